This is an optimization exercise on Yosys and OpenROAD, whose aim is small area and a short achievable clock period, not a production implementation. RTL that was checked went through simulation tests only; none was proved equivalent to the original. Order is by start time. A run may have started before the one above it ended, and the first run may already hold edits. Some runs may be left out. An edit can pass the tests and still lose a function that they never use. Only the layout flow was run in runs 3 to 16, 18, 19, 21, 23, 25, 27 and 29; the RTL was not checked for function there. Power is estimated from default activity; no workload was simulated.

[flow/run.sh]
#!/bin/bash
# synth_recipe.tcl (not shown) runs the flow's synth.tcl, then flattens the netlist and writes it again
# the make line also repeats each setting of config.mk as NAME=value (left out here)
make -C /OpenROAD-flow-scripts/flow DESIGN_CONFIG=/design/flow/config.mk WORK_HOME=/design/flow/orfs CLKGATE_MAP_FILE= SYNTH_SCRIPT=/design/flow/synth_recipe.tcl finish
[flow/config.mk]
export PLATFORM = sky130hd
export DESIGN_NAME = systolic_array
export DESIGN_NICKNAME = systolic_array
export VERILOG_FILES = /design/flow/design.v
export SDC_FILE = /design/flow/constraint.sdc
export NUM_CORES = 4
export LEC_CHECK = 0
export CAP_MARGIN = 20
export CORE_MARGIN = 2
export CORE_UTILIZATION = 40
export SLEW_MARGIN = 20
[flow/constraint.sdc]
create_clock -name core_clock -period 9.0 [get_ports {clk}]
set_input_delay 1.8000 -clock core_clock [delete_from_list [all_inputs] [get_ports {clk}]]
set_output_delay 1.8000 -clock core_clock [all_outputs]
set_load 0.01 [all_outputs]
[flow/design.v]
module mac (
  input logic clk, rst,
  input logic clear, en,
  input logic signed [7:0] row_input, col_input,
  output logic signed [31:0] accumulate
);
  logic signed [31:0] next_accumulate;
  logic signed [15:0] prod;
  always_comb begin
    prod = row_input * col_input;
    if (clear) next_accumulate = '0;
    else if (en) next_accumulate = accumulate + {{16{prod[15]}}, prod};
    else next_accumulate = accumulate;
  end
  always_ff @(posedge clk or posedge rst) begin
    if (rst) accumulate <= '0;
    else accumulate <= next_accumulate;
  end
endmodule
module systolic_array #(
  parameter int ROW_DIM = 4
) (
  input logic clk, rst,
  input logic en, clear,
  input logic signed [7:0] row0_in, row1_in, row2_in, row3_in,
  input logic signed [7:0] col0_in, col1_in, col2_in, col3_in,
  output logic signed [31:0] mac00, mac01, mac02, mac03,  
  output logic signed [31:0] mac10, mac11, mac12, mac13,
  output logic signed [31:0] mac20, mac21, mac22, mac23,
  output logic signed [31:0] mac30, mac31, mac32, mac33
);
  logic signed [7:0] col1_input1, col1_input2, col1_input3, col1_input4;
  logic signed [7:0] col2_input1, col2_input2, col2_input3, col2_input4;
  logic signed [7:0] col3_input1, col3_input2, col3_input3, col3_input4;
  logic signed [7:0] col4_input1, col4_input2, col4_input3, col4_input4;
  logic signed [7:0] next_col1_input2, next_col1_input3, next_col1_input4;
  logic signed [7:0] next_col2_input2, next_col2_input3, next_col2_input4;
  logic signed [7:0] next_col3_input2, next_col3_input3, next_col3_input4;
  logic signed [7:0] next_col4_input2, next_col4_input3, next_col4_input4;
  assign col1_input1 = (rst || clear) ? '0 : col0_in;
  assign col2_input1 = (rst || clear) ? '0 : col1_in;
  assign col3_input1 = (rst || clear) ? '0 : col2_in;
  assign col4_input1 = (rst || clear) ? '0 : col3_in;
  always_comb begin
    next_col1_input2 = col1_input2;
    next_col2_input2 = col2_input2;
    next_col3_input2 = col3_input2;
    next_col4_input2 = col4_input2;
    next_col1_input3 = col1_input3;
    next_col2_input3 = col2_input3;
    next_col3_input3 = col3_input3;
    next_col4_input3 = col4_input3;
    next_col1_input4 = col1_input4;
    next_col2_input4 = col2_input4;
    next_col3_input4 = col3_input4;
    next_col4_input4 = col4_input4;
    if (clear) begin
      next_col1_input2 = '0;
      next_col2_input2 = '0;
      next_col3_input2 = '0;
      next_col4_input2 = '0;
      next_col1_input3 = '0;
      next_col2_input3 = '0;
      next_col3_input3 = '0;
      next_col4_input3 = '0;
      next_col1_input4 = '0;
      next_col2_input4 = '0;
      next_col3_input4 = '0;
      next_col4_input4 = '0;
    end else if (en) begin
      next_col1_input2 = col1_input1;
      next_col2_input2 = col2_input1;
      next_col3_input2 = col3_input1;
      next_col4_input2 = col4_input1;
      next_col1_input3 = col1_input2;
      next_col2_input3 = col2_input2;
      next_col3_input3 = col3_input2;
      next_col4_input3 = col4_input2;
      next_col1_input4 = col1_input3;
      next_col2_input4 = col2_input3;
      next_col3_input4 = col3_input3;
      next_col4_input4 = col4_input3;
    end
  end
  always_ff @(posedge clk or posedge rst) begin
    if (rst) begin
      col1_input2 <= '0;
      col1_input3 <= '0;
      col1_input4 <= '0;
      col2_input2 <= '0;
      col2_input3 <= '0;
      col2_input4 <= '0;
      col3_input2 <= '0;
      col3_input3 <= '0;
      col3_input4 <= '0;
      col4_input2 <= '0;
      col4_input3 <= '0;
      col4_input4 <= '0;
    end else begin
      col1_input2 <= next_col1_input2;
      col1_input3 <= next_col1_input3;
      col1_input4 <= next_col1_input4;
      col2_input2 <= next_col2_input2;
      col2_input3 <= next_col2_input3;
      col2_input4 <= next_col2_input4;
      col3_input2 <= next_col3_input2;
      col3_input3 <= next_col3_input3;
      col3_input4 <= next_col3_input4;
      col4_input2 <= next_col4_input2;
      col4_input3 <= next_col4_input3;
      col4_input4 <= next_col4_input4;
    end
  end
  mac unit11(
    .clk(clk),
    .rst(rst),
    .clear(clear),
    .en(en),
    .row_input(row0_in),
    .col_input(col1_input1),
    .accumulate(mac00)  
  );
  mac unit12(
    .clk(clk),
    .rst(rst),
    .clear(clear),
    .en(en),
    .row_input(row1_in),
    .col_input(col1_input2),
    .accumulate(mac01)  
  );
  mac unit13(
    .clk(clk),
    .rst(rst),
    .clear(clear),
    .en(en),
    .row_input(row2_in),
    .col_input(col1_input3),
    .accumulate(mac02)  
  );
  mac unit14(
    .clk(clk),
    .rst(rst),
    .clear(clear),
    .en(en),
    .row_input(row3_in),
    .col_input(col1_input4),
    .accumulate(mac03)  
  );
  mac unit21(
    .clk(clk),
    .rst(rst),
    .clear(clear),
    .en(en),
    .row_input(row0_in),
    .col_input(col2_input1),
    .accumulate(mac10)  
  );
  mac unit22(
    .clk(clk),
    .rst(rst),
    .clear(clear),
    .en(en),
    .row_input(row1_in),
    .col_input(col2_input2),
    .accumulate(mac11)  
  );
  mac unit23(
    .clk(clk),
    .rst(rst),
    .clear(clear),
    .en(en),
    .row_input(row2_in),
    .col_input(col2_input3),
    .accumulate(mac12)  
  );
  mac unit24(
    .clk(clk),
    .rst(rst),
    .clear(clear),
    .en(en),
    .row_input(row3_in),
    .col_input(col2_input4),
    .accumulate(mac13)  
  );
  mac unit31(
    .clk(clk),
    .rst(rst),
    .clear(clear),
    .en(en),
    .row_input(row0_in),
    .col_input(col3_input1),
    .accumulate(mac20)  
  );
  mac unit32(
    .clk(clk),
    .rst(rst),
    .clear(clear),
    .en(en),
    .row_input(row1_in),
    .col_input(col3_input2),
    .accumulate(mac21)  
  );
  mac unit33(
    .clk(clk),
    .rst(rst),
    .clear(clear),
    .en(en),
    .row_input(row2_in),
    .col_input(col3_input3),
    .accumulate(mac22)  
  );
  mac unit34(
    .clk(clk),
    .rst(rst),
    .clear(clear),
    .en(en),
    .row_input(row3_in),
    .col_input(col3_input4),
    .accumulate(mac23)  
  );
  mac unit41(
    .clk(clk),
    .rst(rst),
    .clear(clear),
    .en(en),
    .row_input(row0_in),
    .col_input(col4_input1),
    .accumulate(mac30)  
  );
  mac unit42(
    .clk(clk),
    .rst(rst),
    .clear(clear),
    .en(en),
    .row_input(row1_in),
    .col_input(col4_input2),
    .accumulate(mac31)  
  );
  mac unit43(
    .clk(clk),
    .rst(rst),
    .clear(clear),
    .en(en),
    .row_input(row2_in),
    .col_input(col4_input3),
    .accumulate(mac32)  
  );
  mac unit44(
    .clk(clk),
    .rst(rst),
    .clear(clear),
    .en(en),
    .row_input(row3_in),
    .col_input(col4_input4),
    .accumulate(mac33)  
  );
endmodule
==> run summary, run 1 <==
Root Driver clkbuf_16; # nets final 12926; Pre-antenna DRT Iters 6; unrepaired setup endpoints after global routing yes; aggregate negative setup slack 0 ns; CP Launch Type input pin; layout cell share with drive strength beyond 1 10.5%; largest net degree at the start of global routing 141; wire length after detailed routing 258 mm; Layout area overhead 21.6%; Final Setup Violations 0; CTS tree built; Die Ht 468 µm; Worst EP required 9.63 ns; Pins Over Slew Limit 0; Setup Crit Path Kind input pin to flop; Initial Utilization 40.2%; clk sinks 608; clock buffer depth 3; vias per cell 5.20; hold depth 2; CP endpoint kind flop; Slowest cell on crit path clkdlybuf4s50_1; Post-Syn Instances 9756; grt total ovfl 0; Max Cap Violations 0; syn avg cell area 8.82 µm²; std cell rows 170; CP peak stage delay 0.57 ns; IO Pins 580; P per Cell Area 140 nW/µm²; via count 72368; fin area 105000 µm²; worst vdd ir 175 µV; crit path from rst; number of hold violations in the final report 0; total track usage 23.8%; vias in the first global route 75322; worst r2r src col4_input3[2]; worst-margin pin slew 1.06 ns; critical path's top delay family adder cells; flops & latches, synth 608; Post-synth ARST share 100%; DR iter-0 viols 3687; reg-to-reg slack, setup 1.63 ns; Synth cell types 102; R2R Path End unit43.accumulate[31]; die area 219000 µm²; post-route ant nets 0; Worst Hold Class flop to flop; DIE WIDTH 468 µm; htree depth 3; sequential-to-total area share from yosys stat 17.7%; I/O Buffers 579; synthesized area 86100 µm²; crit path buf inv count 9; wire length per cell 18.5 µm; Synth Warn # 2; Critical Path AT 9.25 ns; Hold Path Sink unit24.accumulate[28]; drt drc 0; Leakage 0.0547 µW; Hold Crit Start unit24.accumulate[28]; dominant synthesized flop cell dfrtp_1; Max-slew headroom 29.1%; most frequent cells in the layout 1460 x inv_1, 968 x ha_1, 896 x fa_1; Skew-Pair Late Insertion Delay 0.76 ns; R2R cell count 26; most common cell after layout, fill and taps aside inv_1; gpl congestion 0.913; Clock Pin Slew Worst Setup and Hold Paths 0.06 ns; Setup Skew 0.0540 ns; Post-synth EDFFs 0; placed inst area 101000 µm²; initial antenna violation count 12; Inserted Clock Buffers 89; fmax 116 MHz; CP Max Fanout 14; DP HPWL 203 mm; Tcrit/Tclk final 95.8%; core area 214000 µm²; first-pass GRT wire length 415 mm; run status timing/DRC/antenna clean; fin crit period 8.62 ns
## cell type report
type                    count  area (µm²)
clock buffers             115        2480
clock inverters            49         683
well taps                2838        3550
repair buffers           1476       13000
inverters                1464        5510
diodes                      4        10.0
flip-flops and latches    608       15200
fillers                 20202      110000
multi-input cells        7355       64200
## power breakdown
part	switching [µW]	internal [µW]
clock network	1580	2300
logic	3750	3540
registers	434	3080
## timing repair
action / in CTS / in global routing
hold buffers: 0 / 0
resized for setup: 0 / 9
setup buffers: 0 / 2
endpoints found under the setup margin: 0 / 18
## routing by layer
| layer | vias to the layer above | track usage [%] | share of wire, % |
|---|---|---|---|
| met2 | 1457 | 40.2 | 48 |
| met3 | 326 | 4.25 | 5.6 |
| li1 | 34744 | - | - |
| met5 | - | 0 | 0.026 |
| met1 | 35829 | 30.6 | 43 |
| met4 | 12 | 7.83 | 3.4 |
## Yosys cell counts, types with 98 or more instances
library cell,n,area (µm²)
o21ai_0,320,1600
nand2b_1,106,663
o21bai_1,107,803
fa_1,896,17900
mux2i_1,309,3090
a21oi_1,546,2730
and3_1,211,1320
nor2_1,798,3000
dfrtp_1,608,15200
nor2b_1,98,613
nand3_1,153,766
xor2_1,161,1410
nor3_1,105,526
ha_1,968,12100
and2_1,536,3350
inv_1,1463,5490
nand2_1,549,2060
a21o_1,254,1910
xnor2_1,498,4360
clkbuf_1,272,1020
## flip-flops by register name, indices dropped and copies added, names as in the netlist, 32 cells and up
register,count
unit11.accumulate,32
unit12.accumulate,32
unit13.accumulate,32
unit14.accumulate,32
unit21.accumulate,32
unit22.accumulate,32
unit23.accumulate,32
unit24.accumulate,32
unit31.accumulate,32
unit32.accumulate,32
unit33.accumulate,32
unit34.accumulate,32
unit41.accumulate,32
unit42.accumulate,32
unit43.accumulate,32
unit44.accumulate,32
## how the worst max path moves through the flow
stage                                  to  slack (ns)  cells after the start
global placement    unit21.accumulate[31]       -0.42                     30
detailed placement  unit31.accumulate[31]       -0.52                     34
finish              unit11.accumulate[31]        0.38                     32
CTS                 unit31.accumulate[31]        0.26                     34
floorplan                  col1_input2[0]       -1.10                      1
global route        unit21.accumulate[31]       -0.03                     34
## per-stage QoR
step           total power [µW]  hold WS [ns]  util [%]  worst slack (ns)  instances
2_1_floorplan              7750         0.535         -             -1.10       9756
3_3_place_gp              10700         0.501      47.4            -0.420      13739
3_5_place_dp              10800         0.505      47.4            -0.518      13739
4_1_cts                   14800         0.520      48.8             0.262      13903
5_1_grt                   15800         0.544      48.9           -0.0346      13906
6_report                  14700         0.518      48.9             0.376      13909
## worst register-to-register path, stage by stage, from the launching register on
cell	delay, ns
dfrtp_1	0.72
nand2_1	0.18
fa_1	0.54
fa_1	0.55
inv_1	0.05
fa_1	0.50
fa_1	0.45
ha_1	0.32
inv_1	0.05
o21bai_1	0.15
a21oi_1	0.10
o21ai_0	0.27
a211oi_1	0.15
nor4_1	0.38
buf_4	0.19
nor2_1	0.06
buf_4	0.17
ha_1	0.34
o2111ai_1	0.16
a2111oi_0	0.40
a21oi_1	0.19
o311ai_1	0.40
o221ai_1	0.23
o21ai_1	0.21
mux2i_1	0.25
xnor2_1	0.15
nor2_1	0.05
## kinds of logic after synthesis
kind of cell	after synthesis	synth area share, %
multiplexers	314	3.66
AO/OA/AOI/OAI	1785	13.5
AND/OR/NAND/NOR	2732	15.7
adder cells (fa/ha/maj)	1864	34.9
buffers and inverters	1793	7.84
XOR/XNOR	660	6.73
flip-flops	608	17.7
==> run 2, diff against run 1 <==
==> flow/design.v (replaced) <==
module mac (
  input  logic clk, rst,
  input  logic clear,
  input  logic [7:0] a,    
  input  logic [7:0] b,    
  output logic [31:0] accumulate
);
  wire [15:0] al = accumulate[15:0] & {16{~clear}};
  wire pp1 = a[0] & b[0];
  wire pp2 = a[0] & b[1];
  wire pp3 = a[0] & b[2];
  wire pp4 = a[0] & b[3];
  wire pp5 = a[0] & b[4];
  wire pp6 = a[0] & b[5];
  wire pp7 = a[0] & b[6];
  wire pp8 = ~(a[0] & b[7]);
  wire pp9 = a[1] & b[0];
  wire pp10 = a[1] & b[1];
  wire pp11 = a[1] & b[2];
  wire pp12 = a[1] & b[3];
  wire pp13 = a[1] & b[4];
  wire pp14 = a[1] & b[5];
  wire pp15 = a[1] & b[6];
  wire pp16 = ~(a[1] & b[7]);
  wire pp17 = a[2] & b[0];
  wire pp18 = a[2] & b[1];
  wire pp19 = a[2] & b[2];
  wire pp20 = a[2] & b[3];
  wire pp21 = a[2] & b[4];
  wire pp22 = a[2] & b[5];
  wire pp23 = a[2] & b[6];
  wire pp24 = ~(a[2] & b[7]);
  wire pp25 = a[3] & b[0];
  wire pp26 = a[3] & b[1];
  wire pp27 = a[3] & b[2];
  wire pp28 = a[3] & b[3];
  wire pp29 = a[3] & b[4];
  wire pp30 = a[3] & b[5];
  wire pp31 = a[3] & b[6];
  wire pp32 = ~(a[3] & b[7]);
  wire pp33 = a[4] & b[0];
  wire pp34 = a[4] & b[1];
  wire pp35 = a[4] & b[2];
  wire pp36 = a[4] & b[3];
  wire pp37 = a[4] & b[4];
  wire pp38 = a[4] & b[5];
  wire pp39 = a[4] & b[6];
  wire pp40 = ~(a[4] & b[7]);
  wire pp41 = a[5] & b[0];
  wire pp42 = a[5] & b[1];
  wire pp43 = a[5] & b[2];
  wire pp44 = a[5] & b[3];
  wire pp45 = a[5] & b[4];
  wire pp46 = a[5] & b[5];
  wire pp47 = a[5] & b[6];
  wire pp48 = ~(a[5] & b[7]);
  wire pp49 = a[6] & b[0];
  wire pp50 = a[6] & b[1];
  wire pp51 = a[6] & b[2];
  wire pp52 = a[6] & b[3];
  wire pp53 = a[6] & b[4];
  wire pp54 = a[6] & b[5];
  wire pp55 = a[6] & b[6];
  wire pp56 = ~(a[6] & b[7]);
  wire pp57 = ~(a[7] & b[0]);
  wire pp58 = ~(a[7] & b[1]);
  wire pp59 = ~(a[7] & b[2]);
  wire pp60 = ~(a[7] & b[3]);
  wire pp61 = ~(a[7] & b[4]);
  wire pp62 = ~(a[7] & b[5]);
  wire pp63 = ~(a[7] & b[6]);
  wire pp64 = a[7] & b[7];
  wire s65 = al[1] ^ pp2 ^ pp9;
  wire c66 = (al[1] & pp2) | (al[1] & pp9) | (pp2 & pp9);
  wire s67 = al[2] ^ pp3 ^ pp10;
  wire c68 = (al[2] & pp3) | (al[2] & pp10) | (pp3 & pp10);
  wire s69 = pp17 ^ c66 ^ s67;
  wire c70 = (pp17 & c66) | (pp17 & s67) | (c66 & s67);
  wire s71 = al[3] ^ pp4 ^ pp11;
  wire c72 = (al[3] & pp4) | (al[3] & pp11) | (pp4 & pp11);
  wire s73 = pp18 ^ pp25 ^ c68;
  wire c74 = (pp18 & pp25) | (pp18 & c68) | (pp25 & c68);
  wire s75 = s71 ^ c70 ^ s73;
  wire c76 = (s71 & c70) | (s71 & s73) | (c70 & s73);
  wire s77 = al[4] ^ pp5 ^ pp12;
  wire c78 = (al[4] & pp5) | (al[4] & pp12) | (pp5 & pp12);
  wire s79 = pp19 ^ pp26 ^ pp33;
  wire c80 = (pp19 & pp26) | (pp19 & pp33) | (pp26 & pp33);
  wire s81 = c72 ^ s77 ^ s79;
  wire c82 = (c72 & s77) | (c72 & s79) | (s77 & s79);
  wire s83 = c74 ^ s81 ^ c76;
  wire c84 = (c74 & s81) | (c74 & c76) | (s81 & c76);
  wire s85 = al[5] ^ pp6 ^ pp13;
  wire c86 = (al[5] & pp6) | (al[5] & pp13) | (pp6 & pp13);
  wire s87 = pp20 ^ pp27 ^ pp34;
  wire c88 = (pp20 & pp27) | (pp20 & pp34) | (pp27 & pp34);
  wire s89 = pp41 ^ c78 ^ c80;
  wire c90 = (pp41 & c78) | (pp41 & c80) | (c78 & c80);
  wire s91 = s85 ^ s87 ^ c82;
  wire c92 = (s85 & s87) | (s85 & c82) | (s87 & c82);
  wire s93 = s89 ^ s91 ^ c84;
  wire c94 = (s89 & s91) | (s89 & c84) | (s91 & c84);
  wire s95 = al[6] ^ pp7 ^ pp14;
  wire c96 = (al[6] & pp7) | (al[6] & pp14) | (pp7 & pp14);
  wire s97 = pp21 ^ pp28 ^ pp35;
  wire c98 = (pp21 & pp28) | (pp21 & pp35) | (pp28 & pp35);
  wire s99 = pp42 ^ pp49 ^ c86;
  wire c100 = (pp42 & pp49) | (pp42 & c86) | (pp49 & c86);
  wire s101 = c88 ^ s95 ^ s97;
  wire c102 = (c88 & s95) | (c88 & s97) | (s95 & s97);
  wire s103 = c90 ^ s99 ^ s101;
  wire c104 = (c90 & s99) | (c90 & s101) | (s99 & s101);
  wire s105 = c92 ^ s103 ^ c94;
  wire c106 = (c92 & s103) | (c92 & c94) | (s103 & c94);
  wire s107 = al[7] ^ pp8 ^ pp15;
  wire c108 = (al[7] & pp8) | (al[7] & pp15) | (pp8 & pp15);
  wire s109 = pp22 ^ pp29 ^ pp36;
  wire c110 = (pp22 & pp29) | (pp22 & pp36) | (pp29 & pp36);
  wire s111 = pp43 ^ pp50 ^ pp57;
  wire c112 = (pp43 & pp50) | (pp43 & pp57) | (pp50 & pp57);
  wire s113 = c96 ^ c98 ^ s107;
  wire c114 = (c96 & c98) | (c96 & s107) | (c98 & s107);
  wire s115 = s109 ^ s111 ^ c100;
  wire c116 = (s109 & s111) | (s109 & c100) | (s111 & c100);
  wire s117 = c102 ^ s113 ^ s115;
  wire c118 = (c102 & s113) | (c102 & s115) | (s113 & s115);
  wire s119 = c104 ^ s117 ^ c106;
  wire c120 = (c104 & s117) | (c104 & c106) | (s117 & c106);
  wire s121 = 1'b1 ^ al[8] ^ pp16;
  wire c122 = (1'b1 & al[8]) | (1'b1 & pp16) | (al[8] & pp16);
  wire s123 = pp23 ^ pp30 ^ pp37;
  wire c124 = (pp23 & pp30) | (pp23 & pp37) | (pp30 & pp37);
  wire s125 = pp44 ^ pp51 ^ pp58;
  wire c126 = (pp44 & pp51) | (pp44 & pp58) | (pp51 & pp58);
  wire s127 = c108 ^ c110 ^ c112;
  wire c128 = (c108 & c110) | (c108 & c112) | (c110 & c112);
  wire s129 = s121 ^ s123 ^ s125;
  wire c130 = (s121 & s123) | (s121 & s125) | (s123 & s125);
  wire s131 = c114 ^ s127 ^ s129;
  wire c132 = (c114 & s127) | (c114 & s129) | (s127 & s129);
  wire s133 = c116 ^ s131 ^ c118;
  wire c134 = (c116 & s131) | (c116 & c118) | (s131 & c118);
  wire s135 = al[9] ^ pp24 ^ pp31;
  wire c136 = (al[9] & pp24) | (al[9] & pp31) | (pp24 & pp31);
  wire s137 = pp38 ^ pp45 ^ pp52;
  wire c138 = (pp38 & pp45) | (pp38 & pp52) | (pp45 & pp52);
  wire s139 = pp59 ^ c122 ^ c124;
  wire c140 = (pp59 & c122) | (pp59 & c124) | (c122 & c124);
  wire s141 = c126 ^ s135 ^ s137;
  wire c142 = (c126 & s135) | (c126 & s137) | (s135 & s137);
  wire s143 = c128 ^ c130 ^ s139;
  wire c144 = (c128 & c130) | (c128 & s139) | (c130 & s139);
  wire s145 = s141 ^ c132 ^ s143;
  wire c146 = (s141 & c132) | (s141 & s143) | (c132 & s143);
  wire s147 = al[10] ^ pp32 ^ pp39;
  wire c148 = (al[10] & pp32) | (al[10] & pp39) | (pp32 & pp39);
  wire s149 = pp46 ^ pp53 ^ pp60;
  wire c150 = (pp46 & pp53) | (pp46 & pp60) | (pp53 & pp60);
  wire s151 = c136 ^ c138 ^ s147;
  wire c152 = (c136 & c138) | (c136 & s147) | (c138 & s147);
  wire s153 = s149 ^ c140 ^ c142;
  wire c154 = (s149 & c140) | (s149 & c142) | (c140 & c142);
  wire s155 = s151 ^ c144 ^ s153;
  wire c156 = (s151 & c144) | (s151 & s153) | (c144 & s153);
  wire s157 = al[11] ^ pp40 ^ pp47;
  wire c158 = (al[11] & pp40) | (al[11] & pp47) | (pp40 & pp47);
  wire s159 = pp54 ^ pp61 ^ c148;
  wire c160 = (pp54 & pp61) | (pp54 & c148) | (pp61 & c148);
  wire s161 = c150 ^ s157 ^ c152;
  wire c162 = (c150 & s157) | (c150 & c152) | (s157 & c152);
  wire s163 = s159 ^ c154 ^ s161;
  wire c164 = (s159 & c154) | (s159 & s161) | (c154 & s161);
  wire s165 = al[12] ^ pp48 ^ pp55;
  wire c166 = (al[12] & pp48) | (al[12] & pp55) | (pp48 & pp55);
  wire s167 = pp62 ^ c158 ^ s165;
  wire c168 = (pp62 & c158) | (pp62 & s165) | (c158 & s165);
  wire s169 = c160 ^ s167 ^ c162;
  wire c170 = (c160 & s167) | (c160 & c162) | (s167 & c162);
  wire s171 = al[13] ^ pp56 ^ pp63;
  wire c172 = (al[13] & pp56) | (al[13] & pp63) | (pp56 & pp63);
  wire s173 = c166 ^ s171 ^ c168;
  wire c174 = (c166 & s171) | (c166 & c168) | (s171 & c168);
  wire s175 = al[14] ^ pp64 ^ c172;
  wire c176 = (al[14] & pp64) | (al[14] & c172) | (pp64 & c172);
  wire s177 = 1'b1 ^ al[15] ^ c176;
  wire c178 = (1'b1 & al[15]) | (1'b1 & c176) | (al[15] & c176);
  wire [15:0] ra = {s177, c174, c170, c164, c156, c146, c134, c120, s119, s105, s93, s83, s75, s69, s65, pp1};
  wire [15:0] rb = {1'b0, s175, s173, s169, s163, s155, s145, s133, 1'b0, 1'b0, 1'b0, 1'b0, 1'b0, 1'b0, 1'b0, al[0]};
  wire [16:0] lo = {1'b0, ra} + {1'b0, rb};
  wire [1:0] cnt = 2'(c178) + 2'(lo[16]);
  wire up = cnt[1];
  wire dn = ~cnt[1] & ~cnt[0];
  wire [15:0] hi = accumulate[31:16];
  wire [15:0] ones, zeros;
  assign ones[0] = 1'b1;
  assign zeros[0] = 1'b1;
  genvar i;
  for (i = 1; i < 16; i++) begin : g_chain
    assign ones[i] = ones[i-1] & hi[i-1];
    assign zeros[i] = zeros[i-1] & ~hi[i-1];
  end
  wire [15:0] nhi = (hi ^ (({16{up}} & ones) | ({16{dn}} & zeros))) & {16{~clear}};
  always_ff @(posedge clk or posedge rst) begin
    if (rst) accumulate <= '0;
    else accumulate <= {nhi, lo[15:0]};
  end
endmodule
module systolic_array #(
  parameter int ROW_DIM = 4
) (
  input logic clk, rst,
  input logic en, clear,
  input logic signed [7:0] row0_in, row1_in, row2_in, row3_in,
  input logic signed [7:0] col0_in, col1_in, col2_in, col3_in,
  output logic signed [31:0] mac00, mac01, mac02, mac03,  
  output logic signed [31:0] mac10, mac11, mac12, mac13,
  output logic signed [31:0] mac20, mac21, mac22, mac23,
  output logic signed [31:0] mac30, mac31, mac32, mac33
);
  logic [7:0] x1 [4], x2 [4], x3 [4];
  logic [3:1] valid;
  logic [7:0] col_in [4];
  assign col_in[0] = col0_in;
  assign col_in[1] = col1_in;
  assign col_in[2] = col2_in;
  assign col_in[3] = col3_in;
  always_ff @(posedge clk or posedge rst) begin
    if (rst) valid <= '0;
    else if (clear) valid <= '0;
    else if (en) valid <= {valid[2:1], 1'b1};
  end
  always_ff @(posedge clk) begin
    if (en) begin
      for (int c = 0; c < 4; c++) begin
        x1[c] <= col_in[c];
        x2[c] <= x1[c];
        x3[c] <= x2[c];
      end
    end
  end
  logic step;
  assign step = en & ~clear;
  logic signed [7:0] r0, r1, r2, r3;
  assign r0 = row0_in & {8{step}};
  assign r1 = row1_in & {8{step & valid[1]}};
  assign r2 = row2_in & {8{step & valid[2]}};
  assign r3 = row3_in & {8{step & valid[3]}};
  mac u00 (.clk, .rst, .clear, .a(r0), .b(col0_in), .accumulate(mac00));
  mac u01 (.clk, .rst, .clear, .a(r1), .b(x1[0]),   .accumulate(mac01));
  mac u02 (.clk, .rst, .clear, .a(r2), .b(x2[0]),   .accumulate(mac02));
  mac u03 (.clk, .rst, .clear, .a(r3), .b(x3[0]),   .accumulate(mac03));
  mac u10 (.clk, .rst, .clear, .a(r0), .b(col1_in), .accumulate(mac10));
  mac u11 (.clk, .rst, .clear, .a(r1), .b(x1[1]),   .accumulate(mac11));
  mac u12 (.clk, .rst, .clear, .a(r2), .b(x2[1]),   .accumulate(mac12));
  mac u13 (.clk, .rst, .clear, .a(r3), .b(x3[1]),   .accumulate(mac13));
  mac u20 (.clk, .rst, .clear, .a(r0), .b(col2_in), .accumulate(mac20));
  mac u21 (.clk, .rst, .clear, .a(r1), .b(x1[2]),   .accumulate(mac21));
  mac u22 (.clk, .rst, .clear, .a(r2), .b(x2[2]),   .accumulate(mac22));
  mac u23 (.clk, .rst, .clear, .a(r3), .b(x3[2]),   .accumulate(mac23));
  mac u30 (.clk, .rst, .clear, .a(r0), .b(col3_in), .accumulate(mac30));
  mac u31 (.clk, .rst, .clear, .a(r1), .b(x1[3]),   .accumulate(mac31));
  mac u32 (.clk, .rst, .clear, .a(r2), .b(x2[3]),   .accumulate(mac32));
  mac u33 (.clk, .rst, .clear, .a(r3), .b(x3[3]),   .accumulate(mac33));
endmodule
==> run summary, run 2 <==
run status timing/DRC/antenna clean; flops & latches, synth 611 (+0.49%); Pins Over Slew Limit 0 (unchanged); gpl congestion 0.910 (-0.39%); total power 21200 µW (+45%); Leakage 0.0351 µW (-36%); unrepaired setup endpoints after global routing no; Initial Utilization 40.2% (-0.043 points); Post-synth ARST share 84.3% (-16 points); most frequent cell after synthesis inv_1; R2R cell count 27 (+3.8%); Synth cell types 83 (-19%); Inserted Clock Buffers 84 (-5.6%); P per Cell Area 280 nW/µm² (+100%); via count 48424 (-33%); I/O Buffers 579 (unchanged); Synth top area share 28.2% (+7.3 points); crit path buf inv count 8 (-1); Post-synth EDFFs 96 (+96); largest net degree at the start of global routing 139 (-1.4%); Setup Crit Path Kind input pin to flop; CP most frequent cell fa_1; vias per cell 5.09 (-2.2%); grt total ovfl 0 (unchanged); core area 156000 µm² (-27%); worst r2r src valid[2]; reg-to-reg slack, setup 1.60 ns (-0.03 ns); worst-margin pin slew 0.964 ns (-0.0994 ns); most frequent cells in the layout 1198 x inv_1, 880 x fa_1, 577 x clkdlybuf4s50_1; DR iter-0 viols 2637 (-28%); DP HPWL 148 mm (-27%); drt drc 0 (unchanged); total track usage 24.0% (+0.22 points); Placed Cells incl. Taps 9352 (-32%); Hold Path Sink u32.accumulate[31]; post-cts sizing count 0 (unchanged); sequential-to-total area share from yosys stat 25.2% (+7.5 points); clock buffer depth 3 (unchanged); post-route ant nets 0 (unchanged); Skew-Pair Late Insertion Delay 0.71 ns (-0.05 ns); layout cell share with drive strength beyond 1 7.73% (-2.7 points); CP Max Fanout 9 (-5); Max-slew headroom 35.7% (+6.6 points); dominant synthesized flop cell dfrtp_1; Synth Warn # 10 (+8); synthesized area 62600 µm² (-27%); Root Driver clkbuf_16; hold depth 2 (unchanged); # nets final 8551 (-34%); pre-CTS setup slack -0.555 ns (-0.0377 ns); cts hold-fix bufs 0 (unchanged); Worst Hold Class flop to flop; CP Launch Type input pin; Synth area leaders fa_1 28%, dfrtp_1 21%, inv_1 7.2%; Finished Core Util 48.6% (-0.26 points); Slowest cell on crit path or4b_1; std cell rows 145 (-15%); CP peak stage delay 0.56 ns (about the same); critical path's top delay family adder cells; aggregate negative setup slack 0 ns (unchanged); CTS tree built; IO Pins 580 (unchanged); Post-Syn Instances 6585 (-33%); Setup Skew 0.0349 ns (-0.0190 ns); fin crit period 8.53 ns (-0.0947 ns); Critical Path AT 9.15 ns (-0.10 ns); Die Ht 400 µm (-15%); most frequent cells after synthesis 1199 x inv_1, 880 x fa_1, 565 x nand2_1; R2R Path End u32.accumulate[29]; most common cell after layout, fill and taps aside inv_1; post-synth top area cell fa_1; CP endpoint kind flop; number of hold violations in the final report 0 (unchanged); Max Cap Violations 0 (unchanged); wire length per cell 19.8 µm (+7.0%); Hold Crit Start u32.accumulate[31]; first-pass GRT wire length 296 mm (-29%); fin cells 9513 (-32%); crit path from en; final worst slack 0.471 ns (+0.0947 ns); syn avg cell area 9.50 µm² (+7.7%); initial antenna violation count 3 (-9); Clock Pin Slew Worst Setup and Hold Paths 0.06 ns (about the same); worst vdd ir 183 µV (+4.5%); clk sinks 611 (+0.49%); Pre-antenna DRT Iters 5 (-1); Tcrit/Tclk final 94.8% (-1.1 points); DIE WIDTH 400 µm (-15%); Layout area overhead 21.1%; htree depth 3 (unchanged); Final Setup Violations 0 (unchanged); fmax 117 MHz (+1.1%); die area 160000 µm² (-27%); wire length after detailed routing 189 mm (-27%); Worst EP required 9.62 ns (about the same); vias in the first global route 50856 (-32%)
run 2: worst min-delay path, stage by stage (launching register included):
cell and delay, ns:
dfrtp_1 0.37, o21a_1 0.14, nor3_2 0.04
run 2: worst max-delay path by stage:
stage | depth (start not counted) | to
2_1_floorplan | 1 | u00.accumulate[0]
3_3_place_gp | 29 | u23.accumulate[31]
3_5_place_dp | 29 | u23.accumulate[28]
4_1_cts | 29 | u23.accumulate[30]
5_1_grt | 31 | u13.accumulate[28]
6_report | 30 | u23.accumulate[30]
run 2: power breakdown:
part / total (µW) / switching (µW) / internal [µW] / leakage [µW]
clock network: 3410 / 1480 / 1940 / 0.00135
logic: 12800 / 6620 / 6140 / 0.0261
registers: 5060 / 1270 / 3790 / 0.00765
run 2: layout make-up:
| type | count | area [µm²] |
|---|---|---|
| fill | 14691 | 80100 |
| multi-input combinational | 4564 | 41500 |
| sequential | 611 | 15800 |
| timing repair buffer | 923 | 8620 |
| inverter | 1199 | 4500 |
| tap | 2058 | 2570 |
| clock buffer | 104 | 2240 |
| clock inverter | 52 | 526 |
| antenna | 2 | 5.00 |
run 2: timing repair:
action                                 4_1_cts  5_1_grt
setup endpoints to repair                    0       34
endpoints found under the hold margin        0        0
buffers inserted                             0        3
run 2: kinds of logic after synthesis:
group | after synthesis | share of synthesized area (%)
adders and majority gates | 1100 | 32.6
DFF | 611 | 25.2
xor gates and xnor gates | 337 | 4.72
buffers and inverters | 1410 | 8.47
AOI/OAI and AO/OA | 456 | 4.91
muxes | 94 | 1.58
and+or+nand+nor | 2577 | 22.6
run 2: metal layers:
metal	global-route usage [%]	up-vias	share of wire, %
met1	31.1	24599	42
li1	-	22369	-
met5	0	-	0.0074
met4	7.36	2	3.0
met3	6.27	231	7.7
met2	39.2	1223	47
run 2: stage by stage:
stage / area, µm² / hold slack [ns]
after global placement: 72900 / 0.560
after detailed placement: 72900 / 0.575
after CTS: 75700 / 0.584
after floorplan: 62600 / 0.524
after global routing: 75700 / 0.618
final: 75700 / 0.578
==> run 3, diff against run 2 <==
==> flow/design.v (replaced) <==
module mac (
  input  logic clk, rst,
  input  logic clear,
  input  logic [7:0] a,    
  input  logic [7:0] b,    
  output logic [31:0] accumulate
);
  wire [15:0] al = accumulate[15:0] & {16{~clear}};
  wire pp1 = a[0] & b[0];
  wire pp2 = a[0] & b[1];
  wire pp3 = a[0] & b[2];
  wire pp4 = a[0] & b[3];
  wire pp5 = a[0] & b[4];
  wire pp6 = a[0] & b[5];
  wire pp7 = a[0] & b[6];
  wire pp8 = ~(a[0] & b[7]);
  wire pp9 = a[1] & b[0];
  wire pp10 = a[1] & b[1];
  wire pp11 = a[1] & b[2];
  wire pp12 = a[1] & b[3];
  wire pp13 = a[1] & b[4];
  wire pp14 = a[1] & b[5];
  wire pp15 = a[1] & b[6];
  wire pp16 = ~(a[1] & b[7]);
  wire pp17 = a[2] & b[0];
  wire pp18 = a[2] & b[1];
  wire pp19 = a[2] & b[2];
  wire pp20 = a[2] & b[3];
  wire pp21 = a[2] & b[4];
  wire pp22 = a[2] & b[5];
  wire pp23 = a[2] & b[6];
  wire pp24 = ~(a[2] & b[7]);
  wire pp25 = a[3] & b[0];
  wire pp26 = a[3] & b[1];
  wire pp27 = a[3] & b[2];
  wire pp28 = a[3] & b[3];
  wire pp29 = a[3] & b[4];
  wire pp30 = a[3] & b[5];
  wire pp31 = a[3] & b[6];
  wire pp32 = ~(a[3] & b[7]);
  wire pp33 = a[4] & b[0];
  wire pp34 = a[4] & b[1];
  wire pp35 = a[4] & b[2];
  wire pp36 = a[4] & b[3];
  wire pp37 = a[4] & b[4];
  wire pp38 = a[4] & b[5];
  wire pp39 = a[4] & b[6];
  wire pp40 = ~(a[4] & b[7]);
  wire pp41 = a[5] & b[0];
  wire pp42 = a[5] & b[1];
  wire pp43 = a[5] & b[2];
  wire pp44 = a[5] & b[3];
  wire pp45 = a[5] & b[4];
  wire pp46 = a[5] & b[5];
  wire pp47 = a[5] & b[6];
  wire pp48 = ~(a[5] & b[7]);
  wire pp49 = a[6] & b[0];
  wire pp50 = a[6] & b[1];
  wire pp51 = a[6] & b[2];
  wire pp52 = a[6] & b[3];
  wire pp53 = a[6] & b[4];
  wire pp54 = a[6] & b[5];
  wire pp55 = a[6] & b[6];
  wire pp56 = ~(a[6] & b[7]);
  wire pp57 = ~(a[7] & b[0]);
  wire pp58 = ~(a[7] & b[1]);
  wire pp59 = ~(a[7] & b[2]);
  wire pp60 = ~(a[7] & b[3]);
  wire pp61 = ~(a[7] & b[4]);
  wire pp62 = ~(a[7] & b[5]);
  wire pp63 = ~(a[7] & b[6]);
  wire pp64 = a[7] & b[7];
  wire s65 = al[5] ^ pp6;
  wire c66 = al[5] & pp6;
  wire s67 = al[6] ^ pp7 ^ pp14;
  wire c68 = (al[6] & pp7) | (al[6] & pp14) | (pp7 & pp14);
  wire s69 = pp21 ^ pp28;
  wire c70 = pp21 & pp28;
  wire s71 = al[7] ^ pp8 ^ pp15;
  wire c72 = (al[7] & pp8) | (al[7] & pp15) | (pp8 & pp15);
  wire s73 = pp22 ^ pp29 ^ pp36;
  wire c74 = (pp22 & pp29) | (pp22 & pp36) | (pp29 & pp36);
  wire s75 = pp43 ^ pp50;
  wire c76 = pp43 & pp50;
  wire s77 = 1'b1 ^ al[8] ^ pp16;
  wire c78 = (1'b1 & al[8]) | (1'b1 & pp16) | (al[8] & pp16);
  wire s79 = pp23 ^ pp30 ^ pp37;
  wire c80 = (pp23 & pp30) | (pp23 & pp37) | (pp30 & pp37);
  wire s81 = pp44 ^ pp51 ^ pp58;
  wire c82 = (pp44 & pp51) | (pp44 & pp58) | (pp51 & pp58);
  wire s83 = al[9] ^ pp24 ^ pp31;
  wire c84 = (al[9] & pp24) | (al[9] & pp31) | (pp24 & pp31);
  wire s85 = pp38 ^ pp45 ^ pp52;
  wire c86 = (pp38 & pp45) | (pp38 & pp52) | (pp45 & pp52);
  wire s87 = al[10] ^ pp32 ^ pp39;
  wire c88 = (al[10] & pp32) | (al[10] & pp39) | (pp32 & pp39);
  wire s89 = al[3] ^ pp4;
  wire c90 = al[3] & pp4;
  wire s91 = al[4] ^ pp5 ^ pp12;
  wire c92 = (al[4] & pp5) | (al[4] & pp12) | (pp5 & pp12);
  wire s93 = pp19 ^ pp26;
  wire c94 = pp19 & pp26;
  wire s95 = pp13 ^ pp20 ^ pp27;
  wire c96 = (pp13 & pp20) | (pp13 & pp27) | (pp20 & pp27);
  wire s97 = pp34 ^ pp41 ^ s65;
  wire c98 = (pp34 & pp41) | (pp34 & s65) | (pp41 & s65);
  wire s99 = pp35 ^ pp42 ^ pp49;
  wire c100 = (pp35 & pp42) | (pp35 & pp49) | (pp42 & pp49);
  wire s101 = c66 ^ s69 ^ s67;
  wire c102 = (c66 & s69) | (c66 & s67) | (s69 & s67);
  wire s103 = pp57 ^ c70 ^ s75;
  wire c104 = (pp57 & c70) | (pp57 & s75) | (c70 & s75);
  wire s105 = c68 ^ s71 ^ s73;
  wire c106 = (c68 & s71) | (c68 & s73) | (s71 & s73);
  wire s107 = c76 ^ c72 ^ c74;
  wire c108 = (c76 & c72) | (c76 & c74) | (c72 & c74);
  wire s109 = s77 ^ s79 ^ s81;
  wire c110 = (s77 & s79) | (s77 & s81) | (s79 & s81);
  wire s111 = pp59 ^ c78 ^ c80;
  wire c112 = (pp59 & c78) | (pp59 & c80) | (c78 & c80);
  wire s113 = c82 ^ s83 ^ s85;
  wire c114 = (c82 & s83) | (c82 & s85) | (s83 & s85);
  wire s115 = pp46 ^ pp53 ^ pp60;
  wire c116 = (pp46 & pp53) | (pp46 & pp60) | (pp53 & pp60);
  wire s117 = c84 ^ c86 ^ s87;
  wire c118 = (c84 & c86) | (c84 & s87) | (c86 & s87);
  wire s119 = al[11] ^ pp40 ^ pp47;
  wire c120 = (al[11] & pp40) | (al[11] & pp47) | (pp40 & pp47);
  wire s121 = pp54 ^ pp61 ^ c88;
  wire c122 = (pp54 & pp61) | (pp54 & c88) | (pp61 & c88);
  wire s123 = al[12] ^ pp48 ^ pp55;
  wire c124 = (al[12] & pp48) | (al[12] & pp55) | (pp48 & pp55);
  wire s125 = al[2] ^ pp3;
  wire c126 = al[2] & pp3;
  wire s127 = pp11 ^ pp18 ^ pp25;
  wire c128 = (pp11 & pp18) | (pp11 & pp25) | (pp18 & pp25);
  wire s129 = pp33 ^ c90 ^ s93;
  wire c130 = (pp33 & c90) | (pp33 & s93) | (c90 & s93);
  wire s131 = c94 ^ c92 ^ s95;
  wire c132 = (c94 & c92) | (c94 & s95) | (c92 & s95);
  wire s133 = c96 ^ s99 ^ c98;
  wire c134 = (c96 & s99) | (c96 & c98) | (s99 & c98);
  wire s135 = c100 ^ s103 ^ c102;
  wire c136 = (c100 & s103) | (c100 & c102) | (s103 & c102);
  wire s137 = c104 ^ c106 ^ s107;
  wire c138 = (c104 & c106) | (c104 & s107) | (c106 & s107);
  wire s139 = c108 ^ c110 ^ s111;
  wire c140 = (c108 & c110) | (c108 & s111) | (c110 & s111);
  wire s141 = s115 ^ c112 ^ c114;
  wire c142 = (s115 & c112) | (s115 & c114) | (c112 & c114);
  wire s143 = c116 ^ s119 ^ c118;
  wire c144 = (c116 & s119) | (c116 & c118) | (s119 & c118);
  wire s145 = pp62 ^ c120 ^ s123;
  wire c146 = (pp62 & c120) | (pp62 & s123) | (c120 & s123);
  wire s147 = al[13] ^ pp56 ^ pp63;
  wire c148 = (al[13] & pp56) | (al[13] & pp63) | (pp56 & pp63);
  wire s149 = al[1] ^ pp2;
  wire c150 = al[1] & pp2;
  wire s151 = pp10 ^ pp17 ^ s125;
  wire c152 = (pp10 & pp17) | (pp10 & s125) | (pp17 & s125);
  wire s153 = c126 ^ s89 ^ s127;
  wire c154 = (c126 & s89) | (c126 & s127) | (s89 & s127);
  wire s155 = c128 ^ s91 ^ s129;
  wire c156 = (c128 & s91) | (c128 & s129) | (s91 & s129);
  wire s157 = c130 ^ s97 ^ s131;
  wire c158 = (c130 & s97) | (c130 & s131) | (s97 & s131);
  wire s159 = c132 ^ s101 ^ s133;
  wire c160 = (c132 & s101) | (c132 & s133) | (s101 & s133);
  wire s161 = s105 ^ c134 ^ s135;
  wire c162 = (s105 & c134) | (s105 & s135) | (c134 & s135);
  wire s163 = s109 ^ c136 ^ s137;
  wire c164 = (s109 & c136) | (s109 & s137) | (c136 & s137);
  wire s165 = s113 ^ c138 ^ s139;
  wire c166 = (s113 & c138) | (s113 & s139) | (c138 & s139);
  wire s167 = s117 ^ c140 ^ s141;
  wire c168 = (s117 & c140) | (s117 & s141) | (c140 & s141);
  wire s169 = s121 ^ c142 ^ s143;
  wire c170 = (s121 & c142) | (s121 & s143) | (c142 & s143);
  wire s171 = c122 ^ s145 ^ c144;
  wire c172 = (c122 & s145) | (c122 & c144) | (s145 & c144);
  wire s173 = c124 ^ s147 ^ c146;
  wire c174 = (c124 & s147) | (c124 & c146) | (s147 & c146);
  wire s175 = al[14] ^ pp64 ^ c148;
  wire c176 = (al[14] & pp64) | (al[14] & c148) | (pp64 & c148);
  wire s177 = 1'b1 ^ al[15];
  wire c178 = 1'b1 & al[15];
  wire [15:0] ra = {c176, c174, c172, c170, c168, c166, c164, c162, c160, c158, c156, c154, c152, c150, s149, al[0]};
  wire [15:0] rb = {s177, s175, s173, s171, s169, s167, s165, s163, s161, s159, s157, s155, s153, s151, pp9, pp1};
  wire [15:0] g0 = ra & rb;
  wire [15:0] p0 = ra ^ rb;
  wire G1_1 = g0[1] | (p0[1] & g0[0]);
  wire P1_1 = p0[1] & p0[0];
  wire G1_3 = g0[3] | (p0[3] & g0[2]);
  wire P1_3 = p0[3] & p0[2];
  wire G1_5 = g0[5] | (p0[5] & g0[4]);
  wire P1_5 = p0[5] & p0[4];
  wire G1_7 = g0[7] | (p0[7] & g0[6]);
  wire P1_7 = p0[7] & p0[6];
  wire G1_9 = g0[9] | (p0[9] & g0[8]);
  wire P1_9 = p0[9] & p0[8];
  wire G1_11 = g0[11] | (p0[11] & g0[10]);
  wire P1_11 = p0[11] & p0[10];
  wire G1_13 = g0[13] | (p0[13] & g0[12]);
  wire P1_13 = p0[13] & p0[12];
  wire G1_15 = g0[15] | (p0[15] & g0[14]);
  wire P1_15 = p0[15] & p0[14];
  wire G2_2 = g0[2] | (p0[2] & G1_1);
  wire P2_2 = p0[2] & P1_1;
  wire G2_3 = G1_3 | (P1_3 & G1_1);
  wire P2_3 = P1_3 & P1_1;
  wire G2_6 = g0[6] | (p0[6] & G1_5);
  wire P2_6 = p0[6] & P1_5;
  wire G2_7 = G1_7 | (P1_7 & G1_5);
  wire P2_7 = P1_7 & P1_5;
  wire G2_10 = g0[10] | (p0[10] & G1_9);
  wire P2_10 = p0[10] & P1_9;
  wire G2_11 = G1_11 | (P1_11 & G1_9);
  wire P2_11 = P1_11 & P1_9;
  wire G2_14 = g0[14] | (p0[14] & G1_13);
  wire P2_14 = p0[14] & P1_13;
  wire G2_15 = G1_15 | (P1_15 & G1_13);
  wire P2_15 = P1_15 & P1_13;
  wire G4_4 = g0[4] | (p0[4] & G2_3);
  wire P4_4 = p0[4] & P2_3;
  wire G4_5 = G1_5 | (P1_5 & G2_3);
  wire P4_5 = P1_5 & P2_3;
  wire G4_6 = G2_6 | (P2_6 & G2_3);
  wire P4_6 = P2_6 & P2_3;
  wire G4_7 = G2_7 | (P2_7 & G2_3);
  wire P4_7 = P2_7 & P2_3;
  wire G4_12 = g0[12] | (p0[12] & G2_11);
  wire P4_12 = p0[12] & P2_11;
  wire G4_13 = G1_13 | (P1_13 & G2_11);
  wire P4_13 = P1_13 & P2_11;
  wire G4_14 = G2_14 | (P2_14 & G2_11);
  wire P4_14 = P2_14 & P2_11;
  wire G4_15 = G2_15 | (P2_15 & G2_11);
  wire P4_15 = P2_15 & P2_11;
  wire G8_8 = g0[8] | (p0[8] & G4_7);
  wire P8_8 = p0[8] & P4_7;
  wire G8_9 = G1_9 | (P1_9 & G4_7);
  wire P8_9 = P1_9 & P4_7;
  wire G8_10 = G2_10 | (P2_10 & G4_7);
  wire P8_10 = P2_10 & P4_7;
  wire G8_11 = G2_11 | (P2_11 & G4_7);
  wire P8_11 = P2_11 & P4_7;
  wire G8_12 = G4_12 | (P4_12 & G4_7);
  wire P8_12 = P4_12 & P4_7;
  wire G8_13 = G4_13 | (P4_13 & G4_7);
  wire P8_13 = P4_13 & P4_7;
  wire G8_14 = G4_14 | (P4_14 & G4_7);
  wire P8_14 = P4_14 & P4_7;
  wire G8_15 = G4_15 | (P4_15 & G4_7);
  wire P8_15 = P4_15 & P4_7;
  wire [16:0] lo;
  assign lo[0] = p0[0];
  assign lo[1] = p0[1] ^ g0[0];
  assign lo[2] = p0[2] ^ G1_1;
  assign lo[3] = p0[3] ^ G2_2;
  assign lo[4] = p0[4] ^ G2_3;
  assign lo[5] = p0[5] ^ G4_4;
  assign lo[6] = p0[6] ^ G4_5;
  assign lo[7] = p0[7] ^ G4_6;
  assign lo[8] = p0[8] ^ G4_7;
  assign lo[9] = p0[9] ^ G8_8;
  assign lo[10] = p0[10] ^ G8_9;
  assign lo[11] = p0[11] ^ G8_10;
  assign lo[12] = p0[12] ^ G8_11;
  assign lo[13] = p0[13] ^ G8_12;
  assign lo[14] = p0[14] ^ G8_13;
  assign lo[15] = p0[15] ^ G8_14;
  assign lo[16] = G8_15;
  wire [1:0] cnt = 2'(c178) + 2'(lo[16]);
  wire up = cnt[1];
  wire dn = ~cnt[1] & ~cnt[0];
  wire [15:0] hi = accumulate[31:16];
  wire [15:0] ones, zeros;
  assign ones[0] = 1'b1;
  assign zeros[0] = 1'b1;
  genvar i;
  for (i = 1; i < 16; i++) begin : g_chain
    assign ones[i] = ones[i-1] & hi[i-1];
    assign zeros[i] = zeros[i-1] & ~hi[i-1];
  end
  wire [15:0] nhi = (hi ^ (({16{up}} & ones) | ({16{dn}} & zeros))) & {16{~clear}};
  always_ff @(posedge clk or posedge rst) begin
    if (rst) accumulate <= '0;
    else accumulate <= {nhi, lo[15:0]};
  end
endmodule
module systolic_array #(
  parameter int ROW_DIM = 4
) (
  input logic clk, rst,
  input logic en, clear,
  input logic signed [7:0] row0_in, row1_in, row2_in, row3_in,
  input logic signed [7:0] col0_in, col1_in, col2_in, col3_in,
  output logic signed [31:0] mac00, mac01, mac02, mac03,  
  output logic signed [31:0] mac10, mac11, mac12, mac13,
  output logic signed [31:0] mac20, mac21, mac22, mac23,
  output logic signed [31:0] mac30, mac31, mac32, mac33
);
  logic [7:0] x1 [4], x2 [4], x3 [4];
  logic [3:1] valid;
  logic [7:0] col_in [4];
  assign col_in[0] = col0_in;
  assign col_in[1] = col1_in;
  assign col_in[2] = col2_in;
  assign col_in[3] = col3_in;
  always_ff @(posedge clk or posedge rst) begin
    if (rst) valid <= '0;
    else if (clear) valid <= '0;
    else if (en) valid <= {valid[2:1], 1'b1};
  end
  always_ff @(posedge clk) begin
    if (en) begin
      for (int c = 0; c < 4; c++) begin
        x1[c] <= col_in[c];
        x2[c] <= x1[c];
        x3[c] <= x2[c];
      end
    end
  end
  logic step;
  assign step = en & ~clear;
  logic signed [7:0] r0, r1, r2, r3;
  assign r0 = row0_in & {8{step}};
  assign r1 = row1_in & {8{step & valid[1]}};
  assign r2 = row2_in & {8{step & valid[2]}};
  assign r3 = row3_in & {8{step & valid[3]}};
  mac u00 (.clk, .rst, .clear, .a(r0), .b(col0_in), .accumulate(mac00));
  mac u01 (.clk, .rst, .clear, .a(r1), .b(x1[0]),   .accumulate(mac01));
  mac u02 (.clk, .rst, .clear, .a(r2), .b(x2[0]),   .accumulate(mac02));
  mac u03 (.clk, .rst, .clear, .a(r3), .b(x3[0]),   .accumulate(mac03));
  mac u10 (.clk, .rst, .clear, .a(r0), .b(col1_in), .accumulate(mac10));
  mac u11 (.clk, .rst, .clear, .a(r1), .b(x1[1]),   .accumulate(mac11));
  mac u12 (.clk, .rst, .clear, .a(r2), .b(x2[1]),   .accumulate(mac12));
  mac u13 (.clk, .rst, .clear, .a(r3), .b(x3[1]),   .accumulate(mac13));
  mac u20 (.clk, .rst, .clear, .a(r0), .b(col2_in), .accumulate(mac20));
  mac u21 (.clk, .rst, .clear, .a(r1), .b(x1[2]),   .accumulate(mac21));
  mac u22 (.clk, .rst, .clear, .a(r2), .b(x2[2]),   .accumulate(mac22));
  mac u23 (.clk, .rst, .clear, .a(r3), .b(x3[2]),   .accumulate(mac23));
  mac u30 (.clk, .rst, .clear, .a(r0), .b(col3_in), .accumulate(mac30));
  mac u31 (.clk, .rst, .clear, .a(r1), .b(x1[3]),   .accumulate(mac31));
  mac u32 (.clk, .rst, .clear, .a(r2), .b(x2[3]),   .accumulate(mac32));
  mac u33 (.clk, .rst, .clear, .a(r3), .b(x3[3]),   .accumulate(mac33));
endmodule
--- a/flow/config.mk
+++ b/flow/config.mk
@@ -8,4 +8,5 @@
 export CAP_MARGIN = 20
 export CORE_MARGIN = 2
 export CORE_UTILIZATION = 40
+export SETUP_SLACK_MARGIN = 4
 export SLEW_MARGIN = 20
==> run summary, run 3 <==
run status timing/DRC/antenna clean; worst r2r src valid[3]; clock buffer depth 3 (unchanged); Critical Path AT 7.91 ns (-1.24 ns); placed inst area 69800 µm² (-4.4%); CP peak stage delay 0.57 ns (about the same); Synth area leaders fa_1 28%, dfrtp_1 21%, ha_1 8.5%; worst-margin pin slew 0.872 ns (-0.0915 ns); internal power 14400 µW (+22%); die area 154000 µm² (-3.3%); wire length after detailed routing 205 mm (+8.5%); std cell rows 142 (-2.1%); most frequent cells after synthesis 832 x fa_1, 755 x inv_1, 537 x nand2_1; synthesized area 60500 µm² (-3.3%); logic gate share of total power 64.9% (+4.8 points); Max-slew headroom 41.8% (+6.1 points); sequential-to-total area share from yosys stat 26.1% (+0.86 points); core area 150000 µm² (-3.8%); htree depth 3 (unchanged); Final Setup Violations 0 (unchanged); Sequential Power Share 20.4% (-3.4 points); Max Cap Violations 0 (unchanged); Hold Crit Start u20.accumulate[31]; Root Driver clkbuf_16; layout cell share with drive strength beyond 1 28.2% (+20 points); Die Ht 393 µm (-1.7%); IO Pins 580 (unchanged); sw power 10300 µW (+9.9%); fmax 136 MHz (+16%); Layout area overhead 41.0%; aggregate negative setup slack 0 ns (unchanged); unrepaired setup endpoints after global routing yes; Setup Crit Path Kind input pin to flop; Placed Cells incl. Taps 8500 (-9.1%); most frequent cells in the layout 690 x fa_1, 665 x inv_1, 562 x clkdlybuf4s50_1; via count 48475 (+0.11%); Leakage 0.0383 µW (+9.3%); Initial Utilization 40.3% (+0.20 points); syn avg cell area 10.0 µm² (+5.5%); first-pass GRT wire length 303 mm (+2.5%); grt total ovfl 0 (unchanged); Synth cell types 65 (-22%); initial antenna violation count 3 (unchanged); hold depth 2 (unchanged); DIE WIDTH 393 µm (-1.7%); R2R cell count 29 (+7.4%); most common cell after layout, fill and taps aside fa_1; R2R Path End u23.accumulate[9]; Clock Pin Slew Worst Setup and Hold Paths 0.06 ns (about the same); vias in the first global route 50875 (+0.037%); fin crit period 7.38 ns (-1.15 ns); Worst EP required 9.53 ns (-0.09 ns); CP most frequent cell buf_6; Pre-antenna DRT Iters 6 (+1); DR iter-0 viols 2556 (-3.1%); Post-Syn Instances 6033 (-8.4%); DP HPWL 136 mm (-8.2%); total track usage 25.6% (+1.7 points); fin cells 9271 (-2.5%); Tcrit/Tclk final 82.0% (-13 points); post-synth top area cell fa_1; vias per cell 5.23 (+2.7%); Finished Core Util 56.9% (+8.3 points); Post-synth EDFFs 96 (unchanged); Slowest cell on crit path fa_1; most frequent cell after synthesis fa_1; # nets final 8494 (-0.67%); Synth Warn # 10 (unchanged); Skew-Pair Late Insertion Delay 0.69 ns (-0.02 ns); wire length per cell 22.1 µm (+11%); clk sinks 611 (unchanged); Post-synth ARST share 84.3% (unchanged); largest net degree at the start of global routing 143 (+2.9%); switch share 41.6% (-2.5 points); worst vdd ir 296 µV (+62%); fin area 85300 µm² (+13%); gpl congestion 0.890 (-2.2%); area taken by multi-input logic gates 48100 µm² (+16%); drt drc 0 (unchanged); clock share of power 14.7% (-1.4 points); CTS tree built; layout filler cell count 12565 (-14%); Setup Skew 0.0236 ns (-0.0113 ns); dominant synthesized flop cell dfrtp_1; reg-to-reg slack, setup 2.51 ns (+0.91 ns); Worst Hold Class flop to flop; CP endpoint kind flop; number of hold violations in the final report 0 (unchanged); worst hold slack 0.543 ns (-0.0357 ns); I/O Buffers 579 (unchanged); Seq. cell area 15800 µm² (unchanged); Synth top area share 27.5% (-0.63 points); flops & latches, synth 611 (unchanged); post-route ant nets 0 (unchanged); CP Max Fanout 8 (-1); Pins Over Slew Limit 0 (unchanged); P per Cell Area 290 nW/µm² (+3.4%); Hold Path Sink u20.accumulate[31]; CP Launch Type input pin; Inserted Clock Buffers 82 (-2.4%)
run 3: cell count changes after synthesis, moves of 31 or more:
cell      before  now
a21oi_1       97  153
fa_1         880  832
ha_1         220  412
inv_1       1199  755
mux2_2        33    2
nand2b_1     141  102
nand3_1       79   45
nand4_1       84   37
nor2b_1      165  218
nor3_1       169   74
xnor2_1      146  206
run 3: power by group through the flow:
stage	clock network (µW)	registers (µW)	logic [µW]
after floorplan	0	4860	7140
after global placement	0	4920	10900
after detailed placement	0	4920	11000
after CTS	3740	4950	13800
after global routing	3840	5160	17400
final	3640	5040	16100
run 3: through the flow:
stage | total power, µW | setup WS [ns]
after CTS | 22500 | 1.76
after global routing | 26400 | 1.50
after floorplan | 12000 | 0.206
after detailed placement | 16000 | 0.159
final | 24700 | 1.62
after global placement | 15900 | 0.372
run 3: critical path: cells and delay by family:
| kind | cells | cell delay [ns] |
|---|---|---|
| fa+ha+maj | 6 | 2.39 |
| simple gates | 10 | 1.95 |
| buf+inv | 9 | 1.07 |
| compound gates | 4 | 0.68 |
run 3: per-layer routing:
layer	track usage [%]	up-vias	routed length, µm
li1	-	21661	-
met1	32.1	24926	80600
met2	42.5	1420	98700
met3	6.08	468	14500
met4	10.5	0	10800
met5	0	-	0
run 3: cells by family after synthesis:
family | after synthesis | synth area share (%)
simple gates | 2276 | 20.1
buf+inv | 962 | 6.01
mux | 50 | 0.831
flops | 611 | 26.1
compound gates | 492 | 5.16
fa+ha+maj | 1244 | 36.0
xor+xnor | 398 | 5.76
run 3: final cells by class:
type | instances | share of cell area, %
Antenna cell | 3 | 0.00880
Sequential cell | 611 | 18.5
Clock buffer | 108 | 2.72
Timing Repair Buffer | 1259 | 15.3
Clock inverter | 46 | 0.766
Inverter | 755 | 3.33
Tap cell | 2016 | 2.96
Multi-Input combinational cell | 4473 | 56.4
run 3: worst max path at each step:
| stage | start | end | slack [ns] | cells after the start |
|---|---|---|---|---|
| after floorplan | rst | u00.accumulate[0] | 0.21 | 1 |
| after global placement | en | u20.accumulate[30] | 0.37 | 24 |
| after detailed placement | en | u30.accumulate[30] | 0.16 | 23 |
| after CTS | en | u00.accumulate[31] | 1.76 | 30 |
| after global routing | clear | u30.accumulate[30] | 1.50 | 29 |
| final | clear | u30.accumulate[30] | 1.62 | 29 |
run 3: timing repair:
| action | 4_1_cts | 5_1_grt |
|---|---|---|
| hold buffers | 0 | 0 |
| resized for setup | 942 | 714 |
| endpoints found under the setup margin | 407 | 399 |
| pin swaps | 318 | 556 |
| setup buffers | 340 | 232 |
| cloned | 35 | 7 |
==> run 4, diff against run 3 <==
--- a/flow/config.mk
+++ b/flow/config.mk
@@ -8,5 +8,5 @@
 export CAP_MARGIN = 20
 export CORE_MARGIN = 2
 export CORE_UTILIZATION = 40
-export SETUP_SLACK_MARGIN = 4
+export SETUP_SLACK_MARGIN = 3
 export SLEW_MARGIN = 20
==> run summary, run 4 <==
post-synthesis xor/xnor area fraction 5.76% (unchanged); fmax 136 MHz (+0.42%); run status timing/DRC/antenna clean; Synth top area share 27.5% (unchanged); initial antenna violation count 4 (+1); dominant synthesized flop cell dfrtp_1; R2R cell count 22 (-24%); Max Cap Violations 0 (unchanged); Layout area overhead 36.0%; clock buffer depth 3 (unchanged); first-pass GRT wire length 299 mm (-1.4%); aggregate negative setup slack 0 ns (unchanged); DP HPWL 136 mm (unchanged); Final Setup Violations 0 (unchanged); Slowest cell on crit path fa_1; area taken by multi-input logic gates 46300 µm² (-3.8%); via count 47524 (-2.0%); syn avg cell area 10.0 µm² (unchanged); sequential-to-total area share from yosys stat 26.1% (unchanged); synthesized area 60500 µm² (unchanged); compound-gate portion of the synthesized area 5.16% (unchanged); most frequent cells in the layout 721 x fa_1, 688 x inv_1, 563 x clkdlybuf4s50_1; Tcrit/Tclk final 81.6% (-0.34 points); total track usage 25.3% (-0.35 points); Synth cell types 65 (unchanged); clk sinks 611 (unchanged); grt total ovfl 0 (unchanged); vias per cell 5.19 (-0.80%); crit path buf inv count 6 (-3); multiplexer share of the synthesized area 0.831% (unchanged); Die Ht 393 µm (unchanged); worst-margin pin slew 0.844 ns (-0.0286 ns); CP Launch Type input pin; Worst EP required 9.52 ns (about the same); hold depth 2 (unchanged); Post-synth EDFFs 96 (unchanged); die area 154000 µm² (unchanged); Pins Over Slew Limit 0 (unchanged); largest net degree at the start of global routing 143 (unchanged); most common cell after layout, fill and taps aside fa_1; unrepaired setup endpoints after global routing yes; core area 150000 µm² (unchanged); Worst Hold Class flop to flop; DR iter-0 viols 2490 (-2.6%); Clock Pin Slew Worst Setup and Hold Paths 0.06 ns (about the same); fin crit period 7.35 ns (-0.0306 ns); I/O Buffers 579 (unchanged); number of hold violations in the final report 0 (unchanged); CP peak stage delay 0.57 ns (about the same); Levels on crit path 26 (-10%); Synth Warn # 10 (unchanged); Post-Syn Instances 6033 (unchanged); total power 23200 µW (-6.2%); std cell rows 142 (unchanged); post-synth top area cell fa_1; wire length per cell 21.6 µm (-2.2%); Root Driver clkbuf_16; htree depth 3 (unchanged); # nets final 8385 (-1.3%); DIE WIDTH 393 µm (unchanged); Synth area leaders fa_1 28%, dfrtp_1 21%, ha_1 8.5%; IO Pins 580 (unchanged); largest family of logic cells by synthesized area adder cells; CP Max Fanout 6 (-2); Inserted Clock Buffers 82 (unchanged); drt drc 0 (unchanged); Post-synth ARST share 84.3% (unchanged); most frequent cell after synthesis fa_1; CP endpoint kind flop; Pre-antenna DRT Iters 5 (-1); flops & latches, synth 611 (unchanged); Critical Path AT 7.87 ns (-0.04 ns); wire length after detailed routing 198 mm (-3.4%); Adder-Cell Fraction of Synth Area 36.0% (unchanged); post-synthesis simple-gate area fraction 20.1% (unchanged); critical path's top delay family adder cells; Skew-Pair Late Insertion Delay 0.70 ns (about the same); most frequent cells after synthesis 832 x fa_1, 755 x inv_1, 537 x nand2_1; layout cell share with drive strength beyond 1 23.0% (-5.2 points); worst vdd ir 249 µV (-16%); gpl congestion 0.890 (unchanged); layout filler cell count 12920 (+2.8%); Leakage 0.0374 µW (-2.6%); P per Cell Area 282 nW/µm² (-2.8%); post-route ant nets 0 (unchanged); cts hold-fix bufs 0 (unchanged); vias in the first global route 50262 (-1.2%); Seq. cell area 15800 µm² (unchanged); Setup Crit Path Kind input pin to flop; Setup Skew 0.0267 ns (+0.00307 ns); Initial Utilization 40.3% (unchanged); Max-slew headroom 43.8% (+1.9 points); CTS tree built
run 4: cell counts after synthesis:
Identical to the previous run, type by type.
run 4: kinds of logic after synthesis:
group | Yosys count
AND/OR/NAND/NOR | 2276
adder cells (fa/ha/maj) | 1244
buffers and inverters | 962
flip-flops | 611
AO/OA/AOI/OAI | 492
XOR/XNOR | 398
multiplexers | 50
run 4: path summary, 6_finish.rpt:
path,startpoint,to,slack (ns)
min in group asynchronous,rst,u10.accumulate[4],1.58
hold / removal,u20.accumulate[31],u20.accumulate[31],0.54
hold reg to reg,u20.accumulate[31],u20.accumulate[31],0.54
setup / recovery,clear,u13.accumulate[31],1.65
max in group asynchronous,rst,u31.accumulate[12],5.70
setup reg to reg,valid[3],u13.accumulate[31],2.51
run 4: layout make-up:
type                    instances  area share [%]
diodes                          3         0.00912
flip-flops and latches        611            19.2
clock buffers                 108            2.82
multi-input cells            4474            56.3
clock inverters                46           0.794
well taps                    2016            3.07
inverters                     755            3.45
repair buffers               1149            14.4
run 4: layer usage:
layer  track usage, %  routed length (µm)  vias to the layer above
met5                0                   0                        -
met4             9.95                9180                        0
li1                 -                   -                    21426
met1             31.9               78900                    24428
met2             41.8               95800                     1283
met3             5.98               14000                      387
run 4: repair_timing:
action | CTS | global route
cloned | 33 | 7
buffers inserted | 308 | 157
resized for setup | 761 | 406
endpoints found under the setup margin | 283 | 269
pin swaps | 237 | 376
run 4: where the power goes:
| part | internal, µW | leakage (µW) | switching (µW) |
|---|---|---|---|
| clock | 2180 | 0.00143 | 1450 |
| combinational | 7640 | 0.0283 | 6890 |
| sequential | 3740 | 0.00765 | 1280 |
| total | 13600 | 0.0374 | 9620 |
run 4: stage by stage:
step / instance area (µm²) / cells / hold slack [ns] / setup slack, ns / utilization [%]
6_report: 82300 / 9162 / 0.538 / 1.65 / 54.9
5_1_grt: 82300 / 9160 / 0.572 / 1.51 / 54.9
4_1_cts: 79100 / 8995 / 0.542 / 1.76 / 52.7
3_5_place_dp: 69800 / 8500 / 0.527 / 0.159 / 46.5
3_3_place_gp: 69800 / 8500 / 0.521 / 0.372 / 46.5
2_1_floorplan: 62000 / 6033 / 0.532 / 0.206 / -
run 4: worst register-to-register path, delay by kind of cell, from the launching register on:
| kind | cells | cell delay [ns] |
|---|---|---|
| AO/OA/AOI/OAI | 4 | 0.81 |
| AND/OR/NAND/NOR | 8 | 1.89 |
| flip-flops | 1 | 0.81 |
| adder cells (fa/ha/maj) | 6 | 2.38 |
| buffers and inverters | 3 | 0.33 |
| XOR/XNOR | 1 | 0.15 |
==> run 5, diff against run 4 <==
--- a/flow/design.v
+++ b/flow/design.v
@@ -5,7 +5,9 @@
   input  logic [7:0] b,    
   output logic [31:0] accumulate
 );
-  wire [15:0] al = accumulate[15:0] & {16{~clear}};
+  logic [15:0] lo_q, hi_q;
+  logic up_q, dn_q;
+  wire [15:0] al = lo_q & {16{~clear}};
   wire pp1 = a[0] & b[0];
   wire pp2 = a[0] & b[1];
   wire pp3 = a[0] & b[2];
@@ -271,21 +273,26 @@
   assign lo[15] = p0[15] ^ G8_14;
   assign lo[16] = G8_15;
   wire [1:0] cnt = 2'(c178) + 2'(lo[16]);
-  wire up = cnt[1];
-  wire dn = ~cnt[1] & ~cnt[0];
-  wire [15:0] hi = accumulate[31:16];
-  wire [15:0] ones, zeros;
-  assign ones[0] = 1'b1;
-  assign zeros[0] = 1'b1;
-  genvar i;
-  for (i = 1; i < 16; i++) begin : g_chain
-    assign ones[i] = ones[i-1] & hi[i-1];
-    assign zeros[i] = zeros[i-1] & ~hi[i-1];
+  logic [15:0] hi;
+  always_comb begin
+    for (int i = 0; i < 16; i++) begin
+      hi[i] = hi_q[i] ^ ((up_q & (&(hi_q | (16'hffff << i)))) |
+                         (dn_q & ~(|(hi_q & ~(16'hffff << i)))));
+    end
   end
-  wire [15:0] nhi = (hi ^ (({16{up}} & ones) | ({16{dn}} & zeros))) & {16{~clear}};
+  assign accumulate = {hi, lo_q};
   always_ff @(posedge clk or posedge rst) begin
-    if (rst) accumulate <= '0;
-    else accumulate <= {nhi, lo[15:0]};
+    if (rst) begin
+      lo_q <= '0;
+      hi_q <= '0;
+      up_q <= 1'b0;
+      dn_q <= 1'b0;
+    end else begin
+      lo_q <= lo[15:0];
+      hi_q <= hi & {16{~clear}};
+      up_q <= cnt[1];
+      dn_q <= ~cnt[1] & ~cnt[0];
+    end
   end
 endmodule
 module systolic_array #(
--- a/flow/config.mk
+++ b/flow/config.mk
@@ -10,3 +10,4 @@
 export CORE_UTILIZATION = 40
 export SETUP_SLACK_MARGIN = 3
 export SLEW_MARGIN = 20
+export SYNTH_HIERARCHICAL = 1
==> run summary, run 5 <==
Setup Crit Path Kind input pin to flop; post-synth top area cell fa_1; initial antenna violation count 16 (+12); vias per cell 5.22 (+0.70%); unrepaired setup endpoints after global routing yes; # nets final 8057 (-3.9%); via count 46593 (-2.0%); DIE WIDTH 400 µm (+1.9%); Post-synth EDFFs 96 (unchanged); Hold Crit Start u23.lo_q[15]; internal power 12300 µW (-9.2%); Skew-Pair Late Insertion Delay 0.72 ns (+0.02 ns); clock buffer depth 3 (unchanged); final worst slack 3.09 ns (+1.43 ns); post-route ant nets 0 (unchanged); Layout area overhead 19.3%; cts hold-fix bufs 0 (unchanged); worst vdd ir 255 µV (+2.4%); synthesized area 62800 µm² (+3.8%); hold depth 2 (unchanged); fmax 169 MHz (+24%); Inserted Clock Buffers 85 (+3.7%); run status timing/DRC/antenna clean; P per Cell Area 280 nW/µm² (-0.59%); Synth cell types 48 (-26%); worst-margin pin slew 0.858 ns (+0.0144 ns); Synth area leaders fa_1 27%, dfrtp_1 22%, and2_1 9.2%; vias in the first global route 49039 (-2.4%); Clock Pin Slew Worst Setup and Hold Paths 0.06 ns (about the same); crit path from row3_in[3]; Placed Cells incl. Taps 8641 (+1.7%); Initial Utilization 40.3% (-0.083 points); pre-CTS setup slack 1.62 ns (+1.46 ns); grt total ovfl 0 (unchanged); sw power 8660 µW (-9.9%); I/O Buffers 579 (unchanged); sequential-to-total area share from yosys stat 26.4% (+0.31 points); CP endpoint kind flop; most frequent cells in the layout 912 x and2_1, 832 x fa_1, 785 x inv_1; R2R cell count 14 (-36%); most frequent cells after synthesis 920 x and2_1, 832 x fa_1, 801 x inv_1; CTS tree built; layout cell share with drive strength beyond 1 6.28% (-17 points); number of hold violations in the final report 0 (unchanged); Post-synth ARST share 85.1% (+0.78 points); Die Ht 400 µm (+1.9%); Critical Path AT 6.48 ns (-1.39 ns); dominant synthesized flop cell dfrtp_1; htree depth 3 (unchanged); Setup Skew 0.0389 ns (+0.0123 ns); clk sinks 643 (+5.2%); core area 156000 µm² (+4.0%); Pre-antenna DRT Iters 5 (unchanged); Top Registers x1 (32), x2 (32), x3 (32); most frequent cell after synthesis and2_1; Worst Hold Class flop to flop; DP HPWL 132 mm (-3.1%); Synth top area share 26.5% (-1.0 points); IO Pins 580 (unchanged); wire length after detailed routing 190 mm (-3.9%); Final Setup Violations 0 (unchanged); drt drc 0 (unchanged); Max Cap Violations 0 (unchanged); DR iter-0 viols 2513 (+0.92%); aggregate negative setup slack 0 ns (unchanged); die area 160000 µm² (+3.8%); Post-Syn Instances 6110 (+1.3%); fin cells 8920 (-2.6%); CP Max Fanout 8 (+2); most common cell after layout, fill and taps aside and2_1; Tcrit/Tclk final 65.7% (-16 points); fin crit period 5.91 ns (-1.43 ns); Worst EP required 9.56 ns (+0.04 ns); total power 21000 µW (-9.5%); gpl congestion 0.884 (-0.66%); clock share of power 17.4% (+1.7 points); Max-slew headroom 42.8% (-0.96 points); std cell rows 145 (+2.1%); flops & latches, synth 643 (+5.2%); wire length per cell 21.3 µm (-1.3%); CP Launch Type input pin; Root Driver clkbuf_16; first-pass GRT wire length 283 mm (-5.4%); largest net degree at the start of global routing 100 (-30%); Leakage 0.0346 µW (-7.5%); syn avg cell area 10.3 µm² (+2.5%); logic gate share of total power 59.2% (-3.5 points); Sequential Power Share 23.4% (+1.7 points); Pins Over Slew Limit 0 (unchanged); Synth Warn # 16 (+6); switch share 41.3% (-0.21 points); layout filler cell count 14506 (+12%); total track usage 22.4% (-2.9 points); worst r2r src valid[1]
==> run 5: power by group through the flow <==
stage                     clock network [µW]  logic [µW]  registers, µW
after floorplan                            0        7820           4700
after global placement                     0       12200           4900
after detailed placement                   0       12300           4910
after CTS                               3780       12400           4890
after global routing                    3870       13700           5030
final                                   3660       12400           4910
==> run 5: final timing paths <==
path,to,slack (ns)
worst max-delay path,u33.lo_q[14],3.09
min in group asynchronous,u12.lo_q[2],1.21
worst min register to register,u23.up_q,0.57
max in group asynchronous,u01.hi_q[4],6.46
worst min-delay path,u23.up_q,0.57
worst max register to register,u21.lo_q[14],3.85
==> run 5: what timing repair did <==
item,CTS,global route
buffers inserted,11,44
endpoints found under the setup margin,160,53
cloned,12,52
resized for setup,42,34
pin swaps,0,28
==> run 5: logic make-up (layout without fill, tap and decap cells) <==
| logic type | count (synthesis) | after routing | synth area share [%] |
|---|---|---|---|
| simple gates | 2325 | 2372 | 21.0 |
| fa+ha+maj | 1200 | 1200 | 33.8 |
| buf+inv | 932 | 1633 | 5.99 |
| flops | 643 | 643 | 26.4 |
| compound gates | 544 | 544 | 6.02 |
| xor+xnor | 416 | 416 | 5.99 |
| mux | 50 | 50 | 0.797 |
| other cells | 0 | 4 | 0 |
==> run 5: final cells by class <==
| cell class | instances | area, µm² | share of cell area, % |
|---|---|---|---|
| sequential | 643 | 16600 | 22.1 |
| antenna | 4 | 10.0 | 0.0134 |
| timing repair inverter | 15 | 75.1 | 0.100 |
| inverter | 801 | 3060 | 4.09 |
| tap | 2058 | 2570 | 3.44 |
| multi-input combinational | 4582 | 43100 | 57.5 |
| timing repair buffer | 661 | 6590 | 8.80 |
| clock buffer | 117 | 2400 | 3.20 |
| clock inverter | 39 | 569 | 0.760 |
==> run 5: metal layers <==
layer	wire (µm)	up-vias	part of all wire [%]	global-route usage, %
met5	87	-	0.046	0
met4	5740	16	3.0	6.01
met3	12800	278	6.7	5.30
met2	91900	1208	48	37.7
met1	79500	23887	42	28.8
li1	-	21204	-	-
==> run 5: stage by stage <==
step / utilization, % / hold WS [ns] / area [µm²]
6_report: 48.0 / 0.571 / 74900
5_1_grt: 48.0 / 0.601 / 74900
4_1_cts: 47.4 / 0.577 / 74000
3_5_place_dp: 45.3 / 0.569 / 70700
3_3_place_gp: 45.3 / 0.566 / 70700
2_1_floorplan: - / 0.533 / 62900
==> run 5: per-module statistics from Yosys, one instance, submodules excluded <==
module / cells / flops+latches / times used
mac: 373 / 34 / 16
systolic_array: 142 / 99 / 1
==> run 5: worst max-delay path, cell delays in order <==
cell,delay (ns)
clkdlybuf4s50_1,0.61
and3_2,0.41
and2_1,0.19
fa_1,0.50
inv_1,0.07
fa_1,0.36
inv_1,0.08
fa_1,0.43
fa_1,0.51
ha_1,0.36
nand4_1,0.15
nor2_1,0.06
a211o_1,0.34
and4_1,0.21
or3_1,0.38
==> run 6, diff against run 5 <==
--- a/flow/config.mk
+++ b/flow/config.mk
@@ -10,4 +10,3 @@
 export CORE_UTILIZATION = 40
 export SETUP_SLACK_MARGIN = 3
 export SLEW_MARGIN = 20
-export SYNTH_HIERARCHICAL = 1
==> run summary, run 6 <==
run status timing/DRC/antenna clean; Hold Path Sink u21.up_q; post-route ant nets 0 (unchanged); dominant synthesized flop cell dfrtp_1; DP HPWL 147 mm (+11%); worst r2r src valid[1]; Critical Path AT 6.51 ns (+0.03 ns); htree depth 3 (unchanged); syn avg cell area 9.93 µm² (-3.4%); flops & latches, synth 643 (unchanged); post-synthesis simple-gate area fraction 21.1% (+0.095 points); compound-gate portion of the synthesized area 6.41% (+0.39 points); R2R Path End u31.dn_q; most frequent cells in the layout 797 x fa_1, 767 x inv_1, 575 x clkdlybuf4s50_1; CP Max Fanout 20 (+12); DIE WIDTH 401 µm (+0.13%); total power 22400 µW (+6.8%); Worst EP required 9.59 ns (+0.03 ns); Inserted Clock Buffers 88 (+3.5%); cts hold-fix bufs 0 (unchanged); worst-margin pin slew 0.992 ns (+0.134 ns); wire length per cell 21.7 µm (+1.7%); P per Cell Area 297 nW/µm² (+6.0%); post-synth top area cell fa_1; Root Driver clkbuf_16; Max Cap Violations 0 (unchanged); Synth Warn # 10 (-6); Pins Over Slew Limit 0 (unchanged); DR iter-0 viols 3038 (+21%); initial antenna violation count 11 (-5); clock buffer depth 3 (unchanged); unrepaired setup endpoints after global routing yes; synthesized area 63000 µm² (+0.26%); most common cell after layout, fill and taps aside fa_1; sequential-to-total area share from yosys stat 26.3% (-0.068 points); Post-synth EDFFs 96 (unchanged); Tcrit/Tclk final 65.8% (+0.088 points); Post-Syn Instances 6341 (+3.8%); Setup Crit Path Kind input pin to flop; # nets final 8118 (+0.76%); std cell rows 145 (unchanged); gpl congestion 0.891 (+0.84%); core area 156000 µm² (+0.12%); most frequent cell after synthesis fa_1; worst vdd ir 182 µV (-29%); Layout area overhead 19.9%; largest family of logic cells by synthesized area adder cells; Skew-Pair Late Insertion Delay 0.72 ns (about the same); Synth cell types 65 (+35%); total track usage 24.2% (+1.8 points); via count 47225 (+1.4%); R2R cell count 15 (+1); CTS tree built; Leakage 0.0350 µW (+1.2%); post-synthesis xor/xnor area fraction 4.99% (-1.0 points); fin area 75500 µm² (+0.80%); Worst Hold Class flop to flop; IO Pins 580 (unchanged); CP Launch Type input pin; Synth top area share 26.4% (-0.068 points); aggregate negative setup slack 0 ns (unchanged); Max-slew headroom 33.8% (-8.9 points); clk sinks 643 (unchanged); layout cell share with drive strength beyond 1 7.64% (+1.4 points); Clock Pin Slew Worst Setup and Hold Paths 0.05 ns (about the same); drt drc 0 (unchanged); reg-to-reg slack, setup 3.82 ns (-0.03 ns); number of hold violations in the final report 0 (unchanged); Adder-Cell Fraction of Synth Area 33.8% (-0.087 points); most frequent cells after synthesis 832 x fa_1, 779 x inv_1, 547 x dfrtp_1; fin crit period 5.92 ns (+0.00789 ns); vias in the first global route 48919 (-0.24%); Die Ht 401 µm (+0.13%); Initial Utilization 40.3% (+0.057 points); worst hold slack 0.544 ns (-0.0270 ns); Pre-antenna DRT Iters 6 (+1); Top Registers x1 (32), x2 (32), x3 (32); hold depth 2 (unchanged); Post-synth ARST share 85.1% (unchanged); CP endpoint kind flop; Hold Crit Start u21.lo_q[15]; first-pass GRT wire length 300 mm (+5.8%); multiplexer share of the synthesized area 1.27% (+0.47 points); die area 161000 µm² (+0.26%); wire length after detailed routing 195 mm (+2.4%); vias per cell 5.26 (+0.65%); I/O Buffers 579 (unchanged); layout filler cell count 14424 (-0.57%); fmax 169 MHz (-0.13%); placed inst area 71800 µm² (+1.6%); Synth area leaders fa_1 26%, dfrtp_1 22%, ha_1 7.3%; Setup Skew 0.0494 ns (+0.0104 ns); grt total ovfl 0 (unchanged); largest net degree at the start of global routing 151 (+51%); Final Setup Violations 0 (unchanged)
## run 6: cell count changes after synthesis, sizes merged, moves of 46 or more
cell and delta:
and2 -431, nand2 -46, and3 +151, clkbuf +148, nand2b +133, nor2b +219, xnor2 -64, nor2 +96
## run 6: critical path, cell delays in order
cell      delay [ns]
buf_4           0.17
nor2b_4         0.19
buf_12          0.17
and3_2          0.40
buf_6           0.26
and2_1          0.17
fa_1            0.46
fa_2            0.41
fa_1            0.49
fa_1            0.54
ha_4            0.22
a21o_1          0.18
a21oi_1         0.18
o21ai_1         0.14
or2_2           0.32
o311ai_0        0.36
## run 6: cell families (layout without fill, tap and decap cells)
logic type | after synthesis | in the layout
adders and majority gates | 1200 | 1200
other | 0 | 4
DFF | 643 | 643
buffers and inverters | 1036 | 1604
muxes | 74 | 74
AOI/OAI and AO/OA | 611 | 611
xor gates and xnor gates | 359 | 359
and+or+nand+nor | 2418 | 2430
## run 6: per-stage QoR
stage                     setup slack, ns  cells  utilization [%]
after global placement               1.38   8772             46.0
final                                3.08   8983             48.3
after global routing                 2.93   8980             48.3
after CTS                            2.94   8948             48.0
after floorplan                    -0.242   6341                -
after detailed placement             1.28   8772             46.0
## run 6: worst max path at each step
stage	start	end	cells past startpoint
6_report	en	u23.lo_q[14]	16
5_1_grt	en	u02.lo_q[14]	16
4_1_cts	en	u12.dn_q	17
3_5_place_dp	en	u20.lo_q[14]	15
3_3_place_gp	en	u33.lo_q[14]	16
2_1_floorplan	rst	u00.dn_q	1
## run 6: per-layer routing
| metal | global-route usage (%) | vias to the layer above | wire [µm] |
|---|---|---|---|
| met3 | 4.49 | 256 | 12500 |
| met5 | 0 | - | 51 |
| met1 | 33.0 | 24052 | 85500 |
| li1 | - | 21530 | - |
| met2 | 39.1 | 1379 | 90200 |
| met4 | 7.34 | 8 | 6400 |
## run 6: layout make-up
class,count,area (µm²),share of cell area [%]
clock inverters,32,390,0.517
repair buffers,664,6700,8.87
flip-flops and latches,643,16600,21.9
multi-input cells,4674,43800,58.0
inverters,779,2930,3.88
clock buffers,129,2550,3.37
diodes,4,10.0,0.0133
well taps,2058,2570,3.41
## run 6: power breakdown
part	internal (µW)	switching, µW
registers	3970	1360
logic	6680	6850
clock network	2050	1510
## run 6: repair_timing
item	4_1_cts	5_1_grt
endpoints found under the setup margin	166	101
gates resized for setup	39	59
pin swaps	3	14
cloned	5	8
buffers inserted	10	23
==> run 7, diff against run 6 <==
--- a/flow/design.v
+++ b/flow/design.v
@@ -7,7 +7,7 @@
 );
   logic [15:0] lo_q, hi_q;
   logic up_q, dn_q;
-  wire [15:0] al = lo_q & {16{~clear}};
+  wire [15:0] al = lo_q;
   wire pp1 = a[0] & b[0];
   wire pp2 = a[0] & b[1];
   wire pp3 = a[0] & b[2];
@@ -288,7 +288,7 @@
       up_q <= 1'b0;
       dn_q <= 1'b0;
     end else begin
-      lo_q <= lo[15:0];
+      lo_q <= lo[15:0] & {16{~clear}};
       hi_q <= hi & {16{~clear}};
       up_q <= cnt[1];
       dn_q <= ~cnt[1] & ~cnt[0];
--- a/flow/config.mk
+++ b/flow/config.mk
@@ -10,3 +10,4 @@
 export CORE_UTILIZATION = 40
 export SETUP_SLACK_MARGIN = 3
 export SLEW_MARGIN = 20
+export SYNTH_HIERARCHICAL = 1
==> run summary, run 7 <==
Synth area leaders fa_1 27%, dfrtp_1 22%, ha_1 7.5%; most frequent cells in the layout 861 x inv_1, 802 x fa_1, 592 x nand2_1; I/O Buffers 579 (unchanged); sequential-to-total area share from yosys stat 27.1% (+0.76 points); htree depth 3 (unchanged); Max Cap Violations 0 (unchanged); R2R cell count 14 (-1); wire length per cell 20.8 µm (-4.2%); Max-slew headroom 30.1% (-3.8 points); Critical Path, Cell by Cell buf_6 > nor2b_4 > buf_12 > buf_12 > clkbuf_16 > and3_2 > and2_1 > fa_1 > inv_1 > fa_1 > inv_1 > fa_1 > fa_1 > ha_1 > or3_1 > o21ai_4 > o21a_1 > mux2_2; IO Pins 580 (unchanged); Top Registers x1 (32), x2 (32), x3 (32); Root Driver clkbuf_16; worst-margin pin slew 1.05 ns (+0.0567 ns); CP most frequent cell fa_1; fin cells 8922 (-0.68%); CP Launch Type input pin; Worst Hold Class flop to flop; run status timing/DRC/antenna clean; Pins Over Slew Limit 0 (unchanged); clock buffer depth 3 (unchanged); worst vdd ir 246 µV (+35%); CTS tree built; syn avg cell area 10.0 µm² (+1.1%); Placed Cells incl. Taps 8611 (-1.8%); unrepaired setup endpoints after global routing yes; grt total ovfl 0 (unchanged); fmax 165 MHz (-2.0%); Slowest cell on crit path fa_1; total track usage 22.7% (-1.5 points); layout cell share with drive strength beyond 1 8.59% (+0.95 points); core area 152000 µm² (-2.8%); DR iter-0 viols 2473 (-19%); most frequent cells after synthesis 865 x inv_1, 832 x fa_1, 624 x nand2_1; wire length after detailed routing 185 mm (-4.9%); Layout area overhead 22.0%; Post-Syn Instances 6094 (-3.9%); clk sinks 643 (unchanged); dominant synthesized flop cell dfrtp_1; DP HPWL 125 mm (-15%); std cell rows 143 (-1.4%); P per Cell Area 304 nW/µm² (+2.5%); reg-to-reg slack, setup 3.62 ns (-0.20 ns); vias per cell 5.13 (-2.4%); CP endpoint kind flop; Final Setup Violations 0 (unchanged); DIE WIDTH 395 µm (-1.4%); Leakage 0.0354 µW (+1.2%); hold depth 1 (-1); Clock Pin Slew Worst Setup and Hold Paths 0.06 ns (about the same); Skew-Pair Late Insertion Delay 0.72 ns (about the same); aggregate negative setup slack 0 ns (unchanged); CP peak stage delay 0.50 ns (-0.04 ns); Initial Utilization 40.3% (about the same); Tcrit/Tclk final 67.1% (+1.4 points); via count 45762 (-3.1%); post-synth top area cell fa_1; most frequent cell after synthesis inv_1; die area 156000 µm² (-2.8%); initial antenna violation count 14 (+3); Synth cell types 43 (-34%); fin crit period 6.04 ns (+0.122 ns); CP Max Fanout 16 (-20%); first-pass GRT wire length 276 mm (-7.7%); Setup Crit Path Kind input pin to flop; Die Ht 395 µm (-1.4%); Post-synth EDFFs 96 (unchanged); Pre-antenna DRT Iters 7 (+1); largest net degree at the start of global routing 170 (+13%); # nets final 8086 (-0.39%); Critical Path AT 6.62 ns (+0.11 ns); flops & latches, synth 643 (unchanged); Post-synth ARST share 85.1% (unchanged); Synth Warn # 16 (+6); gpl congestion 0.860 (-3.5%); Inserted Clock Buffers 84 (-4.5%); number of hold violations in the final report 0 (unchanged); vias in the first global route 47635 (-2.6%); Worst EP required 9.58 ns (about the same); drt drc 0 (unchanged); post-route ant nets 0 (unchanged); synthesized area 61200 µm² (-2.8%); most common cell after layout, fill and taps aside inv_1; total power 22700 µW (+1.4%); Synth top area share 27.2% (+0.76 points); Setup Skew 0.0452 ns (-0.00414 ns)
## run 7: logic make-up after synthesis
kind of cell               share of synthesized area [%]
AOI/OAI and AO/OA                                   5.89
xor gates and xnor gates                            5.04
adders and majority gates                           34.7
buffers and inverters                               6.14
DFF                                                 27.1
muxes                                              0.850
and+or+nand+nor                                     20.3
## run 7: where the power goes
group / switching, µW / internal, µW
Sequential: 1060 / 3790
Combinational: 7050 / 7180
Clock: 1470 / 2180
Total: 9580 / 13200
## run 7: layer usage
| layer | track usage [%] | vias to the layer above | wire [µm] |
|---|---|---|---|
| li1 | - | 20960 | - |
| met1 | 28.8 | 23335 | 75000 |
| met3 | 5.82 | 294 | 13100 |
| met2 | 38.5 | 1155 | 91400 |
| met4 | 6.02 | 18 | 5570 |
| met5 | 0 | - | 107 |
## run 7: worst max-delay path: cells and delay by family
| family | cells | cell delay (ns) |
|---|---|---|
| AO/OA/AOI/OAI | 2 | 0.42 |
| adder cells (fa/ha/maj) | 5 | 2.05 |
| buffers and inverters | 6 | 0.75 |
| multiplexers | 1 | 0.33 |
| AND/OR/NAND/NOR | 4 | 1.25 |
## run 7: path summary, 6_finish.rpt
path,start,endpoint
worst max-delay path,en,u01.lo_q[15]
worst min-delay path,u00.lo_q[15],u00.dn_q
worst max register to register,valid[1],u01.lo_q[15]
worst min register to register,u00.lo_q[15],u00.dn_q
max in group asynchronous,rst,u02.hi_q[14]
min in group asynchronous,rst,valid[1]
## run 7: through the flow
stage	setup WS [ns]	util (%)	hold slack [ns]	instance area, µm²
final	2.96	49.2	0.500	74700
after global routing	2.83	49.2	0.530	74700
after CTS	2.97	48.3	0.504	73300
after detailed placement	1.43	46.1	0.493	70000
after global placement	1.57	46.1	0.488	70000
after floorplan	2.96	-	0.466	62000
## run 7: final cells by class
cell class | count | area [µm²]
fillers | 14030 | 77200
multi-input cells | 4518 | 42200
flip-flops and latches | 643 | 16600
repair buffers | 706 | 7100
inverters | 865 | 3250
well taps | 2030 | 2540
clock buffers | 116 | 2430
clock inverters | 41 | 528
diodes | 3 | 7.51
## run 7: per-module statistics from Yosys (local to each module, per instance)
module,cells,copies in the design
mac,372,16
systolic_array,142,1
## run 7: timing repair
action | CTS | global route
cloned | 18 | 34
resized for setup | 8 | 64
setup endpoints to repair | 160 | 59
hold endpoints to repair | 0 | 0
pin swaps | 18 | 40
hold buffers | 0 | 0
setup buffers | 18 | 81
==> run 8, diff against run 7 <==
--- a/flow/config.mk
+++ b/flow/config.mk
@@ -8,6 +8,6 @@
 export CAP_MARGIN = 20
 export CORE_MARGIN = 2
 export CORE_UTILIZATION = 40
-export SETUP_SLACK_MARGIN = 3
+export SETUP_SLACK_MARGIN = 4
 export SLEW_MARGIN = 20
 export SYNTH_HIERARCHICAL = 1
==> run summary, run 8 <==
Synth cell types 43 (unchanged); Max-slew headroom 30.2% (+0.16 points); most frequent cell after synthesis inv_1; CP most frequent cell fa_1; clock buffer depth 3 (unchanged); crit path from en; reg-to-reg slack, setup 3.88 ns (+0.26 ns); Pre-antenna DRT Iters 5 (-2); Finished Core Util 53.6% (+4.4 points); largest net degree at the start of global routing 120 (-29%); Critical Path AT 6.33 ns (-0.29 ns); vias per cell 5.13 (about the same); synthesized area 61200 µm² (unchanged); internal power 14400 µW (+9.5%); fmax 173 MHz (+4.6%); Clock Pin Slew Worst Setup and Hold Paths 0.06 ns (about the same); post-synth top area cell fa_1; wire length after detailed routing 196 mm (+5.9%); worst r2r src valid[2]; via count 47830 (+4.5%); aggregate negative setup slack 0 ns (unchanged); DR iter-0 viols 2347 (-5.1%); pre-CTS setup slack 1.26 ns (-0.170 ns); most frequent cells in the layout 809 x inv_1, 719 x fa_1, 542 x dfrtp_1; Post-synth ARST share 85.1% (unchanged); total track usage 24.5% (+1.8 points); Pins Over Slew Limit 0 (unchanged); sequential-to-total area share from yosys stat 27.1% (unchanged); grt total ovfl 0 (unchanged); worst vdd ir 298 µV (+21%); Tcrit/Tclk final 64.2% (-2.9 points); I/O Buffers 579 (unchanged); most common cell after layout, fill and taps aside inv_1; Post-synth EDFFs 96 (unchanged); Sequential Power Share 19.2% (-2.1 points); fin crit period 5.78 ns (-0.263 ns); initial antenna violation count 18 (+4); sw power 10600 µW (+10%); vias in the first global route 50083 (+5.1%); run status timing/DRC/antenna clean; unrepaired setup endpoints after global routing yes; clk sinks 643 (unchanged); Setup Crit Path Kind input pin to flop; CTS tree built; Seq. cell area 16600 µm² (about the same); CP peak stage delay 0.55 ns (+0.05 ns); CP Launch Type input pin; Layout area overhead 32.9%; gpl congestion 0.855 (-0.65%); final worst slack 3.22 ns (+0.263 ns); Slowest cell on crit path fa_1; Critical Path, Cell by Cell buf_12 > nor2b_4 > buf_12 > buf_16 > and3_4 > buf_6 > and2_4 > fa_1 > inv_2 > fa_2 > inv_2 > fa_1 > fa_1 > ha_4 > a21oi_2 > o21ai_2 > or3_4 > o21ai_4 > o21a_1 > mux2_2; post-route ant nets 0 (unchanged); flops & latches, synth 643 (unchanged); Worst Hold Class flop to flop; Synth Warn # 16 (unchanged); Root Driver clkbuf_16; Initial Utilization 40.3% (unchanged); # nets final 8487 (+5.0%); clock share of power 14.9% (-1.2 points); Max Cap Violations 0 (unchanged); worst-margin pin slew 1.05 ns (-0.00243 ns); Skew-Pair Late Insertion Delay 0.70 ns (-0.02 ns); layout cell share with drive strength beyond 1 22.4% (+14 points); Inserted Clock Buffers 88 (+4.8%); number of hold violations in the final report 0 (unchanged); IO Pins 580 (unchanged); Setup Skew 0.0289 ns (-0.0163 ns); logic gate share of total power 65.9% (+3.3 points); Final Setup Violations 0 (unchanged); Synth top area share 27.2% (unchanged); switch share 42.3% (+0.20 points); die area 156000 µm² (unchanged); std cell rows 143 (unchanged); area taken by multi-input logic gates 45700 µm² (+8.2%); syn avg cell area 10.0 µm² (unchanged); most frequent cells after synthesis 865 x inv_1, 832 x fa_1, 624 x nand2_1; htree depth 3 (unchanged); Leakage 0.0383 µW (+8.4%); Top Registers x1 (32), x2 (32), x3 (32); core area 152000 µm² (unchanged); Worst EP required 9.55 ns (-0.03 ns); DIE WIDTH 395 µm (unchanged); CP endpoint kind flop; Die Ht 395 µm (unchanged); P per Cell Area 307 nW/µm² (+0.84%); critical path's top delay family adder cells; Synth area leaders fa_1 27%, dfrtp_1 22%, ha_1 7.5%; crit path buf inv count 6 (unchanged); first-pass GRT wire length 295 mm (+6.7%); dominant synthesized flop cell dfrtp_1; Hold Crit Start u02.lo_q[15]; wire length per cell 21.0 µm (+1.3%); layout filler cell count 13439 (-4.2%); CP Max Fanout 8 (-8); DP HPWL 125 mm (+0.37%); drt drc 0 (unchanged); Post-Syn Instances 6094 (unchanged)
run 8: cell counts after synthesis:
No cell type changed its count.
run 8: worst paths after layout:
path,endpoint,cells past startpoint
min in group asynchronous,valid[1],3
setup / recovery,u33.lo_q[15],20
setup reg to reg,u12.lo_q[15],14
hold / removal,u02.dn_q,1
max in group asynchronous,u21.lo_q[8],4
hold reg to reg,u02.dn_q,1
run 8: timing repair:
| action | in CTS | in global routing |
|---|---|---|
| hold buffers | 0 | 0 |
| pin swaps | 240 | 345 |
| cloned | 57 | 14 |
| endpoints found under the setup margin | 355 | 287 |
| setup buffers | 320 | 155 |
| resized for setup | 581 | 495 |
run 8: logic make-up after synthesis:
| kind of cell | share of synthesized area, % |
|---|---|
| AO/OA/AOI/OAI | 5.89 |
| XOR/XNOR | 5.04 |
| adder cells (fa/ha/maj) | 34.7 |
| buffers and inverters | 6.14 |
| flip-flops | 27.1 |
| multiplexers | 0.850 |
| AND/OR/NAND/NOR | 20.3 |
run 8: power groups by stage:
stage | Clock [µW] | Sequential, µW | Combinational [µW]
6_report | 3720 | 4810 | 16500
5_1_grt | 3940 | 4930 | 18100
4_1_cts | 3830 | 4790 | 15000
3_5_place_dp | 0 | 4870 | 13900
3_3_place_gp | 0 | 4840 | 13800
2_1_floorplan | 0 | 4610 | 9280
run 8: cell type report:
cell class | instances | area share (%)
flip-flops and latches | 643 | 20.4
inverters | 865 | 3.99
clock inverters | 33 | 0.460
multi-input cells | 4531 | 56.2
clock buffers | 127 | 3.27
well taps | 2030 | 3.12
repair buffers | 1090 | 12.6
diodes | 9 | 0.0277
run 8: Yosys stat by module (local to each module, per instance):
module,flops+latches,times used,cells inside,cell area [µm²]
mac,34,16,372,3620
systolic_array,99,1,142,3250
run 8: routing by layer:
layer	up-vias	global-route usage [%]	wire [µm]	part of all wire, %
li1	21799	-	-	-
met1	24441	30.3	78500	40
met2	1253	41.3	95900	49
met3	317	6.35	13900	7.1
met4	20	8.74	7760	4.0
met5	-	0	133	0.068
run 8: through the flow:
step	power [µW]	cell area, µm²	cells	hold slack (ns)
floorplan	13900	62800	6094	0.466
global placement	18600	70800	8613	0.486
detailed placement	18800	70800	8613	0.491
CTS	23600	78300	9150	0.500
global route	27000	81400	9320	0.524
finish	25000	81400	9328	0.499
run 8: worst register-to-register path: cells and delay by family (launching register included):
kind / cells / cell delay (ns)
multiplexers: 1 / 0.33
buffers and inverters: 1 / 0.04
adder cells (fa/ha/maj): 5 / 2.14
AO/OA/AOI/OAI: 4 / 0.56
flip-flops: 1 / 0.94
AND/OR/NAND/NOR: 3 / 0.99
==> run 9, diff against run 8 <==
--- a/flow/design.v
+++ b/flow/design.v
@@ -1,6 +1,6 @@
 module mac (
   input  logic clk, rst,
-  input  logic clear,
+  input  logic en, clear,
   input  logic [7:0] a,    
   input  logic [7:0] b,    
   output logic [31:0] accumulate
@@ -288,10 +288,10 @@
       up_q <= 1'b0;
       dn_q <= 1'b0;
     end else begin
-      lo_q <= lo[15:0] & {16{~clear}};
-      hi_q <= hi & {16{~clear}};
-      up_q <= cnt[1];
-      dn_q <= ~cnt[1] & ~cnt[0];
+      lo_q <= clear ? 16'd0 : en ? lo[15:0] : lo_q;
+      hi_q <= clear ? 16'd0 : hi;
+      up_q <= ~clear & en & cnt[1];
+      dn_q <= ~clear & en & ~cnt[1] & ~cnt[0];
     end
   end
 endmodule
@@ -328,27 +328,28 @@
       end
     end
   end
-  logic step;
-  assign step = en & ~clear;
-  logic signed [7:0] r0, r1, r2, r3;
-  assign r0 = row0_in & {8{step}};
-  assign r1 = row1_in & {8{step & valid[1]}};
-  assign r2 = row2_in & {8{step & valid[2]}};
-  assign r3 = row3_in & {8{step & valid[3]}};
-  mac u00 (.clk, .rst, .clear, .a(r0), .b(col0_in), .accumulate(mac00));
-  mac u01 (.clk, .rst, .clear, .a(r1), .b(x1[0]),   .accumulate(mac01));
-  mac u02 (.clk, .rst, .clear, .a(r2), .b(x2[0]),   .accumulate(mac02));
-  mac u03 (.clk, .rst, .clear, .a(r3), .b(x3[0]),   .accumulate(mac03));
-  mac u10 (.clk, .rst, .clear, .a(r0), .b(col1_in), .accumulate(mac10));
-  mac u11 (.clk, .rst, .clear, .a(r1), .b(x1[1]),   .accumulate(mac11));
-  mac u12 (.clk, .rst, .clear, .a(r2), .b(x2[1]),   .accumulate(mac12));
-  mac u13 (.clk, .rst, .clear, .a(r3), .b(x3[1]),   .accumulate(mac13));
-  mac u20 (.clk, .rst, .clear, .a(r0), .b(col2_in), .accumulate(mac20));
-  mac u21 (.clk, .rst, .clear, .a(r1), .b(x1[2]),   .accumulate(mac21));
-  mac u22 (.clk, .rst, .clear, .a(r2), .b(x2[2]),   .accumulate(mac22));
-  mac u23 (.clk, .rst, .clear, .a(r3), .b(x3[2]),   .accumulate(mac23));
-  mac u30 (.clk, .rst, .clear, .a(r0), .b(col3_in), .accumulate(mac30));
-  mac u31 (.clk, .rst, .clear, .a(r1), .b(x1[3]),   .accumulate(mac31));
-  mac u32 (.clk, .rst, .clear, .a(r2), .b(x2[3]),   .accumulate(mac32));
-  mac u33 (.clk, .rst, .clear, .a(r3), .b(x3[3]),   .accumulate(mac33));
+  logic [7:0] b1 [4], b2 [4], b3 [4];
+  always_comb begin
+    for (int c = 0; c < 4; c++) begin
+      b1[c] = x1[c] & {8{valid[1]}};
+      b2[c] = x2[c] & {8{valid[2]}};
+      b3[c] = x3[c] & {8{valid[3]}};
+    end
+  end
+  mac u00 (.clk, .rst, .en, .clear, .a(row0_in), .b(col0_in), .accumulate(mac00));
+  mac u01 (.clk, .rst, .en, .clear, .a(row1_in), .b(b1[0]),   .accumulate(mac01));
+  mac u02 (.clk, .rst, .en, .clear, .a(row2_in), .b(b2[0]),   .accumulate(mac02));
+  mac u03 (.clk, .rst, .en, .clear, .a(row3_in), .b(b3[0]),   .accumulate(mac03));
+  mac u10 (.clk, .rst, .en, .clear, .a(row0_in), .b(col1_in), .accumulate(mac10));
+  mac u11 (.clk, .rst, .en, .clear, .a(row1_in), .b(b1[1]),   .accumulate(mac11));
+  mac u12 (.clk, .rst, .en, .clear, .a(row2_in), .b(b2[1]),   .accumulate(mac12));
+  mac u13 (.clk, .rst, .en, .clear, .a(row3_in), .b(b3[1]),   .accumulate(mac13));
+  mac u20 (.clk, .rst, .en, .clear, .a(row0_in), .b(col2_in), .accumulate(mac20));
+  mac u21 (.clk, .rst, .en, .clear, .a(row1_in), .b(b1[2]),   .accumulate(mac21));
+  mac u22 (.clk, .rst, .en, .clear, .a(row2_in), .b(b2[2]),   .accumulate(mac22));
+  mac u23 (.clk, .rst, .en, .clear, .a(row3_in), .b(b3[2]),   .accumulate(mac23));
+  mac u30 (.clk, .rst, .en, .clear, .a(row0_in), .b(col3_in), .accumulate(mac30));
+  mac u31 (.clk, .rst, .en, .clear, .a(row1_in), .b(b1[3]),   .accumulate(mac31));
+  mac u32 (.clk, .rst, .en, .clear, .a(row2_in), .b(b2[3]),   .accumulate(mac32));
+  mac u33 (.clk, .rst, .en, .clear, .a(row3_in), .b(b3[3]),   .accumulate(mac33));
 endmodule
--- a/flow/config.mk
+++ b/flow/config.mk
@@ -8,6 +8,6 @@
 export CAP_MARGIN = 20
 export CORE_MARGIN = 2
 export CORE_UTILIZATION = 40
-export SETUP_SLACK_MARGIN = 4
+export SETUP_SLACK_MARGIN = 3
 export SLEW_MARGIN = 20
 export SYNTH_HIERARCHICAL = 1
==> run summary, run 9 <==
run status timing/DRC/antenna clean; clock buffer depth 3 (unchanged); Pre-antenna DRT Iters 7 (+2); syn avg cell area 9.85 µm² (-1.9%); drt drc 0 (unchanged); synthesized area 64000 µm² (+4.6%); fin crit period 5.83 ns (+0.0491 ns); Top Registers x1 (32), x2 (32), x3 (32); DR iter-0 viols 2446 (+4.2%); Root Driver clkbuf_16; Finished Core Util 47.5% (-6.0 points); R2R Path End u22.dn_q; Clock Pin Slew Worst Setup and Hold Paths 0.06 ns (about the same); Synth cell types 45 (+4.7%); post-route ant nets 0 (unchanged); dominant synthesized flop cell dfrtp_1; most frequent cells after synthesis 929 x inv_1, 832 x fa_1, 660 x and2_1; worst r2r src valid[2]; Die Ht 404 µm (+2.2%); CTS tree built; Setup Crit Path Kind input pin to flop; sequential-to-total area share from yosys stat 25.9% (-1.2 points); unrepaired setup endpoints after global routing no; first-pass GRT wire length 285 mm (-3.3%); number of hold violations in the final report 0 (unchanged); fmax 172 MHz (-0.84%); Pins Over Slew Limit 0 (unchanged); sw power 10000 µW (-5.3%); clk sinks 643 (unchanged); wire length after detailed routing 178 mm (-9.2%); Worst EP required 9.57 ns (+0.02 ns); Sequential Power Share 20.8% (+1.6 points); CP Launch Type input pin; CP endpoint kind flop; worst-margin pin slew 0.916 ns (-0.130 ns); via count 46952 (-1.8%); switch share 43.4% (+1.1 points); Layout area overhead 17.8%; reg-to-reg slack, setup 3.52 ns (-0.36 ns); CP Max Fanout 16 (+8); most frequent cell after synthesis inv_1; Leakage 0.0360 µW (-6.2%); total track usage 22.2% (-2.3 points); Synth Warn # 22 (+6); Tcrit/Tclk final 64.8% (+0.55 points); post-synth top area cell fa_1; post-CTS setup buffers 0 (-100%); Synth area leaders fa_1 26%, dfrtp_1 21%, ha_1 7.5%; Initial Utilization 40.3% (about the same); Post-Syn Instances 6499 (+6.6%); logic gate share of total power 64.1% (-1.8 points); final worst slack 3.17 ns (-0.0491 ns); Seq. cell area 16600 µm² (about the same); gpl congestion 0.870 (+1.7%); die area 163000 µm² (+4.5%); flops & latches, synth 643 (unchanged); Post-synth EDFFs 96 (unchanged); Skew-Pair Late Insertion Delay 0.69 ns (about the same); Synth top area share 26.0% (-1.2 points); initial antenna violation count 20 (+2); worst vdd ir 259 µV (-13%); grt total ovfl 0 (unchanged); Critical Path AT 6.40 ns (+0.07 ns); layout cell share with drive strength beyond 1 5.51% (-17 points); internal power 13000 µW (-9.4%); vias in the first global route 50061 (-0.044%); wire length per cell 19.3 µm (-8.4%); area taken by multi-input logic gates 43500 µm² (-4.9%); layout filler cell count 14954 (+11%); DP HPWL 137 mm (+8.9%); total power 23100 µW (-7.7%); worst hold slack 0.448 ns (-0.0517 ns); Setup Skew 0.0206 ns (-0.00833 ns); htree depth 3 (unchanged); aggregate negative setup slack 0 ns (unchanged); Final Setup Violations 0 (unchanged); pre-CTS setup slack 1.49 ns (+0.235 ns); clock share of power 15.1% (+0.2 points); DIE WIDTH 404 µm (+2.2%); most common cell after layout, fill and taps aside inv_1; largest net degree at the start of global routing 148 (+23%); hold depth 0 (-1); cts hold-fix bufs 0 (unchanged); std cell rows 146 (+2.1%); Hold Crit Start x2[0][6]; # nets final 8381 (-1.2%); I/O Buffers 579 (unchanged); most frequent cells in the layout 927 x inv_1, 832 x fa_1, 660 x and2_1; Max Cap Violations 0 (unchanged); Inserted Clock Buffers 85 (-3.4%); core area 159000 µm² (+4.5%); vias per cell 5.08 (-0.94%); R2R cell count 16 (+2); Max-slew headroom 38.9% (+8.7 points); Post-synth ARST share 85.1% (unchanged); IO Pins 580 (unchanged); Hold Path Sink x3[0][6]; Worst Hold Class flop to flop; P per Cell Area 306 nW/µm² (-0.41%)
==> run 9: cell count changes in the layout (fill, tap and decap cells not counted), sizes merged, moves of 50 or more <==
cell | before | now
nor2b | 354 | 304
or3 | 64 | 0
and2 | 597 | 672
mux2i | 34 | 162
clkdlybuf4s50 | 428 | 516
a211oi | 16 | 80
nor2 | 196 | 356
buf | 542 | 76
inv | 868 | 939
==> run 9: per-module statistics from Yosys, one instance, submodules excluded <==
module,times used,area [µm²]
systolic_array,1,3660
mac,16,3770
==> run 9: how the worst max path moves through the flow <==
stage                          start           end  slack [ns]  depth (start not counted)
after CTS                 row1_in[3]      u01.dn_q        2.96                         17
after floorplan           row0_in[7]      u00.dn_q        3.12                         15
after global routing      row1_in[7]      u01.dn_q        2.97                         16
after detailed placement  row1_in[1]      u01.dn_q        1.49                         17
final                     row1_in[7]  u01.lo_q[15]        3.17                         15
after global placement    row2_in[6]      u02.dn_q        1.59                         16
==> run 9: area by class of cell <==
| type | count | share of cell area (%) |
|---|---|---|
| sequential | 643 | 22.0 |
| multi-input combinational | 4790 | 57.6 |
| inverter | 929 | 4.62 |
| clock buffer | 119 | 3.16 |
| timing repair buffer | 648 | 8.60 |
| antenna | 3 | 0.00995 |
| tap | 2072 | 3.44 |
| clock inverter | 40 | 0.572 |
==> run 9: through the flow <==
step	std cells	cell area, µm²
after detailed placement	9078	72400
after floorplan	6499	64000
after global placement	9078	72400
after CTS	9237	75200
after global routing	9244	75400
final	9244	75400
==> run 9: kinds of logic after synthesis <==
kind of cell / after synthesis / share of synthesized area (%)
AO/OA/AOI/OAI: 576 / 5.60
XOR/XNOR: 384 / 5.25
adder cells (fa/ha/maj): 1216 / 33.5
buffers and inverters: 1066 / 6.36
flip-flops: 643 / 25.9
multiplexers: 162 / 2.53
AND/OR/NAND/NOR: 2452 / 20.9
==> run 9: timing repair <==
action	CTS	global route
gates cloned	0	4
gates resized for setup	107	91
setup endpoints to repair	108	48
==> run 9: power groups by stage <==
stage	clock network, µW	logic [µW]	registers (µW)
floorplan	0	9710	4590
global placement	0	14400	4800
detailed placement	0	14600	4830
CTS	3620	14800	4790
global route	3730	16600	4920
finish	3490	14800	4790
==> run 9: critical path, stage by stage <==
cell and delay, ns:
clkdlybuf4s15_2 0.35, buf_6 0.24, nand2_1 0.10, fa_1 0.53, fa_1 0.45, fa_1 0.55
fa_1 0.43, ha_1 0.36, nand2_1 0.09, o21ai_0 0.28, o31ai_1 0.09, a21bo_2 0.27
a211oi_4 0.09, or4b_2 0.62, o311ai_0 0.12
==> run 9: metal layers <==
layer | up-vias | GRT usage (%) | routed length (µm)
li1 | 21931 | - | -
met3 | 241 | 4.78 | 10800
met5 | - | 0 | 92
met2 | 1030 | 37.0 | 85200
met1 | 23736 | 29.3 | 76900
met4 | 14 | 6.22 | 5090
==> run 10, diff against run 9 <==
==> flow/flow/run.sh (new file) <==
#!/bin/bash
# Standard ORFS layout with two changes:
#  - after the standard synthesis, full adders are re-polarised (flow/fapol.py)
#    to drop most of the inverters Yosys leaves between them;
#  - ports are buffered with sky130_fd_sc_hd__buf_1 instead of the default cell.
# Each tool's output goes to a log file of its own in this folder.
set -euo pipefail
R=orfs/results/${FLOW_PLATFORM}/systolic_array/base
bash standard.sh synth > synth.log 2>&1
python3 flow/fapol.py $R/1_2_yosys.v $R/1_2_yosys_pol.v > fapol.log 2>&1
cp $R/1_2_yosys.v 1_2_yosys_std.v
mv $R/1_2_yosys_pol.v $R/1_2_yosys.v
rm -f $R/1_synth.odb $R/1_synth.sdc
BUFFER_PORTS_ARGS="-buffer_cell sky130_fd_sc_hd__buf_1" bash standard.sh finish > layout.log 2>&1
==> flow/flow/fapol.py (new file) <==
#!/usr/bin/env python3
"""Re-polarise full adders in a flat sky130hd Yosys netlist.

A full adder is self-dual: FA(~a,~b,~c) = (~sum, ~cout).  Yosys's extract_fa
leaves many inverters between adders; this flips adders (inverting all their
inputs and outputs) where that lowers the number of inverters needed, then
rebuilds the inverters: one per signal that some load needs inverted.
usage: fapol.py IN.v OUT.v"""
import re, sys
from collections import defaultdict

src = open(sys.argv[1]).read()
m = re.search(r'^module\s+(\S+)\s*\((.*?)\);', src, re.S | re.M)
top_ports = set(p.strip() for p in m.group(2).split(','))
inst_re = re.compile(r'^(\s*)(sky130_fd_sc_hd__\w+)\s+(\S+)\s*\((.*?)\);\n', re.S | re.M)
pin_re = re.compile(r'\.(\w+)\(\s*(.*?)\s*\)(?=\s*,|\s*$)', re.S)

OUTS = {'X', 'Y', 'Q', 'Q_N', 'SUM', 'COUT', 'HI', 'LO'}
insts = []          # dicts: type, name, pins(dict), span
for mm in inst_re.finditer(src):
    pins = {k: v.strip() for k, v in pin_re.findall(mm.group(4))}
    insts.append(dict(type=mm.group(2), name=mm.group(3), pins=pins, span=mm.span(), indent=mm.group(1)))

driver = {}
loads = defaultdict(list)   # net -> [(inst_idx, pin)]
for i, c in enumerate(insts):
    for p, n in c['pins'].items():
        if p in OUTS:
            driver[n] = (i, p)
        else:
            loads[n].append((i, p))

def is_inv(c):
    return c['type'] in ('sky130_fd_sc_hd__inv_1', 'sky130_fd_sc_hd__inv_2', 'sky130_fd_sc_hd__clkinv_1')

assigned = set()
for am in re.finditer(r'^\s*assign\s+(.*?)\s*=\s*(.*?);', src, re.M):
    assigned.add(am.group(1).strip()); assigned.add(am.group(2).strip())

def portlike(n):
    base = n.split('[')[0].strip()
    return base in top_ports or n in assigned or base in assigned

# removable inverters: input driven by a non-inverter cell, output not portlike
rem = set()
for i, c in enumerate(insts):
    if is_inv(c):
        a, y = c['pins']['A'], c['pins']['Y']
        d = driver.get(a)
        if d is None or is_inv(insts[d[0]]) or portlike(y) or portlike(a):
            continue
        # keep inverters that feed other inverters (chains) as they are
        if any(is_inv(insts[j]) for j, _ in loads[y]):
            continue
        rem.add(i)

# consumers per root: root = net driven by non-inverter (or anything not removed)
# need list entries: (inst_idx, pin, pol) with pol relative to root
need = defaultdict(list)
for n, ls in list(loads.items()):
    d = driver.get(n)
    if d is not None and d[0] in rem:
        continue   # handled through the inverter below
    for (j, p) in ls:
        if j in rem:
            continue
        need[n].append((j, p, 0))
for i in rem:
    a, y = insts[i]['pins']['A'], insts[i]['pins']['Y']
    for (j, p) in loads[y]:
        need[a].append((j, p, 1))

FA = [i for i, c in enumerate(insts) if c['type'].startswith('sky130_fd_sc_hd__fa_')]
isfa = set(FA)
flip = {i: 0 for i in FA}
for i in FA:
    for p in ('A', 'B', 'CIN'):
        n = insts[i]['pins'][p]
        if n.startswith("1'") or n not in need and driver.get(n) is None:
            flip[i] = None   # constant or undriven input: leave alone

def phys(r):
    d = driver.get(r)
    if d and d[0] in isfa and flip.get(d[0]):
        return 1
    return 0

def root_cost(r):
    ph = phys(r)
    for (j, p, q) in need[r]:
        want = q ^ (flip[j] if j in isfa and flip[j] else 0)
        if want != ph:
            return 1
    return 0

def roots_of(i):
    rs = set()
    c = insts[i]
    for p in ('A', 'B', 'CIN'):
        rs.add(inroot[(i, p)])
    for p in ('SUM', 'COUT'):
        if p in c['pins']:
            rs.add(c['pins'][p])
    return rs

inroot = {}
for r, lst in need.items():
    for (j, p, q) in lst:
        inroot[(j, p)] = r
for i in FA:
    for p in ('A', 'B', 'CIN'):
        if (i, p) not in inroot:
            flip[i] = None

total0 = sum(root_cost(r) for r in need)
improved = True
rounds = 0
while improved and rounds < 50:
    improved = False; rounds += 1
    for i in FA:
        if flip[i] is None:
            continue
        rs = roots_of(i)
        before = sum(root_cost(r) for r in rs)
        flip[i] ^= 1
        after = sum(root_cost(r) for r in rs)
        if after < before:
            improved = True
        else:
            flip[i] ^= 1
# simulated annealing on top of the greedy result
import random, math
rng = random.Random(1)
cand = [i for i in FA if flip[i] is not None]
rootsets = {i: roots_of(i) for i in cand}
cur = sum(root_cost(r) for r in need)
best = cur; best_flip = dict(flip)
T = 2.0
steps = 200 * len(cand)
for step in range(steps):
    i = rng.choice(cand)
    rs = rootsets[i]
    before = sum(root_cost(r) for r in rs)
    flip[i] ^= 1
    d = sum(root_cost(r) for r in rs) - before
    if d <= 0 or rng.random() < math.exp(-d / T):
        cur += d
        if cur < best:
            best = cur; best_flip = dict(flip)
    else:
        flip[i] ^= 1
    T = max(0.05, 2.0 * (1 - step / steps))
flip = best_flip
total1 = sum(root_cost(r) for r in need)
print(f"inverters removable {len(rem)}; roots needing an inverter {total0} -> {total1}; "
      f"flipped {sum(1 for v in flip.values() if v)} of {len(FA)}", file=sys.stderr)

# rebuild: for each root, physical polarity ph; loads wanting ~ph get net inv_<k>
newpins = {i: dict(c['pins']) for i, c in enumerate(insts)}
new_invs = []
k = 0
for r, lst in need.items():
    ph = phys(r)
    wrong = []
    for (j, p, q) in lst:
        if (q ^ (flip[j] if j in isfa and flip[j] else 0)) != ph:
            wrong.append((j, p))
        else:
            newpins[j][p] = r
    if not wrong:
        continue
    k += 1
    nn = f"_fapol_{k}_"
    new_invs.append((f"_fapol_inv_{k}_", r, nn))
    for (j, p) in wrong:
        newpins[j][p] = nn
def esc(n):
    return n + " " if n.startswith("\\") else n

# flipped FA outputs keep their net names (they now carry the complement)
out = []
pos = 0
wires = []
for i, c in enumerate(insts):
    s, e = c['span']
    out.append(src[pos:s]); pos = e
    if i in rem:
        continue
    pins = newpins[i]
    body = ",\n".join(f"{c['indent']}    .{p}({esc(n)})" for p, n in pins.items())
    out.append(f"{c['indent']}{c['type']} {c['name']} (\n{body}\n{c['indent']}  );\n")
out.append(src[pos:])
txt = "".join(out)
decl = "".join(f"  wire {nn};\n" for _, _, nn in new_invs)
cells = "".join(f"  sky130_fd_sc_hd__inv_1 {name} (\n    .A({esc(r)}),\n    .Y({nn})\n  );\n" for name, r, nn in new_invs)
idx = txt.rindex("endmodule")
txt = txt[:idx] + cells + txt[idx:]
# declare wires right after the port list
mm = re.search(r'^module\s+\S+\s*\(.*?\);\n', txt, re.S | re.M)
txt = txt[:mm.end()] + decl + txt[mm.end():]
open(sys.argv[2], 'w').write(txt)
print(f"removed {len(rem)} inverters, added {len(new_invs)}", file=sys.stderr)
==> flow/standard.sh (new file) <==
#!/bin/bash
# synth_recipe.tcl (not shown) runs the flow's synth.tcl, then flattens the netlist and writes it again
# the make line also repeats each setting of config.mk as NAME=value (left out here)
make -C /OpenROAD-flow-scripts/flow DESIGN_CONFIG=/design/flow/config.mk WORK_HOME=/design/flow/orfs CLKGATE_MAP_FILE= SYNTH_SCRIPT=/design/flow/synth_recipe.tcl "${@:-finish}"
removed: flow/run.sh
==> run summary, run 10 <==
DP HPWL 131 mm (-4.0%); Critical Path, Cell by Cell buf_2 > buf_4 > and2_1 > fa_1 > fa_1 > fa_1 > fa_1 > ha_1 > a21oi_1 > o21ai_0 > o31ai_1 > a21bo_2 > a211oi_2 > o21bai_1 > ha_1 > nor3_1; unrepaired setup endpoints after global routing yes; aggregate negative setup slack 0 ns (unchanged); Top Registers x1 (32), x2 (32), x3 (32); clk sinks 643 (unchanged); Finished Core Util 45.2% (-2.3 points); most common cell after layout, fill and taps aside fa_1; Worst EP required 9.62 ns (+0.05 ns); R2R Path End u21.dn_q; CP peak stage delay 0.54 ns (-0.08 ns); Leakage 0.0337 µW (-6.4%); DIE WIDTH 400 µm (-1.1%); Pins Over Slew Limit 0 (unchanged); Hold Path Sink x3[1][3]; DR iter-0 viols 2346 (-4.1%); initial antenna violation count 11 (-45%); Pre-antenna DRT Iters 5 (-2); Max Cap Violations 0 (unchanged); via count 45454 (-3.2%); layout cell share with drive strength beyond 1 5.61% (+0.096 points); P per Cell Area 300 nW/µm² (-1.8%); Synth Warn # 22 (unchanged); CTS tree built; synthesized area 62600 µm² (-2.3%); clock buffer depth 3 (unchanged); I/O Buffers 579 (unchanged); drt drc 0 (unchanged); htree depth 3 (unchanged); Tcrit/Tclk final 64.1% (-0.67 points); Layout area overhead 12.7%; grt total ovfl 0 (unchanged); total power 21200 µW (-8.2%); vias in the first global route 48802 (-2.5%); number of hold violations in the final report 0 (unchanged); total track usage 22.1% (-0.18 points); post-route ant nets 0 (unchanged); sw power 9640 µW (-3.8%); Setup Skew 0.0378 ns (+0.0172 ns); Hold Crit Start x2[1][3]; Die Ht 400 µm (-1.1%); CP most frequent cell fa_1; cts hold-fix bufs 0 (unchanged); fmax 173 MHz (+1.0%); IO Pins 580 (unchanged); core area 156000 µm² (-1.8%); wire length per cell 19.4 µm (+0.67%); switch share 45.5% (+2.1 points); worst hold slack 0.451 ns (+0.00349 ns); clock share of power 17.4% (+2.3 points); Slowest cell on crit path fa_1; # nets final 7993 (-4.6%); R2R cell count 16 (unchanged); CP Launch Type input pin; Sequential Power Share 21.9% (+1.1 points); first-pass GRT wire length 276 mm (-3.4%); Critical Path AT 6.39 ns (about the same); hold depth 0 (unchanged); Clock Pin Slew Worst Setup and Hold Paths 0.06 ns (about the same); worst r2r src valid[1]; Skew-Pair Late Insertion Delay 0.71 ns (+0.02 ns); most frequent cells in the layout 832 x fa_1, 660 x and2_1, 624 x nand2_1; Final Setup Violations 0 (unchanged); largest net degree at the start of global routing 138 (-6.8%); fin crit period 5.77 ns (-0.0604 ns); Setup Crit Path Kind input pin to flop; syn avg cell area 10.2 µm² (+3.9%); internal power 11500 µW (-12%); gpl congestion 0.871 (+0.15%); Max-slew headroom 43.0% (+4.1 points); worst-margin pin slew 0.855 ns (-0.0615 ns); worst vdd ir 236 µV (-8.8%); std cell rows 145 (-0.68%); CP endpoint kind flop; Worst Hold Class flop to flop; die area 160000 µm² (-2.2%); logic gate share of total power 60.7% (-3.4 points); Post-Syn Instances 6115 (-5.9%); Initial Utilization 40.2% (-0.17 points); Inserted Clock Buffers 89 (+4.7%); vias per cell 5.14 (+1.2%); CP Max Fanout 19 (+3); reg-to-reg slack, setup 3.61 ns (+0.09 ns); wire length after detailed routing 171 mm (-3.7%); run status timing/DRC/antenna clean; Root Driver clkbuf_16
==> run 10: per-stage QoR <==
stage / worst slack [ns] / cell area, µm² / cells
after global routing: 2.89 / 70500 / 8837
after floorplan: 3.12 / 62600 / 6115
final: 3.23 / 70500 / 8841
after CTS: 3.00 / 70400 / 8837
after detailed placement: 2.05 / 67300 / 8676
after global placement: 1.86 / 67300 / 8676
==> run 10: area by class of cell <==
class	count	area (µm²)
fillers	14892	85300
clock inverters	42	519
clock buffers	119	2510
flip-flops and latches	643	16600
multi-input cells	4790	43400
repair buffers	640	2840
inverters	545	2050
diodes	4	10.0
well taps	2058	2570
==> run 10: power groups by stage <==
stage               Sequential [µW]  Combinational [µW]  Clock (µW)
detailed placement             4670               12800           0
finish                         4630               12900        3690
global placement               4640               12600           0
floorplan                      4490                9500           0
global route                   4760               14600        3930
CTS                            4630               12900        3820
==> run 10: timing repair <==
item / CTS / global route
endpoints found under the setup margin: 14 / 44
buffers inserted: 0 / 0
gates resized for setup: 10 / 54
==> run 10: how the worst max path moves through the flow <==
stage / start / to / slack [ns] / cells after the start
2_1_floorplan: row0_in[7] / u00.dn_q / 3.12 / 15
3_3_place_gp: row3_in[3] / u23.dn_q / 1.86 / 17
3_5_place_dp: row0_in[6] / u20.dn_q / 2.05 / 16
4_1_cts: row2_in[0] / u32.dn_q / 3.00 / 16
5_1_grt: row0_in[6] / u20.dn_q / 2.89 / 16
6_report: row0_in[6] / u20.dn_q / 3.23 / 16
==> run 10: critical path, delay by kind of cell <==
kind,cells,cell delay (ns)
compound gates,6,1.11
fa+ha+maj,6,2.49
buf+inv,2,0.61
simple gates,2,0.35
==> run 10: layer usage <==
layer | global-route usage (%) | wire length [µm] | vias up | part of all wire, %
met1 | 28.5 | 72400 | 23041 | 42
met4 | 7.24 | 5380 | 6 | 3.1
met3 | 5.88 | 12400 | 246 | 7.2
li1 | - | - | 21136 | -
met5 | 0 | 38 | - | 0.022
met2 | 35.9 | 81200 | 1025 | 47
==> run 11, diff against run 10 <==
--- a/flow/design.v
+++ b/flow/design.v
@@ -1,6 +1,6 @@
 module mac (
   input  logic clk, rst,
-  input  logic en, clear,
+  input  logic clear,
   input  logic [7:0] a,    
   input  logic [7:0] b,    
   output logic [31:0] accumulate
@@ -288,10 +288,10 @@
       up_q <= 1'b0;
       dn_q <= 1'b0;
     end else begin
-      lo_q <= clear ? 16'd0 : en ? lo[15:0] : lo_q;
+      lo_q <= clear ? 16'd0 : lo[15:0];
       hi_q <= clear ? 16'd0 : hi;
-      up_q <= ~clear & en & cnt[1];
-      dn_q <= ~clear & en & ~cnt[1] & ~cnt[0];
+      up_q <= ~clear & cnt[1];
+      dn_q <= ~clear & ~cnt[1] & ~cnt[0];
     end
   end
 endmodule
@@ -328,28 +328,29 @@
       end
     end
   end
-  logic [7:0] b1 [4], b2 [4], b3 [4];
+  logic [7:0] b0 [4], b1 [4], b2 [4], b3 [4];
   always_comb begin
     for (int c = 0; c < 4; c++) begin
-      b1[c] = x1[c] & {8{valid[1]}};
-      b2[c] = x2[c] & {8{valid[2]}};
-      b3[c] = x3[c] & {8{valid[3]}};
+      b0[c] = col_in[c] & {8{en}};
+      b1[c] = x1[c] & {8{en & valid[1]}};
+      b2[c] = x2[c] & {8{en & valid[2]}};
+      b3[c] = x3[c] & {8{en & valid[3]}};
     end
   end
-  mac u00 (.clk, .rst, .en, .clear, .a(row0_in), .b(col0_in), .accumulate(mac00));
-  mac u01 (.clk, .rst, .en, .clear, .a(row1_in), .b(b1[0]),   .accumulate(mac01));
-  mac u02 (.clk, .rst, .en, .clear, .a(row2_in), .b(b2[0]),   .accumulate(mac02));
-  mac u03 (.clk, .rst, .en, .clear, .a(row3_in), .b(b3[0]),   .accumulate(mac03));
-  mac u10 (.clk, .rst, .en, .clear, .a(row0_in), .b(col1_in), .accumulate(mac10));
-  mac u11 (.clk, .rst, .en, .clear, .a(row1_in), .b(b1[1]),   .accumulate(mac11));
-  mac u12 (.clk, .rst, .en, .clear, .a(row2_in), .b(b2[1]),   .accumulate(mac12));
-  mac u13 (.clk, .rst, .en, .clear, .a(row3_in), .b(b3[1]),   .accumulate(mac13));
-  mac u20 (.clk, .rst, .en, .clear, .a(row0_in), .b(col2_in), .accumulate(mac20));
-  mac u21 (.clk, .rst, .en, .clear, .a(row1_in), .b(b1[2]),   .accumulate(mac21));
-  mac u22 (.clk, .rst, .en, .clear, .a(row2_in), .b(b2[2]),   .accumulate(mac22));
-  mac u23 (.clk, .rst, .en, .clear, .a(row3_in), .b(b3[2]),   .accumulate(mac23));
-  mac u30 (.clk, .rst, .en, .clear, .a(row0_in), .b(col3_in), .accumulate(mac30));
-  mac u31 (.clk, .rst, .en, .clear, .a(row1_in), .b(b1[3]),   .accumulate(mac31));
-  mac u32 (.clk, .rst, .en, .clear, .a(row2_in), .b(b2[3]),   .accumulate(mac32));
-  mac u33 (.clk, .rst, .en, .clear, .a(row3_in), .b(b3[3]),   .accumulate(mac33));
+  mac u00 (.clk, .rst, .clear, .a(row0_in), .b(b0[0]), .accumulate(mac00));
+  mac u01 (.clk, .rst, .clear, .a(row1_in), .b(b1[0]),   .accumulate(mac01));
+  mac u02 (.clk, .rst, .clear, .a(row2_in), .b(b2[0]),   .accumulate(mac02));
+  mac u03 (.clk, .rst, .clear, .a(row3_in), .b(b3[0]),   .accumulate(mac03));
+  mac u10 (.clk, .rst, .clear, .a(row0_in), .b(b0[1]), .accumulate(mac10));
+  mac u11 (.clk, .rst, .clear, .a(row1_in), .b(b1[1]),   .accumulate(mac11));
+  mac u12 (.clk, .rst, .clear, .a(row2_in), .b(b2[1]),   .accumulate(mac12));
+  mac u13 (.clk, .rst, .clear, .a(row3_in), .b(b3[1]),   .accumulate(mac13));
+  mac u20 (.clk, .rst, .clear, .a(row0_in), .b(b0[2]), .accumulate(mac20));
+  mac u21 (.clk, .rst, .clear, .a(row1_in), .b(b1[2]),   .accumulate(mac21));
+  mac u22 (.clk, .rst, .clear, .a(row2_in), .b(b2[2]),   .accumulate(mac22));
+  mac u23 (.clk, .rst, .clear, .a(row3_in), .b(b3[2]),   .accumulate(mac23));
+  mac u30 (.clk, .rst, .clear, .a(row0_in), .b(b0[3]), .accumulate(mac30));
+  mac u31 (.clk, .rst, .clear, .a(row1_in), .b(b1[3]),   .accumulate(mac31));
+  mac u32 (.clk, .rst, .clear, .a(row2_in), .b(b2[3]),   .accumulate(mac32));
+  mac u33 (.clk, .rst, .clear, .a(row3_in), .b(b3[3]),   .accumulate(mac33));
 endmodule
==> run summary, run 11 <==
run status timing/DRC/antenna clean; P per Cell Area 304 nW/µm² (+1.2%); total track usage 22.4% (+0.31 points); most common cell after layout, fill and taps aside and2_1; std cell rows 143 (-1.4%); layout filler cell count 14426 (-3.1%); Layout area overhead 14.1%; fin cells 8481 (-4.1%); core area 151000 µm² (-2.9%); DP HPWL 133 mm (+1.2%); via count 43784 (-3.7%); Critical Path, Cell by Cell clkbuf_4 > buf_4 > nand2_2 > fa_1 > inv_1 > fa_1 > fa_1 > fa_1 > ha_1 > and4_1 > o311a_1 > o211ai_1 > a21boi_1 > a31o_2 > a21o_1 > ha_1 > nor3_1; Pre-antenna DRT Iters 7 (+2); Die Ht 394 µm (-1.5%); DR iter-0 viols 2313 (-1.4%); first-pass GRT wire length 271 mm (-1.6%); vias per cell 5.16 (+0.41%); CP Launch Type input pin; htree depth 3 (unchanged); crit path buf inv count 3 (+1); Setup Skew 0.0263 ns (-0.0115 ns); vias in the first global route 46847 (-4.0%); worst hold slack 0.438 ns (-0.0130 ns); DIE WIDTH 394 µm (-1.5%); unrepaired setup endpoints after global routing yes; Slowest cell on crit path fa_1; Skew-Pair Late Insertion Delay 0.69 ns (-0.02 ns); Initial Utilization 40.1% (about the same); Worst EP required 9.59 ns (-0.03 ns); area taken by multi-input logic gates 42600 µm² (-1.9%); CTS tree built; CP Max Fanout 17 (-2); Max Cap Violations 0 (unchanged); CP endpoint kind flop; largest net degree at the start of global routing 116 (-16%); post-route ant nets 0 (unchanged); CP peak stage delay 0.51 ns (-0.03 ns); wire length per cell 20.3 µm (+4.5%); layout cell share with drive strength beyond 1 8.65% (+3.0 points); clock buffer depth 3 (unchanged); Clock Pin Slew Worst Setup and Hold Paths 0.07 ns (about the same); fmax 170 MHz (-1.9%); Post-Syn Instances 5809 (-5.0%); Worst Hold Class flop to flop; die area 155000 µm² (-2.9%); IO Pins 580 (unchanged); I/O Buffers 579 (unchanged); synthesized area 60800 µm² (-2.9%); Final Setup Violations 0 (unchanged); syn avg cell area 10.5 µm² (+2.2%); Critical Path AT 6.47 ns (+0.08 ns); Max-slew headroom 42.0% (-1.0 points); # nets final 7664 (-4.1%); Pins Over Slew Limit 0 (unchanged); critical path's top delay family adder cells; clk sinks 643 (unchanged); Setup Crit Path Kind input pin to flop; wire length after detailed routing 172 mm (+0.21%); initial antenna violation count 11 (unchanged); aggregate negative setup slack 0 ns (unchanged); Inserted Clock Buffers 84 (-5.6%); Finished Core Util 45.8% (+0.56 points); CP most frequent cell fa_1; Seq. cell area 16600 µm² (unchanged); fin crit period 5.88 ns (+0.113 ns); Root Driver clkbuf_16; Top Registers x1 (32), x2 (32), x3 (32); Tcrit/Tclk final 65.4% (+1.3 points); Leakage 0.0337 µW (about the same); grt total ovfl 0 (unchanged); worst vdd ir 213 µV (-9.8%); drt drc 0 (unchanged); number of hold violations in the final report 0 (unchanged); Synth Warn # 24 (+9.1%); most frequent cells in the layout 802 x and2_1, 789 x fa_1, 559 x buf_1; worst-margin pin slew 0.869 ns (+0.0144 ns); gpl congestion 0.875 (+0.45%); Placed Cells incl. Taps 8308 (-4.2%)
run 11: changes by cell type in the layout (fill, tap and decap cells not counted), sizes merged, moves of 64 or more:
cell	delta
and2	+192
nor2b	-192
mux2i	-144
nor2	-96
a211oi	-80
a21o	+80
and3	+80
o21ai	-80
a21oi	-64
nand2	-64
run 11: path summary, 6_finish.rpt:
kind,start,end,slack [ns],cells past startpoint
max in group asynchronous,rst,u01.hi_q[5],6.67,4
min reg2reg,x1[3][0],x2[3][0],0.44,0
max,row2_in[1],u22.dn_q,3.12,17
max reg2reg,valid[1],u21.dn_q,3.71,16
min in group asynchronous,rst,u02.lo_q[4],1.39,3
min,x1[3][0],x2[3][0],0.44,0
run 11: per-layer routing:
layer	wire, µm	global-route usage [%]	up-vias
li1	-	-	20131
met1	72400	28.9	22344
met2	81900	37.0	1016
met3	11100	5.19	279
met4	6290	7.64	14
met5	96	0	-
run 11: report_power, final:
part / switching, µW / internal, µW
Sequential: 1060 / 3890
Clock: 1450 / 1970
Combinational: 7020 / 5700
run 11: final cells by class:
| cell class | count | area share [%] |
|---|---|---|
| inverters | 497 | 2.69 |
| diodes | 3 | 0.0108 |
| well taps | 2030 | 3.66 |
| clock inverters | 37 | 0.484 |
| multi-input cells | 4502 | 61.5 |
| flip-flops and latches | 643 | 23.9 |
| repair buffers | 652 | 4.28 |
| clock buffers | 117 | 3.49 |
run 11: per-stage QoR:
| stage | setup slack, ns | area, µm² | power (µW) |
|---|---|---|---|
| floorplan | 2.99 | 61900 | 14200 |
| global placement | 1.78 | 66300 | 17500 |
| detailed placement | 1.71 | 66300 | 17700 |
| CTS | 3.01 | 69100 | 21300 |
| global route | 2.87 | 69300 | 23100 |
| finish | 3.12 | 69300 | 21100 |
run 11: timing repair:
action	CTS	global route
pin swaps	1	11
setup buffers	1	8
cloned	1	6
endpoints found under the setup margin	75	46
hold buffers	0	0
resized for setup	9	37
==> run 12, diff against run 11 <==
--- a/flow/design.v
+++ b/flow/design.v
@@ -1,3 +1,27 @@
+module mac_add8 (
+  input  logic [7:0] x, y,
+  output logic [7:0] s,
+  output logic       co
+);
+  assign {co, s} = {1'b0, x} + {1'b0, y};
+endmodule
+module mac_out (
+  input  logic [15:0] lo_q, hi_q,
+  input  logic pc_q, up_q, dn_q,
+  output logic [15:0] lo, hi
+);
+  logic cy, up, dn;
+  assign {cy, lo[15:8]} = {1'b0, lo_q[15:8]} + 9'(pc_q);
+  assign lo[7:0] = lo_q[7:0];
+  assign up = up_q | (cy & ~dn_q);
+  assign dn = dn_q & ~cy;
+  always_comb begin
+    for (int i = 0; i < 16; i++) begin
+      hi[i] = hi_q[i] ^ ((up & (&(hi_q | (16'hffff << i)))) |
+                         (dn & ~(|(hi_q & ~(16'hffff << i)))));
+    end
+  end
+endmodule
 module mac (
   input  logic clk, rst,
   input  logic clear,
@@ -6,8 +30,10 @@
   output logic [31:0] accumulate
 );
   logic [15:0] lo_q, hi_q;
-  logic up_q, dn_q;
-  wire [15:0] al = lo_q;
+  logic pc_q, up_q, dn_q;
+  logic [15:0] lo, hi;
+  mac_out u_out (.lo_q, .hi_q, .pc_q, .up_q, .dn_q, .lo, .hi);
+  assign accumulate = {hi, lo};
   wire pp1 = a[0] & b[0];
   wire pp2 = a[0] & b[1];
   wire pp3 = a[0] & b[2];
@@ -72,34 +98,34 @@
   wire pp62 = ~(a[7] & b[5]);
   wire pp63 = ~(a[7] & b[6]);
   wire pp64 = a[7] & b[7];
-  wire s65 = al[5] ^ pp6;
-  wire c66 = al[5] & pp6;
-  wire s67 = al[6] ^ pp7 ^ pp14;
-  wire c68 = (al[6] & pp7) | (al[6] & pp14) | (pp7 & pp14);
+  wire s65 = lo[5] ^ pp6;
+  wire c66 = lo[5] & pp6;
+  wire s67 = lo[6] ^ pp7 ^ pp14;
+  wire c68 = (lo[6] & pp7) | (lo[6] & pp14) | (pp7 & pp14);
   wire s69 = pp21 ^ pp28;
   wire c70 = pp21 & pp28;
-  wire s71 = al[7] ^ pp8 ^ pp15;
-  wire c72 = (al[7] & pp8) | (al[7] & pp15) | (pp8 & pp15);
+  wire s71 = lo[7] ^ pp8 ^ pp15;
+  wire c72 = (lo[7] & pp8) | (lo[7] & pp15) | (pp8 & pp15);
   wire s73 = pp22 ^ pp29 ^ pp36;
   wire c74 = (pp22 & pp29) | (pp22 & pp36) | (pp29 & pp36);
   wire s75 = pp43 ^ pp50;
   wire c76 = pp43 & pp50;
-  wire s77 = 1'b1 ^ al[8] ^ pp16;
-  wire c78 = (1'b1 & al[8]) | (1'b1 & pp16) | (al[8] & pp16);
+  wire s77 = 1'b1 ^ lo[8] ^ pp16;
+  wire c78 = (1'b1 & lo[8]) | (1'b1 & pp16) | (lo[8] & pp16);
   wire s79 = pp23 ^ pp30 ^ pp37;
   wire c80 = (pp23 & pp30) | (pp23 & pp37) | (pp30 & pp37);
   wire s81 = pp44 ^ pp51 ^ pp58;
   wire c82 = (pp44 & pp51) | (pp44 & pp58) | (pp51 & pp58);
-  wire s83 = al[9] ^ pp24 ^ pp31;
-  wire c84 = (al[9] & pp24) | (al[9] & pp31) | (pp24 & pp31);
+  wire s83 = lo[9] ^ pp24 ^ pp31;
+  wire c84 = (lo[9] & pp24) | (lo[9] & pp31) | (pp24 & pp31);
   wire s85 = pp38 ^ pp45 ^ pp52;
   wire c86 = (pp38 & pp45) | (pp38 & pp52) | (pp45 & pp52);
-  wire s87 = al[10] ^ pp32 ^ pp39;
-  wire c88 = (al[10] & pp32) | (al[10] & pp39) | (pp32 & pp39);
-  wire s89 = al[3] ^ pp4;
-  wire c90 = al[3] & pp4;
-  wire s91 = al[4] ^ pp5 ^ pp12;
-  wire c92 = (al[4] & pp5) | (al[4] & pp12) | (pp5 & pp12);
+  wire s87 = lo[10] ^ pp32 ^ pp39;
+  wire c88 = (lo[10] & pp32) | (lo[10] & pp39) | (pp32 & pp39);
+  wire s89 = lo[3] ^ pp4;
+  wire c90 = lo[3] & pp4;
+  wire s91 = lo[4] ^ pp5 ^ pp12;
+  wire c92 = (lo[4] & pp5) | (lo[4] & pp12) | (pp5 & pp12);
   wire s93 = pp19 ^ pp26;
   wire c94 = pp19 & pp26;
   wire s95 = pp13 ^ pp20 ^ pp27;
@@ -126,14 +152,14 @@
   wire c116 = (pp46 & pp53) | (pp46 & pp60) | (pp53 & pp60);
   wire s117 = c84 ^ c86 ^ s87;
   wire c118 = (c84 & c86) | (c84 & s87) | (c86 & s87);
-  wire s119 = al[11] ^ pp40 ^ pp47;
-  wire c120 = (al[11] & pp40) | (al[11] & pp47) | (pp40 & pp47);
+  wire s119 = lo[11] ^ pp40 ^ pp47;
+  wire c120 = (lo[11] & pp40) | (lo[11] & pp47) | (pp40 & pp47);
   wire s121 = pp54 ^ pp61 ^ c88;
   wire c122 = (pp54 & pp61) | (pp54 & c88) | (pp61 & c88);
-  wire s123 = al[12] ^ pp48 ^ pp55;
-  wire c124 = (al[12] & pp48) | (al[12] & pp55) | (pp48 & pp55);
-  wire s125 = al[2] ^ pp3;
-  wire c126 = al[2] & pp3;
+  wire s123 = lo[12] ^ pp48 ^ pp55;
+  wire c124 = (lo[12] & pp48) | (lo[12] & pp55) | (pp48 & pp55);
+  wire s125 = lo[2] ^ pp3;
+  wire c126 = lo[2] & pp3;
   wire s127 = pp11 ^ pp18 ^ pp25;
   wire c128 = (pp11 & pp18) | (pp11 & pp25) | (pp18 & pp25);
   wire s129 = pp33 ^ c90 ^ s93;
@@ -154,10 +180,10 @@
   wire c144 = (c116 & s119) | (c116 & c118) | (s119 & c118);
   wire s145 = pp62 ^ c120 ^ s123;
   wire c146 = (pp62 & c120) | (pp62 & s123) | (c120 & s123);
-  wire s147 = al[13] ^ pp56 ^ pp63;
-  wire c148 = (al[13] & pp56) | (al[13] & pp63) | (pp56 & pp63);
-  wire s149 = al[1] ^ pp2;
-  wire c150 = al[1] & pp2;
+  wire s147 = lo[13] ^ pp56 ^ pp63;
+  wire c148 = (lo[13] & pp56) | (lo[13] & pp63) | (pp56 & pp63);
+  wire s149 = lo[1] ^ pp2;
+  wire c150 = lo[1] & pp2;
   wire s151 = pp10 ^ pp17 ^ s125;
   wire c152 = (pp10 & pp17) | (pp10 & s125) | (pp17 & s125);
   wire s153 = c126 ^ s89 ^ s127;
@@ -182,116 +208,30 @@
   wire c172 = (c122 & s145) | (c122 & c144) | (s145 & c144);
   wire s173 = c124 ^ s147 ^ c146;
   wire c174 = (c124 & s147) | (c124 & c146) | (s147 & c146);
-  wire s175 = al[14] ^ pp64 ^ c148;
-  wire c176 = (al[14] & pp64) | (al[14] & c148) | (pp64 & c148);
-  wire s177 = 1'b1 ^ al[15];
-  wire c178 = 1'b1 & al[15];
-  wire [15:0] ra = {c176, c174, c172, c170, c168, c166, c164, c162, c160, c158, c156, c154, c152, c150, s149, al[0]};
+  wire s175 = lo[14] ^ pp64 ^ c148;
+  wire c176 = (lo[14] & pp64) | (lo[14] & c148) | (pp64 & c148);
+  wire s177 = 1'b1 ^ lo[15];
+  wire c178 = 1'b1 & lo[15];
+  wire [15:0] ra = {c176, c174, c172, c170, c168, c166, c164, c162, c160, c158, c156, c154, c152, c150, s149, lo[0]};
   wire [15:0] rb = {s177, s175, s173, s171, s169, s167, s165, s163, s161, s159, s157, s155, s153, s151, pp9, pp1};
-  wire [15:0] g0 = ra & rb;
-  wire [15:0] p0 = ra ^ rb;
-  wire G1_1 = g0[1] | (p0[1] & g0[0]);
-  wire P1_1 = p0[1] & p0[0];
-  wire G1_3 = g0[3] | (p0[3] & g0[2]);
-  wire P1_3 = p0[3] & p0[2];
-  wire G1_5 = g0[5] | (p0[5] & g0[4]);
-  wire P1_5 = p0[5] & p0[4];
-  wire G1_7 = g0[7] | (p0[7] & g0[6]);
-  wire P1_7 = p0[7] & p0[6];
-  wire G1_9 = g0[9] | (p0[9] & g0[8]);
-  wire P1_9 = p0[9] & p0[8];
-  wire G1_11 = g0[11] | (p0[11] & g0[10]);
-  wire P1_11 = p0[11] & p0[10];
-  wire G1_13 = g0[13] | (p0[13] & g0[12]);
-  wire P1_13 = p0[13] & p0[12];
-  wire G1_15 = g0[15] | (p0[15] & g0[14]);
-  wire P1_15 = p0[15] & p0[14];
-  wire G2_2 = g0[2] | (p0[2] & G1_1);
-  wire P2_2 = p0[2] & P1_1;
-  wire G2_3 = G1_3 | (P1_3 & G1_1);
-  wire P2_3 = P1_3 & P1_1;
-  wire G2_6 = g0[6] | (p0[6] & G1_5);
-  wire P2_6 = p0[6] & P1_5;
-  wire G2_7 = G1_7 | (P1_7 & G1_5);
-  wire P2_7 = P1_7 & P1_5;
-  wire G2_10 = g0[10] | (p0[10] & G1_9);
-  wire P2_10 = p0[10] & P1_9;
-  wire G2_11 = G1_11 | (P1_11 & G1_9);
-  wire P2_11 = P1_11 & P1_9;
-  wire G2_14 = g0[14] | (p0[14] & G1_13);
-  wire P2_14 = p0[14] & P1_13;
-  wire G2_15 = G1_15 | (P1_15 & G1_13);
-  wire P2_15 = P1_15 & P1_13;
-  wire G4_4 = g0[4] | (p0[4] & G2_3);
-  wire P4_4 = p0[4] & P2_3;
-  wire G4_5 = G1_5 | (P1_5 & G2_3);
-  wire P4_5 = P1_5 & P2_3;
-  wire G4_6 = G2_6 | (P2_6 & G2_3);
-  wire P4_6 = P2_6 & P2_3;
-  wire G4_7 = G2_7 | (P2_7 & G2_3);
-  wire P4_7 = P2_7 & P2_3;
-  wire G4_12 = g0[12] | (p0[12] & G2_11);
-  wire P4_12 = p0[12] & P2_11;
-  wire G4_13 = G1_13 | (P1_13 & G2_11);
-  wire P4_13 = P1_13 & P2_11;
-  wire G4_14 = G2_14 | (P2_14 & G2_11);
-  wire P4_14 = P2_14 & P2_11;
-  wire G4_15 = G2_15 | (P2_15 & G2_11);
-  wire P4_15 = P2_15 & P2_11;
-  wire G8_8 = g0[8] | (p0[8] & G4_7);
-  wire P8_8 = p0[8] & P4_7;
-  wire G8_9 = G1_9 | (P1_9 & G4_7);
-  wire P8_9 = P1_9 & P4_7;
-  wire G8_10 = G2_10 | (P2_10 & G4_7);
-  wire P8_10 = P2_10 & P4_7;
-  wire G8_11 = G2_11 | (P2_11 & G4_7);
-  wire P8_11 = P2_11 & P4_7;
-  wire G8_12 = G4_12 | (P4_12 & G4_7);
-  wire P8_12 = P4_12 & P4_7;
-  wire G8_13 = G4_13 | (P4_13 & G4_7);
-  wire P8_13 = P4_13 & P4_7;
-  wire G8_14 = G4_14 | (P4_14 & G4_7);
-  wire P8_14 = P4_14 & P4_7;
-  wire G8_15 = G4_15 | (P4_15 & G4_7);
-  wire P8_15 = P4_15 & P4_7;
-  wire [16:0] lo;
-  assign lo[0] = p0[0];
-  assign lo[1] = p0[1] ^ g0[0];
-  assign lo[2] = p0[2] ^ G1_1;
-  assign lo[3] = p0[3] ^ G2_2;
-  assign lo[4] = p0[4] ^ G2_3;
-  assign lo[5] = p0[5] ^ G4_4;
-  assign lo[6] = p0[6] ^ G4_5;
-  assign lo[7] = p0[7] ^ G4_6;
-  assign lo[8] = p0[8] ^ G4_7;
-  assign lo[9] = p0[9] ^ G8_8;
-  assign lo[10] = p0[10] ^ G8_9;
-  assign lo[11] = p0[11] ^ G8_10;
-  assign lo[12] = p0[12] ^ G8_11;
-  assign lo[13] = p0[13] ^ G8_12;
-  assign lo[14] = p0[14] ^ G8_13;
-  assign lo[15] = p0[15] ^ G8_14;
-  assign lo[16] = G8_15;
-  wire [1:0] cnt = 2'(c178) + 2'(lo[16]);
-  logic [15:0] hi;
-  always_comb begin
-    for (int i = 0; i < 16; i++) begin
-      hi[i] = hi_q[i] ^ ((up_q & (&(hi_q | (16'hffff << i)))) |
-                         (dn_q & ~(|(hi_q & ~(16'hffff << i)))));
-    end
-  end
-  assign accumulate = {hi, lo_q};
+  wire [15:0] sum;
+  wire c8, c16;
+  mac_add8 u_add_lo (.x(ra[7:0]),  .y(rb[7:0]),  .s(sum[7:0]),  .co(c8));
+  mac_add8 u_add_hi (.x(ra[15:8]), .y(rb[15:8]), .s(sum[15:8]), .co(c16));
+  wire t16 = c178;
   always_ff @(posedge clk or posedge rst) begin
     if (rst) begin
       lo_q <= '0;
       hi_q <= '0;
+      pc_q <= 1'b0;
       up_q <= 1'b0;
       dn_q <= 1'b0;
     end else begin
-      lo_q <= clear ? 16'd0 : lo[15:0];
+      lo_q <= clear ? 16'd0 : sum;
       hi_q <= clear ? 16'd0 : hi;
-      up_q <= ~clear & cnt[1];
-      dn_q <= ~clear & ~cnt[1] & ~cnt[0];
+      pc_q <= ~clear & c8;
+      up_q <= ~clear & c16 & t16;
+      dn_q <= ~clear & ~c16 & ~t16;
     end
   end
 endmodule
==> run summary, run 12 <==
largest net degree at the start of global routing 155 (+34%); clock buffer depth 3 (unchanged); initial antenna violation count 20 (+9); worst vdd ir 226 µV (+6.0%); Max-slew headroom 33.4% (-8.6 points); via count 47352 (+8.1%); Post-Syn Instances 6514 (+12%); Seq. cell area 17000 µm² (+2.4%); wire length per cell 19.3 µm (-4.6%); Tcrit/Tclk final 63.8% (-1.6 points); I/O Buffers 579 (unchanged); Synth Warn # 25 (+4.2%); first-pass GRT wire length 285 mm (+4.9%); Skew-Pair Late Insertion Delay 0.74 ns (+0.05 ns); placed inst area 70200 µm² (+5.9%); most frequent cells in the layout 800 x fa_1, 636 x and2_1, 624 x nand2_1; most common cell after layout, fill and taps aside fa_1; Inserted Clock Buffers 89 (+6.0%); syn avg cell area 10.2 µm² (-2.2%); unrepaired setup endpoints after global routing no; grt total ovfl 0 (unchanged); die area 170000 µm² (+9.5%); DIE WIDTH 412 µm (+4.7%); synthesized area 66600 µm² (+9.6%); sw power 11100 µW (+16%); Setup Crit Path Kind input pin to flop; Top Registers x1 (32), x2 (32), x3 (32); htree depth 3 (unchanged); wire length after detailed routing 179 mm (+4.2%); critical path's top delay family adder cells; DP HPWL 139 mm (+5.0%); CP Max Fanout 32 (+15); CP endpoint kind flop; Setup Skew 0.0502 ns (+0.0239 ns); std cell rows 149 (+4.2%); clk sinks 659 (+2.5%); internal power 13500 µW (+17%); Leakage 0.0338 µW (+0.36%); clock share of power 15.8% (-0.4 points); Layout area overhead 10.4%; Critical Path AT 6.36 ns (-0.11 ns); core area 165000 µm² (+9.1%); Worst Hold Class flop to flop; CTS tree built; final worst slack 3.26 ns (+0.143 ns); DR iter-0 viols 2709 (+17%); Clock Pin Slew Worst Setup and Hold Paths 0.06 ns (about the same); aggregate negative setup slack 0 ns (unchanged); pre-CTS setup slack 2.07 ns (+0.366 ns); drt drc 0 (unchanged); IO Pins 580 (unchanged); Worst EP required 9.62 ns (+0.03 ns); Critical Path, Cell by Cell clkbuf_2 > nand2_1 > fa_1 > inv_1 > fa_1 > fa_1 > fa_1 > ha_1 > fa_1 > a21oi_1 > nor2b_1 > a31oi_1 > o21ai_0 > and3b_1; vias per cell 5.11 (-0.93%); layout cell share with drive strength beyond 1 6.45% (-2.2 points); CP peak stage delay 0.69 ns (+0.18 ns); Slowest cell on crit path clkbuf_2; crit path buf inv count 2 (-1); Final Setup Violations 0 (unchanged); fin area 73500 µm² (+6.0%); cts hold-fix bufs 0 (unchanged); Root Driver clkbuf_16; layout filler cell count 15940 (+10%); fmax 174 MHz (+2.5%); CP Launch Type input pin; worst hold slack 0.438 ns (-0.000116 ns); gpl congestion 0.883 (+0.96%); number of hold violations in the final report 0 (unchanged); Pre-antenna DRT Iters 5 (-2); CP most frequent cell fa_1; logic gate share of total power 62.9% (+2.6 points); post-route ant nets 0 (unchanged); P per Cell Area 334 nW/µm² (+10%); area taken by multi-input logic gates 45800 µm² (+7.3%); fin crit period 5.74 ns (-0.143 ns); Die Ht 412 µm (+4.7%); Pins Over Slew Limit 0 (unchanged); Sequential Power Share 21.3% (-2.2 points); run status timing/DRC/antenna clean; # nets final 8278 (+8.0%); vias in the first global route 49894 (+6.5%); worst-margin pin slew 0.999 ns (+0.130 ns); switch share 45.0% (-0.14 points); Max Cap Violations 0 (unchanged); total track usage 21.3% (-1.0 points); total power 24600 µW (+17%); Initial Utilization 40.3% (+0.19 points)
==> run 12: changes by cell type in the layout (fill, tap and decap cells not counted), sizes merged, moves of 64 or more <==
cell   delta
nor2     -96
xnor2   +208
nand2    +64
and2    -224
a21o     -64
nand3    +80
nor3     +64
nor2b   +480
a21oi    +64
==> run 12: layout make-up <==
class,count,area share [%]
Clock buffer,124,3.63
Multi-Input combinational cell,5062,62.3
Tap cell,2189,3.73
Antenna cell,2,0.00681
Inverter,546,2.79
Clock inverter,40,0.742
Sequential cell,659,23.1
Timing Repair Buffer,636,3.75
==> run 12: worst paths after layout <==
path	startpoint	endpoint	slack, ns	cells past startpoint
worst max register to register	valid[1]	u11.up_q	3.58	14
worst min register to register	x2[3][7]	x3[3][7]	0.44	0
worst max-delay path	row1_in[2]	u11.up_q	3.26	14
min in group asynchronous	rst	u01.hi_q[15]	1.31	3
max in group asynchronous	rst	u33.hi_q[8]	6.78	4
worst min-delay path	x2[3][7]	x3[3][7]	0.44	0
==> run 12: worst reg2reg max path, delay by kind of cell (launching register included) <==
| kind | cells | cell delay [ns] |
|---|---|---|
| AOI/OAI and AO/OA | 3 | 0.69 |
| adders and majority gates | 6 | 2.63 |
| buffers and inverters | 1 | 0.06 |
| DFF | 1 | 0.98 |
| and+or+nand+nor | 4 | 0.97 |
==> run 12: repair_timing <==
item	4_1_cts	5_1_grt
resized for setup	1	14
cloned	0	2
setup buffers	0	0
endpoints found under the setup margin	20	40
==> run 12: through the flow <==
| stage | util [%] | std cells |
|---|---|---|
| after detailed placement | 42.5 | 9090 |
| final | 44.5 | 9258 |
| after floorplan | - | 6514 |
| after CTS | 44.4 | 9254 |
| after global placement | 42.5 | 9090 |
| after global routing | 44.5 | 9256 |
==> run 12: metal layers <==
metal | vias to the layer above | global-route usage [%] | share of wire, %
li1 | 22234 | - | -
met1 | 23760 | 28.5 | 44
met2 | 1042 | 34.3 | 46
met3 | 294 | 4.91 | 6.2
met4 | 22 | 6.89 | 3.4
met5 | - | 0 | 0.074
==> run 12: power groups by stage <==
stage	Sequential, µW	Clock, µW	Combinational, µW
after global routing	5390	4110	17500
final	5230	3870	15500
after CTS	5230	4020	15600
after detailed placement	5260	0	15500
after global placement	5230	0	15300
after floorplan	4810	0	12300
==> run 13, diff against run 12 <==
==> flow/design.v: back to that of run 11 <==
==> flow/flow/run.sh (replaced) <==
#!/bin/bash
# Standard ORFS layout with three changes:
#  - after the standard synthesis, full adders are re-polarised (flow/fapol.py)
#    to drop most of the inverters Yosys leaves between them;
#  - input ports are buffered with buf_4 (flow/pre_place.tcl) and output
#    ports with buf_1, instead of the default buffer cell.
# Each tool's output goes to a log file of its own in this folder.
set -euo pipefail
R=orfs/results/${FLOW_PLATFORM}/systolic_array/base
bash standard.sh synth > synth.log 2>&1
python3 flow/fapol.py $R/1_2_yosys.v $R/1_2_yosys_pol.v > fapol.log 2>&1
cp $R/1_2_yosys.v 1_2_yosys_std.v
mv $R/1_2_yosys_pol.v $R/1_2_yosys.v
rm -f $R/1_synth.odb $R/1_synth.sdc
export PRE_GLOBAL_PLACE_TCL=$PWD/flow/pre_place.tcl
export BUFFER_PORTS_ARGS="-outputs -buffer_cell sky130_fd_sc_hd__buf_1"
bash standard.sh finish > layout.log 2>&1
==> flow/flow/pre_place.tcl (new file) <==
# Buffer the input ports here with buf_4; global_place.tcl then buffers the
# outputs. The input buffers are marked dont_touch so that the timing-driven
# placement's remove_buffers keeps them.
buffer_ports -inputs -buffer_cell sky130_fd_sc_hd__buf_4
foreach port [get_ports -filter "direction == input"] {
  foreach pin [get_pins -of_objects [get_nets -of_objects $port]] {
    set inst [get_cells -of_objects $pin]
    if {[get_property $inst ref_name] == "sky130_fd_sc_hd__buf_4"} {
      set_dont_touch $inst
    }
  }
}
--- a/flow/config.mk
+++ b/flow/config.mk
@@ -8,6 +8,6 @@
 export CAP_MARGIN = 20
 export CORE_MARGIN = 2
 export CORE_UTILIZATION = 40
-export SETUP_SLACK_MARGIN = 3
+export SETUP_SLACK_MARGIN = 3.5
 export SLEW_MARGIN = 20
 export SYNTH_HIERARCHICAL = 1
==> run summary, run 13 <==
run status did not finish; Failed at global placement (3_3_place_gp); Error [ERROR STA-0100] unsupported object type Port.; I/O Buffers 63 (-89%); IO Pins 580 (unchanged); std cell rows 143 (-4.0%); Initial Utilization 40.1% (-0.19 points); Die Ht 394 µm (-4.4%); Post-Syn Instances 5809 (-11%); DIE WIDTH 394 µm (-4.4%); syn avg cell area 10.5 µm² (+2.3%); synthesized area 60800 µm² (-8.8%); Synth Warn # 24 (-4.0%)
--- run 14: outline of the changes from run 13 ---
flow/design.v: 356 -> 371 lines; modules unchanged: 1
  mac_add16: new, 89 lines, not shown
  mac_hi: new, 12 lines
  mac: edited, 297 -> 211 lines, not shown
==> module mac_hi as of run 14 <==
module mac_hi (
  input  logic [15:0] hi_q,
  input  logic up_q, dn_q,
  output logic [15:0] hi
);
  always_comb begin
    for (int i = 0; i < 16; i++) begin
      hi[i] = hi_q[i] ^ ((up_q & (&(hi_q | (16'hffff << i)))) |
                         (dn_q & ~(|(hi_q & ~(16'hffff << i)))));
    end
  end
endmodule
==> run summary, run 14 <==
run status did not finish; Failed at global placement (3_3_place_gp); Error [ERROR STA-0100] unsupported object type Port.; I/O Buffers 67 (+6.3%); Synth Warn # 25 (+4.2%); Post-Syn Instances 6035 (+3.9%); Initial Utilization 40.4% (+0.23 points); IO Pins 580 (unchanged); DIE WIDTH 401 µm (+1.9%); std cell rows 145 (+1.4%); Die Ht 401 µm (+1.9%); synthesized area 63100 µm² (+3.9%); syn avg cell area 10.5 µm² (about the same)
==> run 15, diff against run 14 <==
==> flow/flow/pre_place.tcl (replaced) <==
# Remove synthesis buffers (as the timing-driven placement does) and buffer
# the input ports here with buf_4; global_place.tcl then buffers the outputs.
# The input buffers are marked dont_touch so that the timing-driven
# placement's remove_buffers keeps them.
remove_buffers
buffer_ports -inputs -buffer_cell sky130_fd_sc_hd__buf_4
foreach inst [get_cells -filter "ref_name == sky130_fd_sc_hd__buf_4"] {
  set_dont_touch $inst
}
==> run summary, run 15 <==
initial antenna violation count 3; M2 GR Usage 37.0%; vias per cell 5.20; Synth Warn # 25 (unchanged); Worst Hold Class flop to flop; area taken by multi-input logic gates 45300 µm²; Placed Cells incl. Taps 8537; Top Usage Layer GRT met2; Post-Syn Instances 6035 (unchanged); Leakage 0.0335 µW; Max-slew headroom 35.0%; first-pass GRT wire length 282 mm; gpl congestion 0.864; DP HPWL 133 mm; CP endpoint kind flop; Pre-antenna DRT Iters 5; clk sinks 643; DIE WIDTH 401 µm (unchanged); Setup Skew 0.0342 ns; fmax 179 MHz; grt total ovfl 0; Worst EP required 9.61 ns; reg-to-reg slack, setup 4.04 ns; Top Registers x1 (32), x2 (32), x3 (32); grt met3 use 4.82%; via count 45743; layout cell share with drive strength beyond 1 13.4%; Seq. cell area 16600 µm²; Initial Utilization 40.4% (unchanged); Inserted Clock Buffers 86; worst-margin pin slew 0.974 ns; pre-CTS setup slack 2.07 ns; cts hold-fix bufs 0; largest net degree at the start of global routing 164; Critical Path AT 6.20 ns; number of hold violations in the final report 0; unrepaired setup endpoints after global routing yes; aggregate negative setup slack 0 ns; Clock Pin Slew Worst Setup and Hold Paths 0.06 ns; layout filler cell count 14689; most frequent cells in the layout 768 x fa_1, 590 x inv_1, 589 x and2_1; worst vdd ir 312 µV; htree depth 3; run status timing/DRC/antenna clean; CTS tree built; die area 161000 µm²; Max Cap Violations 0; DR iter-0 viols 2191; Root Driver clkbuf_16; core area 156000 µm²; drt drc 0; vias in the first global route 48860; clock buffer depth 3; I/O Buffers 579 (+760%); final worst slack 3.41 ns; Die Ht 401 µm (unchanged); CP Max Fanout 8; Pins Over Slew Limit 0; wire length per cell 20.0 µm; CP Launch Type input pin; synthesized area 63100 µm² (unchanged); most common cell after layout, fill and taps aside fa_1; wire length after detailed routing 176 mm; Layout area overhead 16.4%; Setup Crit Path Kind input pin to flop; post-route ant nets 0; std cell rows 145 (unchanged); fin crit period 5.59 ns; syn avg cell area 10.5 µm² (unchanged); GR Layer Usage met1 29.2%; Skew-Pair Late Insertion Delay 0.71 ns; Tcrit/Tclk final 62.1%; fin cells 8803; # nets final 7939; total track usage 22.2%; IO Pins 580 (unchanged); Final Setup Violations 0; P per Cell Area 345 nW/µm²
[run 15: path summary, 6_finish.rpt]
kind / start / endpoint / cells past startpoint
worst max-delay path: en / u33.lo_q[14] / 18
worst min-delay path: x2[0][0] / x3[0][0] / 0
worst max register to register: valid[3] / u33.lo_q[14] / 15
worst min register to register: x2[0][0] / x3[0][0] / 0
max in group asynchronous: rst / u12.hi_q[7] / 3
min in group asynchronous: rst / valid[1] / 2
[run 15: power by group]
group | internal, µW | switching [µW]
clock | 2170 | 1490
combinational | 7780 | 8680
sequential | 3960 | 1250
[run 15: worst max-delay path, cell delays in order]
cell	delay, ns
buf_4	0.18
buf_16	0.18
buf_12	0.13
and3_4	0.19
buf_4	0.13
buf_4	0.13
and2_1	0.15
ha_1	0.32
fa_1	0.41
fa_1	0.51
fa_1	0.45
ha_4	0.28
a21oi_1	0.11
and2b_4	0.22
a221o_1	0.41
a2111oi_2	0.32
a2111o_1	0.13
nor2b_1	0.11
[run 15: repair_timing]
item,4_1_cts,5_1_grt
pin swaps,50,63
setup endpoints to repair,135,58
resized for setup,103,88
setup buffers,50,43
cloned,9,2
[run 15: per-layer routing]
metal  share of wire [%]  up-vias
met4                 2.7        0
met3                 5.7      233
met5                   0        -
met2                  48     1020
met1                  43    23429
li1                    -    21061
[run 15: through the flow]
step           total power (µW)  area [µm²]  util, %  hold WS [ns]
6_report                  25300       73500     47.0         0.461
5_1_grt                   27600       73500     47.0         0.463
3_5_place_dp              21000       68600     43.8         0.435
4_1_cts                   25200       72600     46.4         0.458
3_3_place_gp              20800       68600     43.8         0.427
2_1_floorplan             17100       64600        -         0.419
[run 15: final cells by class]
class | count | share of cell area (%)
antenna | 3 | 0.0102
clock buffer | 118 | 3.37
clock inverter | 41 | 0.678
inverter | 595 | 3.04
multi-input combinational | 4630 | 61.7
sequential | 643 | 22.6
tap | 2058 | 3.50
timing repair buffer | 715 | 5.18
==> run 16, diff against run 15 <==
==> flow/design.v: back to that of run 11 <==
==> run summary, run 16 <==
total track usage 22.3% (+0.083 points); Setup Skew 0.0357 ns (+0.00141 ns); Root Driver clkbuf_16; gpl congestion 0.856 (-0.97%); first-pass GRT wire length 270 mm (-4.3%); largest net degree at the start of global routing 121 (-26%); Max Cap Violations 0 (unchanged); aggregate negative setup slack 0 ns (unchanged); Worst Hold Class flop to flop; fin area 71600 µm² (-2.6%); P per Cell Area 315 nW/µm² (-8.7%); fin cells 8584 (-2.5%); drt drc 0 (unchanged); Critical Path AT 6.47 ns (+0.27 ns); area taken by multi-input logic gates 43500 µm² (-3.9%); logic gate share of total power 61.7% (-3.3 points); run status timing/DRC/antenna clean; Placed Cells incl. Taps 8278 (-3.0%); die area 155000 µm² (-3.7%); Initial Utilization 40.1% (-0.23 points); cts hold-fix bufs 0 (unchanged); Final Setup Violations 0 (unchanged); Pre-antenna DRT Iters 5 (unchanged); htree depth 3 (unchanged); Layout area overhead 17.8%; number of hold violations in the final report 0 (unchanged); Pins Over Slew Limit 0 (unchanged); internal power 12500 µW (-10%); grt total ovfl 0 (unchanged); layout filler cell count 14222 (-3.2%); via count 44097 (-3.6%); CTS tree built; Setup Crit Path Kind input pin to flop; Clock Pin Slew Worst Setup and Hold Paths 0.07 ns (about the same); CP endpoint kind flop; Max-slew headroom 50.3% (+15 points); most common cell after layout, fill and taps aside and2_1; Seq. cell area 16600 µm² (unchanged); std cell rows 143 (-1.4%); worst-margin pin slew 0.745 ns (-0.229 ns); synthesized area 60800 µm² (-3.8%); switch share 44.5% (-0.63 points); CP Max Fanout 5 (-3); most frequent cells in the layout 793 x and2_1, 759 x fa_1, 547 x dfrtp_1; worst hold slack 0.439 ns (-0.0220 ns); Tcrit/Tclk final 65.6% (+3.5 points); worst vdd ir 227 µV (-27%); clock buffer depth 3 (unchanged); I/O Buffers 579 (unchanged); Die Ht 394 µm (-1.9%); vias in the first global route 47024 (-3.8%); Skew-Pair Late Insertion Delay 0.71 ns (about the same); DP HPWL 129 mm (-2.8%); wire length per cell 20.0 µm (about the same); initial antenna violation count 12 (+9); DIE WIDTH 394 µm (-1.9%); Inserted Clock Buffers 87 (+1.2%); clock share of power 16.2% (+1.7 points); Synth Warn # 24 (-4.0%); post-route ant nets 0 (unchanged); vias per cell 5.14 (-1.1%); Top Registers x1 (32), x2 (32), x3 (32); sw power 10000 µW (-12%); worst r2r src valid[1]; # nets final 7763 (-2.2%); crit path from en; Worst EP required 9.57 ns (-0.04 ns); fmax 169 MHz (-5.3%); unrepaired setup endpoints after global routing yes; fin crit period 5.90 ns (+0.313 ns); clk sinks 643 (unchanged); placed inst area 66500 µm² (-3.1%); Sequential Power Share 22.0% (+1.4 points); wire length after detailed routing 172 mm (-2.5%); syn avg cell area 10.5 µm² (about the same); layout cell share with drive strength beyond 1 13.6% (+0.25 points); Leakage 0.0346 µW (+3.1%); DR iter-0 viols 2208 (+0.78%); core area 151000 µm² (-3.2%); Hold Crit Start x2[3][1]; CP Launch Type input pin; IO Pins 580 (unchanged); Post-Syn Instances 5809 (-3.7%)
==> run 16: through the flow <==
step | power (µW) | setup WS (ns) | util [%]
floorplan | 14400 | 3.02 | -
global placement | 17700 | 1.91 | 43.9
detailed placement | 17900 | 1.85 | 43.9
CTS | 22200 | 3.20 | 46.7
global route | 24600 | 2.96 | 47.3
finish | 22500 | 3.10 | 47.3
==> run 16: final cells by class <==
cell class	instances	area share (%)
Multi-Input combinational cell	4502	60.8
Inverter	497	2.61
Timing Repair Buffer	748	5.65
Clock inverter	29	0.343
Sequential cell	643	23.1
Antenna cell	3	0.0105
Clock buffer	132	3.89
Tap cell	2030	3.55
==> run 16: power groups by stage <==
stage / clock (µW) / combinational, µW / sequential [µW]
finish: 3660 / 13900 / 4960
global route: 3880 / 15600 / 5110
CTS: 3780 / 13400 / 4960
detailed placement: 0 / 12900 / 4990
global placement: 0 / 12700 / 4960
floorplan: 0 / 9660 / 4710
==> run 16: final timing paths <==
path / end / slack, ns / cells after the start
worst min-delay path: x3[3][1] / 0.44 / 0
max in group asynchronous: u10.hi_q[14] / 6.54 / 4
worst max register to register: u11.dn_q / 3.95 / 16
worst min register to register: x3[3][1] / 0.44 / 0
worst max-delay path: u11.dn_q / 3.10 / 21
min in group asynchronous: u03.lo_q[1] / 1.32 / 2
==> run 16: critical path: stages <==
cell and delay (ns):
buf_4 0.11, buf_4 0.11, buf_8 0.12, buf_6 0.10
buf_8 0.10, and3_4 0.23, nand2_2 0.07, fa_2 0.58
inv_2 0.04, fa_2 0.34, fa_1 0.51, fa_1 0.59
ha_4 0.22, a21o_1 0.19, a21o_1 0.20, a21oi_2 0.26
a21boi_2 0.13, a31o_4 0.26, a21o_1 0.21, ha_4 0.27
nor3_2 0.03
==> run 16: what timing repair did <==
item                                    4_1_cts  5_1_grt
setup buffers                                86       44
endpoints found under the setup margin      145       97
cloned                                        7        5
pin swaps                                    51       91
gates resized for setup                      84      109
==> run 16: routing by layer <==
layer  vias up  wire length (µm)  global-route usage (%)
li1      20358                 -                       -
met1     22474             71200                    27.9
met2       990             82200                    36.9
met3       269             12500                    6.34
met4         6              5790                    7.27
met5         -                35                       0
==> run 17: too many edits to list; what changed since run 16 <==
flow/design.v: 356 -> 375 lines; modules unchanged: 0
  mac_add16: new, 89 lines, not shown
  mac_hi: new, 12 lines, not shown
  mac: edited, 297 -> 211 lines, not shown
  systolic_array: edited, 59 -> 63 lines, not shown
--- a/flow/config.mk
+++ b/flow/config.mk
@@ -7,7 +7,8 @@
 export LEC_CHECK = 0
 export CAP_MARGIN = 20
 export CORE_MARGIN = 2
-export CORE_UTILIZATION = 40
+export CORE_UTILIZATION = 60
+export CTS_BUF_LIST = sky130_fd_sc_hd__clkbuf_4 sky130_fd_sc_hd__clkbuf_8
 export SETUP_SLACK_MARGIN = 3.5
 export SLEW_MARGIN = 20
 export SYNTH_HIERARCHICAL = 1
==> run summary, run 17 <==
clock buffer depth 3 (unchanged); Slowest cell on crit path fa_1; core area 104000 µm² (-31%); DIE WIDTH 328 µm (-17%); CP Launch Type input pin; I/O Buffers 579 (unchanged); worst hold slack 0.433 ns (-0.00601 ns); CTS tree built; wire length per cell 20.8 µm (+3.8%); Setup Skew 0.0476 ns (+0.0119 ns); total power 24400 µW (+8.4%); Inserted Clock Buffers 120 (+38%); CP peak stage delay 0.57 ns (-0.02 ns); Final Setup Violations 0 (unchanged); Critical Path AT 6.15 ns (-0.32 ns); Skew-Pair Late Insertion Delay 0.83 ns (+0.12 ns); Leakage 0.0330 µW (-4.4%); most common cell after layout, fill and taps aside fa_1; Top Registers x1 (32), x2 (32), x3 (32); Setup Crit Path Kind input pin to flop; Initial Utilization 60.7% (+21 points); layout filler cell count 8238 (-42%); die area 108000 µm² (-30%); pre-CTS setup slack 1.92 ns (+0.0654 ns); Tcrit/Tclk final 61.2% (-4.3 points); Clock Pin Slew Worst Setup and Hold Paths 0.07 ns (about the same); Placed Cells incl. Taps 7850 (-5.2%); fmax 181 MHz (+7.0%); DR iter-0 viols 3006 (+36%); wire length after detailed routing 169 mm (-1.3%); Post-Syn Instances 6025 (+3.7%); grt total ovfl 0 (unchanged); largest net degree at the start of global routing 173 (+43%); htree depth 3 (unchanged); drt drc 0 (unchanged); first-pass GRT wire length 263 mm (-2.7%); synthesized area 63100 µm² (+3.9%); aggregate negative setup slack 0 ns (unchanged); worst vdd ir 355 µV (+57%); CP Max Fanout 16 (+11); syn avg cell area 10.5 µm² (+0.14%); # nets final 7934 (+2.2%); fin crit period 5.51 ns (-0.389 ns); Worst EP required 9.64 ns (+0.07 ns); initial antenna violation count 15 (+3); gpl congestion 0.903 (+5.6%); P per Cell Area 341 nW/µm² (+8.5%); final worst slack 3.49 ns (+0.389 ns); CP endpoint kind flop; post-route ant nets 0 (unchanged); Critical Path, Cell by Cell buf_4 > and2_4 > nand2_1 > fa_2 > fa_1 > inv_1 > fa_1 > fa_1 > ha_4 > and3_4 > and2_4 > a221oi_2 > nor3_1 > a2111o_1 > nor2b_1; Root Driver clkbuf_8; CP most frequent cell fa_1; number of hold violations in the final report 0 (unchanged); DP HPWL 121 mm (-6.5%); clk sinks 643 (unchanged); most frequent cells in the layout 745 x fa_1, 644 x and2_1, 577 x inv_1; fin cells 8156 (-5.0%); total track usage 31.2% (+8.9 points); worst-margin pin slew 1.08 ns (+0.335 ns); Worst Hold Class flop to flop; Die Ht 328 µm (-17%); R2R cell count 14 (-2); hold depth 0 (unchanged); Pins Over Slew Limit 0 (unchanged); run status timing/DRC/antenna clean; std cell rows 118 (-17%); cts hold-fix bufs 0 (unchanged); vias per cell 5.65 (+10%); Max-slew headroom 28.0% (-22 points); Max Cap Violations 0 (unchanged); Pre-antenna DRT Iters 6 (+1); vias in the first global route 47523 (+1.1%); unrepaired setup endpoints after global routing yes; Layout area overhead 13.3%; via count 46076 (+4.5%); IO Pins 580 (unchanged); Synth Warn # 23 (-4.2%); layout cell share with drive strength beyond 1 14.4% (+0.80 points)
## run 17: critical path, delay by kind of cell
kind                     cells  cell delay, ns
buffers and inverters        2            0.35
AO/OA/AOI/OAI                2            0.67
adder cells (fa/ha/maj)      5            2.20
AND/OR/NAND/NOR              6            1.09
## run 17: per-layer routing
metal | wire length, µm | track usage [%] | vias up
met1 | 68700 | 41.1 | 23343
met5 | 53 | 0 | -
met4 | 5620 | 9.87 | 8
met2 | 81500 | 51.1 | 1423
met3 | 13600 | 7.42 | 319
li1 | - | - | 20983
## run 17: metrics by stage
stage / area (µm²) / utilization [%]
floorplan: 64900 / -
global placement: 68100 / 65.5
detailed placement: 68100 / 65.5
CTS: 71000 / 68.3
global route: 71500 / 68.8
finish: 71500 / 68.8
## run 17: worst paths after layout
path / from / end / slack [ns]
worst max-delay path: en / u21.lo_q[14] / 3.49
worst min-delay path: x2[0][6] / x3[0][6] / 0.43
worst max register to register: valid[1] / u21.lo_q[14] / 3.68
worst min register to register: x2[0][6] / x3[0][6] / 0.43
max in group asynchronous: rst / u03.dn_q / 6.86
min in group asynchronous: rst / u30.lo_q[3] / 1.13
## run 17: power breakdown
group	switching, µW	internal, µW	total (µW)	leakage [µW]
Sequential	1200	3960	5150	0.00828
Clock	1400	1960	3350	0.00149
Combinational	8460	7440	15900	0.0233
Total	11000	13400	24400	0.0330
## run 17: repair_timing
action	in CTS	in global routing
resized for setup	8	7
pin swaps	9	26
cloned	15	21
hold endpoints to repair	0	0
buffers inserted	0	38
endpoints found under the setup margin	161	40
## run 17: layout make-up
cell class / count / area [µm²] / area share (%)
Inverter: 595 / 2230 / 3.12
Clock inverter: 47 / 584 / 0.817
Antenna cell: 12 / 30.0 / 0.0420
Multi-Input combinational cell: 4662 / 45100 / 63.1
Timing Repair Buffer: 644 / 3010 / 4.21
Sequential cell: 643 / 16600 / 23.2
Tap cell: 1380 / 1730 / 2.41
Clock buffer: 173 / 2210 / 3.09
==> run 18, diff against run 17 <==
--- a/flow/design.v
+++ b/flow/design.v
@@ -1,101 +1,12 @@
-module mac_add16 (
-  input  logic [15:0] x, y,
-  output logic [15:0] s,
-  output logic        co
-);
-  wire [15:0] g = x & y;
-  wire [15:0] p = x ^ y;
-  wire G1_1 = g[1] | (p[1] & g[0]);
-  wire P1_1 = p[1] & p[0];
-  wire G1_3 = g[3] | (p[3] & g[2]);
-  wire P1_3 = p[3] & p[2];
-  wire G1_5 = g[5] | (p[5] & g[4]);
-  wire P1_5 = p[5] & p[4];
-  wire G1_7 = g[7] | (p[7] & g[6]);
-  wire P1_7 = p[7] & p[6];
-  wire G1_9 = g[9] | (p[9] & g[8]);
-  wire P1_9 = p[9] & p[8];
-  wire G1_11 = g[11] | (p[11] & g[10]);
-  wire P1_11 = p[11] & p[10];
-  wire G1_13 = g[13] | (p[13] & g[12]);
-  wire P1_13 = p[13] & p[12];
-  wire G1_15 = g[15] | (p[15] & g[14]);
-  wire P1_15 = p[15] & p[14];
-  wire G2_2 = g[2] | (p[2] & G1_1);
-  wire P2_2 = p[2] & P1_1;
-  wire G2_3 = G1_3 | (P1_3 & G1_1);
-  wire P2_3 = P1_3 & P1_1;
-  wire G2_6 = g[6] | (p[6] & G1_5);
-  wire P2_6 = p[6] & P1_5;
-  wire G2_7 = G1_7 | (P1_7 & G1_5);
-  wire P2_7 = P1_7 & P1_5;
-  wire G2_10 = g[10] | (p[10] & G1_9);
-  wire P2_10 = p[10] & P1_9;
-  wire G2_11 = G1_11 | (P1_11 & G1_9);
-  wire P2_11 = P1_11 & P1_9;
-  wire G2_14 = g[14] | (p[14] & G1_13);
-  wire P2_14 = p[14] & P1_13;
-  wire G2_15 = G1_15 | (P1_15 & G1_13);
-  wire P2_15 = P1_15 & P1_13;
-  wire G4_4 = g[4] | (p[4] & G2_3);
-  wire P4_4 = p[4] & P2_3;
-  wire G4_5 = G1_5 | (P1_5 & G2_3);
-  wire P4_5 = P1_5 & P2_3;
-  wire G4_6 = G2_6 | (P2_6 & G2_3);
-  wire P4_6 = P2_6 & P2_3;
-  wire G4_7 = G2_7 | (P2_7 & G2_3);
-  wire P4_7 = P2_7 & P2_3;
-  wire G4_12 = g[12] | (p[12] & G2_11);
-  wire P4_12 = p[12] & P2_11;
-  wire G4_13 = G1_13 | (P1_13 & G2_11);
-  wire P4_13 = P1_13 & P2_11;
-  wire G4_14 = G2_14 | (P2_14 & G2_11);
-  wire P4_14 = P2_14 & P2_11;
-  wire G4_15 = G2_15 | (P2_15 & G2_11);
-  wire P4_15 = P2_15 & P2_11;
-  wire G8_8 = g[8] | (p[8] & G4_7);
-  wire P8_8 = p[8] & P4_7;
-  wire G8_9 = G1_9 | (P1_9 & G4_7);
-  wire P8_9 = P1_9 & P4_7;
-  wire G8_10 = G2_10 | (P2_10 & G4_7);
-  wire P8_10 = P2_10 & P4_7;
-  wire G8_11 = G2_11 | (P2_11 & G4_7);
-  wire P8_11 = P2_11 & P4_7;
-  wire G8_12 = G4_12 | (P4_12 & G4_7);
-  wire P8_12 = P4_12 & P4_7;
-  wire G8_13 = G4_13 | (P4_13 & G4_7);
-  wire P8_13 = P4_13 & P4_7;
-  wire G8_14 = G4_14 | (P4_14 & G4_7);
-  wire P8_14 = P4_14 & P4_7;
-  wire G8_15 = G4_15 | (P4_15 & G4_7);
-  wire P8_15 = P4_15 & P4_7;
-  assign s[0] = p[0];
-  assign s[1] = p[1] ^ g[0];
-  assign s[2] = p[2] ^ G1_1;
-  assign s[3] = p[3] ^ G2_2;
-  assign s[4] = p[4] ^ G2_3;
-  assign s[5] = p[5] ^ G4_4;
-  assign s[6] = p[6] ^ G4_5;
-  assign s[7] = p[7] ^ G4_6;
-  assign s[8] = p[8] ^ G4_7;
-  assign s[9] = p[9] ^ G8_8;
-  assign s[10] = p[10] ^ G8_9;
-  assign s[11] = p[11] ^ G8_10;
-  assign s[12] = p[12] ^ G8_11;
-  assign s[13] = p[13] ^ G8_12;
-  assign s[14] = p[14] ^ G8_13;
-  assign s[15] = p[15] ^ G8_14;
-  assign co = G8_15;
-endmodule
 module mac_hi (
   input  logic [15:0] hi_q,
-  input  logic up_q, dn_q,
+  input  logic up, dn,
   output logic [15:0] hi
 );
   always_comb begin
     for (int i = 0; i < 16; i++) begin
-      hi[i] = hi_q[i] ^ ((up_q & (&(hi_q | (16'hffff << i)))) |
-                         (dn_q & ~(|(hi_q & ~(16'hffff << i)))));
+      hi[i] = hi_q[i] ^ ((up & (&(hi_q | (16'hffff << i)))) |
+                         (dn & ~(|(hi_q & ~(16'hffff << i)))));
     end
   end
 endmodule
@@ -107,11 +18,38 @@
   output logic [31:0] accumulate
 );
   logic [15:0] lo_q, hi_q;
+  logic pc6_q;
+  logic pc10_q;
+  logic pc14_q;
   logic up_q, dn_q;
-  logic [15:0] hi;
-  mac_hi u_hi (.hi_q, .up_q, .dn_q, .hi);
-  assign accumulate = {hi, lo_q};
-  wire [15:0] lo = lo_q;
+  logic [15:0] lo, hi;
+  assign lo[5:0] = lo_q[5:0];
+  wire ic7 = lo_q[6] & pc6_q;
+  assign lo[6] = lo_q[6] ^ pc6_q;
+  wire ic8 = lo_q[7] & ic7;
+  assign lo[7] = lo_q[7] ^ ic7;
+  wire ic9 = lo_q[8] & ic8;
+  assign lo[8] = lo_q[8] ^ ic8;
+  wire ic10 = lo_q[9] & ic9;
+  assign lo[9] = lo_q[9] ^ ic9;
+  wire ic11 = (lo_q[10] & pc10_q) | (lo_q[10] & ic10) | (pc10_q & ic10);
+  assign lo[10] = lo_q[10] ^ pc10_q ^ ic10;
+  wire ic12 = lo_q[11] & ic11;
+  assign lo[11] = lo_q[11] ^ ic11;
+  wire ic13 = lo_q[12] & ic12;
+  assign lo[12] = lo_q[12] ^ ic12;
+  wire ic14 = lo_q[13] & ic13;
+  assign lo[13] = lo_q[13] ^ ic13;
+  wire ic15 = (lo_q[14] & pc14_q) | (lo_q[14] & ic14) | (pc14_q & ic14);
+  assign lo[14] = lo_q[14] ^ pc14_q ^ ic14;
+  wire ic16 = lo_q[15] & ic15;
+  assign lo[15] = lo_q[15] ^ ic15;
+  wire cy = ic16;
+  logic up, dn;
+  assign up = up_q | (cy & ~dn_q);
+  assign dn = dn_q & ~cy;
+  mac_hi u_hi (.hi_q, .up, .dn, .hi);
+  assign accumulate = {hi, lo};
   wire pp1 = a[0] & b[0];
   wire pp2 = a[0] & b[1];
   wire pp3 = a[0] & b[2];
@@ -293,18 +231,30 @@
   wire [15:0] ra = {c176, c174, c172, c170, c168, c166, c164, c162, c160, c158, c156, c154, c152, c150, s149, lo[0]};
   wire [15:0] rb = {s177, s175, s173, s171, s169, s167, s165, s163, s161, s159, s157, s155, s153, s151, pp9, pp1};
   wire [15:0] sum;
+  wire c6;
+  assign {c6, sum[5:0]} = {1'b0, ra[5:0]} + {1'b0, rb[5:0]};
+  wire c10;
+  assign {c10, sum[9:6]} = {1'b0, ra[9:6]} + {1'b0, rb[9:6]};
+  wire c14;
+  assign {c14, sum[13:10]} = {1'b0, ra[13:10]} + {1'b0, rb[13:10]};
   wire c16;
-  mac_add16 u_add (.x(ra), .y(rb), .s(sum), .co(c16));
+  assign {c16, sum[15:14]} = {1'b0, ra[15:14]} + {1'b0, rb[15:14]};
   wire t16 = c178;
   always_ff @(posedge clk or posedge rst) begin
     if (rst) begin
       lo_q <= '0;
       hi_q <= '0;
+      pc6_q <= 1'b0;
+      pc10_q <= 1'b0;
+      pc14_q <= 1'b0;
       up_q <= 1'b0;
       dn_q <= 1'b0;
     end else begin
       lo_q <= clear ? 16'd0 : sum;
       hi_q <= clear ? 16'd0 : hi;
+      pc6_q <= ~clear & c6;
+      pc10_q <= ~clear & c10;
+      pc14_q <= ~clear & c14;
       up_q <= ~clear & c16 & t16;
       dn_q <= ~clear & ~c16 & ~t16;
     end
--- a/flow/config.mk
+++ b/flow/config.mk
@@ -7,8 +7,7 @@
 export LEC_CHECK = 0
 export CAP_MARGIN = 20
 export CORE_MARGIN = 2
-export CORE_UTILIZATION = 60
-export CTS_BUF_LIST = sky130_fd_sc_hd__clkbuf_4 sky130_fd_sc_hd__clkbuf_8
+export CORE_UTILIZATION = 40
 export SETUP_SLACK_MARGIN = 3.5
 export SLEW_MARGIN = 20
 export SYNTH_HIERARCHICAL = 1
==> run summary, run 18 <==
Inserted Clock Buffers 93 (-23%); P per Cell Area 321 nW/µm² (-5.9%); CP Max Fanout 5 (-11); worst-margin pin slew 1.09 ns (+0.00642 ns); clock share of power 15.0% (+1.3 points); total power 25600 µW (+4.8%); Worst Hold Class flop to flop; vias per cell 5.15 (-8.9%); via count 47414 (+2.9%); Critical Path AT 4.74 ns (-1.41 ns); logic gate share of total power 63.1% (-2.0 points); Clock Pin Slew Worst Setup and Hold Paths 0.06 ns (about the same); clock buffer depth 3 (unchanged); final worst slack 2.46 ns (-1.03 ns); Pre-antenna DRT Iters 7 (+1); clk sinks 691 (+7.5%); Die Ht 410 µm (+25%); worst vdd ir 288 µV (-19%); initial antenna violation count 18 (+3); worst r2r src u21.lo_q[6]; Final Setup Violations 0 (unchanged); wire length per cell 19.7 µm (-5.2%); I/O Buffers 579 (unchanged); gpl congestion 0.848 (-6.1%); fmax 153 MHz (-16%); Initial Utilization 40.4% (-20 points); DR iter-0 viols 2330 (-22%); DIE WIDTH 410 µm (+25%); first-pass GRT wire length 283 mm (+7.7%); total track usage 21.3% (-9.8 points); crit path from u22.pc6_q; most frequent cells in the layout 816 x fa_1, 712 x and2_1, 655 x inv_1; Setup Skew 0.0297 ns (-0.0179 ns); Worst EP required 7.20 ns (-2.44 ns); htree depth 3 (unchanged); synthesized area 65800 µm² (+4.2%); Post-Syn Instances 6311 (+4.7%); vias in the first global route 49763 (+4.7%); unrepaired setup endpoints after global routing yes; Max Cap Violations 0 (unchanged); # nets final 8395 (+5.8%); Skew-Pair Late Insertion Delay 0.73 ns (-0.10 ns); DP HPWL 132 mm (+9.3%); layout cell share with drive strength beyond 1 19.7% (+5.3 points); most common cell after layout, fill and taps aside fa_1; run status timing/DRC/antenna clean; Setup Crit Path Kind flop to output port; Synth Warn # 23 (unchanged); R2R Path End u21.lo_q[13]; core area 163000 µm² (+57%); die area 168000 µm² (+56%); IO Pins 580 (unchanged); drt drc 0 (unchanged); Worst Setup EP mac22[28]; Max-slew headroom 27.6% (-0.43 points); cts hold-fix bufs 0 (unchanged); post-route ant nets 0 (unchanged); sw power 11100 µW (+0.63%); syn avg cell area 10.4 µm² (-0.48%); internal power 14400 µW (+8.2%); reg-to-reg slack, setup 4.26 ns (+0.58 ns); CTS tree built; grt total ovfl 0 (unchanged); Sequential Power Share 21.8% (+0.7 points); CP Launch Type flop; Leakage 0.0374 µW (+13%); Layout area overhead 21.0%; switch share 43.5% (-1.8 points); CP endpoint kind output port; Root Driver clkbuf_16; R2R cell count 15 (+1); aggregate negative setup slack 0 ns (unchanged); fin crit period 6.54 ns (+1.03 ns); Tcrit/Tclk final 72.7% (+11 points); std cell rows 148 (+25%); pre-CTS setup slack 2.27 ns (+0.350 ns); Pins Over Slew Limit 0 (unchanged); largest net degree at the start of global routing 159 (-8.1%); number of hold violations in the final report 0 (unchanged); wire length after detailed routing 181 mm (+7.1%); Top Registers x1 (32), x2 (32), x3 (32)
==> run 18: changes by cell type in the layout (fill, tap and decap cells not counted), moves of 78 or more <==
cell,delta
buf_4,+107
clkbuf_8,-131
buf_2,+240
inv_1,+78
nor2b_1,-80
xnor2_1,-129
nand2_2,-91
xnor2_2,+110
nor2_1,+133
xor2_1,-96
buf_6,+96
clkbuf_16,+99
ha_1,+80
buf_1,-257
==> run 18: power groups by stage <==
stage | Clock, µW | Combinational, µW | Sequential [µW]
2_1_floorplan | 0 | 10400 | 4830
3_3_place_gp | 0 | 13300 | 5220
3_5_place_dp | 0 | 13500 | 5260
4_1_cts | 3960 | 15100 | 5410
5_1_grt | 4080 | 18100 | 5730
6_report | 3840 | 16100 | 5580
==> run 18: cell type report <==
| class | instances | area (µm²) |
|---|---|---|
| multi-input cells | 4696 | 48400 |
| fillers | 14880 | 83400 |
| flip-flops and latches | 691 | 17800 |
| repair buffers | 828 | 5110 |
| well taps | 2175 | 2720 |
| clock inverters | 33 | 360 |
| inverters | 657 | 2470 |
| clock buffers | 133 | 2760 |
| diodes | 2 | 5.00 |
==> run 18: routing by layer <==
layer | part of all wire [%] | track usage, %
met5 | 0.083 | 0
met2 | 49 | 35.5
met3 | 6.6 | 5.37
met1 | 42 | 27.9
met4 | 2.4 | 4.98
==> run 18: repair_timing <==
action	in CTS	in global routing
gates cloned	1	3
gates resized for setup	635	385
pin swaps	367	335
buffers inserted	112	99
setup endpoints to repair	345	299
==> run 18: through the flow <==
step                utilization [%]  cells  cell area, µm²  hold slack (ns)
finish                         48.8   9215           79600            0.450
global route                   48.8   9213           79600            0.462
CTS                            47.1   9111           76800            0.460
detailed placement             43.0   8832           70100            0.434
global placement               43.0   8832           70100            0.424
floorplan                         -   6311           66400            0.418
==> run 18: worst min path at each step <==
stage | to | depth (start not counted) | slack, ns | startpoint
after global placement | x3[2][4] | 0 | 0.42 | x2[2][4]
after floorplan | x2[1][7] | 0 | 0.42 | x1[1][7]
final | x3[1][5] | 0 | 0.45 | x2[1][5]
after detailed placement | x3[2][4] | 0 | 0.43 | x2[2][4]
after global routing | x3[2][3] | 0 | 0.46 | x2[2][3]
after CTS | x3[1][5] | 0 | 0.46 | x2[1][5]
==> run 18: worst max-delay path: stages (launching register included) <==
cell and delay (ns):
dfrtp_1 0.40, ha_4 0.18, ha_4 0.16, ha_4 0.16, ha_4 0.15, fa_2 0.35
ha_4 0.17, ha_4 0.15, ha_4 0.15, fa_2 0.39, ha_4 0.19, nor2_4 0.10
or4b_4 0.53, and4b_2 0.36, mux2i_2 0.10, xnor2_2 0.31, buf_6 0.17
==> run 19, diff against run 18 <==
--- a/flow/design.v
+++ b/flow/design.v
@@ -1,12 +1,101 @@
+module mac_add16 (
+  input  logic [15:0] x, y,
+  output logic [15:0] s,
+  output logic        co
+);
+  wire [15:0] g = x & y;
+  wire [15:0] p = x ^ y;
+  wire G1_1 = g[1] | (p[1] & g[0]);
+  wire P1_1 = p[1] & p[0];
+  wire G1_3 = g[3] | (p[3] & g[2]);
+  wire P1_3 = p[3] & p[2];
+  wire G1_5 = g[5] | (p[5] & g[4]);
+  wire P1_5 = p[5] & p[4];
+  wire G1_7 = g[7] | (p[7] & g[6]);
+  wire P1_7 = p[7] & p[6];
+  wire G1_9 = g[9] | (p[9] & g[8]);
+  wire P1_9 = p[9] & p[8];
+  wire G1_11 = g[11] | (p[11] & g[10]);
+  wire P1_11 = p[11] & p[10];
+  wire G1_13 = g[13] | (p[13] & g[12]);
+  wire P1_13 = p[13] & p[12];
+  wire G1_15 = g[15] | (p[15] & g[14]);
+  wire P1_15 = p[15] & p[14];
+  wire G2_2 = g[2] | (p[2] & G1_1);
+  wire P2_2 = p[2] & P1_1;
+  wire G2_3 = G1_3 | (P1_3 & G1_1);
+  wire P2_3 = P1_3 & P1_1;
+  wire G2_6 = g[6] | (p[6] & G1_5);
+  wire P2_6 = p[6] & P1_5;
+  wire G2_7 = G1_7 | (P1_7 & G1_5);
+  wire P2_7 = P1_7 & P1_5;
+  wire G2_10 = g[10] | (p[10] & G1_9);
+  wire P2_10 = p[10] & P1_9;
+  wire G2_11 = G1_11 | (P1_11 & G1_9);
+  wire P2_11 = P1_11 & P1_9;
+  wire G2_14 = g[14] | (p[14] & G1_13);
+  wire P2_14 = p[14] & P1_13;
+  wire G2_15 = G1_15 | (P1_15 & G1_13);
+  wire P2_15 = P1_15 & P1_13;
+  wire G4_4 = g[4] | (p[4] & G2_3);
+  wire P4_4 = p[4] & P2_3;
+  wire G4_5 = G1_5 | (P1_5 & G2_3);
+  wire P4_5 = P1_5 & P2_3;
+  wire G4_6 = G2_6 | (P2_6 & G2_3);
+  wire P4_6 = P2_6 & P2_3;
+  wire G4_7 = G2_7 | (P2_7 & G2_3);
+  wire P4_7 = P2_7 & P2_3;
+  wire G4_12 = g[12] | (p[12] & G2_11);
+  wire P4_12 = p[12] & P2_11;
+  wire G4_13 = G1_13 | (P1_13 & G2_11);
+  wire P4_13 = P1_13 & P2_11;
+  wire G4_14 = G2_14 | (P2_14 & G2_11);
+  wire P4_14 = P2_14 & P2_11;
+  wire G4_15 = G2_15 | (P2_15 & G2_11);
+  wire P4_15 = P2_15 & P2_11;
+  wire G8_8 = g[8] | (p[8] & G4_7);
+  wire P8_8 = p[8] & P4_7;
+  wire G8_9 = G1_9 | (P1_9 & G4_7);
+  wire P8_9 = P1_9 & P4_7;
+  wire G8_10 = G2_10 | (P2_10 & G4_7);
+  wire P8_10 = P2_10 & P4_7;
+  wire G8_11 = G2_11 | (P2_11 & G4_7);
+  wire P8_11 = P2_11 & P4_7;
+  wire G8_12 = G4_12 | (P4_12 & G4_7);
+  wire P8_12 = P4_12 & P4_7;
+  wire G8_13 = G4_13 | (P4_13 & G4_7);
+  wire P8_13 = P4_13 & P4_7;
+  wire G8_14 = G4_14 | (P4_14 & G4_7);
+  wire P8_14 = P4_14 & P4_7;
+  wire G8_15 = G4_15 | (P4_15 & G4_7);
+  wire P8_15 = P4_15 & P4_7;
+  assign s[0] = p[0];
+  assign s[1] = p[1] ^ g[0];
+  assign s[2] = p[2] ^ G1_1;
+  assign s[3] = p[3] ^ G2_2;
+  assign s[4] = p[4] ^ G2_3;
+  assign s[5] = p[5] ^ G4_4;
+  assign s[6] = p[6] ^ G4_5;
+  assign s[7] = p[7] ^ G4_6;
+  assign s[8] = p[8] ^ G4_7;
+  assign s[9] = p[9] ^ G8_8;
+  assign s[10] = p[10] ^ G8_9;
+  assign s[11] = p[11] ^ G8_10;
+  assign s[12] = p[12] ^ G8_11;
+  assign s[13] = p[13] ^ G8_12;
+  assign s[14] = p[14] ^ G8_13;
+  assign s[15] = p[15] ^ G8_14;
+  assign co = G8_15;
+endmodule
 module mac_hi (
   input  logic [15:0] hi_q,
-  input  logic up, dn,
+  input  logic up_q, dn_q,
   output logic [15:0] hi
 );
   always_comb begin
     for (int i = 0; i < 16; i++) begin
-      hi[i] = hi_q[i] ^ ((up & (&(hi_q | (16'hffff << i)))) |
-                         (dn & ~(|(hi_q & ~(16'hffff << i)))));
+      hi[i] = hi_q[i] ^ ((up_q & (&(hi_q | (16'hffff << i)))) |
+                         (dn_q & ~(|(hi_q & ~(16'hffff << i)))));
     end
   end
 endmodule
@@ -17,38 +106,12 @@
   input  logic [7:0] b,    
   output logic [31:0] accumulate
 );
-  logic [15:0] lo_q, hi_q;
-  logic pc6_q;
-  logic pc10_q;
-  logic pc14_q;
-  logic up_q, dn_q;
+  logic [15:0] s_q, c_q, hi_q;
+  logic dn_q;
   logic [15:0] lo, hi;
-  assign lo[5:0] = lo_q[5:0];
-  wire ic7 = lo_q[6] & pc6_q;
-  assign lo[6] = lo_q[6] ^ pc6_q;
-  wire ic8 = lo_q[7] & ic7;
-  assign lo[7] = lo_q[7] ^ ic7;
-  wire ic9 = lo_q[8] & ic8;
-  assign lo[8] = lo_q[8] ^ ic8;
-  wire ic10 = lo_q[9] & ic9;
-  assign lo[9] = lo_q[9] ^ ic9;
-  wire ic11 = (lo_q[10] & pc10_q) | (lo_q[10] & ic10) | (pc10_q & ic10);
-  assign lo[10] = lo_q[10] ^ pc10_q ^ ic10;
-  wire ic12 = lo_q[11] & ic11;
-  assign lo[11] = lo_q[11] ^ ic11;
-  wire ic13 = lo_q[12] & ic12;
-  assign lo[12] = lo_q[12] ^ ic12;
-  wire ic14 = lo_q[13] & ic13;
-  assign lo[13] = lo_q[13] ^ ic13;
-  wire ic15 = (lo_q[14] & pc14_q) | (lo_q[14] & ic14) | (pc14_q & ic14);
-  assign lo[14] = lo_q[14] ^ pc14_q ^ ic14;
-  wire ic16 = lo_q[15] & ic15;
-  assign lo[15] = lo_q[15] ^ ic15;
-  wire cy = ic16;
-  logic up, dn;
-  assign up = up_q | (cy & ~dn_q);
-  assign dn = dn_q & ~cy;
-  mac_hi u_hi (.hi_q, .up, .dn, .hi);
+  logic cy;
+  mac_add16 u_add (.x(s_q), .y(c_q), .s(lo), .co(cy));
+  mac_hi u_hi (.hi_q, .up_q(cy & ~dn_q), .dn_q(dn_q & ~cy), .hi);
   assign accumulate = {hi, lo};
   wire pp1 = a[0] & b[0];
   wire pp2 = a[0] & b[1];
@@ -230,33 +293,18 @@
   wire c178 = 1'b1 & lo[15];
   wire [15:0] ra = {c176, c174, c172, c170, c168, c166, c164, c162, c160, c158, c156, c154, c152, c150, s149, lo[0]};
   wire [15:0] rb = {s177, s175, s173, s171, s169, s167, s165, s163, s161, s159, s157, s155, s153, s151, pp9, pp1};
-  wire [15:0] sum;
-  wire c6;
-  assign {c6, sum[5:0]} = {1'b0, ra[5:0]} + {1'b0, rb[5:0]};
-  wire c10;
-  assign {c10, sum[9:6]} = {1'b0, ra[9:6]} + {1'b0, rb[9:6]};
-  wire c14;
-  assign {c14, sum[13:10]} = {1'b0, ra[13:10]} + {1'b0, rb[13:10]};
-  wire c16;
-  assign {c16, sum[15:14]} = {1'b0, ra[15:14]} + {1'b0, rb[15:14]};
   wire t16 = c178;
   always_ff @(posedge clk or posedge rst) begin
     if (rst) begin
-      lo_q <= '0;
+      s_q <= '0;
+      c_q <= '0;
       hi_q <= '0;
-      pc6_q <= 1'b0;
-      pc10_q <= 1'b0;
-      pc14_q <= 1'b0;
-      up_q <= 1'b0;
       dn_q <= 1'b0;
     end else begin
-      lo_q <= clear ? 16'd0 : sum;
+      s_q <= clear ? 16'd0 : ra;
+      c_q <= clear ? 16'd0 : rb;
       hi_q <= clear ? 16'd0 : hi;
-      pc6_q <= ~clear & c6;
-      pc10_q <= ~clear & c10;
-      pc14_q <= ~clear & c14;
-      up_q <= ~clear & c16 & t16;
-      dn_q <= ~clear & ~c16 & ~t16;
+      dn_q <= ~clear & ~t16;
     end
   end
 endmodule
==> run summary, run 19 <==
I/O Buffers 579 (unchanged); Setup Crit Path Kind flop to output port; syn avg cell area 10.6 µm² (+2.1%); Setup Skew 0.0236 ns (-0.00606 ns); cts hold-fix bufs 0 (unchanged); Skew-Pair Late Insertion Delay 0.76 ns (+0.03 ns); Top Registers x1 (32), x2 (32), x3 (32); Max-slew headroom 23.4% (-4.1 points); Inserted Clock Buffers 109 (+17%); Layout area overhead 20.9% (about the same); first-pass GRT wire length 295 mm (+4.4%); wire length after detailed routing 189 mm (+4.2%); DR iter-0 viols 2643 (+13%); Seq. cell area 22200 µm² (+25%); worst-margin pin slew 1.15 ns (+0.0620 ns); post-route ant nets 0 (unchanged); Leakage 0.0379 µW (+1.5%); Pre-antenna DRT Iters 5 (-2); aggregate negative setup slack 0 ns (unchanged); core area 172000 µm² (+5.5%); total power 24500 µW (-4.3%); CP Max Fanout 7 (+2); IO Pins 580 (unchanged); worst vdd ir 333 µV (+16%); fin area 83900 µm² (+5.4%); CTS tree built; clock buffer depth 3 (unchanged); layout cell share with drive strength beyond 1 19.9% (+0.23 points); gpl congestion 0.846 (-0.27%); fmax 168 MHz (+9.8%); area taken by multi-input logic gates 46800 µm² (-3.4%); P per Cell Area 292 nW/µm² (-9.2%); die area 177000 µm² (+5.4%); largest net degree at the start of global routing 168 (+5.7%); Final Setup Violations 0 (unchanged); DIE WIDTH 420 µm (+2.7%); via count 50275 (+6.0%); Worst Hold Class flop to flop; Die Ht 420 µm (+2.7%); clk sinks 867 (+25%); number of hold violations in the final report 0 (unchanged); Critical Path AT 4.16 ns (-0.58 ns); synthesized area 69400 µm² (+5.5%); critical path's top delay family simple AND/OR/NAND/NOR gates; # nets final 8672 (+3.3%); final worst slack 3.04 ns (+0.584 ns); Placed Cells incl. Taps 9278 (+5.0%); Pins Over Slew Limit 0 (unchanged); grt total ovfl 0 (unchanged); Clock Pin Slew Worst Setup and Hold Paths 0.06 ns (about the same); initial antenna violation count 6 (-12); unrepaired setup endpoints after global routing yes; Post-Syn Instances 6519 (+3.3%); DP HPWL 135 mm (+1.8%); Worst EP required 7.20 ns (about the same); run status timing/DRC/antenna clean; vias in the first global route 53043 (+6.6%); pre-CTS setup slack 3.25 ns (+0.985 ns); Max Cap Violations 0 (unchanged); wire length per cell 19.3 µm (-2.1%); Tcrit/Tclk final 66.2% (-6.5 points); htree depth 3 (unchanged); Synth Warn # 23 (unchanged); fin crit period 5.96 ns (-0.584 ns); Root Driver clkbuf_16; CP endpoint kind output port; total track usage 21.3% (-0.064 points); drt drc 0 (unchanged); Slowest cell on crit path or4b_4; placed inst area 73800 µm² (+5.2%); CP Launch Type flop; layout filler cell count 15799 (+6.2%); CP peak stage delay 0.59 ns (+0.06 ns); vias per cell 5.13 (-0.37%); crit path buf inv count 1 (unchanged); Critical Path, Cell by Cell ha_2 > fa_2 > a211oi_2 > o21ai_2 > a21oi_2 > o211ai_1 > a21o_1 > nor2b_2 > or4b_4 > and4b_2 > a22oi_2 > xnor2_2 > buf_2; fin cells 9807 (+6.4%); most frequent cells in the layout 815 x fa_1, 771 x dfrtp_1, 724 x and2_1; Initial Utilization 40.4% (about the same); most common cell after layout, fill and taps aside fa_1; std cell rows 152 (+2.7%)
==> run 19: cell count changes in the layout (fill, tap and decap cells not counted), moves of 38 or more <==
| cell | previous run | this run |
|---|---|---|
| nor2_1 | 313 | 507 |
| dfrtp_1 | 595 | 771 |
| buf_4 | 228 | 351 |
| ha_4 | 115 | 5 |
| nor2b_1 | 432 | 351 |
| xor2_1 | 16 | 97 |
| inv_1 | 655 | 609 |
| xnor2_1 | 175 | 218 |
| ha_1 | 384 | 345 |
| nor3b_1 | 48 | 10 |
==> run 19: cell type report <==
cell class / count / share of cell area [%]
multi-input cells: 4854 / 55.7
flip-flops and latches: 867 / 26.4
repair buffers: 947 / 7.12
clock buffers: 159 / 3.84
well taps: 2310 / 3.44
inverters: 625 / 2.82
clock inverters: 43 / 0.601
diodes: 2 / 0.00597
==> run 19: layer usage <==
| layer | part of all wire [%] | up-vias | track usage, % |
|---|---|---|---|
| met5 | 0 | - | 0 |
| met3 | 5.4 | 366 | 4.04 |
| met2 | 49 | 1255 | 35.8 |
| met1 | 41 | 25781 | 26.9 |
| li1 | - | 22873 | - |
| met4 | 4.4 | 0 | 8.58 |
==> run 19: repair_timing <==
action | 4_1_cts | 5_1_grt
resized for setup | 527 | 432
pin swaps | 320 | 345
setup endpoints to repair | 237 | 245
setup buffers | 205 | 120
==> run 19: worst paths after layout <==
kind | from | to | slack [ns] | cells past startpoint
worst min register to register | x2[3][7] | x3[3][7] | 0.45 | 0
worst min-delay path | x2[3][7] | x3[3][7] | 0.45 | 0
max in group asynchronous | rst | u33.c_q[0] | 6.85 | 2
worst max-delay path | u12.s_q[0] | mac12[29] | 3.04 | 13
min in group asynchronous | rst | valid[3] | 1.31 | 2
worst max register to register | u22.c_q[0] | u22.c_q[10] | 4.21 | 17
==> run 19: per-stage QoR <==
| stage | util [%] | hold WS [ns] |
|---|---|---|
| after global placement | 42.9 | 0.430 |
| after CTS | 47.1 | 0.448 |
| after global routing | 48.8 | 0.456 |
| after detailed placement | 42.9 | 0.435 |
| after floorplan | - | 0.418 |
| final | 48.8 | 0.449 |
==> run 19: report_power, final <==
group | switching, µW | total (µW) | internal (µW)
logic | 7840 | 14100 | 6300
registers | 877 | 5760 | 4880
clock network | 1860 | 4580 | 2720
==> run 19: worst register-to-register path: stages (launching register included) <==
cell,delay [ns]
dfrtp_1,0.36
ha_2,0.18
fa_2,0.35
a211oi_2,0.22
o21ai_2,0.11
buf_4,0.14
buf_4,0.14
a21o_2,0.22
a21o_1,0.19
fa_1,0.44
xor2_4,0.21
buf_4,0.16
fa_1,0.49
fa_1,0.40
inv_1,0.07
fa_1,0.42
fa_1,0.49
nor2_1,0.04
==> run 20, diff against run 19 <==
--- a/flow/design.v
+++ b/flow/design.v
@@ -100,18 +100,20 @@
   end
 endmodule
 module mac (
-  input  logic clk, rst,
-  input  logic clear,
+  input  logic clk,
+  input  logic zero,       
   input  logic [7:0] a,    
   input  logic [7:0] b,    
   output logic [31:0] accumulate
 );
   logic [15:0] s_q, c_q, hi_q;
   logic dn_q;
-  logic [15:0] lo, hi;
+  logic [15:0] lo_v, hi_v, lo, hi;
   logic cy;
-  mac_add16 u_add (.x(s_q), .y(c_q), .s(lo), .co(cy));
-  mac_hi u_hi (.hi_q, .up_q(cy & ~dn_q), .dn_q(dn_q & ~cy), .hi);
+  mac_add16 u_add (.x(s_q), .y(c_q), .s(lo_v), .co(cy));
+  mac_hi u_hi (.hi_q, .up_q(cy & ~dn_q), .dn_q(dn_q & ~cy), .hi(hi_v));
+  assign lo = lo_v & {16{~zero}};
+  assign hi = hi_v & {16{~zero}};
   assign accumulate = {hi, lo};
   wire pp1 = a[0] & b[0];
   wire pp2 = a[0] & b[1];
@@ -294,18 +296,11 @@
   wire [15:0] ra = {c176, c174, c172, c170, c168, c166, c164, c162, c160, c158, c156, c154, c152, c150, s149, lo[0]};
   wire [15:0] rb = {s177, s175, s173, s171, s169, s167, s165, s163, s161, s159, s157, s155, s153, s151, pp9, pp1};
   wire t16 = c178;
-  always_ff @(posedge clk or posedge rst) begin
-    if (rst) begin
-      s_q <= '0;
-      c_q <= '0;
-      hi_q <= '0;
-      dn_q <= 1'b0;
-    end else begin
-      s_q <= clear ? 16'd0 : ra;
-      c_q <= clear ? 16'd0 : rb;
-      hi_q <= clear ? 16'd0 : hi;
-      dn_q <= ~clear & ~t16;
-    end
+  always_ff @(posedge clk) begin
+    s_q <= ra;
+    c_q <= rb;
+    hi_q <= hi;
+    dn_q <= ~t16;
   end
 endmodule
 module systolic_array #(
@@ -332,6 +327,11 @@
     else if (clear) valid <= '0;
     else if (en) valid <= {valid[2:1], 1'b1};
   end
+  logic zero;
+  always_ff @(posedge clk or posedge rst) begin
+    if (rst) zero <= 1'b1;
+    else zero <= clear | (zero & ~en);
+  end
   always_ff @(posedge clk) begin
     if (en) begin
       for (int c = 0; c < 4; c++) begin
@@ -354,20 +354,20 @@
       b3[c] = x3[c] & {8{valid[3]}};
     end
   end
-  mac u00 (.clk, .rst, .clear, .a(a0), .b(col0_in), .accumulate(mac00));
-  mac u01 (.clk, .rst, .clear, .a(a1), .b(b1[0]),   .accumulate(mac01));
-  mac u02 (.clk, .rst, .clear, .a(a2), .b(b2[0]),   .accumulate(mac02));
-  mac u03 (.clk, .rst, .clear, .a(a3), .b(b3[0]),   .accumulate(mac03));
-  mac u10 (.clk, .rst, .clear, .a(a0), .b(col1_in), .accumulate(mac10));
-  mac u11 (.clk, .rst, .clear, .a(a1), .b(b1[1]),   .accumulate(mac11));
-  mac u12 (.clk, .rst, .clear, .a(a2), .b(b2[1]),   .accumulate(mac12));
-  mac u13 (.clk, .rst, .clear, .a(a3), .b(b3[1]),   .accumulate(mac13));
-  mac u20 (.clk, .rst, .clear, .a(a0), .b(col2_in), .accumulate(mac20));
-  mac u21 (.clk, .rst, .clear, .a(a1), .b(b1[2]),   .accumulate(mac21));
-  mac u22 (.clk, .rst, .clear, .a(a2), .b(b2[2]),   .accumulate(mac22));
-  mac u23 (.clk, .rst, .clear, .a(a3), .b(b3[2]),   .accumulate(mac23));
-  mac u30 (.clk, .rst, .clear, .a(a0), .b(col3_in), .accumulate(mac30));
-  mac u31 (.clk, .rst, .clear, .a(a1), .b(b1[3]),   .accumulate(mac31));
-  mac u32 (.clk, .rst, .clear, .a(a2), .b(b2[3]),   .accumulate(mac32));
-  mac u33 (.clk, .rst, .clear, .a(a3), .b(b3[3]),   .accumulate(mac33));
+  mac u00 (.clk, .zero, .a(a0), .b(col0_in), .accumulate(mac00));
+  mac u01 (.clk, .zero, .a(a1), .b(b1[0]),   .accumulate(mac01));
+  mac u02 (.clk, .zero, .a(a2), .b(b2[0]),   .accumulate(mac02));
+  mac u03 (.clk, .zero, .a(a3), .b(b3[0]),   .accumulate(mac03));
+  mac u10 (.clk, .zero, .a(a0), .b(col1_in), .accumulate(mac10));
+  mac u11 (.clk, .zero, .a(a1), .b(b1[1]),   .accumulate(mac11));
+  mac u12 (.clk, .zero, .a(a2), .b(b2[1]),   .accumulate(mac12));
+  mac u13 (.clk, .zero, .a(a3), .b(b3[1]),   .accumulate(mac13));
+  mac u20 (.clk, .zero, .a(a0), .b(col2_in), .accumulate(mac20));
+  mac u21 (.clk, .zero, .a(a1), .b(b1[2]),   .accumulate(mac21));
+  mac u22 (.clk, .zero, .a(a2), .b(b2[2]),   .accumulate(mac22));
+  mac u23 (.clk, .zero, .a(a3), .b(b3[2]),   .accumulate(mac23));
+  mac u30 (.clk, .zero, .a(a0), .b(col3_in), .accumulate(mac30));
+  mac u31 (.clk, .zero, .a(a1), .b(b1[3]),   .accumulate(mac31));
+  mac u32 (.clk, .zero, .a(a2), .b(b2[3]),   .accumulate(mac32));
+  mac u33 (.clk, .zero, .a(a3), .b(b3[3]),   .accumulate(mac33));
 endmodule
--- a/flow/flow/run.sh
+++ b/flow/flow/run.sh
@@ -13,5 +13,6 @@
 mv $R/1_2_yosys_pol.v $R/1_2_yosys.v
 rm -f $R/1_synth.odb $R/1_synth.sdc
 export PRE_GLOBAL_PLACE_TCL=$PWD/flow/pre_place.tcl
+export POST_GLOBAL_PLACE_TCL=$PWD/flow/post_place.tcl
 export BUFFER_PORTS_ARGS="-outputs -buffer_cell sky130_fd_sc_hd__buf_1"
 bash standard.sh finish > layout.log 2>&1
==> flow/flow/post_place.tcl (new file) <==
# Undo the dont_touch of pre_place.tcl once global placement is done, so that
# later steps treat the input buffers like any other cell.
foreach inst [get_cells -filter "ref_name == sky130_fd_sc_hd__buf_4"] {
  unset_dont_touch $inst
}
==> run summary, run 20 <==
syn avg cell area 10.8 µm² (+1.2%); Layout area overhead 20.4%; cts hold-fix bufs 0 (unchanged); Clock Pin Slew Worst Setup and Hold Paths 0.06 ns (about the same); critical path's top delay family simple AND/OR/NAND/NOR gates; via count 47423 (-5.7%); crit path buf inv count 2 (+1); Initial Utilization 40.3% (-0.081 points); CP endpoint kind output port; fmax 168 MHz (+0.26%); wire length after detailed routing 179 mm (-5.5%); Slowest cell on crit path or4b_4; Max-slew headroom 26.1% (+2.7 points); DR iter-0 viols 1910 (-28%); Post-Syn Instances 6253 (-4.1%); Critical Path AT 4.14 ns (-0.02 ns); Root Driver clkbuf_16; most common cell after layout, fill and taps aside fa_1; placed inst area 71300 µm² (-3.5%); Worst EP required 7.20 ns (about the same); total track usage 20.5% (-0.77 points); Top Registers x1 (32), x2 (32), x3 (32); Skew-Pair Late Insertion Delay 0.78 ns (+0.02 ns); Max Cap Violations 0 (unchanged); layout cell share with drive strength beyond 1 23.4% (+3.5 points); drt drc 0 (unchanged); DP HPWL 131 mm (-3.0%); Inserted Clock Buffers 108 (-0.92%); wire length per cell 19.0 µm (-1.4%); largest net degree at the start of global routing 132 (-21%); initial antenna violation count 13 (+7); clk sinks 868 (+0.12%); aggregate negative setup slack 0 ns (unchanged); CP most frequent cell nor2b_2; Worst Hold Class flop to flop; std cell rows 150 (-1.3%); htree depth 3 (unchanged); fin crit period 5.94 ns (-0.0152 ns); Final Setup Violations 0 (unchanged); Tcrit/Tclk final 66.1% (-0.17 points); worst vdd ir 247 µV (-26%); run status timing/DRC/antenna clean; post-route ant nets 0 (unchanged); Pins Over Slew Limit 0 (unchanged); number of hold violations in the final report 0 (unchanged); Pre-antenna DRT Iters 5 (unchanged); P per Cell Area 332 nW/µm² (+14%); vias in the first global route 50273 (-5.2%); CP Max Fanout 3 (-4); worst-margin pin slew 1.11 ns (-0.0403 ns); vias per cell 5.05 (-1.5%); Setup Crit Path Kind flop to output port; core area 167000 µm² (-2.7%); fin area 81100 µm² (-3.3%); CP Launch Type flop; Die Ht 414 µm (-1.5%); first-pass GRT wire length 280 mm (-5.1%); DIE WIDTH 414 µm (-1.5%); Setup Skew 0.0328 ns (+0.00916 ns); die area 172000 µm² (-2.9%); Leakage 0.0359 µW (-5.2%); synthesized area 67300 µm² (-2.9%); CTS tree built; Critical Path, Cell by Cell ha_4 > fa_2 > a211oi_4 > o21ai_4 > a21oi_2 > o211ai_1 > a21o_1 > nor2b_2 > or4b_4 > buf_12 > nor2_4 > a32oi_2 > xnor2_1 > nor2b_2 > buf_2; grt total ovfl 0 (unchanged); unrepaired setup endpoints after global routing yes; IO Pins 580 (unchanged); clock buffer depth 3 (unchanged); total power 27000 µW (+10%); most frequent cells in the layout 815 x fa_1, 740 x dfxtp_1, 724 x and2_1; I/O Buffers 579 (unchanged); Synth Warn # 23 (unchanged); # nets final 8359 (-3.6%); CP peak stage delay 0.52 ns (-0.07 ns)
## run 20: worst register-to-register path, stage by stage, from the launching register on
cell and delay (ns):
dfxtp_2 0.33, ha_4 0.15, fa_2 0.37, a211oi_4 0.25
o21ai_4 0.09, buf_4 0.17, a21o_2 0.23, a21o_1 0.18
fa_1 0.40, xor2_2 0.27, buf_4 0.16, nand2b_1 0.07
fa_1 0.54, inv_1 0.05, fa_1 0.40, fa_1 0.51
fa_1 0.40
## run 20: final timing paths
check / from / to / depth (start not counted) / slack (ns)
worst min register to register: x2[0][6] / x3[0][6] / 0 / 0.44
worst max register to register: u32.c_q[0] / u32.c_q[10] / 16 / 4.31
worst max-delay path: u11.c_q[0] / mac11[30] / 15 / 3.06
worst min-delay path: x2[0][6] / x3[0][6] / 0 / 0.44
min in group asynchronous: rst / valid[3] / 2 / 0.96
max in group asynchronous: rst / zero / 2 / 7.81
## run 20: layer usage
metal  vias to the layer above  wire length, µm  GRT usage, %
met3                       308             7640          3.30
met2                      1033            89900          36.0
met4                         0             8140          8.96
li1                      22103                -             -
met5                         -                0             0
met1                     23979            72900          24.8
## run 20: power breakdown
part	switching [µW]	internal, µW
Sequential	998	5040
Combinational	7730	8630
Clock	1840	2730
Total	10600	16400
## run 20: what timing repair did
action                     in CTS  in global routing
setup endpoints to repair     249                257
buffers inserted              196                 81
pin swaps                     251                283
resized for setup             660                394
## run 20: final cells by class
cell class	instances	area [µm²]
fillers	15192	86100
clock buffers	154	3090
well taps	2204	2760
multi-input cells	4727	48000
flip-flops and latches	868	18400
diodes	7	17.5
repair buffers	901	6380
clock inverters	48	622
inverters	485	1820
## run 20: per-stage QoR
| stage | setup slack, ns | std cells | util, % | hold WS (ns) |
|---|---|---|---|---|
| 2_1_floorplan | 4.04 | 6253 | - | 0.418 |
| 3_3_place_gp | 3.21 | 8908 | 42.6 | 0.424 |
| 3_5_place_dp | 3.14 | 8908 | 42.6 | 0.426 |
| 4_1_cts | 2.88 | 9306 | 47.1 | 0.436 |
| 5_1_grt | 2.76 | 9390 | 48.5 | 0.447 |
| 6_report | 3.06 | 9394 | 48.5 | 0.437 |
==> run 21, diff against run 20 <==
--- a/flow/design.v
+++ b/flow/design.v
@@ -87,18 +87,26 @@
   assign s[15] = p[15] ^ G8_14;
   assign co = G8_15;
 endmodule
-module mac_hi (
+module mac_pfx (
   input  logic [15:0] hi_q,
-  input  logic up_q, dn_q,
-  output logic [15:0] hi
+  output logic [15:0] ones, zeros
 );
   always_comb begin
     for (int i = 0; i < 16; i++) begin
-      hi[i] = hi_q[i] ^ ((up_q & (&(hi_q | (16'hffff << i)))) |
-                         (dn_q & ~(|(hi_q & ~(16'hffff << i)))));
+      ones[i] = &(hi_q | (16'hffff << i));
+      zeros[i] = ~(|(hi_q & ~(16'hffff << i)));
     end
   end
 endmodule
+module mac_hi (
+  input  logic [15:0] hi_q,
+  input  logic up_q, dn_q,
+  output logic [15:0] hi
+);
+  logic [15:0] ones, zeros;
+  mac_pfx u_pfx (.hi_q, .ones, .zeros);
+  assign hi = hi_q ^ (({16{up_q}} & ones) | ({16{dn_q}} & zeros));
+endmodule
 module mac (
   input  logic clk,
   input  logic zero,       
@@ -106,13 +114,11 @@
   input  logic [7:0] b,    
   output logic [31:0] accumulate
 );
-  logic [15:0] s_q, c_q, hi_q;
-  logic dn_q;
-  logic [15:0] lo_v, hi_v, lo, hi;
-  logic cy;
-  mac_add16 u_add (.x(s_q), .y(c_q), .s(lo_v), .co(cy));
-  mac_hi u_hi (.hi_q, .up_q(cy & ~dn_q), .dn_q(dn_q & ~cy), .hi(hi_v));
-  assign lo = lo_v & {16{~zero}};
+  logic [15:0] lo_q, hi_q;
+  logic up_q, dn_q;
+  logic [15:0] hi_v, lo, hi;
+  mac_hi u_hi (.hi_q, .up_q, .dn_q, .hi(hi_v));
+  assign lo = lo_q & {16{~zero}};
   assign hi = hi_v & {16{~zero}};
   assign accumulate = {hi, lo};
   wire pp1 = a[0] & b[0];
@@ -295,12 +301,15 @@
   wire c178 = 1'b1 & lo[15];
   wire [15:0] ra = {c176, c174, c172, c170, c168, c166, c164, c162, c160, c158, c156, c154, c152, c150, s149, lo[0]};
   wire [15:0] rb = {s177, s175, s173, s171, s169, s167, s165, s163, s161, s159, s157, s155, s153, s151, pp9, pp1};
+  wire [15:0] sum;
+  wire c16;
+  mac_add16 u_add (.x(ra), .y(rb), .s(sum), .co(c16));
   wire t16 = c178;
   always_ff @(posedge clk) begin
-    s_q <= ra;
-    c_q <= rb;
+    lo_q <= sum;
     hi_q <= hi;
-    dn_q <= ~t16;
+    up_q <= c16 & t16;
+    dn_q <= ~c16 & ~t16;
   end
 endmodule
 module systolic_array #(
==> run summary, run 21 <==
run status timing/DRC/antenna clean; layout filler cell count 15157 (-0.23%); Critical Path AT 6.10 ns (+1.96 ns); Max-slew headroom 34.6% (+8.5 points); most frequent cells in the layout 820 x fa_1, 714 x and2_1, 676 x inv_1; P per Cell Area 290 nW/µm² (-13%); layout cell share with drive strength beyond 1 14.3% (-9.1 points); first-pass GRT wire length 283 mm (+1.0%); placed inst area 68500 µm² (-3.9%); syn avg cell area 10.0 µm² (-7.1%); Pre-antenna DRT Iters 5 (unchanged); grt total ovfl 0 (unchanged); wire length per cell 20.0 µm (+5.4%); fin crit period 5.43 ns (-0.513 ns); clk sinks 644 (-26%); synthesized area 64000 µm² (-5.0%); fmax 184 MHz (+9.4%); Layout area overhead 12.8%; CTS tree built; M2 GR Usage 37.2% (+1.2 points); Top Registers x1 (32), x2 (32), x3 (32); drt drc 0 (unchanged); total power 20900 µW (-22%); Leakage 0.0324 µW (-9.9%); Worst Hold Class flop to flop; CP endpoint kind flop; Pins Over Slew Limit 0 (unchanged); fin area 72100 µm² (-11%); Setup Skew 0.0242 ns (-0.00855 ns); aggregate negative setup slack 0 ns (unchanged); std cell rows 146 (-2.7%); unrepaired setup endpoints after global routing no; Synth Warn # 23 (unchanged); most common cell after layout, fill and taps aside fa_1; GR Layer Usage met1 28.8% (+4.0 points); wire length after detailed routing 182 mm (+2.1%); worst-margin pin slew 0.979 ns (-0.129 ns); DIE WIDTH 404 µm (-2.5%); CP Max Fanout 27 (+24); Setup Crit Path Kind input pin to flop; Top Usage Layer GRT met2; number of hold violations in the final report 0 (unchanged); initial antenna violation count 7 (-6); DR iter-0 viols 2659 (+39%); IO Pins 580 (unchanged); Max Cap Violations 0 (unchanged); Initial Utilization 40.4% (+0.076 points); Clock Pin Slew Worst Setup and Hold Paths 0.07 ns (about the same); htree depth 3 (unchanged); total track usage 22.2% (+1.7 points); Die Ht 404 µm (-2.5%); Root Driver clkbuf_16; post-route ant nets 0 (unchanged); Skew-Pair Late Insertion Delay 0.71 ns (-0.07 ns); cts hold-fix bufs 0 (unchanged); die area 163000 µm² (-5.0%); core area 159000 µm² (-5.2%); vias in the first global route 48690 (-3.1%); reg-to-reg slack, setup 3.69 ns (-0.62 ns); Worst EP required 9.66 ns (+2.46 ns); largest net degree at the start of global routing 107 (-19%); # nets final 8226 (-1.6%); via count 47078 (-0.73%); DP HPWL 132 mm (+0.87%); clock buffer depth 3 (unchanged); vias per cell 5.17 (+2.4%); I/O Buffers 579 (unchanged); Inserted Clock Buffers 89 (-18%); Final Setup Violations 0 (unchanged); Post-Syn Instances 6396 (+2.3%); Tcrit/Tclk final 60.4% (-5.7 points); worst vdd ir 240 µV (-2.9%); grt met3 use 5.31% (+2.0 points); CP Launch Type input pin
==> run 21: report_power, final <==
| group | switching [µW] | leakage [µW] | internal, µW |
|---|---|---|---|
| clock | 1510 | 0.00149 | 2250 |
| sequential | 1310 | 0.00548 | 4010 |
| combinational | 6200 | 0.0254 | 5650 |
| total | 9020 | 0.0324 | 11900 |
==> run 21: layout make-up <==
class                   count  area (µm²)  share of cell area [%]
diodes                      5        12.5                  0.0173
clock buffers             116        2470                    3.42
clock inverters            48         582                   0.806
inverters                 740        2780                    3.85
multi-input cells        4872       47000                    65.1
flip-flops and latches    644       13900                    19.2
well taps                2072        2590                    3.59
repair buffers            611        2870                    3.97
==> run 21: worst paths after layout <==
| path | start | to | depth (start not counted) |
|---|---|---|---|
| max | en | u00.lo_q[14] | 14 |
| min | x2[1][4] | x3[1][4] | 0 |
| max reg2reg | zero | u32.lo_q[14] | 12 |
| min reg2reg | x2[1][4] | x3[1][4] | 0 |
| max in group asynchronous | rst | zero | 2 |
| min in group asynchronous | rst | valid[3] | 2 |
==> run 21: worst max-delay path, stage by stage <==
cell and delay [ns]:
clkbuf_16 0.20, and2_2 0.40, and2_1 0.25, fa_1 0.50
inv_1 0.05, fa_1 0.38, fa_1 0.52, fa_1 0.42
ha_1 0.36, and3_4 0.19, and2_1 0.15, a221o_1 0.33
a2111oi_2 0.38, a2111o_1 0.15
==> run 21: stage by stage <==
step	instances	util, %	hold slack (ns)	setup slack (ns)
2_1_floorplan	6412	-	0.418	3.17
3_3_place_gp	8881	43.2	0.424	2.01
3_5_place_dp	8881	43.2	0.428	1.90
4_1_cts	9087	45.4	0.412	3.60
5_1_grt	9103	45.5	0.448	3.50
6_report	9108	45.5	0.430	3.57
==> run 21: routing by layer <==
layer  share of wire, %  routed length, µm
met1                 43              77600
met2                 48              86800
met3                7.3              13400
met4                2.5               4600
met5              0.026                 47
==> run 21: what timing repair did <==
action,CTS,global route
pin swaps,28,9
endpoints found under the setup margin,161,16
gates resized for setup,9,4
gates cloned,31,4
buffers inserted,11,12
==> run 22, diff against run 21 <==
==> flow/design.v: back to that of run 17 <==
==> run summary, run 22 <==
initial antenna violation count 10 (+3); vias per cell 5.25 (+1.6%); Setup Crit Path Kind input pin to flop; worst vdd ir 278 µV (+16%); most frequent cells in the layout 744 x fa_1, 644 x and2_1, 577 x inv_1; fmax 182 MHz (-0.91%); crit path buf inv count 1 (-1); Initial Utilization 40.4% (about the same); Pins Over Slew Limit 0 (unchanged); logic gate share of total power 64.7% (+8.1 points); wire length per cell 21.4 µm (+6.7%); unrepaired setup endpoints after global routing yes; number of hold violations in the final report 0 (unchanged); htree depth 3 (unchanged); DR iter-0 viols 3026 (+14%); area taken by multi-input logic gates 45200 µm² (-3.7%); final worst slack 3.52 ns (-0.0500 ns); Layout area overhead 15.3%; Tcrit/Tclk final 60.9% (+0.56 points); CP most frequent cell fa_1; worst-margin pin slew 0.917 ns (-0.0621 ns); pre-CTS setup slack 2.07 ns (+0.171 ns); drt drc 0 (unchanged); first-pass GRT wire length 290 mm (+2.3%); fin area 72800 µm² (+0.86%); clk sinks 643 (-0.16%); Die Ht 401 µm (-0.68%); Pre-antenna DRT Iters 5 (unchanged); grt total ovfl 0 (unchanged); Synth Warn # 23 (unchanged); Clock Pin Slew Worst Setup and Hold Paths 0.06 ns (about the same); Final Setup Violations 0 (unchanged); layout cell share with drive strength beyond 1 13.5% (-0.81 points); most common cell after layout, fill and taps aside fa_1; largest net degree at the start of global routing 157 (+47%); CP Max Fanout 26 (-3.7%); DP HPWL 133 mm (+0.79%); total track usage 23.2% (+1.0 points); via count 46062 (-2.2%); Top Registers x1 (32), x2 (32), x3 (32); DIE WIDTH 401 µm (-0.68%); die area 161000 µm² (-1.4%); CP Launch Type input pin; CP endpoint kind flop; Sequential Power Share 20.9% (-4.5 points); internal power 13500 µW (+13%); run status timing/DRC/antenna clean; wire length after detailed routing 188 mm (+2.8%); switch share 45.6% (+2.6 points); Max Cap Violations 0 (unchanged); placed inst area 68900 µm² (+0.62%); syn avg cell area 10.5 µm² (+4.7%); core area 156000 µm² (-1.4%); Critical Path AT 6.02 ns (-0.08 ns); post-route ant nets 0 (unchanged); I/O Buffers 579 (unchanged); Setup Skew 0.0360 ns (+0.0118 ns); sw power 11400 µW (+26%); Worst Hold Class flop to flop; Skew-Pair Late Insertion Delay 0.71 ns (about the same); synthesized area 63100 µm² (-1.4%); Seq. cell area 16600 µm² (+19%); IO Pins 580 (unchanged); Worst EP required 9.54 ns (-0.12 ns); fin crit period 5.48 ns (+0.0500 ns); P per Cell Area 342 nW/µm² (+18%); clock buffer depth 3 (unchanged); Leakage 0.0330 µW (+2.0%); Inserted Clock Buffers 85 (-4.5%); vias in the first global route 48250 (-0.90%); std cell rows 145 (-0.68%); cts hold-fix bufs 0 (unchanged); layout filler cell count 14664 (-3.3%); Critical Path, Cell by Cell buf_16 > and2_4 > and2_1 > fa_1 > fa_1 > fa_1 > fa_1 > ha_1 > and3_4 > and2_4 > a221oi_4 > nor3_1 > a2111o_1 > nor2b_1; # nets final 7905 (-3.9%); clock share of power 14.4% (-3.6 points); CP peak stage delay 0.52 ns (about the same); Post-Syn Instances 6025 (-5.8%); Slowest cell on crit path fa_1; critical path's top delay family adder cells; CTS tree built; Root Driver clkbuf_16; Max-slew headroom 38.8% (+4.2 points); aggregate negative setup slack 0 ns (unchanged)
-- run 22: power groups by stage --
| stage | Sequential (µW) | Clock, µW | Combinational, µW |
|---|---|---|---|
| 2_1_floorplan | 4810 | 0 | 12400 |
| 3_3_place_gp | 5170 | 0 | 15700 |
| 3_5_place_dp | 5210 | 0 | 15900 |
| 4_1_cts | 5180 | 3710 | 16100 |
| 5_1_grt | 5340 | 3800 | 17900 |
| 6_report | 5190 | 3590 | 16100 |
-- run 22: path summary, 6_finish.rpt --
path / start / end / slack [ns] / cells after the start
min in group asynchronous: rst / u31.lo_q[1] / 1.28 / 2
max in group asynchronous: rst / u32.hi_q[9] / 6.71 / 3
hold reg to reg: x2[1][7] / x3[1][7] / 0.44 / 0
setup / recovery: en / u13.lo_q[14] / 3.52 / 14
hold / removal: x2[1][7] / x3[1][7] / 0.44 / 0
setup reg to reg: valid[3] / u33.lo_q[14] / 3.79 / 14
-- run 22: area by class of cell --
type / count / share of cell area [%]
antenna: 10 / 0.0344
tap: 2058 / 3.54
timing repair buffer: 645 / 4.43
multi-input combinational: 4667 / 62.1
clock buffer: 118 / 3.38
sequential: 643 / 22.8
inverter: 595 / 3.07
clock inverter: 39 / 0.621
-- run 22: per-stage QoR --
step                util, %  instances  power [µW]  hold WS (ns)
floorplan                 -       6025       17300         0.418
detailed placement     44.1       8527       21100         0.429
finish                 46.5       8775       24900         0.437
global placement       44.1       8527       20900         0.429
global route           46.5       8768       27100         0.455
CTS                    46.4       8742       25000         0.433
-- run 22: worst register-to-register path, cell delays in order, from the launching register on --
cell	delay, ns
dfrtp_1	0.90
and2_1	0.55
nand2_2	0.12
fa_2	0.58
inv_2	0.04
fa_2	0.35
fa_1	0.48
fa_1	0.53
ha_1	0.32
and3_4	0.17
and2_4	0.15
a221oi_4	0.28
nor3_1	0.09
a2111o_1	0.38
nor2b_1	0.13
-- run 22: per-layer routing --
layer  vias to the layer above  GRT usage (%)  share of wire (%)
li1                      20935              -                  -
met1                     23580           30.5                 42
met2                      1283           38.2                 47
met3                       264           5.73                7.7
met4                         0           6.24                2.9
met5                         -              0                  0
-- run 22: timing repair --
| item | CTS | global route |
|---|---|---|
| endpoints found under the setup margin | 160 | 38 |
| pin swaps | 30 | 14 |
| cloned | 31 | 8 |
| hold endpoints to repair | 0 | 0 |
| buffers inserted | 27 | 15 |
| gates resized for setup | 7 | 14 |
==> run 23, diff against run 22 <==
--- a/flow/design.v
+++ b/flow/design.v
@@ -87,31 +87,42 @@
   assign s[15] = p[15] ^ G8_14;
   assign co = G8_15;
 endmodule
-module mac_hi (
+module mac_pfx (
   input  logic [15:0] hi_q,
-  input  logic up_q, dn_q,
-  output logic [15:0] hi
+  output logic [15:0] ones, zeros
 );
   always_comb begin
     for (int i = 0; i < 16; i++) begin
-      hi[i] = hi_q[i] ^ ((up_q & (&(hi_q | (16'hffff << i)))) |
-                         (dn_q & ~(|(hi_q & ~(16'hffff << i)))));
+      ones[i] = &(hi_q | (16'hffff << i));
+      zeros[i] = ~(|(hi_q & ~(16'hffff << i)));
     end
   end
 endmodule
+module mac_hi (
+  input  logic [15:0] hi_q,
+  input  logic up_q, dn_q,
+  output logic [15:0] hi
+);
+  logic [15:0] ones, zeros;
+  mac_pfx u_pfx (.hi_q, .ones, .zeros);
+  assign hi = hi_q ^ (({16{up_q}} & ones) | ({16{dn_q}} & zeros));
+endmodule
 module mac (
-  input  logic clk, rst,
-  input  logic clear,
+  input  logic clk,
+  input  logic zero,       
   input  logic [7:0] a,    
   input  logic [7:0] b,    
   output logic [31:0] accumulate
 );
-  logic [15:0] lo_q, hi_q;
-  logic up_q, dn_q;
-  logic [15:0] hi;
-  mac_hi u_hi (.hi_q, .up_q, .dn_q, .hi);
-  assign accumulate = {hi, lo_q};
-  wire [15:0] lo = lo_q;
+  logic [15:0] s_q, c_q, hi_q;
+  logic dn_q;
+  logic [15:0] lo_v, hi_v, lo, hi;
+  logic cy;
+  mac_add16 u_add (.x(s_q), .y(c_q), .s(lo_v), .co(cy));
+  mac_hi u_hi (.hi_q, .up_q(cy & ~dn_q), .dn_q(dn_q & ~cy), .hi(hi_v));
+  assign lo = lo_v & {16{~zero}};
+  assign hi = hi_v & {16{~zero}};
+  assign accumulate = {hi, lo};
   wire pp1 = a[0] & b[0];
   wire pp2 = a[0] & b[1];
   wire pp3 = a[0] & b[2];
@@ -292,22 +303,12 @@
   wire c178 = 1'b1 & lo[15];
   wire [15:0] ra = {c176, c174, c172, c170, c168, c166, c164, c162, c160, c158, c156, c154, c152, c150, s149, lo[0]};
   wire [15:0] rb = {s177, s175, s173, s171, s169, s167, s165, s163, s161, s159, s157, s155, s153, s151, pp9, pp1};
-  wire [15:0] sum;
-  wire c16;
-  mac_add16 u_add (.x(ra), .y(rb), .s(sum), .co(c16));
   wire t16 = c178;
-  always_ff @(posedge clk or posedge rst) begin
-    if (rst) begin
-      lo_q <= '0;
-      hi_q <= '0;
-      up_q <= 1'b0;
-      dn_q <= 1'b0;
-    end else begin
-      lo_q <= clear ? 16'd0 : sum;
-      hi_q <= clear ? 16'd0 : hi;
-      up_q <= ~clear & c16 & t16;
-      dn_q <= ~clear & ~c16 & ~t16;
-    end
+  always_ff @(posedge clk) begin
+    s_q <= ra;
+    c_q <= rb;
+    hi_q <= hi;
+    dn_q <= ~t16;
   end
 endmodule
 module systolic_array #(
@@ -334,6 +335,11 @@
     else if (clear) valid <= '0;
     else if (en) valid <= {valid[2:1], 1'b1};
   end
+  logic zero;
+  always_ff @(posedge clk or posedge rst) begin
+    if (rst) zero <= 1'b1;
+    else zero <= clear | (zero & ~en);
+  end
   always_ff @(posedge clk) begin
     if (en) begin
       for (int c = 0; c < 4; c++) begin
@@ -356,20 +362,20 @@
       b3[c] = x3[c] & {8{valid[3]}};
     end
   end
-  mac u00 (.clk, .rst, .clear, .a(a0), .b(col0_in), .accumulate(mac00));
-  mac u01 (.clk, .rst, .clear, .a(a1), .b(b1[0]),   .accumulate(mac01));
-  mac u02 (.clk, .rst, .clear, .a(a2), .b(b2[0]),   .accumulate(mac02));
-  mac u03 (.clk, .rst, .clear, .a(a3), .b(b3[0]),   .accumulate(mac03));
-  mac u10 (.clk, .rst, .clear, .a(a0), .b(col1_in), .accumulate(mac10));
-  mac u11 (.clk, .rst, .clear, .a(a1), .b(b1[1]),   .accumulate(mac11));
-  mac u12 (.clk, .rst, .clear, .a(a2), .b(b2[1]),   .accumulate(mac12));
-  mac u13 (.clk, .rst, .clear, .a(a3), .b(b3[1]),   .accumulate(mac13));
-  mac u20 (.clk, .rst, .clear, .a(a0), .b(col2_in), .accumulate(mac20));
-  mac u21 (.clk, .rst, .clear, .a(a1), .b(b1[2]),   .accumulate(mac21));
-  mac u22 (.clk, .rst, .clear, .a(a2), .b(b2[2]),   .accumulate(mac22));
-  mac u23 (.clk, .rst, .clear, .a(a3), .b(b3[2]),   .accumulate(mac23));
-  mac u30 (.clk, .rst, .clear, .a(a0), .b(col3_in), .accumulate(mac30));
-  mac u31 (.clk, .rst, .clear, .a(a1), .b(b1[3]),   .accumulate(mac31));
-  mac u32 (.clk, .rst, .clear, .a(a2), .b(b2[3]),   .accumulate(mac32));
-  mac u33 (.clk, .rst, .clear, .a(a3), .b(b3[3]),   .accumulate(mac33));
+  mac u00 (.clk, .zero, .a(a0), .b(col0_in), .accumulate(mac00));
+  mac u01 (.clk, .zero, .a(a1), .b(b1[0]),   .accumulate(mac01));
+  mac u02 (.clk, .zero, .a(a2), .b(b2[0]),   .accumulate(mac02));
+  mac u03 (.clk, .zero, .a(a3), .b(b3[0]),   .accumulate(mac03));
+  mac u10 (.clk, .zero, .a(a0), .b(col1_in), .accumulate(mac10));
+  mac u11 (.clk, .zero, .a(a1), .b(b1[1]),   .accumulate(mac11));
+  mac u12 (.clk, .zero, .a(a2), .b(b2[1]),   .accumulate(mac12));
+  mac u13 (.clk, .zero, .a(a3), .b(b3[1]),   .accumulate(mac13));
+  mac u20 (.clk, .zero, .a(a0), .b(col2_in), .accumulate(mac20));
+  mac u21 (.clk, .zero, .a(a1), .b(b1[2]),   .accumulate(mac21));
+  mac u22 (.clk, .zero, .a(a2), .b(b2[2]),   .accumulate(mac22));
+  mac u23 (.clk, .zero, .a(a3), .b(b3[2]),   .accumulate(mac23));
+  mac u30 (.clk, .zero, .a(a0), .b(col3_in), .accumulate(mac30));
+  mac u31 (.clk, .zero, .a(a1), .b(b1[3]),   .accumulate(mac31));
+  mac u32 (.clk, .zero, .a(a2), .b(b2[3]),   .accumulate(mac32));
+  mac u33 (.clk, .zero, .a(a3), .b(b3[3]),   .accumulate(mac33));
 endmodule
==> run summary, run 23 <==
run status timing/DRC/antenna clean; pre-CTS setup slack 3.37 ns (+1.30 ns); most frequent cells in the layout 815 x fa_1, 757 x dfxtp_1, 740 x and2_1; syn avg cell area 10.7 µm² (+2.2%); Leakage 0.0365 µW (+10%); GR Layer Usage met1 24.9% (-5.6 points); hold depth 0 (unchanged); total track usage 21.0% (-2.2 points); Pre-antenna DRT Iters 7 (+2); aggregate negative setup slack 0 ns (unchanged); htree depth 3 (unchanged); # nets final 8562 (+8.3%); Hold Path Sink x3[2][0]; Setup Crit Path Kind flop to output port; Final Setup Violations 0 (unchanged); vias in the first global route 51706 (+7.2%); worst hold slack 0.439 ns (+0.00118 ns); via count 49043 (+6.5%); fin crit period 5.43 ns (-0.0534 ns); Pins Over Slew Limit 0 (unchanged); Layout area overhead 15.4% (about the same); wire length per cell 19.6 µm (-8.4%); grt met3 use 3.28% (-2.4 points); Synth Warn # 23 (unchanged); core area 176000 µm² (+12%); clock buffer depth 3 (unchanged); Max Cap Violations 0 (unchanged); P per Cell Area 315 nW/µm² (-7.8%); DIE WIDTH 424 µm (+5.7%); die area 180000 µm² (+12%); CP Max Fanout 5 (-81%); placed inst area 74500 µm² (+8.1%); Clock Pin Slew Worst Setup and Hold Paths 0.06 ns (about the same); cts hold-fix bufs 0 (unchanged); Post-Syn Instances 6589 (+9.4%); initial antenna violation count 10 (unchanged); Setup Skew 0.0345 ns (-0.00153 ns); layout filler cell count 16581 (+13%); Critical Path AT 3.63 ns (-2.39 ns); worst vdd ir 232 µV (-16%); worst r2r src u22.c_q[0]; Critical Path, Cell by Cell ha_4 > fa_2 > a211oi_4 > o21ai_4 > buf_4 > buf_6 > a21o_2 > a21o_1 > fa_2 > xor2_1 > nor2b_4 > buf_6; fmax 184 MHz (+0.98%); Hold Crit Start x2[2][0]; Die Ht 424 µm (+5.7%); unrepaired setup endpoints after global routing yes; R2R Path End u22.c_q[10]; R2R cell count 14 (unchanged); Inserted Clock Buffers 110 (+29%); fin area 81400 µm² (+12%); DR iter-0 viols 2223 (-27%); Worst Hold Class flop to flop; wire length after detailed routing 191 mm (+1.7%); M2 GR Usage 36.9% (-1.3 points); Worst EP required 7.20 ns (-2.34 ns); Slowest cell on crit path fa_2; first-pass GRT wire length 296 mm (+2.1%); CP endpoint kind output port; CTS tree built; final worst slack 3.57 ns (+0.0534 ns); CP Launch Type flop; worst-margin pin slew 1.19 ns (+0.273 ns); Skew-Pair Late Insertion Delay 0.76 ns (+0.05 ns); IO Pins 580 (unchanged); Initial Utilization 40.1% (-0.20 points); Tcrit/Tclk final 60.3% (-0.59 points); grt total ovfl 0 (unchanged); Top Usage Layer GRT met2; largest net degree at the start of global routing 125 (-20%); I/O Buffers 579 (unchanged); DP HPWL 142 mm (+6.6%); Max-slew headroom 20.6% (-18 points); synthesized area 70600 µm² (+12%); number of hold violations in the final report 0 (unchanged); most common cell after layout, fill and taps aside fa_1; reg-to-reg slack, setup 4.35 ns (+0.56 ns); vias per cell 5.04 (-4.0%); drt drc 0 (unchanged); std cell rows 154 (+6.2%); Top Registers x1 (32), x2 (32), x3 (32); Root Driver clkbuf_16; total power 25700 µW (+3.1%); clk sinks 868 (+35%); CP peak stage delay 0.37 ns (-0.15 ns); layout cell share with drive strength beyond 1 22.3% (+8.8 points); post-route ant nets 0 (unchanged)
run 23: critical path, delay by kind of cell, from the launching register on:
kind	cells	cell delay, ns
buffers and inverters	3	0.41
and+or+nand+nor	1	0.31
adders and majority gates	3	0.85
AOI/OAI and AO/OA	4	0.77
xor gates and xnor gates	1	0.20
DFF	1	0.33
run 23: area by class of cell:
class | count | area [µm²] | area share [%]
Inverter | 597 | 2240 | 2.75
Sequential cell | 868 | 18400 | 22.6
Clock inverter | 51 | 559 | 0.687
Tap cell | 2340 | 2930 | 3.60
Multi-Input combinational cell | 4935 | 49200 | 60.4
Clock buffer | 157 | 3310 | 4.07
Timing Repair Buffer | 782 | 4790 | 5.89
Antenna cell | 7 | 17.5 | 0.0215
run 23: routing by layer:
| metal | share of wire, % | wire length [µm] | vias up |
|---|---|---|---|
| met5 | 0.0084 | 16 | - |
| met4 | 5.2 | 9900 | 2 |
| met3 | 4.5 | 8600 | 373 |
| met2 | 51 | 96600 | 1111 |
| met1 | 40 | 75600 | 24644 |
| li1 | - | - | 22913 |
run 23: timing repair:
action	CTS	global route
endpoints found under the setup margin	270	271
pin swaps	80	146
setup buffers	46	55
cloned	11	16
resized for setup	361	326
run 23: worst max path at each step:
| stage | slack, ns | end | start | depth (start not counted) |
|---|---|---|---|---|
| 2_1_floorplan | 4.17 | u00.c_q[9] | en | 9 |
| 3_5_place_dp | 3.37 | u12.c_q[9] | en | 10 |
| 6_report | 3.57 | mac32[9] | u32.c_q[0] | 12 |
| 3_3_place_gp | 3.43 | u32.c_q[9] | en | 10 |
| 4_1_cts | 3.41 | mac32[20] | u32.c_q[0] | 13 |
| 5_1_grt | 3.40 | mac13[17] | u13.c_q[0] | 13 |
run 23: power by group:
| part | internal (µW) | leakage, µW | switching [µW] |
|---|---|---|---|
| sequential | 4990 | 0.00731 | 885 |
| combinational | 7340 | 0.0273 | 7700 |
| clock | 2840 | 0.00189 | 1890 |
| total | 15200 | 0.0365 | 10500 |
run 23: metrics by stage:
step           cells  utilization [%]
6_report        9737             46.3
5_1_grt         9734             46.3
4_1_cts         9659             45.5
3_5_place_dp    9394             42.4
3_3_place_gp    9394             42.4
2_1_floorplan   6605                -
==> run 24, diff against run 23 <==
--- a/flow/design.v
+++ b/flow/design.v
@@ -87,26 +87,6 @@
   assign s[15] = p[15] ^ G8_14;
   assign co = G8_15;
 endmodule
-module mac_pfx (
-  input  logic [15:0] hi_q,
-  output logic [15:0] ones, zeros
-);
-  always_comb begin
-    for (int i = 0; i < 16; i++) begin
-      ones[i] = &(hi_q | (16'hffff << i));
-      zeros[i] = ~(|(hi_q & ~(16'hffff << i)));
-    end
-  end
-endmodule
-module mac_hi (
-  input  logic [15:0] hi_q,
-  input  logic up_q, dn_q,
-  output logic [15:0] hi
-);
-  logic [15:0] ones, zeros;
-  mac_pfx u_pfx (.hi_q, .ones, .zeros);
-  assign hi = hi_q ^ (({16{up_q}} & ones) | ({16{dn_q}} & zeros));
-endmodule
 module mac (
   input  logic clk,
   input  logic zero,       
@@ -114,13 +94,16 @@
   input  logic [7:0] b,    
   output logic [31:0] accumulate
 );
-  logic [15:0] s_q, c_q, hi_q;
-  logic dn_q;
-  logic [15:0] lo_v, hi_v, lo, hi;
-  logic cy;
-  mac_add16 u_add (.x(s_q), .y(c_q), .s(lo_v), .co(cy));
-  mac_hi u_hi (.hi_q, .up_q(cy & ~dn_q), .dn_q(dn_q & ~cy), .hi(hi_v));
-  assign lo = lo_v & {16{~zero}};
+  logic [15:0] lo_q, hi_q;
+  logic up_q, dn_q;
+  logic [15:0] hi_v, lo, hi;
+  always_comb begin
+    for (int i = 0; i < 16; i++) begin
+      hi_v[i] = hi_q[i] ^ ((up_q & (&(hi_q | (16'hffff << i)))) |
+                           (dn_q & ~(|(hi_q & ~(16'hffff << i)))));
+    end
+  end
+  assign lo = lo_q & {16{~zero}};
   assign hi = hi_v & {16{~zero}};
   assign accumulate = {hi, lo};
   wire pp1 = a[0] & b[0];
@@ -303,12 +286,15 @@
   wire c178 = 1'b1 & lo[15];
   wire [15:0] ra = {c176, c174, c172, c170, c168, c166, c164, c162, c160, c158, c156, c154, c152, c150, s149, lo[0]};
   wire [15:0] rb = {s177, s175, s173, s171, s169, s167, s165, s163, s161, s159, s157, s155, s153, s151, pp9, pp1};
+  wire [15:0] sum;
+  wire c16;
+  mac_add16 u_add (.x(ra), .y(rb), .s(sum), .co(c16));
   wire t16 = c178;
   always_ff @(posedge clk) begin
-    s_q <= ra;
-    c_q <= rb;
+    lo_q <= sum;
     hi_q <= hi;
-    dn_q <= ~t16;
+    up_q <= c16 & t16;
+    dn_q <= ~c16 & ~t16;
   end
 endmodule
 module systolic_array #(
==> run summary, run 24 <==
core area 154000 µm² (-12%); vias per cell 5.29 (+5.1%); grt total ovfl 0 (unchanged); switch share 43.4% (+2.6 points); std cell rows 144 (-6.5%); sw power 8520 µW (-19%); Worst EP required 9.66 ns (+2.46 ns); reg-to-reg slack, setup 3.74 ns (-0.61 ns); Synth Warn # 22 (-4.3%); DP HPWL 133 mm (-6.1%); fmax 186 MHz (+0.86%); Pins Over Slew Limit 0 (unchanged); DIE WIDTH 398 µm (-6.0%); Tcrit/Tclk final 59.8% (-0.51 points); syn avg cell area 9.90 µm² (-7.6%); fin crit period 5.38 ns (-0.0462 ns); Setup Skew 0.0373 ns (+0.00282 ns); Finished Core Util 46.2% (-0.18 points); Layout area overhead 14.4%; CTS tree built; initial antenna violation count 21 (+11); IO Pins 580 (unchanged); Leakage 0.0316 µW (-13%); Setup Crit Path Kind input pin to flop; first-pass GRT wire length 277 mm (-6.4%); Max Cap Violations 0 (unchanged); via count 47377 (-3.4%); largest net degree at the start of global routing 146 (+17%); post-route ant nets 0 (unchanged); Clock Pin Slew Worst Setup and Hold Paths 0.06 ns (about the same); clock share of power 18.5% (about the same); met2 WL 86.8 mm (-10%); Inserted Clock Buffers 86 (-22%); internal power 11100 µW (-27%); drt drc 0 (unchanged); highest metal used met5; vias in the first global route 48150 (-6.9%); length of routed met3 wiring 13.3 mm (+55%); worst vdd ir 193 µV (-17%); pre-CTS setup slack 2.11 ns (-1.26 ns); Max-slew headroom 34.1% (+13 points); Top Registers x1 (32), x2 (32), x3 (32); worst-margin pin slew 0.988 ns (-0.202 ns); I/O Buffers 579 (unchanged); Die Ht 398 µm (-6.0%); # nets final 8090 (-5.5%); most frequent cells in the layout 764 x fa_1, 654 x and2_1, 617 x inv_1; final worst slack 3.62 ns (+0.0462 ns); Root Driver clkbuf_16; P per Cell Area 275 nW/µm² (-13%); clock buffer depth 3 (unchanged); Initial Utilization 40.3% (+0.18 points); DR iter-0 viols 2884 (+30%); layout cell share with drive strength beyond 1 12.5% (-9.8 points); Skew-Pair Late Insertion Delay 0.72 ns (-0.04 ns); run status timing/DRC/antenna clean; CP Launch Type input pin; wire length after detailed routing 184 mm (-3.6%); htree depth 3 (unchanged); cts hold-fix bufs 0 (unchanged); CP Max Fanout 16 (+11); Post-Syn Instances 6284 (-4.6%); logic gate share of total power 55.9% (-2.7 points); Critical Path AT 6.04 ns (+2.41 ns); synthesized area 62200 µm² (-12%); Pre-antenna DRT Iters 5 (-2); aggregate negative setup slack 0 ns (unchanged); Final Setup Violations 0 (unchanged); clk sinks 644 (-26%); most common cell after layout, fill and taps aside fa_1; Worst Hold Class flop to flop; CP endpoint kind flop; total track usage 22.3% (+1.3 points); Sequential Power Share 25.5% (+2.6 points); M1 WL 79.0 mm (+4.5%); wire length per cell 20.5 µm (+4.8%); number of hold violations in the final report 0 (unchanged); die area 159000 µm² (-12%); unrepaired setup endpoints after global routing no
run 24: cell count changes in the layout (fill, tap and decap cells not counted), moves of 192 or more:
cell,previous run,this run
xnor2_1,304,80
nor2_1,132,324
nor2b_4,233,0
a22oi_2,251,0
nor2b_1,48,304
dfxtp_1,757,544
buf_1,312,512
run 24: final cells by class:
type / instances / area [µm²]
Fill cell: 14790 / 83000
Multi-Input combinational cell: 4851 / 46600
Sequential cell: 644 / 13900
Timing Repair Buffer: 611 / 2860
Tap cell: 2044 / 2560
Inverter: 628 / 2360
Clock buffer: 107 / 2350
Clock inverter: 55 / 583
Antenna cell: 13 / 32.5
run 24: final timing paths:
kind / startpoint / to / cells after the start
worst min-delay path: x2[2][5] / x3[2][5] / 0
min in group asynchronous: rst / valid[1] / 2
max in group asynchronous: rst / zero / 2
worst max-delay path: en / u00.lo_q[14] / 16
worst max register to register: zero / u11.lo_q[14] / 12
worst min register to register: x2[2][5] / x3[2][5] / 0
run 24: timing repair:
item,4_1_cts,5_1_grt
endpoints found under the setup margin,165,63
setup buffers,3,14
resized for setup,12,9
gates cloned,9,23
pin swaps,10,22
run 24: per-layer routing:
metal | track usage (%) | vias up
met3 | 4.78 | 219
met2 | 37.1 | 1234
met1 | 29.3 | 23935
met4 | 6.14 | 6
li1 | - | 21983
met5 | 0 | -
run 24: power by group through the flow:
| stage | Clock [µW] | Sequential [µW] | Combinational, µW |
|---|---|---|---|
| after floorplan | 0 | 4530 | 9110 |
| after CTS | 3750 | 4990 | 11000 |
| after global routing | 3850 | 5160 | 12200 |
| after detailed placement | 0 | 5040 | 10900 |
| after global placement | 0 | 5000 | 10700 |
| final | 3630 | 5010 | 11000 |
run 24: per-stage QoR:
step           hold WS [ns]  cell area [µm²]  cells  power, µW
2_1_floorplan         0.418            63700   6284      13600
3_3_place_gp          0.432            67700   8729      15700
3_5_place_dp          0.436            67700   8729      15900
4_1_cts               0.455            70700   8903      19700
5_1_grt               0.473            71200   8942      21200
6_report              0.453            71200   8953      19600
run 24: critical path, cell delays in order:
cell	delay (ns)
buf_16	0.17
buf_16	0.14
buf_2	0.17
and2_4	0.24
nand2_1	0.10
fa_2	0.55
inv_2	0.04
fa_2	0.35
fa_1	0.47
fa_1	0.59
ha_1	0.26
and3_4	0.17
and2_4	0.14
a221o_1	0.37
a2111oi_2	0.31
a2111o_1	0.14
==> run 25, diff against run 24 <==
--- a/flow/design.v
+++ b/flow/design.v
@@ -87,6 +87,26 @@
   assign s[15] = p[15] ^ G8_14;
   assign co = G8_15;
 endmodule
+module mac_pfx (
+  input  logic [15:0] hi_q,
+  output logic [15:0] ones, zeros
+);
+  always_comb begin
+    for (int i = 0; i < 16; i++) begin
+      ones[i] = &(hi_q | (16'hffff << i));
+      zeros[i] = ~(|(hi_q & ~(16'hffff << i)));
+    end
+  end
+endmodule
+module mac_hi (
+  input  logic [15:0] hi_q,
+  input  logic up_q, dn_q,
+  output logic [15:0] hi
+);
+  logic [15:0] ones, zeros;
+  mac_pfx u_pfx (.hi_q, .ones, .zeros);
+  assign hi = hi_q ^ (({16{up_q}} & ones) | ({16{dn_q}} & zeros));
+endmodule
 module mac (
   input  logic clk,
   input  logic zero,       
@@ -97,12 +117,7 @@
   logic [15:0] lo_q, hi_q;
   logic up_q, dn_q;
   logic [15:0] hi_v, lo, hi;
-  always_comb begin
-    for (int i = 0; i < 16; i++) begin
-      hi_v[i] = hi_q[i] ^ ((up_q & (&(hi_q | (16'hffff << i)))) |
-                           (dn_q & ~(|(hi_q & ~(16'hffff << i)))));
-    end
-  end
+  mac_hi u_hi (.hi_q, .up_q, .dn_q, .hi(hi_v));
   assign lo = lo_q & {16{~zero}};
   assign hi = hi_v & {16{~zero}};
   assign accumulate = {hi, lo};
--- a/flow/config.mk
+++ b/flow/config.mk
@@ -8,6 +8,6 @@
 export CAP_MARGIN = 20
 export CORE_MARGIN = 2
 export CORE_UTILIZATION = 40
-export SETUP_SLACK_MARGIN = 3.5
+export SETUP_SLACK_MARGIN = 3.0
 export SLEW_MARGIN = 20
 export SYNTH_HIERARCHICAL = 1
==> run summary, run 25 <==
run status timing/DRC/antenna clean; die area 163000 µm² (+2.8%); std cell rows 146 (+1.4%); fmax 168 MHz (-9.4%); # nets final 8172 (+1.0%); Hold Crit Start x1[3][5]; Worst Hold Class flop to flop; Sequential Power Share 25.9% (+0.4 points); reg-to-reg slack, setup 3.58 ns (-0.16 ns); final worst slack 3.06 ns (-0.559 ns); Critical Path AT 6.62 ns (+0.58 ns); layout cell share with drive strength beyond 1 12.4% (-0.15 points); vias in the first global route 47713 (-0.91%); htree depth 3 (unchanged); DIE WIDTH 404 µm (+1.4%); total track usage 21.0% (-1.3 points); pre-CTS setup slack 1.74 ns (-0.369 ns); DR iter-0 viols 2246 (-22%); fin crit period 5.94 ns (+0.559 ns); CTS tree built; DP HPWL 132 mm (-0.80%); grt total ovfl 0 (unchanged); Tcrit/Tclk final 66.0% (+6.2 points); Die Ht 404 µm (+1.4%); crit path from en; Setup Crit Path Kind input pin to flop; drt drc 0 (unchanged); Layout area overhead 10.9%; IO Pins 580 (unchanged); unrepaired setup endpoints after global routing yes; switch share 43.1% (-0.38 points); Post-Syn Instances 6396 (+1.8%); internal power 11700 µW (+5.6%); CP Launch Type input pin; Clock Pin Slew Worst Setup and Hold Paths 0.06 ns (about the same); Skew-Pair Late Insertion Delay 0.73 ns (about the same); syn avg cell area 10.0 µm² (+1.1%); core area 159000 µm² (+2.8%); logic gate share of total power 55.8% (about the same); vias per cell 5.11 (-3.4%); first-pass GRT wire length 270 mm (-2.6%); fin area 70900 µm² (-0.34%); sw power 8860 µW (+4.0%); Worst EP required 9.68 ns (+0.02 ns); CP endpoint kind flop; Pre-antenna DRT Iters 5 (unchanged); cts hold-fix bufs 0 (unchanged); clk sinks 644 (unchanged); Root Driver clkbuf_16; placed inst area 67800 µm² (+0.28%); wire length after detailed routing 172 mm (-6.5%); wire length per cell 19.0 µm (-7.5%); initial antenna violation count 13 (-38%); I/O Buffers 579 (unchanged); Top Registers x1 (32), x2 (32), x3 (32); Initial Utilization 40.4% (about the same); Synth Warn # 23 (+4.5%); number of hold violations in the final report 0 (unchanged); Inserted Clock Buffers 86 (unchanged); Max-slew headroom 28.5% (-5.6 points); synthesized area 64000 µm² (+2.9%); Leakage 0.0321 µW (+1.7%); clock share of power 18.3% (-0.2 points); P per Cell Area 290 nW/µm² (+5.3%); post-route ant nets 0 (unchanged); most common cell after layout, fill and taps aside fa_1; Max Cap Violations 0 (unchanged); largest net degree at the start of global routing 136 (-6.8%); worst r2r src zero; Final Setup Violations 0 (unchanged); most frequent cells in the layout 832 x fa_1, 725 x and2_1, 676 x inv_1; aggregate negative setup slack 0 ns (unchanged); Pins Over Slew Limit 0 (unchanged); worst vdd ir 219 µV (+13%); Setup Skew 0.0227 ns (-0.0146 ns); via count 46278 (-2.3%); CP Max Fanout 60 (+44); worst-margin pin slew 1.07 ns (+0.0827 ns); clock buffer depth 3 (unchanged)
## run 25: what timing repair did
action,CTS,global route
cloned,0,2
resized for setup,5,2
endpoints found under the setup margin,82,17
pin swaps,0,2
setup buffers,0,0
## run 25: power groups by stage
stage / sequential (µW) / combinational [µW] / clock, µW
final: 5330 / 11500 / 3770
after global routing: 5490 / 12900 / 3980
after CTS: 5310 / 11600 / 3890
after detailed placement: 5350 / 11500 / 0
after global placement: 5330 / 11300 / 0
after floorplan: 4770 / 9710 / 0
## run 25: stage by stage
stage	total power [µW]	hold slack (ns)	instances	util, %
after global placement	16600	0.424	8886	42.8
after floorplan	14500	0.418	6412	-
after CTS	20800	0.448	9047	44.7
after detailed placement	16800	0.432	8886	42.8
final	20600	0.447	9051	44.7
after global routing	22300	0.452	9050	44.7
## run 25: path summary, 6_finish.rpt
check / cells past startpoint / endpoint
setup / recovery: 13 / u32.lo_q[14]
hold / removal: 0 / x2[3][5]
setup reg to reg: 12 / u23.lo_q[14]
hold reg to reg: 0 / x2[3][5]
max in group asynchronous: 2 / zero
min in group asynchronous: 2 / valid[3]
## run 25: worst max-delay path, cell delays in order
cell	delay (ns)
buf_12	0.29
and2_2	0.77
and2_1	0.26
fa_1	0.45
fa_1	0.40
fa_1	0.53
fa_1	0.42
ha_1	0.38
and3_4	0.22
and2_1	0.15
a221o_1	0.33
a2111oi_2	0.38
a2111o_1	0.14
## run 25: final cells by class
| type | count | area, µm² |
|---|---|---|
| antenna | 2 | 5.00 |
| clock buffer | 113 | 2450 |
| clock inverter | 48 | 616 |
| fill | 15356 | 87600 |
| inverter | 740 | 2780 |
| multi-input combinational | 4841 | 46100 |
| sequential | 644 | 13900 |
| tap | 2072 | 2590 |
| timing repair buffer | 591 | 2550 |
## run 25: routing by layer
| metal | track usage [%] | vias up | part of all wire [%] |
|---|---|---|---|
| met5 | 0 | - | 0.072 |
| met4 | 5.56 | 18 | 2.5 |
| met3 | 5.50 | 220 | 7.0 |
| met2 | 34.8 | 1049 | 47 |
| met1 | 27.2 | 23240 | 43 |
| li1 | - | 21751 | - |
==> run 26, diff against run 25 <==
--- a/flow/design.v
+++ b/flow/design.v
@@ -87,26 +87,6 @@
   assign s[15] = p[15] ^ G8_14;
   assign co = G8_15;
 endmodule
-module mac_pfx (
-  input  logic [15:0] hi_q,
-  output logic [15:0] ones, zeros
-);
-  always_comb begin
-    for (int i = 0; i < 16; i++) begin
-      ones[i] = &(hi_q | (16'hffff << i));
-      zeros[i] = ~(|(hi_q & ~(16'hffff << i)));
-    end
-  end
-endmodule
-module mac_hi (
-  input  logic [15:0] hi_q,
-  input  logic up_q, dn_q,
-  output logic [15:0] hi
-);
-  logic [15:0] ones, zeros;
-  mac_pfx u_pfx (.hi_q, .ones, .zeros);
-  assign hi = hi_q ^ (({16{up_q}} & ones) | ({16{dn_q}} & zeros));
-endmodule
 module mac (
   input  logic clk,
   input  logic zero,       
@@ -117,7 +97,12 @@
   logic [15:0] lo_q, hi_q;
   logic up_q, dn_q;
   logic [15:0] hi_v, lo, hi;
-  mac_hi u_hi (.hi_q, .up_q, .dn_q, .hi(hi_v));
+  always_comb begin
+    for (int i = 0; i < 16; i++) begin
+      hi_v[i] = hi_q[i] ^ ((up_q & (&(hi_q | (16'hffff << i)))) |
+                           (dn_q & ~(|(hi_q & ~(16'hffff << i)))));
+    end
+  end
   assign lo = lo_q & {16{~zero}};
   assign hi = hi_v & {16{~zero}};
   assign accumulate = {hi, lo};
--- a/flow/flow/fapol.py
+++ b/flow/flow/fapol.py
@@ -73,6 +73,30 @@
 FA = [i for i, c in enumerate(insts) if c['type'].startswith('sky130_fd_sc_hd__fa_')]
 isfa = set(FA)
 flip = {i: 0 for i in FA}
+# simple gates that can invert their output by swapping to the complementary
+# cell: type -> (complement type, output pin map, area change)
+P = 'sky130_fd_sc_hd__'
+COMP = {
+    P + 'and2_1': (P + 'nand2_1', ('X', 'Y'), -2.5024),
+    P + 'nand2_1': (P + 'and2_1', ('Y', 'X'), 2.5024),
+    P + 'or2_1': (P + 'nor2_1', ('X', 'Y'), -2.5024),
+    P + 'nor2_1': (P + 'or2_1', ('Y', 'X'), 2.5024),
+    P + 'and3_1': (P + 'nand3_1', ('X', 'Y'), -1.2512),
+    P + 'nand3_1': (P + 'and3_1', ('Y', 'X'), 1.2512),
+    P + 'xor2_1': (P + 'xnor2_1', ('X', 'Y'), 0.0),
+    P + 'xnor2_1': (P + 'xor2_1', ('Y', 'X'), 0.0),
+}
+GATES = [i for i, c in enumerate(insts) if c['type'] in COMP]
+gflip = {i: 0 for i in GATES}
+INV_AREA = 3.7536
+
+def gate_roots(i):
+    c = insts[i]
+    return {c['pins'][p] for p in c['pins'] if p in OUTS}
+
+def gdelta(i):
+    return COMP[insts[i]['type']][2] if gflip[i] else 0.0
+
 for i in FA:
     for p in ('A', 'B', 'CIN'):
         n = insts[i]['pins'][p]
@@ -82,6 +106,8 @@
 def phys(r):
     d = driver.get(r)
     if d and d[0] in isfa and flip.get(d[0]):
+        return 1
+    if d and d[0] in gflip and gflip[d[0]]:
         return 1
     return 0
 
@@ -120,15 +146,68 @@
     for i in FA:
         if flip[i] is None:
             continue
-        rs = roots_of(i)
-        before = sum(root_cost(r) for r in rs)
-        flip[i] ^= 1
-        after = sum(root_cost(r) for r in rs)
-        if after < before:
+        # compound move: flip the adder and every swappable gate driving it
+        gs = []
+        for pn in ('A', 'B', 'CIN'):
+            d = driver.get(inroot[(i, pn)])
+            if d and d[0] in gflip and all(r in need for r in gate_roots(d[0])):
+                gs.append(d[0])
+        gs = sorted(set(gs))
+        for move in ([], gs):
+            rs = set(roots_of(i))
+            for g in move:
+                rs |= gate_roots(g)
+            before = INV_AREA * sum(root_cost(r) for r in rs) + sum(gdelta(g) for g in move)
+            flip[i] ^= 1
+            for g in move:
+                gflip[g] ^= 1
+            after = INV_AREA * sum(root_cost(r) for r in rs) + sum(gdelta(g) for g in move)
+            if after < before - 1e-9:
+                improved = True
+                break
+            flip[i] ^= 1
+            for g in move:
+                gflip[g] ^= 1
+# simulated annealing on top of the greedy result, now also over the gates
+improved = True
+while improved:
+    improved = False
+    for i in GATES:
+        rs = gate_roots(i)
+        if not all(r in need for r in rs):
+            continue
+        before = INV_AREA * sum(root_cost(r) for r in rs) + gdelta(i)
+        gflip[i] ^= 1
+        after = INV_AREA * sum(root_cost(r) for r in rs) + gdelta(i)
+        if after < before - 1e-9:
             improved = True
         else:
-            flip[i] ^= 1
-# simulated annealing on top of the greedy result
+            gflip[i] ^= 1
+    for i in FA:
+        if flip[i] is None:
+            continue
+        # compound move: flip the adder and every swappable gate driving it
+        gs = []
+        for pn in ('A', 'B', 'CIN'):
+            d = driver.get(inroot[(i, pn)])
+            if d and d[0] in gflip and all(r in need for r in gate_roots(d[0])):
+                gs.append(d[0])
+        gs = sorted(set(gs))
+        for move in ([], gs):
+            rs = set(roots_of(i))
+            for g in move:
+                rs |= gate_roots(g)
+            before = INV_AREA * sum(root_cost(r) for r in rs) + sum(gdelta(g) for g in move)
+            flip[i] ^= 1
+            for g in move:
+                gflip[g] ^= 1
+            after = INV_AREA * sum(root_cost(r) for r in rs) + sum(gdelta(g) for g in move)
+            if after < before - 1e-9:
+                improved = True
+                break
+            flip[i] ^= 1
+            for g in move:
+                gflip[g] ^= 1
 import random, math
 rng = random.Random(1)
 cand = [i for i in FA if flip[i] is not None]
@@ -187,6 +266,10 @@
     if i in rem:
         continue
     pins = newpins[i]
+    if i in gflip and gflip[i]:
+        ct, (po, pn), _ = COMP[c['type']]
+        pins = {(pn if k == po else k): v for k, v in pins.items()}
+        c = dict(c); c['type'] = ct
     body = ",\n".join(f"{c['indent']}    .{p}({esc(n)})" for p, n in pins.items())
     out.append(f"{c['indent']}{c['type']} {c['name']} (\n{body}\n{c['indent']}  );\n")
 out.append(src[pos:])
@@ -199,4 +282,5 @@
 mm = re.search(r'^module\s+\S+\s*\(.*?\);\n', txt, re.S | re.M)
 txt = txt[:mm.end()] + decl + txt[mm.end():]
 open(sys.argv[2], 'w').write(txt)
-print(f"removed {len(rem)} inverters, added {len(new_invs)}", file=sys.stderr)
+print(f"removed {len(rem)} inverters, added {len(new_invs)}; swapped {sum(gflip.values())} gates "
+      f"(area change {sum(gdelta(i) for i in GATES):.1f})", file=sys.stderr)
--- a/flow/config.mk
+++ b/flow/config.mk
@@ -8,6 +8,6 @@
 export CAP_MARGIN = 20
 export CORE_MARGIN = 2
 export CORE_UTILIZATION = 40
-export SETUP_SLACK_MARGIN = 3.0
+export SETUP_SLACK_MARGIN = 3.5
 export SLEW_MARGIN = 20
 export SYNTH_HIERARCHICAL = 1
==> run summary, run 26 <==
placed inst area 66700 µm² (-1.6%); vias in the first global route 48525 (+1.7%); Leakage 0.0308 µW (-4.1%); worst vdd ir 263 µV (+20%); switch share 42.9% (-0.11 points); Max Cap Violations 0 (unchanged); DIE WIDTH 397 µm (-1.6%); unrepaired setup endpoints after global routing yes; M1 WL 75.4 mm (+1.3%); post-route ant nets 0 (unchanged); Setup Skew 0.0342 ns (+0.0115 ns); fin crit period 5.44 ns (-0.499 ns); # nets final 8084 (-1.1%); Tcrit/Tclk final 60.5% (-5.5 points); I/O Buffers 579 (unchanged); synthesized area 61900 µm² (-3.3%); sw power 8470 µW (-4.3%); critical path's top delay family adder cells; syn avg cell area 9.90 µm² (-1.0%); aggregate negative setup slack 0 ns (unchanged); met2 WL 87.9 mm (+8.6%); Clock Pin Slew Worst Setup and Hold Paths 0.06 ns (about the same); Critical Path, Cell by Cell buf_16 > and2_4 > and2_1 > fa_1 > fa_1 > fa_1 > inv_1 > fa_1 > ha_4 > and3_4 > and2_1 > a221o_1 > a2111oi_2 > a2111o_1; total track usage 22.9% (+1.9 points); CP Max Fanout 32 (-47%); crit path buf inv count 2 (+1); Worst EP required 9.63 ns (-0.05 ns); vias per cell 5.28 (+3.3%); Skew-Pair Late Insertion Delay 0.70 ns (-0.03 ns); Critical Path AT 6.07 ns (-0.55 ns); P per Cell Area 278 nW/µm² (-4.0%); drt drc 0 (unchanged); CP most frequent cell fa_1; final worst slack 3.56 ns (+0.499 ns); CP peak stage delay 0.52 ns (-0.25 ns); Root Driver clkbuf_16; most common cell after layout, fill and taps aside fa_1; IO Pins 580 (unchanged); Pins Over Slew Limit 0 (unchanged); Placed Cells incl. Taps 8693 (-2.2%); run status timing/DRC/antenna clean; largest net degree at the start of global routing 180 (+32%); initial antenna violation count 15 (+2); Post-Syn Instances 6250 (-2.3%); length of routed met3 wiring 12.4 mm (+2.8%); Worst Hold Class flop to flop; CTS tree built; Sequential Power Share 25.4% (-0.5 points); wire length after detailed routing 183 mm (+6.3%); Final Setup Violations 0 (unchanged); clock buffer depth 3 (unchanged); CP endpoint kind flop; internal power 11300 µW (-3.9%); Max-slew headroom 29.6% (+1.1 points); Layout area overhead 14.6%; DR iter-0 viols 2551 (+14%); most frequent cells in the layout 810 x fa_1, 594 x inv_1, 584 x and2_1; htree depth 3 (unchanged); Inserted Clock Buffers 85 (-1.2%); highest metal used met5; die area 158000 µm² (-3.3%); pre-CTS setup slack 2.04 ns (+0.305 ns); core area 154000 µm² (-3.0%); clk sinks 644 (unchanged); Die Ht 397 µm (-1.6%); fmax 184 MHz (+9.2%); Pre-antenna DRT Iters 7 (+2); fin cells 8937 (-1.3%); worst-margin pin slew 1.06 ns (-0.0156 ns); Slowest cell on crit path fa_1; std cell rows 144 (-1.4%); via count 47202 (+2.0%); layout cell share with drive strength beyond 1 10.9% (-1.5 points); wire length per cell 20.5 µm (+7.7%); Synth Warn # 22 (-4.3%); clock share of power 19.6% (+1.3 points); logic gate share of total power 55.0% (-0.8 points); fin area 70900 µm² (about the same); Top Registers x1 (32), x2 (32), x3 (32); number of hold violations in the final report 0 (unchanged); CP Launch Type input pin; DP HPWL 131 mm (-0.91%); first-pass GRT wire length 282 mm (+4.5%); Initial Utilization 40.2% (-0.14 points); grt total ovfl 0 (unchanged); Setup Crit Path Kind input pin to flop
[run 26: what timing repair did]
item | 4_1_cts | 5_1_grt
resized for setup | 9 | 15
gates cloned | 36 | 7
endpoints found under the hold margin | 0 | 0
pin swaps | 32 | 13
hold buffers | 0 | 0
buffers inserted | 16 | 21
endpoints found under the setup margin | 147 | 42
[run 26: power by group through the flow]
stage	Sequential, µW	Combinational, µW	Clock, µW
finish	5010	10800	3870
global route	5170	12100	4080
CTS	4990	10800	3990
detailed placement	5040	10700	0
global placement	5000	10500	0
floorplan	4530	8910	0
[run 26: worst paths after layout]
| path | slack, ns | cells after the start | start | endpoint |
|---|---|---|---|---|
| setup / recovery | 3.56 | 14 | en | u02.lo_q[14] |
| hold / removal | 0.44 | 0 | x2[0][2] | x3[0][2] |
| setup reg to reg | 3.65 | 13 | zero | u30.lo_q[14] |
| hold reg to reg | 0.44 | 0 | x2[0][2] | x3[0][2] |
| max in group asynchronous | 7.65 | 2 | rst | zero |
| min in group asynchronous | 1.07 | 2 | rst | valid[3] |
[run 26: through the flow]
step	power, µW	util, %	hold WS, ns
CTS	19800	45.8	0.441
global route	21300	46.1	0.458
finish	19700	46.1	0.442
global placement	15500	43.4	0.431
floorplan	13400	-	0.418
detailed placement	15700	43.4	0.429
[run 26: routing by layer]
| layer | track usage, % | up-vias |
|---|---|---|
| met4 | 8.08 | 8 |
| met5 | 0 | - |
| met3 | 4.85 | 311 |
| met1 | 29.0 | 23598 |
| met2 | 38.4 | 1327 |
| li1 | - | 21958 |
[run 26: cell type report]
class	count	area, µm²
tap	2044	2560
clock buffer	123	2580
inverter	594	2230
clock inverter	37	599
multi-input combinational	4859	45900
antenna	4	10.0
timing repair buffer	632	3160
fill	14727	83000
sequential	644	13900
==> run 27, diff against run 26 <==
--- a/flow/design.v
+++ b/flow/design.v
@@ -1,10 +1,10 @@
-module mac_add16 (
-  input  logic [15:0] x, y,
-  output logic [15:0] s,
+module mac_add8 (
+  input  logic [7:0] x, y,
+  output logic [7:0] s,
   output logic        co
 );
-  wire [15:0] g = x & y;
-  wire [15:0] p = x ^ y;
+  wire [7:0] g = x & y;
+  wire [7:0] p = x ^ y;
   wire G1_1 = g[1] | (p[1] & g[0]);
   wire P1_1 = p[1] & p[0];
   wire G1_3 = g[3] | (p[3] & g[2]);
@@ -13,14 +13,6 @@
   wire P1_5 = p[5] & p[4];
   wire G1_7 = g[7] | (p[7] & g[6]);
   wire P1_7 = p[7] & p[6];
-  wire G1_9 = g[9] | (p[9] & g[8]);
-  wire P1_9 = p[9] & p[8];
-  wire G1_11 = g[11] | (p[11] & g[10]);
-  wire P1_11 = p[11] & p[10];
-  wire G1_13 = g[13] | (p[13] & g[12]);
-  wire P1_13 = p[13] & p[12];
-  wire G1_15 = g[15] | (p[15] & g[14]);
-  wire P1_15 = p[15] & p[14];
   wire G2_2 = g[2] | (p[2] & G1_1);
   wire P2_2 = p[2] & P1_1;
   wire G2_3 = G1_3 | (P1_3 & G1_1);
@@ -29,14 +21,6 @@
   wire P2_6 = p[6] & P1_5;
   wire G2_7 = G1_7 | (P1_7 & G1_5);
   wire P2_7 = P1_7 & P1_5;
-  wire G2_10 = g[10] | (p[10] & G1_9);
-  wire P2_10 = p[10] & P1_9;
-  wire G2_11 = G1_11 | (P1_11 & G1_9);
-  wire P2_11 = P1_11 & P1_9;
-  wire G2_14 = g[14] | (p[14] & G1_13);
-  wire P2_14 = p[14] & P1_13;
-  wire G2_15 = G1_15 | (P1_15 & G1_13);
-  wire P2_15 = P1_15 & P1_13;
   wire G4_4 = g[4] | (p[4] & G2_3);
   wire P4_4 = p[4] & P2_3;
   wire G4_5 = G1_5 | (P1_5 & G2_3);
@@ -45,30 +29,6 @@
   wire P4_6 = P2_6 & P2_3;
   wire G4_7 = G2_7 | (P2_7 & G2_3);
   wire P4_7 = P2_7 & P2_3;
-  wire G4_12 = g[12] | (p[12] & G2_11);
-  wire P4_12 = p[12] & P2_11;
-  wire G4_13 = G1_13 | (P1_13 & G2_11);
-  wire P4_13 = P1_13 & P2_11;
-  wire G4_14 = G2_14 | (P2_14 & G2_11);
-  wire P4_14 = P2_14 & P2_11;
-  wire G4_15 = G2_15 | (P2_15 & G2_11);
-  wire P4_15 = P2_15 & P2_11;
-  wire G8_8 = g[8] | (p[8] & G4_7);
-  wire P8_8 = p[8] & P4_7;
-  wire G8_9 = G1_9 | (P1_9 & G4_7);
-  wire P8_9 = P1_9 & P4_7;
-  wire G8_10 = G2_10 | (P2_10 & G4_7);
-  wire P8_10 = P2_10 & P4_7;
-  wire G8_11 = G2_11 | (P2_11 & G4_7);
-  wire P8_11 = P2_11 & P4_7;
-  wire G8_12 = G4_12 | (P4_12 & G4_7);
-  wire P8_12 = P4_12 & P4_7;
-  wire G8_13 = G4_13 | (P4_13 & G4_7);
-  wire P8_13 = P4_13 & P4_7;
-  wire G8_14 = G4_14 | (P4_14 & G4_7);
-  wire P8_14 = P4_14 & P4_7;
-  wire G8_15 = G4_15 | (P4_15 & G4_7);
-  wire P8_15 = P4_15 & P4_7;
   assign s[0] = p[0];
   assign s[1] = p[1] ^ g[0];
   assign s[2] = p[2] ^ G1_1;
@@ -77,15 +37,18 @@
   assign s[5] = p[5] ^ G4_4;
   assign s[6] = p[6] ^ G4_5;
   assign s[7] = p[7] ^ G4_6;
-  assign s[8] = p[8] ^ G4_7;
-  assign s[9] = p[9] ^ G8_8;
-  assign s[10] = p[10] ^ G8_9;
-  assign s[11] = p[11] ^ G8_10;
-  assign s[12] = p[12] ^ G8_11;
-  assign s[13] = p[13] ^ G8_12;
-  assign s[14] = p[14] ^ G8_13;
-  assign s[15] = p[15] ^ G8_14;
-  assign co = G8_15;
+  assign co = G4_7;
+endmodule
+module mac_inc8 (
+  input  logic [7:0] x,
+  input  logic pc,
+  output logic [7:0] s,
+  output logic co
+);
+  always_comb begin
+    for (int i = 0; i < 8; i++) s[i] = x[i] ^ (pc & (&(x | (8'hff << i))));
+  end
+  assign co = pc & (&x);
 endmodule
 module mac (
   input  logic clk,
@@ -95,15 +58,20 @@
   output logic [31:0] accumulate
 );
   logic [15:0] lo_q, hi_q;
-  logic up_q, dn_q;
-  logic [15:0] hi_v, lo, hi;
+  logic pc8_q, up_q, dn_q;
+  logic [15:0] lo_v, hi_v, lo, hi;
+  logic cy, up, dn;
+  assign lo_v[7:0] = lo_q[7:0];
+  mac_inc8 u_inc (.x(lo_q[15:8]), .pc(pc8_q), .s(lo_v[15:8]), .co(cy));
+  assign up = up_q | (cy & ~dn_q);
+  assign dn = dn_q & ~cy;
   always_comb begin
     for (int i = 0; i < 16; i++) begin
-      hi_v[i] = hi_q[i] ^ ((up_q & (&(hi_q | (16'hffff << i)))) |
-                           (dn_q & ~(|(hi_q & ~(16'hffff << i)))));
+      hi_v[i] = hi_q[i] ^ ((up & (&(hi_q | (16'hffff << i)))) |
+                           (dn & ~(|(hi_q & ~(16'hffff << i)))));
     end
   end
-  assign lo = lo_q & {16{~zero}};
+  assign lo = lo_v & {16{~zero}};
   assign hi = hi_v & {16{~zero}};
   assign accumulate = {hi, lo};
   wire pp1 = a[0] & b[0];
@@ -287,11 +255,13 @@
   wire [15:0] ra = {c176, c174, c172, c170, c168, c166, c164, c162, c160, c158, c156, c154, c152, c150, s149, lo[0]};
   wire [15:0] rb = {s177, s175, s173, s171, s169, s167, s165, s163, s161, s159, s157, s155, s153, s151, pp9, pp1};
   wire [15:0] sum;
-  wire c16;
-  mac_add16 u_add (.x(ra), .y(rb), .s(sum), .co(c16));
+  wire c8, c16;
+  mac_add8 u_add_lo (.x(ra[7:0]), .y(rb[7:0]), .s(sum[7:0]), .co(c8));
+  mac_add8 u_add_hi (.x(ra[15:8]), .y(rb[15:8]), .s(sum[15:8]), .co(c16));
   wire t16 = c178;
   always_ff @(posedge clk) begin
     lo_q <= sum;
+    pc8_q <= c8;
     hi_q <= hi;
     up_q <= c16 & t16;
     dn_q <= ~c16 & ~t16;
@@ -321,10 +291,10 @@
     else if (clear) valid <= '0;
     else if (en) valid <= {valid[2:1], 1'b1};
   end
-  logic zero;
+  logic [3:0] zero;
   always_ff @(posedge clk or posedge rst) begin
-    if (rst) zero <= 1'b1;
-    else zero <= clear | (zero & ~en);
+    if (rst) zero <= 4'hf;
+    else zero <= {4{clear}} | (zero & {4{~en}});
   end
   always_ff @(posedge clk) begin
     if (en) begin
@@ -348,20 +318,20 @@
       b3[c] = x3[c] & {8{valid[3]}};
     end
   end
-  mac u00 (.clk, .zero, .a(a0), .b(col0_in), .accumulate(mac00));
-  mac u01 (.clk, .zero, .a(a1), .b(b1[0]),   .accumulate(mac01));
-  mac u02 (.clk, .zero, .a(a2), .b(b2[0]),   .accumulate(mac02));
-  mac u03 (.clk, .zero, .a(a3), .b(b3[0]),   .accumulate(mac03));
-  mac u10 (.clk, .zero, .a(a0), .b(col1_in), .accumulate(mac10));
-  mac u11 (.clk, .zero, .a(a1), .b(b1[1]),   .accumulate(mac11));
-  mac u12 (.clk, .zero, .a(a2), .b(b2[1]),   .accumulate(mac12));
-  mac u13 (.clk, .zero, .a(a3), .b(b3[1]),   .accumulate(mac13));
-  mac u20 (.clk, .zero, .a(a0), .b(col2_in), .accumulate(mac20));
-  mac u21 (.clk, .zero, .a(a1), .b(b1[2]),   .accumulate(mac21));
-  mac u22 (.clk, .zero, .a(a2), .b(b2[2]),   .accumulate(mac22));
-  mac u23 (.clk, .zero, .a(a3), .b(b3[2]),   .accumulate(mac23));
-  mac u30 (.clk, .zero, .a(a0), .b(col3_in), .accumulate(mac30));
-  mac u31 (.clk, .zero, .a(a1), .b(b1[3]),   .accumulate(mac31));
-  mac u32 (.clk, .zero, .a(a2), .b(b2[3]),   .accumulate(mac32));
-  mac u33 (.clk, .zero, .a(a3), .b(b3[3]),   .accumulate(mac33));
+  mac u00 (.clk, .zero(zero[0]), .a(a0), .b(col0_in), .accumulate(mac00));
+  mac u01 (.clk, .zero(zero[1]), .a(a1), .b(b1[0]),   .accumulate(mac01));
+  mac u02 (.clk, .zero(zero[2]), .a(a2), .b(b2[0]),   .accumulate(mac02));
+  mac u03 (.clk, .zero(zero[3]), .a(a3), .b(b3[0]),   .accumulate(mac03));
+  mac u10 (.clk, .zero(zero[0]), .a(a0), .b(col1_in), .accumulate(mac10));
+  mac u11 (.clk, .zero(zero[1]), .a(a1), .b(b1[1]),   .accumulate(mac11));
+  mac u12 (.clk, .zero(zero[2]), .a(a2), .b(b2[1]),   .accumulate(mac12));
+  mac u13 (.clk, .zero(zero[3]), .a(a3), .b(b3[1]),   .accumulate(mac13));
+  mac u20 (.clk, .zero(zero[0]), .a(a0), .b(col2_in), .accumulate(mac20));
+  mac u21 (.clk, .zero(zero[1]), .a(a1), .b(b1[2]),   .accumulate(mac21));
+  mac u22 (.clk, .zero(zero[2]), .a(a2), .b(b2[2]),   .accumulate(mac22));
+  mac u23 (.clk, .zero(zero[3]), .a(a3), .b(b3[2]),   .accumulate(mac23));
+  mac u30 (.clk, .zero(zero[0]), .a(a0), .b(col3_in), .accumulate(mac30));
+  mac u31 (.clk, .zero(zero[1]), .a(a1), .b(b1[3]),   .accumulate(mac31));
+  mac u32 (.clk, .zero(zero[2]), .a(a2), .b(b2[3]),   .accumulate(mac32));
+  mac u33 (.clk, .zero(zero[3]), .a(a3), .b(b3[3]),   .accumulate(mac33));
 endmodule
==> run summary, run 27 <==
IO Pins 580 (unchanged); Die Ht 405 µm (+1.8%); Top Registers x1 (32), x2 (32), x3 (32); worst r2r src zero[1]; R2R cell count 13 (unchanged); Layout area overhead 13.3%; clock buffer depth 3 (unchanged); die area 164000 µm² (+3.7%); CP Max Fanout 48 (+50%); layout cell share with drive strength beyond 1 12.2% (+1.3 points); CTS tree built; core area 160000 µm² (+4.0%); drt drc 0 (unchanged); most frequent cells in the layout 784 x fa_1, 658 x inv_1, 587 x nand2_1; cts hold-fix bufs 0 (unchanged); grt total ovfl 0 (unchanged); CP Launch Type input pin; run status timing/DRC/antenna clean; worst vdd ir 198 µV (-25%); worst hold slack 0.445 ns (+0.00280 ns); Inserted Clock Buffers 92 (+8.2%); Clock Pin Slew Worst Setup and Hold Paths 0.06 ns (about the same); I/O Buffers 579 (unchanged); P per Cell Area 260 nW/µm² (-6.6%); htree depth 3 (unchanged); aggregate negative setup slack 0 ns (unchanged); Hold Crit Start x2[0][7]; DIE WIDTH 405 µm (+1.8%); layout filler cell count 15404 (+4.6%); Skew-Pair Late Insertion Delay 0.72 ns (+0.02 ns); Worst Hold Class flop to flop; unrepaired setup endpoints after global routing no; Hold Path Sink x3[0][7]; Max Cap Violations 0 (unchanged); Initial Utilization 40.1% (-0.093 points); Placed Cells incl. Taps 9046 (+4.1%); Setup Skew 0.0262 ns (-0.00801 ns); Tcrit/Tclk final 60.2% (-0.28 points); initial antenna violation count 9 (-6); fin crit period 5.42 ns (-0.0255 ns); Setup Crit Path Kind input pin to flop; fmax 185 MHz (+0.47%); reg-to-reg slack, setup 3.79 ns (+0.14 ns); worst-margin pin slew 1.05 ns (-0.00911 ns); std cell rows 147 (+2.1%); hold depth 0 (unchanged); Max-slew headroom 30.2% (+0.61 points); vias per cell 5.27 (-0.13%); syn avg cell area 9.83 µm² (-0.66%); synthesized area 64200 µm² (+3.8%); # nets final 8411 (+4.0%); most common cell after layout, fill and taps aside fa_1; Worst EP required 9.60 ns (-0.03 ns); Final Setup Violations 0 (unchanged); Pins Over Slew Limit 0 (unchanged); total track usage 22.6% (-0.33 points); Leakage 0.0315 µW (+2.2%); wire length per cell 20.2 µm (-1.2%); clk sinks 663 (+3.0%); fin cells 9278 (+3.8%); DP HPWL 139 mm (+6.5%); DR iter-0 viols 2530 (-0.82%); first-pass GRT wire length 288 mm (+2.3%); Synth Warn # 23 (+4.5%); Root Driver clkbuf_16; via count 48940 (+3.7%); post-route ant nets 0 (unchanged); largest net degree at the start of global routing 85 (-53%); Post-Syn Instances 6528 (+4.4%); number of hold violations in the final report 0 (unchanged); CP endpoint kind flop; wire length after detailed routing 187 mm (+2.6%); R2R Path End u01.lo_q[13]; vias in the first global route 50662 (+4.4%); Critical Path AT 6.01 ns (-0.06 ns); Pre-antenna DRT Iters 7 (unchanged)
run 27: through the flow:
stage | cell area, µm² | setup WS (ns) | util, % | power (µW)
after floorplan | 64700 | 3.22 | - | 12600
after global placement | 69000 | 2.29 | 43.1 | 14700
after detailed placement | 69000 | 2.18 | 43.1 | 15000
after CTS | 72400 | 3.51 | 45.2 | 19100
after global routing | 72700 | 3.55 | 45.5 | 20600
final | 72800 | 3.58 | 45.5 | 18900
run 27: worst max path at each step:
stage / slack (ns) / from / end
4_1_cts: 3.51 / u32.pc8_q / mac32[27]
5_1_grt: 3.55 / en / u11.up_q
3_5_place_dp: 2.18 / en / u02.up_q
6_report: 3.58 / en / u12.lo_q[13]
3_3_place_gp: 2.29 / en / u02.up_q
2_1_floorplan: 3.22 / en / u02.lo_q[13]
run 27: final cells by class:
type                       count  area [µm²]  area share (%)
antenna                        5        12.5          0.0172
sequential                   663       14300            19.6
multi-input combinational   5083       47400            65.1
clock buffer                 115        2500            3.44
tap                         2086        2610            3.59
clock inverter                55         724           0.996
inverter                     658        2470            3.39
timing repair buffer         613        2780            3.82
run 27: critical path: stages:
cell and delay [ns]:
buf_16 0.18, and2_4 0.37, buf_4 0.17, nand2_1 0.07, fa_1 0.53, fa_2 0.41
fa_1 0.50, inv_1 0.05, fa_1 0.47, fa_2 0.45, a21o_1 0.18, a21o_2 0.21
fa_2 0.33, xor2_1 0.16
run 27: metal layers:
metal	track usage [%]	share of wire (%)	wire length [µm]
met1	28.5	41	76600
met2	37.5	48	89100
met3	5.59	7.7	14500
met4	7.88	3.9	7230
met5	0	0.031	59
run 27: timing repair:
action	4_1_cts	5_1_grt
gates resized for setup	8	12
pin swaps	24	19
setup endpoints to repair	122	95
buffers inserted	0	23
gates cloned	22	12
run 27: power breakdown:
| part | internal, µW | leakage (µW) | switching (µW) |
|---|---|---|---|
| registers | 4050 | 0.00564 | 1090 |
| clock network | 2400 | 0.00156 | 1530 |
| logic | 4490 | 0.0243 | 5350 |
| total | 10900 | 0.0315 | 7980 |
==> run 28, diff against run 27 <==
==> flow/design.v: back to that of run 24 <==
==> flow/flow/fapol.py: back to that of run 10 <==
--- a/flow/config.mk
+++ b/flow/config.mk
@@ -8,6 +8,6 @@
 export CAP_MARGIN = 20
 export CORE_MARGIN = 2
 export CORE_UTILIZATION = 40
-export SETUP_SLACK_MARGIN = 3.5
+export SETUP_SLACK_MARGIN = 4.0
 export SLEW_MARGIN = 20
 export SYNTH_HIERARCHICAL = 1
==> run summary, run 28 <==
largest net degree at the start of global routing 93 (+9.4%); Layout area overhead 21.3%; std cell rows 144 (-2.0%); Skew-Pair Late Insertion Delay 0.72 ns (about the same); aggregate negative setup slack 0 ns (unchanged); run status timing/DRC/antenna clean; total track usage 24.6% (+2.0 points); IO Pins 580 (unchanged); Hold Crit Start x2[3][1]; vias per cell 5.34 (+1.2%); Setup Crit Path Kind input pin to flop; pre-CTS setup slack 2.08 ns (-0.0954 ns); Inserted Clock Buffers 88 (-4.3%); fin crit period 5.21 ns (-0.206 ns); final worst slack 3.79 ns (+0.206 ns); grt total ovfl 0 (unchanged); number of hold violations in the final report 0 (unchanged); R2R cell count 13 (unchanged); DR iter-0 viols 2808 (+11%); Worst EP required 9.66 ns (+0.06 ns); critical path's top delay family adder cells; DIE WIDTH 398 µm (-1.6%); length of routed met3 wiring 15.4 mm (+6.4%); drt drc 0 (unchanged); die area 159000 µm² (-3.1%); unrepaired setup endpoints after global routing yes; worst-margin pin slew 0.698 ns (-0.348 ns); wire length per cell 21.5 µm (+6.6%); met2 WL 93.0 mm (+4.5%); most frequent cells in the layout 716 x fa_1, 621 x and2_1, 602 x inv_1; vias in the first global route 50237 (-0.84%); worst r2r src zero; CP most frequent cell fa_1; highest metal used met5; layout cell share with drive strength beyond 1 18.8% (+6.6 points); most common cell after layout, fill and taps aside fa_1; Synth Warn # 22 (-4.3%); Worst Setup EP u01.lo_q[14]; Critical Path, Cell by Cell clkbuf_16 > and2_4 > buf_6 > and2_4 > fa_1 > fa_2 > fa_1 > fa_1 > ha_4 > a21oi_2 > and2b_4 > a221o_1 > a2111oi_4 > a2111o_1; Top Registers x1 (32), x2 (32), x3 (32); # nets final 8359 (-0.62%); Setup Skew 0.0366 ns (+0.0104 ns); CP Max Fanout 11 (-77%); htree depth 3 (unchanged); core area 154000 µm² (-3.6%); Clock Pin Slew Worst Setup and Hold Paths 0.06 ns (about the same); Post-Syn Instances 6284 (-3.7%); Pins Over Slew Limit 0 (unchanged); I/O Buffers 579 (unchanged); initial antenna violation count 26 (+17); CP endpoint kind flop; Slowest cell on crit path fa_1; CTS tree built; first-pass GRT wire length 299 mm (+3.9%); Levels on crit path 14 (unchanged); reg-to-reg slack, setup 4.06 ns (+0.27 ns); worst vdd ir 250 µV (+26%); synthesized area 62200 µm² (-3.1%); wire length after detailed routing 199 mm (+5.9%); crit path buf inv count 2 (-1); Die Ht 398 µm (-1.6%); Worst Hold Class flop to flop; syn avg cell area 9.90 µm² (+0.65%); Max-slew headroom 53.4% (+23 points); Tcrit/Tclk final 57.9% (-2.3 points); via count 49188 (+0.51%); Root Driver clkbuf_16; DP HPWL 133 mm (-4.5%); P per Cell Area 278 nW/µm² (+6.8%); Final Setup Violations 0 (unchanged); R2R Path End u01.lo_q[14]; M1 WL 82.3 mm (+7.3%); CP Launch Type input pin; clock buffer depth 3 (unchanged); clk sinks 644 (-2.9%); fmax 192 MHz (+3.9%); Critical Path AT 5.87 ns (-0.14 ns); CP peak stage delay 0.58 ns (+0.05 ns); Max Cap Violations 0 (unchanged); Initial Utilization 40.3% (+0.21 points); crit path from en; post-route ant nets 0 (unchanged); Leakage 0.0333 µW (+5.7%); Pre-antenna DRT Iters 5 (-2)
==> run 28: final cells by class <==
cell class / count / area (µm²)
fill: 14414 / 78800
multi-input combinational: 4876 / 48400
sequential: 644 / 13900
timing repair buffer: 853 / 5220
tap: 2044 / 2560
clock buffer: 116 / 2490
inverter: 628 / 2360
clock inverter: 45 / 556
antenna: 11 / 27.5
==> run 28: layer usage <==
layer | track usage, % | up-vias
met2 | 40.1 | 1453
met3 | 6.25 | 379
met1 | 31.5 | 24819
met4 | 8.61 | 16
met5 | 0 | -
li1 | - | 22521
==> run 28: worst min-delay path by stage <==
stage               end  slack (ns)  depth (start not counted)
3_3_place_gp   x3[3][1]        0.43                          0
4_1_cts        x3[3][1]        0.45                          0
3_5_place_dp   x3[3][1]        0.44                          0
2_1_floorplan  x2[1][7]        0.42                          0
5_1_grt        x3[3][1]        0.48                          0
6_report       x3[3][1]        0.45                          0
==> run 28: repair_timing <==
item	in CTS	in global routing
endpoints found under the setup margin	178	101
buffers inserted	99	153
cloned	61	6
hold buffers	0	0
resized for setup	114	185
pin swaps	97	204
==> run 28: per-stage QoR <==
step / power (µW) / instances / cell area, µm² / util, % / hold WS (ns)
final: 21000 / 9217 / 75500 / 48.9 / 0.453
after global routing: 22600 / 9210 / 75400 / 48.9 / 0.476
after CTS: 20400 / 9047 / 73100 / 47.4 / 0.451
after detailed placement: 16000 / 8726 / 68000 / 44.1 / 0.438
after global placement: 15800 / 8726 / 68000 / 44.1 / 0.432
after floorplan: 13700 / 6284 / 64000 / - / 0.418
==> run 28: power by group <==
part	switching, µW	total (µW)	internal, µW
Clock	1520	3760	2240
Sequential	1020	5010	3990
Combinational	6510	12200	5680
==> run 29, diff against run 28 <==
==> flow/design.v: back to that of run 27 <==
==> flow/flow/fapol.py: back to that of run 26 <==
--- a/flow/config.mk
+++ b/flow/config.mk
@@ -8,6 +8,6 @@
 export CAP_MARGIN = 20
 export CORE_MARGIN = 2
 export CORE_UTILIZATION = 40
-export SETUP_SLACK_MARGIN = 4.0
+export SETUP_SLACK_MARGIN = 4.2
 export SLEW_MARGIN = 20
 export SYNTH_HIERARCHICAL = 1
==> run summary, run 29 <==
initial antenna violation count 6 (-77%); most frequent cells in the layout 722 x fa_1, 632 x inv_1, 578 x and2_1; number of hold violations in the final report 0 (unchanged); total track usage 24.8% (+0.24 points); Final Setup Violations 0 (unchanged); Leakage 0.0335 µW (+0.59%); Pre-antenna DRT Iters 5 (unchanged); pre-CTS setup slack 2.12 ns (+0.0399 ns); Tcrit/Tclk final 57.0% (-0.92 points); CTS tree built; synthesized area 64200 µm² (+3.2%); CP peak stage delay 0.50 ns (-0.08 ns); Root Driver clkbuf_16; Setup Crit Path Kind input pin to flop; Pins Over Slew Limit 0 (unchanged); Max-slew headroom 51.2% (-2.1 points); vias per cell 5.34 (+0.11%); Slowest cell on crit path fa_1; core area 160000 µm² (+3.8%); vias in the first global route 51697 (+2.9%); Skew-Pair Late Insertion Delay 0.74 ns (+0.02 ns); Critical Path AT 5.73 ns (-0.14 ns); cts hold-fix bufs 0 (unchanged); Layout area overhead 21.5%; layout cell share with drive strength beyond 1 20.6% (+1.8 points); Max Cap Violations 0 (unchanged); worst-margin pin slew 0.730 ns (+0.0321 ns); CP Launch Type input pin; syn avg cell area 9.83 µm² (-0.65%); I/O Buffers 579 (unchanged); drt drc 0 (unchanged); clock buffer depth 3 (unchanged); # nets final 8659 (+3.6%); clk sinks 663 (+3.0%); CP Max Fanout 10 (-1); layout filler cell count 14929 (+3.6%); DIE WIDTH 405 µm (+1.6%); fin crit period 5.13 ns (-0.0828 ns); Setup Skew 0.0487 ns (+0.0120 ns); Post-Syn Instances 6528 (+3.9%); via count 50898 (+3.5%); die area 164000 µm² (+3.2%); Clock Pin Slew Worst Setup and Hold Paths 0.06 ns (about the same); fmax 195 MHz (+1.6%); Synth Warn # 23 (+4.5%); Die Ht 405 µm (+1.6%); most common cell after layout, fill and taps aside fa_1; std cell rows 147 (+2.1%); final worst slack 3.87 ns (+0.0828 ns); Critical Path, Cell by Cell buf_16 > and2_4 > buf_4 > nand2_2 > fa_2 > fa_1 > inv_1 > fa_1 > fa_1 > ha_2 > fa_2 > a21o_1 > a21o_2 > fa_2 > xor2_1; Worst Hold Class flop to flop; aggregate negative setup slack 0 ns (unchanged); critical path's top delay family adder cells; grt total ovfl 0 (unchanged); P per Cell Area 268 nW/µm² (-3.5%); reg-to-reg slack, setup 4.05 ns (about the same); run status timing/DRC/antenna clean; Inserted Clock Buffers 91 (+3.4%); Initial Utilization 40.1% (-0.21 points); Worst EP required 9.61 ns (-0.05 ns); IO Pins 580 (unchanged); first-pass GRT wire length 311 mm (+4.0%); DR iter-0 viols 3112 (+11%); htree depth 3 (unchanged); Finished Core Util 48.7% (-0.20 points); Top Registers x1 (32), x2 (32), x3 (32); wire length per cell 21.6 µm (+0.13%); largest net degree at the start of global routing 80 (-14%); unrepaired setup endpoints after global routing yes; post-route ant nets 0 (unchanged); DP HPWL 140 mm (+5.1%); crit path buf inv count 3 (+1); CP endpoint kind flop; wire length after detailed routing 205 mm (+3.5%); worst vdd ir 218 µV (-13%)
## run 29: cell count changes in the layout (fill, tap and decap cells not counted), moves of 54 or more
cell     delta
a21oi_1    +58
mux2_1     -64
nand4_1    -80
mux2_2    +125
ha_1       +54
nand2_1   +100
a21oi_2    -54
ha_4       -67
## run 29: path summary, 6_finish.rpt
check,startpoint,endpoint,cells after the start
hold reg to reg,x2[0][7],x3[0][7],0
hold / removal,x2[0][7],x3[0][7],0
setup / recovery,en,u22.lo_q[13],15
min in group asynchronous,rst,valid[3],2
setup reg to reg,zero[0],u30.lo_q[13],14
max in group asynchronous,rst,zero[1],2
## run 29: layout make-up
class                   count  area (µm²)  share of cell area (%)
multi-input cells        5110       50000                    64.1
flip-flops and latches    663       14400                    18.4
repair buffers            835        5160                    6.62
clock buffers             121        2650                    3.40
well taps                2086        2610                    3.35
inverters                 658        2470                    3.17
clock inverters            50         763                   0.979
diodes                      4        10.0                  0.0128
## run 29: report_power, final
group,internal (µW),leakage [µW],switching (µW)
Clock,2520,0.00166,1630
Sequential,4070,0.00565,1120
Combinational,5500,0.0262,6050
## run 29: routing by layer
layer	track usage, %	routed length [µm]	share of wire [%]
met1	31.1	82800	40
met2	40.5	96600	47
met3	6.53	16800	8.2
met4	10.0	9190	4.5
met5	0	13	0.0063
## run 29: what timing repair did
item | 4_1_cts | 5_1_grt
setup endpoints to repair | 418 | 301
gates resized for setup | 398 | 257
pin swaps | 198 | 134
buffers inserted | 180 | 57
cloned | 68 | 1
hold endpoints to repair | 0 | 0
## run 29: worst register-to-register path: cells and delay by family (launching register included)
| family | cells | cell delay [ns] |
|---|---|---|
| AO/OA/AOI/OAI | 2 | 0.40 |
| AND/OR/NAND/NOR | 1 | 0.46 |
| XOR/XNOR | 1 | 0.16 |
| buffers and inverters | 3 | 0.49 |
| adder cells (fa/ha/maj) | 7 | 2.72 |
| flip-flops | 1 | 0.58 |
## run 29: through the flow
stage	cell area, µm²	std cells	hold WS (ns)	power (µW)
floorplan	65000	6528	0.417	12700
global placement	69200	9046	0.427	14800
detailed placement	69200	9046	0.427	15100
CTS	76400	9465	0.441	20300
global route	78000	9523	0.450	22500
finish	78000	9527	0.440	20900
==> run 30, diff against run 29 <==
==> flow/design.v: back to that of run 24 <==
--- a/flow/config.mk
+++ b/flow/config.mk
@@ -7,7 +7,8 @@
 export LEC_CHECK = 0
 export CAP_MARGIN = 20
 export CORE_MARGIN = 2
-export CORE_UTILIZATION = 40
-export SETUP_SLACK_MARGIN = 4.2
+export CORE_UTILIZATION = 62
+export CTS_BUF_LIST = sky130_fd_sc_hd__clkbuf_4 sky130_fd_sc_hd__clkbuf_8
+export SETUP_SLACK_MARGIN = 3.5
 export SLEW_MARGIN = 20
 export SYNTH_HIERARCHICAL = 1
==> run summary, run 30 <==
run status timing/DRC/antenna clean; P per Cell Area 274 nW/µm² (+2.4%); area taken by multi-input logic gates 45800 µm² (-8.3%); Layout area overhead 11.5%; Pins Over Slew Limit 0 (unchanged); unrepaired setup endpoints after global routing yes; initial antenna violation count 9 (+3); vias in the first global route 48315 (-6.5%); std cell rows 115 (-22%); CP Max Fanout 45 (+35); fin area 69000 µm² (-12%); fin crit period 5.47 ns (+0.339 ns); Post-Syn Instances 6250 (-4.3%); layout filler cell count 7941 (-47%); Initial Utilization 62.7% (+23 points); DP HPWL 120 mm (-14%); Finished Core Util 69.9% (+21 points); R2R Path End u12.lo_q[14]; via count 47629 (-6.4%); core area 98700 µm² (-38%); worst vdd ir 237 µV (+9.0%); Synth Warn # 22 (-4.3%); first-pass GRT wire length 262 mm (-16%); Placed Cells incl. Taps 7934 (-12%); die area 102000 µm² (-37%); synthesized area 61900 µm² (-3.6%); CP endpoint kind flop; number of hold violations in the final report 0 (unchanged); CP Launch Type input pin; Skew-Pair Late Insertion Delay 0.81 ns (+0.07 ns); Root Driver clkbuf_8; wire length after detailed routing 167 mm (-19%); Tcrit/Tclk final 60.7% (+3.8 points); htree depth 3 (unchanged); hold depth 0 (unchanged); Max Cap Violations 0 (unchanged); wire length per cell 20.4 µm (-5.6%); layout cell share with drive strength beyond 1 11.3% (-9.3 points); drt drc 0 (unchanged); Max-slew headroom 32.6% (-19 points); Pre-antenna DRT Iters 7 (+2); Clock Pin Slew Worst Setup and Hold Paths 0.07 ns (about the same); Leakage 0.0304 µW (-9.2%); worst r2r src zero; clk sinks 644 (-2.9%); syn avg cell area 9.90 µm² (+0.67%); final worst slack 3.53 ns (-0.339 ns); Setup Crit Path Kind input pin to flop; Inserted Clock Buffers 119 (+31%); Top Registers x1 (32), x2 (32), x3 (32); # nets final 8088 (-6.6%); total track usage 32.5% (+7.7 points); fmax 183 MHz (-6.2%); CTS tree built; post-route ant nets 0 (unchanged); reg-to-reg slack, setup 3.60 ns (-0.45 ns); Seq. cell area 13900 µm² (-3.3%); IO Pins 580 (unchanged); Die Ht 320 µm (-21%); DR iter-0 viols 2817 (-9.5%); I/O Buffers 579 (unchanged); Worst EP required 9.75 ns (+0.14 ns); worst-margin pin slew 1.01 ns (+0.281 ns); Setup Skew 0.0497 ns (+0.00108 ns); clock buffer depth 3 (unchanged); fin cells 8213 (-14%); most frequent cells in the layout 812 x fa_1, 594 x inv_1, 584 x and2_1; Critical Path AT 6.22 ns (+0.49 ns); Hold Crit Start x1[2][0]; grt total ovfl 0 (unchanged); most common cell after layout, fill and taps aside fa_1; Final Setup Violations 0 (unchanged); DIE WIDTH 320 µm (-21%); aggregate negative setup slack 0 ns (unchanged); pre-CTS setup slack 2.09 ns (-0.0333 ns); Worst Hold Class flop to flop; placed inst area 65800 µm² (-5.0%); largest net degree at the start of global routing 216 (+170%); Hold Path Sink x2[2][0]; vias per cell 5.80 (+8.5%); R2R cell count 13 (-1)
-- run 30: stage by stage --
step | power, µW | hold WS (ns)
5_1_grt | 20400 | 0.476
2_1_floorplan | 13400 | 0.418
6_report | 18900 | 0.478
3_5_place_dp | 15600 | 0.461
4_1_cts | 19000 | 0.476
3_3_place_gp | 15400 | 0.457
-- run 30: how the worst max path moves through the flow --
stage,cells after the start,startpoint,end
global placement,14,en,u02.lo_q[14]
detailed placement,14,en,u22.lo_q[14]
CTS,14,en,u22.lo_q[14]
global route,13,zero,u12.lo_q[14]
floorplan,15,en,u02.lo_q[14]
finish,14,en,u10.lo_q[14]
-- run 30: repair_timing --
| item | in CTS | in global routing |
|---|---|---|
| gates cloned | 28 | 11 |
| hold endpoints to repair | 0 | 0 |
| pin swaps | 29 | 15 |
| buffers inserted | 0 | 13 |
| setup endpoints to repair | 112 | 25 |
| hold buffers | 0 | 0 |
| resized for setup | 4 | 2 |
-- run 30: critical path: stages --
cell	delay (ns)
buf_16	0.19
and2_4	0.32
buf_4	0.23
and2_1	0.16
fa_1	0.45
fa_1	0.44
fa_1	0.51
fa_1	0.42
ha_1	0.36
and3_4	0.21
and2_1	0.16
a221o_1	0.34
a2111oi_2	0.37
a2111o_1	0.15
-- run 30: where the power goes --
group | switching [µW] | internal (µW) | leakage [µW] | total (µW)
Sequential | 1000 | 3990 | 0.00548 | 4990
Clock | 1360 | 1860 | 0.00142 | 3230
Combinational | 5890 | 4810 | 0.0235 | 10700
Total | 8260 | 10700 | 0.0304 | 18900
-- run 30: cell type report --
type | instances | area share [%]
diodes | 8 | 0.0290
multi-input cells | 4861 | 66.4
clock inverters | 45 | 0.726
repair buffers | 600 | 3.90
clock buffers | 174 | 3.21
well taps | 1287 | 2.34
inverters | 594 | 3.23
flip-flops and latches | 644 | 20.1
-- run 30: per-layer routing --
layer / part of all wire, % / track usage [%] / vias to the layer above
met5: 0.014 / 0 / -
met4: 4.7 / 13.9 / 4
met3: 7.9 / 7.09 / 414
met2: 48 / 54.1 / 1656
met1: 40 / 40.9 / 23560
li1: - / - / 21995
==> run 31, diff against run 30 <==
--- a/flow/config.mk
+++ b/flow/config.mk
@@ -9,6 +9,6 @@
 export CORE_MARGIN = 2
 export CORE_UTILIZATION = 62
 export CTS_BUF_LIST = sky130_fd_sc_hd__clkbuf_4 sky130_fd_sc_hd__clkbuf_8
-export SETUP_SLACK_MARGIN = 3.5
+export SETUP_SLACK_MARGIN = 3.9
 export SLEW_MARGIN = 20
 export SYNTH_HIERARCHICAL = 1
==> run summary, run 31 <==
Worst Hold Class flop to flop; total track usage 34.5% (+2.0 points); fin cells 8380 (+2.0%); post-route ant nets 0 (unchanged); I/O Buffers 579 (unchanged); Final Setup Violations 0 (unchanged); DR iter-0 viols 3536 (+26%); Max Cap Violations 0 (unchanged); wire length per cell 21.6 µm (+6.2%); worst vdd ir 248 µV (+4.4%); drt drc 0 (unchanged); core area 98700 µm² (unchanged); Root Driver clkbuf_8; # nets final 8243 (+1.9%); wire length after detailed routing 181 mm (+8.3%); grt total ovfl 0 (unchanged); initial antenna violation count 12 (+3); worst-margin pin slew 0.724 ns (-0.287 ns); CP endpoint kind flop; Skew-Pair Late Insertion Delay 0.82 ns (about the same); CP Max Fanout 10 (-78%); cts hold-fix bufs 0 (unchanged); Pins Over Slew Limit 0 (unchanged); Seq. cell area 13900 µm² (about the same); Max-slew headroom 51.6% (+19 points); Slowest cell on crit path fa_2; most common cell after layout, fill and taps aside fa_1; Placed Cells incl. Taps 7940 (+0.076%); P per Cell Area 275 nW/µm² (+0.33%); vias per cell 5.90 (+1.8%); layout filler cell count 7355 (-7.4%); Post-Syn Instances 6250 (unchanged); CTS tree built; vias in the first global route 49718 (+2.9%); CP Launch Type input pin; area taken by multi-input logic gates 47200 µm² (+3.1%); syn avg cell area 9.90 µm² (unchanged); Layout area overhead 16.6%; synthesized area 61900 µm² (unchanged); fmax 194 MHz (+6.0%); layout cell share with drive strength beyond 1 16.3% (+5.0 points); htree depth 3 (unchanged); die area 102000 µm² (unchanged); Setup Skew 0.0264 ns (-0.0234 ns); most frequent cells in the layout 748 x fa_1, 590 x inv_1, 571 x and2_1; Clock Pin Slew Worst Setup and Hold Paths 0.06 ns (about the same); first-pass GRT wire length 276 mm (+5.2%); CP most frequent cell and2_4; Setup Crit Path Kind input pin to flop; Leakage 0.0315 µW (+3.6%); clk sinks 644 (unchanged); crit path buf inv count 3 (+1); unrepaired setup endpoints after global routing yes; largest net degree at the start of global routing 83 (-62%); Critical Path AT 5.83 ns (-0.39 ns); aggregate negative setup slack 0 ns (unchanged); DP HPWL 120 mm (+0.20%); run status timing/DRC/antenna clean; CP peak stage delay 0.53 ns (+0.02 ns); IO Pins 580 (unchanged); Top Registers x1 (32), x2 (32), x3 (32); fin crit period 5.16 ns (-0.310 ns); Tcrit/Tclk final 57.3% (-3.4 points); Pre-antenna DRT Iters 5 (-2); Synth Warn # 22 (unchanged); Critical Path, Cell by Cell buf_16 > and2_4 > buf_12 > and2_4 > fa_2 > fa_2 > inv_1 > fa_1 > fa_1 > ha_1 > and3_4 > and2_4 > a221oi_4 > nor3_2 > a2111o_1; Initial Utilization 62.7% (unchanged); std cell rows 115 (unchanged); DIE WIDTH 320 µm (unchanged); number of hold violations in the final report 0 (unchanged); clock buffer depth 3 (unchanged); critical path's top delay family adder cells; via count 49481 (+3.9%); Die Ht 320 µm (unchanged); Inserted Clock Buffers 120 (+0.84%); Worst EP required 9.67 ns (-0.08 ns)
[run 31: cell types whose count changed in the layout (fill, tap and decap cells not counted), moves of 40 or more]
| cell | before | now |
|---|---|---|
| buf_4 | 81 | 176 |
| fa_1 | 812 | 748 |
| fa_2 | 20 | 84 |
| ha_1 | 335 | 295 |
| ha_4 | 33 | 73 |
| nand2_1 | 583 | 534 |
| nand2_2 | 25 | 73 |
[run 31: path summary, 6_finish.rpt]
path / cells past startpoint / startpoint / slack [ns] / end
min in group asynchronous: 2 / rst / 0.93 / valid[2]
max in group asynchronous: 2 / rst / 7.85 / zero
max reg2reg: 12 / valid[3] / 3.97 / u33.lo_q[14]
min: 0 / x2[3][0] / 0.45 / x3[3][0]
min reg2reg: 0 / x2[3][0] / 0.45 / x3[3][0]
max: 15 / en / 3.84 / u33.lo_q[14]
[run 31: area by class of cell]
cell class                 count  area share [%]
multi-input combinational   4876            65.5
sequential                   644            19.2
timing repair buffer         739            5.97
inverter                     594            3.09
clock buffer                 173            3.06
tap                         1287            2.23
clock inverter                53           0.910
antenna                       14          0.0486
[run 31: stage by stage]
step / setup slack (ns) / utilization (%) / hold WS, ns / area [µm²] / total power (µW)
after floorplan: 3.19 / - / 0.418 / 63200 / 13500
after global placement: 2.11 / 67.1 / 0.425 / 66300 / 15400
after detailed placement: 1.97 / 67.1 / 0.427 / 66300 / 15700
after CTS: 3.85 / 71.2 / 0.440 / 70300 / 19300
after global routing: 3.82 / 73.1 / 0.460 / 72100 / 21300
final: 3.84 / 73.1 / 0.450 / 72200 / 19900
[run 31: report_power, final]
group	internal [µW]	total [µW]	switching, µW	leakage, µW
logic	5230	11500	6230	0.0245
registers	3990	5010	1020	0.00548
clock network	2010	3400	1390	0.00151
total	11200	19900	8630	0.0315
[run 31: layer usage]
layer / track usage (%) / up-vias / routed length [µm]
li1: - / 22328 / -
met1: 43.9 / 24615 / 70900
met2: 57.8 / 2033 / 86400
met3: 6.62 / 499 / 14900
met4: 14.2 / 6 / 8950
met5: 0 / - / 45
[run 31: timing repair]
| item | 4_1_cts | 5_1_grt |
|---|---|---|
| cloned | 50 | 16 |
| setup endpoints to repair | 225 | 71 |
| pin swaps | 33 | 144 |
| resized for setup | 24 | 158 |
| setup buffers | 53 | 81 |
==> run 32, diff against run 31 <==
--- a/flow/config.mk
+++ b/flow/config.mk
@@ -9,6 +9,6 @@
 export CORE_MARGIN = 2
 export CORE_UTILIZATION = 62
 export CTS_BUF_LIST = sky130_fd_sc_hd__clkbuf_4 sky130_fd_sc_hd__clkbuf_8
-export SETUP_SLACK_MARGIN = 3.9
+export SETUP_SLACK_MARGIN = 4.1
 export SLEW_MARGIN = 20
 export SYNTH_HIERARCHICAL = 1
==> run summary, run 32 <==
drt drc 0 (unchanged); total track usage 35.0% (+0.57 points); CP endpoint kind flop; Worst Hold Class flop to flop; Critical Path AT 5.92 ns (+0.09 ns); Setup Crit Path Kind input pin to flop; aggregate negative setup slack 0 ns (unchanged); Clock Pin Slew Worst Setup and Hold Paths 0.07 ns (about the same); layout cell share with drive strength beyond 1 18.8% (+2.5 points); Skew-Pair Late Insertion Delay 0.81 ns (about the same); Initial Utilization 62.7% (unchanged); number of hold violations in the final report 0 (unchanged); Inserted Clock Buffers 118 (-1.7%); wire length after detailed routing 185 mm (+2.1%); crit path buf inv count 3 (unchanged); sw power 8830 µW (+2.3%); R2R Path End u31.lo_q[14]; crit path from en; vias per cell 5.92 (+0.20%); # nets final 8368 (+1.5%); Leakage 0.0322 µW (+2.2%); Max Cap Violations 0 (unchanged); Pins Over Slew Limit 0 (unchanged); CP peak stage delay 0.53 ns (about the same); core area 98700 µm² (unchanged); hold depth 0 (unchanged); unrepaired setup endpoints after global routing yes; IO Pins 580 (unchanged); via count 50259 (+1.6%); Hold Crit Start x2[3][4]; Top Registers x1 (32), x2 (32), x3 (32); Final Setup Violations 0 (unchanged); vias in the first global route 49907 (+0.38%); wire length per cell 21.8 µm (+0.70%); logic gate share of total power 59.3% (+1.6 points); CTS tree built; most common cell after layout, fill and taps aside fa_1; syn avg cell area 9.90 µm² (unchanged); Slowest cell on crit path fa_1; fin cells 8495 (+1.4%); largest net degree at the start of global routing 97 (+17%); worst hold slack 0.444 ns (-0.00605 ns); worst-margin pin slew 0.795 ns (+0.0712 ns); DP HPWL 118 mm (-1.8%); Setup Skew 0.0349 ns (+0.00853 ns); Pre-antenna DRT Iters 8 (+3); std cell rows 115 (unchanged); DIE WIDTH 320 µm (unchanged); Layout area overhead 19.0%; P per Cell Area 275 nW/µm² (about the same); I/O Buffers 579 (unchanged); Worst EP required 9.74 ns (+0.07 ns); die area 102000 µm² (unchanged); grt total ovfl 0 (unchanged); CP most frequent cell fa_1; layout filler cell count 7250 (-1.4%); switch share 43.5% (+0.059 points); Hold Path Sink x3[3][4]; worst r2r src zero; fmax 193 MHz (-0.45%); run status timing/DRC/antenna clean; clk sinks 644 (unchanged); post-route ant nets 0 (unchanged); initial antenna violation count 12 (unchanged); fin crit period 5.18 ns (+0.0233 ns); cts hold-fix bufs 0 (unchanged); Sequential Power Share 24.6% (-0.6 points); worst vdd ir 237 µV (-4.5%); clock buffer depth 3 (unchanged); htree depth 3 (unchanged); R2R cell count 14 (+2); synthesized area 61900 µm² (unchanged); DR iter-0 viols 3417 (-3.4%); Max-slew headroom 46.9% (-4.8 points); reg-to-reg slack, setup 4.00 ns (+0.03 ns); CP Launch Type input pin; CP Max Fanout 12 (+2); Post-Syn Instances 6250 (unchanged); first-pass GRT wire length 280 mm (+1.3%); Synth Warn # 22 (unchanged); Placed Cells incl. Taps 7934 (-0.076%); Tcrit/Tclk final 57.6% (+0.26 points); Finished Core Util 74.6% (+1.5 points); Die Ht 320 µm (unchanged); most frequent cells in the layout 743 x fa_1, 588 x inv_1, 559 x and2_1; internal power 11500 µW (+2.0%); critical path's top delay family adder cells; Critical Path, Cell by Cell buf_16 > and2_4 > buf_6 > buf_4 > nand2_2 > fa_1 > fa_2 > fa_1 > fa_1 > ha_4 > and3_4 > and2_4 > a221o_1 > a2111oi_4 > a2111o_1; clock share of power 16.1% (-1.0 points); Root Driver clkbuf_8
-- run 32: changes by cell type in the layout (fill, tap and decap cells not counted), sizes merged --
cell,change
buf,+117
clkbuf,+3
diode,-3
bufinv,-4
and2,+9
clkinv,-10
clkinvlp,+1
bufbuf,+2
-- run 32: worst max path at each step --
stage / cells after the start / slack [ns] / end
after CTS: 14 / 3.96 / u22.lo_q[14]
final: 15 / 3.82 / u31.lo_q[14]
after floorplan: 15 / 3.19 / u02.lo_q[14]
after detailed placement: 14 / 1.95 / u22.lo_q[14]
after global placement: 14 / 2.03 / u02.lo_q[14]
after global routing: 15 / 3.84 / u31.lo_q[14]
-- run 32: repair_timing --
item                                    in CTS  in global routing
endpoints found under the setup margin     383                112
pin swaps                                   72                240
resized for setup                           76                257
setup buffers                              111                146
cloned                                      60                 16
-- run 32: per-stage QoR --
| step | setup slack [ns] | total power, µW | area [µm²] |
|---|---|---|---|
| 2_1_floorplan | 3.19 | 13500 | 63200 |
| 3_3_place_gp | 2.03 | 15400 | 66200 |
| 3_5_place_dp | 1.95 | 15600 | 66200 |
| 5_1_grt | 3.84 | 21700 | 73600 |
| 6_report | 3.82 | 20300 | 73700 |
| 4_1_cts | 3.96 | 19300 | 70900 |
-- run 32: layout make-up --
class / count / area, µm² / area share (%)
Clock buffer: 177 / 2230 / 3.03
Multi-Input combinational cell: 4885 / 47900 / 65.0
Tap cell: 1287 / 1610 / 2.19
Antenna cell: 11 / 27.5 / 0.0374
Sequential cell: 644 / 13900 / 18.8
Clock inverter: 40 / 487 / 0.661
Inverter: 594 / 2230 / 3.03
Timing Repair Buffer: 857 / 5340 / 7.24
-- run 32: power groups by stage --
stage / sequential, µW / clock [µW] / combinational (µW)
after floorplan: 4530 / 0 / 8960
after global placement: 4970 / 0 / 10400
after detailed placement: 5010 / 0 / 10600
after CTS: 4960 / 3310 / 11100
after global routing: 5140 / 3430 / 13200
final: 5000 / 3260 / 12000
-- run 32: layer usage --
layer	part of all wire [%]	routed length [µm]	track usage, %
met2	47	86800	57.7
met1	38	70800	43.7
met5	0.031	57	0
met4	5.3	9720	14.9
met3	9.5	17500	9.08
==> run 33, diff against run 32 <==
--- a/flow/config.mk
+++ b/flow/config.mk
@@ -9,6 +9,6 @@
 export CORE_MARGIN = 2
 export CORE_UTILIZATION = 62
 export CTS_BUF_LIST = sky130_fd_sc_hd__clkbuf_4 sky130_fd_sc_hd__clkbuf_8
-export SETUP_SLACK_MARGIN = 4.1
+export SETUP_SLACK_MARGIN = 3.7
 export SLEW_MARGIN = 20
 export SYNTH_HIERARCHICAL = 1
==> run summary, run 33 <==
run status timing/DRC/antenna clean; Pins Over Slew Limit 0 (unchanged); total track usage 33.3% (-1.8 points); core area 98700 µm² (unchanged); synthesized area 61900 µm² (unchanged); Hold Path Sink x2[3][5]; Worst Hold Class flop to flop; worst r2r src zero; Setup Crit Path Kind input pin to flop; Tcrit/Tclk final 58.5% (+0.93 points); worst vdd ir 218 µV (-7.8%); DIE WIDTH 320 µm (unchanged); Finished Core Util 70.7% (-3.9 points); layout filler cell count 7831 (+8.0%); drt drc 0 (unchanged); I/O Buffers 579 (unchanged); IO Pins 580 (unchanged); pre-CTS setup slack 1.98 ns (+0.0258 ns); Max-slew headroom 46.1% (-0.72 points); via count 47926 (-4.6%); Synth Warn # 22 (unchanged); Post-Syn Instances 6250 (unchanged); Setup Skew 0.0239 ns (-0.0111 ns); R2R Path End u11.lo_q[14]; htree depth 3 (unchanged); Hold Crit Start x1[3][5]; clock buffer depth 3 (unchanged); Worst EP required 9.68 ns (-0.06 ns); CP Launch Type input pin; R2R cell count 14 (unchanged); number of hold violations in the final report 0 (unchanged); DR iter-0 viols 3215 (-5.9%); cts hold-fix bufs 0 (unchanged); fmax 190 MHz (-1.6%); hold depth 0 (unchanged); most frequent cells in the layout 796 x fa_1, 594 x inv_1, 584 x and2_1; initial antenna violation count 7 (-5); wire length after detailed routing 170 mm (-7.9%); most common cell after layout, fill and taps aside fa_1; DP HPWL 120 mm (+1.5%); Die Ht 320 µm (unchanged); layout cell share with drive strength beyond 1 13.2% (-5.6 points); largest net degree at the start of global routing 120 (+24%); grt total ovfl 0 (unchanged); Critical Path AT 5.94 ns (+0.02 ns); vias in the first global route 48961 (-1.9%); Leakage 0.0307 µW (-4.7%); Layout area overhead 12.8%; post-route ant nets 0 (unchanged); first-pass GRT wire length 268 mm (-4.1%); Max Cap Violations 0 (unchanged); Pre-antenna DRT Iters 6 (-2); Root Driver clkbuf_8; reg-to-reg slack, setup 3.95 ns (-0.05 ns); final worst slack 3.74 ns (-0.0834 ns); worst-margin pin slew 0.808 ns (+0.0124 ns); Skew-Pair Late Insertion Delay 0.81 ns (about the same); fin crit period 5.26 ns (+0.0834 ns); aggregate negative setup slack 0 ns (unchanged); syn avg cell area 9.90 µm² (unchanged); CP Max Fanout 27 (+15); worst hold slack 0.440 ns (-0.00358 ns); unrepaired setup endpoints after global routing yes; Initial Utilization 62.7% (unchanged); vias per cell 5.81 (-1.7%); # nets final 8118 (-3.0%); CTS tree built; P per Cell Area 273 nW/µm² (-0.87%); clk sinks 644 (unchanged); Clock Pin Slew Worst Setup and Hold Paths 0.06 ns (about the same); wire length per cell 20.7 µm (-5.1%); die area 102000 µm² (unchanged); Top Registers x1 (32), x2 (32), x3 (32); CP endpoint kind flop; Final Setup Violations 0 (unchanged); Inserted Clock Buffers 119 (+0.85%); std cell rows 115 (unchanged)
==> run 33: cell count changes in the layout (fill, tap and decap cells not counted), sizes merged <==
cell,delta
buf,-221
and2,-24
diode,-5
bufinv,-4
clkbuf,+4
bufbuf,-3
clkinv,+3
clkinvlp,-2
inv,-1
==> run 33: cell type report <==
type / count / area [µm²] / share of cell area, %
multi-input combinational: 4861 / 46300 / 66.3
sequential: 644 / 13900 / 19.9
timing repair buffer: 630 / 3050 / 4.38
clock buffer: 184 / 2340 / 3.36
inverter: 594 / 2230 / 3.19
tap: 1287 / 1610 / 2.31
clock inverter: 36 / 379 / 0.543
antenna: 6 / 15.0 / 0.0215
==> run 33: power by group <==
part / total, µW / internal, µW / switching (µW) / leakage (µW)
Clock: 3250 / 1860 / 1390 / 0.00146
Sequential: 5000 / 3990 / 1010 / 0.00548
Combinational: 10800 / 4860 / 5950 / 0.0238
==> run 33: routing by layer <==
metal / part of all wire, % / vias to the layer above / global-route usage, % / wire length (µm)
li1: - / 22020 / - / -
met1: 40 / 23889 / 42.8 / 68600
met2: 48 / 1626 / 55.7 / 82100
met3: 7.5 / 387 / 6.83 / 12800
met4: 4.0 / 4 / 12.2 / 6820
met5: 0.016 / - / 0 / 27
==> run 33: what timing repair did <==
action,CTS,global route
gates cloned,37,5
pin swaps,32,8
setup buffers,23,13
endpoints found under the setup margin,224,28
gates resized for setup,13,11
==> run 33: worst max path at each step <==
stage	endpoint	slack, ns	cells after the start	from
2_1_floorplan	u02.lo_q[14]	3.19	15	en
3_3_place_gp	u22.lo_q[14]	2.11	14	en
3_5_place_dp	u32.lo_q[14]	1.98	14	en
4_1_cts	u20.lo_q[14]	3.72	13	zero
5_1_grt	u00.lo_q[14]	3.68	14	en
6_report	u12.lo_q[14]	3.74	16	en
==> run 33: per-stage QoR <==
step                      std cells  power, µW  cell area [µm²]
after floorplan                6250      13500            63200
after global placement         7938      15400            66200
after detailed placement       7938      15600            66200
after CTS                      8218      19100            69600
after global routing           8241      20500            69800
final                          8242      19100            69800
==> run 33: worst max-delay path, cell delays in order <==
cell and delay, ns:
buf_16 0.15, and2_2 0.32, buf_4 0.19, and2_1 0.14
ha_1 0.27, inv_1 0.05, fa_1 0.37, fa_1 0.50
inv_1 0.05, fa_1 0.46, ha_1 0.37, and3_1 0.24
and2_1 0.19, a221oi_2 0.30, nor3_1 0.10, a2111o_1 0.39
==> run 34, diff against run 33 <==
--- a/flow/config.mk
+++ b/flow/config.mk
@@ -7,7 +7,7 @@
 export LEC_CHECK = 0
 export CAP_MARGIN = 20
 export CORE_MARGIN = 2
-export CORE_UTILIZATION = 62
+export CORE_UTILIZATION = 70
 export CTS_BUF_LIST = sky130_fd_sc_hd__clkbuf_4 sky130_fd_sc_hd__clkbuf_8
 export SETUP_SLACK_MARGIN = 3.7
 export SLEW_MARGIN = 20
==> run summary, run 34 <==
most frequent cells in the layout 795 x fa_1, 594 x inv_1, 584 x and2_1; Root Driver clkbuf_8; first-pass GRT wire length 265 mm (-1.3%); vias in the first global route 49147 (+0.38%); most common cell after layout, fill and taps aside fa_1; reg-to-reg slack, setup 3.83 ns (-0.12 ns); clk sinks 644 (unchanged); Placed Cells incl. Taps 7817 (-1.5%); DR iter-0 viols 3781 (+18%); Synth Warn # 22 (unchanged); DIE WIDTH 301 µm (-5.8%); drt drc 0 (unchanged); P per Cell Area 275 nW/µm² (+0.82%); Top Registers x1 (32), x2 (32), x3 (32); R2R Path End u33.lo_q[14]; Layout area overhead 12.8% (about the same); Pre-antenna DRT Iters 6 (unchanged); IO Pins 580 (unchanged); worst r2r src zero; vias per cell 5.99 (+3.1%); Initial Utilization 70.3% (+7.7 points); wire length after detailed routing 170 mm (about the same); Pins Over Slew Limit 0 (unchanged); Setup Crit Path Kind input pin to flop; Final Setup Violations 0 (unchanged); syn avg cell area 9.90 µm² (unchanged); fin cells 8133 (-1.3%); Post-Syn Instances 6250 (unchanged); CTS tree built; CP Launch Type input pin; worst vdd ir 318 µV (+46%); grt total ovfl 0 (unchanged); Worst Hold Class flop to flop; CP endpoint kind flop; Tcrit/Tclk final 58.4% (-0.062 points); worst hold slack 0.448 ns (+0.00776 ns); htree depth 3 (unchanged); run status timing/DRC/antenna clean; unrepaired setup endpoints after global routing yes; clock buffer depth 3 (unchanged); aggregate negative setup slack 0 ns (unchanged); Max Cap Violations 0 (unchanged); R2R cell count 14 (unchanged); # nets final 8130 (+0.15%); hold depth 0 (unchanged); CP Max Fanout 23 (-15%); wire length per cell 21.0 µm (+1.4%); via count 48739 (+1.7%); DP HPWL 119 mm (-0.60%); Clock Pin Slew Worst Setup and Hold Paths 0.07 ns (about the same); Hold Crit Start x2[3][5]; cts hold-fix bufs 0 (unchanged); layout cell share with drive strength beyond 1 13.2% (+0.019 points); synthesized area 61900 µm² (unchanged); worst-margin pin slew 0.778 ns (-0.0294 ns); std cell rows 109 (-5.2%); core area 88000 µm² (-11%); I/O Buffers 579 (unchanged); total track usage 37.2% (+4.0 points); Skew-Pair Late Insertion Delay 0.79 ns (-0.02 ns); largest net degree at the start of global routing 112 (-6.7%); Critical Path AT 5.93 ns (about the same); Inserted Clock Buffers 116 (-2.5%); fmax 190 MHz (+0.11%); Setup Skew 0.0356 ns (+0.0117 ns); post-route ant nets 0 (unchanged); Max-slew headroom 48.1% (+2.0 points); Leakage 0.0307 µW (+0.13%); Hold Path Sink x3[3][5]; Die Ht 301 µm (-5.8%); initial antenna violation count 7 (unchanged); Worst EP required 9.68 ns (about the same); die area 90800 µm² (-11%); fin crit period 5.26 ns (-0.00558 ns); number of hold violations in the final report 0 (unchanged)
-- run 34: power breakdown --
part | internal, µW | total [µW] | switching (µW)
Combinational | 4890 | 11000 | 6060
Clock | 1870 | 3250 | 1380
Sequential | 3990 | 5010 | 1020
Total | 10700 | 19200 | 8470
-- run 34: cell type report --
cell class,instances,area (µm²)
inverters,594,2230
fillers,5998,18200
repair buffers,646,3210
diodes,6,15.0
well taps,1165,1460
clock buffers,156,2020
flip-flops and latches,644,13900
multi-input cells,4860,46300
clock inverters,62,672
-- run 34: how the worst max path moves through the flow --
stage                   endpoint  start  slack [ns]  depth (start not counted)
global placement    u12.lo_q[14]     en        2.17                         14
global route        u33.lo_q[14]   zero        3.68                         13
floorplan           u02.lo_q[14]     en        3.19                         15
finish              u31.lo_q[14]     en        3.74                         13
detailed placement  u32.lo_q[14]     en        2.01                         14
CTS                 u22.lo_q[14]     en        3.73                         14
-- run 34: what timing repair did --
action | 4_1_cts | 5_1_grt
buffers inserted | 34 | 17
endpoints found under the hold margin | 0 | 0
endpoints found under the setup margin | 177 | 27
cloned | 34 | 7
resized for setup | 10 | 15
pin swaps | 32 | 12
-- run 34: per-layer routing --
layer | routed length, µm | up-vias | global-route usage, %
met5 | 40 | - | 0
met4 | 9040 | 6 | 17.5
li1 | - | 22075 | -
met2 | 81800 | 2064 | 62.0
met3 | 15700 | 526 | 9.27
met1 | 63900 | 24068 | 45.6
-- run 34: worst max-delay path, stage by stage --
cell and delay, ns:
clkbuf_16 0.22, and2_4 0.38, nand2_1 0.14, fa_1 0.50
fa_1 0.43, fa_1 0.52, fa_1 0.44, ha_1 0.36
and3_4 0.21, and2_4 0.14, a221oi_2 0.31, nor3_1 0.09
a2111o_1 0.38
-- run 34: metrics by stage --
step	worst slack, ns	util, %	total power, µW	cell area, µm²
after floorplan	3.19	-	13500	63200
after global placement	2.17	75.1	15300	66100
after detailed placement	2.01	75.1	15700	66100
after CTS	3.73	79.0	19100	69500
after global routing	3.68	79.3	20600	69800
final	3.74	79.3	19200	69800
==> run 35, diff against run 34 <==
--- a/flow/design.v
+++ b/flow/design.v
@@ -1,10 +1,11 @@
-module mac_add16 (
-  input  logic [15:0] x, y,
-  output logic [15:0] s,
+module mac_add10c (
+  input  logic [9:0] x, y,
+  input  logic ci,
+  output logic [9:0] s,
   output logic        co
 );
-  wire [15:0] g = x & y;
-  wire [15:0] p = x ^ y;
+  wire [9:0] g = x & y;
+  wire [9:0] p = x ^ y;
   wire G1_1 = g[1] | (p[1] & g[0]);
   wire P1_1 = p[1] & p[0];
   wire G1_3 = g[3] | (p[3] & g[2]);
@@ -15,12 +16,6 @@
   wire P1_7 = p[7] & p[6];
   wire G1_9 = g[9] | (p[9] & g[8]);
   wire P1_9 = p[9] & p[8];
-  wire G1_11 = g[11] | (p[11] & g[10]);
-  wire P1_11 = p[11] & p[10];
-  wire G1_13 = g[13] | (p[13] & g[12]);
-  wire P1_13 = p[13] & p[12];
-  wire G1_15 = g[15] | (p[15] & g[14]);
-  wire P1_15 = p[15] & p[14];
   wire G2_2 = g[2] | (p[2] & G1_1);
   wire P2_2 = p[2] & P1_1;
   wire G2_3 = G1_3 | (P1_3 & G1_1);
@@ -29,14 +24,6 @@
   wire P2_6 = p[6] & P1_5;
   wire G2_7 = G1_7 | (P1_7 & G1_5);
   wire P2_7 = P1_7 & P1_5;
-  wire G2_10 = g[10] | (p[10] & G1_9);
-  wire P2_10 = p[10] & P1_9;
-  wire G2_11 = G1_11 | (P1_11 & G1_9);
-  wire P2_11 = P1_11 & P1_9;
-  wire G2_14 = g[14] | (p[14] & G1_13);
-  wire P2_14 = p[14] & P1_13;
-  wire G2_15 = G1_15 | (P1_15 & G1_13);
-  wire P2_15 = P1_15 & P1_13;
   wire G4_4 = g[4] | (p[4] & G2_3);
   wire P4_4 = p[4] & P2_3;
   wire G4_5 = G1_5 | (P1_5 & G2_3);
@@ -45,47 +32,21 @@
   wire P4_6 = P2_6 & P2_3;
   wire G4_7 = G2_7 | (P2_7 & G2_3);
   wire P4_7 = P2_7 & P2_3;
-  wire G4_12 = g[12] | (p[12] & G2_11);
-  wire P4_12 = p[12] & P2_11;
-  wire G4_13 = G1_13 | (P1_13 & G2_11);
-  wire P4_13 = P1_13 & P2_11;
-  wire G4_14 = G2_14 | (P2_14 & G2_11);
-  wire P4_14 = P2_14 & P2_11;
-  wire G4_15 = G2_15 | (P2_15 & G2_11);
-  wire P4_15 = P2_15 & P2_11;
   wire G8_8 = g[8] | (p[8] & G4_7);
   wire P8_8 = p[8] & P4_7;
   wire G8_9 = G1_9 | (P1_9 & G4_7);
   wire P8_9 = P1_9 & P4_7;
-  wire G8_10 = G2_10 | (P2_10 & G4_7);
-  wire P8_10 = P2_10 & P4_7;
-  wire G8_11 = G2_11 | (P2_11 & G4_7);
-  wire P8_11 = P2_11 & P4_7;
-  wire G8_12 = G4_12 | (P4_12 & G4_7);
-  wire P8_12 = P4_12 & P4_7;
-  wire G8_13 = G4_13 | (P4_13 & G4_7);
-  wire P8_13 = P4_13 & P4_7;
-  wire G8_14 = G4_14 | (P4_14 & G4_7);
-  wire P8_14 = P4_14 & P4_7;
-  wire G8_15 = G4_15 | (P4_15 & G4_7);
-  wire P8_15 = P4_15 & P4_7;
-  assign s[0] = p[0];
-  assign s[1] = p[1] ^ g[0];
-  assign s[2] = p[2] ^ G1_1;
-  assign s[3] = p[3] ^ G2_2;
-  assign s[4] = p[4] ^ G2_3;
-  assign s[5] = p[5] ^ G4_4;
-  assign s[6] = p[6] ^ G4_5;
-  assign s[7] = p[7] ^ G4_6;
-  assign s[8] = p[8] ^ G4_7;
-  assign s[9] = p[9] ^ G8_8;
-  assign s[10] = p[10] ^ G8_9;
-  assign s[11] = p[11] ^ G8_10;
-  assign s[12] = p[12] ^ G8_11;
-  assign s[13] = p[13] ^ G8_12;
-  assign s[14] = p[14] ^ G8_13;
-  assign s[15] = p[15] ^ G8_14;
-  assign co = G8_15;
+  assign s[0] = p[0] ^ ci;
+  assign s[1] = p[1] ^ (g[0] | (p[0] & ci));
+  assign s[2] = p[2] ^ (G1_1 | (P1_1 & ci));
+  assign s[3] = p[3] ^ (G2_2 | (P2_2 & ci));
+  assign s[4] = p[4] ^ (G2_3 | (P2_3 & ci));
+  assign s[5] = p[5] ^ (G4_4 | (P4_4 & ci));
+  assign s[6] = p[6] ^ (G4_5 | (P4_5 & ci));
+  assign s[7] = p[7] ^ (G4_6 | (P4_6 & ci));
+  assign s[8] = p[8] ^ (G4_7 | (P4_7 & ci));
+  assign s[9] = p[9] ^ (G8_8 | (P8_8 & ci));
+  assign co = G8_9 | (P8_9 & ci);
 endmodule
 module mac (
   input  logic clk,
@@ -288,7 +249,13 @@
   wire [15:0] rb = {s177, s175, s173, s171, s169, s167, s165, s163, s161, s159, s157, s155, s153, s151, pp9, pp1};
   wire [15:0] sum;
   wire c16;
-  mac_add16 u_add (.x(ra), .y(rb), .s(sum), .co(c16));
+  wire [6:0] rc;
+  assign rc[0] = 1'b0;
+  for (genvar i = 0; i < 6; i++) begin : g_rip
+    assign sum[i] = ra[i] ^ rb[i] ^ rc[i];
+    assign rc[i+1] = (ra[i] & rb[i]) | (ra[i] & rc[i]) | (rb[i] & rc[i]);
+  end
+  mac_add10c u_add (.x(ra[15:6]), .y(rb[15:6]), .ci(rc[6]), .s(sum[15:6]), .co(c16));
   wire t16 = c178;
   always_ff @(posedge clk) begin
     lo_q <= sum;
--- a/flow/config.mk
+++ b/flow/config.mk
@@ -7,7 +7,7 @@
 export LEC_CHECK = 0
 export CAP_MARGIN = 20
 export CORE_MARGIN = 2
-export CORE_UTILIZATION = 70
+export CORE_UTILIZATION = 62
 export CTS_BUF_LIST = sky130_fd_sc_hd__clkbuf_4 sky130_fd_sc_hd__clkbuf_8
 export SETUP_SLACK_MARGIN = 3.7
 export SLEW_MARGIN = 20
==> run summary, run 35 <==
run status timing/DRC/antenna clean; wire length per cell 20.9 µm (-0.39%); Die Ht 315 µm (+4.5%); first-pass GRT wire length 260 mm (-1.8%); layout cell share with drive strength beyond 1 12.1% (-1.1 points); Hold Path Sink x2[1][5]; R2R Path End u11.lo_q[15]; fin area 68100 µm² (-2.4%); Sequential Power Share 26.1% (about the same); fin crit period 5.30 ns (+0.0377 ns); Layout area overhead 13.5%; CTS tree built; number of hold violations in the final report 0 (unchanged); Final Setup Violations 0 (unchanged); Top Usage Layer GRT met2; Setup Crit Path Kind input pin to flop; core area 96300 µm² (+9.5%); grt total ovfl 0 (unchanged); post-route ant nets 0 (unchanged); P per Cell Area 276 nW/µm² (about the same); synthesized area 60000 µm² (-3.1%); Max Cap Violations 0 (unchanged); Placed Cells incl. Taps 7817 (unchanged); Worst EP required 9.70 ns (+0.02 ns); largest net degree at the start of global routing 147 (+31%); Clock Pin Slew Worst Setup and Hold Paths 0.06 ns (about the same); Post-Syn Instances 6142 (-1.7%); vias in the first global route 47219 (-3.9%); drt drc 0 (unchanged); fmax 189 MHz (-0.71%); grt met3 use 7.89% (-1.4 points); CP Launch Type input pin; htree depth 3 (unchanged); reg-to-reg slack, setup 3.86 ns (+0.03 ns); wire length after detailed routing 170 mm (-0.19%); most common cell after layout, fill and taps aside fa_1; placed inst area 64300 µm² (-2.7%); Pins Over Slew Limit 0 (unchanged); Setup Skew 0.0361 ns (+0.000518 ns); DP HPWL 116 mm (-2.5%); IO Pins 580 (unchanged); sw power 8180 µW (-3.4%); aggregate negative setup slack 0 ns (unchanged); Skew-Pair Late Insertion Delay 0.82 ns (+0.03 ns); Top Registers x1 (32), x2 (32), x3 (32); DIE WIDTH 315 µm (+4.5%); die area 99200 µm² (+9.3%); total power 18800 µW (-2.3%); worst vdd ir 237 µV (-25%); CP endpoint kind flop; Slowest cell on crit path a2111o_1; worst-margin pin slew 0.875 ns (+0.0961 ns); CP Max Fanout 23 (unchanged); worst r2r src zero; Hold Crit Start x1[1][5]; Tcrit/Tclk final 58.8% (+0.42 points); GR Layer Usage met1 42.2% (-3.3 points); Critical Path, Cell by Cell clkbuf_16 > and2_4 > buf_4 > nand2_1 > fa_1 > inv_1 > fa_1 > fa_2 > fa_2 > fa_2 > a21o_1 > a2111o_1 > a41oi_2 > o21ai_1 > and2_1; hold depth 0 (unchanged); CP peak stage delay 0.56 ns (+0.04 ns); CP most frequent cell fa_2; I/O Buffers 579 (unchanged); via count 47110 (-3.3%); Critical Path AT 6.00 ns (+0.07 ns); total track usage 33.6% (-3.6 points); std cell rows 114 (+4.6%); syn avg cell area 9.76 µm² (-1.4%); R2R cell count 13 (-1); Max-slew headroom 41.7% (-6.4 points); Root Driver clkbuf_8; vias per cell 5.78 (-3.5%); logic gate share of total power 56.7% (-0.3 points); DR iter-0 viols 3141 (-17%); internal power 10600 µW (-1.6%); Worst Hold Class flop to flop; clock buffer depth 3 (unchanged); Pre-antenna DRT Iters 5 (-1); most frequent cells in the layout 748 x fa_1, 646 x inv_1, 640 x nand2_1; clk sinks 644 (unchanged); initial antenna violation count 12 (+5); Synth Warn # 22 (unchanged); fin cells 8150 (+0.21%); Inserted Clock Buffers 121 (+4.3%); unrepaired setup endpoints after global routing yes; switch share 43.6% (-0.45 points); clock share of power 17.2% (+0.3 points); Leakage 0.0302 µW (-1.8%); # nets final 8001 (-1.6%); M2 GR Usage 55.6% (-6.4 points); Initial Utilization 62.3% (-8.1 points)
==> run 35: changes by cell type in the layout (fill, tap and decap cells not counted), moves of 47 or more <==
cell,previous run,this run
nand4_1,112,48
fa_1,795,748
and3_1,26,80
nor3_1,224,160
inv_1,594,646
nand2b_1,80,144
and2_1,584,512
fa_2,37,116
nor2_1,324,276
nand2_1,539,640
or4_1,16,64
ha_1,323,264
xor2_1,160,80
==> run 35: stage by stage <==
stage	worst slack, ns	util, %	hold WS [ns]
2_1_floorplan	3.20	-	0.418
3_3_place_gp	2.21	66.8	0.432
3_5_place_dp	2.10	66.8	0.426
4_1_cts	3.67	70.1	0.443
5_1_grt	3.69	70.7	0.450
6_report	3.70	70.7	0.442
==> run 35: worst max-delay path: cells and delay by family <==
family | cells | cell delay [ns]
adder cells (fa/ha/maj) | 5 | 2.07
AO/OA/AOI/OAI | 4 | 1.11
AND/OR/NAND/NOR | 3 | 0.53
buffers and inverters | 3 | 0.45
==> run 35: power groups by stage <==
stage | logic [µW] | clock network [µW] | registers (µW)
after floorplan | 8640 | 0 | 4470
after global placement | 10100 | 0 | 4880
after detailed placement | 10400 | 0 | 4930
after CTS | 10500 | 3260 | 4870
after global routing | 11800 | 3390 | 5050
final | 10600 | 3220 | 4900
==> run 35: how the worst max path moves through the flow <==
stage          from            to  slack, ns
2_1_floorplan    en      u10.up_q       3.20
3_3_place_gp     en      u23.up_q       2.21
3_5_place_dp     en  u23.lo_q[15]       2.10
4_1_cts        zero  u33.lo_q[15]       3.67
5_1_grt          en      u30.up_q       3.69
6_report         en      u11.up_q       3.70
==> run 35: final cells by class <==
type,instances,area (µm²)
Multi-Input combinational cell,4699,44200
Fill cell,7532,28200
Sequential cell,644,13900
Timing Repair Buffer,653,3330
Inverter,646,2420
Clock buffer,184,2240
Tap cell,1276,1600
Clock inverter,43,437
Antenna cell,5,12.5
==> run 35: per-layer routing <==
layer  vias to the layer above  wire length, µm
met4                        14             8330
met2                      1890            80900
met5                         -               91
li1                      21412                -
met3                       476            15400
met1                     23318            65500
==> run 35: repair_timing <==
item | 4_1_cts | 5_1_grt
cloned | 31 | 10
endpoints found under the setup margin | 182 | 79
hold buffers | 0 | 0
pin swaps | 30 | 26
setup buffers | 13 | 47
gates resized for setup | 13 | 29
==> run 36, diff against run 35 <==
--- a/flow/design.v
+++ b/flow/design.v
@@ -1,11 +1,11 @@
-module mac_add10c (
-  input  logic [9:0] x, y,
+module mac_add12c (
+  input  logic [11:0] x, y,
   input  logic ci,
-  output logic [9:0] s,
+  output logic [11:0] s,
   output logic        co
 );
-  wire [9:0] g = x & y;
-  wire [9:0] p = x ^ y;
+  wire [11:0] g = x & y;
+  wire [11:0] p = x ^ y;
   wire G1_1 = g[1] | (p[1] & g[0]);
   wire P1_1 = p[1] & p[0];
   wire G1_3 = g[3] | (p[3] & g[2]);
@@ -16,6 +16,8 @@
   wire P1_7 = p[7] & p[6];
   wire G1_9 = g[9] | (p[9] & g[8]);
   wire P1_9 = p[9] & p[8];
+  wire G1_11 = g[11] | (p[11] & g[10]);
+  wire P1_11 = p[11] & p[10];
   wire G2_2 = g[2] | (p[2] & G1_1);
   wire P2_2 = p[2] & P1_1;
   wire G2_3 = G1_3 | (P1_3 & G1_1);
@@ -24,6 +26,10 @@
   wire P2_6 = p[6] & P1_5;
   wire G2_7 = G1_7 | (P1_7 & G1_5);
   wire P2_7 = P1_7 & P1_5;
+  wire G2_10 = g[10] | (p[10] & G1_9);
+  wire P2_10 = p[10] & P1_9;
+  wire G2_11 = G1_11 | (P1_11 & G1_9);
+  wire P2_11 = P1_11 & P1_9;
   wire G4_4 = g[4] | (p[4] & G2_3);
   wire P4_4 = p[4] & P2_3;
   wire G4_5 = G1_5 | (P1_5 & G2_3);
@@ -36,6 +42,10 @@
   wire P8_8 = p[8] & P4_7;
   wire G8_9 = G1_9 | (P1_9 & G4_7);
   wire P8_9 = P1_9 & P4_7;
+  wire G8_10 = G2_10 | (P2_10 & G4_7);
+  wire P8_10 = P2_10 & P4_7;
+  wire G8_11 = G2_11 | (P2_11 & G4_7);
+  wire P8_11 = P2_11 & P4_7;
   assign s[0] = p[0] ^ ci;
   assign s[1] = p[1] ^ (g[0] | (p[0] & ci));
   assign s[2] = p[2] ^ (G1_1 | (P1_1 & ci));
@@ -46,7 +56,9 @@
   assign s[7] = p[7] ^ (G4_6 | (P4_6 & ci));
   assign s[8] = p[8] ^ (G4_7 | (P4_7 & ci));
   assign s[9] = p[9] ^ (G8_8 | (P8_8 & ci));
-  assign co = G8_9 | (P8_9 & ci);
+  assign s[10] = p[10] ^ (G8_9 | (P8_9 & ci));
+  assign s[11] = p[11] ^ (G8_10 | (P8_10 & ci));
+  assign co = G8_11 | (P8_11 & ci);
 endmodule
 module mac (
   input  logic clk,
@@ -249,13 +261,13 @@
   wire [15:0] rb = {s177, s175, s173, s171, s169, s167, s165, s163, s161, s159, s157, s155, s153, s151, pp9, pp1};
   wire [15:0] sum;
   wire c16;
-  wire [6:0] rc;
+  wire [4:0] rc;
   assign rc[0] = 1'b0;
-  for (genvar i = 0; i < 6; i++) begin : g_rip
+  for (genvar i = 0; i < 4; i++) begin : g_rip
     assign sum[i] = ra[i] ^ rb[i] ^ rc[i];
     assign rc[i+1] = (ra[i] & rb[i]) | (ra[i] & rc[i]) | (rb[i] & rc[i]);
   end
-  mac_add10c u_add (.x(ra[15:6]), .y(rb[15:6]), .ci(rc[6]), .s(sum[15:6]), .co(c16));
+  mac_add12c u_add (.x(ra[15:4]), .y(rb[15:4]), .ci(rc[4]), .s(sum[15:4]), .co(c16));
   wire t16 = c178;
   always_ff @(posedge clk) begin
     lo_q <= sum;
==> run summary, run 36 <==
Tcrit/Tclk final 57.2% (-1.6 points); CTS tree built; Setup Crit Path Kind input pin to flop; Critical Path AT 5.85 ns (-0.15 ns); Final Setup Violations 0 (unchanged); Setup Skew 0.0462 ns (+0.0101 ns); worst vdd ir 248 µV (+4.5%); Skew-Pair Late Insertion Delay 0.84 ns (+0.02 ns); P per Cell Area 277 nW/µm² (+0.72%); Max-slew headroom 35.3% (-6.4 points); most common cell after layout, fill and taps aside fa_1; vias per cell 5.76 (-0.43%); syn avg cell area 9.63 µm² (-1.4%); initial antenna violation count 9 (-3); logic gate share of total power 58.3% (+1.6 points); fin area 69000 µm² (+1.3%); run status timing/DRC/antenna clean; Top Registers x1 (32), x2 (32), x3 (32); first-pass GRT wire length 259 mm (-0.50%); Max Cap Violations 0 (unchanged); CP endpoint kind flop; Initial Utilization 62.3% (about the same); clock buffer depth 3 (unchanged); Finished Core Util 70.5% (-0.24 points); fin crit period 5.15 ns (-0.144 ns); total track usage 32.2% (-1.4 points); Pre-antenna DRT Iters 6 (+1); pre-CTS setup slack 2.45 ns (+0.352 ns); placed inst area 65800 µm² (+2.4%); Clock Pin Slew Worst Setup and Hold Paths 0.07 ns (about the same); Pins Over Slew Limit 0 (unchanged); synthesized area 61000 µm² (+1.6%); total power 19100 µW (+2.0%); cts hold-fix bufs 0 (unchanged); IO Pins 580 (unchanged); DR iter-0 viols 3183 (+1.3%); worst-margin pin slew 0.971 ns (+0.0961 ns); Sequential Power Share 25.3% (-0.8 points); Root Driver clkbuf_8; switch share 42.7% (-0.87 points); fmax 194 MHz (+2.8%); I/O Buffers 579 (unchanged); Worst Hold Class flop to flop; core area 97800 µm² (+1.6%); number of hold violations in the final report 0 (unchanged); die area 101000 µm² (+1.6%); DIE WIDTH 318 µm (+0.81%); unrepaired setup endpoints after global routing yes; Layout area overhead 13.1%; internal power 11000 µW (+3.6%); Post-Syn Instances 6330 (+3.1%); Worst EP required 9.69 ns (about the same); Synth Warn # 22 (unchanged); vias in the first global route 48181 (+2.0%); most frequent cells in the layout 744 x fa_1, 629 x and2_1, 594 x inv_1; grt total ovfl 0 (unchanged); final worst slack 3.85 ns (+0.144 ns); layout cell share with drive strength beyond 1 12.6% (+0.52 points); Leakage 0.0292 µW (-3.3%); std cell rows 115 (+0.88%); # nets final 8132 (+1.6%); Inserted Clock Buffers 116 (-4.1%); largest net degree at the start of global routing 142 (-3.4%); post-route ant nets 0 (unchanged); wire length after detailed routing 166 mm (-2.3%); wire length per cell 20.1 µm (-4.0%); aggregate negative setup slack 0 ns (unchanged); htree depth 3 (unchanged); reg-to-reg slack, setup 3.87 ns (about the same); sw power 8180 µW (about the same); clk sinks 644 (unchanged); via count 47694 (+1.2%); drt drc 0 (unchanged); DP HPWL 119 mm (+2.6%); CP Launch Type input pin; CP Max Fanout 48 (+110%); clock share of power 16.4% (-0.8 points); Die Ht 318 µm (+0.81%)
==> run 36: worst max-delay path, cell delays in order <==
cell and delay, ns:
buf_16 0.22, and2_4 0.36, buf_4 0.17, nand2_1 0.06, fa_1 0.52, inv_1 0.05
fa_1 0.37, fa_1 0.51, fa_1 0.45, ha_4 0.28, nand4b_1 0.22, a21oi_2 0.13
o211a_1 0.26, a211o_1 0.28, and2_1 0.14
==> run 36: stage by stage <==
stage	hold WS (ns)	cells
2_1_floorplan	0.418	6330
3_3_place_gp	0.428	7999
3_5_place_dp	0.429	7999
4_1_cts	0.431	8229
5_1_grt	0.440	8283
6_report	0.431	8287
==> run 36: routing by layer <==
metal	up-vias	wire, µm	track usage (%)
met1	23510	67200	41.6
li1	22103	-	-
met5	-	40	0
met3	394	13400	6.70
met2	1679	78600	53.1
met4	8	6990	13.0
==> run 36: path summary, 6_finish.rpt <==
check,start,end,cells after the start
max reg2reg,zero,u21.up_q,15
min in group asynchronous,rst,valid[1],2
max,en,u30.up_q,15
max in group asynchronous,rst,zero,2
min,x1[3][5],x2[3][5],0
min reg2reg,x1[3][5],x2[3][5],0
==> run 36: power groups by stage <==
stage | registers (µW) | clock network [µW] | logic (µW)
6_report | 4850 | 3130 | 11200
5_1_grt | 4980 | 3310 | 12300
4_1_cts | 4820 | 3200 | 11100
3_5_place_dp | 4870 | 0 | 11000
3_3_place_gp | 4830 | 0 | 10800
2_1_floorplan | 4390 | 0 | 9350
==> run 36: final cells by class <==
| class | count | area (µm²) |
|---|---|---|
| multi-input combinational | 4922 | 45800 |
| fill | 7706 | 28900 |
| sequential | 644 | 13900 |
| timing repair buffer | 618 | 2840 |
| inverter | 594 | 2230 |
| clock buffer | 161 | 2030 |
| tap | 1287 | 1610 |
| clock inverter | 54 | 537 |
| antenna | 7 | 17.5 |
==> run 36: repair_timing <==
item                                    in CTS  in global routing
gates resized for setup                      3                  6
pin swaps                                   18                 27
gates cloned                                15                 21
setup buffers                                0                 30
endpoints found under the setup margin     144                 78
==> run 37, diff against run 36 <==
--- a/flow/config.mk
+++ b/flow/config.mk
@@ -9,6 +9,6 @@
 export CORE_MARGIN = 2
 export CORE_UTILIZATION = 62
 export CTS_BUF_LIST = sky130_fd_sc_hd__clkbuf_4 sky130_fd_sc_hd__clkbuf_8
-export SETUP_SLACK_MARGIN = 3.7
+export SETUP_SLACK_MARGIN = 3.85
 export SLEW_MARGIN = 20
 export SYNTH_HIERARCHICAL = 1
==> run summary, run 37 <==
critical path's top delay family adder cells; run status timing/DRC/antenna clean; aggregate negative setup slack 0 ns (unchanged); Post-Syn Instances 6330 (unchanged); total track usage 32.8% (+0.63 points); DP HPWL 120 mm (+0.38%); fin crit period 5.12 ns (-0.0341 ns); die area 101000 µm² (unchanged); CP peak stage delay 0.52 ns (about the same); clk sinks 644 (unchanged); Initial Utilization 62.3% (unchanged); fmax 195 MHz (+0.67%); Final Setup Violations 0 (unchanged); synthesized area 61000 µm² (unchanged); post-route ant nets 0 (unchanged); drt drc 0 (unchanged); fin cells 8311 (+0.29%); Critical Path, Cell by Cell bufbuf_16 > and2_2 > and2_1 > ha_1 > fa_1 > fa_1 > fa_1 > ha_4 > nand4b_1 > a21oi_2 > o211a_1 > a211o_1 > and2_1; first-pass GRT wire length 263 mm (+1.7%); worst-margin pin slew 0.943 ns (-0.0277 ns); CTS tree built; Synth Warn # 22 (unchanged); initial antenna violation count 10 (+1); Critical Path AT 5.86 ns (about the same); Max-slew headroom 37.1% (+1.8 points); unrepaired setup endpoints after global routing yes; Top Usage Layer GRT met2; DIE WIDTH 318 µm (unchanged); CP Max Fanout 31 (-35%); P per Cell Area 280 nW/µm² (+0.78%); Root Driver clkbuf_8; via count 48379 (+1.4%); GR Layer Usage met1 42.1% (+0.47 points); Slowest cell on crit path fa_1; Clock Pin Slew Worst Setup and Hold Paths 0.06 ns (about the same); Worst EP required 9.74 ns (+0.05 ns); Pins Over Slew Limit 0 (unchanged); core area 97800 µm² (unchanged); Top Registers x1 (32), x2 (32), x3 (32); CP endpoint kind flop; Max Cap Violations 0 (unchanged); most common cell after layout, fill and taps aside fa_1; IO Pins 580 (unchanged); most frequent cells in the layout 744 x fa_1, 625 x and2_1, 594 x inv_1; grt met3 use 6.63% (-0.070 points); std cell rows 115 (unchanged); clock buffer depth 3 (unchanged); vias in the first global route 48376 (+0.40%); CP Launch Type input pin; layout cell share with drive strength beyond 1 13.1% (+0.53 points); Tcrit/Tclk final 56.9% (-0.38 points); I/O Buffers 579 (unchanged); wire length per cell 20.8 µm (+3.5%); Skew-Pair Late Insertion Delay 0.82 ns (-0.02 ns); Worst Hold Class flop to flop; # nets final 8153 (+0.26%); htree depth 3 (unchanged); worst vdd ir 273 µV (+10%); Pre-antenna DRT Iters 8 (+2); Setup Skew 0.0442 ns (-0.00197 ns); grt total ovfl 0 (unchanged); vias per cell 5.82 (+1.1%); DR iter-0 viols 3302 (+3.7%); Inserted Clock Buffers 118 (+1.7%); cts hold-fix bufs 0 (unchanged); Leakage 0.0295 µW (+0.94%); reg-to-reg slack, setup 3.89 ns (+0.02 ns); Die Ht 318 µm (unchanged); M2 GR Usage 54.2% (+1.2 points); largest net degree at the start of global routing 120 (-15%); Setup Crit Path Kind input pin to flop; syn avg cell area 9.63 µm² (unchanged); crit path buf inv count 1 (-2); number of hold violations in the final report 0 (unchanged); CP most frequent cell fa_1; Placed Cells incl. Taps 8002 (+0.038%); wire length after detailed routing 172 mm (+3.8%); Layout area overhead 14.1%
[run 37: changes by cell type in the layout (fill, tap and decap cells not counted), sizes merged]
cell,delta
diode,-1
clkbuf,+15
clkinv,-9
and2,+6
inv,-2
bufinv,+5
buf,+8
clkinvlp,+1
bufbuf,+1
[run 37: routing by layer]
layer,vias to the layer above,part of all wire [%]
met1,24101,40
li1,22148,-
met5,-,0.030
met3,387,8.2
met2,1735,47
met4,8,4.7
[run 37: stage by stage]
stage / utilization [%] / cell area (µm²) / hold slack (ns) / setup WS [ns] / total power, µW
final: 71.1 / 69600 / 0.454 / 3.88 / 19500
after global routing: 71.1 / 69500 / 0.462 / 3.74 / 20900
after CTS: 70.5 / 68900 / 0.453 / 3.81 / 19400
after detailed placement: 67.3 / 65800 / 0.440 / 2.15 / 15900
after global placement: 67.3 / 65800 / 0.450 / 2.26 / 15600
after floorplan: - / 62800 / 0.418 / 3.43 / 13700
[run 37: timing repair]
| action | CTS | global route |
|---|---|---|
| pin swaps | 20 | 27 |
| setup buffers | 7 | 29 |
| cloned | 19 | 27 |
| endpoints found under the setup margin | 245 | 98 |
| gates resized for setup | 7 | 18 |
[run 37: final cells by class]
| class | instances | area [µm²] |
|---|---|---|
| repair buffers | 631 | 3080 |
| flip-flops and latches | 644 | 13900 |
| clock inverters | 49 | 633 |
| multi-input cells | 4928 | 45900 |
| fillers | 7614 | 28300 |
| well taps | 1287 | 1610 |
| clock buffers | 172 | 2200 |
| inverters | 594 | 2230 |
| diodes | 6 | 15.0 |
[run 37: path summary, 6_finish.rpt]
path	from	to	cells after the start
max in group asynchronous	rst	zero	2
worst max register to register	zero	u33.up_q	15
worst max-delay path	en	u22.up_q	13
worst min register to register	x2[3][4]	x3[3][4]	0
min in group asynchronous	rst	valid[1]	2
worst min-delay path	x2[3][4]	x3[3][4]	0
[run 37: report_power, final]
part	leakage (µW)	internal (µW)	total [µW]	switching, µW
registers	0.00548	3950	4860	908
clock network	0.00147	2000	3380	1390
logic	0.0225	5260	11200	5940
==> run 38, diff against run 37 <==
--- a/flow/design.v
+++ b/flow/design.v
@@ -1,11 +1,11 @@
-module mac_add12c (
-  input  logic [11:0] x, y,
+module mac_add13c (
+  input  logic [12:0] x, y,
   input  logic ci,
-  output logic [11:0] s,
+  output logic [12:0] s,
   output logic        co
 );
-  wire [11:0] g = x & y;
-  wire [11:0] p = x ^ y;
+  wire [12:0] g = x & y;
+  wire [12:0] p = x ^ y;
   wire G1_1 = g[1] | (p[1] & g[0]);
   wire P1_1 = p[1] & p[0];
   wire G1_3 = g[3] | (p[3] & g[2]);
@@ -38,6 +38,8 @@
   wire P4_6 = P2_6 & P2_3;
   wire G4_7 = G2_7 | (P2_7 & G2_3);
   wire P4_7 = P2_7 & P2_3;
+  wire G4_12 = g[12] | (p[12] & G2_11);
+  wire P4_12 = p[12] & P2_11;
   wire G8_8 = g[8] | (p[8] & G4_7);
   wire P8_8 = p[8] & P4_7;
   wire G8_9 = G1_9 | (P1_9 & G4_7);
@@ -46,6 +48,8 @@
   wire P8_10 = P2_10 & P4_7;
   wire G8_11 = G2_11 | (P2_11 & G4_7);
   wire P8_11 = P2_11 & P4_7;
+  wire G8_12 = G4_12 | (P4_12 & G4_7);
+  wire P8_12 = P4_12 & P4_7;
   assign s[0] = p[0] ^ ci;
   assign s[1] = p[1] ^ (g[0] | (p[0] & ci));
   assign s[2] = p[2] ^ (G1_1 | (P1_1 & ci));
@@ -58,7 +62,8 @@
   assign s[9] = p[9] ^ (G8_8 | (P8_8 & ci));
   assign s[10] = p[10] ^ (G8_9 | (P8_9 & ci));
   assign s[11] = p[11] ^ (G8_10 | (P8_10 & ci));
-  assign co = G8_11 | (P8_11 & ci);
+  assign s[12] = p[12] ^ (G8_11 | (P8_11 & ci));
+  assign co = G8_12 | (P8_12 & ci);
 endmodule
 module mac (
   input  logic clk,
@@ -261,13 +266,13 @@
   wire [15:0] rb = {s177, s175, s173, s171, s169, s167, s165, s163, s161, s159, s157, s155, s153, s151, pp9, pp1};
   wire [15:0] sum;
   wire c16;
-  wire [4:0] rc;
+  wire [3:0] rc;
   assign rc[0] = 1'b0;
-  for (genvar i = 0; i < 4; i++) begin : g_rip
+  for (genvar i = 0; i < 3; i++) begin : g_rip
     assign sum[i] = ra[i] ^ rb[i] ^ rc[i];
     assign rc[i+1] = (ra[i] & rb[i]) | (ra[i] & rc[i]) | (rb[i] & rc[i]);
   end
-  mac_add12c u_add (.x(ra[15:4]), .y(rb[15:4]), .ci(rc[4]), .s(sum[15:4]), .co(c16));
+  mac_add13c u_add (.x(ra[15:3]), .y(rb[15:3]), .ci(rc[3]), .s(sum[15:3]), .co(c16));
   wire t16 = c178;
   always_ff @(posedge clk) begin
     lo_q <= sum;
--- a/flow/config.mk
+++ b/flow/config.mk
@@ -9,6 +9,7 @@
 export CORE_MARGIN = 2
 export CORE_UTILIZATION = 62
 export CTS_BUF_LIST = sky130_fd_sc_hd__clkbuf_4 sky130_fd_sc_hd__clkbuf_8
-export SETUP_SLACK_MARGIN = 3.85
+export PLACE_DENSITY = 0.75
+export SETUP_SLACK_MARGIN = 3.7
 export SLEW_MARGIN = 20
 export SYNTH_HIERARCHICAL = 1
==> run summary, run 38 <==
run status timing/DRC/antenna clean; wire length per cell 20.7 µm (about the same); number of hold violations in the final report 0 (unchanged); Inserted Clock Buffers 118 (unchanged); Hold Crit Start x2[1][3]; worst r2r src valid[1]; Max-slew headroom 33.5% (-3.6 points); aggregate negative setup slack 0 ns (unchanged); IO Pins 580 (unchanged); Clock Pin Slew Worst Setup and Hold Paths 0.06 ns (about the same); switch share 42.7% (+0.34 points); total power 18900 µW (-2.7%); grt total ovfl 0 (unchanged); drt drc 0 (unchanged); initial antenna violation count 10 (unchanged); Pre-antenna DRT Iters 5 (-3); Pins Over Slew Limit 0 (unchanged); Sequential Power Share 26.1% (+1.1 points); worst vdd ir 251 µV (-8.2%); DR iter-0 viols 3103 (-6.0%); vias in the first global route 47157 (-2.5%); core area 96400 µm² (-1.5%); Worst EP required 9.74 ns (about the same); clock share of power 16.7% (-0.7 points); Max Cap Violations 0 (unchanged); Setup Crit Path Kind input pin to flop; I/O Buffers 579 (unchanged); DIE WIDTH 316 µm (-0.63%); pre-CTS setup slack 1.99 ns (-0.164 ns); Skew-Pair Late Insertion Delay 0.82 ns (about the same); Critical Path AT 5.97 ns (+0.11 ns); DP HPWL 117 mm (-2.3%); wire length after detailed routing 167 mm (-3.2%); syn avg cell area 9.91 µm² (+2.9%); Synth Warn # 22 (unchanged); post-route ant nets 0 (unchanged); Top Registers x1 (32), x2 (32), x3 (32); synthesized area 60200 µm² (-1.3%); fin crit period 5.23 ns (+0.116 ns); clk sinks 644 (unchanged); Post-Syn Instances 6074 (-4.0%); Setup Skew 0.0451 ns (+0.000916 ns); # nets final 7905 (-3.0%); Leakage 0.0288 µW (-2.2%); unrepaired setup endpoints after global routing no; most frequent cells in the layout 792 x fa_1, 610 x and2_1, 571 x nand2_1; via count 46658 (-3.6%); vias per cell 5.79 (-0.47%); htree depth 3 (unchanged); clock buffer depth 3 (unchanged); most common cell after layout, fill and taps aside fa_1; internal power 10800 µW (-3.2%); final worst slack 3.77 ns (-0.116 ns); crit path from en; first-pass GRT wire length 253 mm (-3.7%); fmax 191 MHz (-2.2%); CP Launch Type input pin; sw power 8080 µW (-1.9%); die area 99600 µm² (-1.3%); CP Max Fanout 13 (-58%); Final Setup Violations 0 (unchanged); layout filler cell count 7453 (-2.1%); CTS tree built; Initial Utilization 62.4% (+0.11 points); cts hold-fix bufs 0 (unchanged); largest net degree at the start of global routing 161 (+34%); P per Cell Area 280 nW/µm² (about the same); Root Driver clkbuf_8; Worst Hold Class flop to flop; logic gate share of total power 57.2% (-0.4 points); worst-margin pin slew 0.998 ns (+0.0546 ns); Die Ht 316 µm (-0.63%); CP endpoint kind flop; total track usage 32.4% (-0.40 points); Tcrit/Tclk final 58.2% (+1.3 points); Layout area overhead 12.6%; std cell rows 114 (-0.87%); layout cell share with drive strength beyond 1 13.2% (+0.065 points)
==> run 38: changes by cell type in the layout (fill, tap and decap cells not counted), moves of 36 or more <==
cell	change
o21a_1	-96
xor2_1	+48
fa_2	-64
nand2_2	-61
mux2_2	+64
nor3_1	-160
a21oi_2	+49
fa_1	+48
nor4_1	-48
ha_1	+50
inv_1	-80
nor2b_1	+48
o21ai_0	-36
==> run 38: path summary, 6_finish.rpt <==
kind	to	slack [ns]	cells past startpoint
setup / recovery	u03.lo_q[14]	3.77	16
hold / removal	x3[1][3]	0.44	0
setup reg to reg	u11.lo_q[14]	3.87	12
hold reg to reg	x3[1][3]	0.44	0
max in group asynchronous	zero	7.83	2
min in group asynchronous	valid[2]	0.93	2
==> run 38: cell type report <==
| cell class | instances | area (µm²) | area share, % |
|---|---|---|---|
| flip-flops and latches | 644 | 13900 | 20.5 |
| clock buffers | 174 | 2180 | 3.22 |
| clock inverters | 48 | 455 | 0.672 |
| multi-input cells | 4765 | 44600 | 65.8 |
| inverters | 514 | 1930 | 2.85 |
| diodes | 6 | 15.0 | 0.0222 |
| repair buffers | 626 | 3090 | 4.57 |
| well taps | 1276 | 1600 | 2.36 |
==> run 38: power groups by stage <==
stage / clock network (µW) / registers (µW) / logic, µW
floorplan: 0 / 4500 / 8910
global placement: 0 / 4910 / 10300
detailed placement: 0 / 4960 / 10600
CTS: 3210 / 4920 / 10800
global route: 3330 / 5080 / 11900
finish: 3150 / 4950 / 10800
==> run 38: worst max-delay path, cell delays in order <==
cell      delay (ns)
buf_16          0.15
buf_16          0.17
and2_4          0.18
buf_4           0.17
and2_1          0.15
fa_1            0.42
fa_1            0.52
inv_1           0.05
fa_1            0.49
fa_1            0.45
ha_4            0.31
and3_4          0.21
nand4_1         0.13
a21boi_2        0.25
mux2_4          0.33
a211oi_2        0.18
==> run 38: layer usage <==
metal / vias to the layer above / part of all wire [%] / GRT usage (%)
met1: 23240 / 38 / 39.3
li1: 21273 / - / -
met3: 420 / 8.6 / 8.20
met2: 1715 / 48 / 54.6
met4: 10 / 4.8 / 14.6
met5: - / 0.034 / 0
==> run 38: stage by stage <==
step / utilization, % / instances / area, µm² / hold WS [ns]
3_5_place_dp: 66.6 / 7747 / 64200 / 0.427
6_report: 70.3 / 8053 / 67700 / 0.442
5_1_grt: 70.2 / 8048 / 67700 / 0.464
4_1_cts: 69.8 / 8006 / 67300 / 0.438
2_1_floorplan: - / 6074 / 61100 / 0.418
3_3_place_gp: 66.6 / 7747 / 64200 / 0.422
==> run 38: what timing repair did <==
| action | in CTS | in global routing |
|---|---|---|
| gates cloned | 25 | 21 |
| resized for setup | 21 | 5 |
| pin swaps | 23 | 25 |
| setup endpoints to repair | 136 | 57 |
| setup buffers | 12 | 20 |
==> run 39, diff against run 38 <==
--- a/flow/config.mk
+++ b/flow/config.mk
@@ -9,6 +9,7 @@
 export CORE_MARGIN = 2
 export CORE_UTILIZATION = 62
 export CTS_BUF_LIST = sky130_fd_sc_hd__clkbuf_4 sky130_fd_sc_hd__clkbuf_8
+export GPL_ROUTABILITY_DRIVEN = 0
 export PLACE_DENSITY = 0.75
 export SETUP_SLACK_MARGIN = 3.7
 export SLEW_MARGIN = 20
==> run summary, run 39 <==
aggregate negative setup slack 0 ns (unchanged); die area 99600 µm² (unchanged); worst hold slack 0.442 ns (unchanged); CP Max Fanout 13 (unchanged); synthesized area 60200 µm² (unchanged); CP Launch Type input pin; fin crit period 5.23 ns (unchanged); Inserted Clock Buffers 118 (unchanged); total track usage 32.4% (unchanged); Seq. cell area 13900 µm² (unchanged); vias in the first global route 47157 (unchanged); CP most frequent cell fa_1; Critical Path AT 5.97 ns (about the same); number of hold violations in the final report 0 (unchanged); P per Cell Area 280 nW/µm² (unchanged); drt drc 0 (unchanged); Critical Path, Cell by Cell buf_16 > buf_16 > and2_4 > buf_4 > and2_1 > fa_1 > fa_1 > inv_1 > fa_1 > fa_1 > ha_4 > and3_4 > nand4_1 > a21boi_2 > mux2_4 > a211oi_2; Die Ht 316 µm (unchanged); unrepaired setup endpoints after global routing no; Skew-Pair Late Insertion Delay 0.82 ns (about the same); IO Pins 580 (unchanged); most frequent cells in the layout 792 x fa_1, 610 x and2_1, 571 x nand2_1; I/O Buffers 579 (unchanged); post-route ant nets 0 (unchanged); Placed Cells incl. Taps 7747 (unchanged); Pins Over Slew Limit 0 (unchanged); wire length per cell 20.7 µm (unchanged); Layout area overhead 12.6% (unchanged); Clock Pin Slew Worst Setup and Hold Paths 0.06 ns (about the same); DR iter-0 viols 3103 (unchanged); total power 18900 µW (unchanged); largest net degree at the start of global routing 161 (unchanged); Worst EP required 9.74 ns (about the same); Tcrit/Tclk final 58.2% (unchanged); Setup Skew 0.0451 ns (unchanged); Slowest cell on crit path fa_1; CP peak stage delay 0.52 ns (about the same); DP HPWL 117 mm (unchanged); clock buffer depth 3 (unchanged); wire length after detailed routing 167 mm (unchanged); Initial Utilization 62.4% (unchanged); syn avg cell area 9.91 µm² (unchanged); run status timing/DRC/antenna clean; Finished Core Util 70.3% (unchanged); Setup Crit Path Kind input pin to flop; htree depth 3 (unchanged); CTS tree built; crit path buf inv count 4 (unchanged); grt total ovfl 0 (unchanged); critical path's top delay family adder cells; layout filler cell count 7453 (unchanged); Leakage 0.0288 µW (unchanged); clk sinks 644 (unchanged); Max Cap Violations 0 (unchanged); most common cell after layout, fill and taps aside fa_1; Pre-antenna DRT Iters 5 (unchanged); # nets final 7905 (unchanged); via count 46658 (unchanged); Max-slew headroom 33.5% (unchanged); fmax 191 MHz (unchanged); worst-margin pin slew 0.998 ns (unchanged); worst vdd ir 251 µV (unchanged); vias per cell 5.79 (unchanged); Root Driver clkbuf_8; DIE WIDTH 316 µm (unchanged); Worst Hold Class flop to flop; fin cells 8053 (unchanged); first-pass GRT wire length 253 mm (unchanged); std cell rows 114 (unchanged); area taken by multi-input logic gates 44600 µm² (unchanged); Synth Warn # 22 (unchanged); layout cell share with drive strength beyond 1 13.2% (unchanged); Post-Syn Instances 6074 (unchanged); Final Setup Violations 0 (unchanged); CP endpoint kind flop; core area 96400 µm² (unchanged); initial antenna violation count 10 (unchanged); Top Registers x1 (32), x2 (32), x3 (32)
run 39: worst reg2reg max path: stages (launching register included):
cell	delay [ns]
dfrtp_1	0.99
and2_1	0.49
and2_1	0.21
fa_1	0.46
fa_1	0.43
fa_1	0.52
fa_1	0.46
ha_4	0.31
and3_4	0.21
nand4_1	0.13
a21boi_2	0.33
mux2_4	0.34
a211oi_2	0.18
run 39: power by group:
group          switching (µW)  internal (µW)
logic                    5750           5080
registers                 950           4000
clock network            1390           1770
total                    8080          10800
run 39: layer usage:
metal  global-route usage, %  up-vias  routed length, µm
met1                    39.3    23240              64000
met3                    8.20      420              14300
li1                        -    21273                  -
met4                    14.6       10               8090
met5                       0        -                 56
met2                    54.6     1715              80500
run 39: final timing paths:
check,start,end,slack (ns),cells past startpoint
hold / removal,x2[1][3],x3[1][3],0.44,0
setup reg to reg,valid[1],u11.lo_q[14],3.87,12
hold reg to reg,x2[1][3],x3[1][3],0.44,0
max in group asynchronous,rst,zero,7.83,2
min in group asynchronous,rst,valid[2],0.93,2
setup / recovery,en,u03.lo_q[14],3.77,16
run 39: per-stage QoR:
step           worst slack (ns)  instance area [µm²]
4_1_cts                    3.62                67300
3_5_place_dp               1.99                64200
3_3_place_gp               2.15                64200
6_report                   3.77                67700
2_1_floorplan              3.25                61100
5_1_grt                    3.69                67700
run 39: cell type report:
type,instances,share of cell area (%)
multi-input combinational,4765,65.8
sequential,644,20.5
timing repair buffer,626,4.57
clock buffer,174,3.22
inverter,514,2.85
tap,1276,2.36
clock inverter,48,0.672
antenna,6,0.0222
run 39: repair_timing:
action                                  CTS  global route
buffers inserted                         12            20
endpoints found under the setup margin  136            57
hold buffers                              0             0
gates cloned                             25            21
pin swaps                                23            25
gates resized for setup                  21             5
==> run 40, diff against run 39 <==
--- a/flow/config.mk
+++ b/flow/config.mk
@@ -9,8 +9,6 @@
 export CORE_MARGIN = 2
 export CORE_UTILIZATION = 62
 export CTS_BUF_LIST = sky130_fd_sc_hd__clkbuf_4 sky130_fd_sc_hd__clkbuf_8
-export GPL_ROUTABILITY_DRIVEN = 0
-export PLACE_DENSITY = 0.75
 export SETUP_SLACK_MARGIN = 3.7
 export SLEW_MARGIN = 20
 export SYNTH_HIERARCHICAL = 1
==> run summary, run 40 <==
DP HPWL 118 mm (+0.68%); P per Cell Area 278 nW/µm² (-0.37%); htree depth 3 (unchanged); CP endpoint kind flop; CP Max Fanout 16 (+3); Sequential Power Share 26.2% (about the same); pre-CTS setup slack 2.02 ns (+0.0368 ns); layout cell share with drive strength beyond 1 13.2% (+0.035 points); Leakage 0.0288 µW (-0.16%); fin area 67700 µm² (about the same); synthesized area 60200 µm² (unchanged); clock share of power 16.5% (-0.2 points); Max-slew headroom 51.2% (+18 points); Critical Path AT 5.96 ns (about the same); Die Ht 316 µm (unchanged); area taken by multi-input logic gates 44600 µm² (about the same); Layout area overhead 12.5% (about the same); Pre-antenna DRT Iters 5 (unchanged); std cell rows 114 (unchanged); clock buffer depth 3 (unchanged); unrepaired setup endpoints after global routing no; Post-Syn Instances 6074 (unchanged); post-route ant nets 0 (unchanged); reg-to-reg slack, setup 3.94 ns (+0.07 ns); Setup Crit Path Kind input pin to flop; sw power 8030 µW (-0.64%); grt total ovfl 0 (unchanged); final worst slack 3.77 ns (-0.000820 ns); wire length per cell 20.8 µm (+0.25%); switch share 42.6% (-0.087 points); # nets final 7906 (+0.013%); total track usage 33.0% (+0.61 points); Inserted Clock Buffers 119 (+0.85%); via count 46288 (-0.79%); die area 99600 µm² (unchanged); worst vdd ir 211 µV (-16%); wire length after detailed routing 167 mm (+0.20%); largest net degree at the start of global routing 122 (-24%); DR iter-0 viols 2964 (-4.5%); first-pass GRT wire length 258 mm (+1.9%); I/O Buffers 579 (unchanged); aggregate negative setup slack 0 ns (unchanged); CP Launch Type input pin; IO Pins 580 (unchanged); initial antenna violation count 7 (-3); Tcrit/Tclk final 58.2% (about the same); most common cell after layout, fill and taps aside fa_1; vias per cell 5.75 (-0.74%); crit path from en; Max Cap Violations 0 (unchanged); internal power 10800 µW (-0.29%); Worst Hold Class flop to flop; cts hold-fix bufs 0 (unchanged); fin crit period 5.23 ns (+0.000820 ns); Final Setup Violations 0 (unchanged); Initial Utilization 62.4% (unchanged); Seq. cell area 13900 µm² (about the same); layout filler cell count 7755 (+4.1%); Top Registers x1 (32), x2 (32), x3 (32); Worst EP required 9.73 ns (about the same); Root Driver clkbuf_8; core area 96400 µm² (unchanged); worst r2r src zero; CTS tree built; placed inst area 64200 µm² (about the same); Skew-Pair Late Insertion Delay 0.82 ns (about the same); DIE WIDTH 316 µm (unchanged); logic gate share of total power 57.3% (about the same); Synth Warn # 22 (unchanged); clk sinks 644 (unchanged); Pins Over Slew Limit 0 (unchanged); worst-margin pin slew 0.725 ns (-0.272 ns); syn avg cell area 9.91 µm² (unchanged); most frequent cells in the layout 790 x fa_1, 610 x and2_1, 571 x nand2_1; R2R cell count 13 (+1); Clock Pin Slew Worst Setup and Hold Paths 0.06 ns (about the same); Setup Skew 0.0441 ns (-0.00104 ns); number of hold violations in the final report 0 (unchanged); vias in the first global route 47072 (-0.18%); drt drc 0 (unchanged); run status timing/DRC/antenna clean; R2R Path End u23.lo_q[14]; Worst Setup EP u30.lo_q[14]; fmax 191 MHz (about the same)
run 40: per-stage QoR:
stage | total power, µW | hold WS (ns) | instances | utilization, %
finish | 18900 | 0.439 | 8049 | 70.2
global route | 20300 | 0.448 | 8048 | 70.2
CTS | 18800 | 0.438 | 8013 | 69.8
detailed placement | 15500 | 0.425 | 7752 | 66.6
global placement | 15300 | 0.422 | 7752 | 66.6
floorplan | 13400 | 0.418 | 6074 | -
run 40: what timing repair did:
action | CTS | global route
hold endpoints to repair | 0 | 0
gates resized for setup | 15 | 11
endpoints found under the setup margin | 134 | 61
buffers inserted | 16 | 14
gates cloned | 26 | 17
pin swaps | 26 | 19
run 40: area by class of cell:
| class | count | area share, % |
|---|---|---|
| Antenna cell | 5 | 0.0185 |
| Clock buffer | 185 | 3.35 |
| Clock inverter | 34 | 0.466 |
| Inverter | 514 | 2.85 |
| Multi-Input combinational cell | 4764 | 65.9 |
| Sequential cell | 644 | 20.5 |
| Tap cell | 1276 | 2.36 |
| Timing Repair Buffer | 627 | 4.58 |
run 40: worst min-delay path by stage:
| stage | start | end | cells past startpoint |
|---|---|---|---|
| after floorplan | x1[1][7] | x2[1][7] | 0 |
| after global placement | x2[1][1] | x3[1][1] | 0 |
| after detailed placement | x2[1][6] | x3[1][6] | 0 |
| after CTS | x2[1][6] | x3[1][6] | 0 |
| after global routing | x2[0][2] | x3[0][2] | 0 |
| final | x2[1][3] | x3[1][3] | 0 |
run 40: power groups by stage:
stage | Sequential, µW | Clock, µW | Combinational [µW]
after CTS | 4920 | 3160 | 10700
after global placement | 4920 | 0 | 10400
after detailed placement | 4970 | 0 | 10600
after floorplan | 4500 | 0 | 8910
final | 4950 | 3100 | 10800
after global routing | 5090 | 3290 | 12000
run 40: critical path, cell delays in order:
cell and delay [ns]:
clkbuf_16 0.18, and2_4 0.35, nand2_1 0.14, fa_1 0.46
fa_1 0.49, inv_1 0.05, fa_1 0.50, fa_1 0.45
ha_4 0.31, and3_4 0.20, nand4_1 0.12, a21boi_2 0.36
mux2_4 0.34, a211oi_2 0.18
run 40: routing by layer:
layer  GRT usage [%]  vias to the layer above  share of wire [%]
met5               0                        -              0.018
met4            14.7                        4                5.2
met3            6.78                      426                7.6
met2            54.9                     1638                 48
met1            41.8                    22984                 40
li1                -                    21236                  -
==> run 41, diff against run 40 <==
--- a/flow/config.mk
+++ b/flow/config.mk
@@ -9,6 +9,6 @@
 export CORE_MARGIN = 2
 export CORE_UTILIZATION = 62
 export CTS_BUF_LIST = sky130_fd_sc_hd__clkbuf_4 sky130_fd_sc_hd__clkbuf_8
-export SETUP_SLACK_MARGIN = 3.7
+export SETUP_SLACK_MARGIN = 3.6
 export SLEW_MARGIN = 20
 export SYNTH_HIERARCHICAL = 1
==> run summary, run 41 <==
run status timing/DRC/antenna clean; logic gate share of total power 57.3% (about the same); worst vdd ir 235 µV (+11%); die area 99600 µm² (unchanged); final worst slack 3.68 ns (-0.0867 ns); Root Driver clkbuf_8; IO Pins 580 (unchanged); Tcrit/Tclk final 59.1% (+0.96 points); Critical Path AT 6.04 ns (+0.08 ns); Hold Crit Start x2[0][4]; Pins Over Slew Limit 0 (unchanged); # nets final 7919 (+0.16%); Post-Syn Instances 6074 (unchanged); clock buffer depth 3 (unchanged); std cell rows 114 (unchanged); Worst EP required 9.72 ns (about the same); pre-CTS setup slack 1.96 ns (-0.0639 ns); Worst Hold Class flop to flop; Sequential Power Share 26.2% (about the same); grt total ovfl 0 (unchanged); Setup Crit Path Kind input pin to flop; initial antenna violation count 6 (-1); Inserted Clock Buffers 117 (-1.7%); via count 46388 (+0.22%); Initial Utilization 62.4% (unchanged); Finished Core Util 70.3% (+0.13 points); post-route ant nets 0 (unchanged); wire length after detailed routing 169 mm (+0.88%); layout cell share with drive strength beyond 1 13.3% (+0.12 points); Setup Skew 0.0361 ns (-0.00794 ns); CTS tree built; P per Cell Area 279 nW/µm² (about the same); layout filler cell count 7647 (-1.4%); CP Max Fanout 21 (+5); largest net degree at the start of global routing 166 (+36%); placed inst area 64200 µm² (about the same); most common cell after layout, fill and taps aside fa_1; most frequent cells in the layout 792 x fa_1, 610 x and2_1, 571 x nand2_1; Top Registers x1 (32), x2 (32), x3 (32); worst r2r src zero; total track usage 32.3% (-0.74 points); Final Setup Violations 0 (unchanged); sw power 8040 µW (+0.11%); aggregate negative setup slack 0 ns (unchanged); Max-slew headroom 33.0% (-18 points); Layout area overhead 12.7%; wire length per cell 20.9 µm (+0.74%); unrepaired setup endpoints after global routing no; synthesized area 60200 µm² (unchanged); DR iter-0 viols 3121 (+5.3%); fmax 188 MHz (-1.6%); number of hold violations in the final report 0 (unchanged); Max Cap Violations 0 (unchanged); DIE WIDTH 316 µm (unchanged); htree depth 3 (unchanged); worst-margin pin slew 1.01 ns (+0.280 ns); Seq. cell area 13900 µm² (about the same); Synth Warn # 22 (unchanged); I/O Buffers 579 (unchanged); first-pass GRT wire length 253 mm (-2.1%); clock share of power 16.5% (about the same); fin area 67800 µm² (+0.18%); crit path from en; switch share 42.6% (-0.052 points); fin crit period 5.32 ns (+0.0868 ns); core area 96400 µm² (unchanged); internal power 10900 µW (+0.32%); Pre-antenna DRT Iters 6 (+1); Clock Pin Slew Worst Setup and Hold Paths 0.06 ns (about the same); DP HPWL 118 mm (about the same); CP endpoint kind flop; CP Launch Type input pin; Skew-Pair Late Insertion Delay 0.82 ns (about the same); area taken by multi-input logic gates 44600 µm² (about the same); Die Ht 316 µm (unchanged); vias per cell 5.76 (about the same); Leakage 0.0289 µW (+0.29%); syn avg cell area 9.91 µm² (unchanged); vias in the first global route 46644 (-0.91%); drt drc 0 (unchanged); clk sinks 644 (unchanged)
-- run 41: final timing paths --
| path | to | slack (ns) | cells past startpoint |
|---|---|---|---|
| worst max-delay path | u30.lo_q[14] | 3.68 | 14 |
| max in group asynchronous | zero | 7.82 | 2 |
| worst max register to register | u31.lo_q[14] | 3.81 | 13 |
| worst min-delay path | x3[0][4] | 0.43 | 0 |
| worst min register to register | x3[0][4] | 0.43 | 0 |
| min in group asynchronous | valid[2] | 0.94 | 2 |
-- run 41: area by class of cell --
class                   instances  share of cell area (%)
diodes                          4                  0.0148
clock buffers                 185                    3.37
clock inverters                31                   0.454
inverters                     514                    2.85
multi-input cells            4768                    65.8
flip-flops and latches        644                    20.5
well taps                    1276                    2.35
repair buffers                638                    4.69
-- run 41: timing repair --
action / CTS / global route
gates resized for setup: 14 / 12
endpoints found under the setup margin: 121 / 90
setup buffers: 10 / 35
pin swaps: 16 / 32
hold buffers: 0 / 0
cloned: 17 / 30
-- run 41: worst max-delay path, cell delays in order --
cell and delay (ns):
buf_16 0.16, buf_16 0.18, and2_2 0.34, and2_1 0.20
fa_1 0.43, fa_1 0.42, fa_1 0.51, fa_1 0.46
ha_4 0.32, and3_4 0.21, nand4_1 0.16, a21boi_4 0.28
mux2_4 0.33, a211oi_2 0.18
-- run 41: per-stage QoR --
step	hold WS, ns	total power (µW)	std cells
4_1_cts	0.439	18800	7991
3_3_place_gp	0.423	15200	7748
3_5_place_dp	0.426	15500	7748
2_1_floorplan	0.418	13400	6074
6_report	0.433	18900	8060
5_1_grt	0.445	20400	8058
-- run 41: power groups by stage --
stage	Combinational, µW	Sequential (µW)	Clock [µW]
4_1_cts	10700	4920	3190
3_3_place_gp	10300	4920	0
3_5_place_dp	10600	4970	0
5_1_grt	12000	5090	3300
2_1_floorplan	8910	4500	0
6_report	10800	4950	3130
-- run 41: per-layer routing --
metal | wire (µm) | track usage (%) | vias to the layer above
li1 | - | - | 21314
met2 | 81300 | 54.4 | 1660
met1 | 66800 | 41.1 | 23032
met3 | 13900 | 6.69 | 380
met4 | 6640 | 12.1 | 2
met5 | 13 | 0 | -
==> run 42, diff against run 41 <==
--- a/flow/config.mk
+++ b/flow/config.mk
@@ -7,8 +7,8 @@
 export LEC_CHECK = 0
 export CAP_MARGIN = 20
 export CORE_MARGIN = 2
-export CORE_UTILIZATION = 62
+export CORE_UTILIZATION = 66
 export CTS_BUF_LIST = sky130_fd_sc_hd__clkbuf_4 sky130_fd_sc_hd__clkbuf_8
-export SETUP_SLACK_MARGIN = 3.6
+export SETUP_SLACK_MARGIN = 3.8
 export SLEW_MARGIN = 20
 export SYNTH_HIERARCHICAL = 1
==> run summary, run 42 <==
run status timing/DRC/antenna clean; unrepaired setup endpoints after global routing yes; Synth Warn # 22 (unchanged); Layout area overhead 13.4%; Worst Hold Class flop to flop; Clock Pin Slew Worst Setup and Hold Paths 0.06 ns (about the same); wire length per cell 20.8 µm (-0.85%); number of hold violations in the final report 0 (unchanged); Leakage 0.0292 µW (+0.99%); Tcrit/Tclk final 57.4% (-1.7 points); worst hold slack 0.445 ns (+0.0127 ns); htree depth 3 (unchanged); DP HPWL 115 mm (-2.4%); worst-margin pin slew 0.925 ns (-0.0806 ns); P per Cell Area 279 nW/µm² (+0.30%); I/O Buffers 579 (unchanged); CTS tree built; initial antenna violation count 6 (unchanged); Final Setup Violations 0 (unchanged); internal power 11000 µW (+1.3%); CP Max Fanout 17 (-19%); most common cell after layout, fill and taps aside fa_1; logic gate share of total power 56.9% (-0.4 points); vias in the first global route 47184 (+1.2%); CP Launch Type input pin; clk sinks 644 (unchanged); via count 46848 (+0.99%); fmax 194 MHz (+3.0%); CP endpoint kind flop; largest net degree at the start of global routing 104 (-37%); Top Registers x1 (32), x2 (32), x3 (32); first-pass GRT wire length 253 mm (+0.24%); pre-CTS setup slack 1.93 ns (-0.0266 ns); aggregate negative setup slack 0 ns (unchanged); sw power 8080 µW (+0.48%); worst vdd ir 262 µV (+12%); clock share of power 17.1% (+0.6 points); layout cell share with drive strength beyond 1 13.7% (+0.38 points); DR iter-0 viols 3236 (+3.7%); # nets final 7949 (+0.38%); Max-slew headroom 37.9% (+4.9 points); drt drc 0 (unchanged); Setup Skew 0.0707 ns (+0.0346 ns); final worst slack 3.83 ns (+0.153 ns); grt total ovfl 0 (unchanged); vias per cell 5.86 (+1.9%); Sequential Power Share 26.0% (-0.2 points); post-route ant nets 0 (unchanged); Finished Core Util 75.7% (+5.4 points); total track usage 34.2% (+1.9 points); fin crit period 5.17 ns (-0.153 ns); Skew-Pair Late Insertion Delay 0.85 ns (+0.03 ns); most frequent cells in the layout 792 x fa_1, 610 x and2_1, 565 x nand2_1; Inserted Clock Buffers 119 (+1.7%); synthesized area 60200 µm² (unchanged); Pins Over Slew Limit 0 (unchanged); Post-Syn Instances 6074 (unchanged); syn avg cell area 9.91 µm² (unchanged); cts hold-fix bufs 0 (unchanged); wire length after detailed routing 166 mm (-1.7%); Max Cap Violations 0 (unchanged); std cell rows 110 (-3.5%); DIE WIDTH 306 µm (-3.0%); Setup Crit Path Kind input pin to flop; switch share 42.4% (-0.21 points); IO Pins 580 (unchanged); Die Ht 306 µm (-3.0%); Critical Path AT 5.91 ns (-0.13 ns); clock buffer depth 3 (unchanged); die area 93600 µm² (-6.0%); Initial Utilization 66.7% (+4.3 points); Root Driver clkbuf_8; Pre-antenna DRT Iters 5 (-1); Worst EP required 9.74 ns (+0.02 ns); core area 90100 µm² (-6.5%)
==> run 42: path summary, 6_finish.rpt <==
check	to	startpoint	depth (start not counted)	slack, ns
min reg2reg	x3[2][6]	x2[2][6]	0	0.45
min	x3[2][6]	x2[2][6]	0	0.45
min in group asynchronous	valid[3]	rst	2	0.88
max	u12.lo_q[14]	en	14	3.83
max in group asynchronous	zero	rst	2	7.89
max reg2reg	u32.lo_q[14]	zero	13	3.86
==> run 42: per-layer routing <==
metal | track usage [%] | share of wire [%] | vias up
li1 | - | - | 21354
met1 | 43.5 | 39 | 23237
met2 | 56.4 | 48 | 1847
met3 | 8.27 | 9.0 | 402
met4 | 13.6 | 4.5 | 8
met5 | 0 | 0.032 | -
==> run 42: through the flow <==
stage | std cells | power (µW) | instance area [µm²]
after floorplan | 6074 | 13400 | 61200
after global placement | 7650 | 15200 | 64200
after detailed placement | 7650 | 15500 | 64200
after CTS | 7896 | 18900 | 67300
after global routing | 7986 | 20500 | 68300
final | 7989 | 19100 | 68300
==> run 42: power by group through the flow <==
stage | Combinational, µW | Sequential, µW | Clock [µW]
floorplan | 8920 | 4500 | 0
global placement | 10300 | 4920 | 0
detailed placement | 10500 | 4970 | 0
CTS | 10700 | 4920 | 3310
global route | 12000 | 5090 | 3420
finish | 10900 | 4950 | 3260
==> run 42: final cells by class <==
cell class	count	area, µm²
Clock buffer	176	2220
Tap cell	1176	1470
Timing Repair Buffer	662	3430
Antenna cell	4	10.0
Fill cell	6548	21900
Clock inverter	41	513
Sequential cell	644	13900
Inverter	514	1930
Multi-Input combinational cell	4772	44800
==> run 42: what timing repair did <==
action | in CTS | in global routing
endpoints found under the setup margin | 153 | 71
setup buffers | 5 | 62
cloned | 24 | 27
resized for setup | 18 | 30
pin swaps | 27 | 36
==> run 42: worst max-delay path, cell delays in order <==
cell      delay (ns)
buf_16          0.17
and2_4          0.20
buf_4           0.20
and2_1          0.20
fa_1            0.47
fa_1            0.44
fa_1            0.53
fa_1            0.46
ha_4            0.32
and3_4          0.21
nand4_1         0.12
a21boi_2        0.25
mux2_4          0.32
a211oi_2        0.17

[afterwards: timing with drivers on the ports]
Ports are ideal in the flow. The routed layouts listed here were re-timed in OpenROAD.
Step 1 sets driving cells, clkbuf_16 on the clock port and buf_2 on the other inputs (assumed; they add their load-dependent delay and slew).
Step 2, shift: input delay + t, output delay - t, t = (earliest + latest rising clock arrival at the registers) / 2. This alone moves slack from input paths to output paths.
Slacks: ideal / step 1 / step 2; pairs: ideal / step 1.
run	shift t [ns]	setup WS [ns]	worst data-port slew with drivers (ns)
run 1	0.828	0.376 / 0.439 / -0.389	0.13
run 2	0.772	0.471 / 0.518 / -0.254	0.07
run 3	0.760	1.623 / 1.639 / 0.879	0.12
run 4	0.756	1.654 / 1.670 / 0.914	0.13
run 5	0.776	3.087 / 2.962 / 2.187	0.23
run 6	0.778	3.079 / 3.008 / 2.230	0.22
run 7	0.772	2.957 / 2.853 / 2.081	0.24
run 8	0.764	3.220 / 3.112 / 2.349	0.26
run 9	0.759	3.171 / 3.209 / 2.450	0.09
run 10	0.772	3.232 / 3.264 / 2.493	0.08
run 11	0.766	3.118 / 2.901 / 2.135	0.31
run 12	0.799	3.261 / 3.257 / 2.457	0.22
run 15	0.774	3.413 / 3.315 / 2.541	0.18
run 16	0.768	3.100 / 2.995 / 2.227	0.18
run 17	0.879	3.489 / 3.227 / 2.348	0.35
run 18	0.792	2.456 / 2.378 / 2.661	0.21
run 19	0.831	3.040 / 2.960 / 3.355	0.11
run 20	0.845	3.055 / 2.972 / 3.418	0.13
run 21	0.779	3.568 / 3.405 / 2.626	0.33
run 22	0.769	3.518 / 3.276 / 2.507	0.32
run 23	0.820	3.572 / 3.493 / 3.423	0.19
run 24	0.786	3.618 / 3.365 / 2.580	0.37
run 25	0.796	3.059 / 3.063 / 2.267	0.20
run 26	0.758	3.559 / 3.301 / 2.543	0.37
run 27	0.795	3.584 / 3.391 / 2.596	0.30
run 28	0.776	3.790 / 3.043 / 2.267	0.96
run 29	0.797	3.873 / 3.255 / 2.458	0.89
run 30	0.861	3.533 / 3.286 / 2.425	0.35
run 31	0.873	3.843 / 3.339 / 2.467	0.66
run 32	0.865	3.820 / 3.198 / 2.333	0.88
run 33	0.875	3.737 / 3.530 / 2.655	0.31
run 34	0.849	3.742 / 3.458 / 2.609	0.36
run 35	0.881	3.705 / 3.447 / 2.567	0.33
run 36	0.883	3.849 / 3.666 / 2.783	0.27
run 37	0.871	3.883 / 3.508 / 2.637	0.47
run 38	0.871	3.766 / 3.509 / 2.638	0.37
run 39	0.871	3.766 / 3.509 / 2.638	0.37
run 40	0.875	3.766 / 3.466 / 2.591	0.38
run 41	0.870	3.679 / 3.447 / 2.577	0.34
run 42	0.891	3.832 / 3.531 / 2.640	0.39
With both steps, setup timing fails in run 1 and run 2, where it was met with ideal ports. For run 28, which loses most, drivers alone change the setup slack by -0.747 ns; drivers and shift together by -1.523 ns.
